What follows belongs to an exercise in optimizing a design on an open flow for small area and a short achievable clock period; a production flow would make more cautious choices.
RTL that was checked went through simulation tests only; none was proved equivalent to the original.
Order is by start time. A run may have started before the one above it ended, and the first run may already hold edits.
Not every run is shown, and edits may drop behaviour that the tests do not exercise.
For runs 3, 4, 9 to 11, 14, 17, 20, 22 to 27, 29, 32 and 33, only the layout was checked, not whether the RTL still works.
No driver is modelled on the clock port, so clocking that relies on it looks cheaper here than on a real chip.

`flow/run.sh`:
```
#!/bin/bash
# synth_recipe.tcl (not shown) runs the flow's synth.tcl, then flattens the netlist and writes it again
# the make line also repeats each setting of config.mk as NAME=value (left out here)
make -C /OpenROAD-flow-scripts/flow DESIGN_CONFIG=/design/flow/config.mk WORK_HOME=/design/flow/orfs CLKGATE_MAP_FILE= SYNTH_SCRIPT=/design/flow/synth_recipe.tcl finish
```
`flow/config.mk`:
```
export PLATFORM = sky130hd
export DESIGN_NAME = fir_32nd
export DESIGN_NICKNAME = fir_32nd
export VERILOG_FILES = /design/flow/design.v
export SDC_FILE = /design/flow/constraint.sdc
export NUM_CORES = 4
export LEC_CHECK = 0
export CAP_MARGIN = 20
export CORE_MARGIN = 2
export CORE_UTILIZATION = 30
export SLEW_MARGIN = 20
```
`flow/constraint.sdc`:
```
create_clock -name core_clock -period 15.0 [get_ports {clk}]
set_input_delay 3.0000 -clock core_clock [delete_from_list [all_inputs] [get_ports {clk}]]
set_output_delay 3.0000 -clock core_clock [all_outputs]
set_load 0.01 [all_outputs]
```
`flow/design.v`:
```
module fir_32nd (
    input clk,
    input reset,
    input signed [15:0] data_in,
    output reg signed [15:0] filtered_output
);
    parameter signed [15:0] h0  = 16'sd2;
    parameter signed [15:0] h1  = 16'sd188;
    parameter signed [15:0] h2  = 16'sd187;
    parameter signed [15:0] h3  = 16'sd876;
    parameter signed [15:0] h4  = 16'sd1327;
    parameter signed [15:0] h5  = 16'sd2048;
    parameter signed [15:0] h6  = 16'sd2767;
    parameter signed [15:0] h7  = 16'sd3398;
    parameter signed [15:0] h8  = 16'sd3855;
    parameter signed [15:0] h9  = 16'sd4097;
    parameter signed [15:0] h10 = 16'sd3855;
    parameter signed [15:0] h11 = 16'sd3398;
    parameter signed [15:0] h12 = 16'sd2767;
    parameter signed [15:0] h13 = 16'sd2048;
    parameter signed [15:0] h14 = 16'sd1329;
    parameter signed [15:0] h15 = 16'sd702;
    parameter signed [15:0] h16 = 16'sd241;
    parameter signed [15:0] h17 = 16'sd2;  
    parameter signed [15:0] h18 = 16'sd241;
    parameter signed [15:0] h19 = 16'sd702;
    parameter signed [15:0] h20 = 16'sd1329;
    parameter signed [15:0] h21 = 16'sd2048;
    parameter signed [15:0] h22 = 16'sd2767;
    parameter signed [15:0] h23 = 16'sd3398;
    parameter signed [15:0] h24 = 16'sd3855;
    parameter signed [15:0] h25 = 16'sd4097;
    parameter signed [15:0] h26 = 16'sd3855;
    parameter signed [15:0] h27 = 16'sd3398;
    parameter signed [15:0] h28 = 16'sd2767;
    parameter signed [15:0] h29 = 16'sd2048;
    parameter signed [15:0] h30 = 16'sd1329;
    parameter signed [15:0] h31 = 16'sd702;
    parameter signed [15:0] h32 = 16'sd2;
    reg signed [15:0] x[0:32];
    reg signed [31:0] acc;
    integer i;
    always @(posedge clk or posedge reset) begin
        if (reset) begin
            for (i = 0; i < 33; i = i + 1)
                x[i] <= 0;
            acc <= 0;
            filtered_output <= 0;
        end else begin
            for (i = 32; i > 0; i = i - 1)
                x[i] <= x[i - 1];
            x[0] <= data_in;
            acc <= h0  * x[0]  + h1  * x[1]  + h2  * x[2]  + h3  * x[3] +
                   h4  * x[4]  + h5  * x[5]  + h6  * x[6]  + h7  * x[7] +
                   h8  * x[8]  + h9  * x[9]  + h10 * x[10] + h11 * x[11] +
                   h12 * x[12] + h13 * x[13] + h14 * x[14] + h15 * x[15] +
                   h16 * x[16] + h17 * x[17] + h18 * x[18] + h19 * x[19] +
                   h20 * x[20] + h21 * x[21] + h22 * x[22] + h23 * x[23] +
                   h24 * x[24] + h25 * x[25] + h26 * x[26] + h27 * x[27] +
                   h28 * x[28] + h29 * x[29] + h30 * x[30] + h31 * x[31] +
                   h32 * x[32];
            filtered_output <= (acc + (1 <<< 14)) >>> 15;
        end
    end
endmodule
```
==> notes.md, run 1 <==
status: finished clean
Final HPWL DP: 334,000 um
Die Wd: 635 um
Clock Sinks: 561
fmax: 0.0701 GHz
largest cells by area after synthesis: fa_1 (47%), ha_1 (21%), dfrtp_1 (12%)
met3 routed WL: 23,200 um
site row count: 231
Max-Cap Viols: 0
RD Place Congestion: 0.987
DRT antenna net count: 0
Longest Clk Path Bufs: 3
wl on met1: 162,000 um
area leader, netlist: fa_1
DR vias/cell: 4.43
Die ar.: 0.403 mm2
Worst Setup Start Kind: register
initial antenna violation count: 12
DRC: 0
total gr overflow: 0
uppermost layer routed: met5
Wirelength per Cell: 23.0 um
Synth Cell Area: 0.119 mm2
hold slack: 0.399 ns
Mapped Nets: 15,465
first-pass GRT wire length: 549,000 um
I/O pin count: 34
gr usage total: 19.1%
nets: 15,623
Final Cell Area: 0.130 mm2
# fillers: 40,092
dpl cell area: 0.127 mm2
largest net degree at the start of global routing: 125
DRT Wirelength: 370,000 um
register area share after synthesis: 11.8%
Critical Setup Path Class: reg -> reg
Req. time, crit path: 15.61 ns
clk_skew: 0.0406 ns
CP peak stage delay: 0.59 ns
Area growth, synth to finish: 8.69%
Post-synth EDFFs: 0
endpoint arrival time on the critical path: 14.88 ns
vias in the first global route: 79,602
Critical Path Most Common Cell: fa_1
CTS tree: built
slowest CP cell: fa_1
Hold Path Class: reg -> reg
R2R Setup Slk: 0.73 ns
Post-Syn Area per Cell: 11.2 um2
synthesis-stage register bit count: 561
Hold Violations, Final: 0
Worst R2R End: acc[30]$_DFF_PP0_
Rel. slew slack: 23.7%
Worst-Margin Slew: 1.14 ns
Synth Instances: 10,641
Worst Setup EP: acc[30]$_DFF_PP0_
hold buffer count at CTS: 0
RR Startpoint: x[15][2]$_DFF_PP0_
async set or reset register ratio after synthesis: 100%
share of the synthesized area in the top cell type: 47.3%
max-slew violations: 0
number of port buffers: 33
core area: 0.396 mm2
1st-pass router iterations: 6
clk root buf: clkbuf_16
CP Capture Type: register
worst-path maximum fanout: 7
layout cells sized above 1: 2.44%
setup tns final: 0 ns
Netlist cell types: 68
wire length on met2: 169,000 um
die height: 635 um
path depth of the worst reg2reg path: 49
overall via count from detail_route: 71,454
Setup-failing EPs final: 0
initial core utilization: 30.1%
Main synth FF type: dfrtp_1
htree depth: 3
number of warnings issued by yosys: 2
RSZ-0062 raised after global routing: no
Clock transition at path regs: 0.06 ns
crit path launch: x[15][2]$_DFF_PP0_
Final period util: 95.1%
DR iter-0 viols: 5,079
Worst-Skew Late Latency: 0.77 ns
fin crit period: 14.27 ns
CTS Buf Count: 80
state kept, by name (all words and copies together), names as in the netlist:
signal / flops
x: 528
filtered_output: 16
acc: 17
worst max-delay path, delay by kind of cell, from the launching register on:
family                     cells  cell delay [ns]
AOI/OAI and AO/OA             11             2.51
xor gates and xnor gates       3             0.68
adders and majority gates     20             9.26
buffers and inverters         14             1.13
DFF                            1             0.50
and+or+nand+nor                1             0.05
layout by cell type (no fill, tap or decap), types with 31 or more instances in the layout:
cell type        synthesis  routed
nor2_1                 164     163
xor2_1                 146     145
xnor2_1                299     298
diode_2                  0      37
o21ai_0                108     108
fa_1                  2818    2818
o21a_1                  45      45
nand2b_1                31      31
a21oi_1                166     166
inv_1                 3732    3731
nor3_1                  46      46
clkdlybuf4s50_1          0      33
nand3_1                 40      40
a21o_1                  56      56
nand2_1                126     126
ha_1                  1988    1988
clkbuf_16                0      83
dfrtp_1                561     557
buf_4                    0      74
cells by family (layout without fill, tap and decap cells):
group / after synthesis / count (layout) / share of synthesized area [%]
compound gates: 523 / 523 / 2.79
flops: 561 / 561 / 11.8
buf+inv: 3767 / 3990 / 11.9
mux: 18 / 18 / 0.151
fa+ha+maj: 4806 / 4806 / 68.1
xor+xnor: 445 / 445 / 3.27
other cells: 0 / 37 / 0
simple gates: 521 / 521 / 2.06
Yosys cell counts, drive strengths merged, types with 7 or more instances:
library cell and instances:
a211oi 10, a21boi 7, a21o 56, a21oi 170, a31o 8, a31oi 21, a41oi 7, and2 9
and3 20, buf 7, clkbuf 27, dfrtp 561, fa 2818, ha 1988, inv 3732, mux2i 18
nand2 126, nand2b 31, nand3 40, nor2 164, nor2b 24, nor3 46, nor4 8, o211ai 7
o21a 45, o21ai 110, o21bai 21, o41ai 7, or2 20, or3 16, xnor2 299, xor2 146
metrics by stage:
stage / util, % / setup slack, ns / cells
3_5_place_dp: 32.0 / 0.260 / 15958
3_3_place_gp: 32.0 / 0.345 / 15958
2_1_floorplan: - / 2.01 / 10641
6_report: 32.8 / 0.734 / 16143
5_1_grt: 32.8 / 0.0133 / 16136
4_1_cts: 32.7 / 0.176 / 16105
worst min path at each step:
stage / depth (start not counted) / slack (ns) / from / to
after CTS: 0 / 0.40 / x[13][14]$_DFF_PP0_ / x[14][14]$_DFF_PP0_
after detailed placement: 0 / 0.38 / x[13][8]$_DFF_PP0_ / x[14][8]$_DFF_PP0_
after global placement: 0 / 0.38 / x[13][4]$_DFF_PP0_ / x[14][4]$_DFF_PP0_
after floorplan: 0 / 0.37 / x[13][0]$_DFF_PP0_ / x[14][0]$_DFF_PP0_
after global routing: 0 / 0.41 / x[17][1]$_DFF_PP0_ / x[18][1]$_DFF_PP0_
final: 0 / 0.40 / x[13][14]$_DFF_PP0_ / x[14][14]$_DFF_PP0_
final cells by class:
class | instances | area, um2 | share of cell area [%]
multi-input combinational | 6313 | 91200 | 70.3
sequential | 561 | 14000 | 10.8
inverter | 3733 | 14000 | 10.8
tap | 5242 | 6560 | 5.06
clock buffer | 106 | 2290 | 1.77
timing repair buffer | 110 | 946 | 0.729
clock inverter | 41 | 566 | 0.436
antenna | 37 | 92.6 | 0.0714
metal layers:
layer	vias to the layer above	GRT usage, %
met5	-	0
met3	407	3.13
met1	37861	26.1
met2	1759	30.6
met4	4	6.79
li1	31423	-
repair_timing:
item,in CTS,in global routing
endpoints found under the setup margin,0,4
resized for setup,0,6
setup buffers,0,1
Power of run 1 is not shown: default switching activity piles up to over one toggle a cycle in this logic, so the estimate is an artifact.
--- run 2: outline of the changes from run 1 ---
flow/design.v: 65 -> 1915 lines; modules unchanged: 0
  fir_32nd: edited, 65 -> 1915 lines, not shown
==> notes.md, run 2 <==
total gr overflow: 0 (unchanged)
I/O pin count: 34 (unchanged)
worst setup margin: 8.68 ns (+7.94 ns)
CTS Buf Count: 79 (-1.3%)
setup bufs post-CTS: 0 (unchanged)
Worst Setup Start Kind: register
top flop regs: R2a: 31 flops, R1a: 29 flops
Max-Cap Viols: 0 (unchanged)
Final period util: 42.1% (-53 points)
vias in the first global route: 26,778 (-66%)
first-pass GRT wire length: 179,000 um (-67%)
synth cell count leaders: inv_1 (1,158), fa_1 (874), dfrtp_1 (541)
async set or reset register ratio after synthesis: 74.5% (-25 points)
nets: 4,515 (-71%)
hold path depth: 0 (unchanged)
setup tns final: 0 ns (unchanged)
DRT antenna net count: 0 (unchanged)
Post-synth EDFFs: 0 (unchanged)
Post-Syn Area per Cell: 13.0 um2 (+16%)
Req. time, crit path: 15.52 ns (-0.09 ns)
Area growth, synth to finish: 12.8%
Synth Cell Area: 0.0438 mm2 (-63%)
hold buffer count at CTS: 0 (unchanged)
Main synth FF type: dfrtp_1
Post-Layout Cell Count: 5,484 (-66%)
largest cells by area after synthesis: fa_1 (40%), dfrtp_1 (31%), inv_1 (9.9%)
path depth of the worst reg2reg path: 22 (-55%)
RD Place Congestion: 0.959 (-2.8%)
placed cell count: 5,331 (-67%)
synthesis-stage register bit count: 726 (+29%)
RR Startpoint: x1[2]$_DFF_PP0_
fin crit period: 6.32 ns (-7.94 ns)
worst-path maximum fanout: 6 (-1)
Final HPWL DP: 101,000 um (-70%)
fmax: 0.158 GHz (+130%)
clk_skew: 0.0287 ns (-0.0118 ns)
initial antenna violation count: 4 (-8)
Die ar.: 0.149 mm2 (-63%)
initial core utilization: 30.1% (about the same)
critical path cell sequence: fa_1 -> inv_1 -> fa_1 -> inv_1 -> fa_1 -> inv_1 -> fa_1 -> fa_1 -> fa_1 -> fa_1 -> fa_1 -> inv_1 -> ha_1 -> and4b_1 -> o2111ai_1 -> a22oi_2 -> a311o_2 -> a31oi_4 -> a2111oi_2 -> a21oi_1 -> xor2_1 -> nor2_1
Hold Violations, Final: 0 (unchanged)
Hold Path Class: reg -> reg
core area: 0.145 mm2 (-63%)
Synth Instances: 3,377 (-68%)
Worst Hold End: R2a[0]$_DFF_P_
CP peak stage delay: 0.61 ns (+0.02 ns)
most frequent cells in the layout: inv_1 (1,157), fa_1 (874), dfrtp_1 (541)
count leader, synth: inv_1
Critical Path Most Common Cell: fa_1
DRT Wirelength: 119,000 um (-68%)
number of port buffers: 33 (unchanged)
RSZ-0062 raised after global routing: no
pre-CTS setup slack: 8.54 ns (+8.28 ns)
Rel. slew slack: 30.3% (+6.6 points)
clk root buf: clkbuf_16
max reg flops: 31 (-94%)
Setup-failing EPs final: 0 (unchanged)
Longest Clk Path Bufs: 3 (unchanged)
met2 usage: 27.8% (-2.8 points)
global route hottest layer: met2
gr usage total: 16.8% (-2.3 points)
Worst R2R End: filtered_output[14]$_DFF_PP0_
largest net degree at the start of global routing: 188 (+50%)
Die Wd: 386 um (-39%)
DR iter-0 viols: 1,440 (-72%)
Worst-Margin Slew: 1.02 ns (-0.125 ns)
overall via count from detail_route: 23,103 (-68%)
Wirelength per Cell: 21.7 um (-5.6%)
Largest Register: R2a
grt met3 use: 2.81% (-0.32 points)
Worst-Skew Late Latency: 0.67 ns (-0.10 ns)
DRC: 0 (unchanged)
Critical Setup Path Class: reg -> reg
GRT met1 Usage: 22.5% (-3.6 points)
htree depth: 3 (unchanged)
die height: 386 um (-39%)
number of warnings issued by yosys: 1 (-1)
slowest CP cell: dfrtp_1
1st-pass router iterations: 5 (-1)
Clock Sinks: 726 (+29%)
share of the synthesized area in the top cell type: 39.9% (-7.4 points)
area leader, netlist: fa_1
Netlist cell types: 59 (-13%)
register area share after synthesis: 39.3% (+28 points)
endpoint arrival time on the critical path: 6.85 ns (-8.03 ns)
CP Capture Type: register
most common cell after layout, fill and taps aside: inv_1
layout cells sized above 1: 4.43% (+2.0 points)
site row count: 140 (-39%)
DR vias/cell: 4.21 (-4.8%)
hold path start: R1a[0]$_DFF_P_
R2R Setup Slk: 8.68 ns (+7.94 ns)
CTS tree: built
Clock transition at path regs: 0.06 ns (about the same)
CTS resizes: 0 (unchanged)
Mapped Nets: 4,395 (-72%)
status: finished clean
max-slew violations: 0 (unchanged)
[run 2: cell count changes in the layout (fill, tap and decap cells not counted), sizes merged, moves of 128 or more]
cell   before   now
xnor2     299    72
ha       1988   126
fa       2818   874
inv      3734  1162
dfxtp       0   185
xor2      146    18
[run 2: layout make-up]
cell class              instances  area (um2)
fillers                     14290       95900
multi-input cells            1492       22200
flip-flops and latches        726       17200
inverters                    1158        4350
well taps                    1917        2400
clock buffers                 109        2270
clock inverters                39         474
repair buffers                 40         460
diodes                          3        7.51
[run 2: worst max-delay path, delay by kind of cell, from the launching register on]
family          cells  cell delay (ns)
xor+xnor            1             0.15
simple gates        2             0.23
buf+inv             4             0.26
flops               1             0.61
compound gates      6             1.73
fa+ha+maj           9             3.17
[run 2: cell families (layout without fill, tap and decap cells)]
| kind of cell | count (synthesis) | count (layout) | synth area share, % |
|---|---|---|---|
| buf+inv | 1159 | 1346 | 9.93 |
| fa+ha+maj | 1000 | 1000 | 43.5 |
| flops | 726 | 726 | 39.3 |
| compound gates | 211 | 211 | 3.26 |
| simple gates | 190 | 190 | 2.16 |
| xor+xnor | 90 | 90 | 1.80 |
| other cells | 1 | 4 | 0.00856 |
[run 2: stage by stage]
step | area [um2] | hold slack, ns | utilization [%]
floorplan | 43800 | 0.310 | -
global placement | 46600 | 0.317 | 32.1
detailed placement | 46600 | 0.334 | 32.1
CTS | 49400 | 0.338 | 34.0
global route | 49400 | 0.340 | 34.0
finish | 49400 | 0.334 | 34.0
[run 2: how the worst max path moves through the flow]
stage                         start                            end
global route        x1[2]$_DFF_PP0_  filtered_output[14]$_DFF_PP0_
global placement    x1[2]$_DFF_PP0_  filtered_output[14]$_DFF_PP0_
finish              x1[2]$_DFF_PP0_  filtered_output[14]$_DFF_PP0_
CTS                 x1[2]$_DFF_PP0_  filtered_output[14]$_DFF_PP0_
floorplan                     reset   filtered_output[0]$_DFF_PP0_
detailed placement  x1[2]$_DFF_PP0_  filtered_output[14]$_DFF_PP0_
[run 2: routing by layer]
metal	vias to the layer above	wire length [um]
met2	543	57800
met3	149	5820
met5	-	41
li1	9870	-
met1	12535	51600
met4	6	3620
Power of run 2 is left out for the same reason.
--- run 3: outline of the changes from run 2 ---
flow/design.v: 1915 -> 2158 lines; modules unchanged: 0
  fir_32nd: edited, 1915 -> 2150 lines, not shown
  fir_fa: new, 4 lines
  fir_ha: new, 4 lines
==> module fir_fa as of run 3 <==
module fir_fa (input a, input b, input c, output s, output co);
  assign s = a ^ b ^ c;
  assign co = (a & b) | (a & c) | (b & c);
endmodule
==> module fir_ha as of run 3 <==
module fir_ha (input a, input b, output s, output co);
  assign s = a ^ b;
  assign co = a & b;
endmodule
--- a/flow/config.mk
+++ b/flow/config.mk
@@ -9,3 +9,4 @@
 export CORE_MARGIN = 2
-export CORE_UTILIZATION = 30
+export CORE_UTILIZATION = 45
 export SLEW_MARGIN = 20
+export SYNTH_HIERARCHICAL = 1
==> notes.md, run 3 <==
DRT Wirelength: 114,000 um (-4.4%)
Clock Sinks: 751 (+3.4%)
die height: 312 um (-19%)
hold buffer count at CTS: 0 (unchanged)
Post-synth EDFFs: 0 (unchanged)
Final period util: 34.4% (-7.7 points)
Longest Clk Path Bufs: 3 (unchanged)
most common cell after layout, fill and taps aside: fa_1
global route hottest layer: met2
area leader, netlist: fa_1
Critical Path Most Common Cell: buf_4
Req. time, crit path: 15.65 ns (+0.13 ns)
pre-CTS setup slack: 8.91 ns (+0.366 ns)
GRT met1 Usage: 34.7% (+12 points)
Worst-Skew Late Latency: 0.67 ns (about the same)
1st-pass router iterations: 5 (unchanged)
clk root buf: clkbuf_16
Main synth FF type: dfrtp_1
DRC: 0 (unchanged)
overall via count from detail_route: 21,742 (-5.9%)
first-pass GRT wire length: 170,000 um (-5.1%)
CP Capture Type: asynchronous set/reset pin
Synth Instances: 2,713 (-20%)
Netlist cell types: 65 (+10%)
Final HPWL DP: 94,200 um (-6.6%)
endpoint arrival time on the critical path: 5.82 ns (-1.03 ns)
clk_skew: 0.0409 ns (+0.0122 ns)
number of warnings issued by yosys: 7 (+6)
register area share after synthesis: 41.7% (+2.3 points)
count leader, synth: fa_1
CTS tree: built
initial core utilization: 45.5% (+15 points)
initial antenna violation count: 9 (+5)
area of the multi-input gates: 0.0238 mm2 (+6.9%)
Die Wd: 312 um (-19%)
site row count: 112 (-20%)
number of port buffers: 33 (unchanged)
share of the synthesized area in the top cell type: 40.5% (+0.55 points)
DR iter-0 viols: 1,429 (-0.76%)
DR vias/cell: 5.24 (+24%)
Synth Cell Area: 0.0426 mm2 (-2.8%)
critical path cell sequence: clkdlybuf4s50_1 -> clkinvlp_4 -> buf_4 -> buf_4
CTS resizes: 0 (unchanged)
Post-Syn Area per Cell: 15.7 um2 (+21%)
htree depth: 3 (unchanged)
total gr overflow: 0 (unchanged)
CP top delay family: buffers and inverters
DRT antenna net count: 0 (unchanged)
# fillers: 7,823 (-45%)
max-slew violations: 0 (unchanged)
core area: 0.0936 mm2 (-36%)
fmax: 0.194 GHz (+22%)
setup tns final: 0 ns (unchanged)
Setup-failing EPs final: 0 (unchanged)
RSZ-0062 raised after global routing: no
nets: 3,919 (-13%)
RR Startpoint: x1[12]$_DFF_PP0_
crit path launch: reset
Hold Violations, Final: 0 (unchanged)
Worst Setup Start Kind: input port
synth cell count leaders: fa_1 (861), dfrtp_1 (541), inv_1 (281)
top flop regs: R2a: 31 flops, R2b: 31 flops
slowest CP cell: buf_4
fin crit period: 5.17 ns (-1.15 ns)
grt met3 use: 5.41% (+2.6 points)
Util after Layout: 50.6% (+17 points)
largest net degree at the start of global routing: 83 (-56%)
CP peak stage delay: 0.83 ns (+0.22 ns)
Max-Cap Viols: 0 (unchanged)
Rel. slew slack: 35.0% (+4.7 points)
largest cells by area after synthesis: fa_1 (40%), dfrtp_1 (32%), dfxtp_1 (9.9%)
met2 usage: 38.7% (+11 points)
RD Place Congestion: 0.938 (-2.2%)
Area growth, synth to finish: 11.1%
most frequent cells in the layout: fa_1 (861), dfrtp_1 (541), inv_1 (280)
I/O pin count: 34 (unchanged)
Hold Path Class: reg -> reg
worst-path maximum fanout: 77 (+71)
Worst-Margin Slew: 0.966 ns (-0.0523 ns)
hold path start: x14[11]$_DFF_PP0_
gr usage total: 24.7% (+7.8 points)
CTS Buf Count: 80 (+1.3%)
register area: 0.0177 mm2 (+2.9%)
setup bufs post-CTS: 0 (unchanged)
Clock transition at path regs: 0.06 ns (about the same)
Critical path buffers and inverters: 4 (unchanged)
Critical Setup Path Class: in -> async
layout cells sized above 1: 5.63% (+1.2 points)
async set or reset register ratio after synthesis: 72.0% (-2.5 points)
Mapped Nets: 3,801 (-14%)
synthesis-stage register bit count: 751 (+3.4%)
worst setup margin: 9.83 ns (+1.15 ns)
Wirelength per Cell: 27.4 um (+26%)
status: finished clean
Die ar.: 0.0971 mm2 (-35%)
vias in the first global route: 25,226 (-5.8%)
## run 3: cell type report
type	count	area share, %
clock inverter	38	1.07
inverter	281	2.24
clock buffer	109	4.80
multi-input combinational	1675	50.2
timing repair buffer	42	0.849
antenna	2	0.0106
sequential	751	37.5
tap	1254	3.32
## run 3: stage by stage
step	cell area [um2]	instances	hold WS (ns)
CTS	47300	4150	0.343
finish	47300	4152	0.343
floorplan	42600	2713	0.331
global placement	44500	4003	0.331
detailed placement	44500	4003	0.335
global route	47300	4150	0.350
## run 3: final timing paths
check / endpoint / slack [ns] / depth (start not counted)
max: p7[9]$_DFF_PP0_ / 9.83 / 4
min: x15[11]$_DFF_PP0_ / 0.34 / 0
max reg2reg: filtered_output[12]$_DFF_PP0_ / 10.39 / 12
min reg2reg: x15[11]$_DFF_PP0_ / 0.34 / 0
max in group core_clock: filtered_output[12]$_DFF_PP0_ / 10.39 / 12
min in group asynchronous: x5[2]$_DFF_PP0_ / 2.91 / 2
## run 3: kinds of logic after synthesis
kind of cell	synth area share (%)
multiplexers	0.167
XOR/XNOR	1.89
buffers and inverters	2.53
other	0.00880
AO/OA/AOI/OAI	4.69
AND/OR/NAND/NOR	2.44
flip-flops	41.7
adder cells (fa/ha/maj)	46.6
## run 3: per-layer routing
layer / wire length, um / vias up / share of wire (%)
met5: 51 / - / 0.045
met4: 3550 / 8 / 3.1
met3: 6860 / 190 / 6.0
met2: 52800 / 669 / 46
met1: 50400 / 11953 / 44
li1: - / 8922 / -
## run 3: per-module statistics from Yosys (local to each module, per instance)
module,copies in the design,cells,cell area [um2],flops+latches
fir_32nd,1,1807,24800,751
fir_fa,855,1,20.0,0
fir_ha,51,1,12.5,0
## run 3: worst reg2reg max path, stage by stage, from the launching register on
cell and delay [ns]:
dfrtp_1 0.84, fa_1 0.57, fa_1 0.49, inv_1 0.04
ha_1 0.26, inv_1 0.04, ha_1 0.33, nand4_1 0.25
or2_2 0.39, o31ai_2 0.64, a311oi_2 0.28, o21bai_1 0.21
mux2i_1 0.22
Power of run 3 is left out for the same reason.
==> run 4, diff against run 3 <==
--- a/flow/config.mk
+++ b/flow/config.mk
@@ -7,6 +7,6 @@
 export LEC_CHECK = 0
-export CAP_MARGIN = 20
+export CAP_MARGIN = 50
 export CORE_MARGIN = 2
 export CORE_UTILIZATION = 45
-export SLEW_MARGIN = 20
+export SLEW_MARGIN = 70
 export SYNTH_HIERARCHICAL = 1
==> notes.md, run 4 <==
status: finished clean
area of the multi-input gates: 0.0240 mm2 (+0.82%)
most frequent cells in the layout: fa_1 (861), dfrtp_1 (491), inv_1 (280)
# fillers: 7,797 (-0.33%)
R2R Setup Slk: 10.71 ns (+0.32 ns)
Worst Setup Start Kind: register
top flop regs: R2a: 31 flops, R2b: 31 flops
area leader, netlist: fa_1
synthesis-stage register bit count: 751 (unchanged)
Netlist cell types: 65 (unchanged)
Final HPWL DP: 95,300 um (+1.2%)
critical path cell sequence: clkdlybuf4s50_1
hold buffer count at CTS: 0 (unchanged)
htree depth: 3 (unchanged)
Post-Syn Area per Cell: 15.7 um2 (unchanged)
share of the synthesized area in the top cell type: 40.5% (unchanged)
DRC: 0 (unchanged)
CTS tree: built
max-slew violations: 0 (unchanged)
Final period util: 30.2% (-4.2 points)
Synth Instances: 2,713 (unchanged)
die height: 312 um (unchanged)
DR iter-0 viols: 1,503 (+5.2%)
CP top delay family: buffers and inverters
setup tns final: 0 ns (unchanged)
first-pass GRT wire length: 172,000 um (+1.3%)
largest cells by area after synthesis: fa_1 (40%), dfrtp_1 (32%), dfxtp_1 (9.9%)
1st-pass router iterations: 5 (unchanged)
Die ar.: 0.0971 mm2 (unchanged)
layout cells sized above 1: 11.8% (+6.2 points)
initial antenna violation count: 6 (-3)
clk root buf: clkbuf_16
Critical Setup Path Class: reg -> out
Longest Clk Path Bufs: 3 (unchanged)
DRT Wirelength: 115,000 um (+1.3%)
hold path start: x14[7]$_DFF_PP0_
register area share after synthesis: 41.7% (unchanged)
gr usage total: 24.9% (+0.21 points)
Hold Path Class: reg -> reg
CP peak stage delay: 0.56 ns (-0.27 ns)
CTS Buf Count: 82 (+2.5%)
I/O pin count: 34 (unchanged)
endpoint arrival time on the critical path: 1.53 ns (-4.29 ns)
vias in the first global route: 25,444 (+0.86%)
setup bufs post-CTS: 0 (unchanged)
Die Wd: 312 um (unchanged)
Max-Cap Viols: 0 (unchanged)
clk_skew: 0.0353 ns (-0.00562 ns)
register area: 0.0179 mm2 (+1.0%)
fin crit period: 4.53 ns (-0.633 ns)
Req. time, crit path: 12.00 ns (-3.65 ns)
slowest CP cell: clkdlybuf4s50_1
Hold Violations, Final: 0 (unchanged)
Area growth, synth to finish: 12.9%
count leader, synth: fa_1
largest net degree at the start of global routing: 45 (-46%)
initial core utilization: 45.5% (unchanged)
overall via count from detail_route: 21,889 (+0.68%)
async set or reset register ratio after synthesis: 72.0% (unchanged)
fmax: 0.221 GHz (+14%)
RD Place Congestion: 0.938 (unchanged)
Synth Cell Area: 0.0426 mm2 (unchanged)
number of port buffers: 33 (unchanged)
CTS resizes: 0 (unchanged)
RR Startpoint: x1[11]$_DFF_PP0_
total gr overflow: 0 (unchanged)
Clock transition at path regs: 0.06 ns (about the same)
Clock Sinks: 751 (unchanged)
RSZ-0062 raised after global routing: no
crit path launch: filtered_output[5]$_DFF_PP0_
DR vias/cell: 5.24 (about the same)
synth cell count leaders: fa_1 (861), dfrtp_1 (541), inv_1 (281)
number of warnings issued by yosys: 7 (unchanged)
core area: 0.0936 mm2 (unchanged)
most common cell after layout, fill and taps aside: fa_1
worst-path maximum fanout: 1 (-99%)
DRT antenna net count: 0 (unchanged)
Setup-failing EPs final: 0 (unchanged)
Critical path buffers and inverters: 1 (-3)
Mapped Nets: 3,801 (unchanged)
site row count: 112 (unchanged)
Post-synth EDFFs: 0 (unchanged)
Main synth FF type: dfrtp_1
CP Capture Type: output port
Wirelength per Cell: 27.6 um (+0.69%)
nets: 3,940 (+0.54%)
Worst-Skew Late Latency: 0.66 ns (about the same)
## run 4: worst paths after layout
kind	cells after the start	endpoint
worst min-delay path	0	x15[7]$_DFF_PP0_
worst max register to register	8	R1b[13]$_DFF_P_
worst max-delay path	1	filtered_output[5]
min in group asynchronous	2	x6[2]$_DFF_PP0_
worst min register to register	0	x15[7]$_DFF_PP0_
max in group asynchronous	10	filtered_output[5]$_DFF_PP0_
## run 4: final cells by class
cell class / count / area share (%)
Antenna cell: 1 / 0.00520
Clock buffer: 122 / 5.12
Clock inverter: 32 / 0.840
Inverter: 281 / 2.20
Multi-Input combinational cell: 1675 / 49.8
Sequential cell: 751 / 37.3
Tap cell: 1254 / 3.26
Timing Repair Buffer: 61 / 1.48
## run 4: worst reg2reg max path, cell delays in order (launching register included)
cell	delay [ns]
dfrtp_4	0.62
fa_1	0.63
fa_1	0.45
fa_1	0.50
inv_1	0.07
fa_1	0.50
fa_1	0.44
fa_1	0.57
fa_1	0.42
## run 4: cell families (layout without fill, tap and decap cells)
logic type | after synthesis | count (layout) | share of synthesized area (%)
XOR/XNOR | 92 | 92 | 1.89
AND/OR/NAND/NOR | 217 | 217 | 2.44
adder cells (fa/ha/maj) | 1070 | 1070 | 46.6
AO/OA/AOI/OAI | 288 | 288 | 4.69
flip-flops | 751 | 751 | 41.7
multiplexers | 7 | 7 | 0.167
buffers and inverters | 287 | 496 | 2.53
other | 1 | 2 | 0.00880
## run 4: Yosys stat by module, one instance, submodules excluded
| module | cells inside | flops+latches | area [um2] | copies in the design |
|---|---|---|---|---|
| fir_32nd | 1807 | 751 | 24800 | 1 |
| fir_fa | 1 | 0 | 20.0 | 855 |
| fir_ha | 1 | 0 | 12.5 | 51 |
## run 4: metal layers
metal | up-vias | track usage [%] | wire (um)
li1 | 8968 | - | -
met5 | - | 0 | 21
met1 | 12154 | 35.7 | 52400
met2 | 574 | 39.9 | 54300
met3 | 189 | 4.00 | 5370
met4 | 4 | 6.55 | 3000
## run 4: stage by stage
step / instance area (um2) / cells / utilization [%] / setup WS [ns] / hold slack (ns)
after floorplan: 42600 / 2713 / - / 4.64 / 0.331
after global placement: 44500 / 4003 / 47.6 / 8.97 / 0.331
after detailed placement: 45200 / 4020 / 48.2 / 9.72 / 0.335
after CTS: 48000 / 4174 / 51.3 / 10.39 / 0.331
after global routing: 48100 / 4176 / 51.4 / 10.22 / 0.335
final: 48100 / 4177 / 51.4 / 10.47 / 0.328
Power of run 4 is left out for the same reason.
## Run 5: large edit since run 4, in outline
flow/design.v: 2158 -> 2028 lines; modules unchanged: 2
  fir_32nd: edited, 2150 -> 2020 lines, not shown
removed: flow/run.sh
==> flow/flow/run.sh (new file) <==
#!/bin/bash
# Own flow: the standard synthesis, then the standard ORFS steps with
# faster port buffers and a larger setup margin for timing repair.
set -e
bash standard.sh synth > synth.log 2>&1
bash standard.sh SETUP_SLACK_MARGIN=10 BUFFER_PORTS_ARGS="-buffer_cell sky130_fd_sc_hd__buf_4" finish > layout.log 2>&1
==> flow/standard.sh (new file) <==
#!/bin/bash
# synth_recipe.tcl (not shown) runs the flow's synth.tcl, then flattens the netlist and writes it again
# the make line also repeats each setting of config.mk as NAME=value (left out here)
make -C /OpenROAD-flow-scripts/flow DESIGN_CONFIG=/design/flow/config.mk WORK_HOME=/design/flow/orfs CLKGATE_MAP_FILE= SYNTH_SCRIPT=/design/flow/synth_recipe.tcl "${@:-finish}"
--- a/flow/config.mk
+++ b/flow/config.mk
@@ -7,6 +7,6 @@
 export LEC_CHECK = 0
-export CAP_MARGIN = 50
+export CAP_MARGIN = 20
 export CORE_MARGIN = 2
 export CORE_UTILIZATION = 45
-export SLEW_MARGIN = 70
+export SLEW_MARGIN = 20
 export SYNTH_HIERARCHICAL = 1
==> notes.md, run 5 <==
status: finished clean
worst-path maximum fanout: 176 (+175)
RSZ-0062 raised after global routing: no
number of warnings issued by yosys: 7 (unchanged)
Die ar.: 0.0950 mm2 (-2.2%)
site row count: 111 (-0.89%)
setup bufs post-CTS: 0 (unchanged)
DR iter-0 viols: 1,601 (+6.5%)
largest net degree at the start of global routing: 177 (+290%)
Synth Cell Area: 0.0416 mm2 (-2.2%)
Req. time, crit path: 15.70 ns (+3.70 ns)
most frequent cells in the layout: fa_1 (814), dfrtp_1 (541), inv_1 (278)
Area growth, synth to finish: 10.9%
most common cell after layout, fill and taps aside: fa_1
Post-synth EDFFs: 0 (unchanged)
Hold Path Class: reg -> reg
crit path launch: reset
total gr overflow: 0 (unchanged)
Worst-Margin Slew: 0.965 ns
# fillers: 7,643 (-2.0%)
Setup-failing EPs final: 0 (unchanged)
nets: 3,825 (-2.9%)
die height: 308 um (-1.1%)
placed cell count: 3,886 (-3.3%)
DR vias/cell: 5.33 (+1.7%)
RR Startpoint: x1[6]$_DFF_PP0_
first-pass GRT wire length: 162,000 um (-5.8%)
Clock transition at path regs: 0.06 ns (about the same)
Worst R2R End: R1b[14]$_DFF_P_
htree depth: 3 (unchanged)
fin crit period: 4.62 ns (+0.0882 ns)
Rel. slew slack: 35.6%
Clock Sinks: 751 (unchanged)
count leader, synth: fa_1
async set or reset register ratio after synthesis: 72.0% (unchanged)
Synth Instances: 2,672 (-1.5%)
synthesis-stage register bit count: 751 (unchanged)
core area: 0.0917 mm2 (-2.1%)
Worst Setup Start Kind: input port
DRT Wirelength: 109,000 um (-5.7%)
Post-Layout Cell Count: 4,038 (-3.3%)
setup tns final: 0 ns (unchanged)
Mapped Nets: 3,715 (-2.3%)
Worst Setup EP: p8[12]$_DFF_PP0_
share of the synthesized area in the top cell type: 39.1% (-1.3 points)
Final Cell Area: 0.0462 mm2 (-4.0%)
layout cells sized above 1: 6.84% (-5.0 points)
Main synth FF type: dfrtp_1
CTS Buf Count: 80 (-2.4%)
Longest Clk Path Bufs: 3 (unchanged)
Wirelength per Cell: 26.9 um (-2.5%)
top flop regs: R2a: 31 flops, R2b: 31 flops
Netlist cell types: 64 (-1.5%)
fmax: 0.216 GHz (-1.9%)
R2R Setup Slk: 10.45 ns (-0.26 ns)
initial antenna violation count: 4 (-2)
endpoint arrival time on the critical path: 5.32 ns (+3.79 ns)
clk_skew: 0.0277 ns (-0.00758 ns)
number of port buffers: 33 (unchanged)
initial core utilization: 45.4% (-0.063 points)
Worst-Skew Late Latency: 0.65 ns (about the same)
synth cell count leaders: fa_1 (814), dfrtp_1 (541), inv_1 (279)
largest cells by area after synthesis: fa_1 (39%), dfrtp_1 (33%), dfxtp_1 (10%)
max-slew violations: 0 (unchanged)
vias in the first global route: 24,447 (-3.9%)
overall via count from detail_route: 21,520 (-1.7%)
CP Capture Type: asynchronous set/reset pin
register area share after synthesis: 42.6% (+0.94 points)
Hold Violations, Final: 0 (unchanged)
Post-Syn Area per Cell: 15.6 um2 (-0.71%)
area leader, netlist: fa_1
clk root buf: clkbuf_16
DRT antenna net count: 0 (unchanged)
Max-Cap Viols: 0 (unchanged)
Critical Setup Path Class: in -> async
1st-pass router iterations: 5 (unchanged)
Final period util: 30.8% (+0.59 points)
Final HPWL DP: 88,100 um (-7.5%)
RD Place Congestion: 0.951 (+1.4%)
dpl cell area: 0.0434 mm2 (-3.9%)
Die Wd: 308 um (-1.1%)
I/O pin count: 34 (unchanged)
gr usage total: 24.1% (-0.78 points)
hold buffer count at CTS: 0 (unchanged)
path depth of the worst reg2reg path: 9 (+1)
DRC: 0 (unchanged)
CTS tree: built
run 5: cell types whose count changed after synthesis, sizes merged, moves of 7 or more:
cell / previous run / this run
nor2: 71 / 55
nand2: 43 / 64
nor2b: 13 / 5
o21a: 4 / 13
o211ai: 2 / 9
o21bai: 26 / 17
a41oi: 1 / 10
fa: 861 / 814
a21boi: 7 / 0
nand4: 6 / 14
run 5: layer usage:
metal	vias up	share of wire [%]	GRT usage (%)
met5	-	0	0
met4	0	3.6	8.63
met2	755	46	37.5
met3	184	5.9	3.24
li1	8849	-	-
met1	11732	45	35.0
run 5: how the worst min path moves through the flow:
stage	slack [ns]	startpoint	end	cells past startpoint
6_report	0.33	x14[7]$_DFF_PP0_	x15[7]$_DFF_PP0_	0
5_1_grt	0.34	x14[7]$_DFF_PP0_	x15[7]$_DFF_PP0_	0
3_5_place_dp	0.33	x9[7]$_DFF_PP0_	x10[7]$_DFF_PP0_	0
4_1_cts	0.33	x14[7]$_DFF_PP0_	x15[7]$_DFF_PP0_	0
3_3_place_gp	0.33	v1_$_DFF_PP0_	v2_$_DFF_PP0_	0
2_1_floorplan	0.33	v1_$_DFF_PP0_	v2_$_DFF_PP0_	0
run 5: worst max-delay path, cell delays in order:
cell	delay, ns
buf_4	0.12
clkinvlp_4	0.62
buf_12	0.67
clkbuf_8	0.71
run 5: per-stage QoR:
step | setup slack [ns] | util (%) | hold slack, ns
global placement | 9.35 | 47.4 | 0.331
global route | 10.02 | 50.4 | 0.339
detailed placement | 9.25 | 47.4 | 0.335
finish | 10.38 | 50.4 | 0.326
floorplan | 4.64 | - | 0.331
CTS | 10.29 | 50.4 | 0.330
run 5: cell families (layout without fill, tap and decap cells):
family / Yosys count / count (layout) / synth area share (%)
xor+xnor: 87 / 87 / 1.83
flops: 751 / 751 / 42.6
compound gates: 289 / 289 / 4.70
mux: 4 / 4 / 0.0961
other cells: 1 / 4 / 0.00900
simple gates: 226 / 226 / 2.69
fa+ha+maj: 1025 / 1025 / 45.5
buf+inv: 289 / 466 / 2.60
run 5: cell type report:
class | count | area [um2] | area share [%]
diodes | 3 | 7.51 | 0.0163
clock buffers | 113 | 2270 | 4.91
clock inverters | 36 | 505 | 1.09
inverters | 279 | 1050 | 2.28
multi-input cells | 1632 | 22800 | 49.4
flip-flops and latches | 751 | 17700 | 38.4
well taps | 1186 | 1480 | 3.21
repair buffers | 38 | 317 | 0.685
run 5: Yosys stat by module, one instance, submodules excluded:
module	cell area, um2	copies in the design	flip-flops and latches
fir_ha	12.5	54	0
fir_32nd	25100	1	751
fir_fa	20.0	791	0
run 5: timing repair:
action | CTS | global route
pin swaps | 0 | 0
endpoints found under the setup margin | 87 | 87
endpoints found under the hold margin | 0 | 0
gates resized for setup | 1 | 1
Power of run 5 is left out for the same reason.
==> run 6, diff against run 5 <==
==> flow/flow/run.sh (replaced) <==
#!/bin/bash
# Own flow: the standard synthesis, then the standard ORFS steps with
# faster port buffers and a larger setup margin for timing repair.
set -e
bash standard.sh synth > synth.log 2>&1
bash standard.sh SETUP_SLACK_MARGIN=11 BUFFER_PORTS_ARGS="-buffer_cell sky130_fd_sc_hd__buf_4" finish > layout.log 2>&1
==> notes.md, run 6 <==
# fillers: 7,501 (-1.9%)
total gr overflow: 0 (unchanged)
fin crit period: 4.15 ns (-0.468 ns)
CTS tree: built
DR iter-0 viols: 1,703 (+6.4%)
DRC: 0 (unchanged)
number of warnings issued by yosys: 7 (unchanged)
CP Capture Type: register
die height: 308 um (unchanged)
Wirelength per Cell: 26.9 um (+0.22%)
slowest CP cell: fa_1
DRT antenna net count: 0 (unchanged)
area leader, netlist: fa_1
dpl cell area: 0.0434 mm2 (unchanged)
DRT Wirelength: 111,000 um (+2.6%)
Final HPWL DP: 88,100 um (unchanged)
critical path cell sequence: fa_1 -> fa_1 -> fa_1 -> inv_1 -> fa_1 -> inv_2 -> fa_2 -> fa_1 -> fa_2
Mapped Nets: 3,715 (unchanged)
core area: 0.0917 mm2 (unchanged)
Post-Layout Cell Count: 4,132 (+2.3%)
initial core utilization: 45.4% (unchanged)
global route hottest layer: met2
Critical Path Most Common Cell: fa_1
grt met3 use: 3.70% (+0.46 points)
met2 usage: 38.9% (+1.4 points)
Worst Setup Start Kind: register
synth cell count leaders: fa_1 (814), dfrtp_1 (541), inv_1 (279)
Die Wd: 308 um (unchanged)
share of the synthesized area in the top cell type: 39.1% (unchanged)
fmax: 0.241 GHz (+11%)
Main synth FF type: dfrtp_1
overall via count from detail_route: 21,889 (+1.7%)
first-pass GRT wire length: 165,000 um (+1.8%)
max-slew violations: 0 (unchanged)
Setup-failing EPs final: 0 (unchanged)
Worst-Skew Late Latency: 0.66 ns (about the same)
Critical path buffers and inverters: 2 (-2)
1st-pass router iterations: 5 (unchanged)
Post-Syn Area per Cell: 15.6 um2 (unchanged)
htree depth: 3 (unchanged)
clk root buf: clkbuf_16
site row count: 111 (unchanged)
Critical Setup Path Class: reg -> reg
Rel. slew slack: 35.7% (about the same)
Longest Clk Path Bufs: 3 (unchanged)
number of port buffers: 33 (unchanged)
nets: 3,921 (+2.5%)
gr usage total: 24.5% (+0.44 points)
top flop regs: R2a: 31 flops, R2b: 31 flops
async set or reset register ratio after synthesis: 72.0% (unchanged)
I/O pin count: 34 (unchanged)
Netlist cell types: 64 (unchanged)
DR vias/cell: 5.30 (-0.60%)
Clock Sinks: 751 (unchanged)
most frequent cells in the layout: fa_1 (713), dfrtp_1 (501), inv_1 (260)
status: finished clean
RD Place Congestion: 0.951 (unchanged)
layout cells sized above 1: 18.3% (+11 points)
Synth Cell Area: 0.0416 mm2 (unchanged)
placed cell count: 3,886 (unchanged)
CP peak stage delay: 0.56 ns (-0.15 ns)
largest net degree at the start of global routing: 165 (-6.8%)
vias in the first global route: 24,793 (+1.4%)
CTS Buf Count: 80 (unchanged)
Hold Path Class: reg -> reg
initial antenna violation count: 3 (-1)
Post-synth EDFFs: 0 (unchanged)
synthesis-stage register bit count: 751 (unchanged)
Die ar.: 0.0950 mm2 (unchanged)
Max-Cap Viols: 0 (unchanged)
Req. time, crit path: 15.59 ns (-0.11 ns)
setup tns final: 0 ns (unchanged)
Final Cell Area: 0.0478 mm2 (+3.5%)
endpoint arrival time on the critical path: 4.75 ns (-0.57 ns)
GRT met1 Usage: 34.9% (-0.098 points)
RSZ-0062 raised after global routing: yes
largest cells by area after synthesis: fa_1 (39%), dfrtp_1 (33%), dfxtp_1 (10%)
Worst-Margin Slew: 0.965 ns (-0.000202 ns)
count leader, synth: fa_1
clk_skew: 0.0299 ns (+0.00213 ns)
CP top delay family: adder cells
register area share after synthesis: 42.6% (unchanged)
worst-path maximum fanout: 3 (-98%)
Hold Violations, Final: 0 (unchanged)
Synth Instances: 2,672 (unchanged)
Area growth, synth to finish: 14.8%
most common cell after layout, fill and taps aside: fa_1
Final period util: 27.7% (-3.1 points)
Clock transition at path regs: 0.06 ns (about the same)
==> run 6: cells by family (layout without fill, tap and decap cells) <==
group | count (synthesis) | after routing | share of synthesized area [%]
flip-flops | 751 | 751 | 42.6
buffers and inverters | 289 | 562 | 2.60
AO/OA/AOI/OAI | 289 | 289 | 4.70
XOR/XNOR | 87 | 87 | 1.83
AND/OR/NAND/NOR | 226 | 226 | 2.69
adder cells (fa/ha/maj) | 1025 | 1025 | 45.5
other | 1 | 2 | 0.00900
multiplexers | 4 | 4 | 0.0961
==> run 6: timing repair <==
item,4_1_cts,5_1_grt
hold endpoints to repair,0,0
hold buffers,0,0
setup buffers,55,39
setup endpoints to repair,316,236
gates resized for setup,248,117
gates cloned,2,0
pin swaps,51,91
==> run 6: area by class of cell <==
type	count	area (um2)	area share, %
Sequential cell	751	18100	37.8
Clock buffer	113	2270	4.74
Clock inverter	36	505	1.06
Inverter	279	1050	2.20
Timing Repair Buffer	133	1260	2.64
Antenna cell	1	2.50	0.00524
Timing Repair inverter	1	5.00	0.0105
Tap cell	1186	1480	3.10
Multi-Input combinational cell	1632	23100	48.4
==> run 6: per-stage QoR <==
stage	utilization [%]	hold slack (ns)	worst slack [ns]
final	52.1	0.329	10.85
after global routing	52.1	0.340	10.77
after CTS	51.5	0.330	10.80
after detailed placement	47.4	0.335	9.25
after global placement	47.4	0.331	9.35
after floorplan	-	0.331	4.64
==> run 6: Yosys stat by module (local to each module, per instance) <==
module	times used	flops+latches	area, um2	cells inside
fir_fa	791	0	20.0	1
fir_ha	54	0	12.5	1
fir_32nd	1	751	25100	1827
==> run 6: per-layer routing <==
layer,up-vias,wire [um]
li1,9045,-
met1,11930,49400
met2,735,51900
met3,179,6220
met4,0,3850
met5,-,0
==> run 6: path summary, 6_finish.rpt <==
path                                  start                             to  slack, ns  cells after the start
setup / recovery            x1[6]$_DFF_PP0_                R1b[14]$_DFF_P_      10.85                      9
hold reg to reg            x14[7]$_DFF_PP0_               x15[7]$_DFF_PP0_       0.33                      0
min in group asynchronous             reset                x7[4]$_DFF_PP0_       2.48                      2
setup reg to reg            x1[6]$_DFF_PP0_                R1b[14]$_DFF_P_      10.85                      9
max in group asynchronous             reset  filtered_output[14]$_DFF_PP0_      11.17                      3
hold / removal             x14[7]$_DFF_PP0_               x15[7]$_DFF_PP0_       0.33                      0
==> run 6: worst register-to-register path: stages (launching register included) <==
cell and delay, ns:
dfrtp_4 0.51, fa_1 0.56, fa_1 0.43, fa_1 0.51
inv_1 0.06, fa_1 0.51, inv_2 0.04, fa_2 0.52
fa_1 0.42, fa_2 0.53
Power of run 6 is left out for the same reason.
==> run 7, diff against run 6 <==
==> flow/flow/run.sh (replaced) <==
#!/bin/bash
# Own flow: the standard synthesis, then the standard ORFS steps with
# faster port buffers, a reset buffer tree and a larger setup margin.
set -e
bash standard.sh synth > synth.log 2>&1
bash standard.sh SETUP_SLACK_MARGIN=10 BUFFER_PORTS_ARGS="-buffer_cell sky130_fd_sc_hd__buf_4" PRE_RESIZE_TCL=$PWD/flow/pre_resize.tcl finish > layout.log 2>&1
==> flow/flow/pre_resize.tcl (new file) <==
# Split high-fanout nets (the reset net) into a buffer tree.
set_max_fanout 10 [current_design]
==> notes.md, run 7 <==
status: finished clean
initial core utilization: 45.4% (unchanged)
CP Capture Type: asynchronous set/reset pin
initial antenna violation count: 7 (+4)
overall via count from detail_route: 21,770 (-0.54%)
site row count: 111 (unchanged)
CTS tree: built
total gr overflow: 0 (unchanged)
hold buffer count at CTS: 0 (unchanged)
endpoint arrival time on the critical path: 5.67 ns (+0.92 ns)
die height: 308 um (unchanged)
largest cells by area after synthesis: fa_1 (39%), dfrtp_1 (33%), dfxtp_1 (10%)
Post-synth EDFFs: 0 (unchanged)
CTS resizes: 105 (-58%)
RD Place Congestion: 0.951 (unchanged)
count leader, synth: fa_1
most common cell after layout, fill and taps aside: fa_1
synth cell count leaders: fa_1 (814), dfrtp_1 (541), inv_1 (279)
top flop regs: R2a: 31 flops, R2b: 31 flops
number of warnings issued by yosys: 7 (unchanged)
vias in the first global route: 24,953 (+0.65%)
max-slew violations: 0 (unchanged)
async set or reset register ratio after synthesis: 72.0% (unchanged)
setup tns final: 0 ns (unchanged)
fin crit period: 4.84 ns (+0.682 ns)
DR iter-0 viols: 1,594 (-6.4%)
synthesis-stage register bit count: 751 (unchanged)
nets: 3,898 (-0.59%)
Worst Setup Start Kind: input port
dpl cell area: 0.0441 mm2 (+1.7%)
gr usage total: 24.6% (+0.10 points)
Setup-failing EPs final: 0 (unchanged)
Area growth, synth to finish: 12.5%
share of the synthesized area in the top cell type: 39.1% (unchanged)
area leader, netlist: fa_1
Max-Cap Viols: 0 (unchanged)
I/O pin count: 34 (unchanged)
register area share after synthesis: 42.6% (unchanged)
Main synth FF type: dfrtp_1
clk root buf: clkbuf_16
Final period util: 32.2% (+4.5 points)
Die ar.: 0.0950 mm2 (unchanged)
core area: 0.0917 mm2 (unchanged)
Longest Clk Path Bufs: 3 (unchanged)
Post-Syn Area per Cell: 15.6 um2 (unchanged)
layout cells sized above 1: 7.67% (-11 points)
CTS Buf Count: 80 (unchanged)
Critical Setup Path Class: in -> async
DRT Wirelength: 111,000 um (-0.45%)
most frequent cells in the layout: fa_1 (814), dfrtp_1 (541), inv_1 (278)
Final HPWL DP: 91,500 um (+3.8%)
first-pass GRT wire length: 165,000 um (+0.42%)
Synth Cell Area: 0.0416 mm2 (unchanged)
htree depth: 3 (unchanged)
Final Cell Area: 0.0469 mm2 (-2.0%)
Hold Path Class: reg -> reg
Worst-Margin Slew: 0.822 ns (-0.143 ns)
number of diodes: 0 (-1)
Wirelength per Cell: 27.0 um (+0.18%)
Netlist cell types: 64 (unchanged)
RSZ-0062 raised after global routing: no
Mapped Nets: 3,715 (unchanged)
Die Wd: 308 um (unchanged)
Synth Instances: 2,672 (unchanged)
Clock transition at path regs: 0.06 ns (about the same)
setup bufs post-CTS: 0 (-100%)
worst-path maximum fanout: 10 (+7)
clk_skew: 0.0388 ns (+0.00896 ns)
Rel. slew slack: 45.2% (+9.5 points)
Req. time, crit path: 15.84 ns (+0.25 ns)
DRT antenna net count: 0 (unchanged)
fmax: 0.207 GHz (-14%)
Worst-Skew Late Latency: 0.67 ns (about the same)
largest net degree at the start of global routing: 15 (-91%)
DRC: 0 (unchanged)
1st-pass router iterations: 5 (unchanged)
Clock Sinks: 751 (unchanged)
number of port buffers: 33 (unchanged)
Hold Violations, Final: 0 (unchanged)
DR vias/cell: 5.30 (about the same)
==> run 7: stage by stage <==
stage | std cells | util, % | hold WS (ns) | setup WS (ns)
after floorplan | 2672 | - | 0.331 | 4.64
final | 4106 | 51.1 | 0.325 | 10.16
after global routing | 4106 | 51.1 | 0.332 | 10.00
after CTS | 4106 | 51.2 | 0.317 | 10.00
after detailed placement | 3959 | 48.2 | 0.335 | 6.80
after global placement | 3886 | 47.4 | 0.331 | 9.35
==> run 7: final timing paths <==
check                      slack, ns          endpoint  cells after the start              from
hold reg to reg                 0.32  x11[1]$_DFF_PP0_                      0  x10[1]$_DFF_PP0_
setup / recovery               10.16  x17[0]$_DFF_PP0_                      8             reset
max in group core_clock        10.50   R2b[11]$_DFF_P_                      8     G6[5]$_DFF_P_
min in group asynchronous       2.53   x5[5]$_DFF_PP0_                      3             reset
setup reg to reg               10.50   R2b[11]$_DFF_P_                      8     G6[5]$_DFF_P_
hold / removal                  0.32  x11[1]$_DFF_PP0_                      0  x10[1]$_DFF_PP0_
==> run 7: cells by family (layout without fill, tap and decap cells) <==
group / Yosys count / in the layout / share of synthesized area, %
other: 1 / 1 / 0.00900
and+or+nand+nor: 226 / 226 / 2.69
adders and majority gates: 1025 / 1025 / 45.5
DFF: 751 / 751 / 42.6
xor gates and xnor gates: 87 / 87 / 1.83
buffers and inverters: 289 / 537 / 2.60
muxes: 4 / 4 / 0.0961
AOI/OAI and AO/OA: 289 / 289 / 4.70
==> run 7: per-module statistics from Yosys, one instance, submodules excluded <==
module	times used	area (um2)	cells inside	flip-flops and latches
fir_fa	791	20.0	1	0
fir_ha	54	12.5	1	0
fir_32nd	1	25100	1827	751
==> run 7: area by class of cell <==
type,instances,area (um2)
sequential,751,17700
clock inverter,33,504
tap,1186,1480
fill,7573,44800
inverter,279,1050
timing repair buffer,111,1000
clock buffer,114,2260
multi-input combinational,1632,22800
==> run 7: critical path: stages <==
cell and delay, ns:
buf_4 0.12, clkinvlp_4 0.08, clkdlybuf4s50_1 0.61, buf_4 0.24
buf_12 0.15, clkdlybuf4s15_2 0.36, clkdlybuf4s50_1 0.68, clkdlybuf4s15_2 0.41
==> run 7: metal layers <==
| layer | GRT usage, % | wire, um |
|---|---|---|
| met3 | 4.12 | 7180 |
| met1 | 35.0 | 48600 |
| met2 | 38.6 | 51100 |
| met5 | 0 | 27 |
| met4 | 8.85 | 3910 |
Power of run 7 is left out for the same reason.
==> run 8, diff against run 7 <==
==> flow/flow/run.sh (replaced) <==
#!/bin/bash
# Own flow: the standard synthesis, then the standard ORFS steps with
# faster port buffers, a reset buffer tree and a larger setup margin.
set -e
bash standard.sh synth > synth.log 2>&1
bash standard.sh SETUP_SLACK_MARGIN=11 BUFFER_PORTS_ARGS="-buffer_cell sky130_fd_sc_hd__buf_4" PRE_RESIZE_TCL=$PWD/flow/pre_resize.tcl finish > layout.log 2>&1
==> notes.md, run 8 <==
CP Capture Type: register
dpl cell area: 0.0441 mm2 (unchanged)
share of the synthesized area in the top cell type: 39.1% (unchanged)
slowest CP cell: fa_1
core area: 0.0917 mm2 (unchanged)
Mapped Nets: 3,715 (unchanged)
Netlist cell types: 64 (unchanged)
synth cell count leaders: fa_1 (814), dfrtp_1 (541), inv_1 (279)
htree depth: 3 (unchanged)
Final HPWL DP: 91,500 um (unchanged)
Worst-Skew Late Latency: 0.68 ns (about the same)
Worst-Margin Slew: 0.642 ns (-0.180 ns)
async set or reset register ratio after synthesis: 72.0% (unchanged)
most frequent cells in the layout: fa_1 (712), dfrtp_1 (498), inv_1 (250)
Final Cell Area: 0.0486 mm2 (+3.7%)
Main synth FF type: dfrtp_1
Critical Setup Path Class: reg -> reg
Post-Syn Area per Cell: 15.6 um2 (unchanged)
site row count: 111 (unchanged)
Longest Clk Path Bufs: 3 (unchanged)
layout cells sized above 1: 20.7% (+13 points)
Critical path buffers and inverters: 2 (-6)
Hold Path Class: reg -> reg
most common cell after layout, fill and taps aside: fa_1
Hold Violations, Final: 0 (unchanged)
gr usage total: 25.0% (+0.33 points)
DRC: 0 (unchanged)
Critical Path Most Common Cell: fa_1
area leader, netlist: fa_1
max-slew violations: 0 (unchanged)
number of port buffers: 33 (unchanged)
setup tns final: 0 ns (unchanged)
Clock transition at path regs: 0.06 ns (about the same)
clk root buf: clkbuf_16
endpoint arrival time on the critical path: 4.76 ns (-0.91 ns)
RD Place Congestion: 0.951 (unchanged)
register area share after synthesis: 42.6% (unchanged)
top flop regs: R2a: 31 flops, R2b: 31 flops
first-pass GRT wire length: 167,000 um (+1.1%)
Synth Cell Area: 0.0416 mm2 (unchanged)
Die Wd: 308 um (unchanged)
CTS Buf Count: 80 (unchanged)
Die ar.: 0.0950 mm2 (unchanged)
DR vias/cell: 5.25 (-0.96%)
1st-pass router iterations: 7 (+2)
critical path cell sequence: fa_1 -> fa_1 -> fa_1 -> inv_1 -> fa_1 -> inv_2 -> fa_2 -> fa_1 -> fa_2
Final period util: 27.7% (-4.5 points)
overall via count from detail_route: 22,217 (+2.1%)
count leader, synth: fa_1
number of warnings issued by yosys: 7 (unchanged)
DR iter-0 viols: 1,534 (-3.8%)
fin crit period: 4.15 ns (-0.682 ns)
CP top delay family: adder cells
RSZ-0062 raised after global routing: yes
hold buffer count at CTS: 0 (unchanged)
status: finished clean
DRT antenna net count: 0 (unchanged)
Req. time, crit path: 15.60 ns (-0.24 ns)
total gr overflow: 0 (unchanged)
die height: 308 um (unchanged)
initial antenna violation count: 7 (unchanged)
CTS tree: built
vias in the first global route: 25,351 (+1.6%)
clk_skew: 0.0449 ns (+0.00607 ns)
Synth Instances: 2,672 (unchanged)
Rel. slew slack: 57.0% (+12 points)
initial core utilization: 45.4% (unchanged)
Max-Cap Viols: 0 (unchanged)
Post-synth EDFFs: 0 (unchanged)
worst-path maximum fanout: 2 (-8)
fmax: 0.241 GHz (+16%)
Area growth, synth to finish: 16.7%
R2R Setup Slk: 10.85 ns (+0.35 ns)
Setup-failing EPs final: 0 (unchanged)
Worst Setup Start Kind: register
Clock Sinks: 751 (unchanged)
CP peak stage delay: 0.55 ns (-0.13 ns)
nets: 4,022 (+3.2%)
synthesis-stage register bit count: 751 (unchanged)
DRT Wirelength: 113,000 um (+1.9%)
largest net degree at the start of global routing: 15 (unchanged)
Wirelength per Cell: 26.7 um (-1.1%)
I/O pin count: 34 (unchanged)
largest cells by area after synthesis: fa_1 (39%), dfrtp_1 (33%), dfxtp_1 (10%)
==> run 8: cell counts after synthesis <==
No cell type changed its count.
==> run 8: Yosys stat by module (local to each module, per instance) <==
module,flops+latches,cells inside
fir_32nd,751,1827
fir_ha,0,1
fir_fa,0,1
==> run 8: final timing paths <==
path                                   from          endpoint  cells after the start
min in group asynchronous             reset   x5[5]$_DFF_PP0_                      3
max                         x1[3]$_DFF_PP0_   R1b[11]$_DFF_P_                      9
min reg2reg                x10[1]$_DFF_PP0_  x11[1]$_DFF_PP0_                      0
min                        x10[1]$_DFF_PP0_  x11[1]$_DFF_PP0_                      0
max in group asynchronous             reset  x0[13]$_DFF_PP0_                      7
max reg2reg                 x1[3]$_DFF_PP0_   R1b[11]$_DFF_P_                      9
==> run 8: cell type report <==
class                           instances  area, um2
Fill cell                            7447      43000
Multi-Input combinational cell       1632      23200
Sequential cell                       751      18100
Clock buffer                          114       2260
Timing Repair Buffer                  235       2060
Tap cell                             1186       1480
Inverter                              279       1050
Clock inverter                         33        504
Antenna cell                            1       2.50
==> run 8: kinds of logic (layout without fill, tap and decap cells) <==
family	count (synthesis)	in the layout	synth area share [%]
fa+ha+maj	1025	1025	45.5
flops	751	751	42.6
compound gates	289	289	4.70
buf+inv	289	661	2.60
simple gates	226	226	2.69
xor+xnor	87	87	1.83
mux	4	4	0.0961
other cells	1	2	0.00900
==> run 8: what timing repair did <==
item | 4_1_cts | 5_1_grt
buffers inserted | 54 | 70
resized for setup | 465 | 172
pin swaps | 58 | 105
endpoints found under the setup margin | 585 | 298
cloned | 0 | 0
==> run 8: layer usage <==
layer / track usage [%] / share of wire [%]
met4: 9.40 / 4.2
met5: 0 / 0.024
met2: 39.4 / 46
met1: 34.8 / 44
met3: 4.56 / 6.0
==> run 8: metrics by stage <==
stage	std cells	hold slack, ns	worst slack (ns)	utilization, %
final	4231	0.325	10.85	53.0
after global routing	4230	0.331	10.78	53.0
after CTS	4160	0.317	10.80	52.2
after detailed placement	3959	0.335	6.80	48.2
after global placement	3886	0.331	9.35	47.4
after floorplan	2672	0.331	4.64	-
Power of run 8 is left out for the same reason.
## Run 9: large edit since run 8, in outline
flow/design.v: 2028 -> 2128 lines; modules unchanged: 2
  fir_32nd: edited, 2020 -> 2120 lines, not shown
removed: flow/flow/pre_resize.tcl
==> flow/flow/run.sh (replaced) <==
#!/bin/bash
# Own flow: the standard synthesis, then the standard ORFS steps with
# buf_4 port buffers, no delay cells in buffering, a fanout limit that
# turns the reset net into a buffer tree, and a larger setup margin so
# timing repair works on the paths that set the achieved period.
set -e
H=$PWD/flow/hook.tcl
bash standard.sh synth > synth.log 2>&1
bash standard.sh SETUP_SLACK_MARGIN=12 BUFFER_PORTS_ARGS="-buffer_cell sky130_fd_sc_hd__buf_4" \
  PRE_GLOBAL_PLACE_TCL=$H PRE_RESIZE_TCL=$H PRE_CTS_TCL=$H PRE_GLOBAL_ROUTE_TCL=$H finish > layout.log 2>&1
==> flow/flow/hook.tcl (new file) <==
# Keep delay cells out of buffering and sizing; split high-fanout nets (the reset net).
set_dont_use [get_lib_cells {sky130_fd_sc_hd__clkdlybuf4s* sky130_fd_sc_hd__dlygate4sd* sky130_fd_sc_hd__dlymetal6s*}]
set_max_fanout 16 [current_design]
==> notes.md, run 9 <==
status: finished clean
endpoint arrival time on the critical path: 1.22 ns (-3.54 ns)
DRT antenna net count: 0 (unchanged)
Hold Violations, Final: 0 (unchanged)
Die Wd: 315 um (+2.1%)
Final period util: 28.1% (+0.41 points)
top flop regs: R1a: 31 flops, R2a: 31 flops, R2b: 31 flops
synthesis-stage register bit count: 788 (+4.9%)
Mapped Nets: 3,901 (+5.0%)
vias in the first global route: 27,933 (+10%)
DR vias/cell: 5.20 (-0.95%)
share of the synthesized area in the top cell type: 37.5% (-1.6 points)
Final HPWL DP: 92,600 um (+1.2%)
core area: 0.0953 mm2 (+4.0%)
DRC: 0 (unchanged)
Rel. slew slack: 49.8% (-7.2 points)
Setup-failing EPs final: 0 (unchanged)
worst setup margin: 10.78 ns (-0.0618 ns)
async set or reset register ratio after synthesis: 77.5% (+5.5 points)
Main synth FF type: dfrtp_1
fin crit period: 4.22 ns (+0.0618 ns)
Clock transition at path regs: 0.06 ns (about the same)
Req. time, crit path: 12.00 ns (-3.60 ns)
register area share after synthesis: 43.4% (+0.82 points)
nets: 4,518 (+12%)
area leader, netlist: fa_1
R2R Setup Slk: 11.08 ns (+0.23 ns)
count leader, synth: fa_1
layout cells sized above 1: 31.9% (+11 points)
initial core utilization: 45.6% (+0.15 points)
number of warnings issued by yosys: 7 (unchanged)
most common cell after layout, fill and taps aside: fa_1
Max-Cap Viols: 0 (unchanged)
first-pass GRT wire length: 181,000 um (+8.2%)
Clock Sinks: 788 (+4.9%)
Worst Setup Start Kind: register
Critical Setup Path Class: reg -> out
Worst-Margin Slew: 0.746 ns (+0.103 ns)
number of port buffers: 33 (unchanged)
CP Capture Type: output port
synth cell count leaders: fa_1 (814), dfrtp_1 (588), inv_1 (380)
I/O pin count: 34 (unchanged)
most frequent cells in the layout: fa_1 (536), dfrtp_1 (505), inv_1 (312)
RSZ-0062 raised after global routing: yes
DRT Wirelength: 123,000 um (+8.6%)
pre-CTS setup slack: 8.36 ns (+1.56 ns)
1st-pass router iterations: 5 (-2)
fmax: 0.237 GHz (-1.5%)
Worst-Skew Late Latency: 0.68 ns (about the same)
gr usage total: 25.7% (+0.74 points)
worst-path maximum fanout: 1 (-1)
RD Place Congestion: 0.938 (-1.4%)
setup tns final: 0 ns (unchanged)
CP top delay family: flip-flops
Hold Path Class: reg -> reg
Wirelength per Cell: 25.6 um (-4.2%)
slowest CP cell: dfrtp_1
Die ar.: 0.0990 mm2 (+4.2%)
Synth Cell Area: 0.0434 mm2 (+4.3%)
DR iter-0 viols: 1,788 (+17%)
initial antenna violation count: 8 (+1)
largest net degree at the start of global routing: 16 (+1)
hold buffer count at CTS: 0 (unchanged)
Post-Syn Area per Cell: 15.3 um2 (-2.1%)
# fillers: 7,326 (-1.6%)
CTS Buf Count: 83 (+3.8%)
Post-synth EDFFs: 0 (unchanged)
overall via count from detail_route: 24,951 (+12%)
total gr overflow: 0 (unchanged)
critical path cell sequence: buf_6
Synth Instances: 2,847 (+6.5%)
CTS tree: built
clk_skew: 0.0519 ns (+0.00697 ns)
die height: 315 um (+2.1%)
max-slew violations: 0 (unchanged)
CP peak stage delay: 0.41 ns (-0.14 ns)
Netlist cell types: 74 (+16%)
largest cells by area after synthesis: fa_1 (38%), dfrtp_1 (34%), dfxtp_1 (8.2%)
site row count: 113 (+1.8%)
Area growth, synth to finish: 27.0%
Critical path buffers and inverters: 1 (-1)
==> run 9: logic make-up after synthesis <==
family | Yosys count | synth area share, %
adders and majority gates | 1036 | 43.9
DFF | 788 | 43.4
buffers and inverters | 392 | 3.40
and+or+nand+nor | 280 | 3.36
AOI/OAI and AO/OA | 264 | 4.16
xor gates and xnor gates | 84 | 1.69
muxes | 2 | 0.0490
other | 1 | 0.00863
==> run 9: metal layers <==
layer  GRT usage [%]  part of all wire (%)  vias up  wire length (um)
met3            4.71                   7.5      254              9140
met2            40.8                    47      813             57700
li1                -                     -    10345                 -
met4            8.42                   4.2        8              5180
met1            36.2                    41    13531             50600
met5               0                 0.033        -                40
==> run 9: final cells by class <==
cell class	count	area, um2	share of cell area (%)
Clock inverter	41	543	0.984
Multi-Input combinational cell	1667	24500	44.3
Inverter	381	1440	2.61
Antenna cell	1	2.50	0.00454
Tap cell	1265	1580	2.87
Timing Repair Buffer	543	5650	10.2
Clock buffer	111	2320	4.21
Sequential cell	788	19200	34.7
==> run 9: what timing repair did <==
item | in CTS | in global routing
setup buffers | 257 | 156
gates cloned | 16 | 15
endpoints found under the setup margin | 765 | 639
gates resized for setup | 993 | 362
pin swaps | 280 | 134
endpoints found under the hold margin | 0 | 0
==> run 9: Yosys stat by module, one instance, submodules excluded <==
| module | flops+latches | cells | area (um2) | copies in the design |
|---|---|---|---|---|
| fir_32nd | 788 | 1991 | 26800 | 1 |
| fir_fa | 0 | 1 | 20.0 | 791 |
| fir_ha | 0 | 1 | 12.5 | 65 |
==> run 9: final timing paths <==
kind                                                   start                            end  cells after the start
worst max-delay path            filtered_output[3]$_DFF_PP0_             filtered_output[3]                      1
worst min-delay path                       x13[14]$_DFF_PP0_              x14[14]$_DFF_PP0_                      0
worst max register to register              x1[10]$_DFF_PP0_  filtered_output[15]$_DFF_PP0_                     16
worst min register to register             x13[14]$_DFF_PP0_              x14[14]$_DFF_PP0_                      0
max in group asynchronous                              reset               p14[1]$_DFF_PP0_                     14
min in group asynchronous                              reset               x4[12]$_DFF_PP0_                      6
==> run 9: through the flow <==
stage / cells / area, um2 / hold WS, ns / utilization (%)
2_1_floorplan: 2847 / 43500 / 0.331 / -
5_1_grt: 4796 / 55200 / 0.339 / 57.9
4_1_cts: 4625 / 53000 / 0.324 / 55.7
3_5_place_dp: 4200 / 45500 / 0.335 / 47.8
6_report: 4797 / 55200 / 0.317 / 57.9
3_3_place_gp: 4200 / 45500 / 0.332 / 47.8
Power of run 9 is left out for the same reason.
==> run 10, diff against run 9 <==
--- a/flow/flow/run.sh
+++ b/flow/flow/run.sh
@@ -8,3 +8,3 @@
 bash standard.sh synth > synth.log 2>&1
-bash standard.sh SETUP_SLACK_MARGIN=12 BUFFER_PORTS_ARGS="-buffer_cell sky130_fd_sc_hd__buf_4" \
+bash standard.sh SETUP_SLACK_MARGIN=11 BUFFER_PORTS_ARGS="-buffer_cell sky130_fd_sc_hd__buf_4" \
   PRE_GLOBAL_PLACE_TCL=$H PRE_RESIZE_TCL=$H PRE_CTS_TCL=$H PRE_GLOBAL_ROUTE_TCL=$H finish > layout.log 2>&1
==> notes.md, run 10 <==
most frequent cells in the layout: fa_1 (812), dfrtp_1 (560), inv_1 (375)
Post-synth EDFFs: 0 (unchanged)
core area: 0.0953 mm2 (unchanged)
clk_skew: 0.0310 ns (-0.0208 ns)
first-pass GRT wire length: 170,000 um (-6.2%)
Die ar.: 0.0990 mm2 (unchanged)
largest cells by area after synthesis: fa_1 (38%), dfrtp_1 (34%), dfxtp_1 (8.2%)
Req. time, crit path: 12.00 ns (about the same)
global route hottest layer: met2
initial antenna violation count: 1 (-7)
site row count: 113 (unchanged)
CP peak stage delay: 0.42 ns (about the same)
endpoint arrival time on the critical path: 1.20 ns (-0.02 ns)
share of the synthesized area in the top cell type: 37.5% (unchanged)
Clock Sinks: 788 (unchanged)
Main synth FF type: dfrtp_1
RSZ-0062 raised after global routing: yes
top flop regs: R1a: 31 flops, R2a: 31 flops, R2b: 31 flops
1st-pass router iterations: 5 (unchanged)
register area share after synthesis: 43.4% (unchanged)
fmax: 0.238 GHz (+0.28%)
fin crit period: 4.20 ns (-0.0120 ns)
largest net degree at the start of global routing: 17 (+1)
vias in the first global route: 26,902 (-3.7%)
Final HPWL DP: 92,700 um (about the same)
layout cells sized above 1: 10.4% (-21 points)
CP Capture Type: output port
die height: 315 um (unchanged)
gr usage total: 24.2% (-1.5 points)
Synth Instances: 2,847 (unchanged)
Hold Violations, Final: 0 (unchanged)
Die Wd: 315 um (unchanged)
Mapped Nets: 3,901 (unchanged)
slowest CP cell: dfrtp_1
DR vias/cell: 5.20 (about the same)
status: finished clean
area leader, netlist: fa_1
initial core utilization: 45.6% (unchanged)
Clock transition at path regs: 0.06 ns (about the same)
synthesis-stage register bit count: 788 (unchanged)
setup tns final: 0 ns (unchanged)
most common cell after layout, fill and taps aside: fa_1
Worst-Margin Slew: 0.931 ns (+0.185 ns)
max-slew violations: 0 (unchanged)
DRT antenna net count: 0 (unchanged)
grt met3 use: 7.46% (+2.7 points)
number of port buffers: 33 (unchanged)
hold buffer count at CTS: 0 (unchanged)
DR iter-0 viols: 1,559 (-13%)
worst-path maximum fanout: 1 (unchanged)
Worst Setup Start Kind: register
Critical Setup Path Class: reg -> out
Hold Path Class: reg -> reg
total gr overflow: 0 (unchanged)
Synth Cell Area: 0.0434 mm2 (unchanged)
nets: 4,103 (-9.2%)
overall via count from detail_route: 22,812 (-8.6%)
CTS tree: built
Post-Syn Area per Cell: 15.3 um2 (unchanged)
Critical path buffers and inverters: 1 (unchanged)
Max-Cap Viols: 0 (unchanged)
async set or reset register ratio after synthesis: 77.5% (unchanged)
synth cell count leaders: fa_1 (814), dfrtp_1 (588), inv_1 (380)
CTS Buf Count: 82 (-1.2%)
I/O pin count: 34 (unchanged)
critical path cell sequence: buf_6
count leader, synth: fa_1
Wirelength per Cell: 25.5 um (about the same)
CP top delay family: flip-flops
GRT met1 Usage: 31.6% (-4.6 points)
Setup-failing EPs final: 0 (unchanged)
met2 usage: 37.6% (-3.2 points)
Worst-Skew Late Latency: 0.66 ns (-0.02 ns)
number of warnings issued by yosys: 7 (unchanged)
DRC: 0 (unchanged)
DRT Wirelength: 112,000 um (-8.7%)
Netlist cell types: 74 (unchanged)
Final period util: 28.0% (-0.080 points)
Area growth, synth to finish: 12.8%
RD Place Congestion: 0.933 (-0.48%)
Rel. slew slack: 37.3% (-12 points)
-- run 10: final cells by class --
class                           count  area [um2]
Tap cell                         1265        1580
Sequential cell                   788       18900
Timing Repair Buffer              129         863
Inverter                          381        1440
Clock inverter                     31         470
Fill cell                        7951       46300
Antenna cell                        1        2.50
Clock buffer                      122        2380
Multi-Input combinational cell   1667       23300
-- run 10: final timing paths --
path / from / end / slack [ns] / cells past startpoint
setup / recovery: filtered_output[0]$_DFF_PP0_ / filtered_output[0] / 10.80 / 1
hold / removal: x8[10]$_DFF_PP0_ / x9[10]$_DFF_PP0_ / 0.33 / 0
setup reg to reg: x1[13]$_DFF_PP0_ / filtered_output[15]$_DFF_PP0_ / 10.99 / 12
hold reg to reg: x8[10]$_DFF_PP0_ / x9[10]$_DFF_PP0_ / 0.33 / 0
max in group asynchronous: reset / p8[2]$_DFF_PP0_ / 11.18 / 8
min in group asynchronous: reset / x20[10]$_DFF_PP0_ / 2.36 / 3
-- run 10: repair_timing --
action	4_1_cts	5_1_grt
pin swaps	2	20
gates resized for setup	111	59
buffers inserted	15	19
endpoints found under the setup margin	468	178
-- run 10: per-module statistics from Yosys, one instance, submodules excluded --
module / copies in the design / flops+latches / cell area, um2
fir_32nd: 1 / 788 / 26800
fir_fa: 791 / 0 / 20.0
fir_ha: 65 / 0 / 12.5
-- run 10: cell families (layout without fill, tap and decap cells) --
| kind of cell | after synthesis | in the layout | share of synthesized area [%] |
|---|---|---|---|
| AOI/OAI and AO/OA | 264 | 264 | 4.16 |
| xor gates and xnor gates | 84 | 84 | 1.69 |
| adders and majority gates | 1036 | 1036 | 43.9 |
| buffers and inverters | 392 | 663 | 3.40 |
| DFF | 788 | 788 | 43.4 |
| muxes | 2 | 2 | 0.0490 |
| other | 1 | 2 | 0.00863 |
| and+or+nand+nor | 280 | 280 | 3.36 |
-- run 10: through the flow --
| step | setup WS, ns | utilization, % | cells | hold slack (ns) | instance area, um2 |
|---|---|---|---|---|---|
| floorplan | 3.68 | - | 2847 | 0.331 | 43400 |
| global placement | 8.70 | 47.7 | 4196 | 0.331 | 45500 |
| detailed placement | 8.52 | 47.7 | 4196 | 0.335 | 45500 |
| CTS | 10.75 | 51.1 | 4364 | 0.337 | 48700 |
| global route | 10.76 | 51.4 | 4383 | 0.334 | 49000 |
| finish | 10.80 | 51.4 | 4384 | 0.332 | 49000 |
-- run 10: per-layer routing --
layer | vias to the layer above | share of wire (%)
met3 | 213 | 8.6
met2 | 773 | 47
met5 | - | 0.16
met4 | 2 | 4.8
met1 | 12310 | 40
li1 | 9514 | -
Power of run 10 is left out for the same reason.
==> run 11, diff against run 10 <==
--- a/flow/config.mk
+++ b/flow/config.mk
@@ -10,2 +10,4 @@
 export CORE_UTILIZATION = 45
+export CTS_CLUSTER_DIAMETER = 120
+export CTS_CLUSTER_SIZE = 40
 export SLEW_MARGIN = 20
==> notes.md, run 11 <==
DRT Wirelength: 112,000 um (about the same)
Synth Cell Area: 0.0434 mm2 (unchanged)
DRC: 0 (unchanged)
synth cell count leaders: fa_1 (814), dfrtp_1 (588), inv_1 (380)
met3 routed WL: 8490 um (-12%)
Post-synth EDFFs: 0 (unchanged)
Hold Path Class: reg -> reg
Critical path buffers and inverters: 1 (unchanged)
initial core utilization: 45.6% (unchanged)
clk_skew: 0.0429 ns (+0.0118 ns)
dpl cell area: 0.0455 mm2 (unchanged)
CP top delay family: flip-flops
number of diodes: 0 (-1)
pre-CTS setup slack: 8.52 ns (unchanged)
setup tns final: 0 ns (unchanged)
DR vias/cell: 5.27 (+1.3%)
Clock Sinks: 788 (unchanged)
worst-path maximum fanout: 1 (unchanged)
core area: 0.0953 mm2 (unchanged)
CP Capture Type: output port
fmax: 0.236 GHz (-0.59%)
register area share after synthesis: 43.4% (unchanged)
uppermost layer routed: met5
wire length on met2: 53,000 um (+0.97%)
top flop regs: R1a: 31 flops, R2a: 31 flops, R2b: 31 flops
Mapped Nets: 3,901 (unchanged)
I/O pin count: 34 (unchanged)
RSZ-0062 raised after global routing: yes
initial antenna violation count: 3 (+2)
Final period util: 28.2% (+0.17 points)
worst setup margin: 10.77 ns (-0.0248 ns)
Rel. slew slack: 34.5% (-2.8 points)
Max-Cap Viols: 0 (unchanged)
CP peak stage delay: 0.42 ns (about the same)
largest cells by area after synthesis: fa_1 (38%), dfrtp_1 (34%), dfxtp_1 (8.2%)
Final HPWL DP: 92,700 um (unchanged)
Area growth, synth to finish: 9.84%
Worst-Margin Slew: 0.980 ns (+0.0495 ns)
most common cell after layout, fill and taps aside: fa_1
nets: 4,075 (-0.68%)
Worst Setup Start Kind: register
Netlist cell types: 74 (unchanged)
CTS Buf Count: 55 (-33%)
Final Cell Area: 0.0477 mm2 (-2.6%)
Main synth FF type: dfrtp_1
slowest CP cell: dfrtp_1
Setup-failing EPs final: 0 (unchanged)
# fillers: 8,067 (+1.5%)
Post-Syn Area per Cell: 15.3 um2 (unchanged)
share of the synthesized area in the top cell type: 37.5% (unchanged)
1st-pass router iterations: 5 (unchanged)
Die Wd: 315 um (unchanged)
synthesis-stage register bit count: 788 (unchanged)
RD Place Congestion: 0.933 (unchanged)
Critical Setup Path Class: reg -> out
die height: 315 um (unchanged)
status: finished clean
gr usage total: 24.1% (-0.14 points)
Die ar.: 0.0990 mm2 (unchanged)
most frequent cells in the layout: fa_1 (812), dfrtp_1 (561), inv_1 (377)
number of warnings issued by yosys: 7 (unchanged)
first-pass GRT wire length: 170,000 um (-0.14%)
vias in the first global route: 26,602 (-1.1%)
Hold Violations, Final: 0 (unchanged)
endpoint arrival time on the critical path: 1.23 ns (+0.03 ns)
CTS tree: built
max-slew violations: 0 (unchanged)
number of port buffers: 33 (unchanged)
count leader, synth: fa_1
async set or reset register ratio after synthesis: 77.5% (unchanged)
wl on met1: 45,700 um (+2.9%)
total gr overflow: 0 (unchanged)
Wirelength per Cell: 25.9 um (+1.2%)
overall via count from detail_route: 22,836 (+0.11%)
Worst-Skew Late Latency: 0.68 ns (+0.02 ns)
DR iter-0 viols: 1,604 (+2.9%)
fin crit period: 4.23 ns (+0.0248 ns)
layout cells sized above 1: 8.28% (-2.1 points)
Req. time, crit path: 12.00 ns (about the same)
largest net degree at the start of global routing: 18 (+1)
site row count: 113 (unchanged)
Clock transition at path regs: 0.08 ns (+0.02 ns)
Synth Instances: 2,847 (unchanged)
area leader, netlist: fa_1
critical path cell sequence: buf_6
DRT antenna net count: 0 (unchanged)
==> run 11: cell counts after synthesis <==
Identical to the previous run, type by type.
==> run 11: per-module statistics from Yosys, one instance, submodules excluded <==
module / flip-flops and latches / copies in the design / cells inside / cell area, um2
fir_32nd: 788 / 1 / 1991 / 26800
fir_fa: 0 / 791 / 1 / 20.0
fir_ha: 0 / 65 / 1 / 12.5
==> run 11: layout make-up <==
class | instances | area (um2) | share of cell area [%]
Clock buffer | 99 | 1550 | 3.25
Tap cell | 1265 | 1580 | 3.32
Multi-Input combinational cell | 1667 | 23300 | 48.8
Sequential cell | 788 | 18900 | 39.6
Clock inverter | 5 | 92.6 | 0.194
Timing Repair Buffer | 128 | 853 | 1.79
Inverter | 381 | 1430 | 3.01
==> run 11: timing repair <==
item | CTS | global route
setup buffers | 12 | 21
gates resized for setup | 114 | 51
pin swaps | 5 | 12
endpoints found under the setup margin | 469 | 263
hold buffers | 0 | 0
==> run 11: metal layers <==
| layer | global-route usage (%) | vias to the layer above |
|---|---|---|
| met3 | 6.29 | 202 |
| met1 | 32.3 | 12446 |
| met2 | 38.2 | 769 |
| li1 | - | 9415 |
| met4 | 8.93 | 4 |
| met5 | 0 | - |
==> run 11: cells by family (layout without fill, tap and decap cells) <==
group / count (synthesis) / count (layout) / share of synthesized area, %
flops: 788 / 788 / 43.4
other cells: 1 / 1 / 0.00863
xor+xnor: 84 / 84 / 1.69
compound gates: 264 / 264 / 4.16
simple gates: 280 / 280 / 3.36
mux: 2 / 2 / 0.0490
fa+ha+maj: 1036 / 1036 / 43.9
buf+inv: 392 / 613 / 3.40
==> run 11: through the flow <==
stage               hold WS [ns]  cells  util, %
global route               0.321   4333     50.1
CTS                        0.306   4312     49.8
detailed placement         0.335   4196     47.7
finish                     0.310   4333     50.1
global placement           0.331   4196     47.7
floorplan                  0.331   2847        -
==> run 11: worst paths after layout <==
kind	start	endpoint	slack (ns)	cells past startpoint
max	filtered_output[0]$_DFF_PP0_	filtered_output[0]	10.77	1
min	v1_$_DFF_PP0_	v2_$_DFF_PP0_	0.31	0
max reg2reg	x1[13]$_DFF_PP0_	filtered_output[15]$_DFF_PP0_	10.88	12
min reg2reg	v1_$_DFF_PP0_	v2_$_DFF_PP0_	0.31	0
max in group asynchronous	reset	G7[12]$_DFF_PP0_	11.16	6
min in group asynchronous	reset	x16[10]$_DFF_PP0_	2.54	3
Power of run 11 is left out for the same reason.
==> run 12, diff against run 11 <==
==> flow/design.v: back to that of run 5 <==
--- a/flow/config.mk
+++ b/flow/config.mk
@@ -10,4 +10,2 @@
 export CORE_UTILIZATION = 45
-export CTS_CLUSTER_DIAMETER = 120
-export CTS_CLUSTER_SIZE = 40
 export SLEW_MARGIN = 20
==> notes.md, run 12 <==
status: finished clean
CTS tree: built
Mapped Nets: 3,715 (-4.8%)
number of port buffers: 33 (unchanged)
Wirelength per Cell: 26.6 um (+2.8%)
synth cell count leaders: fa_1 (814), dfrtp_1 (541), inv_1 (279)
number of diodes: 0 (unchanged)
critical path cell sequence: fa_2 -> fa_1 -> fa_1 -> inv_1 -> fa_1 -> inv_1 -> fa_2 -> fa_2 -> fa_2
Final HPWL DP: 90,900 um (-2.0%)
DRC: 0 (unchanged)
hold path depth: 0 (unchanged)
largest cells by area after synthesis: fa_1 (39%), dfrtp_1 (33%), dfxtp_1 (10%)
initial antenna violation count: 4 (+1)
Hold Violations, Final: 0 (unchanged)
CP Capture Type: register
site row count: 111 (-1.8%)
Synth Cell Area: 0.0416 mm2 (-4.1%)
async set or reset register ratio after synthesis: 72.0% (-5.5 points)
Setup-failing EPs final: 0 (unchanged)
Die Wd: 308 um (-2.1%)
CTS Buf Count: 80 (+45%)
count leader, synth: fa_1
setup tns final: 0 ns (unchanged)
Main synth FF type: dfrtp_1
1st-pass router iterations: 5 (unchanged)
largest net degree at the start of global routing: 17 (-1)
RSZ-0062 raised after global routing: yes
Netlist cell types: 64 (-14%)
Critical Setup Path Class: reg -> reg
Die ar.: 0.0950 mm2 (-4.1%)
clk_skew: 0.0305 ns (-0.0123 ns)
RD Place Congestion: 0.929 (-0.43%)
most common cell after layout, fill and taps aside: fa_1
Worst-Skew Late Latency: 0.65 ns (-0.03 ns)
slowest CP cell: fa_2
R2R Setup Slk: 10.82 ns (-0.06 ns)
DR iter-0 viols: 1,474 (-8.1%)
most frequent cells in the layout: fa_1 (717), dfrtp_1 (500), inv_1 (260)
Synth Instances: 2,672 (-6.1%)
Post-Syn Area per Cell: 15.6 um2 (+2.2%)
Max-Cap Viols: 0 (unchanged)
gr usage total: 24.7% (+0.61 points)
RR Startpoint: x1[6]$_DFF_PP0_
path depth of the worst reg2reg path: 9 (-3)
core area: 0.0917 mm2 (-3.8%)
nets: 3,998 (-1.9%)
DRT antenna net count: 0 (unchanged)
DRT Wirelength: 112,000 um (-0.20%)
number of warnings issued by yosys: 7 (unchanged)
worst-path maximum fanout: 3 (+2)
vias in the first global route: 25,332 (-4.8%)
Area growth, synth to finish: 14.7%
Worst Hold End: x13[3]$_DFF_PP0_
I/O pin count: 34 (unchanged)
Clock Sinks: 751 (-4.7%)
Worst-Margin Slew: 0.747 ns (-0.233 ns)
area leader, netlist: fa_1
endpoint arrival time on the critical path: 4.77 ns (+3.54 ns)
initial core utilization: 45.4% (-0.15 points)
Clock transition at path regs: 0.06 ns (-0.02 ns)
top flop regs: R2a: 31 flops, R2b: 31 flops
Worst Setup Start Kind: register
Critical Path Most Common Cell: fa_2
DR vias/cell: 5.25 (-0.37%)
Hold Path Class: reg -> reg
CP peak stage delay: 0.59 ns (+0.17 ns)
Critical path buffers and inverters: 2 (+1)
# fillers: 7,551 (-6.4%)
total gr overflow: 0 (unchanged)
max-slew violations: 0 (unchanged)
CP Depth: 9 (+8)
CP top delay family: adder cells
Post-synth EDFFs: 0 (unchanged)
Worst R2R End: R1b[14]$_DFF_P_
Rel. slew slack: 50.2% (+16 points)
hold path start: x12[3]$_DFF_PP0_
share of the synthesized area in the top cell type: 39.1% (+1.6 points)
Req. time, crit path: 15.59 ns (+3.59 ns)
overall via count from detail_route: 22,084 (-3.3%)
synthesis-stage register bit count: 751 (-4.7%)
die height: 308 um (-2.1%)
fmax: 0.239 GHz (+1.1%)
layout cells sized above 1: 17.3% (+9.0 points)
fin crit period: 4.18 ns (-0.0477 ns)
register area share after synthesis: 42.6% (-0.82 points)
Final period util: 27.9% (-0.32 points)
first-pass GRT wire length: 166,000 um (-2.3%)
run 12: per-stage QoR:
| stage | util, % | hold WS [ns] | setup slack, ns | cells | instance area (um2) |
|---|---|---|---|---|---|
| final | 52.1 | 0.342 | 10.82 | 4206 | 47800 |
| after floorplan | - | 0.331 | 4.64 | 2672 | 41700 |
| after global placement | 47.5 | 0.332 | 8.67 | 3927 | 43500 |
| after detailed placement | 47.5 | 0.335 | 8.35 | 3927 | 43500 |
| after CTS | 51.5 | 0.347 | 10.79 | 4134 | 47200 |
| after global routing | 52.1 | 0.349 | 10.75 | 4206 | 47800 |
run 12: cell type report:
type | instances | area [um2] | area share [%]
tap | 1186 | 1480 | 3.11
sequential | 751 | 18100 | 37.8
clock buffer | 108 | 2320 | 4.86
multi-input combinational | 1632 | 23100 | 48.4
inverter | 279 | 1050 | 2.20
timing repair buffer | 211 | 1270 | 2.66
clock inverter | 39 | 473 | 0.990
run 12: worst register-to-register path, stage by stage (launching register included):
cell,delay (ns)
dfrtp_4,0.52
fa_2,0.59
fa_1,0.43
fa_1,0.50
inv_1,0.05
fa_1,0.49
inv_1,0.05
fa_2,0.53
fa_2,0.44
fa_2,0.53
run 12: repair_timing:
action                     4_1_cts  5_1_grt
setup buffers                   60       72
setup endpoints to repair      460      228
hold buffers                     0        0
resized for setup              289      140
pin swaps                       31       88
run 12: Yosys stat by module (local to each module, per instance):
module | times used | cell area (um2)
fir_ha | 54 | 12.5
fir_fa | 791 | 20.0
fir_32nd | 1 | 25100
run 12: worst max path at each step:
stage / from / to / slack [ns]
final: x1[6]$_DFF_PP0_ / R1b[14]$_DFF_P_ / 10.82
after global routing: x1[6]$_DFF_PP0_ / R1b[14]$_DFF_P_ / 10.75
after CTS: filtered_output[15]$_DFF_PP0_ / filtered_output[15] / 10.79
after detailed placement: reset / p15[0]$_DFF_PP0_ / 8.35
after global placement: reset / p15[0]$_DFF_PP0_ / 8.67
after floorplan: reset / filtered_output[0]$_DFF_PP0_ / 4.64
run 12: per-layer routing:
| metal | GRT usage (%) | vias to the layer above | routed length [um] |
|---|---|---|---|
| met5 | 0 | - | 0 |
| met4 | 8.38 | 0 | 3720 |
| met3 | 4.38 | 203 | 6690 |
| met2 | 39.7 | 713 | 52800 |
| met1 | 34.3 | 11976 | 48700 |
| li1 | - | 9192 | - |
run 12: cells by family after synthesis:
group,Yosys count,synth area share (%)
muxes,4,0.0961
adders and majority gates,1025,45.5
AOI/OAI and AO/OA,289,4.70
xor gates and xnor gates,87,1.83
DFF,751,42.6
and+or+nand+nor,226,2.69
buffers and inverters,289,2.60
other,1,0.00900
Power of run 12 is left out for the same reason.
==> run 13: too many edits to list; what changed since run 12 <==
flow/design.v: 2028 -> 2029 lines; modules unchanged: 2
  fir_32nd: edited, 2020 -> 2021 lines, not shown
--- a/flow/config.mk
+++ b/flow/config.mk
@@ -10,2 +10,4 @@
 export CORE_UTILIZATION = 45
+export CTS_CLUSTER_DIAMETER = 120
+export CTS_CLUSTER_SIZE = 40
 export SLEW_MARGIN = 20
==> notes.md, run 13 <==
worst-path maximum fanout: 4 (+1)
Req. time, crit path: 15.50 ns (-0.09 ns)
CP top delay family: adder cells
fmax: 0.237 GHz (-0.72%)
crit path launch: x1[9]$_DFF_PP0_
share of the synthesized area in the top cell type: 39.3% (+0.16 points)
top flop regs: R2a: 31 flops, R2b: 31 flops
area of the multi-input gates: 0.0230 mm2 (-0.40%)
Clock Sinks: 751 (unchanged)
max-slew violations: 0 (unchanged)
Critical Path Most Common Cell: fa_1
initial core utilization: 45.3% (-0.11 points)
DRC: 0 (unchanged)
count leader, synth: fa_1
die height: 308 um (-0.20%)
initial antenna violation count: 10 (+6)
critical path cell sequence: buf_6 -> buf_8 -> fa_1 -> fa_1 -> fa_1 -> inv_2 -> fa_1 -> fa_2 -> fa_1 -> fa_1
dpl cell area: 0.0434 mm2 (-0.33%)
endpoint arrival time on the critical path: 4.71 ns (-0.06 ns)
number of warnings issued by yosys: 7 (unchanged)
Worst-Margin Slew: 0.854 ns (+0.107 ns)
CP Capture Type: register
Post-synth EDFFs: 0 (unchanged)
Rel. slew slack: 43.0% (-7.1 points)
Post-Layout Cell Count: 4,115 (-2.2%)
Final period util: 28.1% (+0.20 points)
1st-pass router iterations: 5 (unchanged)
hold path start: x14[10]$_DFF_PP0_
largest cells by area after synthesis: fa_1 (39%), dfrtp_1 (33%), dfxtp_1 (10%)
CTS tree: built
status: finished clean
DR vias/cell: 5.16 (-1.7%)
Worst Setup Start Kind: register
Hold Violations, Final: 0 (unchanged)
CTS Buf Count: 53 (-34%)
# fillers: 7,545 (-0.079%)
DR iter-0 viols: 1,261 (-14%)
Final HPWL DP: 89,800 um (-1.2%)
Area growth, synth to finish: 12.0%
Synth Cell Area: 0.0415 mm2 (-0.40%)
Hold Path Class: reg -> reg
Setup-failing EPs final: 0 (unchanged)
area leader, netlist: fa_1
most frequent cells in the layout: fa_1 (719), dfrtp_1 (505), inv_1 (253)
RR Startpoint: x1[9]$_DFF_PP0_
Wirelength per Cell: 26.3 um (-1.0%)
register area share after synthesis: 42.8% (+0.17 points)
number of port buffers: 33 (unchanged)
Synth Instances: 2,630 (-1.6%)
setup tns final: 0 ns (unchanged)
Clock transition at path regs: 0.08 ns (+0.02 ns)
site row count: 111 (unchanged)
gr usage total: 24.0% (-0.67 points)
synth cell count leaders: fa_1 (814), dfrtp_1 (541), inv_1 (272)
layout cells sized above 1: 15.1% (-2.2 points)
Worst-Skew Late Latency: 0.64 ns (about the same)
first-pass GRT wire length: 162,000 um (-2.1%)
RSZ-0062 raised after global routing: yes
vias in the first global route: 24,625 (-2.8%)
overall via count from detail_route: 21,237 (-3.8%)
Critical Setup Path Class: reg -> reg
placed cell count: 3,888 (-0.99%)
Critical path buffers and inverters: 3 (+1)
Max-Cap Viols: 0 (unchanged)
slowest CP cell: fa_1
Final Cell Area: 0.0465 mm2 (-2.8%)
most common cell after layout, fill and taps aside: fa_1
Mapped Nets: 3,680 (-0.94%)
nets: 3,933 (-1.6%)
Main synth FF type: dfrtp_1
Netlist cell types: 64 (unchanged)
DRT Wirelength: 108,000 um (-3.2%)
largest net degree at the start of global routing: 18 (+1)
Die ar.: 0.0946 mm2 (-0.39%)
CP peak stage delay: 0.55 ns (-0.04 ns)
async set or reset register ratio after synthesis: 72.0% (unchanged)
I/O pin count: 34 (unchanged)
synthesis-stage register bit count: 751 (unchanged)
clk_skew: 0.0465 ns (+0.0160 ns)
GRT met1 Usage: 33.8% (-0.45 points)
Die Wd: 308 um (-0.20%)
register area: 0.0180 mm2 (-0.12%)
RD Place Congestion: 0.951 (+2.3%)
fin crit period: 4.21 ns (+0.0302 ns)
met2 usage: 38.0% (-1.7 points)
DRT antenna net count: 0 (unchanged)
grt met3 use: 5.20% (+0.83 points)
total gr overflow: 0 (unchanged)
global route hottest layer: met2
core area: 0.0915 mm2 (-0.15%)
Post-Syn Area per Cell: 15.8 um2 (+1.2%)
run 13: what timing repair did:
item                                    4_1_cts  5_1_grt
endpoints found under the setup margin      477      177
hold buffers                                  0        0
gates resized for setup                     282      118
pin swaps                                    51      106
buffers inserted                             52       74
cloned                                        0        0
run 13: kinds of logic (layout without fill, tap and decap cells):
| family | Yosys count | after routing | synth area share, % |
|---|---|---|---|
| other | 1 | 2 | 0.00904 |
| and+or+nand+nor | 218 | 218 | 2.58 |
| adders and majority gates | 1032 | 1032 | 45.9 |
| buffers and inverters | 278 | 576 | 2.52 |
| DFF | 751 | 751 | 42.8 |
| AOI/OAI and AO/OA | 251 | 251 | 4.17 |
| xor gates and xnor gates | 96 | 96 | 2.03 |
| muxes | 3 | 3 | 0.0724 |
run 13: layer usage:
metal | part of all wire (%) | vias up
met5 | 0.085 | -
met2 | 46 | 640
li1 | - | 8894
met1 | 44 | 11494
met3 | 6.5 | 195
met4 | 3.3 | 14
run 13: worst paths after layout:
path,end,slack (ns),cells past startpoint
worst max-delay path,R1b[12]$_DFF_P_,10.79,10
worst min-delay path,x15[10]$_DFF_PP0_,0.34,0
worst max register to register,R1b[12]$_DFF_P_,10.79,10
worst min register to register,x15[10]$_DFF_PP0_,0.34,0
max in group asynchronous,p10[0]$_DFF_PP0_,11.22,7
min in group asynchronous,x4[9]$_DFF_PP0_,2.49,3
run 13: final cells by class:
type / count / area share [%]
Multi-Input combinational cell: 1601 / 49.6
Sequential cell: 751 / 38.8
Clock buffer: 96 / 3.32
Tap cell: 1186 / 3.19
Timing Repair Buffer: 204 / 2.75
Inverter: 272 / 2.21
Clock inverter: 4 / 0.116
Antenna cell: 1 / 0.00539
run 13: per-stage QoR:
stage	setup WS (ns)	hold slack [ns]	utilization [%]
floorplan	4.64	0.331	-
global placement	8.67	0.331	47.4
detailed placement	8.49	0.335	47.4
CTS	10.77	0.341	50.1
global route	10.69	0.350	50.8
finish	10.79	0.336	50.8
run 13: per-module statistics from Yosys, one instance, submodules excluded:
module | flip-flops and latches | area (um2) | copies in the design
fir_fa | 0 | 20.0 | 791
fir_32nd | 751 | 24900 | 1
fir_ha | 0 | 12.5 | 61
Power of run 13 is left out for the same reason.
==> run 14: too many edits to list; what changed since run 13 <==
flow/design.v: 2029 -> 2083 lines; modules unchanged: 2
  fir_32nd: edited, 2021 -> 2075 lines, not shown
==> notes.md, run 14 <==
status: finished clean
Final period util: 28.2% (+0.15 points)
Post-synth EDFFs: 0 (unchanged)
Die Wd: 312 um (+1.4%)
core area: 0.0936 mm2 (+2.3%)
I/O pin count: 34 (unchanged)
Main synth FF type: dfrtp_1
Hold Violations, Final: 0 (unchanged)
RD Place Congestion: 0.898 (-5.6%)
slowest CP cell: fa_1
Netlist cell types: 56 (-13%)
area leader, netlist: fa_1
layout cells sized above 1: 8.21% (-6.9 points)
setup tns final: 0 ns (unchanged)
Final HPWL DP: 90,400 um (+0.62%)
critical path cell sequence: buf_8 -> fa_1 -> fa_1 -> ha_4 -> ha_4 -> a21o_1 -> a311o_1 -> a2111oi_4 -> nor4_2 -> o311ai_2 -> buf_4 -> a31oi_2 -> or3_1 -> and3_1
nets: 3,933 (unchanged)
Setup-failing EPs final: 0 (unchanged)
largest net degree at the start of global routing: 18 (unchanged)
endpoint arrival time on the critical path: 4.79 ns (+0.08 ns)
initial core utilization: 45.6% (+0.27 points)
most common cell after layout, fill and taps aside: fa_1
DR vias/cell: 5.14 (-0.41%)
CTS tree: built
register area share after synthesis: 44.2% (+1.4 points)
total gr overflow: 0 (unchanged)
Synth Cell Area: 0.0427 mm2 (+2.9%)
max-slew violations: 0 (unchanged)
Synth Instances: 2,694 (+2.4%)
Post-Syn Area per Cell: 15.8 um2 (+0.43%)
Mapped Nets: 3,750 (+1.9%)
fin crit period: 4.23 ns (+0.0221 ns)
DR iter-0 viols: 1,586 (+26%)
worst-path maximum fanout: 5 (+1)
hold path start: x13[6]$_DFF_PP0_
top flop regs: R1a: 31 flops, R2a: 31 flops, R2b: 31 flops
RR Startpoint: x1[13]$_DFF_PP0_
Wirelength per Cell: 26.1 um (-0.77%)
first-pass GRT wire length: 167,000 um (+2.9%)
Worst Setup Start Kind: register
largest cells by area after synthesis: fa_1 (38%), dfrtp_1 (34%), dfxtp_1 (8.3%)
dpl cell area: 0.0447 mm2 (+3.1%)
DRT antenna net count: 0 (unchanged)
Critical Setup Path Class: reg -> reg
Clock Sinks: 788 (+4.9%)
synth cell count leaders: fa_1 (814), dfrtp_1 (588), inv_1 (302)
overall via count from detail_route: 21,474 (+1.1%)
Hold Path Class: reg -> reg
share of the synthesized area in the top cell type: 38.2% (-1.1 points)
Max-Cap Viols: 0 (unchanged)
fmax: 0.236 GHz (-0.52%)
RSZ-0062 raised after global routing: yes
Worst-Margin Slew: 1.10 ns (+0.249 ns)
number of diodes: 0 (-1)
gr usage total: 23.8% (-0.28 points)
1st-pass router iterations: 5 (unchanged)
Area growth, synth to finish: 10.1%
DRC: 0 (unchanged)
die height: 312 um (+1.4%)
Rel. slew slack: 25.6% (-17 points)
most frequent cells in the layout: fa_1 (812), dfrtp_1 (565), inv_1 (300)
CTS Buf Count: 55 (+3.8%)
number of warnings issued by yosys: 7 (unchanged)
Worst-Skew Late Latency: 0.68 ns (+0.04 ns)
initial antenna violation count: 0 (-10)
crit path launch: x1[13]$_DFF_PP0_
clk_skew: 0.0483 ns (+0.00184 ns)
CP Capture Type: register
vias in the first global route: 25,460 (+3.4%)
CP peak stage delay: 0.53 ns (-0.02 ns)
site row count: 112 (+0.90%)
number of port buffers: 33 (unchanged)
Die ar.: 0.0973 mm2 (+2.8%)
Clock transition at path regs: 0.07 ns (about the same)
Req. time, crit path: 15.56 ns (+0.06 ns)
synthesis-stage register bit count: 788 (+4.9%)
DRT Wirelength: 109,000 um (+0.75%)
async set or reset register ratio after synthesis: 77.5% (+5.5 points)
Final Cell Area: 0.0470 mm2 (+1.2%)
count leader, synth: fa_1
-- run 14: logic make-up after synthesis --
| logic type | synth area share (%) |
|---|---|
| compound gates | 4.08 |
| xor+xnor | 1.91 |
| fa+ha+maj | 44.8 |
| buf+inv | 2.69 |
| flops | 44.2 |
| mux | 0.120 |
| other cells | 0.00879 |
| simple gates | 2.25 |
-- run 14: worst paths after layout --
| kind | to | slack (ns) | depth (start not counted) |
|---|---|---|---|
| max reg2reg | filtered_output[15]$_DFF_PP0_ | 10.77 | 14 |
| min reg2reg | x14[6]$_DFF_PP0_ | 0.33 | 0 |
| min | x14[6]$_DFF_PP0_ | 0.33 | 0 |
| max | filtered_output[15]$_DFF_PP0_ | 10.77 | 14 |
| max in group asynchronous | G7[8]$_DFF_PP0_ | 11.21 | 5 |
| min in group asynchronous | x6[10]$_DFF_PP0_ | 2.38 | 3 |
-- run 14: per-module statistics from Yosys, one instance, submodules excluded --
module	cells	flops+latches
fir_32nd	1836	788
fir_ha	1	0
fir_fa	1	0
-- run 14: what timing repair did --
item	CTS	global route
resized for setup	109	61
pin swaps	8	7
setup endpoints to repair	532	230
hold buffers	0	0
setup buffers	16	17
-- run 14: area by class of cell --
type / count / area, um2
fill: 7983 / 46600
multi-input combinational: 1600 / 22800
sequential: 788 / 18900
tap: 1254 / 1570
clock buffer: 100 / 1560
inverter: 302 / 1140
timing repair buffer: 130 / 876
clock inverter: 4 / 87.6
-- run 14: metal layers --
layer / track usage (%) / wire length, um
met5: 0 / 0
met4: 5.67 / 2700
met3: 3.70 / 5650
met2: 39.1 / 53200
met1: 33.6 / 47500
-- run 14: per-stage QoR --
stage	util [%]	cells	setup slack, ns	hold WS, ns
2_1_floorplan	-	2694	3.68	0.331
3_3_place_gp	47.8	4041	8.60	0.331
3_5_place_dp	47.8	4041	8.24	0.335
4_1_cts	49.9	4161	10.76	0.334
5_1_grt	50.2	4178	10.63	0.343
6_report	50.2	4178	10.77	0.327
-- run 14: critical path: cells and delay by family (launching register included) --
kind,cells,cell delay [ns]
AO/OA/AOI/OAI,5,1.21
adder cells (fa/ha/maj),4,1.49
buffers and inverters,2,0.35
flip-flops,1,0.48
AND/OR/NAND/NOR,3,0.63
Power of run 14 is left out for the same reason.
==> run 15, diff against run 14 <==
==> flow/design.v: back to that of run 13 <==
--- a/flow/config.mk
+++ b/flow/config.mk
@@ -9,3 +9,3 @@
 export CORE_MARGIN = 2
-export CORE_UTILIZATION = 45
+export CORE_UTILIZATION = 60
 export CTS_CLUSTER_DIAMETER = 120
==> notes.md, run 15 <==
layout cells sized above 1: 15.2% (+7.0 points)
endpoint arrival time on the critical path: 4.72 ns (-0.07 ns)
DRT Wirelength: 106,000 um (-3.0%)
die height: 267 um (-14%)
initial antenna violation count: 7 (+7)
vias in the first global route: 24,555 (-3.6%)
RD Place Congestion: 0.951 (+5.9%)
number of port buffers: 33 (unchanged)
Critical Setup Path Class: reg -> reg
register area: 0.0180 mm2 (-4.7%)
largest net degree at the start of global routing: 18 (unchanged)
Final Cell Area: 0.0459 mm2 (-2.3%)
setup tns final: 0 ns (unchanged)
RSZ-0062 raised after global routing: yes
Mapped Nets: 3,680 (-1.9%)
synthesis-stage register bit count: 751 (-4.7%)
top flop regs: R2a: 31 flops, R2b: 31 flops
synth cell count leaders: fa_1 (814), dfrtp_1 (541), inv_1 (272)
Post-Synth Adder-Cell Area: 45.9% (+1.1 points)
total gr overflow: 0 (unchanged)
# fillers: 4,844 (-39%)
Die ar.: 0.0713 mm2 (-27%)
crit path launch: x1[9]$_DFF_PP0_
Post-Syn Area per Cell: 15.8 um2 (-0.43%)
Post-synth EDFFs: 0 (unchanged)
CTS Buf Count: 53 (-3.6%)
CTS tree: built
hold path start: x11[2]$_DFF_PP0_
Req. time, crit path: 15.55 ns (about the same)
Netlist cell types: 64 (+14%)
largest cells by area after synthesis: fa_1 (39%), dfrtp_1 (33%), dfxtp_1 (10%)
1st-pass router iterations: 5 (unchanged)
Final HPWL DP: 87,500 um (-3.2%)
Worst Setup Start Kind: register
Area growth, synth to finish: 10.7%
worst-path maximum fanout: 4 (-1)
core area: 0.0685 mm2 (-27%)
Main synth FF type: dfrtp_1
Synth Cell Area: 0.0415 mm2 (-2.8%)
main combinational cell family by area after synthesis: adder cells
dpl cell area: 0.0430 mm2 (-3.9%)
Final period util: 27.7% (-0.48 points)
Worst-Margin Slew: 0.805 ns (-0.299 ns)
Hold Violations, Final: 0 (unchanged)
count leader, synth: fa_1
status: finished clean
Clock Sinks: 751 (-4.7%)
multiplexer area fraction after synthesis: 0.0724% (-0.048 points)
I/O pin count: 34 (unchanged)
Setup-failing EPs final: 0 (unchanged)
most frequent cells in the layout: fa_1 (715), dfrtp_1 (509), inv_1 (253)
Synth Instances: 2,630 (-2.4%)
initial core utilization: 60.6% (+15 points)
Rel. slew slack: 46.3% (+21 points)
Hold Path Class: reg -> reg
gr usage total: 31.8% (+8.0 points)
DRT antenna net count: 0 (unchanged)
DR vias/cell: 5.68 (+10%)
share of the synthesized area in the top cell type: 39.3% (+1.1 points)
area of the multi-input gates: 0.0231 mm2 (+1.1%)
area leader, netlist: fa_1
Clock transition at path regs: 0.08 ns (about the same)
Max-Cap Viols: 0 (unchanged)
clk_skew: 0.0254 ns (-0.0229 ns)
Wirelength per Cell: 28.0 um (+7.4%)
nets: 3,896 (-0.94%)
Simple-Gate Fraction of Synth Area: 2.58% (+0.33 points)
Worst-Skew Late Latency: 0.63 ns (-0.05 ns)
site row count: 96 (-14%)
fmax: 0.240 GHz (+1.7%)
RR Startpoint: x1[9]$_DFF_PP0_
number of warnings issued by yosys: 7 (unchanged)
most common cell after layout, fill and taps aside: fa_1
DRC: 0 (unchanged)
Die Wd: 267 um (-14%)
overall via count from detail_route: 21,416 (-0.27%)
post-synthesis compound-gate area fraction: 4.17% (+0.099 points)
CP Capture Type: register
xor/xnor cell area share of the yosys netlist: 2.03% (+0.12 points)
DR iter-0 viols: 1,603 (+1.1%)
async set or reset register ratio after synthesis: 72.0% (-5.5 points)
register area share after synthesis: 42.8% (-1.4 points)
fin crit period: 4.16 ns (-0.0722 ns)
first-pass GRT wire length: 159,000 um (-4.9%)
max-slew violations: 0 (unchanged)
-- run 15: cell types whose count changed after synthesis, moves of 10 or more --
cell	change
inv_1	-30
o21ai_0	-25
dfrtp_1	-47
a21oi_1	+10
dfstp_2	-23
dfxtp_1	+33
-- run 15: cell type report --
class,count,area share [%]
clock buffer,94,3.29
multi-input combinational,1601,50.3
clock inverter,3,0.0818
antenna,1,0.00545
sequential,751,39.3
tap,882,2.40
timing repair buffer,167,2.41
inverter,272,2.23
-- run 15: per-stage QoR --
step | hold slack (ns) | instances | setup WS [ns] | util [%]
floorplan | 0.331 | 2630 | 4.64 | -
global placement | 0.332 | 3582 | 8.57 | 62.8
detailed placement | 0.335 | 3582 | 8.35 | 62.8
CTS | 0.344 | 3731 | 10.82 | 66.4
global route | 0.348 | 3770 | 10.73 | 67.1
finish | 0.340 | 3771 | 10.84 | 67.1
-- run 15: per-module statistics from Yosys, one instance, submodules excluded --
module	cells	area (um2)	flops+latches	times used
fir_ha	1	12.5	0	61
fir_32nd	1778	24900	751	1
fir_fa	1	20.0	0	791
-- run 15: repair_timing --
item,CTS,global route
buffers inserted,52,39
resized for setup,277,106
endpoints found under the hold margin,0,0
pin swaps,77,73
endpoints found under the setup margin,483,194
hold buffers,0,0
-- run 15: final timing paths --
kind | end | slack, ns | depth (start not counted)
min | x12[2]$_DFF_PP0_ | 0.34 | 0
max | R1b[12]$_DFF_P_ | 10.84 | 11
min in group asynchronous | x11[7]$_DFF_PP0_ | 2.30 | 2
min reg2reg | x12[2]$_DFF_PP0_ | 0.34 | 0
max in group asynchronous | p8[16]$_DFF_PP0_ | 11.19 | 8
max reg2reg | R1b[12]$_DFF_P_ | 10.84 | 11
-- run 15: critical path, cell delays in order, from the launching register on --
cell and delay, ns:
dfrtp_4 0.49, buf_2 0.15, fa_1 0.53, fa_2 0.45
fa_1 0.49, inv_1 0.05, fa_2 0.51, inv_1 0.05
fa_2 0.34, inv_2 0.07, fa_2 0.45, fa_2 0.53
-- run 15: logic make-up after synthesis --
logic type | count (synthesis)
DFF | 751
xor gates and xnor gates | 96
muxes | 3
and+or+nand+nor | 218
buffers and inverters | 278
adders and majority gates | 1032
AOI/OAI and AO/OA | 251
other | 1
-- run 15: per-layer routing --
layer,track usage (%),vias to the layer above,part of all wire [%]
met5,0,-,0.043
met4,9.00,6,3.0
met3,7.14,160,7.4
met2,49.6,679,46
met1,45.9,11746,43
li1,-,8825,-
Power of run 15 is left out for the same reason.
==> run 16, diff against run 15 <==
--- a/flow/config.mk
+++ b/flow/config.mk
@@ -9,3 +9,3 @@
 export CORE_MARGIN = 2
-export CORE_UTILIZATION = 60
+export CORE_UTILIZATION = 75
 export CTS_CLUSTER_DIAMETER = 120
@@ -14 +14,2 @@
 export SYNTH_HIERARCHICAL = 1
+export TNS_END_PERCENT = 5
==> notes.md, run 16 <==
first-pass GRT wire length: 161,000 um (+1.5%)
number of warnings issued by yosys: 7 (unchanged)
number of port buffers: 33 (unchanged)
die height: 239 um (-10%)
Final Cell Area: 0.0446 mm2 (-2.8%)
CP Capture Type: register
Die ar.: 0.0572 mm2 (-20%)
Max-Cap Viols: 0 (unchanged)
Rel. slew slack: 43.4% (-2.9 points)
Mapped Nets: 3,680 (unchanged)
top flop regs: R2a: 31 flops, R2b: 31 flops
max-slew violations: 0 (unchanged)
Post-synth EDFFs: 0 (unchanged)
largest cells by area after synthesis: fa_1 (39%), dfrtp_1 (33%), dfxtp_1 (10%)
Hold Violations, Final: 0 (unchanged)
total gr overflow: 0 (unchanged)
dpl cell area: 0.0428 mm2 (-0.55%)
DRT Wirelength: 106,000 um (+0.30%)
CP peak stage delay: 0.62 ns (+0.09 ns)
Critical path buffers and inverters: 2 (-2)
Clock Sinks: 751 (unchanged)
gr usage total: 40.3% (+8.5 points)
most common cell after layout, fill and taps aside: fa_1
worst-path maximum fanout: 4 (unchanged)
slowest CP cell: dfxtp_1
Wirelength per Cell: 30.1 um (+7.4%)
fmax: 0.239 GHz (-0.36%)
count leader, synth: fa_1
1st-pass router iterations: 5 (unchanged)
DRC: 0 (unchanged)
Synth Instances: 2,630 (unchanged)
status: finished clean
Main synth FF type: dfrtp_1
Area growth, synth to finish: 7.59%
Netlist cell types: 64 (unchanged)
Worst-Skew Late Latency: 0.62 ns (about the same)
Setup-failing EPs final: 0 (unchanged)
synth cell count leaders: fa_1 (814), dfrtp_1 (541), inv_1 (272)
Clock transition at path regs: 0.09 ns (about the same)
setup tns final: 0 ns (unchanged)
async set or reset register ratio after synthesis: 72.0% (unchanged)
Post-Syn Area per Cell: 15.8 um2 (unchanged)
initial core utilization: 75.6% (+15 points)
CTS Buf Count: 52 (-1.9%)
Util after Layout: 81.3% (+14 points)
critical path cell sequence: fa_1 -> fa_1 -> fa_1 -> inv_1 -> fa_1 -> inv_1 -> fa_1 -> fa_1 -> fa_1
overall via count from detail_route: 22,075 (+3.1%)
Critical Setup Path Class: reg -> reg
hold slack: 0.343 ns (+0.00318 ns)
core area: 0.0549 mm2 (-20%)
Die Wd: 239 um (-10%)
RD Place Congestion: 0.990 (+4.1%)
Worst-Margin Slew: 0.849 ns (+0.0442 ns)
Critical Path Most Common Cell: fa_1
largest net degree at the start of global routing: 18 (unchanged)
Synth Cell Area: 0.0415 mm2 (unchanged)
register area share after synthesis: 42.8% (unchanged)
Hold Path Class: reg -> reg
layout cells sized above 1: 8.75% (-6.4 points)
DR vias/cell: 6.27 (+10%)
CTS tree: built
clk_skew: 0.0186 ns (-0.00682 ns)
most frequent cells in the layout: fa_1 (814), dfrtp_1 (520), inv_1 (270)
DR iter-0 viols: 1,917 (+20%)
Req. time, crit path: 15.51 ns (-0.04 ns)
share of the synthesized area in the top cell type: 39.3% (unchanged)
fin crit period: 4.18 ns (+0.0150 ns)
CP top delay family: adder cells
vias in the first global route: 25,646 (+4.4%)
RSZ-0062 raised after global routing: yes
synthesis-stage register bit count: 751 (unchanged)
Final HPWL DP: 85,500 um (-2.2%)
DRT antenna net count: 0 (unchanged)
I/O pin count: 34 (unchanged)
endpoint arrival time on the critical path: 4.68 ns (-0.04 ns)
initial antenna violation count: 10 (+3)
Final period util: 27.8% (+0.10 points)
Worst Setup Start Kind: register
area leader, netlist: fa_1
nets: 3,821 (-1.9%)
site row count: 86 (-10%)
## run 16: final cells by class
| class | instances | area, um2 |
|---|---|---|
| Antenna cell | 5 | 12.5 |
| Inverter | 272 | 1020 |
| Clock inverter | 1 | 16.3 |
| Tap cell | 704 | 881 |
| Timing Repair Buffer | 93 | 576 |
| Sequential cell | 751 | 17900 |
| Fill cell | 2791 | 10200 |
| Clock buffer | 93 | 1500 |
| Multi-Input combinational cell | 1601 | 22700 |
## run 16: modules after synthesis (local to each module, per instance)
| module | flip-flops and latches | cell area [um2] | copies in the design | cells inside |
|---|---|---|---|---|
| fir_32nd | 751 | 24900 | 1 | 1778 |
| fir_fa | 0 | 20.0 | 791 | 1 |
| fir_ha | 0 | 12.5 | 61 | 1 |
## run 16: cell families after synthesis
kind of cell               count (synthesis)  synth area share (%)
xor gates and xnor gates                  96                  2.03
adders and majority gates               1032                  45.9
muxes                                      3                0.0724
AOI/OAI and AO/OA                        251                  4.17
and+or+nand+nor                          218                  2.58
buffers and inverters                    278                  2.52
DFF                                      751                  42.8
other                                      1               0.00904
## run 16: timing repair
action / CTS / global route
hold buffers: 0 / 0
resized for setup: 100 / 61
endpoints found under the setup margin: 427 / 266
pin swaps: 0 / 2
setup buffers: 10 / 7
## run 16: per-layer routing
layer | track usage [%] | up-vias | share of wire, %
met5 | 0 | - | 0.054
met4 | 15.9 | 8 | 4.8
met3 | 11.8 | 309 | 11
met2 | 62.5 | 1247 | 47
met1 | 55.6 | 11827 | 37
li1 | - | 8684 | -
## run 16: final timing paths
path                                 start                 to  slack [ns]  depth (start not counted)
setup / recovery            G8[10]$_DFF_P_    R2b[15]$_DFF_P_       10.82                          9
hold / removal             x8[0]$_DFF_PP0_    x9[0]$_DFF_PP0_        0.34                          0
setup reg to reg            G8[10]$_DFF_P_    R2b[15]$_DFF_P_       10.82                          9
hold reg to reg            x8[0]$_DFF_PP0_    x9[0]$_DFF_PP0_        0.34                          0
max in group asynchronous            reset  p10[15]$_DFF_PP0_       11.01                          7
min in group asynchronous            reset    x1[6]$_DFF_PP0_        2.34                          2
## run 16: per-stage QoR
stage / instances / setup WS [ns]
after floorplan: 2630 / 4.64
after CTS: 3508 / 10.80
after global routing: 3516 / 10.77
after detailed placement: 3404 / 8.65
after global placement: 3404 / 8.95
final: 3520 / 10.82
Power of run 16 is left out for the same reason.
==> run 17, diff against run 16 <==
==> flow/design.v: back to that of run 14 <==
--- a/flow/config.mk
+++ b/flow/config.mk
@@ -9,3 +9,3 @@
 export CORE_MARGIN = 2
-export CORE_UTILIZATION = 75
+export CORE_UTILIZATION = 65
 export CTS_CLUSTER_DIAMETER = 120
==> notes.md, run 17 <==
status: finished clean
slowest CP cell: dfrtp_1
largest cells by area after synthesis: fa_1 (38%), dfrtp_1 (34%), dfxtp_1 (8.3%)
Final HPWL DP: 86,200 um (+0.76%)
placed cell count: 3,634 (+6.8%)
die height: 260 um (+8.8%)
most common cell after layout, fill and taps aside: fa_1
initial antenna violation count: 3 (-7)
async set or reset register ratio after synthesis: 77.5% (+5.5 points)
Synth Instances: 2,694 (+2.4%)
main combinational cell family by area after synthesis: adder cells
endpoint arrival time on the critical path: 1.15 ns (-3.53 ns)
core area: 0.0647 mm2 (+18%)
Max-Cap Viols: 0 (unchanged)
clk_skew: 0.0213 ns (+0.00270 ns)
Die Wd: 260 um (+8.8%)
Worst Setup Start Kind: register
register area share after synthesis: 44.2% (+1.4 points)
hold path depth: 0 (unchanged)
DRT Wirelength: 106,000 um (-0.33%)
DR vias/cell: 5.83 (-7.0%)
site row count: 93 (+8.1%)
CP Depth: 1 (-8)
Final Cell Area: 0.0462 mm2 (+3.5%)
Wirelength per Cell: 28.1 um (-6.8%)
largest net degree at the start of global routing: 18 (unchanged)
Mapped Nets: 3,750 (+1.9%)
total gr overflow: 0 (unchanged)
Hold Path Class: reg -> reg
post-synthesis compound-gate area fraction: 4.08% (-0.099 points)
overall via count from detail_route: 21,942 (-0.60%)
fmax: 0.241 GHz (+0.70%)
Main synth FF type: dfrtp_1
first-pass GRT wire length: 161,000 um (+0.14%)
RD Place Congestion: 0.942 (-4.9%)
Worst-Margin Slew: 0.969 ns (+0.119 ns)
synth cell count leaders: fa_1 (814), dfrtp_1 (588), inv_1 (302)
most frequent cells in the layout: fa_1 (814), dfrtp_1 (566), inv_1 (301)
number of warnings issued by yosys: 7 (unchanged)
Post-synth EDFFs: 0 (unchanged)
CTS tree: built
CP top delay family: flip-flops
hold buffer count at CTS: 0 (unchanged)
CP Capture Type: output port
# fillers: 4,280 (+53%)
layout cells sized above 1: 7.02% (-1.7 points)
Post-Layout Cell Count: 3,764 (+6.9%)
critical path cell sequence: buf_4
xor/xnor cell area share of the yosys netlist: 1.91% (-0.12 points)
Netlist cell types: 56 (-13%)
Critical path buffers and inverters: 1 (-1)
Clock Sinks: 788 (+4.9%)
RSZ-0062 raised after global routing: yes
I/O pin count: 34 (unchanged)
path depth of the worst reg2reg path: 13 (+4)
gr usage total: 33.9% (-6.4 points)
DRT antenna net count: 0 (unchanged)
share of the synthesized area in the top cell type: 38.2% (-1.1 points)
Synth Cell Area: 0.0427 mm2 (+2.9%)
synthesis-stage register bit count: 788 (+4.9%)
Worst-Skew Late Latency: 0.64 ns (+0.02 ns)
Simple-Gate Fraction of Synth Area: 2.25% (-0.33 points)
Critical Setup Path Class: reg -> out
number of port buffers: 33 (unchanged)
CP peak stage delay: 0.38 ns (-0.24 ns)
Setup-failing EPs final: 0 (unchanged)
DR iter-0 viols: 1,636 (-15%)
Post-Synth Adder-Cell Area: 44.8% (-1.1 points)
Area growth, synth to finish: 8.20%
1st-pass router iterations: 5 (unchanged)
initial core utilization: 66.0% (-9.6 points)
Die ar.: 0.0677 mm2 (+18%)
nets: 3,916 (+2.5%)
Hold Violations, Final: 0 (unchanged)
DRC: 0 (unchanged)
area leader, netlist: fa_1
multiplexer area fraction after synthesis: 0.120% (+0.048 points)
vias in the first global route: 25,424 (-0.87%)
Rel. slew slack: 34.7% (-8.6 points)
Util after Layout: 71.4% (-10 points)
Clock transition at path regs: 0.08 ns (about the same)
Post-Syn Area per Cell: 15.8 um2 (+0.43%)
count leader, synth: fa_1
max-slew violations: 0 (unchanged)
Req. time, crit path: 12.00 ns (-3.51 ns)
setup tns final: 0 ns (unchanged)
fin crit period: 4.15 ns (-0.0288 ns)
CTS Buf Count: 55 (+5.8%)
dpl cell area: 0.0442 mm2 (+3.4%)
top flop regs: R1a: 31 flops, R2a: 31 flops, R2b: 31 flops
worst-path maximum fanout: 1 (-3)
Final period util: 27.7% (-0.19 points)
## run 17: cell types whose count changed in the layout (fill, tap and decap cells not counted), moves of 9 or more
cell,change
dfrtp_1,+46
inv_1,+31
o21ai_0,+24
dfxtp_2,-56
dfxtp_4,-11
buf_1,+18
a21oi_1,-9
dfstp_2,+23
dfxtp_1,+34
## run 17: logic make-up (layout without fill, tap and decap cells)
logic type      Yosys count  count (layout)
compound gates          263             263
xor+xnor                 93              93
fa+ha+maj              1038            1038
buf+inv                 306             518
flops                   788             788
mux                       5               5
other cells               1               4
simple gates            200             200
## run 17: final timing paths
kind	startpoint	endpoint	slack, ns
min	p7[4]$_DFF_PP0_	p8[4]$_DFF_PP0_	0.34
min in group asynchronous	reset	x13[10]$_DFF_PP0_	2.51
max reg2reg	x1[11]$_DFF_PP0_	filtered_output[15]$_DFF_PP0_	10.87
max	filtered_output[5]$_DFF_PP0_	filtered_output[5]	10.85
min reg2reg	p7[4]$_DFF_PP0_	p8[4]$_DFF_PP0_	0.34
max in group asynchronous	reset	p7[4]$_DFF_PP0_	11.00
## run 17: cell type report
class / count / area (um2) / area share, %
Antenna cell: 3 / 7.51 / 0.0163
Clock buffer: 100 / 1550 / 3.35
Clock inverter: 3 / 45.0 / 0.0975
Inverter: 302 / 1140 / 2.46
Multi-Input combinational cell: 1600 / 22800 / 49.4
Sequential cell: 788 / 18900 / 40.9
Tap cell: 855 / 1070 / 2.32
Timing Repair Buffer: 113 / 672 / 1.46
## run 17: stage by stage
step / hold WS, ns / worst slack, ns
3_5_place_dp: 0.335 / 8.26
4_1_cts: 0.342 / 10.66
2_1_floorplan: 0.331 / 3.68
5_1_grt: 0.349 / 10.75
3_3_place_gp: 0.332 / 8.51
6_report: 0.343 / 10.85
## run 17: what timing repair did
item,4_1_cts,5_1_grt
buffers inserted,4,20
resized for setup,53,50
endpoints found under the setup margin,473,230
hold endpoints to repair,0,0
pin swaps,1,13
## run 17: layer usage
| metal | global-route usage, % | part of all wire, % | vias to the layer above | routed length (um) |
|---|---|---|---|---|
| li1 | - | - | 8904 | - |
| met1 | 48.5 | 41 | 12020 | 43700 |
| met5 | 0 | 0.012 | - | 13 |
| met3 | 5.81 | 6.5 | 221 | 6920 |
| met2 | 54.1 | 48 | 795 | 50600 |
| met4 | 12.0 | 4.3 | 2 | 4510 |
## run 17: Yosys stat by module, one instance, submodules excluded
module / cells inside / flops+latches / times used
fir_fa: 1 / 0 / 791
fir_ha: 1 / 0 / 67
fir_32nd: 1836 / 788 / 1
Power of run 17 is left out for the same reason.
==> run 18, diff against run 17 <==
==> flow/design.v: back to that of run 13 <==
--- a/flow/config.mk
+++ b/flow/config.mk
@@ -14,2 +14,2 @@
 export SYNTH_HIERARCHICAL = 1
-export TNS_END_PERCENT = 5
+export TNS_END_PERCENT = 0
==> notes.md, run 18 <==
overall via count from detail_route: 21,251 (-3.1%)
endpoint arrival time on the critical path: 4.65 ns (+3.50 ns)
setup tns final: 0 ns (unchanged)
DRT Wirelength: 102,000 um (-3.2%)
Max-Cap Viols: 0 (unchanged)
R2R Setup Slk: 10.82 ns (-0.05 ns)
Post-synth EDFFs: 0 (unchanged)
Mapped Nets: 3,680 (-1.9%)
Synth Cell Area: 0.0415 mm2 (-2.8%)
Post-Syn Area per Cell: 15.8 um2 (-0.43%)
largest cells by area after synthesis: fa_1 (39%), dfrtp_1 (33%), dfxtp_1 (10%)
site row count: 92 (-1.1%)
top flop regs: R2a: 31 flops, R2b: 31 flops
area leader, netlist: fa_1
number of warnings issued by yosys: 7 (unchanged)
first-pass GRT wire length: 155,000 um (-4.0%)
I/O pin count: 34 (unchanged)
die height: 257 um (-1.4%)
Rel. slew slack: 43.6% (+8.9 points)
CTS Buf Count: 52 (-5.5%)
count leader, synth: fa_1
gr usage total: 33.1% (-0.83 points)
RSZ-0062 raised after global routing: yes
Setup-failing EPs final: 0 (unchanged)
Clock Sinks: 751 (-4.7%)
hold slack: 0.343 ns (-0.000557 ns)
Final HPWL DP: 85,300 um (-1.0%)
share of the synthesized area in the top cell type: 39.3% (+1.1 points)
worst setup margin: 10.82 ns (-0.0271 ns)
Req. time, crit path: 15.47 ns (+3.47 ns)
fin crit period: 4.18 ns (+0.0271 ns)
Critical Setup Path Class: reg -> reg
max-slew violations: 0 (unchanged)
Die ar.: 0.0659 mm2 (-2.8%)
Hold Violations, Final: 0 (unchanged)
Worst-Margin Slew: 0.846 ns (-0.123 ns)
Worst-Skew Late Latency: 0.62 ns (-0.02 ns)
synth cell count leaders: fa_1 (814), dfrtp_1 (541), inv_1 (272)
Clock transition at path regs: 0.09 ns (about the same)
largest net degree at the start of global routing: 18 (unchanged)
1st-pass router iterations: 5 (unchanged)
Area growth, synth to finish: 7.85%
Worst Setup EP: R1a[13]$_DFF_P_
initial antenna violation count: 6 (+3)
Hold Path Class: reg -> reg
Wirelength per Cell: 28.0 um (-0.38%)
Synth Instances: 2,630 (-2.4%)
register area share after synthesis: 42.8% (-1.4 points)
fmax: 0.240 GHz (-0.65%)
status: finished clean
Main synth FF type: dfrtp_1
crit path launch: x1[11]$_DFF_PP0_
CP Capture Type: register
RR Startpoint: x1[11]$_DFF_PP0_
pre-CTS setup slack: 8.56 ns (+0.296 ns)
DRT antenna net count: 0 (unchanged)
total gr overflow: 0 (unchanged)
most frequent cells in the layout: fa_1 (814), dfrtp_1 (523), inv_1 (271)
DR vias/cell: 5.81 (-0.32%)
synthesis-stage register bit count: 751 (-4.7%)
path depth of the worst reg2reg path: 10 (-3)
number of port buffers: 33 (unchanged)
DR iter-0 viols: 1,879 (+15%)
initial core utilization: 65.8% (-0.20 points)
Worst R2R End: R1a[13]$_DFF_P_
layout cells sized above 1: 8.36% (+1.3 points)
Netlist cell types: 64 (+14%)
RD Place Congestion: 0.957 (+1.6%)
clk_skew: 0.0304 ns (+0.00911 ns)
most common cell after layout, fill and taps aside: fa_1
worst-path maximum fanout: 6 (+5)
Final period util: 27.8% (+0.18 points)
core area: 0.0631 mm2 (-2.5%)
Post-Layout Cell Count: 3,657 (-2.8%)
DRC: 0 (unchanged)
nets: 3,818 (-2.5%)
Die Wd: 257 um (-1.4%)
vias in the first global route: 24,531 (-3.5%)
Worst Setup Start Kind: register
async set or reset register ratio after synthesis: 72.0% (-5.5 points)
placed cell count: 3,544 (-2.5%)
CTS tree: built
run 18: cell count changes in the layout (fill, tap and decap cells not counted), moves of 10 or more:
cell	change
a21oi_1	+10
dfstp_2	-23
o21ai_0	-24
dfxtp_4	+14
buf_1	-15
inv_1	-30
dfrtp_1	-43
dfxtp_1	-34
dfxtp_2	+53
run 18: how the worst min path moves through the flow:
stage                     start                to  slack (ns)  depth (start not counted)
3_5_place_dp   x10[9]$_DFF_PP0_  x11[9]$_DFF_PP0_        0.33                          0
4_1_cts        x13[2]$_DFF_PP0_  x14[2]$_DFF_PP0_        0.35                          0
3_3_place_gp   x12[6]$_DFF_PP0_  x13[6]$_DFF_PP0_        0.33                          0
6_report        x8[4]$_DFF_PP0_   x9[4]$_DFF_PP0_        0.34                          0
2_1_floorplan     v1_$_DFF_PP0_     v2_$_DFF_PP0_        0.33                          0
5_1_grt         x8[4]$_DFF_PP0_   x9[4]$_DFF_PP0_        0.35                          0
run 18: critical path, stage by stage (launching register included):
cell and delay (ns):
dfrtp_4 0.60, fa_1 0.53, fa_1 0.43, fa_1 0.51, inv_1 0.07, fa_1 0.47
inv_1 0.05, fa_1 0.36, inv_1 0.07, fa_1 0.43, fa_1 0.50
run 18: cell type report:
cell class                 count  area, um2
timing repair buffer          90        539
fill                        4165      18300
clock buffer                  94       1480
tap                          846       1060
sequential                   751      17900
clock inverter                 2       17.5
inverter                     272       1020
multi-input combinational   1601      22700
antenna                        1       2.50
run 18: logic make-up (layout without fill, tap and decap cells):
logic type	Yosys count	after routing	synth area share (%)
AOI/OAI and AO/OA	251	251	4.17
xor gates and xnor gates	96	96	2.03
adders and majority gates	1032	1032	45.9
buffers and inverters	278	458	2.52
DFF	751	751	42.8
muxes	3	3	0.0724
other	1	2	0.00904
and+or+nand+nor	218	218	2.58
run 18: modules after synthesis, one instance, submodules excluded:
module    area (um2)  times used  flops+latches
fir_ha          12.5          61              0
fir_32nd       24900           1            751
fir_fa          20.0         791              0
run 18: repair_timing:
action | 4_1_cts | 5_1_grt
resized for setup | 96 | 55
endpoints found under the setup margin | 451 | 299
hold buffers | 0 | 0
setup buffers | 0 | 16
run 18: layer usage:
metal / global-route usage [%] / share of wire, %
met1: 48.6 / 43
met2: 51.6 / 47
met3: 7.17 / 7.4
met4: 8.69 / 2.8
met5: 0 / 0.054
run 18: stage by stage:
stage,instance area [um2],utilization (%)
4_1_cts,44600,70.6
6_report,44700,70.9
3_5_place_dp,42900,68.1
5_1_grt,44700,70.9
3_3_place_gp,42900,68.1
2_1_floorplan,41500,-
Power of run 18 is left out for the same reason.
==> run 19, diff against run 18 <==
--- a/flow/config.mk
+++ b/flow/config.mk
@@ -9,3 +9,4 @@
 export CORE_MARGIN = 2
-export CORE_UTILIZATION = 65
+export CORE_UTILIZATION = 60
+export CTS_BUF_LIST = sky130_fd_sc_hd__clkbuf_8
 export CTS_CLUSTER_DIAMETER = 120
@@ -14,2 +15,2 @@
 export SYNTH_HIERARCHICAL = 1
-export TNS_END_PERCENT = 0
+export TNS_END_PERCENT = 5
==> notes.md, run 19 <==
status: finished clean
Final period util: 28.3% (+0.48 points)
Hold Path Class: reg -> reg
fin crit period: 4.25 ns (+0.0725 ns)
critical path cell sequence: fa_1 -> fa_1 -> fa_1 -> fa_1 -> fa_1 -> fa_1 -> fa_1
clk_skew: 0.0410 ns (+0.0106 ns)
worst-path maximum fanout: 5 (-1)
Area growth, synth to finish: 6.50%
path depth of the worst reg2reg path: 7 (-3)
nets: 3,812 (-0.16%)
DR vias/cell: 5.66 (-2.7%)
hold path start: x14[12]$_DFF_PP0_
Synth Cell Area: 0.0415 mm2 (unchanged)
Wirelength per Cell: 28.3 um (+1.1%)
initial core utilization: 60.6% (-5.2 points)
DRT antenna net count: 0 (unchanged)
top flop regs: R2a: 31 flops, R2b: 31 flops
Critical Path Most Common Cell: fa_1
synthesis-stage register bit count: 751 (unchanged)
Die Wd: 267 um (+4.0%)
1st-pass router iterations: 7 (+2)
hold path depth: 0 (unchanged)
layout cells sized above 1: 7.85% (-0.52 points)
slowest CP cell: dfxtp_1
share of the synthesized area in the top cell type: 39.3% (unchanged)
register area: 0.0178 mm2 (-0.33%)
die height: 267 um (+4.0%)
CP peak stage delay: 0.69 ns (+0.09 ns)
Rel. slew slack: 44.6% (+1.0 points)
Req. time, crit path: 15.60 ns (+0.13 ns)
area of the multi-input gates: 0.0227 mm2 (unchanged)
I/O pin count: 34 (unchanged)
Final Cell Area: 0.0442 mm2 (-1.3%)
RSZ-0062 raised after global routing: yes
Clock Sinks: 751 (unchanged)
Synth Instances: 2,630 (unchanged)
hold buffer count at CTS: 0 (unchanged)
R2R Setup Slk: 10.75 ns (-0.07 ns)
Worst Setup Start Kind: register
register area share after synthesis: 42.8% (unchanged)
dpl cell area: 0.0430 mm2 (+0.11%)
Worst-Skew Late Latency: 0.72 ns (+0.10 ns)
Netlist cell types: 64 (unchanged)
vias in the first global route: 23,894 (-2.6%)
overall via count from detail_route: 20,860 (-1.8%)
gr usage total: 31.5% (-1.6 points)
async set or reset register ratio after synthesis: 72.0% (unchanged)
total gr overflow: 0 (unchanged)
most common cell after layout, fill and taps aside: fa_1
initial antenna violation count: 8 (+2)
first-pass GRT wire length: 156,000 um (+0.49%)
hold slack: 0.344 ns (+0.00123 ns)
Worst-Margin Slew: 0.831 ns (-0.0150 ns)
Post-synth EDFFs: 0 (unchanged)
Worst R2R End: R2b[18]$_DFF_P_
largest net degree at the start of global routing: 18 (unchanged)
site row count: 96 (+4.3%)
most frequent cells in the layout: fa_1 (814), dfrtp_1 (528), inv_1 (308)
largest cells by area after synthesis: fa_1 (39%), dfrtp_1 (33%), dfxtp_1 (10%)
Die ar.: 0.0713 mm2 (+8.2%)
core area: 0.0685 mm2 (+8.5%)
max-slew violations: 0 (unchanged)
count leader, synth: fa_1
RR Startpoint: G14[16]$_DFF_P_
RD Place Congestion: 0.975 (+1.9%)
Main synth FF type: dfrtp_1
DRC: 0 (unchanged)
Clock transition at path regs: 0.11 ns (+0.02 ns)
Critical path buffers and inverters: 0 (-3)
Post-Syn Area per Cell: 15.8 um2 (unchanged)
CTS tree: built
number of warnings issued by yosys: 7 (unchanged)
synth cell count leaders: fa_1 (814), dfrtp_1 (541), inv_1 (272)
setup tns final: 0 ns (unchanged)
Critical Setup Path Class: reg -> reg
Mapped Nets: 3,680 (unchanged)
endpoint arrival time on the critical path: 4.84 ns (+0.19 ns)
DR iter-0 viols: 1,488 (-21%)
fmax: 0.235 GHz (-1.7%)
DRT Wirelength: 104,000 um (+2.0%)
Setup-failing EPs final: 0 (unchanged)
CP Capture Type: register
Hold Violations, Final: 0 (unchanged)
area leader, netlist: fa_1
CP top delay family: adder cells
Max-Cap Viols: 0 (unchanged)
CTS Buf Count: 53 (+1.9%)
# fillers: 4,933 (+18%)
Final HPWL DP: 87,600 um (+2.7%)
Worst Hold End: x15[12]$_DFF_PP0_
number of port buffers: 33 (unchanged)
-- run 19: cell counts after synthesis --
No cell type changed its count.
-- run 19: cell families (layout without fill, tap and decap cells) --
group	count (synthesis)	after routing	synth area share (%)
fa+ha+maj	1032	1032	45.9
flops	751	751	42.8
buf+inv	278	452	2.52
compound gates	251	251	4.17
simple gates	218	218	2.58
xor+xnor	96	96	2.03
mux	3	3	0.0724
other cells	1	3	0.00904
-- run 19: repair_timing --
item	CTS	global route
pin swaps	0	2
setup endpoints to repair	407	292
cloned	0	0
resized for setup	74	45
setup buffers	0	8
-- run 19: Yosys stat by module (local to each module, per instance) --
module,area (um2),cells,times used
fir_32nd,24900,1778,1
fir_ha,12.5,1,61
fir_fa,20.0,1,791
-- run 19: per-layer routing --
layer	vias to the layer above	global-route usage, %	share of wire, %
met1	11330	44.2	42
li1	8649	-	-
met2	716	49.0	46
met5	-	0	0.051
met4	8	8.09	2.8
met3	157	9.60	8.6
-- run 19: cell type report --
cell class / instances / share of cell area, %
Tap cell: 882 / 2.50
Inverter: 272 / 2.32
Antenna cell: 2 / 0.0113
Sequential cell: 751 / 40.4
Clock buffer: 53 / 1.65
Multi-Input combinational cell: 1601 / 51.4
Clock inverter: 44 / 0.541
Timing Repair Buffer: 83 / 1.18
-- run 19: worst max-delay path by stage --
stage                                             start                            to  slack, ns  cells after the start
after floorplan                                   reset  filtered_output[0]$_DFF_PP0_       4.64                      1
after global placement                            reset             x12[15]$_DFF_PP0_       8.76                      7
after detailed placement                          reset              x6[15]$_DFF_PP0_       8.59                      7
after CTS                 filtered_output[12]$_DFF_PP0_           filtered_output[12]      10.71                      1
after global routing                              reset              p7[16]$_DFF_PP0_      10.71                      6
final                                   G14[16]$_DFF_P_               R2b[18]$_DFF_P_      10.75                      7
-- run 19: stage by stage --
step | util (%) | setup slack (ns) | cells
floorplan | - | 4.64 | 2630
global placement | 62.8 | 8.76 | 3581
detailed placement | 62.8 | 8.59 | 3581
CTS | 64.3 | 10.71 | 3678
global route | 64.5 | 10.71 | 3687
finish | 64.5 | 10.75 | 3688
Power of run 19 is left out for the same reason.
--- run 20: outline of the changes from run 19 ---
flow/design.v: 2029 -> 2053 lines; modules unchanged: 2
  fir_32nd: edited, 2021 -> 2045 lines, not shown
--- a/flow/config.mk
+++ b/flow/config.mk
@@ -10,3 +10,2 @@
 export CORE_UTILIZATION = 60
-export CTS_BUF_LIST = sky130_fd_sc_hd__clkbuf_8
 export CTS_CLUSTER_DIAMETER = 120
==> notes.md, run 20 <==
DRC: 0 (unchanged)
vias in the first global route: 25,130 (+5.2%)
met3 routed WL: 7210 um (-20%)
share of the synthesized area in the top cell type: 38.1% (-1.2 points)
largest net degree at the start of global routing: 18 (unchanged)
wl on met1: 44,500 um (+1.2%)
Post-synth EDFFs: 0 (unchanged)
Max-Cap Viols: 0 (unchanged)
setup tns final: 0 ns (unchanged)
Main synth FF type: dfrtp_1
DR iter-0 viols: 1,603 (+7.7%)
critical path cell sequence: buf_4
clk_skew: 0.0302 ns (-0.0108 ns)
Worst Setup Start Kind: register
hold buffer count at CTS: 0 (unchanged)
register area share after synthesis: 44.3% (+1.5 points)
async set or reset register ratio after synthesis: 77.7% (+5.6 points)
Rel. slew slack: 30.1% (-14 points)
CTS Buf Count: 55 (+3.8%)
top flop regs: R1a: 31 flops, R2a: 31 flops, R2b: 31 flops
I/O pin count: 34 (unchanged)
slowest CP cell: dfrtp_1
Req. time, crit path: 12.00 ns (-3.60 ns)
RD Place Congestion: 0.951 (-2.5%)
Netlist cell types: 61 (-4.7%)
endpoint arrival time on the critical path: 1.13 ns (-3.71 ns)
Final HPWL DP: 87,800 um (+0.17%)
overall via count from detail_route: 21,593 (+3.5%)
RSZ-0062 raised after global routing: yes
initial core utilization: 60.3% (-0.31 points)
1st-pass router iterations: 7 (unchanged)
Worst-Margin Slew: 1.04 ns (+0.210 ns)
status: finished clean
gr usage total: 30.3% (-1.2 points)
uppermost layer routed: met4
Die ar.: 0.0736 mm2 (+3.3%)
count leader, synth: fa_1
fmax: 0.242 GHz (+2.8%)
Die Wd: 271 um (+1.6%)
Synth Instances: 2,733 (+3.9%)
Setup-failing EPs final: 0 (unchanged)
DRT antenna net count: 0 (unchanged)
die height: 271 um (+1.6%)
worst-path maximum fanout: 1 (-4)
largest cells by area after synthesis: fa_1 (38%), dfrtp_1 (35%), dfxtp_1 (8.3%)
max-slew violations: 0 (unchanged)
layout cells sized above 1: 5.96% (-1.9 points)
total gr overflow: 0 (unchanged)
Hold Violations, Final: 0 (unchanged)
CTS tree: built
synth cell count leaders: fa_1 (815), dfrtp_1 (592), inv_1 (316)
fin crit period: 4.13 ns (-0.117 ns)
area leader, netlist: fa_1
DRT Wirelength: 105,000 um (+0.68%)
number of port buffers: 33 (unchanged)
Hold Path Class: reg -> reg
# fillers: 5,151 (+4.4%)
CP Capture Type: output port
Clock Sinks: 793 (+5.6%)
CP peak stage delay: 0.37 ns (-0.32 ns)
DR vias/cell: 5.58 (-1.3%)
most common cell after layout, fill and taps aside: fa_1
core area: 0.0711 mm2 (+3.9%)
first-pass GRT wire length: 160,000 um (+2.9%)
Synth Cell Area: 0.0429 mm2 (+3.3%)
Critical path buffers and inverters: 1 (+1)
Worst-Skew Late Latency: 0.64 ns (-0.08 ns)
wire length on met2: 50,300 um (+4.0%)
number of warnings issued by yosys: 7 (unchanged)
most frequent cells in the layout: fa_1 (815), dfrtp_1 (586), inv_1 (315)
Post-Syn Area per Cell: 15.7 um2 (-0.55%)
site row count: 98 (+2.1%)
Wirelength per Cell: 27.2 um (-4.0%)
Mapped Nets: 3,774 (+2.6%)
Critical Setup Path Class: reg -> out
Final period util: 27.5% (-0.78 points)
Clock transition at path regs: 0.08 ns (-0.03 ns)
initial antenna violation count: 5 (-3)
synthesis-stage register bit count: 793 (+5.6%)
Area growth, synth to finish: 7.75%
nets: 3,915 (+2.7%)
CP top delay family: flip-flops
## run 20: cell count changes after synthesis, moves of 9 or more
| cell | before | now |
|---|---|---|
| dfrtp_1 | 541 | 592 |
| o21ai_0 | 26 | 45 |
| o21a_1 | 4 | 13 |
| a21oi_1 | 84 | 96 |
| inv_1 | 272 | 316 |
| dfxtp_1 | 210 | 177 |
| dfstp_2 | 0 | 24 |
| and2_1 | 1 | 11 |
| o211ai_1 | 3 | 12 |
| ha_1 | 218 | 208 |
| a211oi_1 | 5 | 18 |
| nand2b_1 | 7 | 16 |
## run 20: cell families (layout without fill, tap and decap cells)
| family | after synthesis | after routing | share of synthesized area (%) |
|---|---|---|---|
| fa+ha+maj | 1023 | 1023 | 44.1 |
| simple gates | 197 | 197 | 2.20 |
| compound gates | 290 | 290 | 4.34 |
| buf+inv | 326 | 511 | 2.87 |
| other cells | 1 | 2 | 0.00875 |
| flops | 793 | 793 | 44.3 |
| mux | 13 | 13 | 0.315 |
| xor+xnor | 90 | 90 | 1.84 |
## run 20: through the flow
step	instance area (um2)	util (%)	worst slack (ns)	hold WS, ns	cells
finish	46200	65.0	10.87	0.339	3869
global route	46200	64.9	10.81	0.344	3868
CTS	46200	64.9	10.75	0.346	3868
detailed placement	44500	62.5	8.33	0.335	3763
global placement	44500	62.5	8.56	0.331	3763
floorplan	42900	-	3.61	0.324	2733
## run 20: final timing paths
kind	start	to	slack (ns)	cells after the start
worst max register to register	x1[7]$_DFF_PP0_	R0b[15]$_DFF_PP0_	10.91	9
worst min register to register	x17[14]$_DFF_PP0_	x18[14]$_DFF_PP0_	0.34	0
worst min-delay path	x17[14]$_DFF_PP0_	x18[14]$_DFF_PP0_	0.34	0
min in group asynchronous	reset	x16[14]$_DFF_PP0_	2.57	3
worst max-delay path	filtered_output[4]$_DFF_PP0_	filtered_output[4]	10.87	1
max in group asynchronous	reset	filtered_output[12]$_DFF_PP0_	10.99	6
## run 20: per-module statistics from Yosys, one instance, submodules excluded
module	flops+latches	cell area [um2]	cells inside
fir_fa	0	20.0	1
fir_32nd	793	26400	1890
fir_ha	0	12.5	1
## run 20: final cells by class
class,instances,area (um2),share of cell area [%]
well taps,950,1190,2.57
clock inverters,3,33.8,0.0731
clock buffers,98,1560,3.37
multi-input cells,1614,22700,49.0
inverters,316,1190,2.58
repair buffers,94,573,1.24
diodes,1,2.50,0.00542
flip-flops and latches,793,19000,41.1
## run 20: what timing repair did
item,4_1_cts,5_1_grt
setup endpoints to repair,392,258
buffers inserted,4,0
resized for setup,36,21
## run 20: metal layers
layer  vias up  global-route usage (%)
li1       8979                       -
met1     11821                    42.9
met2       624                    48.7
met3       169                    6.43
met4         0                    8.31
met5         -                       0
Power of run 20 is left out for the same reason.
==> run 21, diff against run 20 <==
==> flow/design.v: back to that of run 13 <==
==> notes.md, run 21 <==
number of warnings issued by yosys: 7 (unchanged)
largest cells by area after synthesis: fa_1 (39%), dfrtp_1 (33%), dfxtp_1 (10%)
Mapped Nets: 3,680 (-2.5%)
initial core utilization: 60.6% (+0.31 points)
async set or reset register ratio after synthesis: 72.0% (-5.6 points)
Die Wd: 267 um (-1.6%)
dpl cell area: 0.0430 mm2 (-3.4%)
Final Cell Area: 0.0452 mm2 (-2.3%)
overall via count from detail_route: 20,906 (-3.2%)
synthesis-stage register bit count: 751 (-5.3%)
CTS Buf Count: 53 (-3.6%)
most frequent cells in the layout: fa_1 (809), dfrtp_1 (517), inv_1 (268)
fmax: 0.241 GHz (-0.46%)
CTS tree: built
Wirelength per Cell: 28.2 um (+4.0%)
core area: 0.0685 mm2 (-3.7%)
worst-path maximum fanout: 1 (unchanged)
Final HPWL DP: 87,600 um (-0.17%)
CP Depth: 1 (unchanged)
slowest CP cell: dfrtp_1
DR vias/cell: 5.62 (+0.67%)
pre-CTS setup slack: 8.59 ns (+0.261 ns)
register area share after synthesis: 42.8% (-1.5 points)
1st-pass router iterations: 5 (-2)
most common cell after layout, fill and taps aside: fa_1
Main synth FF type: dfrtp_1
DR iter-0 viols: 1,545 (-3.6%)
global route hottest layer: met2
area leader, netlist: fa_1
Worst R2R End: R1b[15]$_DFF_P_
endpoint arrival time on the critical path: 1.15 ns (+0.02 ns)
first-pass GRT wire length: 156,000 um (-2.4%)
Rel. slew slack: 44.3% (+14 points)
Req. time, crit path: 12.00 ns (about the same)
vias in the first global route: 24,066 (-4.2%)
number of port buffers: 33 (unchanged)
synth cell count leaders: fa_1 (814), dfrtp_1 (541), inv_1 (272)
critical path cell sequence: buf_6
Max-Cap Viols: 0 (unchanged)
Die ar.: 0.0713 mm2 (-3.2%)
met2 usage: 49.2% (+0.52 points)
Worst-Margin Slew: 0.835 ns (-0.206 ns)
worst setup margin: 10.85 ns (-0.0192 ns)
Final period util: 27.7% (+0.13 points)
fin crit period: 4.15 ns (+0.0192 ns)
Synth Instances: 2,630 (-3.8%)
Netlist cell types: 64 (+4.9%)
status: finished clean
Critical Setup Path Class: reg -> out
Area growth, synth to finish: 8.84%
share of the synthesized area in the top cell type: 39.3% (+1.2 points)
Synth Cell Area: 0.0415 mm2 (-3.2%)
clk_skew: 0.0326 ns (+0.00246 ns)
Worst-Skew Late Latency: 0.64 ns (about the same)
Clock transition at path regs: 0.08 ns (about the same)
Hold Violations, Final: 0 (unchanged)
nets: 3,844 (-1.8%)
Post-synth EDFFs: 0 (unchanged)
Worst Setup Start Kind: register
Critical path buffers and inverters: 1 (unchanged)
hold path start: x14[12]$_DFF_PP0_
RSZ-0062 raised after global routing: yes
CP top delay family: flip-flops
CP Capture Type: output port
max-slew violations: 0 (unchanged)
site row count: 96 (-2.0%)
largest net degree at the start of global routing: 18 (unchanged)
Worst Hold End: x15[12]$_DFF_PP0_
DRC: 0 (unchanged)
die height: 267 um (-1.6%)
R2R Setup Slk: 10.87 ns (-0.04 ns)
Hold Path Class: reg -> reg
DRT Wirelength: 105,000 um (about the same)
initial antenna violation count: 5 (unchanged)
Clock Sinks: 751 (-5.3%)
total gr overflow: 0 (unchanged)
DRT antenna net count: 0 (unchanged)
RR Startpoint: x1[12]$_DFF_PP0_
count leader, synth: fa_1
layout cells sized above 1: 9.59% (+3.6 points)
Post-Syn Area per Cell: 15.8 um2 (+0.56%)
GRT met1 Usage: 43.6% (+0.75 points)
top flop regs: R2a: 31 flops, R2b: 31 flops
path depth of the worst reg2reg path: 10 (+1)
Setup-failing EPs final: 0 (unchanged)
hold path depth: 0 (unchanged)
RD Place Congestion: 0.975 (+2.5%)
grt met3 use: 10.5% (+4.1 points)
I/O pin count: 34 (unchanged)
setup tns final: 0 ns (unchanged)
gr usage total: 31.7% (+1.4 points)
CP peak stage delay: 0.39 ns (+0.02 ns)
run 21: cell types whose count changed after synthesis, moves of 9 or more:
cell / previous run / this run
dfrtp_1: 592 / 541
inv_1: 316 / 272
dfxtp_1: 177 / 210
dfstp_2: 24 / 0
o21ai_0: 45 / 26
a211oi_1: 18 / 5
a21oi_1: 96 / 84
and2_1: 11 / 1
ha_1: 208 / 218
nand2b_1: 16 / 7
o211ai_1: 12 / 3
o21a_1: 13 / 4
run 21: worst register-to-register path: stages (launching register included):
cell and delay, ns:
dfrtp_4 0.53, fa_1 0.54, fa_1 0.43, fa_1 0.52, inv_1 0.08, fa_1 0.49, inv_1 0.05, fa_1 0.36
inv_1 0.08, fa_1 0.43, fa_1 0.48
run 21: kinds of logic (layout without fill, tap and decap cells):
family	Yosys count	count (layout)	synth area share [%]
multiplexers	3	3	0.0724
buffers and inverters	278	484	2.52
adder cells (fa/ha/maj)	1032	1032	45.9
flip-flops	751	751	42.8
other	1	4	0.00904
AND/OR/NAND/NOR	218	218	2.58
AO/OA/AOI/OAI	251	251	4.17
XOR/XNOR	96	96	2.03
run 21: worst max-delay path by stage:
stage	start	to	slack, ns
floorplan	reset	filtered_output[0]$_DFF_PP0_	4.64
global placement	reset	x12[15]$_DFF_PP0_	8.76
detailed placement	reset	x6[15]$_DFF_PP0_	8.59
CTS	filtered_output[12]$_DFF_PP0_	filtered_output[12]	10.82
global route	x1[7]$_DFF_PP0_	R1b[15]$_DFF_P_	10.74
finish	filtered_output[12]$_DFF_PP0_	filtered_output[12]	10.85
run 21: modules after synthesis, one instance, submodules excluded:
module	copies in the design	flops+latches	cells	area [um2]
fir_32nd	1	751	1778	24900
fir_fa	791	0	1	20.0
fir_ha	61	0	1	12.5
run 21: final cells by class:
| type | count | area, um2 |
|---|---|---|
| sequential | 751 | 18000 |
| clock buffer | 90 | 1470 |
| timing repair buffer | 115 | 698 |
| tap | 882 | 1100 |
| multi-input combinational | 1601 | 22800 |
| fill | 4807 | 23300 |
| clock inverter | 7 | 111 |
| inverter | 272 | 1020 |
| antenna | 3 | 7.51 |
run 21: metrics by stage:
step / hold WS (ns) / instances / util, %
2_1_floorplan: 0.331 / 2630 / -
3_5_place_dp: 0.335 / 3581 / 62.8
5_1_grt: 0.351 / 3718 / 65.9
3_3_place_gp: 0.332 / 3581 / 62.8
4_1_cts: 0.346 / 3689 / 65.4
6_report: 0.340 / 3721 / 65.9
run 21: timing repair:
| item | in CTS | in global routing |
|---|---|---|
| buffers inserted | 11 | 29 |
| hold buffers | 0 | 0 |
| gates resized for setup | 109 | 99 |
| endpoints found under the setup margin | 422 | 263 |
| pin swaps | 0 | 17 |
run 21: routing by layer:
metal  up-vias  wire length [um]
met5         -                35
met2       752             48900
met3       161              9840
li1       8734                 -
met4         6              3000
met1     11253             43300
Power of run 21 is left out for the same reason.
==> run 22, diff against run 21 <==
==> flow/design.v (replaced) <==
module fir_32nd (
    input clk,
    input reset,
    input signed [15:0] data_in,
    output reg signed [15:0] filtered_output
);
  reg [15:0] x0;
  reg [15:0] x1;
  reg [15:0] x2;
  reg [15:0] x3;
  reg [15:0] x4;
  reg [15:0] x5;
  reg [15:0] x6;
  reg [15:0] x7;
  reg [15:0] x8;
  reg [15:0] x9;
  reg [15:0] x10;
  reg [15:0] x11;
  reg [15:0] x12;
  reg [15:0] x13;
  reg [15:0] x14;
  reg [15:0] x15;
  reg [15:0] x16;
  reg [15:0] x17;
  reg [15:0] x18;
  reg [15:0] x19;
  reg [15:0] x20;
  reg [16:0] p5;
  reg [16:0] p6;
  reg [16:0] p7;
  reg [16:0] p8;
  reg [16:0] p9;
  reg [16:0] p10;
  reg [16:0] p11;
  reg [16:0] p12;
  reg [16:0] p13;
  reg [16:0] p14;
  reg [16:0] p15;
  reg [17:0] G6;
  reg [17:0] G7;
  reg [17:0] G8;
  reg [17:0] G14;
  reg [17:0] G15;
  reg [28:0] R1a;
  reg [28:0] R1b;
  reg [30:0] R2a;
  reg [30:0] R2b;
  reg [0:0] v1_;
  reg [0:0] v2_;
  wire m0 = ~x0[15];
  wire m1 = ~x1[15];
  wire m2 = ~x2[15];
  wire m3 = ~x3[15];
  wire m4 = ~x15[15];
  wire m5 = ~x16[15];
  wire m6 = ~x17[15];
  wire m7 = ~p8[16];
  wire m8 = ~p12[16];
  wire m9 = ~p15[16];
  wire s10, c10;
  fir_ha us10 (x0[1], x0[2], s10, c10);
  wire s11, c11;
  fir_fa us11 (x0[2], x0[3], x1[2], s11, c11);
  wire s12, c12;
  fir_fa us12 (x0[3], x0[4], x1[3], s12, c12);
  wire s13, c13;
  fir_ha us13 (x0[8], x1[8], s13, c13);
  wire s14, c14;
  fir_fa us14 (x0[4], x0[5], x1[4], s14, c14);
  wire s15, c15;
  fir_fa us15 (x0[9], x1[9], x1[11], s15, c15);
  wire s16, c16;
  fir_ha us16 (x1[5], x2[1], s16, c16);
  wire s17, c17;
  fir_fa us17 (x0[5], x0[6], x1[5], s17, c17);
  wire s18, c18;
  fir_fa us18 (x1[6], x2[2], x15[4], s18, c18);
  wire s19, c19;
  fir_fa us19 (x0[10], x1[10], x1[12], s19, c19);
  wire s20, c20;
  fir_ha us20 (x16[11], x17[12], s20, c20);
  wire s21, c21;
  fir_fa us21 (x0[6], x0[7], x1[6], s21, c21);
  wire s22, c22;
  fir_fa us22 (x1[7], x2[3], x15[5], s22, c22);
  wire s23, c23;
  fir_fa us23 (x0[11], x1[11], x1[13], s23, c23);
  wire s24, c24;
  fir_fa us24 (x16[12], x17[13], x17[5], s24, c24);
  wire s25, c25;
  fir_fa us25 (x0[7], x0[8], x1[7], s25, c25);
  wire s26, c26;
  fir_fa us26 (x1[8], x2[4], x15[6], s26, c26);
  wire s27, c27;
  fir_fa us27 (x0[12], x1[12], x1[14], s27, c27);
  wire s28, c28;
  fir_fa us28 (x16[13], x17[14], x17[6], s28, c28);
  wire s29, c29;
  fir_fa us29 (x0[8], x0[9], x1[8], s29, c29);
  wire s30, c30;
  fir_fa us30 (x1[9], x2[5], x15[7], s30, c30);
  wire s31, c31;
  fir_fa us31 (x0[13], x1[13], m1, s31, c31);
  wire s32, c32;
  fir_fa us32 (x16[14], m6, x17[7], s32, c32);
  wire s33, c33;
  fir_fa us33 (x0[9], x0[10], x1[9], s33, c33);
  wire s34, c34;
  fir_fa us34 (x1[10], x2[6], x15[8], s34, c34);
  wire s35, c35;
  fir_ha us35 (x0[14], x1[14], s35, c35);
  wire s36, c36;
  fir_ha us36 (x0[10], x0[11], s36, c36);
  wire s37, c37;
  fir_fa us37 (x0[4], x1[4], x1[6], s37, c37);
  wire s38, c38;
  fir_fa us38 (x0[5], x1[5], x1[7], s38, c38);
  wire s39, c39;
  fir_fa us39 (x0[0], x0[1], x1[0], s39, c39);
  wire s40, c40;
  fir_fa us40 (x2[5], x2[3], x2[0], s40, c40);
  wire s41, c41;
  fir_fa us41 (x0[6], x1[6], x1[8], s41, c41);
  wire s42, c42;
  fir_fa us42 (x1[1], x1[2], x15[0], s42, c42);
  wire s43, c43;
  fir_fa us43 (x2[6], x2[4], x2[1], s43, c43);
  wire s44, c44;
  fir_fa us44 (x16[7], x17[8], x17[0], s44, c44);
  wire s45, c45;
  fir_ha us45 (x3[7], x15[8], s45, c45);
  wire s46, c46;
  fir_fa us46 (x0[7], x1[7], x1[9], s46, c46);
  wire s47, c47;
  fir_fa us47 (x1[3], x15[1], x16[8], s47, c47);
  wire s48, c48;
  fir_fa us48 (x2[7], x2[5], x2[2], s48, c48);
  wire s49, c49;
  fir_fa us49 (x17[9], x17[1], p8[9], s49, c49);
  wire s50, c50;
  fir_fa us50 (x3[8], x15[9], x15[5], s50, c50);
  wire s51, c51;
  fir_ha us51 (p15[8], c10, s51, c51);
  wire s52, c52;
  fir_fa us52 (x1[4], x2[0], x15[2], s52, c52);
  wire s53, c53;
  fir_fa us53 (x1[10], x2[8], x2[6], s53, c53);
  wire s54, c54;
  fir_fa us54 (x16[9], x17[10], x17[2], s54, c54);
  wire s55, c55;
  fir_fa us55 (x2[3], x3[9], x15[10], s55, c55);
  wire s56, c56;
  fir_fa us56 (p8[10], p15[9], c11, s56, c56);
  wire s57, c57;
  fir_fa us57 (x15[6], x17[6], s13, s57, c57);
  wire s58, c58;
  fir_fa us58 (x15[3], x16[10], x17[11], s58, c58);
  wire s59, c59;
  fir_fa us59 (x2[9], x2[7], x2[4], s59, c59);
  wire s60, c60;
  fir_fa us60 (x17[3], p8[11], p12[0], s60, c60);
  wire s61, c61;
  fir_fa us61 (x3[10], x15[11], x15[7], s61, c61);
  wire s62, c62;
  fir_fa us62 (p15[10], s16, c12, s62, c62);
  wire s63, c63;
  fir_fa us63 (x17[7], c13, s15, s63, c63);
  wire s64, c64;
  fir_fa us64 (x17[4], p8[12], p8[0], s64, c64);
  wire s65, c65;
  fir_fa us65 (x2[10], x2[8], x2[5], s65, c65);
  wire s66, c66;
  fir_fa us66 (p12[1], p15[11], c16, s66, c66);
  wire s67, c67;
  fir_fa us67 (x3[11], x15[12], x15[8], s67, c67);
  wire s68, c68;
  fir_fa us68 (s20, c14, s17, s68, c68);
  wire s69, c69;
  fir_fa us69 (x17[8], c15, s19, s69, c69);
  wire s70, c70;
  fir_fa us70 (p8[13], p8[1], p12[2], s70, c70);
  wire s71, c71;
  fir_fa us71 (x2[11], x2[9], x2[6], s71, c71);
  wire s72, c72;
  fir_fa us72 (p15[12], c20, c17, s72, c72);
  wire s73, c73;
  fir_fa us73 (x3[12], x15[13], x15[9], s73, c73);
  wire s74, c74;
  fir_fa us74 (c18, s21, s22, s74, c74);
  wire s75, c75;
  fir_fa us75 (x17[9], c19, s23, s75, c75);
  wire s76, c76;
  fir_fa us76 (p8[14], p8[2], p12[3], s76, c76);
  wire s77, c77;
  fir_fa us77 (x2[12], x2[10], x2[7], s77, c77);
  wire s78, c78;
  fir_fa us78 (p15[13], c21, c22, s78, c78);
  wire s79, c79;
  fir_fa us79 (x3[13], x15[14], x15[10], s79, c79);
  wire s80, c80;
  fir_fa us80 (c24, s25, s26, s80, c80);
  wire s81, c81;
  fir_fa us81 (x17[10], c23, s27, s81, c81);
  wire s82, c82;
  fir_fa us82 (p8[15], p8[3], p12[4], s82, c82);
  wire s83, c83;
  fir_fa us83 (x2[13], x2[11], x2[8], s83, c83);
  wire s84, c84;
  fir_fa us84 (p15[14], c25, c26, s84, c84);
  wire s85, c85;
  fir_fa us85 (x3[14], m4, x15[11], s85, c85);
  wire s86, c86;
  fir_fa us86 (c28, s29, s30, s86, c86);
  wire s87, c87;
  fir_fa us87 (x17[11], c27, s31, s87, c87);
  wire s88, c88;
  fir_fa us88 (m5, x17[8], m7, s88, c88);
  wire s89, c89;
  fir_fa us89 (p8[4], p12[5], p15[15], s89, c89);
  wire s90, c90;
  fir_fa us90 (x2[14], x2[12], x2[9], s90, c90);
  wire s91, c91;
  fir_fa us91 (c29, c30, c32, s91, c91);
  wire s92, c92;
  fir_fa us92 (m3, x15[12], x17[12], s92, c92);
  wire i93 = ~s35;
  wire s94, c94;
  fir_fa us94 (s33, s34, i93, s94, c94);
  wire s95, c95;
  fir_fa us95 (x1[10], x1[11], x2[7], s95, c95);
  wire s96, c96;
  fir_fa us96 (x15[9], x17[9], p8[5], s96, c96);
  wire s97, c97;
  fir_fa us97 (m0, m1, m2, s97, c97);
  wire s98, c98;
  fir_fa us98 (p12[6], m9, s36, s98, c98);
  wire s99, c99;
  fir_fa us99 (x2[13], x2[10], x15[13], s99, c99);
  wire i100 = ~x17[13];
  wire s101, c101;
  fir_fa us101 (c33, c34, i100, s101, c101);
  wire s102, c102;
  fir_fa us102 (x0[11], x0[12], x1[11], s102, c102);
  wire s103, c103;
  fir_fa us103 (x1[12], x2[8], x15[10], s103, c103);
  wire s104, c104;
  fir_fa us104 (x17[10], p8[6], p12[7], s104, c104);
  wire s105, c105;
  fir_ha us105 (x2[14], x2[11], s105, c105);
  wire s106, c106;
  fir_fa us106 (x0[12], x0[13], x1[12], s106, c106);
  wire s107, c107;
  fir_fa us107 (x1[13], x2[9], x15[11], s107, c107);
  wire s108, c108;
  fir_ha us108 (x0[0], x1[0], s108, c108);
  wire s109, c109;
  fir_fa us109 (x0[1], x1[1], x1[3], s109, c109);
  wire s110, c110;
  fir_fa us110 (x0[2], x1[2], x1[4], s110, c110);
  wire s111, c111;
  fir_fa us111 (x2[2], x2[0], x3[3], s111, c111);
  wire s112, c112;
  fir_ha us112 (x16[3], x17[4], s112, c112);
  wire s113, c113;
  fir_fa us113 (x0[3], x1[3], x1[5], s113, c113);
  wire s114, c114;
  fir_fa us114 (x2[3], x2[1], x3[4], s114, c114);
  wire s115, c115;
  fir_fa us115 (x16[4], x17[5], p8[5], s115, c115);
  wire s116, c116;
  fir_ha us116 (x15[5], x15[1], s116, c116);
  wire s117, c117;
  fir_fa us117 (x2[4], x2[2], x3[5], s117, c117);
  wire s118, c118;
  fir_fa us118 (x0[0], x1[0], x16[5], s118, c118);
  wire s119, c119;
  fir_fa us119 (x15[6], x15[2], x17[2], s119, c119);
  wire s120, c120;
  fir_fa us120 (x17[6], p8[6], p15[5], s120, c120);
  wire s121, c121;
  fir_fa us121 (x3[6], x15[7], x15[3], s121, c121);
  wire s122, c122;
  fir_fa us122 (x1[1], x16[6], x17[7], s122, c122);
  wire s123, c123;
  fir_fa us123 (x17[3], c37, s38, s123, c123);
  wire s124, c124;
  fir_fa us124 (p8[7], p15[6], s39, s124, c124);
  wire s125, c125;
  fir_fa us125 (x15[4], x17[4], s45, s125, c125);
  wire s126, c126;
  fir_fa us126 (p8[8], p15[7], s10, s126, c126);
  wire s127, c127;
  fir_fa us127 (c38, c40, s41, s127, c127);
  wire s128, c128;
  fir_fa us128 (c39, s42, s44, s128, c128);
  wire s129, c129;
  fir_fa us129 (x17[5], c45, c41, s129, c129);
  wire s130, c130;
  fir_fa us130 (c42, c44, s47, s130, c130);
  wire s131, c131;
  fir_fa us131 (c43, s46, s48, s131, c131);
  wire s132, c132;
  fir_fa us132 (s49, s11, s51, s132, c132);
  wire s133, c133;
  fir_fa us133 (c47, c49, s52, s133, c133);
  wire s134, c134;
  fir_fa us134 (c46, c48, c50, s134, c134);
  wire s135, c135;
  fir_fa us135 (s54, s12, c51, s135, c135);
  wire s136, c136;
  fir_fa us136 (s53, s55, s57, s136, c136);
  wire s137, c137;
  fir_fa us137 (c52, c54, s58, s137, c137);
  wire s138, c138;
  fir_fa us138 (c53, c55, s59, s138, c138);
  wire s139, c139;
  fir_fa us139 (s60, s14, c56, s139, c139);
  wire s140, c140;
  fir_fa us140 (s61, c57, s63, s140, c140);
  wire s141, c141;
  fir_fa us141 (c58, c60, s64, s141, c141);
  wire s142, c142;
  fir_fa us142 (c59, c61, s65, s142, c142);
  wire s143, c143;
  fir_fa us143 (s18, s66, c62, s143, c143);
  wire s144, c144;
  fir_fa us144 (s67, c63, s69, s144, c144);
  wire s145, c145;
  fir_fa us145 (c64, s70, s24, s145, c145);
  wire s146, c146;
  fir_fa us146 (c65, c67, s71, s146, c146);
  wire s147, c147;
  fir_fa us147 (c66, c68, s72, s147, c147);
  wire s148, c148;
  fir_fa us148 (s73, c69, s75, s148, c148);
  wire s149, c149;
  fir_fa us149 (c70, s76, s28, s149, c149);
  wire s150, c150;
  fir_fa us150 (c71, c73, s77, s150, c150);
  wire s151, c151;
  fir_fa us151 (c72, c74, s78, s151, c151);
  wire s152, c152;
  fir_fa us152 (s79, c75, s81, s152, c152);
  wire s153, c153;
  fir_fa us153 (c76, s82, s32, s153, c153);
  wire s154, c154;
  fir_fa us154 (c77, c79, s83, s154, c154);
  wire s155, c155;
  fir_fa us155 (c78, c80, s84, s155, c155);
  wire s156, c156;
  fir_fa us156 (s85, c81, s87, s156, c156);
  wire s157, c157;
  fir_fa us157 (c82, s88, s89, s157, c157);
  wire s158, c158;
  fir_fa us158 (c83, c85, s90, s158, c158);
  wire s159, c159;
  fir_fa us159 (c84, c86, s91, s159, c159);
  wire s160, c160;
  fir_fa us160 (s92, c31, c87, s160, c160);
  wire s161, c161;
  fir_fa us161 (c88, c89, s95, s161, c161);
  wire s162, c162;
  fir_fa us162 (s96, s98, c91, s162, c162);
  wire s163, c163;
  fir_fa us163 (c35, c90, c92, s163, c163);
  wire i164 = ~s97;
  wire s165, c165;
  fir_fa us165 (c94, s101, i164, s165, c165);
  wire s166, c166;
  fir_fa us166 (c36, c95, c96, s166, c166);
  wire s167, c167;
  fir_fa us167 (s102, s103, s104, s167, c167);
  wire s168, c168;
  fir_fa us168 (x15[14], x17[14], s105, s168, c168);
  wire i169 = ~c97;
  wire s170, c170;
  fir_fa us170 (c98, c101, i169, s170, c170);
  wire s171, c171;
  fir_fa us171 (x17[11], p8[7], p12[8], s171, c171);
  wire s172, c172;
  fir_fa us172 (c102, c103, c104, s172, c172);
  wire s173, c173;
  fir_fa us173 (m2, x2[12], m4, s173, c173);
  wire i174 = ~m6;
  wire s175, c175;
  fir_fa us175 (s106, s107, i174, s175, c175);
  wire s176, c176;
  fir_fa us176 (x0[13], x0[14], x1[13], s176, c176);
  wire s177, c177;
  fir_fa us177 (x1[14], x2[10], x15[12], s177, c177);
  wire s178, c178;
  fir_fa us178 (x17[12], p8[8], p12[9], s178, c178);
  wire s179, c179;
  fir_ha us179 (c106, c107, s179, c179);
  wire s180, c180;
  fir_fa us180 (x0[14], m0, x1[14], s180, c180);
  wire s181, c181;
  fir_fa us181 (m1, x2[11], x15[13], s181, c181);
  wire s182, c182;
  fir_ha us182 (x17[13], p8[9], s182, c182);
  wire s183, c183;
  fir_fa us183 (m0, m1, x2[12], s183, c183);
  wire s184, c184;
  fir_ha us184 (x16[0], x17[1], s184, c184);
  wire s185, c185;
  fir_fa us185 (x1[2], x2[0], x3[1], s185, c185);
  wire s186, c186;
  fir_fa us186 (x16[1], x17[2], p8[2], s186, c186);
  wire s187, c187;
  fir_fa us187 (x2[1], x3[2], x15[3], s187, c187);
  wire s188, c188;
  fir_fa us188 (x16[2], x17[3], p8[3], s188, c188);
  wire s189, c189;
  fir_ha us189 (c108, s109, s189, c189);
  wire s190, c190;
  fir_fa us190 (x15[4], x15[0], x17[0], s190, c190);
  wire s191, c191;
  fir_fa us191 (p8[4], p15[3], s112, s191, c191);
  wire s192, c192;
  fir_fa us192 (c109, s110, s111, s192, c192);
  wire s193, c193;
  fir_fa us193 (x17[1], s116, c110, s193, c193);
  wire s194, c194;
  fir_fa us194 (p15[4], c112, s115, s194, c194);
  wire s195, c195;
  fir_fa us195 (c111, s113, s114, s195, c195);
  wire s196, c196;
  fir_fa us196 (c116, c113, c114, s196, c196);
  wire s197, c197;
  fir_fa us197 (c115, s118, s120, s197, c197);
  wire s198, c198;
  fir_fa us198 (s117, s119, s37, s198, c198);
  wire s199, c199;
  fir_fa us199 (c117, c119, s121, s199, c199);
  wire s200, c200;
  fir_fa us200 (c118, c120, s122, s200, c200);
  wire i201 = ~s124;
  wire s202, c202;
  fir_fa us202 (s40, s123, i201, s202, c202);
  wire s203, c203;
  fir_fa us203 (c121, s43, s125, s203, c203);
  wire s204, c204;
  fir_fa us204 (c122, s126, c124, s204, c204);
  wire i205 = ~s128;
  wire s206, c206;
  fir_fa us206 (c123, s127, i205, s206, c206);
  wire s207, c207;
  fir_fa us207 (s50, c125, c127, s207, c207);
  wire s208, c208;
  fir_fa us208 (c126, c128, s130, s208, c208);
  wire i209 = ~s132;
  wire s210, c210;
  fir_fa us210 (s129, s131, i209, s210, c210);
  wire s211, c211;
  fir_fa us211 (c130, s133, s56, s211, c211);
  wire s212, c212;
  fir_fa us212 (c129, c131, s134, s212, c212);
  wire i213 = ~s136;
  wire s214, c214;
  fir_fa us214 (s135, c132, i213, s214, c214);
  wire s215, c215;
  fir_fa us215 (c133, s137, s62, s215, c215);
  wire s216, c216;
  fir_fa us216 (c134, s138, c136, s216, c216);
  wire i217 = ~s140;
  wire s218, c218;
  fir_fa us218 (c135, s139, i217, s218, c218);
  wire s219, c219;
  fir_fa us219 (c137, s141, s68, s219, c219);
  wire s220, c220;
  fir_fa us220 (c138, s142, c140, s220, c220);
  wire i221 = ~s144;
  wire s222, c222;
  fir_fa us222 (c139, s143, i221, s222, c222);
  wire s223, c223;
  fir_fa us223 (c141, s145, s74, s223, c223);
  wire s224, c224;
  fir_fa us224 (c142, s146, c144, s224, c224);
  wire i225 = ~s148;
  wire s226, c226;
  fir_fa us226 (c143, s147, i225, s226, c226);
  wire s227, c227;
  fir_fa us227 (c145, s149, s80, s227, c227);
  wire s228, c228;
  fir_fa us228 (c146, s150, c148, s228, c228);
  wire i229 = ~s152;
  wire s230, c230;
  fir_fa us230 (c147, s151, i229, s230, c230);
  wire s231, c231;
  fir_fa us231 (c149, s153, s86, s231, c231);
  wire s232, c232;
  fir_fa us232 (c150, s154, c152, s232, c232);
  wire i233 = ~s156;
  wire s234, c234;
  fir_fa us234 (c151, s155, i233, s234, c234);
  wire s235, c235;
  fir_fa us235 (c153, s157, s94, s235, c235);
  wire s236, c236;
  fir_fa us236 (c154, s158, c156, s236, c236);
  wire i237 = ~s160;
  wire s238, c238;
  fir_fa us238 (c155, s159, i237, s238, c238);
  wire s239, c239;
  fir_fa us239 (c157, s161, c159, s239, c239);
  wire s240, c240;
  fir_fa us240 (s99, c158, s163, s240, c240);
  wire i241 = ~c160;
  wire s242, c242;
  fir_fa us242 (s162, s165, i241, s242, c242);
  wire s243, c243;
  fir_fa us243 (c161, s166, s167, s243, c243);
  wire s244, c244;
  fir_fa us244 (c162, c165, s170, s244, c244);
  wire s245, c245;
  fir_fa us245 (c99, s168, c163, s245, c245);
  wire s246, c246;
  fir_fa us246 (s171, c166, c167, s246, c246);
  wire s247, c247;
  fir_fa us247 (s172, s175, c170, s247, c247);
  wire s248, c248;
  fir_fa us248 (c105, s173, c168, s248, c248);
  wire s249, c249;
  fir_fa us249 (c171, s176, s177, s249, c249);
  wire s250, c250;
  fir_fa us250 (s178, s179, c172, s250, c250);
  wire i251 = ~c175;
  wire s252, c252;
  fir_fa us252 (x2[13], c173, i251, s252, c252);
  wire s253, c253;
  fir_fa us253 (p12[10], s182, c176, s253, c253);
  wire s254, c254;
  fir_fa us254 (c177, c178, s180, s254, c254);
  wire i255 = ~x2[14];
  wire s256, c256;
  fir_fa us256 (s181, c179, i255, s256, c256);
  wire s257, c257;
  fir_fa us257 (x15[14], x17[14], p8[10], s257, c257);
  wire s258, c258;
  fir_fa us258 (p12[11], c182, c180, s258, c258);
  wire i259 = ~m2;
  wire s260, c260;
  fir_fa us260 (c181, s183, i259, s260, c260);
  wire s261, c261;
  fir_fa us261 (x2[13], m4, m6, s261, c261);
  wire s262, c262;
  fir_ha us262 (p8[11], p12[12], s262, c262);
  wire s263, c263;
  fir_fa us263 (p8[1], p15[0], s184, s263, c263);
  wire s264, c264;
  fir_fa us264 (p15[1], c184, s186, s264, c264);
  wire s265, c265;
  fir_ha us265 (x15[2], s108, s265, c265);
  wire s266, c266;
  fir_fa us266 (p15[2], c186, s188, s266, c266);
  wire s267, c267;
  fir_fa us267 (c185, s187, s189, s267, c267);
  wire s268, c268;
  fir_fa us268 (c187, s190, c189, s268, c268);
  wire i269 = ~s192;
  wire s270, c270;
  fir_fa us270 (c188, s191, i269, s270, c270);
  wire s271, c271;
  fir_fa us271 (c190, c192, s193, s271, c271);
  wire i272 = ~s195;
  wire s273, c273;
  fir_fa us273 (c191, s194, i272, s273, c273);
  wire s274, c274;
  fir_fa us274 (c193, c195, s196, s274, c274);
  wire i275 = ~s198;
  wire s276, c276;
  fir_fa us276 (c194, s197, i275, s276, c276);
  wire s277, c277;
  fir_fa us277 (c196, c198, s199, s277, c277);
  wire i278 = ~s202;
  wire s279, c279;
  fir_fa us279 (c197, s200, i278, s279, c279);
  wire s280, c280;
  fir_fa us280 (c199, s203, c202, s280, c280);
  wire i281 = ~s206;
  wire s282, c282;
  fir_fa us282 (c200, s204, i281, s282, c282);
  wire s283, c283;
  fir_fa us283 (c203, s207, c206, s283, c283);
  wire i284 = ~s210;
  wire s285, c285;
  fir_fa us285 (c204, s208, i284, s285, c285);
  wire s286, c286;
  fir_fa us286 (c208, s211, s214, s286, c286);
  wire s287, c287;
  fir_fa us287 (c207, s212, c210, s287, c287);
  wire s288, c288;
  fir_fa us288 (c211, s215, c214, s288, c288);
  wire i289 = ~s218;
  wire s290, c290;
  fir_fa us290 (c212, s216, i289, s290, c290);
  wire s291, c291;
  fir_fa us291 (c215, s219, c218, s291, c291);
  wire i292 = ~s222;
  wire s293, c293;
  fir_fa us293 (c216, s220, i292, s293, c293);
  wire s294, c294;
  fir_fa us294 (c219, s223, c222, s294, c294);
  wire i295 = ~s226;
  wire s296, c296;
  fir_fa us296 (c220, s224, i295, s296, c296);
  wire s297, c297;
  fir_fa us297 (c223, s227, c226, s297, c297);
  wire i298 = ~s230;
  wire s299, c299;
  fir_fa us299 (c224, s228, i298, s299, c299);
  wire s300, c300;
  fir_fa us300 (c227, s231, c230, s300, c300);
  wire i301 = ~s234;
  wire s302, c302;
  fir_fa us302 (c228, s232, i301, s302, c302);
  wire s303, c303;
  fir_fa us303 (c231, s235, c234, s303, c303);
  wire i304 = ~s238;
  wire s305, c305;
  fir_fa us305 (c232, s236, i304, s305, c305);
  wire s306, c306;
  fir_fa us306 (c235, s239, c238, s306, c306);
  wire i307 = ~s242;
  wire s308, c308;
  fir_fa us308 (s240, c236, i307, s308, c308);
  wire s309, c309;
  fir_fa us309 (s243, c239, s244, s309, c309);
  wire i310 = ~c242;
  wire s311, c311;
  fir_fa us311 (c240, s245, i310, s311, c311);
  wire s312, c312;
  fir_fa us312 (c243, s246, c244, s312, c312);
  wire i313 = ~s247;
  wire s314, c314;
  fir_fa us314 (s248, c245, i313, s314, c314);
  wire s315, c315;
  fir_fa us315 (s249, c246, s250, s315, c315);
  wire i316 = ~c247;
  wire s317, c317;
  fir_fa us317 (c248, s252, i316, s317, c317);
  wire s318, c318;
  fir_fa us318 (c249, s253, s254, s318, c318);
  wire i319 = ~c252;
  wire s320, c320;
  fir_fa us320 (s256, c250, i319, s320, c320);
  wire s321, c321;
  fir_fa us321 (s257, c253, c254, s321, c321);
  wire s322, c322;
  fir_fa us322 (s258, s260, c256, s322, c322);
  wire s323, c323;
  fir_fa us323 (s262, c257, s261, s323, c323);
  wire s324, c324;
  fir_fa us324 (c183, c258, c260, s324, c324);
  wire s325, c325;
  fir_fa us325 (x2[14], p8[12], p12[13], s325, c325);
  wire s326, c326;
  fir_ha us326 (c262, c261, s326, c326);
  wire s327, c327;
  fir_ha us327 (m2, p8[13], s327, c327);
  wire s328, c328;
  fir_ha us328 (x17[0], p8[0], s328, c328);
  wire s329, c329;
  fir_fa us329 (x1[1], x3[0], x15[1], s329, c329);
  wire i330 = ~s185;
  wire s331, c331;
  fir_fa us331 (c263, s264, i330, s331, c331);
  wire i332 = ~c265;
  wire s333, c333;
  fir_fa us333 (c264, s266, i332, s333, c333);
  wire i334 = ~s268;
  wire s335, c335;
  fir_fa us335 (c266, s270, i334, s335, c335);
  wire i336 = ~c268;
  wire s337, c337;
  fir_fa us337 (c270, s273, i336, s337, c337);
  wire i338 = ~c271;
  wire s339, c339;
  fir_fa us339 (c273, s276, i338, s339, c339);
  wire i340 = ~c274;
  wire s341, c341;
  fir_fa us341 (c276, s279, i340, s341, c341);
  wire i342 = ~c277;
  wire s343, c343;
  fir_fa us343 (c279, s282, i342, s343, c343);
  wire i344 = ~c280;
  wire s345, c345;
  fir_fa us345 (c282, s285, i344, s345, c345);
  wire i346 = ~c283;
  wire s347, c347;
  fir_fa us347 (c285, s286, i346, s347, c347);
  wire i348 = ~c287;
  wire s349, c349;
  fir_fa us349 (c286, s288, i348, s349, c349);
  wire i350 = ~c290;
  wire s351, c351;
  fir_fa us351 (c288, s291, i350, s351, c351);
  wire i352 = ~c293;
  wire s353, c353;
  fir_fa us353 (c291, s294, i352, s353, c353);
  wire i354 = ~c296;
  wire s355, c355;
  fir_fa us355 (c294, s297, i354, s355, c355);
  wire i356 = ~c299;
  wire s357, c357;
  fir_fa us357 (c297, s300, i356, s357, c357);
  wire i358 = ~c302;
  wire s359, c359;
  fir_fa us359 (c300, s303, i358, s359, c359);
  wire i360 = ~c305;
  wire s361, c361;
  fir_fa us361 (c303, s306, i360, s361, c361);
  wire i362 = ~c308;
  wire s363, c363;
  fir_fa us363 (s309, c306, i362, s363, c363);
  wire i364 = ~s314;
  wire s365, c365;
  fir_fa us365 (c309, s312, i364, s365, c365);
  wire i366 = ~c314;
  wire s367, c367;
  fir_fa us367 (s315, c312, i366, s367, c367);
  wire s368, c368;
  fir_fa us368 (s318, c315, s320, s368, c368);
  wire s369, c369;
  fir_fa us369 (c318, s321, s322, s369, c369);
  wire s370, c370;
  fir_fa us370 (s323, c321, s324, s370, c370);
  wire s371, c371;
  fir_fa us371 (s325, s326, c323, s371, c371);
  wire s372, c372;
  fir_fa us372 (p12[14], s327, c325, s372, c372);
  wire s373, c373;
  fir_ha us373 (p8[14], p12[15], s373, c373);
  wire s374, c374;
  fir_ha us374 (x1[0], x15[0], s374, c374);
  wire i375 = ~s329;
  wire s376, c376;
  fir_fa us376 (c328, s263, i375, s376, c376);
  wire i377 = ~s331;
  wire s378, c378;
  fir_fa us378 (c329, s265, i377, s378, c378);
  wire i379 = ~s267;
  wire s380, c380;
  fir_fa us380 (c331, s333, i379, s380, c380);
  wire i381 = ~c267;
  wire s382, c382;
  fir_fa us382 (c333, s335, i381, s382, c382);
  wire i383 = ~s271;
  wire s384, c384;
  fir_fa us384 (c335, s337, i383, s384, c384);
  wire i385 = ~s274;
  wire s386, c386;
  fir_fa us386 (c337, s339, i385, s386, c386);
  wire i387 = ~s277;
  wire s388, c388;
  fir_fa us388 (c339, s341, i387, s388, c388);
  wire i389 = ~s280;
  wire s390, c390;
  fir_fa us390 (c341, s343, i389, s390, c390);
  wire i391 = ~s283;
  wire s392, c392;
  fir_fa us392 (c343, s345, i391, s392, c392);
  wire i393 = ~s287;
  wire s394, c394;
  fir_fa us394 (c345, s347, i393, s394, c394);
  wire i395 = ~s290;
  wire s396, c396;
  fir_fa us396 (c347, s349, i395, s396, c396);
  wire i397 = ~s293;
  wire s398, c398;
  fir_fa us398 (c349, s351, i397, s398, c398);
  wire i399 = ~s296;
  wire s400, c400;
  fir_fa us400 (c351, s353, i399, s400, c400);
  wire i401 = ~s299;
  wire s402, c402;
  fir_fa us402 (c353, s355, i401, s402, c402);
  wire i403 = ~s302;
  wire s404, c404;
  fir_fa us404 (c355, s357, i403, s404, c404);
  wire i405 = ~s305;
  wire s406, c406;
  fir_fa us406 (c357, s359, i405, s406, c406);
  wire i407 = ~s308;
  wire s408, c408;
  fir_fa us408 (c359, s361, i407, s408, c408);
  wire i409 = ~s311;
  wire s410, c410;
  fir_fa us410 (c361, s363, i409, s410, c410);
  wire i411 = ~c311;
  wire s412, c412;
  fir_fa us412 (s365, c363, i411, s412, c412);
  wire i413 = ~s317;
  wire s414, c414;
  fir_fa us414 (c365, s367, i413, s414, c414);
  wire i415 = ~c317;
  wire s416, c416;
  fir_fa us416 (s368, c367, i415, s416, c416);
  wire s417, c417;
  fir_fa us417 (c320, s369, c368, s417, c417);
  wire s418, c418;
  fir_fa us418 (c322, s370, c369, s418, c418);
  wire s419, c419;
  fir_fa us419 (s371, c324, c370, s419, c419);
  wire s420, c420;
  fir_fa us420 (c326, s372, c371, s420, c420);
  wire s421, c421;
  fir_fa us421 (c327, s373, c372, s421, c421);
  wire s422, c422;
  fir_fa us422 (p8[15], m8, c373, s422, c422);
  wire m423 = ~G6[17];
  wire m424 = ~G7[17];
  wire m425 = ~G8[17];
  wire m426 = ~G14[17];
  wire m427 = ~G15[17];
  wire s428, c428;
  fir_ha us428 (G6[1], G6[2], s428, c428);
  wire s429, c429;
  fir_fa us429 (G6[0], G6[2], G6[3], s429, c429);
  wire s430, c430;
  fir_fa us430 (G6[5], G7[1], G7[3], s430, c430);
  wire s431, c431;
  fir_fa us431 (G6[1], G6[3], G6[4], s431, c431);
  wire s432, c432;
  fir_fa us432 (G6[6], G7[0], G7[2], s432, c432);
  wire s433, c433;
  fir_fa us433 (G7[4], G7[7], G8[6], s433, c433);
  wire s434, c434;
  fir_ha us434 (G14[0], G14[2], s434, c434);
  wire s435, c435;
  fir_fa us435 (G6[0], G6[2], G6[4], s435, c435);
  wire s436, c436;
  fir_fa us436 (G6[5], G6[7], G7[0], s436, c436);
  wire s437, c437;
  fir_fa us437 (G7[1], G7[3], G7[5], s437, c437);
  wire s438, c438;
  fir_fa us438 (G7[8], G8[7], G14[1], s438, c438);
  wire s439, c439;
  fir_fa us439 (G14[3], G14[6], G14[7], s439, c439);
  wire s440, c440;
  fir_ha us440 (G14[11], G15[2], s440, c440);
  wire s441, c441;
  fir_fa us441 (G6[1], G6[3], G6[5], s441, c441);
  wire s442, c442;
  fir_fa us442 (G6[6], G6[8], G7[1], s442, c442);
  wire s443, c443;
  fir_fa us443 (G7[2], G7[4], G7[6], s443, c443);
  wire s444, c444;
  fir_fa us444 (G7[9], G8[8], G8[0], s444, c444);
  wire s445, c445;
  fir_fa us445 (G14[2], G14[4], G14[7], s445, c445);
  wire s446, c446;
  fir_fa us446 (G14[8], G14[12], G15[3], s446, c446);
  wire s447, c447;
  fir_fa us447 (G6[12], G7[11], G8[12], s447, c447);
  wire s448, c448;
  fir_fa us448 (G6[2], G6[4], G6[6], s448, c448);
  wire s449, c449;
  fir_fa us449 (G6[7], G6[9], G7[2], s449, c449);
  wire s450, c450;
  fir_fa us450 (G7[3], G7[5], G7[7], s450, c450);
  wire s451, c451;
  fir_fa us451 (G7[10], G8[9], G8[1], s451, c451);
  wire s452, c452;
  fir_fa us452 (G14[3], G14[5], G14[8], s452, c452);
  wire s453, c453;
  fir_fa us453 (G14[9], G14[13], G15[4], s453, c453);
  wire s454, c454;
  fir_fa us454 (G6[13], G7[12], G8[13], s454, c454);
  wire s455, c455;
  fir_ha us455 (G15[6], G15[7], s455, c455);
  wire s456, c456;
  fir_fa us456 (G6[3], G6[5], G6[7], s456, c456);
  wire s457, c457;
  fir_fa us457 (G6[8], G6[10], G7[3], s457, c457);
  wire s458, c458;
  fir_fa us458 (G7[4], G7[6], G7[8], s458, c458);
  wire s459, c459;
  fir_fa us459 (G7[11], G8[10], G8[2], s459, c459);
  wire s460, c460;
  fir_fa us460 (G14[4], G14[6], G14[9], s460, c460);
  wire s461, c461;
  fir_fa us461 (G14[10], G14[14], G15[5], s461, c461);
  wire s462, c462;
  fir_fa us462 (G6[14], G7[13], G8[14], s462, c462);
  wire s463, c463;
  fir_fa us463 (G15[7], G15[8], R1a[14], s463, c463);
  wire s464, c464;
  fir_fa us464 (G6[4], G6[6], G6[8], s464, c464);
  wire s465, c465;
  fir_fa us465 (G6[9], G6[11], G7[4], s465, c465);
  wire s466, c466;
  fir_fa us466 (G7[5], G7[7], G7[9], s466, c466);
  wire s467, c467;
  fir_fa us467 (G7[12], G8[11], G8[3], s467, c467);
  wire s468, c468;
  fir_fa us468 (G14[5], G14[7], G14[10], s468, c468);
  wire s469, c469;
  fir_fa us469 (G14[11], G14[15], G15[6], s469, c469);
  wire s470, c470;
  fir_fa us470 (G6[15], G7[14], G8[15], s470, c470);
  wire s471, c471;
  fir_fa us471 (G15[8], G15[9], R1a[15], s471, c471);
  wire s472, c472;
  fir_fa us472 (G6[5], G6[7], G6[9], s472, c472);
  wire s473, c473;
  fir_fa us473 (G6[10], G6[12], G7[5], s473, c473);
  wire s474, c474;
  fir_fa us474 (G7[6], G7[8], G7[10], s474, c474);
  wire s475, c475;
  fir_fa us475 (G7[13], G8[12], G8[4], s475, c475);
  wire s476, c476;
  fir_fa us476 (G14[6], G14[8], G14[11], s476, c476);
  wire s477, c477;
  fir_fa us477 (G14[12], G14[16], G15[7], s477, c477);
  wire s478, c478;
  fir_fa us478 (G6[16], G7[15], G8[16], s478, c478);
  wire s479, c479;
  fir_fa us479 (G15[9], G15[10], R1a[16], s479, c479);
  wire s480, c480;
  fir_fa us480 (G6[6], G6[8], G6[10], s480, c480);
  wire s481, c481;
  fir_fa us481 (G6[11], G6[13], G7[6], s481, c481);
  wire s482, c482;
  fir_fa us482 (G7[7], G7[9], G7[11], s482, c482);
  wire s483, c483;
  fir_fa us483 (G7[14], G8[13], G8[5], s483, c483);
  wire s484, c484;
  fir_fa us484 (G14[7], G14[9], G14[12], s484, c484);
  wire s485, c485;
  fir_fa us485 (G14[13], m426, G15[8], s485, c485);
  wire s486, c486;
  fir_fa us486 (m423, G7[16], m425, s486, c486);
  wire s487, c487;
  fir_fa us487 (G15[10], G15[11], R1a[17], s487, c487);
  wire s488, c488;
  fir_fa us488 (G6[7], G6[9], G6[11], s488, c488);
  wire s489, c489;
  fir_fa us489 (G6[12], G6[14], G7[7], s489, c489);
  wire s490, c490;
  fir_fa us490 (G7[8], G7[10], G7[12], s490, c490);
  wire s491, c491;
  fir_fa us491 (G7[15], G8[14], G8[6], s491, c491);
  wire s492, c492;
  fir_fa us492 (G14[8], G14[10], G14[13], s492, c492);
  wire s493, c493;
  fir_fa us493 (G14[14], G15[9], G15[11], s493, c493);
  wire s494, c494;
  fir_ha us494 (G15[12], R1a[18], s494, c494);
  wire s495, c495;
  fir_fa us495 (G6[8], G6[10], G6[12], s495, c495);
  wire s496, c496;
  fir_fa us496 (G6[13], G6[15], G7[8], s496, c496);
  wire s497, c497;
  fir_fa us497 (G7[9], G7[11], G7[13], s497, c497);
  wire s498, c498;
  fir_fa us498 (G7[16], G8[15], G8[7], s498, c498);
  wire s499, c499;
  fir_fa us499 (G14[9], G14[11], G14[14], s499, c499);
  wire s500, c500;
  fir_fa us500 (G6[9], G6[11], G6[13], s500, c500);
  wire s501, c501;
  fir_fa us501 (G6[14], G6[16], G7[9], s501, c501);
  wire s502, c502;
  fir_fa us502 (G7[10], G7[12], G7[14], s502, c502);
  wire s503, c503;
  fir_fa us503 (m424, G8[16], G8[8], s503, c503);
  wire s504, c504;
  fir_fa us504 (G6[10], G6[12], G6[14], s504, c504);
  wire s505, c505;
  fir_fa us505 (G6[15], m423, G7[10], s505, c505);
  wire s506, c506;
  fir_fa us506 (G7[11], G7[13], G7[15], s506, c506);
  wire s507, c507;
  fir_fa us507 (G6[11], G6[13], G6[15], s507, c507);
  wire s508, c508;
  fir_fa us508 (G6[0], G6[2], G7[0], s508, c508);
  wire s509, c509;
  fir_fa us509 (G6[0], G6[1], G6[3], s509, c509);
  wire s510, c510;
  fir_fa us510 (G7[1], G7[4], G8[3], s510, c510);
  wire s511, c511;
  fir_ha us511 (G14[2], G14[3], s511, c511);
  wire s512, c512;
  fir_fa us512 (G6[4], G7[0], G7[2], s512, c512);
  wire s513, c513;
  fir_fa us513 (G7[5], G8[4], G14[0], s513, c513);
  wire s514, c514;
  fir_fa us514 (G14[3], G14[4], G14[8], s514, c514);
  wire s515, c515;
  fir_fa us515 (G15[1], G15[2], R1a[8], s515, c515);
  wire s516, c516;
  fir_ha us516 (G6[8], G7[7], s516, c516);
  wire s517, c517;
  fir_fa us517 (G7[6], G8[5], G14[1], s517, c517);
  wire s518, c518;
  fir_fa us518 (G14[4], G14[5], G14[9], s518, c518);
  wire s519, c519;
  fir_fa us519 (G15[0], G15[2], G15[3], s519, c519);
  wire s520, c520;
  fir_fa us520 (R1a[9], R1b[9], c428, s520, c520);
  wire s521, c521;
  fir_fa us521 (G6[9], G7[8], G8[9], s521, c521);
  wire s522, c522;
  fir_ha us522 (s429, s430, s522, c522);
  wire s523, c523;
  fir_fa us523 (G14[5], G14[6], G14[10], s523, c523);
  wire s524, c524;
  fir_fa us524 (G15[1], G15[3], G15[4], s524, c524);
  wire s525, c525;
  fir_fa us525 (R1a[10], R1b[10], s434, s525, c525);
  wire s526, c526;
  fir_fa us526 (c429, c430, s431, s526, c526);
  wire s527, c527;
  fir_fa us527 (G6[10], G7[9], G8[10], s527, c527);
  wire i528 = ~G8[2];
  wire s529, c529;
  fir_fa us529 (s432, s433, i528, s529, c529);
  wire s530, c530;
  fir_fa us530 (G15[4], G15[5], R1a[11], s530, c530);
  wire s531, c531;
  fir_fa us531 (R1b[11], c434, s440, s531, c531);
  wire s532, c532;
  fir_fa us532 (c431, c432, c433, s532, c532);
  wire s533, c533;
  fir_fa us533 (s435, s436, s437, s533, c533);
  wire s534, c534;
  fir_fa us534 (G6[11], G7[10], G8[11], s534, c534);
  wire i535 = ~G8[3];
  wire s536, c536;
  fir_fa us536 (s438, s439, i535, s536, c536);
  wire s537, c537;
  fir_fa us537 (G15[5], G15[6], R1a[12], s537, c537);
  wire s538, c538;
  fir_fa us538 (R1b[12], c440, c435, s538, c538);
  wire s539, c539;
  fir_fa us539 (c436, c437, c438, s539, c539);
  wire s540, c540;
  fir_fa us540 (c439, s441, s442, s540, c540);
  wire s541, c541;
  fir_fa us541 (s443, s444, s445, s541, c541);
  wire s542, c542;
  fir_fa us542 (G8[4], G15[11], s447, s542, c542);
  wire s543, c543;
  fir_fa us543 (R1a[13], R1b[13], s455, s543, c543);
  wire s544, c544;
  fir_fa us544 (c441, c442, c443, s544, c544);
  wire s545, c545;
  fir_fa us545 (c444, c445, c446, s545, c545);
  wire s546, c546;
  fir_fa us546 (s448, s449, s450, s546, c546);
  wire s547, c547;
  fir_fa us547 (G8[5], G15[12], c447, s547, c547);
  wire s548, c548;
  fir_fa us548 (s451, s452, s453, s548, c548);
  wire s549, c549;
  fir_fa us549 (R1b[14], c455, c448, s549, c549);
  wire s550, c550;
  fir_fa us550 (c449, c450, c451, s550, c550);
  wire s551, c551;
  fir_fa us551 (c452, c453, s456, s551, c551);
  wire s552, c552;
  fir_fa us552 (s457, s458, s459, s552, c552);
  wire s553, c553;
  fir_fa us553 (G8[6], G15[13], c454, s553, c553);
  wire s554, c554;
  fir_fa us554 (s460, s461, s463, s554, c554);
  wire s555, c555;
  fir_fa us555 (R1b[15], c456, c457, s555, c555);
  wire s556, c556;
  fir_fa us556 (c458, c459, c460, s556, c556);
  wire s557, c557;
  fir_fa us557 (c461, c463, s464, s557, c557);
  wire s558, c558;
  fir_fa us558 (s465, s466, s467, s558, c558);
  wire s559, c559;
  fir_fa us559 (G8[7], G15[14], c462, s559, c559);
  wire s560, c560;
  fir_fa us560 (s468, s469, s471, s560, c560);
  wire s561, c561;
  fir_fa us561 (R1b[16], c464, c465, s561, c561);
  wire s562, c562;
  fir_fa us562 (c466, c467, c468, s562, c562);
  wire s563, c563;
  fir_fa us563 (c469, c471, s472, s563, c563);
  wire s564, c564;
  fir_fa us564 (s473, s474, s475, s564, c564);
  wire s565, c565;
  fir_fa us565 (G8[8], G15[15], c470, s565, c565);
  wire s566, c566;
  fir_fa us566 (s476, s477, s479, s566, c566);
  wire s567, c567;
  fir_fa us567 (R1b[17], c472, c473, s567, c567);
  wire s568, c568;
  fir_fa us568 (c474, c475, c476, s568, c568);
  wire s569, c569;
  fir_fa us569 (c477, c479, s480, s569, c569);
  wire s570, c570;
  fir_fa us570 (s481, s482, s483, s570, c570);
  wire s571, c571;
  fir_fa us571 (G8[9], G15[16], c478, s571, c571);
  wire s572, c572;
  fir_fa us572 (s484, s485, s487, s572, c572);
  wire s573, c573;
  fir_fa us573 (R1b[18], s494, c480, s573, c573);
  wire s574, c574;
  fir_fa us574 (c481, c482, c483, s574, c574);
  wire s575, c575;
  fir_fa us575 (c484, c485, c487, s575, c575);
  wire s576, c576;
  fir_fa us576 (s488, s489, s490, s576, c576);
  wire s577, c577;
  fir_fa us577 (m424, G8[10], m427, s577, c577);
  wire s578, c578;
  fir_fa us578 (s491, s492, s493, s578, c578);
  wire s579, c579;
  fir_fa us579 (G14[15], G15[10], G15[12], s579, c579);
  wire s580, c580;
  fir_fa us580 (G15[13], R1a[19], R1b[19], s580, c580);
  wire s581, c581;
  fir_fa us581 (c494, c488, c489, s581, c581);
  wire s582, c582;
  fir_fa us582 (c490, c491, c492, s582, c582);
  wire s583, c583;
  fir_fa us583 (c493, s495, s496, s583, c583);
  wire s584, c584;
  fir_fa us584 (s497, s498, s499, s584, c584);
  wire s585, c585;
  fir_fa us585 (G14[10], G14[12], G14[15], s585, c585);
  wire s586, c586;
  fir_fa us586 (G14[16], G15[11], G15[13], s586, c586);
  wire s587, c587;
  fir_fa us587 (G15[14], R1a[20], R1b[20], s587, c587);
  wire s588, c588;
  fir_fa us588 (c495, c496, c497, s588, c588);
  wire s589, c589;
  fir_fa us589 (c498, c499, s500, s589, c589);
  wire s590, c590;
  fir_fa us590 (s501, s502, s503, s590, c590);
  wire s591, c591;
  fir_fa us591 (m425, G8[9], G14[11], s591, c591);
  wire s592, c592;
  fir_fa us592 (G14[13], G14[16], m426, s592, c592);
  wire s593, c593;
  fir_fa us593 (G15[12], G15[14], G15[15], s593, c593);
  wire s594, c594;
  fir_fa us594 (R1a[21], R1b[21], c500, s594, c594);
  wire s595, c595;
  fir_fa us595 (c501, c502, c503, s595, c595);
  wire s596, c596;
  fir_fa us596 (s504, s505, s506, s596, c596);
  wire s597, c597;
  fir_fa us597 (G6[16], G7[11], G7[12], s597, c597);
  wire s598, c598;
  fir_fa us598 (G7[14], G7[16], G8[10], s598, c598);
  wire s599, c599;
  fir_fa us599 (G14[12], G14[14], m426, s599, c599);
  wire s600, c600;
  fir_fa us600 (G15[13], G15[15], G15[16], s600, c600);
  wire s601, c601;
  fir_fa us601 (R1a[22], R1b[22], c504, s601, c601);
  wire s602, c602;
  fir_fa us602 (c505, c506, s507, s602, c602);
  wire s603, c603;
  fir_fa us603 (G6[12], G6[14], G6[16], s603, c603);
  wire s604, c604;
  fir_fa us604 (m423, G7[12], G7[13], s604, c604);
  wire s605, c605;
  fir_fa us605 (G7[15], m424, G8[11], s605, c605);
  wire s606, c606;
  fir_fa us606 (G14[13], G14[15], G15[14], s606, c606);
  wire s607, c607;
  fir_fa us607 (G15[16], m427, R1a[23], s607, c607);
  wire s608, c608;
  fir_ha us608 (R1b[23], c507, s608, c608);
  wire s609, c609;
  fir_fa us609 (G6[13], G6[15], m423, s609, c609);
  wire s610, c610;
  fir_fa us610 (G7[13], G7[14], G7[16], s610, c610);
  wire s611, c611;
  fir_fa us611 (G8[12], G14[14], G14[16], s611, c611);
  wire s612, c612;
  fir_ha us612 (G15[15], m427, s612, c612);
  wire s613, c613;
  fir_fa us613 (G6[14], G6[16], G7[14], s613, c613);
  wire s614, c614;
  fir_ha us614 (G7[15], m424, s614, c614);
  wire s615, c615;
  fir_fa us615 (G6[0], G7[1], G8[0], s615, c615);
  wire s616, c616;
  fir_fa us616 (G6[1], G7[2], G8[1], s616, c616);
  wire s617, c617;
  fir_fa us617 (G14[0], G14[1], G14[5], s617, c617);
  wire s618, c618;
  fir_fa us618 (G7[3], G8[2], G14[1], s618, c618);
  wire s619, c619;
  fir_fa us619 (G14[2], G14[6], G15[0], s619, c619);
  wire s620, c620;
  fir_fa us620 (G6[6], G7[5], G8[6], s620, c620);
  wire s621, c621;
  fir_fa us621 (G14[7], G15[0], G15[1], s621, c621);
  wire s622, c622;
  fir_fa us622 (R1a[7], R1b[7], s511, s622, c622);
  wire s623, c623;
  fir_fa us623 (G6[7], G7[6], G8[7], s623, c623);
  wire s624, c624;
  fir_ha us624 (c508, s509, s624, c624);
  wire s625, c625;
  fir_fa us625 (R1b[8], c511, s428, s625, c625);
  wire s626, c626;
  fir_fa us626 (c509, c510, s512, s626, c626);
  wire s627, c627;
  fir_fa us627 (G8[8], G8[0], G15[7], s627, c627);
  wire s628, c628;
  fir_fa us628 (s513, s514, s515, s628, c628);
  wire s629, c629;
  fir_fa us629 (c512, c513, c514, s629, c629);
  wire s630, c630;
  fir_fa us630 (c515, s517, s518, s630, c630);
  wire s631, c631;
  fir_fa us631 (G8[1], G15[8], c516, s631, c631);
  wire s632, c632;
  fir_fa us632 (s519, s520, s522, s632, c632);
  wire s633, c633;
  fir_fa us633 (c517, c518, c519, s633, c633);
  wire s634, c634;
  fir_fa us634 (s523, s524, c520, s634, c634);
  wire s635, c635;
  fir_fa us635 (c522, s525, s526, s635, c635);
  wire s636, c636;
  fir_fa us636 (G15[9], c521, s527, s636, c636);
  wire s637, c637;
  fir_fa us637 (c523, c524, s530, s637, c637);
  wire s638, c638;
  fir_fa us638 (c525, s531, c526, s638, c638);
  wire s639, c639;
  fir_fa us639 (c529, s532, s533, s639, c639);
  wire s640, c640;
  fir_fa us640 (G15[10], c527, s534, s640, c640);
  wire s641, c641;
  fir_fa us641 (c530, s537, s446, s641, c641);
  wire s642, c642;
  fir_fa us642 (c531, c532, c533, s642, c642);
  wire s643, c643;
  fir_fa us643 (c536, s538, s539, s643, c643);
  wire i644 = ~c534;
  wire s645, c645;
  fir_fa us645 (s540, s541, i644, s645, c645);
  wire s646, c646;
  fir_fa us646 (c537, s543, c538, s646, c646);
  wire s647, c647;
  fir_fa us647 (c539, c540, c541, s647, c647);
  wire s648, c648;
  fir_fa us648 (s544, s545, s546, s648, c648);
  wire s649, c649;
  fir_fa us649 (s454, c542, s547, s649, c649);
  wire s650, c650;
  fir_fa us650 (c543, c544, c545, s650, c650);
  wire s651, c651;
  fir_fa us651 (c546, c548, s549, s651, c651);
  wire s652, c652;
  fir_fa us652 (s550, s551, s552, s652, c652);
  wire s653, c653;
  fir_fa us653 (s462, c547, s553, s653, c653);
  wire s654, c654;
  fir_fa us654 (c549, c550, c551, s654, c654);
  wire s655, c655;
  fir_fa us655 (c552, c554, s555, s655, c655);
  wire s656, c656;
  fir_fa us656 (s556, s557, s558, s656, c656);
  wire s657, c657;
  fir_fa us657 (s470, c553, s559, s657, c657);
  wire s658, c658;
  fir_fa us658 (c555, c556, c557, s658, c658);
  wire s659, c659;
  fir_fa us659 (c558, c560, s561, s659, c659);
  wire s660, c660;
  fir_fa us660 (s562, s563, s564, s660, c660);
  wire s661, c661;
  fir_fa us661 (s478, c559, s565, s661, c661);
  wire s662, c662;
  fir_fa us662 (c561, c562, c563, s662, c662);
  wire s663, c663;
  fir_fa us663 (c564, c566, s567, s663, c663);
  wire s664, c664;
  fir_fa us664 (s568, s569, s570, s664, c664);
  wire s665, c665;
  fir_fa us665 (s486, c565, s571, s665, c665);
  wire s666, c666;
  fir_fa us666 (c567, c568, c569, s666, c666);
  wire s667, c667;
  fir_fa us667 (c570, c572, s573, s667, c667);
  wire s668, c668;
  fir_fa us668 (s574, s575, s576, s668, c668);
  wire s669, c669;
  fir_fa us669 (s577, c486, c571, s669, c669);
  wire s670, c670;
  fir_fa us670 (s579, s580, c573, s670, c670);
  wire s671, c671;
  fir_fa us671 (c574, c575, c576, s671, c671);
  wire s672, c672;
  fir_fa us672 (c578, s581, s582, s672, c672);
  wire i673 = ~G8[11];
  wire s674, c674;
  fir_fa us674 (s583, s584, i673, s674, c674);
  wire s675, c675;
  fir_fa us675 (c579, c580, s585, s675, c675);
  wire s676, c676;
  fir_fa us676 (s586, s587, c581, s676, c676);
  wire s677, c677;
  fir_fa us677 (c582, c583, c584, s677, c677);
  wire s678, c678;
  fir_fa us678 (s588, s589, s590, s678, c678);
  wire s679, c679;
  fir_fa us679 (c585, c586, c587, s679, c679);
  wire s680, c680;
  fir_fa us680 (s591, s592, s593, s680, c680);
  wire s681, c681;
  fir_fa us681 (c588, c589, c590, s681, c681);
  wire s682, c682;
  fir_fa us682 (s594, s595, s596, s682, c682);
  wire s683, c683;
  fir_fa us683 (c591, c592, c593, s683, c683);
  wire s684, c684;
  fir_fa us684 (s597, s598, s599, s684, c684);
  wire s685, c685;
  fir_fa us685 (s600, c594, c595, s685, c685);
  wire s686, c686;
  fir_fa us686 (c596, s601, s602, s686, c686);
  wire s687, c687;
  fir_fa us687 (c597, c598, c599, s687, c687);
  wire s688, c688;
  fir_fa us688 (c600, s603, s604, s688, c688);
  wire s689, c689;
  fir_fa us689 (s605, s606, s607, s689, c689);
  wire s690, c690;
  fir_fa us690 (s608, c601, c602, s690, c690);
  wire s691, c691;
  fir_fa us691 (R1a[24], R1b[24], s612, s691, c691);
  wire s692, c692;
  fir_fa us692 (c603, c604, c605, s692, c692);
  wire s693, c693;
  fir_fa us693 (c606, c607, s609, s693, c693);
  wire s694, c694;
  fir_fa us694 (s610, s611, c608, s694, c694);
  wire s695, c695;
  fir_fa us695 (G8[13], G14[15], m426, s695, c695);
  wire s696, c696;
  fir_fa us696 (G15[16], R1a[25], R1b[25], s696, c696);
  wire s697, c697;
  fir_fa us697 (c612, s614, c609, s697, c697);
  wire s698, c698;
  fir_fa us698 (c610, c611, s613, s698, c698);
  wire s699, c699;
  fir_fa us699 (G6[15], m423, G7[15], s699, c699);
  wire s700, c700;
  fir_fa us700 (G7[16], G8[14], G14[16], s700, c700);
  wire s701, c701;
  fir_fa us701 (m427, R1a[26], R1b[26], s701, c701);
  wire s702, c702;
  fir_ha us702 (G6[16], G7[16], s702, c702);
  wire s703, c703;
  fir_ha us703 (G6[1], G7[0], s703, c703);
  wire s704, c704;
  fir_fa us704 (G6[2], G7[1], G8[2], s704, c704);
  wire s705, c705;
  fir_fa us705 (G6[3], G7[2], G8[3], s705, c705);
  wire s706, c706;
  fir_ha us706 (G7[0], G14[3], s706, c706);
  wire s707, c707;
  fir_fa us707 (G14[0], G14[4], R1a[4], s707, c707);
  wire s708, c708;
  fir_fa us708 (G6[4], G7[3], G8[4], s708, c708);
  wire s709, c709;
  fir_ha us709 (R1b[4], s615, s709, c709);
  wire s710, c710;
  fir_fa us710 (R1a[5], R1b[5], c615, s710, c710);
  wire s711, c711;
  fir_fa us711 (G6[5], G7[4], G8[5], s711, c711);
  wire i712 = ~G15[4];
  wire s713, c713;
  fir_fa us713 (s616, s617, i712, s713, c713);
  wire s714, c714;
  fir_fa us714 (R1a[6], R1b[6], c616, s714, c714);
  wire s715, c715;
  fir_fa us715 (c617, s618, s619, s715, c715);
  wire i716 = ~s508;
  wire s717, c717;
  fir_fa us717 (G15[5], s620, i716, s717, c717);
  wire s718, c718;
  fir_fa us718 (c618, c619, s621, s718, c718);
  wire s719, c719;
  fir_fa us719 (s510, s622, s624, s719, c719);
  wire s720, c720;
  fir_fa us720 (G15[6], c620, s623, s720, c720);
  wire s721, c721;
  fir_fa us721 (c621, c624, c622, s721, c721);
  wire s722, c722;
  fir_fa us722 (s625, s626, s628, s722, c722);
  wire s723, c723;
  fir_fa us723 (s516, c623, s627, s723, c723);
  wire s724, c724;
  fir_fa us724 (c625, c626, c628, s724, c724);
  wire s725, c725;
  fir_fa us725 (s629, s630, s632, s725, c725);
  wire s726, c726;
  fir_fa us726 (c627, s521, s631, s726, c726);
  wire s727, c727;
  fir_fa us727 (c629, c630, s633, s727, c727);
  wire s728, c728;
  fir_fa us728 (s529, s634, c632, s728, c728);
  wire i729 = ~s635;
  wire s730, c730;
  fir_fa us730 (c631, s636, i729, s730, c730);
  wire s731, c731;
  fir_fa us731 (c633, s637, s536, s731, c731);
  wire s732, c732;
  fir_fa us732 (c634, c635, s638, s732, c732);
  wire i733 = ~s639;
  wire s734, c734;
  fir_fa us734 (c636, s640, i733, s734, c734);
  wire s735, c735;
  fir_fa us735 (c637, s641, c638, s735, c735);
  wire s736, c736;
  fir_fa us736 (c639, s642, s643, s736, c736);
  wire i737 = ~s645;
  wire s738, c738;
  fir_fa us738 (c640, s542, i737, s738, c738);
  wire s739, c739;
  fir_fa us739 (c641, s548, c642, s739, c739);
  wire s740, c740;
  fir_fa us740 (c643, c645, s646, s740, c740);
  wire i741 = ~s649;
  wire s742, c742;
  fir_fa us742 (s647, s648, i741, s742, c742);
  wire s743, c743;
  fir_fa us743 (s554, c646, c647, s743, c743);
  wire s744, c744;
  fir_fa us744 (c648, s650, s651, s744, c744);
  wire i745 = ~s652;
  wire s746, c746;
  fir_fa us746 (c649, s653, i745, s746, c746);
  wire s747, c747;
  fir_fa us747 (s560, c650, c651, s747, c747);
  wire s748, c748;
  fir_fa us748 (c652, s654, s655, s748, c748);
  wire i749 = ~s656;
  wire s750, c750;
  fir_fa us750 (c653, s657, i749, s750, c750);
  wire s751, c751;
  fir_fa us751 (s566, c654, c655, s751, c751);
  wire s752, c752;
  fir_fa us752 (c656, s658, s659, s752, c752);
  wire i753 = ~s660;
  wire s754, c754;
  fir_fa us754 (c657, s661, i753, s754, c754);
  wire s755, c755;
  fir_fa us755 (s572, c658, c659, s755, c755);
  wire s756, c756;
  fir_fa us756 (c660, s662, s663, s756, c756);
  wire i757 = ~s664;
  wire s758, c758;
  fir_fa us758 (c661, s665, i757, s758, c758);
  wire s759, c759;
  fir_fa us759 (s578, c662, c663, s759, c759);
  wire s760, c760;
  fir_fa us760 (c664, s666, s667, s760, c760);
  wire i761 = ~s668;
  wire s762, c762;
  fir_fa us762 (c665, s669, i761, s762, c762);
  wire s763, c763;
  fir_fa us763 (c666, c667, c668, s763, c763);
  wire s764, c764;
  fir_fa us764 (s670, s671, s672, s764, c764);
  wire i765 = ~s674;
  wire s766, c766;
  fir_fa us766 (c577, c669, i765, s766, c766);
  wire s767, c767;
  fir_fa us767 (s675, c670, c671, s767, c767);
  wire s768, c768;
  fir_fa us768 (c672, c674, s676, s768, c768);
  wire i769 = ~G8[12];
  wire s770, c770;
  fir_fa us770 (s677, s678, i769, s770, c770);
  wire s771, c771;
  fir_fa us771 (c675, s679, s680, s771, c771);
  wire s772, c772;
  fir_fa us772 (c676, c677, c678, s772, c772);
  wire i773 = ~G8[13];
  wire s774, c774;
  fir_fa us774 (s681, s682, i773, s774, c774);
  wire s775, c775;
  fir_fa us775 (c679, c680, s683, s775, c775);
  wire s776, c776;
  fir_fa us776 (s684, c681, c682, s776, c776);
  wire i777 = ~G8[14];
  wire s778, c778;
  fir_fa us778 (s685, s686, i777, s778, c778);
  wire s779, c779;
  fir_fa us779 (c683, c684, s687, s779, c779);
  wire s780, c780;
  fir_fa us780 (s688, s689, c685, s780, c780);
  wire i781 = ~G8[15];
  wire s782, c782;
  fir_fa us782 (c686, s690, i781, s782, c782);
  wire s783, c783;
  fir_fa us783 (s691, c687, c688, s783, c783);
  wire s784, c784;
  fir_fa us784 (c689, s692, s693, s784, c784);
  wire i785 = ~G8[16];
  wire s786, c786;
  fir_fa us786 (s694, c690, i785, s786, c786);
  wire s787, c787;
  fir_fa us787 (s695, s696, c691, s787, c787);
  wire s788, c788;
  fir_fa us788 (c692, c693, s697, s788, c788);
  wire i789 = ~m425;
  wire s790, c790;
  fir_fa us790 (s698, c694, i789, s790, c790);
  wire s791, c791;
  fir_fa us791 (c614, c695, c696, s791, c791);
  wire s792, c792;
  fir_fa us792 (s699, s700, s701, s792, c792);
  wire s793, c793;
  fir_fa us793 (c613, c697, c698, s793, c793);
  wire s794, c794;
  fir_fa us794 (m424, G8[15], m426, s794, c794);
  wire s795, c795;
  fir_fa us795 (R1a[27], R1b[27], s702, s795, c795);
  wire s796, c796;
  fir_fa us796 (c699, c700, c701, s796, c796);
  wire s797, c797;
  fir_fa us797 (m423, m424, G8[16], s797, c797);
  wire s798, c798;
  fir_ha us798 (R1a[28], R1b[28], s798, c798);
  wire s799, c799;
  fir_ha us799 (G6[0], G8[0], s799, c799);
  wire s800, c800;
  fir_fa us800 (G8[1], G15[0], R1a[1], s800, c800);
  wire s801, c801;
  fir_ha us801 (G14[1], R1b[1], s801, c801);
  wire s802, c802;
  fir_fa us802 (G15[1], R1b[2], c703, s802, c802);
  wire i803 = ~s704;
  wire s804, c804;
  fir_fa us804 (G14[2], R1a[2], i803, s804, c804);
  wire s805, c805;
  fir_fa us805 (G15[2], R1a[3], c704, s805, c805);
  wire i806 = ~s705;
  wire s807, c807;
  fir_fa us807 (R1b[3], s706, i806, s807, c807);
  wire s808, c808;
  fir_fa us808 (c706, s707, s709, s808, c808);
  wire s809, c809;
  fir_fa us809 (G15[3], c705, s708, s809, c809);
  wire s810, c810;
  fir_fa us810 (c707, c709, s710, s810, c810);
  wire i811 = ~s713;
  wire s812, c812;
  fir_fa us812 (c708, s711, i811, s812, c812);
  wire s813, c813;
  fir_fa us813 (c710, c713, s714, s813, c813);
  wire i814 = ~s715;
  wire s815, c815;
  fir_fa us815 (c711, s717, i814, s815, c815);
  wire s816, c816;
  fir_fa us816 (c714, c715, s718, s816, c816);
  wire i817 = ~s719;
  wire s818, c818;
  fir_fa us818 (s720, c717, i817, s818, c818);
  wire s819, c819;
  fir_fa us819 (c718, c719, s721, s819, c819);
  wire i820 = ~s722;
  wire s821, c821;
  fir_fa us821 (c720, s723, i820, s821, c821);
  wire s822, c822;
  fir_fa us822 (c721, c722, s724, s822, c822);
  wire i823 = ~s725;
  wire s824, c824;
  fir_fa us824 (c723, s726, i823, s824, c824);
  wire s825, c825;
  fir_fa us825 (c724, s727, c725, s825, c825);
  wire i826 = ~s728;
  wire s827, c827;
  fir_fa us827 (c726, s730, i826, s827, c827);
  wire s828, c828;
  fir_fa us828 (c727, s731, c728, s828, c828);
  wire i829 = ~s732;
  wire s830, c830;
  fir_fa us830 (c730, s734, i829, s830, c830);
  wire s831, c831;
  fir_fa us831 (c731, c732, s735, s831, c831);
  wire i832 = ~s736;
  wire s833, c833;
  fir_fa us833 (c734, s738, i832, s833, c833);
  wire s834, c834;
  fir_fa us834 (c735, c736, s739, s834, c834);
  wire i835 = ~c738;
  wire s836, c836;
  fir_fa us836 (s740, s742, i835, s836, c836);
  wire s837, c837;
  fir_fa us837 (c739, c740, s743, s837, c837);
  wire i838 = ~s746;
  wire s839, c839;
  fir_fa us839 (s744, c742, i838, s839, c839);
  wire s840, c840;
  fir_fa us840 (c743, c744, s747, s840, c840);
  wire i841 = ~s748;
  wire s842, c842;
  fir_fa us842 (c746, s750, i841, s842, c842);
  wire s843, c843;
  fir_fa us843 (c747, c748, s751, s843, c843);
  wire i844 = ~s752;
  wire s845, c845;
  fir_fa us845 (c750, s754, i844, s845, c845);
  wire s846, c846;
  fir_fa us846 (c751, c752, s755, s846, c846);
  wire i847 = ~s756;
  wire s848, c848;
  fir_fa us848 (c754, s758, i847, s848, c848);
  wire s849, c849;
  fir_fa us849 (c755, c756, s759, s849, c849);
  wire i850 = ~s760;
  wire s851, c851;
  fir_fa us851 (c758, s762, i850, s851, c851);
  wire s852, c852;
  fir_fa us852 (c759, c760, s763, s852, c852);
  wire i853 = ~s764;
  wire s854, c854;
  fir_fa us854 (c762, s766, i853, s854, c854);
  wire s855, c855;
  fir_fa us855 (c763, c764, s767, s855, c855);
  wire i856 = ~c766;
  wire s857, c857;
  fir_fa us857 (s768, s770, i856, s857, c857);
  wire s858, c858;
  fir_fa us858 (s771, c767, c768, s858, c858);
  wire s859, c859;
  fir_fa us859 (c770, s772, s774, s859, c859);
  wire s860, c860;
  fir_fa us860 (c771, s775, c772, s860, c860);
  wire s861, c861;
  fir_fa us861 (c774, s776, s778, s861, c861);
  wire s862, c862;
  fir_fa us862 (c775, s779, c776, s862, c862);
  wire s863, c863;
  fir_fa us863 (c778, s780, s782, s863, c863);
  wire s864, c864;
  fir_fa us864 (c779, s783, s784, s864, c864);
  wire s865, c865;
  fir_fa us865 (c780, c782, s786, s865, c865);
  wire s866, c866;
  fir_fa us866 (s787, c783, c784, s866, c866);
  wire s867, c867;
  fir_fa us867 (s788, s790, c786, s867, c867);
  wire s868, c868;
  fir_fa us868 (s791, s792, c787, s868, c868);
  wire s869, c869;
  fir_fa us869 (c788, s793, c790, s869, c869);
  wire s870, c870;
  fir_fa us870 (s794, s795, c791, s870, c870);
  wire s871, c871;
  fir_fa us871 (c792, s796, c793, s871, c871);
  wire s872, c872;
  fir_fa us872 (c702, s798, c794, s872, c872);
  wire s873, c873;
  fir_fa us873 (s797, c795, c796, s873, c873);
  wire s874, c874;
  fir_ha us874 (m425, c798, s874, c874);
  wire s875, c875;
  fir_ha us875 (G14[0], R1b[0], s875, c875);
  wire s876, c876;
  fir_fa us876 (c799, s703, s800, s876, c876);
  wire i877 = ~c800;
  wire s878, c878;
  fir_fa us878 (c801, s804, i877, s878, c878);
  wire i879 = ~c802;
  wire s880, c880;
  fir_fa us880 (c804, s807, i879, s880, c880);
  wire i881 = ~c805;
  wire s882, c882;
  fir_fa us882 (c807, s808, i881, s882, c882);
  wire i883 = ~c809;
  wire s884, c884;
  fir_fa us884 (c808, s810, i883, s884, c884);
  wire i885 = ~c812;
  wire s886, c886;
  fir_fa us886 (c810, s813, i885, s886, c886);
  wire i887 = ~c815;
  wire s888, c888;
  fir_fa us888 (c813, s816, i887, s888, c888);
  wire i889 = ~c818;
  wire s890, c890;
  fir_fa us890 (c816, s819, i889, s890, c890);
  wire i891 = ~c821;
  wire s892, c892;
  fir_fa us892 (c819, s822, i891, s892, c892);
  wire i893 = ~c824;
  wire s894, c894;
  fir_fa us894 (c822, s825, i893, s894, c894);
  wire i895 = ~c827;
  wire s896, c896;
  fir_fa us896 (c825, s828, i895, s896, c896);
  wire i897 = ~c830;
  wire s898, c898;
  fir_fa us898 (c828, s831, i897, s898, c898);
  wire s899, c899;
  fir_fa us899 (c831, s834, s836, s899, c899);
  wire s900, c900;
  fir_fa us900 (c834, s837, c836, s900, c900);
  wire s901, c901;
  fir_fa us901 (c837, s840, c839, s901, c901);
  wire i902 = ~c842;
  wire s903, c903;
  fir_fa us903 (c840, s843, i902, s903, c903);
  wire i904 = ~c845;
  wire s905, c905;
  fir_fa us905 (c843, s846, i904, s905, c905);
  wire i906 = ~c848;
  wire s907, c907;
  fir_fa us907 (c846, s849, i906, s907, c907);
  wire i908 = ~c851;
  wire s909, c909;
  fir_fa us909 (c849, s852, i908, s909, c909);
  wire s910, c910;
  fir_fa us910 (c852, s855, s857, s910, c910);
  wire s911, c911;
  fir_fa us911 (c855, s858, s859, s911, c911);
  wire s912, c912;
  fir_fa us912 (c858, c859, s860, s912, c912);
  wire s913, c913;
  fir_fa us913 (c860, c861, s862, s913, c913);
  wire s914, c914;
  fir_fa us914 (s864, c862, c863, s914, c914);
  wire s915, c915;
  fir_fa us915 (c864, s866, c865, s915, c915);
  wire s916, c916;
  fir_fa us916 (s868, c866, s869, s916, c916);
  wire s917, c917;
  fir_fa us917 (s870, c868, s871, s917, c917);
  wire s918, c918;
  fir_fa us918 (s872, c870, s873, s918, c918);
  wire s919, c919;
  fir_fa us919 (c797, s874, c872, s919, c919);
  wire s920, c920;
  fir_ha us920 (R1a[0], s799, s920, c920);
  wire i921 = ~s876;
  wire s922, c922;
  fir_fa us922 (c875, s801, i921, s922, c922);
  wire i923 = ~s878;
  wire s924, c924;
  fir_fa us924 (s802, c876, i923, s924, c924);
  wire i925 = ~s805;
  wire s926, c926;
  fir_fa us926 (c878, s880, i925, s926, c926);
  wire i927 = ~s809;
  wire s928, c928;
  fir_fa us928 (c880, s882, i927, s928, c928);
  wire i929 = ~s812;
  wire s930, c930;
  fir_fa us930 (c882, s884, i929, s930, c930);
  wire i931 = ~s815;
  wire s932, c932;
  fir_fa us932 (c884, s886, i931, s932, c932);
  wire i933 = ~s818;
  wire s934, c934;
  fir_fa us934 (c886, s888, i933, s934, c934);
  wire i935 = ~s821;
  wire s936, c936;
  fir_fa us936 (c888, s890, i935, s936, c936);
  wire i937 = ~s824;
  wire s938, c938;
  fir_fa us938 (c890, s892, i937, s938, c938);
  wire i939 = ~s827;
  wire s940, c940;
  fir_fa us940 (c892, s894, i939, s940, c940);
  wire i941 = ~s830;
  wire s942, c942;
  fir_fa us942 (c894, s896, i941, s942, c942);
  wire i943 = ~s833;
  wire s944, c944;
  fir_fa us944 (c896, s898, i943, s944, c944);
  wire i945 = ~c833;
  wire s946, c946;
  fir_fa us946 (c898, s899, i945, s946, c946);
  wire s947, c947;
  fir_fa us947 (s839, c899, s900, s947, c947);
  wire i948 = ~s842;
  wire s949, c949;
  fir_fa us949 (c900, s901, i948, s949, c949);
  wire i950 = ~s845;
  wire s951, c951;
  fir_fa us951 (c901, s903, i950, s951, c951);
  wire i952 = ~s848;
  wire s953, c953;
  fir_fa us953 (c903, s905, i952, s953, c953);
  wire i954 = ~s851;
  wire s955, c955;
  fir_fa us955 (c905, s907, i954, s955, c955);
  wire i956 = ~s854;
  wire s957, c957;
  fir_fa us957 (c907, s909, i956, s957, c957);
  wire i958 = ~c854;
  wire s959, c959;
  fir_fa us959 (c909, s910, i958, s959, c959);
  wire s960, c960;
  fir_fa us960 (c857, s911, c910, s960, c960);
  wire s961, c961;
  fir_fa us961 (s861, c911, s912, s961, c961);
  wire s962, c962;
  fir_fa us962 (s863, c912, s913, s962, c962);
  wire s963, c963;
  fir_fa us963 (s865, c913, s914, s963, c963);
  wire s964, c964;
  fir_fa us964 (s867, c914, s915, s964, c964);
  wire s965, c965;
  fir_fa us965 (c867, s916, c915, s965, c965);
  wire s966, c966;
  fir_fa us966 (c869, s917, c916, s966, c966);
  wire s967, c967;
  fir_fa us967 (s918, c871, c917, s967, c967);
  wire s968, c968;
  fir_fa us968 (s919, c873, c918, s968, c968);
  wire s969, c969;
  fir_ha us969 (c874, c919, s969, c969);
  wire m970 = ~p6[16];
  wire s971, c971;
  fir_ha us971 (p6[0], x1[10], s971, c971);
  wire s972, c972;
  fir_fa us972 (p6[1], x1[11], R2a[12], s972, c972);
  wire s973, c973;
  fir_fa us973 (p6[2], x1[12], R2a[13], s973, c973);
  wire s974, c974;
  fir_fa us974 (p6[3], x1[13], R2a[14], s974, c974);
  wire s975, c975;
  fir_fa us975 (p6[4], x1[14], R2a[15], s975, c975);
  wire s976, c976;
  fir_fa us976 (p6[5], m1, R2a[16], s976, c976);
  wire s977, c977;
  fir_ha us977 (p6[6], R2a[17], s977, c977);
  wire s978, c978;
  fir_ha us978 (p6[7], R2a[18], s978, c978);
  wire s979, c979;
  fir_ha us979 (p6[8], R2a[19], s979, c979);
  wire s980, c980;
  fir_ha us980 (p6[9], R2a[20], s980, c980);
  wire s981, c981;
  fir_ha us981 (p6[10], R2a[21], s981, c981);
  wire s982, c982;
  fir_ha us982 (p6[11], R2a[22], s982, c982);
  wire s983, c983;
  fir_ha us983 (p6[12], R2a[23], s983, c983);
  wire s984, c984;
  fir_ha us984 (p6[13], R2a[24], s984, c984);
  wire s985, c985;
  fir_ha us985 (p6[14], R2a[25], s985, c985);
  wire s986, c986;
  fir_ha us986 (p6[15], R2a[26], s986, c986);
  wire s987, c987;
  fir_ha us987 (m970, R2a[27], s987, c987);
  wire s988, c988;
  fir_ha us988 (x1[0], R2b[1], s988, c988);
  wire i989 = ~R2b[2];
  wire s990, c990;
  fir_fa us990 (x1[1], R2a[2], i989, s990, c990);
  wire i991 = ~R2a[3];
  wire s992, c992;
  fir_fa us992 (x1[2], R2b[3], i991, s992, c992);
  wire s993, c993;
  fir_fa us993 (x1[3], R2a[4], R2b[4], s993, c993);
  wire s994, c994;
  fir_fa us994 (x1[4], R2a[5], R2b[5], s994, c994);
  wire s995, c995;
  fir_fa us995 (x1[5], R2a[6], R2b[6], s995, c995);
  wire s996, c996;
  fir_fa us996 (x1[6], R2a[7], R2b[7], s996, c996);
  wire s997, c997;
  fir_fa us997 (x1[7], R2a[8], R2b[8], s997, c997);
  wire s998, c998;
  fir_fa us998 (x1[8], R2a[9], R2b[9], s998, c998);
  wire s999, c999;
  fir_fa us999 (x1[9], R2a[10], R2b[10], s999, c999);
  wire s1000, c1000;
  fir_fa us1000 (R2a[11], R2b[11], s971, s1000, c1000);
  wire s1001, c1001;
  fir_fa us1001 (R2b[12], c971, s972, s1001, c1001);
  wire s1002, c1002;
  fir_fa us1002 (R2b[13], c972, s973, s1002, c1002);
  wire s1003, c1003;
  fir_fa us1003 (R2b[14], c973, s974, s1003, c1003);
  wire s1004, c1004;
  fir_fa us1004 (R2b[15], c974, s975, s1004, c1004);
  wire s1005, c1005;
  fir_fa us1005 (R2b[16], c975, s976, s1005, c1005);
  wire s1006, c1006;
  fir_fa us1006 (R2b[17], s977, c976, s1006, c1006);
  wire s1007, c1007;
  fir_fa us1007 (R2b[18], c977, s978, s1007, c1007);
  wire s1008, c1008;
  fir_fa us1008 (R2b[19], c978, s979, s1008, c1008);
  wire s1009, c1009;
  fir_fa us1009 (R2b[20], c979, s980, s1009, c1009);
  wire s1010, c1010;
  fir_fa us1010 (R2b[21], c980, s981, s1010, c1010);
  wire s1011, c1011;
  fir_fa us1011 (R2b[22], c981, s982, s1011, c1011);
  wire s1012, c1012;
  fir_fa us1012 (R2b[23], c982, s983, s1012, c1012);
  wire s1013, c1013;
  fir_fa us1013 (R2b[24], c983, s984, s1013, c1013);
  wire s1014, c1014;
  fir_fa us1014 (R2b[25], c984, s985, s1014, c1014);
  wire s1015, c1015;
  fir_fa us1015 (R2b[26], c985, s986, s1015, c1015);
  wire s1016, c1016;
  fir_fa us1016 (R2b[27], c986, s987, s1016, c1016);
  wire s1017, c1017;
  fir_fa us1017 (R2a[28], R2b[28], c987, s1017, c1017);
  wire s1018, c1018;
  fir_ha us1018 (R2a[29], R2b[29], s1018, c1018);
  wire s1019, c1019;
  fir_ha us1019 (R2a[30], R2b[30], s1019, c1019);
  wire i1020 = ~R2a[0];
  wire i1021 = ~R2a[1];
  wire [30:0] fa_ = {c1018, c1017, c1016, c1015, c1014, c1013, c1012, c1011, c1010, c1009, c1008, c1007, c1006, c1005, c1004, c1003, c1002, c1001, c1000, c999, c998, c997, c996, c995, c994, c993, c992, c990, c988, s988, i1020};
  wire [30:0] fb_ = {s1019, s1018, s1017, s1016, s1015, s1014, s1013, s1012, s1011, s1010, s1009, s1008, s1007, s1006, s1005, s1004, s1003, s1002, s1001, s1000, s999, s998, s997, s996, s995, s994, s993, s992, s990, i1021, R2b[0]};
  wire [30:0] fk_ = 31'd2039987089;
  wire [30:0] fs_ = fa_ ^ fb_ ^ fk_;
  wire [30:0] fc_ = (fa_ & fb_) | (fa_ & fk_) | (fb_ & fk_);
  wire [30:0] fsum = fs_ + {fc_[29:0], 1'b0};
  always @(posedge clk or posedge reset) begin
    if (reset) begin
      x0 <= 16'd0;
      x1 <= 16'd0;
      x2 <= 16'd0;
      x3 <= 16'd0;
      x4 <= 16'd0;
      x5 <= 16'd0;
      x6 <= 16'd0;
      x7 <= 16'd0;
      x8 <= 16'd0;
      x9 <= 16'd0;
      x10 <= 16'd0;
      x11 <= 16'd0;
      x12 <= 16'd0;
      x13 <= 16'd0;
      x14 <= 16'd0;
      x15 <= 16'd0;
      x16 <= 16'd0;
      x17 <= 16'd0;
      x18 <= 16'd0;
      x19 <= 16'd0;
      x20 <= 16'd0;
      p5 <= 17'd0;
      p6 <= 17'd0;
      p7 <= 17'd0;
      p8 <= 17'd0;
      p9 <= 17'd0;
      p10 <= 17'd0;
      p11 <= 17'd0;
      p12 <= 17'd0;
      p13 <= 17'd0;
      p14 <= 17'd0;
      p15 <= 17'd0;
      v1_ <= 1'd0;
      v2_ <= 1'd0;
      filtered_output <= 16'd0;
    end else begin
      x0 <= data_in;
      x1 <= x0;
      x2 <= x1;
      x3 <= x2;
      x4 <= x3;
      x5 <= x4;
      x6 <= x5;
      x7 <= x6;
      x8 <= x7;
      x9 <= x8;
      x10 <= x9;
      x11 <= x10;
      x12 <= x11;
      x13 <= x12;
      x14 <= x13;
      x15 <= x14;
      x16 <= x15;
      x17 <= x16;
      x18 <= x17;
      x19 <= x18;
      x20 <= x19;
      p5 <= {x4[15], x4} + {x20[15], x20};
      p6 <= p5;
      p7 <= p6;
      p8 <= p7;
      p9 <= p8;
      p10 <= p9;
      p11 <= p10;
      p12 <= p11;
      p13 <= p12;
      p14 <= p13;
      p15 <= p14;
      v1_ <= 1'b1;
      v2_ <= v1_;
      filtered_output <= v2_ ? fsum[30:15] : 16'd0;
    end
  end
  always @(posedge clk) begin
    G6 <= {{1{p5[16]}}, p5} + {{1{p11[16]}}, p11};
    G7 <= {{1{p6[16]}}, p6} + {{1{p10[16]}}, p10};
    G8 <= {{1{p7[16]}}, p7} + {{1{p9[16]}}, p9};
    G14 <= {{1{p13[16]}}, p13} + {{2{x19[15]}}, x19} + {{2{x3[15]}}, x3};
    G15 <= {{1{p14[16]}}, p14} + {{2{x18[15]}}, x18};
    R1a <= {c422, c421, c420, c419, c418, c417, c416, c414, c412, c410, c408, c406, c404, c402, c400, c398, c396, c394, c392, c390, c388, c386, c384, c382, c380, c378, c376, c374, s374};
    R1b <= {m7, s422, s421, s420, s419, s418, s417, s416, s414, s412, s410, s408, s406, s404, s402, s400, s398, s396, s394, s392, s390, s388, s386, s384, s382, s380, s378, s376, s328};
    R2a <= {c968, c967, c966, c965, c964, c963, c962, c961, c960, c959, c957, c955, c953, c951, c949, c947, c946, c944, c942, c940, c938, c936, c934, c932, c930, c928, c926, c924, c922, c920, s920};
    R2b <= {s969, s968, s967, s966, s965, s964, s963, s962, s961, s960, s959, s957, s955, s953, s951, s949, s947, s946, s944, s942, s940, s938, s936, s934, s932, s930, s928, s926, s924, s922, s875};
  end
endmodule
module fir_fa (input a, input b, input c, output s, output co);
  assign s = a ^ b ^ c;
  assign co = (a & b) | (a & c) | (b & c);
endmodule
module fir_ha (input a, input b, output s, output co);
  assign s = a ^ b;
  assign co = a & b;
endmodule
--- a/flow/config.mk
+++ b/flow/config.mk
@@ -10,2 +10,3 @@
 export CORE_UTILIZATION = 60
+export CTS_BUF_LIST = sky130_fd_sc_hd__clkbuf_8 sky130_fd_sc_hd__clkbuf_16
 export CTS_CLUSTER_DIAMETER = 120
==> notes.md, run 22 <==
RR Startpoint: x1[11]$_DFF_PP0_
number of warnings issued by yosys: 7 (unchanged)
Hold Path Class: reg -> reg
Worst R2R End: R1b[12]$_DFF_P_
vias in the first global route: 24,660 (+2.5%)
Netlist cell types: 71 (+11%)
Worst-Skew Late Latency: 0.63 ns (about the same)
count leader, synth: fa_1
fin crit period: 4.23 ns (+0.0761 ns)
Post-Syn Area per Cell: 15.7 um2 (-0.40%)
Synth Instances: 2,648 (+0.68%)
hold path start: x9[3]$_DFF_PP0_
initial core utilization: 60.7% (+0.062 points)
Worst Hold End: x10[3]$_DFF_PP0_
Clock Sinks: 751 (unchanged)
Wirelength per Cell: 28.0 um (-0.89%)
RD Place Congestion: 0.942 (-3.4%)
R2R Setup Slk: 10.77 ns (-0.10 ns)
Area growth, synth to finish: 8.17%
synthesis-stage register bit count: 751 (unchanged)
DR iter-0 viols: 1,646 (+6.5%)
DR vias/cell: 5.72 (+1.8%)
setup tns final: 0 ns (unchanged)
Clock transition at path regs: 0.08 ns (about the same)
site row count: 96 (unchanged)
Max-Cap Viols: 0 (unchanged)
largest net degree at the start of global routing: 18 (unchanged)
endpoint arrival time on the critical path: 4.71 ns (+3.56 ns)
Mapped Nets: 3,698 (+0.49%)
top flop regs: R2a: 31 flops, R2b: 31 flops
Synth Cell Area: 0.0416 mm2 (+0.28%)
CTS tree: built
max-slew violations: 0 (unchanged)
total gr overflow: 0 (unchanged)
Main synth FF type: dfrtp_1
worst-path maximum fanout: 6 (+5)
I/O pin count: 34 (unchanged)
async set or reset register ratio after synthesis: 72.0% (unchanged)
Post-synth EDFFs: 0 (unchanged)
Critical Setup Path Class: reg -> reg
most common cell after layout, fill and taps aside: fa_1
largest cells by area after synthesis: fa_1 (39%), dfrtp_1 (33%), dfxtp_1 (10%)
layout cells sized above 1: 7.65% (-1.9 points)
hold path depth: 0 (unchanged)
Final period util: 28.2% (+0.51 points)
clk_skew: 0.0312 ns (-0.00143 ns)
path depth of the worst reg2reg path: 10 (unchanged)
Setup-failing EPs final: 0 (unchanged)
synth cell count leaders: fa_1 (814), dfrtp_1 (541), inv_1 (256)
number of port buffers: 33 (unchanged)
1st-pass router iterations: 5 (unchanged)
DRT Wirelength: 106,000 um (+0.42%)
register area share after synthesis: 42.7% (-0.12 points)
Hold Violations, Final: 0 (unchanged)
Req. time, crit path: 15.49 ns (+3.49 ns)
Die ar.: 0.0715 mm2 (+0.27%)
initial antenna violation count: 6 (+1)
Final HPWL DP: 88,600 um (+1.2%)
area leader, netlist: fa_1
core area: 0.0686 mm2 (+0.18%)
Die Wd: 267 um (+0.13%)
first-pass GRT wire length: 160,000 um (+2.2%)
DRC: 0 (unchanged)
die height: 267 um (+0.13%)
Worst-Margin Slew: 0.923 ns (+0.0871 ns)
status: finished clean
Rel. slew slack: 38.2% (-6.1 points)
most frequent cells in the layout: fa_1 (808), dfrtp_1 (531), inv_1 (294)
gr usage total: 31.9% (+0.25 points)
share of the synthesized area in the top cell type: 39.2% (-0.11 points)
Worst Setup Start Kind: register
fmax: 0.237 GHz (-1.8%)
DRT antenna net count: 0 (unchanged)
nets: 3,844 (unchanged)
overall via count from detail_route: 21,552 (+3.1%)
RSZ-0062 raised after global routing: yes
CTS Buf Count: 52 (-1.9%)
CP Capture Type: register
==> run 22: cell count changes after synthesis, moves of 6 or more <==
cell / before / now
nor4_1: 1 / 7
and3_1: 11 / 17
a211oi_1: 5 / 15
o21a_1: 4 / 24
o21ai_0: 26 / 44
xnor2_1: 67 / 60
a21oi_1: 84 / 73
and4_1: 8 / 2
inv_1: 272 / 256
a21oi_2: 7 / 1
nand2_1: 56 / 48
o211ai_1: 3 / 9
nor2_1: 54 / 68
==> run 22: stage by stage <==
step | utilization (%) | area, um2 | setup WS [ns] | hold slack (ns) | instances
global route | 65.6 | 45000 | 10.67 | 0.355 | 3769
finish | 65.6 | 45000 | 10.77 | 0.347 | 3770
detailed placement | 62.9 | 43200 | 8.64 | 0.335 | 3651
floorplan | - | 41600 | 4.64 | 0.331 | 2648
global placement | 62.9 | 43200 | 8.75 | 0.331 | 3651
CTS | 65.3 | 44800 | 10.73 | 0.348 | 3751
==> run 22: final cells by class <==
type                            instances  area (um2)
Antenna cell                            1        2.50
Clock buffer                           53        1330
Clock inverter                         45         200
Fill cell                            4904       23600
Inverter                              256         976
Multi-Input combinational cell       1636       22900
Sequential cell                       751       17900
Tap cell                              931        1160
Timing Repair Buffer                   97         581
==> run 22: routing by layer <==
metal  part of all wire [%]  global-route usage [%]  routed length (um)  vias up
met5                 0.0085                       0                   9        -
met4                    3.7                    10.3                3880        2
met3                    7.5                    5.96                7940      185
met2                     46                    49.0               48500      806
met1                     43                    47.2               45200    11763
li1                       -                       -                   -     8796
==> run 22: logic make-up (layout without fill, tap and decap cells) <==
family	count (synthesis)	in the layout	synth area share, %
adder cells (fa/ha/maj)	1032	1032	45.7
AND/OR/NAND/NOR	234	234	2.81
flip-flops	751	751	42.7
XOR/XNOR	88	88	1.85
AO/OA/AOI/OAI	276	276	4.45
multiplexers	5	5	0.123
other	1	2	0.00901
buffers and inverters	261	451	2.38
==> run 22: timing repair <==
| item | 4_1_cts | 5_1_grt |
|---|---|---|
| pin swaps | 0 | 7 |
| resized for setup | 80 | 49 |
| hold buffers | 0 | 0 |
| cloned | 0 | 0 |
| endpoints found under the hold margin | 0 | 0 |
| setup buffers | 2 | 18 |
| endpoints found under the setup margin | 423 | 375 |
==> run 22: worst max-delay path by stage <==
stage / start / end / slack, ns / depth (start not counted)
2_1_floorplan: reset / filtered_output[0]$_DFF_PP0_ / 4.64 / 1
3_3_place_gp: reset / filtered_output[1]$_DFF_PP0_ / 8.75 / 7
3_5_place_dp: reset / filtered_output[2]$_DFF_PP0_ / 8.64 / 7
4_1_cts: G6[0]$_DFF_P_ / R2b[12]$_DFF_P_ / 10.73 / 9
5_1_grt: G8[7]$_DFF_P_ / R2b[13]$_DFF_P_ / 10.67 / 7
6_report: x1[11]$_DFF_PP0_ / R1b[12]$_DFF_P_ / 10.77 / 10
==> run 22: critical path: stages, from the launching register on <==
cell and delay (ns):
dfrtp_4 0.60, fa_1 0.54, fa_1 0.44, fa_1 0.50, inv_1 0.06, fa_1 0.49
inv_1 0.05, fa_1 0.37, inv_1 0.10, fa_1 0.44, fa_1 0.48
==> run 22: per-module statistics from Yosys (local to each module, per instance) <==
module	copies in the design	cells inside
fir_fa	791	1
fir_32nd	1	1796
fir_ha	61	1
Power of run 22 is left out for the same reason.
==> run 23, diff against run 22 <==
--- a/flow/flow/run.sh
+++ b/flow/flow/run.sh
@@ -8,3 +8,3 @@
 bash standard.sh synth > synth.log 2>&1
-bash standard.sh SETUP_SLACK_MARGIN=11 BUFFER_PORTS_ARGS="-buffer_cell sky130_fd_sc_hd__buf_4" \
+bash standard.sh SETUP_SLACK_MARGIN=10.9 BUFFER_PORTS_ARGS="-buffer_cell sky130_fd_sc_hd__buf_4" \
   PRE_GLOBAL_PLACE_TCL=$H PRE_RESIZE_TCL=$H PRE_CTS_TCL=$H PRE_GLOBAL_ROUTE_TCL=$H finish > layout.log 2>&1
--- a/flow/config.mk
+++ b/flow/config.mk
@@ -10,3 +10,2 @@
 export CORE_UTILIZATION = 60
-export CTS_BUF_LIST = sky130_fd_sc_hd__clkbuf_8 sky130_fd_sc_hd__clkbuf_16
 export CTS_CLUSTER_DIAMETER = 120
==> notes.md, run 23 <==
status: finished clean
initial core utilization: 60.7% (unchanged)
I/O pin count: 34 (unchanged)
dpl cell area: 0.0432 mm2 (unchanged)
Worst-Skew Late Latency: 0.63 ns (about the same)
Netlist cell types: 71 (unchanged)
Worst Hold End: x10[3]$_DFF_PP0_
Req. time, crit path: 15.50 ns (about the same)
Critical Setup Path Class: reg -> reg
Hold Violations, Final: 0 (unchanged)
Critical Path Most Common Cell: fa_1
Post-Syn Area per Cell: 15.7 um2 (unchanged)
R2R Setup Slk: 10.69 ns (-0.08 ns)
# fillers: 4,922 (+0.37%)
Wirelength per Cell: 28.1 um (+0.33%)
Rel. slew slack: 37.3% (-0.91 points)
Post-synth EDFFs: 0 (unchanged)
RR Startpoint: G14[8]$_DFF_P_
Area growth, synth to finish: 7.72%
synth cell count leaders: fa_1 (814), dfrtp_1 (541), inv_1 (256)
Clock transition at path regs: 0.07 ns (about the same)
placed cell count: 3,651 (unchanged)
CTS Buf Count: 52 (unchanged)
CP peak stage delay: 0.70 ns (+0.10 ns)
Final period util: 28.7% (+0.55 points)
hold buffer count at CTS: 0 (unchanged)
overall via count from detail_route: 21,445 (-0.50%)
layout cells sized above 1: 6.10% (-1.5 points)
Main synth FF type: dfrtp_1
hold path depth: 0 (unchanged)
path depth of the worst reg2reg path: 7 (-3)
1st-pass router iterations: 7 (+2)
count leader, synth: fa_1
area leader, netlist: fa_1
Final HPWL DP: 88,600 um (unchanged)
Max-Cap Viols: 0 (unchanged)
register area share after synthesis: 42.7% (unchanged)
Post-Layout Cell Count: 3,752 (-0.48%)
vias in the first global route: 24,669 (+0.036%)
top flop regs: R2a: 31 flops, R2b: 31 flops
endpoint arrival time on the critical path: 4.80 ns (+0.09 ns)
DRT Wirelength: 105,000 um (-0.15%)
Final Cell Area: 0.0448 mm2 (-0.42%)
gr usage total: 31.9% (about the same)
RD Place Congestion: 0.942 (unchanged)
Critical path buffers and inverters: 0 (-3)
clk_skew: 0.0297 ns (-0.00149 ns)
Die ar.: 0.0715 mm2 (unchanged)
largest cells by area after synthesis: fa_1 (39%), dfrtp_1 (33%), dfxtp_1 (10%)
hold slack: 0.347 ns (+0.0000110 ns)
max-slew violations: 0 (unchanged)
fin crit period: 4.31 ns (+0.0831 ns)
Die Wd: 267 um (unchanged)
Clock Sinks: 751 (unchanged)
DR vias/cell: 5.72 (about the same)
core area: 0.0686 mm2 (unchanged)
largest net degree at the start of global routing: 18 (unchanged)
Setup-failing EPs final: 0 (unchanged)
number of port buffers: 33 (unchanged)
CP Capture Type: register
most frequent cells in the layout: fa_1 (814), dfrtp_1 (533), inv_1 (254)
Synth Cell Area: 0.0416 mm2 (unchanged)
CTS tree: built
nets: 3,826 (-0.47%)
slowest CP cell: dfxtp_1
setup tns final: 0 ns (unchanged)
Worst-Margin Slew: 0.936 ns (+0.0136 ns)
first-pass GRT wire length: 160,000 um (about the same)
Mapped Nets: 3,698 (unchanged)
synthesis-stage register bit count: 751 (unchanged)
initial antenna violation count: 6 (unchanged)
Hold Path Class: reg -> reg
worst-path maximum fanout: 5 (-1)
critical path cell sequence: fa_1 -> fa_1 -> fa_1 -> fa_1 -> fa_1 -> fa_1 -> fa_1
Worst Setup Start Kind: register
CP top delay family: adder cells
total gr overflow: 0 (unchanged)
RSZ-0062 raised after global routing: yes
most common cell after layout, fill and taps aside: fa_1
Synth Instances: 2,648 (unchanged)
async set or reset register ratio after synthesis: 72.0% (unchanged)
Worst R2R End: R2b[20]$_DFF_P_
fmax: 0.232 GHz (-1.9%)
number of warnings issued by yosys: 7 (unchanged)
share of the synthesized area in the top cell type: 39.2% (unchanged)
DRC: 0 (unchanged)
DR iter-0 viols: 1,678 (+1.9%)
hold path start: x9[3]$_DFF_PP0_
site row count: 96 (unchanged)
die height: 267 um (unchanged)
DRT antenna net count: 0 (unchanged)
==> run 23: cell counts after synthesis <==
No cell type changed its count.
==> run 23: logic make-up (layout without fill, tap and decap cells) <==
family | after synthesis | count (layout) | synth area share [%]
AND/OR/NAND/NOR | 234 | 234 | 2.81
flip-flops | 751 | 751 | 42.7
adder cells (fa/ha/maj) | 1032 | 1032 | 45.7
multiplexers | 5 | 5 | 0.123
buffers and inverters | 261 | 433 | 2.38
XOR/XNOR | 88 | 88 | 1.85
other | 1 | 2 | 0.00901
AO/OA/AOI/OAI | 276 | 276 | 4.45
==> run 23: layout make-up <==
class | count | area [um2] | share of cell area (%)
Multi-Input combinational cell | 1636 | 22900 | 51.0
Sequential cell | 751 | 17800 | 39.7
Clock buffer | 96 | 1490 | 3.32
Tap cell | 931 | 1160 | 2.60
Inverter | 256 | 968 | 2.16
Timing Repair Buffer | 79 | 495 | 1.11
Clock inverter | 2 | 38.8 | 0.0866
Antenna cell | 1 | 2.50 | 0.00558
==> run 23: worst max-delay path by stage <==
stage	start	endpoint	slack [ns]	depth (start not counted)
2_1_floorplan	reset	filtered_output[0]$_DFF_PP0_	4.64	1
3_3_place_gp	reset	filtered_output[1]$_DFF_PP0_	8.75	7
3_5_place_dp	reset	filtered_output[2]$_DFF_PP0_	8.64	7
4_1_cts	G6[8]$_DFF_P_	R2b[16]$_DFF_P_	10.67	9
5_1_grt	x1[7]$_DFF_PP0_	R1b[16]$_DFF_P_	10.56	9
6_report	G14[8]$_DFF_P_	R2b[20]$_DFF_P_	10.69	7
==> run 23: modules after synthesis, one instance, submodules excluded <==
module    flops+latches  area [um2]  cells inside
fir_ha                0        12.5             1
fir_32nd            751       25000          1796
fir_fa                0        20.0             1
==> run 23: timing repair <==
item                                    4_1_cts  5_1_grt
gates cloned                                  0        0
gates resized for setup                      56       15
setup buffers                                 2        0
endpoints found under the setup margin      415      372
==> run 23: metrics by stage <==
step / setup WS (ns) / util [%]
after floorplan: 4.64 / -
final: 10.69 / 65.3
after global routing: 10.56 / 65.3
after CTS: 10.67 / 65.3
after detailed placement: 8.64 / 62.9
after global placement: 8.75 / 62.9
==> run 23: per-layer routing <==
metal / vias to the layer above / GRT usage (%) / wire length, um / part of all wire [%]
met2: 787 / 49.0 / 48100 / 46
met5: - / 0 / 9 / 0.0085
met4: 2 / 10.3 / 3980 / 3.8
met1: 11707 / 47.2 / 45600 / 43
li1: 8764 / - / - / -
met3: 185 / 5.96 / 7660 / 7.3
Power of run 23 is left out for the same reason.
==> run 24: too many edits to list; what changed since run 23 <==
flow/design.v: 2024 -> 2036 lines; modules unchanged: 2
  fir_32nd: edited, 2016 -> 2028 lines, not shown
--- a/flow/flow/run.sh
+++ b/flow/flow/run.sh
@@ -8,3 +8,3 @@
 bash standard.sh synth > synth.log 2>&1
-bash standard.sh SETUP_SLACK_MARGIN=10.9 BUFFER_PORTS_ARGS="-buffer_cell sky130_fd_sc_hd__buf_4" \
+bash standard.sh SETUP_SLACK_MARGIN=11 BUFFER_PORTS_ARGS="-buffer_cell sky130_fd_sc_hd__buf_4" \
   PRE_GLOBAL_PLACE_TCL=$H PRE_RESIZE_TCL=$H PRE_CTS_TCL=$H PRE_GLOBAL_ROUTE_TCL=$H finish > layout.log 2>&1
--- a/flow/config.mk
+++ b/flow/config.mk
@@ -10,4 +10,4 @@
 export CORE_UTILIZATION = 60
-export CTS_CLUSTER_DIAMETER = 120
-export CTS_CLUSTER_SIZE = 40
+export CTS_CLUSTER_DIAMETER = 60
+export CTS_CLUSTER_SIZE = 30
 export SLEW_MARGIN = 20
==> notes.md, run 24 <==
Rel. slew slack: 36.4% (-0.92 points)
die height: 270 um (+1.1%)
DR iter-0 viols: 1,596 (-4.9%)
hold buffer count at CTS: 0 (unchanged)
Final period util: 27.9% (-0.84 points)
DRT antenna net count: 0 (unchanged)
Mapped Nets: 3,695 (-0.081%)
CTS tree: built
gr usage total: 29.9% (-2.0 points)
fin crit period: 4.18 ns (-0.126 ns)
first-pass GRT wire length: 156,000 um (-2.2%)
Post-synth EDFFs: 0 (unchanged)
slowest CP cell: buf_2
CP peak stage delay: 0.40 ns (-0.30 ns)
Synth Instances: 2,654 (+0.23%)
status: finished clean
Synth Cell Area: 0.0425 mm2 (+2.2%)
Worst Setup Start Kind: input port
setup bufs post-CTS: 0 (-2)
CTS Buf Count: 69 (+33%)
Setup-failing EPs final: 0 (unchanged)
pre-CTS setup slack: 8.44 ns (-0.200 ns)
initial antenna violation count: 5 (-1)
DRT Wirelength: 102,000 um (-3.2%)
synthesis-stage register bit count: 794 (+5.7%)
DR vias/cell: 5.55 (-2.9%)
layout cells sized above 1: 6.89% (+0.79 points)
vias in the first global route: 24,613 (-0.23%)
total gr overflow: 0 (unchanged)
Critical Path Most Common Cell: buf_2
max-slew violations: 0 (unchanged)
count leader, synth: fa_1
initial core utilization: 60.6% (about the same)
Netlist cell types: 57 (-20%)
clk_skew: 0.0337 ns (+0.00396 ns)
Main synth FF type: dfrtp_1
synth cell count leaders: fa_1 (815), dfrtp_1 (591), inv_1 (283)
Hold Path Class: reg -> reg
Die Wd: 270 um (+1.1%)
most frequent cells in the layout: fa_1 (815), dfrtp_1 (591), inv_1 (282)
most common cell after layout, fill and taps aside: fa_1
Wirelength per Cell: 26.8 um (-4.5%)
Final HPWL DP: 85,000 um (-4.1%)
DRC: 0 (unchanged)
area leader, netlist: fa_1
CP top delay family: buffers and inverters
core area: 0.0701 mm2 (+2.3%)
critical path cell sequence: buf_4 -> clkinvlp_4 -> buf_2 -> buf_2 -> buf_2 -> buf_2
Worst-Skew Late Latency: 0.65 ns (+0.02 ns)
number of warnings issued by yosys: 7 (unchanged)
setup tns final: 0 ns (unchanged)
Clock Sinks: 794 (+5.7%)
largest cells by area after synthesis: fa_1 (38%), dfrtp_1 (35%), dfxtp_1 (8.3%)
Critical path buffers and inverters: 6 (+6)
RD Place Congestion: 0.914 (-3.0%)
share of the synthesized area in the top cell type: 38.4% (-0.81 points)
register area share after synthesis: 44.7% (+2.1 points)
Post-Syn Area per Cell: 16.0 um2 (+2.0%)
worst setup margin: 10.82 ns (+0.126 ns)
Die ar.: 0.0730 mm2 (+2.2%)
number of port buffers: 33 (unchanged)
async set or reset register ratio after synthesis: 77.7% (+5.7 points)
# fillers: 4,983 (+1.2%)
site row count: 97 (+1.0%)
largest net degree at the start of global routing: 18 (unchanged)
CP Capture Type: asynchronous set/reset pin
Clock transition at path regs: 0.07 ns (about the same)
worst-path maximum fanout: 16 (+11)
nets: 3,853 (+0.71%)
top flop regs: R1a: 31 flops, R2a: 31 flops, R2b: 31 flops
1st-pass router iterations: 7 (unchanged)
register area: 0.0190 mm2 (+7.0%)
Worst-Margin Slew: 0.954 ns (+0.0182 ns)
Hold Violations, Final: 0 (unchanged)
RSZ-0062 raised after global routing: yes
fmax: 0.239 GHz (+3.0%)
Req. time, crit path: 15.74 ns (+0.24 ns)
endpoint arrival time on the critical path: 4.92 ns (+0.12 ns)
Max-Cap Viols: 0 (unchanged)
I/O pin count: 34 (unchanged)
Critical Setup Path Class: in -> async
Area growth, synth to finish: 9.16%
area of the multi-input gates: 0.0224 mm2 (-1.9%)
hold slack: 0.333 ns (-0.0142 ns)
overall via count from detail_route: 21,108 (-1.6%)
==> run 24: changes by cell type after synthesis, moves of 15 or more <==
cell     before  now
dfstp_2       0   26
inv_1       256  283
a21oi_1      73   88
dfxtp_1     210  177
dfrtp_1     541  591
nor2_1       68   34
==> run 24: cell type report <==
type,instances,share of cell area (%)
diodes,3,0.0162
clock buffers,95,3.93
clock inverters,25,0.827
inverters,283,2.30
multi-input cells,1576,48.4
flip-flops and latches,794,41.0
well taps,940,2.53
repair buffers,88,1.09
==> run 24: metrics by stage <==
stage,util (%),cells,cell area (um2)
2_1_floorplan,-,2654,42500
3_3_place_gp,63.0,3681,44200
3_5_place_dp,63.0,3681,44200
4_1_cts,66.2,3801,46400
5_1_grt,66.2,3801,46400
6_report,66.2,3804,46400
==> run 24: path summary, 6_finish.rpt <==
kind,startpoint,to,slack [ns],depth (start not counted)
worst max register to register,x1[8]$_DFF_PP0_,R0b[17]$_DFF_PP0_,10.84,7
worst min register to register,p10[5]$_DFF_PP0_,p11[5]$_DFF_PP0_,0.33,0
worst max-delay path,reset,R0b[16]$_DFF_PP1_,10.82,6
max in group core_clock,filtered_output[15]$_DFF_PP0_,filtered_output[15],10.82,1
worst min-delay path,p10[5]$_DFF_PP0_,p11[5]$_DFF_PP0_,0.33,0
min in group asynchronous,reset,x13[3]$_DFF_PP0_,2.32,2
==> run 24: kinds of logic (layout without fill, tap and decap cells) <==
group | Yosys count | count (layout) | share of synthesized area, %
compound gates | 269 | 269 | 4.07
xor+xnor | 97 | 97 | 2.00
fa+ha+maj | 1023 | 1023 | 44.5
buf+inv | 284 | 491 | 2.51
flops | 794 | 794 | 44.7
mux | 4 | 4 | 0.0941
other cells | 1 | 4 | 0.00882
simple gates | 182 | 182 | 2.13
==> run 24: modules after synthesis, one instance, submodules excluded <==
module	flip-flops and latches	cell area, um2	copies in the design
fir_ha	0	12.5	51
fir_fa	0	20.0	792
fir_32nd	794	26000	1
==> run 24: worst reg2reg max path: stages (launching register included) <==
cell and delay (ns):
dfrtp_1 0.97, fa_1 0.58, fa_1 0.49, inv_1 0.05
fa_1 0.41, fa_1 0.44, fa_1 0.59, fa_1 0.48
==> run 24: layer usage <==
metal	up-vias	wire length, um	global-route usage, %
li1	8751	-	-
met1	11559	45400	43.9
met2	608	47900	46.9
met3	190	5710	5.60
met4	0	3010	8.26
met5	-	0	0
==> run 24: repair_timing <==
action,4_1_cts,5_1_grt
gates resized for setup,32,4
setup endpoints to repair,430,288
cloned,0,0
pin swaps,0,0
Power of run 24 is left out for the same reason.
==> run 25, diff against run 24 <==
==> flow/flow/run.sh (replaced) <==
#!/bin/bash
# Own flow: the standard synthesis, then the standard ORFS steps with
# buf_4 port buffers, no delay cells in buffering, a fanout limit that
# turns the reset net into a buffer tree, and a larger setup margin so
# timing repair works on the paths that set the achieved period, and
# clock tree options for a shallower (lower-latency) balanced tree.
set -e
H=$PWD/flow/hook.tcl
bash standard.sh synth > synth.log 2>&1
bash standard.sh SETUP_SLACK_MARGIN=11 BUFFER_PORTS_ARGS="-buffer_cell sky130_fd_sc_hd__buf_4" \
  PRE_GLOBAL_PLACE_TCL=$H PRE_RESIZE_TCL=$H PRE_CTS_TCL=$H PRE_GLOBAL_ROUTE_TCL=$H CTS_ARGS="-sink_clustering_enable -repair_clock_nets -sink_clustering_size 30 -sink_clustering_max_diameter 100 -dont_use_dummy_load" finish > layout.log 2>&1
--- a/flow/config.mk
+++ b/flow/config.mk
@@ -10,4 +10,2 @@
 export CORE_UTILIZATION = 60
-export CTS_CLUSTER_DIAMETER = 60
-export CTS_CLUSTER_SIZE = 30
 export SLEW_MARGIN = 20
==> notes.md, run 25 <==
status: finished clean
RSZ-0062 raised after global routing: yes
initial core utilization: 60.6% (unchanged)
overall via count from detail_route: 20,934 (-0.82%)
Req. time, crit path: 15.70 ns (-0.04 ns)
Netlist cell types: 57 (unchanged)
Post-Layout Cell Count: 3,743 (-1.6%)
most frequent cells in the layout: fa_1 (815), dfrtp_1 (591), inv_1 (282)
count leader, synth: fa_1
Final Cell Area: 0.0457 mm2 (-1.6%)
site row count: 97 (unchanged)
Clock transition at path regs: 0.07 ns (about the same)
max-slew violations: 0 (unchanged)
Worst Setup Start Kind: input port
largest cells by area after synthesis: fa_1 (38%), dfrtp_1 (35%), dfxtp_1 (8.3%)
DRC: 0 (unchanged)
DR iter-0 viols: 1,461 (-8.5%)
Critical Setup Path Class: in -> async
nets: 3,842 (-0.29%)
setup bufs post-CTS: 0 (unchanged)
hold buffer count at CTS: 0 (unchanged)
initial antenna violation count: 6 (+1)
die height: 270 um (unchanged)
Worst-Skew Late Latency: 0.64 ns (about the same)
Worst-Margin Slew: 0.930 ns (-0.0239 ns)
Post-Syn Area per Cell: 16.0 um2 (unchanged)
largest net degree at the start of global routing: 17 (-1)
layout cells sized above 1: 5.72% (-1.2 points)
CTS resizes: 32 (unchanged)
CTS Buf Count: 58 (-16%)
1st-pass router iterations: 7 (unchanged)
most common cell after layout, fill and taps aside: fa_1
area leader, netlist: fa_1
placed cell count: 3,681 (unchanged)
Synth Cell Area: 0.0425 mm2 (unchanged)
Max-Cap Viols: 0 (unchanged)
core area: 0.0701 mm2 (unchanged)
number of port buffers: 33 (unchanged)
gr usage total: 29.7% (-0.19 points)
DRT Wirelength: 101,000 um (-0.53%)
number of warnings issued by yosys: 7 (unchanged)
Main synth FF type: dfrtp_1
Synth Instances: 2,654 (unchanged)
I/O pin count: 34 (unchanged)
async set or reset register ratio after synthesis: 77.7% (unchanged)
Hold Path Class: reg -> reg
setup tns final: 0 ns (unchanged)
DR vias/cell: 5.59 (+0.79%)
Post-synth EDFFs: 0 (unchanged)
top flop regs: R1a: 31 flops, R2a: 31 flops, R2b: 31 flops
Wirelength per Cell: 27.1 um (+1.1%)
Final HPWL DP: 85,000 um (unchanged)
worst-path maximum fanout: 16 (unchanged)
Area growth, synth to finish: 7.38%
fin crit period: 4.17 ns (-0.0128 ns)
share of the synthesized area in the top cell type: 38.4% (unchanged)
CP Capture Type: asynchronous set/reset pin
dpl cell area: 0.0442 mm2 (unchanged)
Rel. slew slack: 38.0% (+1.6 points)
endpoint arrival time on the critical path: 4.86 ns (-0.06 ns)
synthesis-stage register bit count: 794 (unchanged)
CTS tree: built
Die Wd: 270 um (unchanged)
Mapped Nets: 3,695 (unchanged)
total gr overflow: 0 (unchanged)
fmax: 0.240 GHz (+0.30%)
register area share after synthesis: 44.7% (unchanged)
Clock Sinks: 794 (unchanged)
Final period util: 27.8% (-0.085 points)
first-pass GRT wire length: 156,000 um (-0.27%)
Hold Violations, Final: 0 (unchanged)
clk_skew: 0.0576 ns (+0.0240 ns)
Die ar.: 0.0730 mm2 (unchanged)
vias in the first global route: 24,486 (-0.52%)
DRT antenna net count: 0 (unchanged)
synth cell count leaders: fa_1 (815), dfrtp_1 (591), inv_1 (283)
RD Place Congestion: 0.914 (unchanged)
Setup-failing EPs final: 0 (unchanged)
[run 25: cell counts after synthesis]
No cell type changed its count.
[run 25: layout make-up]
cell class,count,area (um2)
diodes,4,10.0
clock buffers,58,1450
fillers,5033,24500
inverters,283,1070
multi-input cells,1576,22400
flip-flops and latches,794,19000
well taps,940,1180
repair buffers,88,503
[run 25: cell families (layout without fill, tap and decap cells)]
kind of cell | count (synthesis) | count (layout) | synth area share, %
adder cells (fa/ha/maj) | 1023 | 1023 | 44.5
AND/OR/NAND/NOR | 182 | 182 | 2.13
XOR/XNOR | 97 | 97 | 2.00
AO/OA/AOI/OAI | 269 | 269 | 4.07
multiplexers | 4 | 4 | 0.0941
other | 1 | 5 | 0.00882
flip-flops | 794 | 794 | 44.7
buffers and inverters | 284 | 429 | 2.51
[run 25: path summary, 6_finish.rpt]
path	startpoint	to	slack (ns)	depth (start not counted)
worst max-delay path	reset	R0a[17]$_DFF_PP1_	10.83	6
worst min-delay path	x8[0]$_DFF_PP0_	x9[0]$_DFF_PP0_	0.34	0
max in group core_clock	filtered_output[15]$_DFF_PP0_	filtered_output[15]	10.83	1
min in group asynchronous	reset	x13[3]$_DFF_PP0_	2.32	2
worst max register to register	x1[11]$_DFF_PP0_	R0b[17]$_DFF_PP0_	10.84	7
worst min register to register	x8[0]$_DFF_PP0_	x9[0]$_DFF_PP0_	0.34	0
[run 25: Yosys stat by module, one instance, submodules excluded]
module | times used | flip-flops and latches
fir_32nd | 1 | 794
fir_ha | 51 | 0
fir_fa | 792 | 0
[run 25: critical path: stages]
cell,delay [ns]
buf_4,0.12
clkinvlp_4,0.21
buf_2,0.40
buf_2,0.39
buf_2,0.35
buf_2,0.37
[run 25: stage by stage]
stage	util (%)	worst slack [ns]	hold slack, ns
2_1_floorplan	-	3.60	0.324
3_3_place_gp	63.0	8.65	0.332
3_5_place_dp	63.0	8.44	0.335
4_1_cts	65.1	10.75	0.341
5_1_grt	65.1	10.60	0.346
6_report	65.1	10.83	0.337
[run 25: per-layer routing]
metal	vias to the layer above	global-route usage (%)	wire length [um]
met1	11469	43.7	44800
li1	8668	-	-
met4	2	7.20	2560
met5	-	0	13
met2	636	46.9	47800
met3	159	5.71	6330
Power of run 25 is left out for the same reason.
==> run 26, diff against run 25 <==
--- a/flow/flow/run.sh
+++ b/flow/flow/run.sh
@@ -10,2 +10,2 @@
 bash standard.sh SETUP_SLACK_MARGIN=11 BUFFER_PORTS_ARGS="-buffer_cell sky130_fd_sc_hd__buf_4" \
-  PRE_GLOBAL_PLACE_TCL=$H PRE_RESIZE_TCL=$H PRE_CTS_TCL=$H PRE_GLOBAL_ROUTE_TCL=$H CTS_ARGS="-sink_clustering_enable -repair_clock_nets -sink_clustering_size 30 -sink_clustering_max_diameter 100 -dont_use_dummy_load" finish > layout.log 2>&1
+  PRE_GLOBAL_PLACE_TCL=$H PRE_RESIZE_TCL=$H PRE_CTS_TCL=$H PRE_GLOBAL_ROUTE_TCL=$H CTS_ARGS="-sink_clustering_enable -repair_clock_nets -sink_clustering_size 40 -sink_clustering_max_diameter 150 -sink_clustering_levels 1 -dont_use_dummy_load" finish > layout.log 2>&1
==> notes.md, run 26 <==
CP Capture Type: asynchronous set/reset pin
CP peak stage delay: 0.41 ns (about the same)
Critical path buffers and inverters: 6 (unchanged)
synth cell count leaders: fa_1 (815), dfrtp_1 (591), inv_1 (283)
area leader, netlist: fa_1
first-pass GRT wire length: 156,000 um (-0.17%)
die height: 270 um (unchanged)
CTS tree: built
fin crit period: 4.18 ns (+0.00700 ns)
nets: 3,839 (-0.078%)
Die Wd: 270 um (unchanged)
top flop regs: R1a: 31 flops, R2a: 31 flops, R2b: 31 flops
Hold Violations, Final: 0 (unchanged)
Max-Cap Viols: 0 (unchanged)
CP top delay family: buffers and inverters
Clock transition at path regs: 0.07 ns (about the same)
Die ar.: 0.0730 mm2 (unchanged)
Area growth, synth to finish: 7.21%
# fillers: 5,041 (+0.16%)
DRT antenna net count: 0 (unchanged)
count leader, synth: fa_1
I/O pin count: 34 (unchanged)
RSZ-0062 raised after global routing: yes
Worst-Margin Slew: 1.01 ns (+0.0761 ns)
gr usage total: 29.7% (-0.054 points)
Worst Setup Start Kind: input port
DR vias/cell: 5.58 (-0.19%)
Wirelength per Cell: 27.1 um (+0.14%)
DR iter-0 viols: 1,498 (+2.5%)
endpoint arrival time on the critical path: 4.91 ns (+0.05 ns)
Final period util: 27.8% (+0.047 points)
RR Startpoint: x1[8]$_DFF_PP0_
site row count: 97 (unchanged)
Worst Hold End: x11[2]$_DFF_PP0_
overall via count from detail_route: 20,877 (-0.27%)
hold path depth: 0 (unchanged)
setup tns final: 0 ns (unchanged)
most common cell after layout, fill and taps aside: fa_1
CTS Buf Count: 55 (-5.2%)
Hold Path Class: reg -> reg
number of warnings issued by yosys: 7 (unchanged)
register area share after synthesis: 44.7% (unchanged)
clk_skew: 0.0602 ns (+0.00258 ns)
critical path cell sequence: buf_4 -> clkinvlp_4 -> buf_2 -> buf_2 -> buf_2 -> buf_2
async set or reset register ratio after synthesis: 77.7% (unchanged)
vias in the first global route: 24,427 (-0.24%)
share of the synthesized area in the top cell type: 38.4% (unchanged)
Final HPWL DP: 85,000 um (unchanged)
1st-pass router iterations: 5 (-2)
worst-path maximum fanout: 16 (unchanged)
Clock Sinks: 794 (unchanged)
hold path start: x10[2]$_DFF_PP0_
slowest CP cell: buf_2
Setup-failing EPs final: 0 (unchanged)
pre-CTS setup slack: 8.44 ns (unchanged)
Post-synth EDFFs: 0 (unchanged)
most frequent cells in the layout: fa_1 (815), dfrtp_1 (591), inv_1 (282)
core area: 0.0701 mm2 (unchanged)
max-slew violations: 0 (unchanged)
Worst R2R End: R1b[14]$_DFF_P_
placed cell count: 3,681 (unchanged)
Req. time, crit path: 15.74 ns (+0.04 ns)
R2R Setup Slk: 10.83 ns (about the same)
DRC: 0 (unchanged)
CP Depth: 6 (unchanged)
synthesis-stage register bit count: 794 (unchanged)
Critical Setup Path Class: in -> async
Post-Layout Cell Count: 3,740 (-0.080%)
Synth Instances: 2,654 (unchanged)
Worst-Skew Late Latency: 0.64 ns (about the same)
worst setup margin: 10.82 ns (-0.00700 ns)
status: finished clean
total gr overflow: 0 (unchanged)
initial antenna violation count: 6 (unchanged)
fmax: 0.239 GHz (-0.17%)
initial core utilization: 60.6% (unchanged)
layout cells sized above 1: 5.62% (-0.10 points)
Critical Path Most Common Cell: buf_2
RD Place Congestion: 0.914 (unchanged)
Mapped Nets: 3,695 (unchanged)
hold slack: 0.333 ns (-0.00419 ns)
largest net degree at the start of global routing: 17 (unchanged)
number of port buffers: 33 (unchanged)
Synth Cell Area: 0.0425 mm2 (unchanged)
Netlist cell types: 57 (unchanged)
DRT Wirelength: 102,000 um (about the same)
Rel. slew slack: 32.9% (-5.1 points)
Post-Syn Area per Cell: 16.0 um2 (unchanged)
largest cells by area after synthesis: fa_1 (38%), dfrtp_1 (35%), dfxtp_1 (8.3%)
path depth of the worst reg2reg path: 8 (+1)
Main synth FF type: dfrtp_1
-- run 26: how the worst max path moves through the flow --
| stage | start | endpoint | slack [ns] |
|---|---|---|---|
| 2_1_floorplan | reset | G7[0]$_DFF_PP0_ | 3.60 |
| 3_3_place_gp | reset | p9[13]$_DFF_PP0_ | 8.65 |
| 3_5_place_dp | reset | p11[13]$_DFF_PP0_ | 8.44 |
| 4_1_cts | reset | x9[1]$_DFF_PP0_ | 10.74 |
| 5_1_grt | reset | x15[5]$_DFF_PP0_ | 10.59 |
| 6_report | reset | filtered_output[12]$_DFF_PP0_ | 10.82 |
-- run 26: worst reg2reg max path: stages (launching register included) --
cell and delay (ns):
dfrtp_1 1.01, fa_1 0.58, fa_1 0.46, fa_1 0.49, inv_1 0.05, fa_1 0.48, inv_1 0.05, fa_1 0.47
fa_1 0.48
-- run 26: per-layer routing --
metal  GRT usage [%]  routed length, um  vias to the layer above
li1                -                  -                     8661
met1            44.0              45000                    11508
met2            47.2              48300                      566
met3            5.19               5970                      142
met4            6.34               2240                        0
met5               0                  0                        -
-- run 26: Yosys stat by module (local to each module, per instance) --
module,copies in the design,flops+latches,cell area (um2),cells inside
fir_32nd,1,794,26000,1811
fir_fa,792,0,20.0,1
fir_ha,51,0,12.5,1
-- run 26: timing repair --
item | 4_1_cts | 5_1_grt
buffers inserted | 0 | 0
gates resized for setup | 32 | 3
hold buffers | 0 | 0
setup endpoints to repair | 429 | 293
-- run 26: cell families (layout without fill, tap and decap cells) --
kind of cell	count (synthesis)	count (layout)	synth area share, %
AO/OA/AOI/OAI	269	269	4.07
AND/OR/NAND/NOR	182	182	2.13
XOR/XNOR	97	97	2.00
multiplexers	4	4	0.0941
buffers and inverters	284	426	2.51
other	1	5	0.00882
adder cells (fa/ha/maj)	1023	1023	44.5
flip-flops	794	794	44.7
-- run 26: metrics by stage --
stage	area, um2	utilization [%]
CTS	45600	65.0
global placement	44200	63.0
detailed placement	44200	63.0
finish	45600	65.0
floorplan	42500	-
global route	45600	65.0
-- run 26: area by class of cell --
type / instances / area (um2) / share of cell area (%)
antenna: 4 / 10.0 / 0.0220
clock buffer: 55 / 1380 / 3.02
inverter: 283 / 1070 / 2.34
multi-input combinational: 1576 / 22400 / 49.2
sequential: 794 / 19000 / 41.7
tap: 940 / 1180 / 2.58
timing repair buffer: 88 / 503 / 1.10
Power of run 26 is left out for the same reason.
==> run 27, diff against run 26 <==
==> flow/flow/run.sh (replaced) <==
#!/bin/bash
# Own flow: the standard synthesis, then the standard ORFS steps with
# buf_4 port buffers, no delay cells in buffering, the reset net rebuilt
# as a balanced buffer tree after placement (flow/reset_tree.tcl), and a
# larger setup margin so timing repair works on the paths that set the
# achieved period.
set -e
H=$PWD/flow/hook.tcl
bash standard.sh synth > synth.log 2>&1
bash standard.sh SETUP_SLACK_MARGIN=11 BUFFER_PORTS_ARGS="-buffer_cell sky130_fd_sc_hd__buf_4" \
  PRE_GLOBAL_PLACE_TCL=$H PRE_RESIZE_TCL=$H POST_RESIZE_TCL=$PWD/flow/reset_tree.tcl PRE_CTS_TCL=$H PRE_GLOBAL_ROUTE_TCL=$H finish > layout.log 2>&1
==> flow/flow/hook.tcl (replaced) <==
# Keep delay cells out of buffering and sizing.
set_dont_use [get_lib_cells {sky130_fd_sc_hd__clkdlybuf4s* sky130_fd_sc_hd__dlygate4sd* sky130_fd_sc_hd__dlymetal6s*}]
==> flow/flow/reset_tree.tcl (new file) <==
# Rebuild the asynchronous reset net as a balanced two-level buffer tree.
# The reset port's buffer drives the inverter that makes the active-low
# RESET_B/SET_B signal; every buffer below that inverter is removed and
# the flip-flops are re-clustered by recursive bisection of their
# locations: leaf buffers drive up to LEAF pins, mid buffers drive up to
# MID leaf buffers, and the inverter drives the mid buffers.
set LEAF 20
set MID 8
set block [ord::get_db_block]
set db [ord::get_db]

proc is_async_pin {it} {
  set n [[$it getMTerm] getName]
  return [expr {$n eq "RESET_B" || $n eq "SET_B"}]
}
proc is_buf {inst} {
  set m [[$inst getMaster] getName]
  return [expr {[string match "sky130_fd_sc_hd__buf_*" $m] || [string match "sky130_fd_sc_hd__clkbuf_*" $m]}]
}
proc out_iterm {inst} {
  foreach it [$inst getITerms] {
    if {[$it isOutputSignal]} { return $it }
  }
  return ""
}

# root: the net driven by the inverter fed from the reset port's buffer
set rport [$block findBTerm reset]
set pnet [$rport getNet]
set root ""
set inv ""
foreach it [$pnet getITerms] {
  set b [$it getInst]
  set bo [out_iterm $b]
  if {$bo eq ""} continue
  foreach it2 [[$bo getNet] getITerms] {
    if {[$it2 isInputSignal]} {
      set m [[[$it2 getInst] getMaster] getName]
      if {[string match "*inv*" $m]} { set inv [$it2 getInst]; set root [[out_iterm $inv] getNet] }
    }
  }
}
if {$root eq ""} { puts "reset_tree: root not found"; return }

# collect sinks and the buffers between the root and the sinks
set sinks {}
set bufs {}
set nets {}
proc walk {net} {
  global sinks bufs nets
  foreach it [$net getITerms] {
    if {![$it isInputSignal]} continue
    set inst [$it getInst]
    if {[is_async_pin $it]} {
      lappend sinks $it
    } elseif {[is_buf $inst]} {
      lappend bufs $inst
      set o [[out_iterm $inst] getNet]
      lappend nets $o
      walk $o
    } else {
      puts "reset_tree: unexpected load [$inst getName]/[[$it getMTerm] getName]"
    }
  }
}
walk $root
puts "reset_tree: [llength $sinks] sinks, removing [llength $bufs] buffers"
foreach it $sinks { $it disconnect }
foreach b $bufs { odb::dbInst_destroy $b }
foreach n $nets { odb::dbNet_destroy $n }

proc loc {it} {
  set bb [[$it getInst] getBBox]
  return [list [expr {([$bb xMin] + [$bb xMax]) / 2}] [expr {([$bb yMin] + [$bb yMax]) / 2}]]
}
# recursive bisection of {x y payload} items into groups of at most n
proc bisect {items n} {
  if {[llength $items] <= $n} { return [list $items] }
  set xs [lsort -integer [lmap i $items {lindex $i 0}]]
  set ys [lsort -integer [lmap i $items {lindex $i 1}]]
  set k [expr {([lindex $xs end] - [lindex $xs 0]) >= ([lindex $ys end] - [lindex $ys 0]) ? 0 : 1}]
  set s [lsort -integer -index $k $items]
  set h [expr {[llength $s] / 2}]
  return [concat [bisect [lrange $s 0 [expr {$h - 1}]] $n] [bisect [lrange $s $h end] $n]]
}
proc centroid {grp} {
  set sx 0; set sy 0
  foreach i $grp { incr sx [lindex $i 0]; incr sy [lindex $i 1] }
  set c [llength $grp]
  return [list [expr {$sx / $c}] [expr {$sy / $c}]]
}
set cnt 0
proc add_buf {master xy innet} {
  global block db cnt
  set name "rsttree_$cnt"
  incr cnt
  set inst [odb::dbInst_create $block [$db findMaster $master] $name]
  $inst setLocation [lindex $xy 0] [lindex $xy 1]
  $inst setPlacementStatus PLACED
  set net [odb::dbNet_create $block "${name}_o"]
  [$inst findITerm A] connect $innet
  [$inst findITerm X] connect $net
  return [list $inst $net]
}

set items [lmap it $sinks {concat [loc $it] [list $it]}]
set leaves {}
foreach grp [bisect $items $LEAF] {
  set xy [centroid $grp]
  lassign [add_buf sky130_fd_sc_hd__buf_4 $xy $root] inst net
  foreach i $grp { [lindex $i 2] connect $net }
  lappend leaves [concat $xy [list $inst]]
}
foreach grp [bisect $leaves $MID] {
  set xy [centroid $grp]
  lassign [add_buf sky130_fd_sc_hd__buf_8 $xy $root] inst net
  foreach i $grp {
    set a [[lindex $i 2] findITerm A]
    $a disconnect
    $a connect $net
  }
}
$inv swapMaster [$db findMaster sky130_fd_sc_hd__inv_8]
puts "reset_tree: built [llength $leaves] leaf buffers, $cnt buffers in all"
--- a/flow/config.mk
+++ b/flow/config.mk
@@ -10,2 +10,4 @@
 export CORE_UTILIZATION = 60
+export CTS_CLUSTER_DIAMETER = 120
+export CTS_CLUSTER_SIZE = 40
 export SLEW_MARGIN = 20
==> notes.md, run 27 <==
die height: 270 um (unchanged)
I/O pin count: 34 (unchanged)
Post-synth EDFFs: 0 (unchanged)
largest cells by area after synthesis: fa_1 (38%), dfrtp_1 (35%), dfxtp_1 (8.3%)
synthesis-stage register bit count: 794 (unchanged)
number of warnings issued by yosys: 7 (unchanged)
Err: Error: resize.tcl, 39 divide by zero
status: aborted with a tool error
Synth Instances: 2,654 (unchanged)
synth cell count leaders: fa_1 (815), dfrtp_1 (591), inv_1 (283)
Synth Cell Area: 0.0425 mm2 (unchanged)
initial core utilization: 60.6% (unchanged)
count leader, synth: fa_1
RD Place Congestion: 0.930 (+1.7%)
register area share after synthesis: 44.7% (unchanged)
Fail Step: placement repair
Post-Syn Area per Cell: 16.0 um2 (unchanged)
async set or reset register ratio after synthesis: 77.7% (unchanged)
number of port buffers: 33 (unchanged)
Netlist cell types: 57 (unchanged)
area leader, netlist: fa_1
Mapped Nets: 3,695 (unchanged)
share of the synthesized area in the top cell type: 38.4% (unchanged)
site row count: 97 (unchanged)
Die Wd: 270 um (unchanged)
Main synth FF type: dfrtp_1
run 27: cell families after synthesis:
family          after synthesis  synth area share (%)
fa+ha+maj                  1023                  44.5
flops                       794                  44.7
buf+inv                     284                  2.51
compound gates              269                  4.07
simple gates                182                  2.13
xor+xnor                     97                  2.00
mux                           4                0.0941
other cells                   1               0.00882
run 27: through the flow:
step | instance area (um2) | setup slack [ns] | hold WS, ns | std cells
2_1_floorplan | 42500 | 3.60 | 0.324 | 2654
3_3_place_gp | 44000 | 8.58 | 0.332 | 3640
run 27: worst max-delay path by stage:
| stage | start | cells past startpoint | endpoint | slack, ns |
|---|---|---|---|---|
| after global placement | reset | 5 | p10[14]$_DFF_PP0_ | 8.58 |
| after floorplan | reset | 1 | G7[0]$_DFF_PP0_ | 3.60 |
run 27: per-module statistics from Yosys, one instance, submodules excluded:
module    cell area [um2]  flops+latches  cells
fir_32nd            26000            794   1811
fir_fa               20.0              0      1
fir_ha               12.5              0      1
==> run 28, diff against run 27 <==
==> flow/design.v: back to that of run 13 <==
==> notes.md, run 28 <==
die height: 267 um (-1.2%)
Fail Step: placement repair
count leader, synth: fa_1
Post-synth EDFFs: 0 (unchanged)
status: aborted with a tool error
Synth Cell Area: 0.0415 mm2 (-2.5%)
Err: Error: resize.tcl, 39 divide by zero
largest cells by area after synthesis: fa_1 (39%), dfrtp_1 (33%), dfxtp_1 (10%)
RD Place Congestion: 0.970 (+4.3%)
Die Wd: 267 um (-1.2%)
share of the synthesized area in the top cell type: 39.3% (+0.92 points)
Mapped Nets: 3,680 (-0.41%)
Synth Instances: 2,630 (-0.90%)
I/O pin count: 34 (unchanged)
register area share after synthesis: 42.8% (-1.9 points)
site row count: 96 (-1.0%)
synth cell count leaders: fa_1 (814), dfrtp_1 (541), inv_1 (272)
initial core utilization: 60.6% (about the same)
Post-Syn Area per Cell: 15.8 um2 (-1.6%)
number of port buffers: 33 (unchanged)
Netlist cell types: 64 (+12%)
synthesis-stage register bit count: 751 (-5.4%)
Main synth FF type: dfrtp_1
async set or reset register ratio after synthesis: 72.0% (-5.7 points)
number of warnings issued by yosys: 7 (unchanged)
area leader, netlist: fa_1
[run 28: logic make-up after synthesis]
family	share of synthesized area [%]
adder cells (fa/ha/maj)	45.9
XOR/XNOR	2.03
other	0.00904
buffers and inverters	2.52
AND/OR/NAND/NOR	2.58
flip-flops	42.8
multiplexers	0.0724
AO/OA/AOI/OAI	4.17
[run 28: stage by stage]
step / setup slack (ns) / instance area, um2 / instances / hold WS (ns)
floorplan: 4.64 / 41500 / 2630 / 0.331
global placement: 8.94 / 42900 / 3546 / 0.331
[run 28: worst max path at each step]
| stage | start | endpoint | slack, ns |
|---|---|---|---|
| 2_1_floorplan | reset | filtered_output[0]$_DFF_PP0_ | 4.64 |
| 3_3_place_gp | reset | x3[15]$_DFF_PP0_ | 8.94 |
[run 28: modules after synthesis, one instance, submodules excluded]
| module | cell area (um2) | times used |
|---|---|---|
| fir_32nd | 24900 | 1 |
| fir_fa | 20.0 | 791 |
| fir_ha | 12.5 | 61 |
==> run 29, diff against run 28 <==
==> flow/design.v: back to that of run 24 <==
--- a/flow/flow/reset_tree.tcl
+++ b/flow/flow/reset_tree.tcl
@@ -6,6 +6,8 @@
 # MID leaf buffers, and the inverter drives the mid buffers.
-set LEAF 20
-set MID 8
-set block [ord::get_db_block]
-set db [ord::get_db]
+# (This file is sourced from inside a proc: keep state in ::rt.)
+namespace eval rt {}
+set ::rt::LEAF 20
+set ::rt::MID 8
+set ::rt::block [ord::get_db_block]
+set ::rt::db [ord::get_db]
 
@@ -27,3 +29,3 @@
 # root: the net driven by the inverter fed from the reset port's buffer
-set rport [$block findBTerm reset]
+set rport [$::rt::block findBTerm reset]
 set pnet [$rport getNet]
@@ -45,7 +47,6 @@
 # collect sinks and the buffers between the root and the sinks
-set sinks {}
-set bufs {}
-set nets {}
-proc walk {net} {
-  global sinks bufs nets
+set ::rt::sinks {}
+set ::rt::bufs {}
+set ::rt::nets {}
+proc ::rt::walk {net} {
   foreach it [$net getITerms] {
@@ -54,8 +55,8 @@
     if {[is_async_pin $it]} {
-      lappend sinks $it
+      lappend ::rt::sinks $it
     } elseif {[is_buf $inst]} {
-      lappend bufs $inst
+      lappend ::rt::bufs $inst
       set o [[out_iterm $inst] getNet]
-      lappend nets $o
-      walk $o
+      lappend ::rt::nets $o
+      ::rt::walk $o
     } else {
@@ -65,7 +66,9 @@
 }
-walk $root
-puts "reset_tree: [llength $sinks] sinks, removing [llength $bufs] buffers"
+::rt::walk $root
+set sinks $::rt::sinks
+puts "reset_tree: [llength $sinks] sinks, removing [llength $::rt::bufs] buffers"
+if {[llength $sinks] == 0} { return }
 foreach it $sinks { $it disconnect }
-foreach b $bufs { odb::dbInst_destroy $b }
-foreach n $nets { odb::dbNet_destroy $n }
+foreach b $::rt::bufs { odb::dbInst_destroy $b }
+foreach n $::rt::nets { odb::dbNet_destroy $n }
 
@@ -91,11 +94,10 @@
 }
-set cnt 0
+set ::rt::cnt 0
 proc add_buf {master xy innet} {
-  global block db cnt
-  set name "rsttree_$cnt"
-  incr cnt
-  set inst [odb::dbInst_create $block [$db findMaster $master] $name]
+  set name "rsttree_$::rt::cnt"
+  incr ::rt::cnt
+  set inst [odb::dbInst_create $::rt::block [$::rt::db findMaster $master] $name]
   $inst setLocation [lindex $xy 0] [lindex $xy 1]
   $inst setPlacementStatus PLACED
-  set net [odb::dbNet_create $block "${name}_o"]
+  set net [odb::dbNet_create $::rt::block "${name}_o"]
   [$inst findITerm A] connect $innet
@@ -107,3 +109,3 @@
 set leaves {}
-foreach grp [bisect $items $LEAF] {
+foreach grp [bisect $items $::rt::LEAF] {
   set xy [centroid $grp]
@@ -113,3 +115,3 @@
 }
-foreach grp [bisect $leaves $MID] {
+foreach grp [bisect $leaves $::rt::MID] {
   set xy [centroid $grp]
@@ -122,3 +124,3 @@
 }
-$inv swapMaster [$db findMaster sky130_fd_sc_hd__inv_8]
-puts "reset_tree: built [llength $leaves] leaf buffers, $cnt buffers in all"
+$inv swapMaster [$::rt::db findMaster sky130_fd_sc_hd__inv_8]
+puts "reset_tree: built [llength $leaves] leaf buffers, $::rt::cnt buffers in all"
--- a/flow/config.mk
+++ b/flow/config.mk
@@ -11,3 +11,3 @@
 export CTS_CLUSTER_DIAMETER = 120
-export CTS_CLUSTER_SIZE = 40
+export CTS_CLUSTER_SIZE = 16
 export SLEW_MARGIN = 20
==> notes.md, run 29 <==
vias in the first global route: 24,639
Synth Instances: 2,654 (+0.91%)
RD Place Congestion: 0.930 (-4.2%)
fin crit period: 4.15 ns
worst-path maximum fanout: 1
Clock transition at path regs: 0.09 ns
first-pass GRT wire length: 157,000 um
async set or reset register ratio after synthesis: 77.7% (+5.7 points)
CTS tree: built
Max-Cap Viols: 0
CTS Buf Count: 55
endpoint arrival time on the critical path: 1.15 ns
share of the synthesized area in the top cell type: 38.4% (-0.92 points)
initial antenna violation count: 8
Netlist cell types: 57 (-11%)
Post-Syn Area per Cell: 16.0 um2 (+1.6%)
Main synth FF type: dfrtp_1
total gr overflow: 0
Area growth, synth to finish: 7.96%
core area: 0.0701 mm2
nets: 3,826
DR vias/cell: 5.60
synthesis-stage register bit count: 794 (+5.7%)
met3 routed WL: 5830 um
site row count: 97 (+1.0%)
CP top delay family: flip-flops
Mapped Nets: 3,695 (+0.41%)
Post-synth EDFFs: 0 (unchanged)
fmax: 0.241 GHz
die height: 270 um (+1.2%)
DRT antenna net count: 0
1st-pass router iterations: 5
register area share after synthesis: 44.7% (+1.9 points)
Critical Setup Path Class: reg -> out
gr usage total: 30.2%
CP Capture Type: output port
DRC: 0
CTS resizes: 5
Worst Setup Start Kind: register
Setup-failing EPs final: 0
largest cells by area after synthesis: fa_1 (38%), dfrtp_1 (35%), dfxtp_1 (8.3%)
wire length on met2: 48,800 um
Clock Sinks: 794
CP peak stage delay: 0.39 ns
Hold Violations, Final: 0
number of port buffers: 33 (unchanged)
DR iter-0 viols: 1,561
largest net degree at the start of global routing: 21
most frequent cells in the layout: fa_1 (815), dfrtp_1 (587), inv_1 (282)
top flop regs: R1a: 31 flops, R2a: 31 flops, R2b: 31 flops
most common cell after layout, fill and taps aside: fa_1
setup tns final: 0 ns
Die Wd: 270 um (+1.2%)
wl on met1: 45,500 um
Hold Path Class: reg -> reg
Final period util: 27.6%
slowest CP cell: dfrtp_1
critical path cell sequence: buf_6
Final HPWL DP: 85,500 um
Critical path buffers and inverters: 1
Worst-Margin Slew: 0.955 ns
synth cell count leaders: fa_1 (815), dfrtp_1 (591), inv_1 (283)
area leader, netlist: fa_1
I/O pin count: 34 (unchanged)
DRT Wirelength: 104,000 um
max-slew violations: 0
clk_skew: 0.0349 ns
hold buffer count at CTS: 0
RSZ-0062 raised after global routing: yes
overall via count from detail_route: 21,114
Die ar.: 0.0730 mm2
count leader, synth: fa_1
status: finished clean
Req. time, crit path: 12.00 ns
setup bufs post-CTS: 0
uppermost layer routed: met4
Worst-Skew Late Latency: 0.65 ns
Synth Cell Area: 0.0425 mm2 (+2.5%)
layout cells sized above 1: 6.08%
initial core utilization: 60.6% (about the same)
Rel. slew slack: 35.8%
number of warnings issued by yosys: 7 (unchanged)
Wirelength per Cell: 27.4 um
[run 29: cell count changes after synthesis, sizes merged, moves of 8 or more]
cell,delta
and2,+16
nand2b,+11
dfrtp,+50
nand2,-8
a211oi,+10
and4,-8
dfstp,+26
dfxtp,-33
nor2,-20
nor3,-8
ha,-10
o21ai,+17
inv,+11
[run 29: modules after synthesis, one instance, submodules excluded]
module / times used / flops+latches / cells
fir_32nd: 1 / 794 / 1811
fir_fa: 792 / 0 / 1
fir_ha: 51 / 0 / 1
[run 29: area by class of cell, without the clock buffers]
class / count / area, um2
Tap cell: 940 / 1180
Timing Repair Buffer: 39 / 290
Antenna cell: 1 / 2.50
Clock inverter: 2 / 37.5
Buffer: 36 / 300
Multi-Input combinational cell: 1576 / 22400
Inverter: 283 / 1070
Fill cell: 5023 / 24200
Sequential cell: 794 / 19000
[run 29: path summary, 6_finish.rpt]
path,from,to,slack [ns],cells past startpoint
max in group asynchronous,reset,x1[8]$_DFF_PP0_,11.98,4
min in group asynchronous,reset,x18[11]$_DFF_PP0_,2.66,4
max reg2reg,x1[9]$_DFF_PP0_,R0b[14]$_DFF_PP0_,10.97,9
max,filtered_output[12]$_DFF_PP0_,filtered_output[12],10.85,1
min,x6[13]$_DFF_PP0_,x7[13]$_DFF_PP0_,0.34,0
min reg2reg,x6[13]$_DFF_PP0_,x7[13]$_DFF_PP0_,0.34,0
[run 29: metrics by stage]
step	cells	hold slack [ns]	instance area (um2)	util [%]	setup WS (ns)
2_1_floorplan	2654	0.324	42500	-	3.60
3_3_place_gp	3640	0.332	44000	62.8	8.58
3_5_place_dp	3668	0.335	44300	63.1	10.83
4_1_cts	3771	0.335	45900	65.4	10.82
5_1_grt	3771	0.348	45900	65.4	10.80
6_report	3772	0.337	45900	65.5	10.85
[run 29: logic make-up (layout without fill, tap and decap cells)]
family | count (synthesis) | after routing | synth area share [%]
AOI/OAI and AO/OA | 269 | 269 | 4.07
xor gates and xnor gates | 97 | 97 | 2.00
adders and majority gates | 1023 | 1023 | 44.5
buffers and inverters | 284 | 461 | 2.51
DFF | 794 | 794 | 44.7
muxes | 4 | 4 | 0.0941
other | 1 | 2 | 0.00882
and+or+nand+nor | 182 | 182 | 2.13
[run 29: layer usage]
layer	vias up	track usage (%)
met1	11597	44.8
li1	8689	-
met2	636	47.5
met4	0	8.97
met3	192	4.50
met5	-	0
Power of run 29 is left out for the same reason.
==> run 30, diff against run 29 <==
==> flow/design.v: back to that of run 13 <==
==> notes.md, run 30 <==
Die Wd: 267 um (-1.2%)
number of port buffers: 33 (unchanged)
Post-Syn Area per Cell: 15.8 um2 (-1.6%)
Setup-failing EPs final: 0 (unchanged)
Max-Cap Viols: 0 (unchanged)
fin crit period: 4.13 ns (-0.0128 ns)
CTS tree: built
critical path cell sequence: buf_1 -> fa_2 -> fa_2 -> fa_1 -> inv_1 -> fa_1 -> fa_2 -> fa_2 -> fa_1
nets: 3,827 (+0.026%)
clk_skew: 0.0521 ns (+0.0173 ns)
status: finished clean
share of the synthesized area in the top cell type: 39.3% (+0.92 points)
largest net degree at the start of global routing: 18 (-14%)
site row count: 96 (-1.0%)
# fillers: 4,803 (-4.4%)
die height: 267 um (-1.2%)
Mapped Nets: 3,680 (-0.41%)
DRC: 0 (unchanged)
max-slew violations: 0 (unchanged)
Synth Cell Area: 0.0415 mm2 (-2.5%)
core area: 0.0685 mm2 (-2.4%)
count leader, synth: fa_1
Final HPWL DP: 87,200 um (+1.9%)
Final period util: 27.6% (-0.085 points)
register area share after synthesis: 42.8% (-1.9 points)
Post-synth EDFFs: 0 (unchanged)
Netlist cell types: 64 (+12%)
slowest CP cell: fa_2
Die ar.: 0.0713 mm2 (-2.4%)
setup tns final: 0 ns (unchanged)
most common cell after layout, fill and taps aside: fa_1
Hold Path Class: reg -> reg
gr usage total: 31.6% (+1.4 points)
top flop regs: R2a: 31 flops, R2b: 31 flops
Clock transition at path regs: 0.08 ns (about the same)
endpoint arrival time on the critical path: 4.64 ns (+3.49 ns)
first-pass GRT wire length: 158,000 um (about the same)
initial core utilization: 60.6% (about the same)
CTS Buf Count: 53 (-3.6%)
number of warnings issued by yosys: 7 (unchanged)
Worst Setup Start Kind: register
CP top delay family: adder cells
RSZ-0062 raised after global routing: yes
RD Place Congestion: 0.970 (+4.3%)
Main synth FF type: dfrtp_1
area of the multi-input gates: 0.0227 mm2 (+1.3%)
Worst-Skew Late Latency: 0.66 ns (about the same)
CP peak stage delay: 0.55 ns (+0.16 ns)
Wirelength per Cell: 28.1 um (+2.5%)
async set or reset register ratio after synthesis: 72.0% (-5.7 points)
initial antenna violation count: 3 (-5)
synth cell count leaders: fa_1 (814), dfrtp_1 (541), inv_1 (272)
most frequent cells in the layout: fa_1 (802), dfrtp_1 (517), inv_1 (268)
Worst-Margin Slew: 0.660 ns (-0.295 ns)
register area: 0.0180 mm2 (-5.5%)
1st-pass router iterations: 6 (+1)
Synth Instances: 2,630 (-0.90%)
Critical Setup Path Class: reg -> reg
total gr overflow: 0 (unchanged)
DRT antenna net count: 0 (unchanged)
area leader, netlist: fa_1
Critical path buffers and inverters: 2 (+1)
layout cells sized above 1: 9.85% (+3.8 points)
DR iter-0 viols: 1,737 (+11%)
number of diodes: 0 (-1)
Util after Layout: 65.9% (+0.45 points)
hold buffer count at CTS: 0 (unchanged)
overall via count from detail_route: 21,119 (+0.024%)
Req. time, crit path: 15.51 ns (+3.51 ns)
Area growth, synth to finish: 8.77%
CP Capture Type: register
synthesis-stage register bit count: 751 (-5.4%)
DR vias/cell: 5.70 (+1.9%)
largest cells by area after synthesis: fa_1 (39%), dfrtp_1 (33%), dfxtp_1 (10%)
Critical Path Most Common Cell: fa_2
Rel. slew slack: 55.6% (+20 points)
vias in the first global route: 24,465 (-0.71%)
fmax: 0.242 GHz (+0.31%)
I/O pin count: 34 (unchanged)
Clock Sinks: 751 (-5.4%)
DRT Wirelength: 104,000 um (+0.62%)
Hold Violations, Final: 0 (unchanged)
worst-path maximum fanout: 4 (+3)
[run 30: cell count changes in the layout (fill, tap and decap cells not counted), moves of 13 or more]
| cell | delta |
|---|---|
| o21ai_0 | -18 |
| dfxtp_1 | -41 |
| dfxtp_2 | +38 |
| and2_1 | -16 |
| inv_1 | -14 |
| dfrtp_1 | -70 |
| dfstp_2 | -26 |
| dfrtp_2 | +15 |
| fa_1 | -13 |
| nor2_1 | +20 |
| dfxtp_4 | +36 |
[run 30: final cells by class, without the clock buffers]
class                   instances  area share (%)
clock inverters                 5           0.169
inverters                     272            2.28
multi-input cells            1601            50.4
flip-flops and latches        751            39.8
plain buffers                  36           0.665
well taps                     882            2.45
repair buffers                 62           0.948
[run 30: Yosys stat by module (local to each module, per instance)]
module	times used	cells	flops+latches	area, um2
fir_ha	61	1	0	12.5
fir_fa	791	1	0	20.0
fir_32nd	1	1778	751	24900
[run 30: repair_timing]
| action | in CTS | in global routing |
|---|---|---|
| pin swaps | 10 | 9 |
| setup buffers | 21 | 8 |
| endpoints found under the setup margin | 87 | 79 |
| resized for setup | 111 | 50 |
[run 30: final timing paths]
path | start | to | slack [ns] | cells after the start
setup / recovery | x1[12]$_DFF_PP0_ | R1b[13]$_DFF_P_ | 10.87 | 9
setup reg to reg | x1[12]$_DFF_PP0_ | R1b[13]$_DFF_P_ | 10.87 | 9
hold reg to reg | x7[4]$_DFF_PP0_ | x8[4]$_DFF_PP0_ | 0.34 | 0
max in group asynchronous | reset | filtered_output[4]$_DFF_PP0_ | 11.97 | 4
min in group asynchronous | reset | x12[10]$_DFF_PP0_ | 2.67 | 4
hold / removal | x7[4]$_DFF_PP0_ | x8[4]$_DFF_PP0_ | 0.34 | 0
[run 30: logic make-up after synthesis]
logic type	Yosys count	synth area share, %
flip-flops	751	42.8
multiplexers	3	0.0724
AND/OR/NAND/NOR	218	2.58
AO/OA/AOI/OAI	251	4.17
buffers and inverters	278	2.52
other	1	0.00904
XOR/XNOR	96	2.03
adder cells (fa/ha/maj)	1032	45.9
[run 30: stage by stage]
step	hold WS, ns	std cells	cell area, um2	worst slack, ns
final	0.336	3703	45100	10.87
after global routing	0.336	3703	45100	10.78
after CTS	0.337	3695	45000	10.84
after detailed placement	0.335	3575	43100	10.55
after global placement	0.331	3546	42900	8.94
after floorplan	0.331	2630	41500	4.64
[run 30: per-layer routing]
| metal | wire [um] | track usage, % | share of wire (%) |
|---|---|---|---|
| met1 | 44900 | 46.1 | 43 |
| met2 | 49000 | 49.7 | 47 |
| met3 | 6880 | 5.83 | 6.6 |
| met4 | 3360 | 9.17 | 3.2 |
| met5 | 25 | 0 | 0.024 |
Power of run 30 is left out for the same reason.
==> run 31, diff against run 30 <==
--- a/flow/design.v
+++ b/flow/design.v
@@ -322,3 +322,3 @@
   wire s137, c137;
-  fir_fa us137 (c56, c58, s62, s137, c137);
+  fir_fa us137 (c56, s62, c58, s137, c137);
   wire s138, c138;
@@ -330,3 +330,3 @@
   wire s141, c141;
-  fir_fa us141 (c62, c64, s68, s141, c141);
+  fir_fa us141 (c62, s68, c64, s141, c141);
   wire s142, c142;
@@ -338,3 +338,3 @@
   wire s145, c145;
-  fir_fa us145 (c70, s73, s75, s145, c145);
+  fir_fa us145 (s73, c70, s75, s145, c145);
   wire s146, c146;
@@ -344,3 +344,3 @@
   wire s148, c148;
-  fir_fa us148 (c73, c75, s82, s148, c148);
+  fir_fa us148 (c73, s82, c75, s148, c148);
   wire s149, c149;
@@ -349,7 +349,7 @@
   wire s151, c151;
-  fir_fa us151 (c78, s85, i150, s151, c151);
+  fir_fa us151 (i150, c78, s85, s151, c151);
   wire s152, c152;
-  fir_fa us152 (c79, c80, s86, s152, c152);
+  fir_fa us152 (c79, c80, c23, s152, c152);
   wire s153, c153;
-  fir_fa us153 (s87, s88, c23, s153, c153);
+  fir_fa us153 (s86, s87, s88, s153, c153);
   wire s154, c154;
@@ -366,3 +366,3 @@
   wire s160, c160;
-  fir_fa us160 (s94, c90, i159, s160, c160);
+  fir_fa us160 (s94, i159, c90, s160, c160);
   wire s161, c161;
@@ -375,3 +375,3 @@
   wire s165, c165;
-  fir_fa us165 (s96, s97, i164, s165, c165);
+  fir_fa us165 (i164, s96, s97, s165, c165);
   wire s166, c166;
@@ -437,3 +437,3 @@
   wire s197, c197;
-  fir_fa us197 (s40, c115, c117, s197, c197);
+  fir_fa us197 (s40, c115, s119, s197, c197);
   wire s198, c198;
@@ -442,5 +442,5 @@
   wire s200, c200;
-  fir_fa us200 (s119, s121, i199, s200, c200);
+  fir_fa us200 (c117, s121, i199, s200, c200);
   wire s201, c201;
-  fir_fa us201 (c120, s123, s46, s201, c201);
+  fir_fa us201 (s46, c120, s123, s201, c201);
   wire s202, c202;
@@ -451,3 +451,3 @@
   wire s205, c205;
-  fir_fa us205 (c123, s127, s52, s205, c205);
+  fir_fa us205 (s52, c123, s127, s205, c205);
   wire s206, c206;
@@ -458,3 +458,3 @@
   wire s209, c209;
-  fir_fa us209 (c127, s131, s58, s209, c209);
+  fir_fa us209 (c127, s58, s131, s209, c209);
   wire s210, c210;
@@ -479,3 +479,3 @@
   wire s221, c221;
-  fir_fa us221 (c139, s78, c141, s221, c221);
+  fir_fa us221 (c139, s78, s143, s221, c221);
   wire s222, c222;
@@ -484,3 +484,3 @@
   wire s224, c224;
-  fir_fa us224 (s143, s145, i223, s224, c224);
+  fir_fa us224 (c141, i223, s145, s224, c224);
   wire s225, c225;
@@ -491,3 +491,3 @@
   wire s228, c228;
-  fir_fa us228 (s148, s151, i227, s228, c228);
+  fir_fa us228 (i227, s148, s151, s228, c228);
   wire s229, c229;
@@ -495,7 +495,7 @@
   wire s230, c230;
-  fir_fa us230 (c148, c151, s155, s230, c230);
+  fir_fa us230 (c148, s155, c151, s230, c230);
   wire s231, c231;
-  fir_fa us231 (c149, s154, s91, s231, c231);
+  fir_fa us231 (s91, c149, s154, s231, c231);
   wire s232, c232;
-  fir_fa us232 (c152, c153, s156, s232, c232);
+  fir_fa us232 (s156, c152, c153, s232, c232);
   wire s233, c233;
@@ -503,3 +503,3 @@
   wire s234, c234;
-  fir_fa us234 (s158, c154, c91, s234, c234);
+  fir_fa us234 (s158, c91, c154, s234, c234);
   wire s235, c235;
@@ -507,3 +507,3 @@
   wire s236, c236;
-  fir_fa us236 (c157, s163, s165, s236, c236);
+  fir_fa us236 (c157, s165, s163, s236, c236);
   wire i237 = ~c160;
@@ -517,3 +517,3 @@
   wire s242, c242;
-  fir_fa us242 (c163, c165, i241, s242, c242);
+  fir_fa us242 (i241, c163, c165, s242, c242);
   wire s243, c243;
@@ -551,3 +551,3 @@
   wire s260, c260;
-  fir_fa us260 (c180, c182, s183, s260, c260);
+  fir_fa us260 (c180, s183, c182, s260, c260);
   wire i261 = ~s185;
@@ -556,3 +556,3 @@
   wire s263, c263;
-  fir_fa us263 (c183, c185, s186, s263, c263);
+  fir_fa us263 (c183, s186, c185, s263, c263);
   wire i264 = ~s188;
@@ -615,8 +615,8 @@
   wire s298, c298;
-  fir_fa us298 (c229, s232, c230, s298, c298);
-  wire i299 = ~s233;
+  fir_fa us298 (s232, c229, s233, s298, c298);
+  wire i299 = ~c230;
   wire s300, c300;
-  fir_fa us300 (c231, s234, i299, s300, c300);
+  fir_fa us300 (s234, c231, i299, s300, c300);
   wire s301, c301;
-  fir_fa us301 (c232, s235, s236, s301, c301);
+  fir_fa us301 (s235, c232, s236, s301, c301);
   wire i302 = ~c233;
@@ -628,8 +628,8 @@
   wire s306, c306;
-  fir_fa us306 (c236, s242, i305, s306, c306);
+  fir_fa us306 (s242, c236, i305, s306, c306);
   wire s307, c307;
-  fir_fa us307 (c239, s243, s244, s307, c307);
+  fir_fa us307 (s243, c239, s244, s307, c307);
   wire i308 = ~s246;
   wire s309, c309;
-  fir_fa us309 (c240, c242, i308, s309, c309);
+  fir_fa us309 (c240, i308, c242, s309, c309);
   wire s310, c310;
@@ -638,5 +638,5 @@
   wire s312, c312;
-  fir_fa us312 (s249, c246, i311, s312, c312);
+  fir_fa us312 (s249, i311, c246, s312, c312);
   wire s313, c313;
-  fir_fa us313 (c247, s250, c173, s313, c313);
+  fir_fa us313 (c247, c173, s250, s313, c313);
   wire i314 = ~c248;
@@ -657,30 +657,30 @@
   wire s323, c323;
-  fir_fa us323 (c252, s253, i322, s323, c323);
+  fir_fa us323 (i322, c252, s253, s323, c323);
   wire i324 = ~c254;
   wire s325, c325;
-  fir_fa us325 (c253, s255, i324, s325, c325);
+  fir_fa us325 (i324, c253, s255, s325, c325);
   wire i326 = ~s257;
   wire s327, c327;
-  fir_fa us327 (c255, s259, i326, s327, c327);
+  fir_fa us327 (c255, i326, s259, s327, c327);
   wire i328 = ~c257;
   wire s329, c329;
-  fir_fa us329 (c259, s262, i328, s329, c329);
+  fir_fa us329 (i328, c259, s262, s329, c329);
   wire i330 = ~c260;
   wire s331, c331;
-  fir_fa us331 (c262, s265, i330, s331, c331);
+  fir_fa us331 (i330, c262, s265, s331, c331);
   wire i332 = ~c263;
   wire s333, c333;
-  fir_fa us333 (c265, s268, i332, s333, c333);
+  fir_fa us333 (i332, c265, s268, s333, c333);
   wire i334 = ~c266;
   wire s335, c335;
-  fir_fa us335 (c268, s271, i334, s335, c335);
+  fir_fa us335 (i334, c268, s271, s335, c335);
   wire i336 = ~c269;
   wire s337, c337;
-  fir_fa us337 (c271, s274, i336, s337, c337);
+  fir_fa us337 (i336, c271, s274, s337, c337);
   wire i338 = ~c272;
   wire s339, c339;
-  fir_fa us339 (c274, s275, i338, s339, c339);
+  fir_fa us339 (i338, c274, s275, s339, c339);
   wire i340 = ~c276;
   wire s341, c341;
-  fir_fa us341 (c275, s277, i340, s341, c341);
+  fir_fa us341 (i340, c275, s277, s341, c341);
   wire i342 = ~c279;
@@ -703,6 +703,6 @@
   fir_fa us353 (c292, s295, i352, s353, c353);
-  wire i354 = ~c297;
+  wire i354 = ~s300;
   wire s355, c355;
-  fir_fa us355 (c295, s298, i354, s355, c355);
-  wire i356 = ~c300;
+  fir_fa us355 (s298, c295, i354, s355, c355);
+  wire i356 = ~s303;
   wire s357, c357;
@@ -710,3 +710,3 @@
   wire s358, c358;
-  fir_fa us358 (c301, s304, s306, s358, c358);
+  fir_fa us358 (s304, c301, s306, s358, c358);
   wire s359, c359;
@@ -714,3 +714,3 @@
   wire s360, c360;
-  fir_fa us360 (c307, s310, c309, s360, c360);
+  fir_fa us360 (s310, c307, c309, s360, c360);
   wire i361 = ~s315;
@@ -728,3 +728,3 @@
   wire s368, c368;
-  fir_fa us368 (c320, s252, i367, s368, c368);
+  fir_fa us368 (c320, i367, s252, s368, c368);
   wire i369 = ~s323;
@@ -734,54 +734,54 @@
   wire s372, c372;
-  fir_fa us372 (c323, s325, i371, s372, c372);
+  fir_fa us372 (c323, i371, s325, s372, c372);
   wire i373 = ~c256;
   wire s374, c374;
-  fir_fa us374 (c325, s327, i373, s374, c374);
+  fir_fa us374 (i373, c325, s327, s374, c374);
   wire i375 = ~s260;
   wire s376, c376;
-  fir_fa us376 (c327, s329, i375, s376, c376);
+  fir_fa us376 (i375, c327, s329, s376, c376);
   wire i377 = ~s263;
   wire s378, c378;
-  fir_fa us378 (c329, s331, i377, s378, c378);
+  fir_fa us378 (i377, c329, s331, s378, c378);
   wire i379 = ~s266;
   wire s380, c380;
-  fir_fa us380 (c331, s333, i379, s380, c380);
+  fir_fa us380 (i379, c331, s333, s380, c380);
   wire i381 = ~s269;
   wire s382, c382;
-  fir_fa us382 (c333, s335, i381, s382, c382);
+  fir_fa us382 (i381, c333, s335, s382, c382);
   wire i383 = ~s272;
   wire s384, c384;
-  fir_fa us384 (c335, s337, i383, s384, c384);
+  fir_fa us384 (i383, c335, s337, s384, c384);
   wire i385 = ~s276;
   wire s386, c386;
-  fir_fa us386 (c337, s339, i385, s386, c386);
+  fir_fa us386 (i385, c337, s339, s386, c386);
   wire i387 = ~s279;
   wire s388, c388;
-  fir_fa us388 (c339, s341, i387, s388, c388);
+  fir_fa us388 (i387, c339, s341, s388, c388);
   wire i389 = ~s282;
   wire s390, c390;
-  fir_fa us390 (c341, s343, i389, s390, c390);
+  fir_fa us390 (i389, c341, s343, s390, c390);
   wire i391 = ~s285;
   wire s392, c392;
-  fir_fa us392 (c343, s345, i391, s392, c392);
+  fir_fa us392 (i391, c343, s345, s392, c392);
   wire i393 = ~s288;
   wire s394, c394;
-  fir_fa us394 (c345, s347, i393, s394, c394);
+  fir_fa us394 (i393, c345, s347, s394, c394);
   wire i395 = ~s291;
   wire s396, c396;
-  fir_fa us396 (c347, s349, i395, s396, c396);
+  fir_fa us396 (i395, c347, s349, s396, c396);
   wire i397 = ~s294;
   wire s398, c398;
-  fir_fa us398 (c349, s351, i397, s398, c398);
+  fir_fa us398 (i397, c349, s351, s398, c398);
   wire i399 = ~s297;
   wire s400, c400;
-  fir_fa us400 (c351, s353, i399, s400, c400);
-  wire i401 = ~s300;
+  fir_fa us400 (i399, c351, s353, s400, c400);
+  wire i401 = ~c297;
   wire s402, c402;
-  fir_fa us402 (c353, s355, i401, s402, c402);
-  wire i403 = ~s303;
+  fir_fa us402 (i401, s355, c353, s402, c402);
+  wire i403 = ~c300;
   wire s404, c404;
-  fir_fa us404 (c355, s357, i403, s404, c404);
+  fir_fa us404 (i403, s357, c355, s404, c404);
   wire i405 = ~c303;
   wire s406, c406;
-  fir_fa us406 (s358, c357, i405, s406, c406);
+  fir_fa us406 (i405, s358, c357, s406, c406);
   wire s407, c407;
@@ -790,12 +790,12 @@
   wire s409, c409;
-  fir_fa us409 (c359, s360, i408, s409, c409);
+  fir_fa us409 (i408, c359, s360, s409, c409);
   wire i410 = ~c312;
   wire s411, c411;
-  fir_fa us411 (s362, c360, i410, s411, c411);
+  fir_fa us411 (i410, s362, c360, s411, c411);
   wire i412 = ~c315;
   wire s413, c413;
-  fir_fa us413 (s363, c362, i412, s413, c413);
+  fir_fa us413 (s363, i412, c362, s413, c413);
   wire i414 = ~x2[15];
   wire s415, c415;
-  fir_fa us415 (s364, c363, i414, s415, c415);
+  fir_fa us415 (i414, s364, c363, s415, c415);
   wire s416, c416;
@@ -804,3 +804,3 @@
   wire s418, c418;
-  fir_fa us418 (p8[15], c365, i417, s418, c418);
+  fir_fa us418 (p8[15], i417, c365, s418, c418);
   wire s419, c419;
@@ -1007,3 +1007,3 @@
   wire s520, c520;
-  fir_fa us520 (s423, s424, i519, s520, c520);
+  fir_fa us520 (i519, s423, s424, s520, c520);
   wire s521, c521;
@@ -1020,3 +1020,3 @@
   wire s527, c527;
-  fir_fa us527 (s429, s430, i526, s527, c527);
+  fir_fa us527 (i526, s429, s430, s527, c527);
   wire s528, c528;
@@ -1105,3 +1105,3 @@
   wire s570, c570;
-  fir_fa us570 (s483, s484, i569, s570, c570);
+  fir_fa us570 (i569, s483, s484, s570, c570);
   wire s571, c571;
@@ -1130,3 +1130,3 @@
   wire s583, c583;
-  fir_fa us583 (s493, s494, i582, s583, c583);
+  fir_fa us583 (i582, s493, s494, s583, c583);
   wire s584, c584;
@@ -1155,3 +1155,3 @@
   wire s596, c596;
-  fir_fa us596 (c497, s498, i595, s596, c596);
+  fir_fa us596 (i595, c497, s498, s596, c596);
   wire s597, c597;
@@ -1221,3 +1221,3 @@
   wire s629, c629;
-  fir_fa us629 (c513, s516, s517, s629, c629);
+  fir_fa us629 (s516, c513, s520, s629, c629);
   wire s630, c630;
@@ -1229,3 +1229,3 @@
   wire s633, c633;
-  fir_fa us633 (c520, s523, s524, s633, c633);
+  fir_fa us633 (c520, s527, s523, s633, c633);
   wire s634, c634;
@@ -1235,8 +1235,8 @@
   wire s636, c636;
-  fir_fa us636 (c522, c523, c524, s636, c636);
+  fir_fa us636 (c522, s529, c523, s636, c636);
   wire s637, c637;
-  fir_fa us637 (c527, s529, s530, s637, c637);
+  fir_fa us637 (c527, c524, s530, s637, c637);
   wire i638 = ~c525;
   wire s639, c639;
-  fir_fa us639 (s531, s532, i638, s639, c639);
+  fir_fa us639 (i638, s531, s532, s639, c639);
   wire s640, c640;
@@ -1248,7 +1248,7 @@
   wire s643, c643;
-  fir_fa us643 (s445, c533, s538, s643, c643);
+  fir_fa us643 (s445, s538, c533, s643, c643);
   wire s644, c644;
-  fir_fa us644 (c534, c535, c536, s644, c644);
+  fir_fa us644 (c534, s540, c535, s644, c644);
   wire s645, c645;
-  fir_fa us645 (c537, c539, s540, s645, c645);
+  fir_fa us645 (c536, c537, c539, s645, c645);
   wire s646, c646;
@@ -1258,5 +1258,5 @@
   wire s648, c648;
-  fir_fa us648 (c540, c541, c542, s648, c648);
+  fir_fa us648 (c540, s546, c541, s648, c648);
   wire s649, c649;
-  fir_fa us649 (c543, c545, s546, s649, c649);
+  fir_fa us649 (c542, c543, c545, s649, c649);
   wire s650, c650;
@@ -1266,5 +1266,5 @@
   wire s652, c652;
-  fir_fa us652 (c546, c547, c548, s652, c652);
+  fir_fa us652 (c546, s552, c547, s652, c652);
   wire s653, c653;
-  fir_fa us653 (c549, c551, s552, s653, c653);
+  fir_fa us653 (c548, c549, c551, s653, c653);
   wire s654, c654;
@@ -1274,19 +1274,19 @@
   wire s656, c656;
-  fir_fa us656 (s477, c552, c553, s656, c656);
+  fir_fa us656 (s477, c552, s558, s656, c656);
   wire s657, c657;
-  fir_fa us657 (c554, c555, c557, s657, c657);
+  fir_fa us657 (c553, c554, c555, s657, c657);
   wire s658, c658;
-  fir_fa us658 (s558, s559, s560, s658, c658);
+  fir_fa us658 (c557, s559, s560, s658, c658);
   wire i659 = ~c556;
   wire s660, c660;
-  fir_fa us660 (s561, s562, i659, s660, c660);
+  fir_fa us660 (i659, s561, s562, s660, c660);
   wire s661, c661;
-  fir_fa us661 (s564, c558, c559, s661, c661);
+  fir_fa us661 (s564, c558, s565, s661, c661);
   wire s662, c662;
-  fir_fa us662 (c560, c561, c562, s662, c662);
+  fir_fa us662 (c559, c560, s570, s662, c662);
   wire s663, c663;
-  fir_fa us663 (s565, s566, s567, s663, c663);
+  fir_fa us663 (c561, c562, s566, s663, c663);
   wire i664 = ~c478;
   wire s665, c665;
-  fir_fa us665 (s568, s570, i664, s665, c665);
+  fir_fa us665 (i664, s567, s568, s665, c665);
   wire s666, c666;
@@ -1294,5 +1294,5 @@
   wire s667, c667;
-  fir_fa us667 (c565, c566, c567, s667, c667);
+  fir_fa us667 (c565, s573, c566, s667, c667);
   wire s668, c668;
-  fir_fa us668 (c568, c570, s573, s668, c668);
+  fir_fa us668 (c567, c570, c568, s668, c668);
   wire s669, c669;
@@ -1302,7 +1302,7 @@
   wire s671, c671;
-  fir_fa us671 (s578, c573, c574, s671, c671);
+  fir_fa us671 (s578, c573, s579, s671, c671);
   wire s672, c672;
-  fir_fa us672 (c575, c576, s579, s672, c672);
+  fir_fa us672 (c574, c575, s583, s672, c672);
   wire s673, c673;
-  fir_fa us673 (s580, s581, s583, s673, c673);
+  fir_fa us673 (c576, s580, s581, s673, c673);
   wire s674, c674;
@@ -1310,8 +1310,8 @@
   wire s675, c675;
-  fir_fa us675 (s585, c579, c580, s675, c675);
+  fir_fa us675 (s585, c579, s586, s675, c675);
   wire s676, c676;
-  fir_fa us676 (c581, c583, s586, s676, c676);
+  fir_fa us676 (c580, c581, c583, s676, c676);
   wire i677 = ~G14[17];
   wire s678, c678;
-  fir_fa us678 (s587, s589, i677, s678, c678);
+  fir_fa us678 (i677, s587, s589, s678, c678);
   wire s679, c679;
@@ -1321,6 +1321,6 @@
   wire s681, c681;
-  fir_fa us681 (c586, c587, c589, s681, c681);
+  fir_fa us681 (c586, s594, c587, s681, c681);
   wire i682 = ~G14[17];
   wire s683, c683;
-  fir_fa us683 (s594, s596, i682, s683, c683);
+  fir_fa us683 (i682, s596, c589, s683, c683);
   wire s684, c684;
@@ -1333,3 +1333,3 @@
   wire s688, c688;
-  fir_fa us688 (c594, c596, i687, s688, c688);
+  fir_fa us688 (i687, c594, c596, s688, c688);
   wire s689, c689;
@@ -1378,3 +1378,3 @@
   wire s711, c711;
-  fir_fa us711 (s610, s611, i710, s711, c711);
+  fir_fa us711 (i710, s610, s611, s711, c711);
   wire s712, c712;
@@ -1393,5 +1393,5 @@
   wire s719, c719;
-  fir_fa us719 (c615, c618, c616, s719, c719);
+  fir_fa us719 (c615, c616, s619, s719, c719);
   wire s720, c720;
-  fir_fa us720 (s619, s620, s622, s720, c720);
+  fir_fa us720 (c618, s620, s622, s720, c720);
   wire s721, c721;
@@ -1407,3 +1407,3 @@
   wire s726, c726;
-  fir_fa us726 (s520, s628, c626, s726, c726);
+  fir_fa us726 (s517, s628, c626, s726, c726);
   wire i727 = ~s629;
@@ -1412,3 +1412,3 @@
   wire s729, c729;
-  fir_fa us729 (c627, s631, s527, s729, c729);
+  fir_fa us729 (c627, s631, s524, s729, c729);
   wire s730, c730;
@@ -1421,3 +1421,3 @@
   wire s734, c734;
-  fir_fa us734 (c633, s636, s637, s734, c734);
+  fir_fa us734 (s636, c633, s637, s734, c734);
   wire i735 = ~s639;
@@ -1426,12 +1426,12 @@
   wire s737, c737;
-  fir_fa us737 (c635, s539, c636, s737, c737);
+  fir_fa us737 (c635, s539, s640, s737, c737);
   wire s738, c738;
-  fir_fa us738 (c637, c639, s640, s738, c738);
+  fir_fa us738 (c636, c637, c639, s738, c738);
   wire i739 = ~s643;
   wire s740, c740;
-  fir_fa us740 (s641, s642, i739, s740, c740);
+  fir_fa us740 (i739, s641, s642, s740, c740);
   wire s741, c741;
-  fir_fa us741 (s545, c640, c641, s741, c741);
+  fir_fa us741 (s545, c640, s644, s741, c741);
   wire s742, c742;
-  fir_fa us742 (c642, s644, s645, s742, c742);
+  fir_fa us742 (c641, c642, s645, s742, c742);
   wire i743 = ~s646;
@@ -1440,5 +1440,5 @@
   wire s745, c745;
-  fir_fa us745 (s551, c644, c645, s745, c745);
+  fir_fa us745 (s551, c644, s648, s745, c745);
   wire s746, c746;
-  fir_fa us746 (c646, s648, s649, s746, c746);
+  fir_fa us746 (c645, c646, s649, s746, c746);
   wire i747 = ~s650;
@@ -1449,3 +1449,3 @@
   wire s750, c750;
-  fir_fa us750 (c650, s652, s653, s750, c750);
+  fir_fa us750 (s652, c650, s653, s750, c750);
   wire i751 = ~s654;
@@ -1454,6 +1454,6 @@
   wire s753, c753;
-  fir_fa us753 (c652, c653, c654, s753, c753);
+  fir_fa us753 (s656, c652, c653, s753, c753);
   wire s754, c754;
-  fir_fa us754 (s656, s657, s658, s754, c754);
-  wire i755 = ~s660;
+  fir_fa us754 (c654, s657, s660, s754, c754);
+  wire i755 = ~s658;
   wire s756, c756;
@@ -1461,8 +1461,8 @@
   wire s757, c757;
-  fir_fa us757 (c656, c657, c658, s757, c757);
+  fir_fa us757 (c656, s661, c657, s757, c757);
   wire s758, c758;
-  fir_fa us758 (s661, s662, s663, s758, c758);
+  fir_fa us758 (c658, s662, c660, s758, c758);
   wire i759 = ~c563;
   wire s760, c760;
-  fir_fa us760 (s665, c660, i759, s760, c760);
+  fir_fa us760 (i759, s665, s663, s760, c760);
   wire s761, c761;
@@ -1470,13 +1470,13 @@
   wire s762, c762;
-  fir_fa us762 (c663, c665, s667, s762, c762);
+  fir_fa us762 (s667, c665, c663, s762, c762);
   wire i763 = ~G8[11];
   wire s764, c764;
-  fir_fa us764 (s668, s669, i763, s764, c764);
+  fir_fa us764 (i763, s668, s669, s764, c764);
   wire s765, c765;
-  fir_fa us765 (c666, s670, c667, s765, c765);
+  fir_fa us765 (c666, s670, s671, s765, c765);
   wire s766, c766;
-  fir_fa us766 (c668, c669, s671, s766, c766);
+  fir_fa us766 (c667, c668, c669, s766, c766);
   wire i767 = ~G8[12];
   wire s768, c768;
-  fir_fa us768 (s672, s673, i767, s768, c768);
+  fir_fa us768 (i767, s672, s673, s768, c768);
   wire s769, c769;
@@ -1484,6 +1484,6 @@
   wire s770, c770;
-  fir_fa us770 (c672, c673, s675, s770, c770);
+  fir_fa us770 (s675, c672, c673, s770, c770);
   wire i771 = ~s588;
   wire s772, c772;
-  fir_fa us772 (s676, s678, i771, s772, c772);
+  fir_fa us772 (i771, s676, s678, s772, c772);
   wire s773, c773;
@@ -1491,6 +1491,6 @@
   wire s774, c774;
-  fir_fa us774 (c675, c676, c678, s774, c774);
+  fir_fa us774 (c675, s681, c676, s774, c774);
   wire i775 = ~c588;
   wire s776, c776;
-  fir_fa us776 (s681, s683, i775, s776, c776);
+  fir_fa us776 (i775, s683, c678, s776, c776);
   wire s777, c777;
@@ -1501,10 +1501,10 @@
   wire s780, c780;
-  fir_fa us780 (c683, s688, i779, s780, c780);
+  fir_fa us780 (i779, s688, c683, s780, c780);
   wire s781, c781;
-  fir_fa us781 (c602, c684, c685, s781, c781);
+  fir_fa us781 (c602, s689, c684, s781, c781);
   wire s782, c782;
-  fir_fa us782 (s689, s690, s691, s782, c782);
+  fir_fa us782 (c685, s690, s691, s782, c782);
   wire i783 = ~s692;
   wire s784, c784;
-  fir_fa us784 (c686, c688, i783, s784, c784);
+  fir_fa us784 (i783, c686, c688, s784, c784);
   wire s785, c785;
@@ -1519,3 +1519,3 @@
   wire s790, c790;
-  fir_fa us790 (c694, c695, s699, s790, c790);
+  fir_fa us790 (c694, s699, c695, s790, c790);
   wire s791, c791;
@@ -1559,3 +1559,3 @@
   wire s812, c812;
-  fir_fa us812 (c708, c711, s712, s812, c812);
+  fir_fa us812 (c708, s712, c711, s812, c812);
   wire i813 = ~s713;
@@ -1569,3 +1569,3 @@
   wire s818, c818;
-  fir_fa us818 (c716, c717, s719, s818, c818);
+  fir_fa us818 (c716, s719, c717, s818, c818);
   wire i819 = ~s720;
@@ -1574,3 +1574,3 @@
   wire s821, c821;
-  fir_fa us821 (c719, c720, s722, s821, c821);
+  fir_fa us821 (c719, s722, c720, s821, c821);
   wire i822 = ~s723;
@@ -1582,3 +1582,3 @@
   wire s826, c826;
-  fir_fa us826 (c724, s728, i825, s826, c826);
+  fir_fa us826 (c724, i825, s728, s826, c826);
   wire s827, c827;
@@ -1587,5 +1587,5 @@
   wire s829, c829;
-  fir_fa us829 (c728, s732, i828, s829, c829);
+  fir_fa us829 (c728, i828, s732, s829, c829);
   wire s830, c830;
-  fir_fa us830 (c729, c730, s733, s830, c830);
+  fir_fa us830 (c729, s733, c730, s830, c830);
   wire i831 = ~s734;
@@ -1594,13 +1594,13 @@
   wire s833, c833;
-  fir_fa us833 (c733, c734, s737, s833, c833);
+  fir_fa us833 (s737, c733, s738, s833, c833);
   wire i834 = ~c736;
   wire s835, c835;
-  fir_fa us835 (s738, s740, i834, s835, c835);
+  fir_fa us835 (c734, s740, i834, s835, c835);
   wire s836, c836;
-  fir_fa us836 (c737, c738, s741, s836, c836);
+  fir_fa us836 (c737, s741, c738, s836, c836);
   wire i837 = ~s744;
   wire s838, c838;
-  fir_fa us838 (s742, c740, i837, s838, c838);
+  fir_fa us838 (c740, s742, i837, s838, c838);
   wire s839, c839;
-  fir_fa us839 (c741, c742, s745, s839, c839);
+  fir_fa us839 (c741, s745, c742, s839, c839);
   wire i840 = ~s746;
@@ -1609,3 +1609,3 @@
   wire s842, c842;
-  fir_fa us842 (c745, c746, s749, s842, c842);
+  fir_fa us842 (c745, s749, c746, s842, c842);
   wire i843 = ~s750;
@@ -1614,3 +1614,3 @@
   wire s845, c845;
-  fir_fa us845 (c749, c750, s753, s845, c845);
+  fir_fa us845 (c749, s753, c750, s845, c845);
   wire i846 = ~s754;
@@ -1619,38 +1619,38 @@
   wire s848, c848;
-  fir_fa us848 (c753, c754, s757, s848, c848);
+  fir_fa us848 (c753, s757, c754, s848, c848);
   wire i849 = ~c756;
   wire s850, c850;
-  fir_fa us850 (s758, s760, i849, s850, c850);
+  fir_fa us850 (s760, s758, i849, s850, c850);
   wire s851, c851;
-  fir_fa us851 (c757, c758, s761, s851, c851);
+  fir_fa us851 (c757, s761, c760, s851, c851);
   wire s852, c852;
-  fir_fa us852 (s762, s764, c760, s852, c852);
+  fir_fa us852 (c758, s762, s764, s852, c852);
   wire s853, c853;
-  fir_fa us853 (c761, c762, c764, s853, c853);
+  fir_fa us853 (s765, c761, c762, s853, c853);
   wire s854, c854;
-  fir_fa us854 (s765, s766, s768, s854, c854);
+  fir_fa us854 (s766, c764, s768, s854, c854);
   wire s855, c855;
-  fir_fa us855 (c765, c766, c768, s855, c855);
+  fir_fa us855 (c765, s769, c766, s855, c855);
   wire s856, c856;
-  fir_fa us856 (s769, s770, s772, s856, c856);
+  fir_fa us856 (s770, c768, s772, s856, c856);
   wire s857, c857;
-  fir_fa us857 (s773, c769, c770, s857, c857);
+  fir_fa us857 (s773, c769, s774, s857, c857);
   wire s858, c858;
-  fir_fa us858 (c772, s774, s776, s858, c858);
+  fir_fa us858 (c770, s776, c772, s858, c858);
   wire s859, c859;
-  fir_fa us859 (c773, s777, c774, s859, c859);
+  fir_fa us859 (c773, s777, s778, s859, c859);
   wire s860, c860;
-  fir_fa us860 (c776, s778, s780, s860, c860);
+  fir_fa us860 (c774, s780, c776, s860, c860);
   wire s861, c861;
-  fir_fa us861 (c777, s781, s782, s861, c861);
+  fir_fa us861 (s781, c777, s782, s861, c861);
   wire s862, c862;
-  fir_fa us862 (c778, c780, s784, s862, c862);
+  fir_fa us862 (c778, s784, c780, s862, c862);
   wire s863, c863;
-  fir_fa us863 (s785, c781, c782, s863, c863);
+  fir_fa us863 (s785, c781, s786, s863, c863);
   wire i864 = ~s788;
   wire s865, c865;
-  fir_fa us865 (s786, c784, i864, s865, c865);
+  fir_fa us865 (c782, i864, c784, s865, c865);
   wire s866, c866;
-  fir_fa us866 (s789, c785, c786, s866, c866);
-  wire i867 = ~s790;
+  fir_fa us866 (s789, c785, s790, s866, c866);
+  wire i867 = ~c786;
   wire s868, c868;
@@ -1658,3 +1658,3 @@
   wire s869, c869;
-  fir_fa us869 (s792, c789, s793, s869, c869);
+  fir_fa us869 (s792, s793, c789, s869, c869);
   wire i870 = ~c790;
@@ -1674,12 +1674,12 @@
   wire s878, c878;
-  fir_fa us878 (c800, s803, i877, s878, c878);
+  fir_fa us878 (c800, i877, s803, s878, c878);
   wire i879 = ~c801;
   wire s880, c880;
-  fir_fa us880 (c803, s806, i879, s880, c880);
+  fir_fa us880 (i879, c803, s806, s880, c880);
   wire i881 = ~c804;
   wire s882, c882;
-  fir_fa us882 (c806, s807, i881, s882, c882);
+  fir_fa us882 (i881, c806, s807, s882, c882);
   wire i883 = ~c808;
   wire s884, c884;
-  fir_fa us884 (c807, s809, i883, s884, c884);
+  fir_fa us884 (i883, c807, s809, s884, c884);
   wire i885 = ~c811;
@@ -1720,26 +1720,26 @@
   wire s907, c907;
-  fir_fa us907 (c848, s851, s852, s907, c907);
+  fir_fa us907 (c848, s851, c850, s907, c907);
   wire s908, c908;
-  fir_fa us908 (c851, s853, s854, s908, c908);
+  fir_fa us908 (c851, s853, c852, s908, c908);
   wire s909, c909;
-  fir_fa us909 (c853, c854, s855, s909, c909);
+  fir_fa us909 (c853, s855, c854, s909, c909);
   wire s910, c910;
-  fir_fa us910 (c855, c856, s857, s910, c910);
+  fir_fa us910 (c855, s857, c856, s910, c910);
   wire s911, c911;
-  fir_fa us911 (c857, c858, s859, s911, c911);
+  fir_fa us911 (s859, c857, c858, s911, c911);
   wire s912, c912;
-  fir_fa us912 (s861, c859, c860, s912, c912);
+  fir_fa us912 (s861, c859, s862, s912, c912);
   wire s913, c913;
-  fir_fa us913 (c861, s863, c862, s913, c913);
+  fir_fa us913 (s863, c861, s865, s913, c913);
   wire s914, c914;
-  fir_fa us914 (c863, s866, c865, s914, c914);
-  wire i915 = ~c868;
+  fir_fa us914 (s866, c863, c865, s914, c914);
+  wire i915 = ~s871;
   wire s916, c916;
   fir_fa us916 (s869, c866, i915, s916, c916);
-  wire i917 = ~c871;
+  wire i917 = ~s873;
   wire s918, c918;
-  fir_fa us918 (c869, s872, i917, s918, c918);
+  fir_fa us918 (s872, c869, i917, s918, c918);
   wire i919 = ~s874;
   wire s920, c920;
-  fir_fa us920 (c796, c872, i919, s920, c920);
+  fir_fa us920 (c796, i919, c872, s920, c920);
   wire s921, c921;
@@ -1754,33 +1754,33 @@
   wire s927, c927;
-  fir_fa us927 (c878, s880, i926, s927, c927);
+  fir_fa us927 (i926, c878, s880, s927, c927);
   wire i928 = ~s808;
   wire s929, c929;
-  fir_fa us929 (c880, s882, i928, s929, c929);
+  fir_fa us929 (i928, c880, s882, s929, c929);
   wire i930 = ~s811;
   wire s931, c931;
-  fir_fa us931 (c882, s884, i930, s931, c931);
+  fir_fa us931 (i930, c882, s884, s931, c931);
   wire i932 = ~s814;
   wire s933, c933;
-  fir_fa us933 (c884, s886, i932, s933, c933);
+  fir_fa us933 (i932, c884, s886, s933, c933);
   wire i934 = ~s817;
   wire s935, c935;
-  fir_fa us935 (c886, s888, i934, s935, c935);
+  fir_fa us935 (i934, c886, s888, s935, c935);
   wire i936 = ~s820;
   wire s937, c937;
-  fir_fa us937 (c888, s890, i936, s937, c937);
+  fir_fa us937 (c888, i936, s890, s937, c937);
   wire i938 = ~s823;
   wire s939, c939;
-  fir_fa us939 (c890, s892, i938, s939, c939);
+  fir_fa us939 (c890, i938, s892, s939, c939);
   wire i940 = ~s826;
   wire s941, c941;
-  fir_fa us941 (c892, s894, i940, s941, c941);
+  fir_fa us941 (i940, c892, s894, s941, c941);
   wire i942 = ~s829;
   wire s943, c943;
-  fir_fa us943 (c894, s896, i942, s943, c943);
+  fir_fa us943 (i942, c894, s896, s943, c943);
   wire i944 = ~s832;
   wire s945, c945;
-  fir_fa us945 (c896, s898, i944, s945, c945);
+  fir_fa us945 (i944, c896, s898, s945, c945);
   wire i946 = ~c832;
   wire s947, c947;
-  fir_fa us947 (c898, s899, i946, s947, c947);
+  fir_fa us947 (i946, c898, s899, s947, c947);
   wire s948, c948;
@@ -1789,16 +1789,16 @@
   wire s950, c950;
-  fir_fa us950 (c900, s901, i949, s950, c950);
+  fir_fa us950 (i949, c900, s901, s950, c950);
   wire i951 = ~s844;
   wire s952, c952;
-  fir_fa us952 (c901, s903, i951, s952, c952);
+  fir_fa us952 (i951, c901, s903, s952, c952);
   wire i953 = ~s847;
   wire s954, c954;
-  fir_fa us954 (c903, s905, i953, s954, c954);
+  fir_fa us954 (i953, c903, s905, s954, c954);
   wire i955 = ~c847;
   wire s956, c956;
-  fir_fa us956 (c905, s906, i955, s956, c956);
+  fir_fa us956 (i955, c905, s906, s956, c956);
   wire s957, c957;
-  fir_fa us957 (c850, s907, c906, s957, c957);
+  fir_fa us957 (s852, s907, c906, s957, c957);
   wire s958, c958;
-  fir_fa us958 (c852, s908, c907, s958, c958);
+  fir_fa us958 (s854, c907, s908, s958, c958);
   wire s959, c959;
@@ -1810,17 +1810,17 @@
   wire s962, c962;
-  fir_fa us962 (s862, c911, s912, s962, c962);
+  fir_fa us962 (c860, s912, c911, s962, c962);
   wire s963, c963;
-  fir_fa us963 (s865, c912, s913, s963, c963);
+  fir_fa us963 (c862, s913, c912, s963, c963);
   wire i964 = ~s868;
   wire s965, c965;
-  fir_fa us965 (c913, s914, i964, s965, c965);
-  wire i966 = ~s871;
+  fir_fa us965 (i964, c913, s914, s965, c965);
+  wire i966 = ~c868;
   wire s967, c967;
-  fir_fa us967 (s916, c914, i966, s967, c967);
-  wire i968 = ~s873;
+  fir_fa us967 (i966, s916, c914, s967, c967);
+  wire i968 = ~c871;
   wire s969, c969;
-  fir_fa us969 (c916, s918, i968, s969, c969);
+  fir_fa us969 (i968, s918, c916, s969, c969);
   wire i970 = ~c873;
   wire s971, c971;
-  fir_fa us971 (s920, c918, i970, s971, c971);
+  fir_fa us971 (s920, i970, c918, s971, c971);
   wire i972 = ~c874;
@@ -1896,3 +1896,3 @@
   wire s1009, c1009;
-  fir_fa us1009 (c978, s979, i1008, s1009, c1009);
+  fir_fa us1009 (i1008, c978, s979, s1009, c1009);
   wire s1010, c1010;
@@ -1919,3 +1919,3 @@
   wire s1021, c1021;
-  fir_fa us1021 (c989, s990, i1020, s1021, c1021);
+  fir_fa us1021 (i1020, c989, s990, s1021, c1021);
   wire s1022, c1022;
--- a/flow/flow/run.sh
+++ b/flow/flow/run.sh
@@ -5,3 +5,3 @@
 # larger setup margin so timing repair works on the paths that set the
-# achieved period.
+# achieved period. CTS_ARGS picks smaller leaf clock buffers.
 set -e
@@ -10,2 +10,3 @@
 bash standard.sh SETUP_SLACK_MARGIN=11 BUFFER_PORTS_ARGS="-buffer_cell sky130_fd_sc_hd__buf_4" \
-  PRE_GLOBAL_PLACE_TCL=$H PRE_RESIZE_TCL=$H POST_RESIZE_TCL=$PWD/flow/reset_tree.tcl PRE_CTS_TCL=$H PRE_GLOBAL_ROUTE_TCL=$H finish > layout.log 2>&1
+  PRE_GLOBAL_PLACE_TCL=$H PRE_RESIZE_TCL=$H POST_RESIZE_TCL=$PWD/flow/reset_tree.tcl PRE_CTS_TCL=$H PRE_GLOBAL_ROUTE_TCL=$H \
+  CTS_ARGS="-sink_clustering_enable -repair_clock_nets -sink_clustering_size 16 -sink_clustering_max_diameter 120 -dont_use_dummy_load" finish > layout.log 2>&1
==> notes.md, run 31 <==
Die ar.: 0.0713 mm2 (unchanged)
setup tns final: 0 ns (unchanged)
vias in the first global route: 24,233 (-0.95%)
Synth Cell Area: 0.0415 mm2 (unchanged)
slowest CP cell: dfrtp_1
fin crit period: 4.11 ns (-0.0222 ns)
overall via count from detail_route: 21,001 (-0.56%)
site row count: 96 (unchanged)
Final period util: 27.4% (-0.15 points)
CTS Buf Count: 52 (-1.9%)
die height: 267 um (unchanged)
Worst-Margin Slew: 0.665 ns (+0.00479 ns)
initial core utilization: 60.6% (unchanged)
Worst Hold End: x14[9]$_DFF_PP0_
DR vias/cell: 5.74 (+0.58%)
largest net degree at the start of global routing: 18 (unchanged)
path depth of the worst reg2reg path: 11 (+2)
total gr overflow: 0 (unchanged)
Setup-failing EPs final: 0 (unchanged)
CP top delay family: flip-flops
I/O pin count: 34 (unchanged)
synthesis-stage register bit count: 751 (unchanged)
Hold Path Class: reg -> reg
number of warnings issued by yosys: 7 (unchanged)
endpoint arrival time on the critical path: 1.11 ns (-3.53 ns)
most frequent cells in the layout: fa_1 (806), dfrtp_1 (525), inv_1 (270)
Clock Sinks: 751 (unchanged)
Synth Instances: 2,630 (unchanged)
Post-synth EDFFs: 0 (unchanged)
Final HPWL DP: 89,200 um (+2.4%)
Die Wd: 267 um (unchanged)
hold buffer count at CTS: 0 (unchanged)
Critical path buffers and inverters: 1 (-1)
Worst Setup Start Kind: register
worst-path maximum fanout: 1 (-3)
DR iter-0 viols: 1,692 (-2.6%)
initial antenna violation count: 5 (+2)
fmax: 0.243 GHz (+0.54%)
CTS tree: built
status: finished clean
DRC: 0 (unchanged)
count leader, synth: fa_1
Hold Violations, Final: 0 (unchanged)
synth cell count leaders: fa_1 (814), dfrtp_1 (541), inv_1 (272)
gr usage total: 32.2% (+0.55 points)
area leader, netlist: fa_1
Main synth FF type: dfrtp_1
Critical Setup Path Class: reg -> out
RSZ-0062 raised after global routing: yes
# fillers: 4,830 (+0.56%)
DRT antenna net count: 0 (unchanged)
Req. time, crit path: 12.00 ns (-3.51 ns)
Rel. slew slack: 55.4% (-0.26 points)
largest cells by area after synthesis: fa_1 (39%), dfrtp_1 (33%), dfxtp_1 (10%)
hold path start: x13[9]$_DFF_PP0_
CP Depth: 1 (-8)
layout cells sized above 1: 9.50% (-0.35 points)
Clock transition at path regs: 0.07 ns (about the same)
share of the synthesized area in the top cell type: 39.3% (unchanged)
number of port buffers: 33 (unchanged)
Max-Cap Viols: 0 (unchanged)
top flop regs: R2a: 31 flops, R2b: 31 flops
Post-Syn Area per Cell: 15.8 um2 (unchanged)
nets: 3,830 (+0.078%)
clk_skew: 0.0504 ns (-0.00171 ns)
Worst-Skew Late Latency: 0.63 ns (-0.03 ns)
RR Startpoint: x1[12]$_DFF_PP0_
CP peak stage delay: 0.38 ns (-0.17 ns)
Mapped Nets: 3,680 (unchanged)
register area share after synthesis: 42.8% (unchanged)
core area: 0.0685 mm2 (unchanged)
DRT Wirelength: 107,000 um (+3.0%)
hold path depth: 0 (unchanged)
first-pass GRT wire length: 159,000 um (+0.67%)
R2R Setup Slk: 10.90 ns (+0.03 ns)
async set or reset register ratio after synthesis: 72.0% (unchanged)
Wirelength per Cell: 29.3 um (+4.2%)
CP Capture Type: output port
Netlist cell types: 64 (unchanged)
Area growth, synth to finish: 8.25%
most common cell after layout, fill and taps aside: fa_1
Worst R2R End: R1b[13]$_DFF_P_
1st-pass router iterations: 7 (+1)
max-slew violations: 0 (unchanged)
critical path cell sequence: buf_4
RD Place Congestion: 0.941 (-3.0%)
## run 31: cell counts after synthesis
Identical to the previous run, type by type.
## run 31: metal layers
layer | wire (um) | global-route usage [%]
met1 | 46100 | 45.9
met2 | 49300 | 49.7
met3 | 7700 | 7.55
met4 | 4200 | 10.7
met5 | 13 | 0
## run 31: final cells by class, without the clock buffers
| type | count | area, um2 | share of cell area [%] |
|---|---|---|---|
| buffer | 36 | 300 | 0.669 |
| multi-input combinational | 1601 | 22800 | 50.7 |
| tap | 882 | 1100 | 2.46 |
| antenna | 1 | 2.50 | 0.00557 |
| sequential | 751 | 18000 | 40.0 |
| inverter | 272 | 1030 | 2.29 |
| timing repair buffer | 66 | 443 | 0.986 |
## run 31: worst max-delay path by stage
stage | from | end | slack, ns
6_report | filtered_output[14]$_DFF_PP0_ | filtered_output[14] | 10.89
5_1_grt | x1[12]$_DFF_PP0_ | R1b[13]$_DFF_P_ | 10.81
2_1_floorplan | reset | filtered_output[0]$_DFF_PP0_ | 4.64
4_1_cts | filtered_output[10]$_DFF_PP0_ | filtered_output[10] | 10.87
3_3_place_gp | reset | filtered_output[13]$_DFF_PP0_ | 9.49
3_5_place_dp | G6[7]$_DFF_P_ | R2b[17]$_DFF_P_ | 10.62
## run 31: timing repair
| action | in CTS | in global routing |
|---|---|---|
| endpoints found under the setup margin | 82 | 72 |
| pin swaps | 7 | 4 |
| gates resized for setup | 129 | 28 |
| setup buffers | 8 | 24 |
## run 31: through the flow
stage	util (%)	std cells	setup slack (ns)	instance area, um2	hold WS [ns]
2_1_floorplan	-	2630	4.64	41500	0.331
3_3_place_gp	62.6	3546	9.49	42900	0.332
3_5_place_dp	63.0	3576	10.62	43100	0.335
4_1_cts	65.3	3636	10.87	44700	0.341
5_1_grt	65.6	3660	10.81	44900	0.347
6_report	65.6	3661	10.89	44900	0.338
## run 31: logic make-up (layout without fill, tap and decap cells)
logic type	Yosys count	in the layout	synth area share [%]
mux	3	3	0.0724
xor+xnor	96	96	2.03
flops	751	751	42.8
buf+inv	278	426	2.52
other cells	1	2	0.00904
simple gates	218	218	2.58
fa+ha+maj	1032	1032	45.9
compound gates	251	251	4.17
## run 31: Yosys stat by module (local to each module, per instance)
| module | flip-flops and latches | cells |
|---|---|---|
| fir_32nd | 751 | 1778 |
| fir_fa | 0 | 1 |
| fir_ha | 0 | 1 |
Power of run 31 is left out for the same reason.
==> run 32: too many edits to list; what changed since run 31 <==
flow/design.v: 2029 -> 2029 lines; modules unchanged: 2
  fir_32nd: edited, 2021 -> 2021 lines, not shown
--- a/flow/flow/run.sh
+++ b/flow/flow/run.sh
@@ -11,2 +11,2 @@
   PRE_GLOBAL_PLACE_TCL=$H PRE_RESIZE_TCL=$H POST_RESIZE_TCL=$PWD/flow/reset_tree.tcl PRE_CTS_TCL=$H PRE_GLOBAL_ROUTE_TCL=$H \
-  CTS_ARGS="-sink_clustering_enable -repair_clock_nets -sink_clustering_size 16 -sink_clustering_max_diameter 120 -dont_use_dummy_load" finish > layout.log 2>&1
+  CTS_ARGS="-sink_clustering_enable -repair_clock_nets -sink_clustering_size 12 -sink_clustering_max_diameter 100 -sink_clustering_buffer sky130_fd_sc_hd__clkbuf_8 -root_buf sky130_fd_sc_hd__clkbuf_16 -buf_list sky130_fd_sc_hd__clkbuf_16 -dont_use_dummy_load" finish > layout.log 2>&1
==> notes.md, run 32 <==
Hold Path Class: reg -> reg
largest net degree at the start of global routing: 18 (unchanged)
RSZ-0062 raised after global routing: yes
setup tns final: 0 ns (unchanged)
met2 usage: 52.4% (+2.7 points)
core area: 0.0685 mm2 (unchanged)
Critical path buffers and inverters: 3 (+2)
hold path depth: 0 (unchanged)
Final period util: 27.8% (+0.35 points)
Worst Hold End: x10[13]$_DFF_PP0_
initial antenna violation count: 2 (-3)
largest cells by area after synthesis: fa_1 (39%), dfrtp_1 (33%), dfxtp_1 (10%)
number of port buffers: 33 (unchanged)
Critical Setup Path Class: reg -> reg
share of the synthesized area in the top cell type: 39.3% (unchanged)
Die ar.: 0.0713 mm2 (unchanged)
site row count: 96 (unchanged)
Worst-Skew Late Latency: 0.60 ns (-0.03 ns)
async set or reset register ratio after synthesis: 72.0% (unchanged)
die height: 267 um (unchanged)
# fillers: 4,952 (+2.5%)
Max-Cap Viols: 0 (unchanged)
hold buffer count at CTS: 0 (unchanged)
overall via count from detail_route: 20,952 (-0.23%)
hold path start: x9[13]$_DFF_PP0_
Worst-Margin Slew: 0.897 ns (+0.232 ns)
status: finished clean
DRT antenna net count: 0 (unchanged)
DRC: 0 (unchanged)
fmax: 0.240 GHz (-1.3%)
initial core utilization: 60.6% (unchanged)
Synth Cell Area: 0.0415 mm2 (unchanged)
CTS Buf Count: 73 (+40%)
Wirelength per Cell: 28.9 um (-1.5%)
Hold Violations, Final: 0 (unchanged)
Setup-failing EPs final: 0 (unchanged)
area leader, netlist: fa_1
area of the multi-input gates: 0.0227 mm2 (-0.17%)
vias in the first global route: 24,404 (+0.71%)
1st-pass router iterations: 5 (-2)
number of warnings issued by yosys: 7 (unchanged)
clk_skew: 0.0466 ns (-0.00383 ns)
Worst Setup Start Kind: register
global route hottest layer: met2
Worst R2R End: R1b[14]$_DFF_P_
Die Wd: 267 um (unchanged)
Critical Path Most Common Cell: fa_1
R2R Setup Slk: 10.84 ns (-0.06 ns)
Area growth, synth to finish: 7.26%
slowest CP cell: fa_1
top flop regs: R2a: 31 flops, R2b: 31 flops
CP top delay family: adder cells
first-pass GRT wire length: 160,000 um (+0.86%)
synth cell count leaders: fa_1 (814), dfrtp_1 (541), inv_1 (272)
RD Place Congestion: 0.947 (+0.69%)
layout cells sized above 1: 9.81% (+0.31 points)
path depth of the worst reg2reg path: 10 (-1)
Clock transition at path regs: 0.08 ns (about the same)
Clock Sinks: 751 (unchanged)
total gr overflow: 0 (unchanged)
register area share after synthesis: 42.8% (unchanged)
DR iter-0 viols: 1,430 (-15%)
DR vias/cell: 5.72 (-0.37%)
grt met3 use: 6.23% (-1.3 points)
CTS tree: built
most common cell after layout, fill and taps aside: fa_1
endpoint arrival time on the critical path: 4.65 ns (+3.54 ns)
CP Capture Type: register
Post-synth EDFFs: 0 (unchanged)
most frequent cells in the layout: fa_1 (808), dfrtp_1 (515), inv_1 (270)
Rel. slew slack: 39.8% (-16 points)
RR Startpoint: x3[12]$_DFF_PP0_
gr usage total: 32.4% (+0.22 points)
Post-Syn Area per Cell: 15.8 um2 (unchanged)
I/O pin count: 34 (unchanged)
Netlist cell types: 64 (unchanged)
worst-path maximum fanout: 2 (+1)
critical path cell sequence: fa_1 -> fa_1 -> fa_1 -> inv_1 -> fa_1 -> inv_1 -> fa_1 -> inv_1 -> fa_1 -> fa_2
Req. time, crit path: 15.49 ns (+3.49 ns)
max-slew violations: 0 (unchanged)
nets: 3,835 (+0.13%)
Mapped Nets: 3,680 (unchanged)
synthesis-stage register bit count: 751 (unchanged)
count leader, synth: fa_1
Main synth FF type: dfrtp_1
fin crit period: 4.16 ns (+0.0532 ns)
Synth Instances: 2,630 (unchanged)
register area: 0.0179 mm2 (-0.24%)
DRT Wirelength: 106,000 um (-1.4%)
GRT met1 Usage: 43.7% (-2.2 points)
Final HPWL DP: 88,000 um (-1.4%)
CP peak stage delay: 0.59 ns (+0.21 ns)
-- run 32: layout make-up, without the clock buffers --
class / instances / share of cell area (%)
inverters: 272 / 2.31
plain buffers: 36 / 0.675
flip-flops and latches: 751 / 40.3
repair buffers: 50 / 0.700
well taps: 882 / 2.48
diodes: 1 / 0.00562
multi-input cells: 1601 / 51.0
-- run 32: worst reg2reg max path: stages, from the launching register on --
cell	delay, ns
dfrtp_2	0.44
fa_1	0.59
fa_1	0.46
fa_1	0.52
inv_1	0.06
fa_1	0.47
inv_1	0.05
fa_1	0.35
inv_1	0.10
fa_1	0.43
fa_2	0.59
-- run 32: repair_timing --
item,in CTS,in global routing
pin swaps,1,6
gates cloned,0,0
setup endpoints to repair,66,64
gates resized for setup,121,11
setup buffers,14,3
-- run 32: logic make-up (layout without fill, tap and decap cells) --
| group | after synthesis | after routing | share of synthesized area [%] |
|---|---|---|---|
| other cells | 1 | 2 | 0.00904 |
| buf+inv | 278 | 431 | 2.52 |
| flops | 751 | 751 | 42.8 |
| compound gates | 251 | 251 | 4.17 |
| xor+xnor | 96 | 96 | 2.03 |
| simple gates | 218 | 218 | 2.58 |
| fa+ha+maj | 1032 | 1032 | 45.9 |
| mux | 3 | 3 | 0.0724 |
-- run 32: through the flow --
| stage | instances | cell area, um2 | setup WS (ns) | util, % | hold WS [ns] |
|---|---|---|---|---|---|
| global placement | 3546 | 42900 | 8.86 | 62.6 | 0.331 |
| global route | 3665 | 44500 | 10.77 | 65.0 | 0.312 |
| finish | 3666 | 44500 | 10.84 | 65.0 | 0.300 |
| detailed placement | 3575 | 43100 | 10.65 | 63.0 | 0.335 |
| CTS | 3662 | 44500 | 10.85 | 64.9 | 0.298 |
| floorplan | 2630 | 41500 | 4.64 | - | 0.331 |
-- run 32: worst max-delay path by stage --
stage                     start  depth (start not counted)                           end
5_1_grt        x3[12]$_DFF_PP0_                         10               R1b[14]$_DFF_P_
3_3_place_gp              reset                          5             p11[16]$_DFF_PP0_
6_report       x3[12]$_DFF_PP0_                         10               R1b[14]$_DFF_P_
2_1_floorplan             reset                          1  filtered_output[0]$_DFF_PP0_
4_1_cts        x3[12]$_DFF_PP0_                         10               R1b[14]$_DFF_P_
3_5_place_dp      G8[9]$_DFF_P_                          7               R2b[13]$_DFF_P_
-- run 32: modules after synthesis, one instance, submodules excluded --
module | cells | cell area (um2) | flops+latches | times used
fir_ha | 1 | 12.5 | 0 | 61
fir_fa | 1 | 20.0 | 0 | 791
fir_32nd | 1778 | 24900 | 751 | 1
-- run 32: routing by layer --
metal | vias to the layer above | routed length (um) | share of wire [%]
met1 | 11447 | 43300 | 41
met3 | 220 | 5970 | 5.6
met5 | - | 0 | 0
met4 | 0 | 5410 | 5.1
li1 | 8666 | - | -
met2 | 619 | 51100 | 48
Power of run 32 is left out for the same reason.
==> run 33, diff against run 32 <==
--- a/flow/flow/run.sh
+++ b/flow/flow/run.sh
@@ -11,2 +11,2 @@
   PRE_GLOBAL_PLACE_TCL=$H PRE_RESIZE_TCL=$H POST_RESIZE_TCL=$PWD/flow/reset_tree.tcl PRE_CTS_TCL=$H PRE_GLOBAL_ROUTE_TCL=$H \
-  CTS_ARGS="-sink_clustering_enable -repair_clock_nets -sink_clustering_size 12 -sink_clustering_max_diameter 100 -sink_clustering_buffer sky130_fd_sc_hd__clkbuf_8 -root_buf sky130_fd_sc_hd__clkbuf_16 -buf_list sky130_fd_sc_hd__clkbuf_16 -dont_use_dummy_load" finish > layout.log 2>&1
+  CTS_ARGS="-sink_clustering_enable -repair_clock_nets -sink_clustering_size 16 -sink_clustering_max_diameter 120 -dont_use_dummy_load" finish > layout.log 2>&1
==> notes.md, run 33 <==
status: finished clean
worst-path maximum fanout: 2 (unchanged)
fmax: 0.241 GHz (+0.36%)
Critical Path Most Common Cell: fa_1
site row count: 96 (unchanged)
met3 routed WL: 5680 um (-5.0%)
count leader, synth: fa_1
initial antenna violation count: 4 (+2)
Area growth, synth to finish: 7.69%
critical path cell sequence: fa_1 -> fa_1 -> fa_1 -> inv_1 -> fa_1 -> inv_1 -> fa_1 -> inv_1 -> fa_1 -> fa_2
path depth of the worst reg2reg path: 10 (unchanged)
Post-Syn Area per Cell: 15.8 um2 (unchanged)
Max-Cap Viols: 0 (unchanged)
gr usage total: 32.4% (about the same)
largest net degree at the start of global routing: 18 (unchanged)
Synth Instances: 2,630 (unchanged)
DRT antenna net count: 0 (unchanged)
Post-synth EDFFs: 0 (unchanged)
RSZ-0062 raised after global routing: yes
Hold Violations, Final: 0 (unchanged)
uppermost layer routed: met5
number of diodes: 0 (-1)
Final period util: 27.7% (-0.099 points)
Critical Setup Path Class: reg -> reg
clk_skew: 0.0446 ns (-0.00195 ns)
wl on met1: 43,100 um (-0.31%)
async set or reset register ratio after synthesis: 72.0% (unchanged)
DRT Wirelength: 106,000 um (about the same)
Worst R2R End: R1b[14]$_DFF_P_
largest cells by area after synthesis: fa_1 (39%), dfrtp_1 (33%), dfxtp_1 (10%)
Rel. slew slack: 41.6% (+1.8 points)
Clock Sinks: 751 (unchanged)
number of warnings issued by yosys: 7 (unchanged)
synth cell count leaders: fa_1 (814), dfrtp_1 (541), inv_1 (272)
top flop regs: R2a: 31 flops, R2b: 31 flops
hold buffer count at CTS: 0 (unchanged)
hold slack: 0.344 ns (+0.0437 ns)
Clock transition at path regs: 0.07 ns (about the same)
setup tns final: 0 ns (unchanged)
CP top delay family: adder cells
Mapped Nets: 3,680 (unchanged)
Critical path buffers and inverters: 3 (unchanged)
slowest CP cell: fa_1
Die ar.: 0.0713 mm2 (unchanged)
hold path start: x10[8]$_DFF_PP0_
CTS Buf Count: 52 (-29%)
CP peak stage delay: 0.59 ns (about the same)
# fillers: 4,910 (-0.85%)
Main synth FF type: dfrtp_1
register area share after synthesis: 42.8% (unchanged)
DR iter-0 viols: 1,475 (+3.1%)
area leader, netlist: fa_1
layout cells sized above 1: 9.56% (-0.25 points)
first-pass GRT wire length: 160,000 um (+0.13%)
number of port buffers: 33 (unchanged)
Wirelength per Cell: 29.1 um (+0.73%)
Die Wd: 267 um (unchanged)
overall via count from detail_route: 20,881 (-0.34%)
Worst Setup Start Kind: register
hold path depth: 0 (unchanged)
1st-pass router iterations: 5 (unchanged)
most frequent cells in the layout: fa_1 (806), dfrtp_1 (508), inv_1 (268)
Hold Path Class: reg -> reg
Final HPWL DP: 88,000 um (unchanged)
Worst Hold End: x11[8]$_DFF_PP0_
synthesis-stage register bit count: 751 (unchanged)
vias in the first global route: 24,372 (-0.13%)
share of the synthesized area in the top cell type: 39.3% (unchanged)
nets: 3,813 (-0.57%)
initial core utilization: 60.6% (unchanged)
endpoint arrival time on the critical path: 4.66 ns (about the same)
most common cell after layout, fill and taps aside: fa_1
DR vias/cell: 5.73 (+0.29%)
Req. time, crit path: 15.51 ns (+0.02 ns)
CTS tree: built
wire length on met2: 51,600 um (+1.0%)
Synth Cell Area: 0.0415 mm2 (unchanged)
die height: 267 um (unchanged)
RD Place Congestion: 0.947 (unchanged)
I/O pin count: 34 (unchanged)
total gr overflow: 0 (unchanged)
Worst-Skew Late Latency: 0.62 ns (+0.02 ns)
max-slew violations: 0 (unchanged)
R2R Setup Slk: 10.85 ns (about the same)
RR Startpoint: x3[12]$_DFF_PP0_
crit path launch: x3[12]$_DFF_PP0_
fin crit period: 4.15 ns (-0.0148 ns)
Worst-Margin Slew: 0.867 ns (-0.0302 ns)
DRC: 0 (unchanged)
Netlist cell types: 64 (unchanged)
CP Capture Type: register
Setup-failing EPs final: 0 (unchanged)
core area: 0.0685 mm2 (unchanged)
run 33: cell counts after synthesis:
No cell type changed its count.
run 33: worst max path at each step:
stage / end / slack [ns] / cells after the start
after floorplan: filtered_output[0]$_DFF_PP0_ / 4.64 / 1
after global placement: p11[16]$_DFF_PP0_ / 8.86 / 5
after detailed placement: R2b[13]$_DFF_P_ / 10.65 / 7
after CTS: R1b[14]$_DFF_P_ / 10.85 / 10
after global routing: R1b[14]$_DFF_P_ / 10.76 / 10
final: R1b[14]$_DFF_P_ / 10.85 / 10
run 33: cell families after synthesis:
group	count (synthesis)	synth area share, %
and+or+nand+nor	218	2.58
other	1	0.00904
AOI/OAI and AO/OA	251	4.17
adders and majority gates	1032	45.9
muxes	3	0.0724
xor gates and xnor gates	96	2.03
buffers and inverters	278	2.52
DFF	751	42.8
run 33: modules after synthesis, one instance, submodules excluded:
module	times used	cells	area, um2
fir_32nd	1	1778	24900
fir_fa	791	1	20.0
fir_ha	61	1	12.5
run 33: what timing repair did:
| action | in CTS | in global routing |
|---|---|---|
| pin swaps | 0 | 6 |
| setup buffers | 11 | 5 |
| endpoints found under the setup margin | 67 | 68 |
| cloned | 0 | 0 |
| gates resized for setup | 110 | 19 |
run 33: layout make-up, without the clock buffers:
| class | count | area [um2] | area share (%) |
|---|---|---|---|
| timing repair buffer | 49 | 315 | 0.706 |
| multi-input combinational | 1601 | 22700 | 50.9 |
| tap | 882 | 1100 | 2.47 |
| inverter | 272 | 1030 | 2.30 |
| buffer | 36 | 300 | 0.672 |
| sequential | 751 | 17900 | 40.1 |
run 33: metrics by stage:
stage | utilization (%) | std cells | area [um2] | worst slack, ns
2_1_floorplan | - | 2630 | 41500 | 4.64
3_3_place_gp | 62.6 | 3546 | 42900 | 8.86
3_5_place_dp | 63.0 | 3575 | 43100 | 10.65
4_1_cts | 65.2 | 3638 | 44600 | 10.85
5_1_grt | 65.2 | 3643 | 44700 | 10.76
6_report | 65.2 | 3643 | 44700 | 10.85
run 33: per-layer routing:
layer / GRT usage [%] / vias to the layer above
li1: - / 8635
met1: 43.7 / 11465
met2: 52.9 / 586
met3: 5.38 / 193
met4: 13.7 / 2
met5: 0 / -
Power of run 33 is left out for the same reason.
==> run 34, diff against run 33 <==
==> flow/design.v: back to that of run 31 <==
--- a/flow/flow/run.sh
+++ b/flow/flow/run.sh
@@ -11,2 +11,2 @@
   PRE_GLOBAL_PLACE_TCL=$H PRE_RESIZE_TCL=$H POST_RESIZE_TCL=$PWD/flow/reset_tree.tcl PRE_CTS_TCL=$H PRE_GLOBAL_ROUTE_TCL=$H \
-  CTS_ARGS="-sink_clustering_enable -repair_clock_nets -sink_clustering_size 16 -sink_clustering_max_diameter 120 -dont_use_dummy_load" finish > layout.log 2>&1
+  CTS_ARGS="-sink_clustering_enable -repair_clock_nets -sink_clustering_size 12 -sink_clustering_max_diameter 100 -sink_clustering_buffer sky130_fd_sc_hd__clkbuf_8 -root_buf sky130_fd_sc_hd__clkbuf_16 -buf_list sky130_fd_sc_hd__clkbuf_16 -dont_use_dummy_load" finish > layout.log 2>&1
--- a/flow/config.mk
+++ b/flow/config.mk
@@ -9,3 +9,3 @@
 export CORE_MARGIN = 2
-export CORE_UTILIZATION = 60
+export CORE_UTILIZATION = 70
 export CTS_CLUSTER_DIAMETER = 120
==> notes.md, run 34 <==
Worst-Margin Slew: 0.640 ns (-0.226 ns)
Worst-Skew Late Latency: 0.57 ns (-0.05 ns)
hold buffer count at CTS: 0 (unchanged)
area leader, netlist: fa_1
die height: 247 um (-7.3%)
RSZ-0062 raised after global routing: yes
fin crit period: 4.09 ns (-0.0552 ns)
Clock Sinks: 751 (unchanged)
R2R Setup Slk: 10.91 ns (+0.06 ns)
async set or reset register ratio after synthesis: 72.0% (unchanged)
Critical path buffers and inverters: 0 (-3)
Worst Setup Start Kind: register
Post-Layout Cell Count: 3,564 (-2.2%)
hold slack: 0.314 ns (-0.0300 ns)
count leader, synth: fa_1
dpl cell area: 0.0430 mm2 (-0.32%)
most frequent cells in the layout: fa_1 (802), dfrtp_1 (517), inv_1 (267)
number of warnings issued by yosys: 7 (unchanged)
total gr overflow: 0 (unchanged)
Req. time, crit path: 15.45 ns (-0.06 ns)
Wirelength per Cell: 29.2 um (+0.37%)
Final period util: 27.3% (-0.37 points)
Mapped Nets: 3,680 (unchanged)
number of port buffers: 33 (unchanged)
max-slew violations: 0 (unchanged)
DRT Wirelength: 104,000 um (-1.8%)
DRT antenna net count: 0 (unchanged)
largest net degree at the start of global routing: 18 (unchanged)
initial core utilization: 70.6% (+10 points)
Final HPWL DP: 85,700 um (-2.6%)
Netlist cell types: 64 (unchanged)
# fillers: 3,422 (-30%)
critical path cell sequence: fa_1 -> fa_1 -> fa_1 -> fa_2 -> fa_2 -> fa_1 -> fa_1
worst-path maximum fanout: 6 (+4)
Synth Cell Area: 0.0415 mm2 (unchanged)
first-pass GRT wire length: 157,000 um (-2.3%)
core area: 0.0588 mm2 (-14%)
crit path launch: G6[6]$_DFF_P_
initial antenna violation count: 7 (+3)
layout cells sized above 1: 10.7% (+1.1 points)
synthesis-stage register bit count: 751 (unchanged)
Die Wd: 247 um (-7.3%)
share of the synthesized area in the top cell type: 39.3% (unchanged)
CTS tree: built
Synth Instances: 2,630 (unchanged)
RR Startpoint: G6[6]$_DFF_P_
CP Capture Type: register
RD Place Congestion: 1.01 (+6.6%)
endpoint arrival time on the critical path: 4.54 ns (-0.12 ns)
DRC: 0 (unchanged)
register area share after synthesis: 42.8% (unchanged)
synth cell count leaders: fa_1 (814), dfrtp_1 (541), inv_1 (272)
site row count: 89 (-7.3%)
Critical Setup Path Class: reg -> reg
Main synth FF type: dfrtp_1
1st-pass router iterations: 7 (+2)
overall via count from detail_route: 21,662 (+3.7%)
CP Depth: 7 (-3)
most common cell after layout, fill and taps aside: fa_1
Worst Setup EP: R2b[18]$_DFF_P_
Hold Violations, Final: 0 (unchanged)
Area growth, synth to finish: 7.43%
global route hottest layer: met2
Setup-failing EPs final: 0 (unchanged)
DR vias/cell: 6.08 (+6.0%)
met2 usage: 56.5% (+3.6 points)
DR iter-0 viols: 1,886 (+28%)
GRT met1 Usage: 53.5% (+9.8 points)
vias in the first global route: 24,911 (+2.2%)
I/O pin count: 34 (unchanged)
Worst R2R End: R2b[18]$_DFF_P_
Hold Path Class: reg -> reg
Rel. slew slack: 57.3% (+16 points)
grt met3 use: 8.61% (+3.2 points)
setup tns final: 0 ns (unchanged)
Post-synth EDFFs: 0 (unchanged)
top flop regs: R2a: 31 flops, R2b: 31 flops
largest cells by area after synthesis: fa_1 (39%), dfrtp_1 (33%), dfxtp_1 (10%)
CP top delay family: adder cells
Critical Path Most Common Cell: fa_1
gr usage total: 36.8% (+4.5 points)
CP peak stage delay: 0.62 ns (+0.03 ns)
status: finished clean
Post-Syn Area per Cell: 15.8 um2 (unchanged)
Final Cell Area: 0.0446 mm2 (-0.24%)
path depth of the worst reg2reg path: 7 (-3)
CTS Buf Count: 73 (+40%)
fmax: 0.244 GHz (+1.3%)
clk_skew: 0.0356 ns (-0.00900 ns)
Clock transition at path regs: 0.08 ns (about the same)
Die ar.: 0.0612 mm2 (-14%)
placed cell count: 3,466 (-3.0%)
slowest CP cell: fa_1
Max-Cap Viols: 0 (unchanged)
nets: 3,840 (+0.71%)
==> run 34: cell counts after synthesis <==
No cell type changed its count.
==> run 34: through the flow <==
step                util, %  setup slack (ns)
detailed placement     73.1             10.61
CTS                    75.3             10.88
floorplan                 -              4.64
global placement       72.7              8.74
finish                 75.8             10.91
global route           75.8             10.87
==> run 34: area by class of cell, without the clock buffers <==
cell class                 instances  area [um2]  area share, %
tap                              773         967           2.17
sequential                       751       18000           40.3
inverter                         272        1030           2.31
antenna                            3        7.51         0.0168
buffer                            36         300          0.674
multi-input combinational       1601       22800           51.2
timing repair buffer              55         394          0.884
==> run 34: repair_timing <==
action / CTS / global route
gates resized for setup: 98 / 67
pin swaps: 0 / 10
endpoints found under the setup margin: 80 / 75
buffers inserted: 5 / 17
==> run 34: worst min-delay path by stage <==
stage / start / end / slack, ns / cells past startpoint
after floorplan: v1_$_DFF_PP0_ / v2_$_DFF_PP0_ / 0.33 / 0
after global placement: x14[0]$_DFF_PP0_ / x15[0]$_DFF_PP0_ / 0.33 / 0
after detailed placement: x10[5]$_DFF_PP0_ / x11[5]$_DFF_PP0_ / 0.33 / 0
after CTS: x5[5]$_DFF_PP0_ / x6[5]$_DFF_PP0_ / 0.31 / 0
after global routing: x5[5]$_DFF_PP0_ / x6[5]$_DFF_PP0_ / 0.31 / 0
final: x5[5]$_DFF_PP0_ / x6[5]$_DFF_PP0_ / 0.31 / 0
==> run 34: routing by layer <==
layer / routed length (um) / part of all wire (%)
met5: 0 / 0
met4: 3840 / 3.7
met3: 9490 / 9.1
met2: 48700 / 47
met1: 42000 / 40
==> run 34: modules after synthesis, one instance, submodules excluded <==
module | times used | cells
fir_32nd | 1 | 1778
fir_ha | 61 | 1
fir_fa | 791 | 1
==> run 34: cells by family (layout without fill, tap and decap cells) <==
family	after synthesis	in the layout	share of synthesized area [%]
AO/OA/AOI/OAI	251	251	4.17
XOR/XNOR	96	96	2.03
adder cells (fa/ha/maj)	1032	1032	45.9
buffers and inverters	278	436	2.52
flip-flops	751	751	42.8
multiplexers	3	3	0.0724
other	1	4	0.00904
AND/OR/NAND/NOR	218	218	2.58
Power of run 34 is left out for the same reason.
==> run 35, diff against run 34 <==
--- a/flow/config.mk
+++ b/flow/config.mk
@@ -9,3 +9,3 @@
 export CORE_MARGIN = 2
-export CORE_UTILIZATION = 70
+export CORE_UTILIZATION = 60
 export CTS_CLUSTER_DIAMETER = 120
==> notes.md, run 35 <==
critical path cell sequence: buf_1 -> fa_1 -> fa_1 -> fa_1 -> inv_1 -> fa_1 -> inv_1 -> fa_1 -> inv_1 -> fa_1 -> fa_1
DR iter-0 viols: 1,765 (-6.4%)
RSZ-0062 raised after global routing: yes
Clock transition at path regs: 0.09 ns (about the same)
Final period util: 27.5% (+0.24 points)
setup tns final: 0 ns (unchanged)
fmax: 0.242 GHz (-0.89%)
initial core utilization: 60.6% (-10 points)
Final HPWL DP: 89,200 um (+4.1%)
Die ar.: 0.0713 mm2 (+16%)
Simple-Gate Fraction of Synth Area: 2.58% (unchanged)
R2R Setup Slk: 10.87 ns (-0.04 ns)
Rel. slew slack: 55.2% (-2.1 points)
1st-pass router iterations: 5 (-2)
Post-Synth Adder-Cell Area: 45.9% (unchanged)
register area share after synthesis: 42.8% (unchanged)
status: finished clean
RR Startpoint: x1[12]$_DFF_PP0_
Hold Violations, Final: 0 (unchanged)
I/O pin count: 34 (unchanged)
Max-Cap Viols: 0 (unchanged)
multiplexer area fraction after synthesis: 0.0724% (unchanged)
area leader, netlist: fa_1
Post-synth EDFFs: 0 (unchanged)
share of the synthesized area in the top cell type: 39.3% (unchanged)
CP Depth: 11 (+4)
site row count: 96 (+7.9%)
xor/xnor cell area share of the yosys netlist: 2.03% (unchanged)
Worst Setup Start Kind: register
Synth Instances: 2,630 (unchanged)
endpoint arrival time on the critical path: 4.56 ns (+0.02 ns)
worst-path maximum fanout: 4 (-2)
Worst Setup EP: R1b[13]$_DFF_P_
initial antenna violation count: 4 (-3)
synthesis-stage register bit count: 751 (unchanged)
max-slew violations: 0 (unchanged)
largest cells by area after synthesis: fa_1 (39%), dfrtp_1 (33%), dfxtp_1 (10%)
vias in the first global route: 24,331 (-2.3%)
top flop regs: R2a: 31 flops, R2b: 31 flops
CTS tree: built
core area: 0.0685 mm2 (+16%)
Critical Setup Path Class: reg -> reg
DRT antenna net count: 0 (unchanged)
Mapped Nets: 3,680 (unchanged)
Netlist cell types: 64 (unchanged)
Setup-failing EPs final: 0 (unchanged)
overall via count from detail_route: 20,995 (-3.1%)
Worst-Skew Late Latency: 0.60 ns (+0.03 ns)
most common cell after layout, fill and taps aside: fa_1
Wirelength per Cell: 29.1 um (-0.41%)
Req. time, crit path: 15.43 ns (-0.02 ns)
CTS Buf Count: 73 (unchanged)
synth cell count leaders: fa_1 (814), dfrtp_1 (541), inv_1 (272)
Die Wd: 267 um (+7.9%)
clk_skew: 0.0619 ns (+0.0262 ns)
DRT Wirelength: 107,000 um (+2.6%)
nets: 3,840 (unchanged)
Area growth, synth to finish: 7.39% (about the same)
crit path launch: x1[12]$_DFF_PP0_
Hold Path Class: reg -> reg
number of warnings issued by yosys: 7 (unchanged)
die height: 267 um (+7.9%)
main combinational cell family by area after synthesis: adder cells
RD Place Congestion: 0.941 (-6.9%)
CP top delay family: adder cells
number of port buffers: 33 (unchanged)
Synth Cell Area: 0.0415 mm2 (unchanged)
CP Capture Type: register
hold slack: 0.321 ns (+0.00691 ns)
DR vias/cell: 5.72 (-5.9%)
slowest CP cell: dfrtp_4
post-synthesis compound-gate area fraction: 4.17% (unchanged)
layout cells sized above 1: 9.40% (-1.3 points)
Util after Layout: 65.1% (-11 points)
first-pass GRT wire length: 159,000 um (+1.8%)
Critical path buffers and inverters: 4 (+4)
Worst R2R End: R1b[13]$_DFF_P_
total gr overflow: 0 (unchanged)
DRC: 0 (unchanged)
CP peak stage delay: 0.53 ns (-0.09 ns)
Post-Syn Area per Cell: 15.8 um2 (unchanged)
gr usage total: 32.2% (-4.7 points)
Main synth FF type: dfrtp_1
count leader, synth: fa_1
async set or reset register ratio after synthesis: 72.0% (unchanged)
Clock Sinks: 751 (unchanged)
Critical Path Most Common Cell: fa_1
fin crit period: 4.13 ns (+0.0367 ns)
largest net degree at the start of global routing: 18 (unchanged)
most frequent cells in the layout: fa_1 (811), dfrtp_1 (525), inv_1 (270)
Worst-Margin Slew: 0.670 ns (+0.0295 ns)
path depth of the worst reg2reg path: 11 (+4)
-- run 35: logic make-up after synthesis --
family,count (synthesis)
adder cells (fa/ha/maj),1032
other,1
flip-flops,751
XOR/XNOR,96
multiplexers,3
AND/OR/NAND/NOR,218
buffers and inverters,278
AO/OA/AOI/OAI,251
-- run 35: modules after synthesis (local to each module, per instance) --
module    cells  area (um2)  flip-flops and latches
fir_ha        1        12.5                       0
fir_fa        1        20.0                       0
fir_32nd   1778       24900                     751
-- run 35: worst min-delay path by stage --
stage / slack (ns) / cells past startpoint / from / to
after CTS: 0.32 / 0 / x7[9]$_DFF_PP0_ / x8[9]$_DFF_PP0_
after floorplan: 0.33 / 0 / v1_$_DFF_PP0_ / v2_$_DFF_PP0_
final: 0.32 / 0 / x7[9]$_DFF_PP0_ / x8[9]$_DFF_PP0_
after detailed placement: 0.33 / 0 / x9[2]$_DFF_PP0_ / x10[2]$_DFF_PP0_
after global routing: 0.33 / 0 / x7[9]$_DFF_PP0_ / x8[9]$_DFF_PP0_
after global placement: 0.33 / 0 / x10[2]$_DFF_PP0_ / x11[2]$_DFF_PP0_
-- run 35: final cells by class, without the clock buffers --
| cell class | count | area [um2] |
|---|---|---|
| Antenna cell | 2 | 5.00 |
| Fill cell | 4864 | 23900 |
| Tap cell | 882 | 1100 |
| Buffer | 36 | 300 |
| Sequential cell | 751 | 17900 |
| Inverter | 272 | 1030 |
| Timing Repair Buffer | 55 | 362 |
| Multi-Input combinational cell | 1601 | 22700 |
-- run 35: per-layer routing --
metal	wire (um)	GRT usage (%)	vias up
met3	7430	6.14	186
met2	49600	50.1	726
li1	-	-	8648
met5	27	0	-
met4	3390	9.78	4
met1	46200	47.0	11431
-- run 35: repair_timing --
item	CTS	global route
buffers inserted	3	18
pin swaps	0	4
resized for setup	101	20
hold buffers	0	0
setup endpoints to repair	79	74
-- run 35: through the flow --
step / instances / worst slack (ns) / area, um2
after floorplan: 2630 / 4.64 / 41500
after global routing: 3670 / 10.78 / 44500
after CTS: 3652 / 10.87 / 44400
final: 3672 / 10.87 / 44500
after detailed placement: 3576 / 10.62 / 43100
after global placement: 3546 / 9.49 / 42900
Power of run 35 is left out for the same reason.
## Run 36: large edit since run 35, in outline
flow/design.v: 2029 -> 2073 lines; modules unchanged: 2
  fir_32nd: edited, 2021 -> 2065 lines, not shown
--- a/flow/config.mk
+++ b/flow/config.mk
@@ -9,3 +9,3 @@
 export CORE_MARGIN = 2
-export CORE_UTILIZATION = 60
+export CORE_UTILIZATION = 70
 export CTS_CLUSTER_DIAMETER = 120
==> notes.md, run 36 <==
most common cell after layout, fill and taps aside: fa_1
Hold Violations, Final: 0 (unchanged)
DRT antenna net count: 0 (unchanged)
hold buffer count at CTS: 0 (unchanged)
die height: 248 um (-7.1%)
DR vias/cell: 6.09 (+6.5%)
largest net degree at the start of global routing: 18 (unchanged)
Main synth FF type: dfrtp_1
share of the synthesized area in the top cell type: 39.1% (-0.22 points)
endpoint arrival time on the critical path: 1.11 ns (-3.45 ns)
Critical path buffers and inverters: 1 (-3)
Max-Cap Viols: 0 (unchanged)
CP top delay family: flip-flops
fmax: 0.243 GHz (+0.39%)
hold path start: x6[7]$_DFF_PP0_
RD Place Congestion: 0.991 (+5.3%)
layout cells sized above 1: 8.39% (-1.0 points)
met3 routed WL: 8690 um (+17%)
Post-Syn Area per Cell: 15.5 um2 (-1.6%)
first-pass GRT wire length: 157,000 um (-1.4%)
RSZ-0062 raised after global routing: yes
DRT Wirelength: 104,000 um (-2.6%)
core area: 0.0590 mm2 (-14%)
Post-synth EDFFs: 0 (unchanged)
register area share after synthesis: 42.5% (-0.23 points)
Worst Setup Start Kind: register
max-slew violations: 0 (unchanged)
synthesis-stage register bit count: 751 (unchanged)
wire length on met2: 49,200 um (-0.84%)
setup tns final: 0 ns (unchanged)
wl on met1: 41,300 um (-11%)
area leader, netlist: fa_1
gr usage total: 36.7% (+4.5 points)
Req. time, crit path: 12.00 ns (-3.43 ns)
site row count: 89 (-7.3%)
Mapped Nets: 3,737 (+1.5%)
Worst-Skew Late Latency: 0.60 ns (about the same)
Rel. slew slack: 46.6% (-8.6 points)
vias in the first global route: 25,299 (+4.0%)
Hold Path Class: reg -> reg
initial antenna violation count: 3 (-1)
uppermost layer routed: met4
largest cells by area after synthesis: fa_1 (39%), dfrtp_1 (32%), dfxtp_1 (10%)
Synth Instances: 2,687 (+2.2%)
CTS tree: built
Setup-failing EPs final: 0 (unchanged)
count leader, synth: fa_1
number of warnings issued by yosys: 7 (unchanged)
slowest CP cell: dfrtp_1
Netlist cell types: 57 (-11%)
Die ar.: 0.0616 mm2 (-14%)
initial core utilization: 70.7% (+10 points)
Area growth, synth to finish: 6.58%
crit path launch: filtered_output[2]$_DFF_PP0_
Clock Sinks: 751 (unchanged)
fin crit period: 4.11 ns (-0.0158 ns)
CP Capture Type: output port
CTS Buf Count: 72 (-1.4%)
I/O pin count: 34 (unchanged)
top flop regs: R2a: 31 flops, R2b: 31 flops
RR Startpoint: p8[14]$_DFF_PP0_
1st-pass router iterations: 5 (unchanged)
worst-path maximum fanout: 1 (-3)
total gr overflow: 0 (unchanged)
status: finished clean
Die Wd: 248 um (-7.1%)
synth cell count leaders: fa_1 (814), dfrtp_1 (541), inv_1 (296)
most frequent cells in the layout: fa_1 (810), dfrtp_1 (526), inv_1 (295)
Wirelength per Cell: 28.8 um (-0.74%)
Critical Setup Path Class: reg -> out
clk_skew: 0.0471 ns (-0.0147 ns)
Worst-Margin Slew: 0.795 ns (+0.126 ns)
CP peak stage delay: 0.40 ns (-0.13 ns)
Synth Cell Area: 0.0417 mm2 (+0.55%)
DR iter-0 viols: 1,837 (+4.1%)
Final period util: 27.4% (-0.11 points)
number of port buffers: 33 (unchanged)
async set or reset register ratio after synthesis: 72.0% (unchanged)
DRC: 0 (unchanged)
critical path cell sequence: buf_6
Clock transition at path regs: 0.09 ns (about the same)
Final HPWL DP: 86,700 um (-2.9%)
overall via count from detail_route: 21,931 (+4.5%)
nets: 3,878 (+0.99%)
-- run 36: cell count changes after synthesis, sizes merged, moves of 9 or more --
cell,before,now
inv,272,296
nand2,57,37
nor2,54,77
o21a,5,16
o21ai,36,49
o21bai,19,28
-- run 36: what timing repair did --
action | 4_1_cts | 5_1_grt
gates resized for setup | 60 | 28
endpoints found under the setup margin | 52 | 65
buffers inserted | 0 | 3
pin swaps | 0 | 9
-- run 36: metal layers --
layer  GRT usage (%)  vias up
met5               0        -
met4            15.0        0
met3            8.05      244
met2            57.4      996
met1            51.5    11896
li1                -     8795
-- run 36: layout make-up, without the clock buffers --
class	instances	area [um2]
diodes	3	7.51
multi-input cells	1634	22800
well taps	773	967
inverters	296	1120
plain buffers	36	300
repair buffers	37	270
flip-flops and latches	751	17900
fillers	3567	14600
-- run 36: through the flow --
stage               hold slack, ns  instance area (um2)  std cells  utilization [%]  setup slack (ns)
floorplan                    0.331                41700       2687                -              4.64
detailed placement           0.335                43200       3524             73.2             10.72
finish                       0.332                44500       3602             75.3             10.89
CTS                          0.336                44400       3596             75.2             10.87
global route                 0.329                44500       3599             75.3             10.84
global placement             0.332                43000       3495             72.8              9.22
-- run 36: final timing paths --
| check | slack (ns) | depth (start not counted) | to |
|---|---|---|---|
| setup / recovery | 10.89 | 1 | filtered_output[2] |
| hold / removal | 0.33 | 0 | x7[7]$_DFF_PP0_ |
| setup reg to reg | 10.89 | 7 | R1b[15]$_DFF_P_ |
| hold reg to reg | 0.33 | 0 | x7[7]$_DFF_PP0_ |
| max in group asynchronous | 11.94 | 4 | p7[8]$_DFF_PP0_ |
| min in group asynchronous | 2.72 | 4 | x8[7]$_DFF_PP0_ |
-- run 36: cells by family (layout without fill, tap and decap cells) --
group	count (synthesis)	after routing	synth area share, %
adder cells (fa/ha/maj)	1032	1032	45.6
flip-flops	751	751	42.5
buffers and inverters	302	441	2.72
AO/OA/AOI/OAI	290	290	4.60
AND/OR/NAND/NOR	216	216	2.52
XOR/XNOR	89	89	1.87
multiplexers	6	6	0.147
other	1	4	0.00899
-- run 36: per-module statistics from Yosys (local to each module, per instance) --
module    copies in the design  cells inside  area (um2)  flip-flops and latches
fir_ha                      61             1        12.5                       0
fir_32nd                     1          1835       25100                     751
fir_fa                     791             1        20.0                       0
Power of run 36 is left out for the same reason.
==> run 37, diff against run 36 <==
--- a/flow/config.mk
+++ b/flow/config.mk
@@ -9,3 +9,3 @@
 export CORE_MARGIN = 2
-export CORE_UTILIZATION = 70
+export CORE_UTILIZATION = 60
 export CTS_CLUSTER_DIAMETER = 120
==> notes.md, run 37 <==
DRT antenna net count: 0 (unchanged)
Worst Setup Start Kind: register
crit path launch: filtered_output[12]$_DFF_PP0_
Req. time, crit path: 12.00 ns (about the same)
Critical path buffers and inverters: 1 (unchanged)
nets: 3,877 (-0.026%)
Max-Cap Viols: 0 (unchanged)
CP peak stage delay: 0.40 ns (about the same)
synth cell count leaders: fa_1 (814), dfrtp_1 (541), inv_1 (296)
overall via count from detail_route: 21,406 (-2.4%)
number of warnings issued by yosys: 7 (unchanged)
Rel. slew slack: 44.8% (-1.8 points)
Setup-failing EPs final: 0 (unchanged)
RD Place Congestion: 0.945 (-4.7%)
# fillers: 4,998 (+40%)
number of diodes: 0 (-3)
CP top delay family: flip-flops
Main synth FF type: dfrtp_1
worst-path maximum fanout: 1 (unchanged)
RR Startpoint: p8[15]$_DFF_PP0_
status: finished clean
core area: 0.0687 mm2 (+16%)
RSZ-0062 raised after global routing: yes
total gr overflow: 0 (unchanged)
CP Capture Type: output port
gr usage total: 32.0% (-4.8 points)
Worst-Skew Late Latency: 0.60 ns (about the same)
Critical Setup Path Class: reg -> out
CTS Buf Count: 72 (unchanged)
synthesis-stage register bit count: 751 (unchanged)
Post-Syn Area per Cell: 15.5 um2 (unchanged)
Hold Path Class: reg -> reg
critical path cell sequence: buf_6
DR iter-0 viols: 1,506 (-18%)
I/O pin count: 34 (unchanged)
setup tns final: 0 ns (unchanged)
clk_skew: 0.0439 ns (-0.00327 ns)
vias in the first global route: 24,736 (-2.2%)
number of port buffers: 33 (unchanged)
count leader, synth: fa_1
register area share after synthesis: 42.5% (unchanged)
slowest CP cell: dfrtp_1
Synth Cell Area: 0.0417 mm2 (unchanged)
largest cells by area after synthesis: fa_1 (39%), dfrtp_1 (32%), dfxtp_1 (10%)
site row count: 96 (+7.9%)
endpoint arrival time on the critical path: 1.10 ns (about the same)
DRT Wirelength: 106,000 um (+1.6%)
CTS tree: built
Die Wd: 268 um (+7.9%)
async set or reset register ratio after synthesis: 72.0% (unchanged)
Die ar.: 0.0716 mm2 (+16%)
fin crit period: 4.10 ns (-0.0167 ns)
Final HPWL DP: 88,800 um (+2.4%)
top flop regs: R2a: 31 flops, R2b: 31 flops
Wirelength per Cell: 28.1 um (-2.5%)
DRC: 0 (unchanged)
most common cell after layout, fill and taps aside: fa_1
layout cells sized above 1: 8.71% (+0.32 points)
initial core utilization: 60.7% (-10 points)
hold buffer count at CTS: 0 (unchanged)
DR vias/cell: 5.70 (-6.4%)
Hold Violations, Final: 0 (unchanged)
Post-synth EDFFs: 0 (unchanged)
1st-pass router iterations: 7 (+2)
share of the synthesized area in the top cell type: 39.1% (unchanged)
fmax: 0.244 GHz (+0.41%)
Clock transition at path regs: 0.08 ns (about the same)
Final period util: 27.3% (-0.11 points)
most frequent cells in the layout: fa_1 (812), dfrtp_1 (523), inv_1 (295)
largest net degree at the start of global routing: 18 (unchanged)
Synth Instances: 2,687 (unchanged)
area leader, netlist: fa_1
Clock Sinks: 751 (unchanged)
Netlist cell types: 57 (unchanged)
die height: 268 um (+7.9%)
max-slew violations: 0 (unchanged)
hold path start: x14[3]$_DFF_PP0_
initial antenna violation count: 9 (+6)
first-pass GRT wire length: 159,000 um (+1.5%)
Area growth, synth to finish: 7.07%
Mapped Nets: 3,737 (unchanged)
Worst-Margin Slew: 0.828 ns (+0.0325 ns)
[run 37: cell counts after synthesis]
No cell type changed its count.
[run 37: timing repair]
action,4_1_cts,5_1_grt
pin swaps,0,2
buffers inserted,0,2
resized for setup,59,36
endpoints found under the hold margin,0,0
endpoints found under the setup margin,51,64
[run 37: per-layer routing]
metal | GRT usage, % | vias to the layer above | wire length, um
met2 | 50.5 | 745 | 49500
met1 | 45.0 | 11627 | 44800
met4 | 10.0 | 10 | 3770
met3 | 7.17 | 213 | 7470
met5 | 0 | - | 53
li1 | - | 8811 | -
[run 37: cells by family after synthesis]
logic type | Yosys count | synth area share, %
other cells | 1 | 0.00899
buf+inv | 302 | 2.72
fa+ha+maj | 1032 | 45.6
simple gates | 216 | 2.52
compound gates | 290 | 4.60
mux | 6 | 0.147
flops | 751 | 42.5
xor+xnor | 89 | 1.87
[run 37: cell type report, without the clock buffers]
type                    instances  area [um2]  share of cell area (%)
plain buffers                  36         300                   0.672
well taps                     931        1160                    2.61
inverters                     296        1120                    2.50
repair buffers                 36         268                   0.600
flip-flops and latches        751       17900                    40.0
multi-input cells            1634       22900                    51.2
[run 37: path summary, 6_finish.rpt]
kind	end	cells after the start	slack, ns
min	x15[3]$_DFF_PP0_	0	0.34
min in group asynchronous	x7[5]$_DFF_PP0_	4	2.70
max reg2reg	R1a[17]$_DFF_P_	7	10.94
max	filtered_output[12]	1	10.90
min reg2reg	x15[3]$_DFF_PP0_	0	0.34
max in group asynchronous	p11[8]$_DFF_PP0_	4	11.95
[run 37: worst register-to-register path: cells and delay by family (launching register included)]
kind                     cells  cell delay [ns]
flip-flops                   1             0.49
adder cells (fa/ha/maj)      7             3.40
[run 37: modules after synthesis (local to each module, per instance)]
| module | flip-flops and latches | cell area, um2 |
|---|---|---|
| fir_32nd | 751 | 25100 |
| fir_fa | 0 | 20.0 |
| fir_ha | 0 | 12.5 |
[run 37: through the flow]
step / instance area, um2 / util (%) / worst slack [ns] / std cells / hold slack (ns)
finish: 44700 / 65.0 / 10.90 / 3756 / 0.341
global route: 44700 / 65.0 / 10.87 / 3756 / 0.346
CTS: 44600 / 64.9 / 10.88 / 3754 / 0.347
detailed placement: 43400 / 63.2 / 10.73 / 3682 / 0.335
global placement: 43200 / 62.8 / 8.72 / 3652 / 0.331
floorplan: 41700 / - / 4.64 / 2687 / 0.331
Power of run 37 is left out for the same reason.
==> run 38, diff against run 37 <==
--- a/flow/config.mk
+++ b/flow/config.mk
@@ -14,2 +14,2 @@
 export SYNTH_HIERARCHICAL = 1
-export TNS_END_PERCENT = 5
+export TNS_END_PERCENT = 20
==> notes.md, run 38 <==
register area share after synthesis: 42.5% (unchanged)
top flop regs: R2a: 31 flops, R2b: 31 flops
most common cell after layout, fill and taps aside: fa_1
Req. time, crit path: 12.00 ns (about the same)
site row count: 96 (unchanged)
hold buffer count at CTS: 0 (unchanged)
RR Startpoint: G15[11]$_DFF_P_
crit path launch: filtered_output[12]$_DFF_PP0_
number of warnings issued by yosys: 7 (unchanged)
fmax: 0.244 GHz (about the same)
register area: 0.0179 mm2 (+0.24%)
Rel. slew slack: 43.5% (-1.3 points)
slowest CP cell: dfrtp_1
Post-Syn Area per Cell: 15.5 um2 (unchanged)
area leader, netlist: fa_1
max-slew violations: 0 (unchanged)
worst-path maximum fanout: 1 (unchanged)
DRT Wirelength: 106,000 um (+0.14%)
Setup-failing EPs final: 0 (unchanged)
Worst Setup Start Kind: register
Worst-Margin Slew: 0.838 ns (+0.0101 ns)
largest cells by area after synthesis: fa_1 (39%), dfrtp_1 (32%), dfxtp_1 (10%)
path depth of the worst reg2reg path: 7 (unchanged)
status: finished clean
DRT antenna net count: 0 (unchanged)
Critical path buffers and inverters: 1 (unchanged)
Area growth, synth to finish: 7.32%
first-pass GRT wire length: 160,000 um (+0.16%)
hold slack: 0.342 ns (+0.000849 ns)
number of port buffers: 33 (unchanged)
initial antenna violation count: 8 (-1)
Mapped Nets: 3,737 (unchanged)
CTS tree: built
DRC: 0 (unchanged)
critical path cell sequence: buf_6
Main synth FF type: dfrtp_1
nets: 3,888 (+0.28%)
most frequent cells in the layout: fa_1 (804), dfrtp_1 (517), inv_1 (295)
Post-synth EDFFs: 0 (unchanged)
overall via count from detail_route: 21,416 (+0.047%)
Hold Path Class: reg -> reg
fin crit period: 4.10 ns (-0.00180 ns)
CP top delay family: flip-flops
vias in the first global route: 24,741 (+0.020%)
synthesis-stage register bit count: 751 (unchanged)
Worst-Skew Late Latency: 0.60 ns (about the same)
core area: 0.0687 mm2 (unchanged)
# fillers: 5,003 (+0.10%)
total gr overflow: 0 (unchanged)
layout cells sized above 1: 9.52% (+0.81 points)
count leader, synth: fa_1
Synth Instances: 2,687 (unchanged)
R2R Setup Slk: 10.98 ns (+0.04 ns)
1st-pass router iterations: 7 (unchanged)
Post-Layout Cell Count: 3,768 (+0.32%)
Critical Setup Path Class: reg -> out
Die Wd: 268 um (unchanged)
worst setup margin: 10.90 ns (+0.00180 ns)
CP Capture Type: output port
die height: 268 um (unchanged)
RSZ-0062 raised after global routing: yes
RD Place Congestion: 0.945 (unchanged)
Wirelength per Cell: 28.1 um (-0.17%)
DR iter-0 viols: 1,517 (+0.73%)
async set or reset register ratio after synthesis: 72.0% (unchanged)
CTS Buf Count: 72 (unchanged)
endpoint arrival time on the critical path: 1.10 ns (about the same)
pre-CTS setup slack: 10.73 ns (unchanged)
Max-Cap Viols: 0 (unchanged)
Synth Cell Area: 0.0417 mm2 (unchanged)
synth cell count leaders: fa_1 (814), dfrtp_1 (541), inv_1 (296)
placed cell count: 3,682 (unchanged)
setup tns final: 0 ns (unchanged)
gr usage total: 32.0% (+0.041 points)
Final period util: 27.3% (about the same)
CP peak stage delay: 0.40 ns (about the same)
Hold Violations, Final: 0 (unchanged)
clk_skew: 0.0434 ns (-0.000515 ns)
DR vias/cell: 5.68 (-0.27%)
area of the multi-input gates: 0.0229 mm2 (about the same)
Clock transition at path regs: 0.08 ns (about the same)
I/O pin count: 34 (unchanged)
share of the synthesized area in the top cell type: 39.1% (unchanged)
Clock Sinks: 751 (unchanged)
Netlist cell types: 57 (unchanged)
Die ar.: 0.0716 mm2 (unchanged)
largest net degree at the start of global routing: 18 (unchanged)
Worst Setup EP: filtered_output[12]
Worst R2R End: R2b[18]$_DFF_P_
initial core utilization: 60.7% (unchanged)
Final HPWL DP: 88,800 um (unchanged)
CP Depth: 1 (unchanged)
## run 38: layout make-up, without the clock buffers
| type | instances | share of cell area [%] |
|---|---|---|
| Multi-Input combinational cell | 1634 | 51.1 |
| Antenna cell | 1 | 0.00559 |
| Timing Repair Buffer | 47 | 0.690 |
| Buffer | 36 | 0.671 |
| Inverter | 296 | 2.50 |
| Tap cell | 931 | 2.60 |
| Sequential cell | 751 | 40.0 |
## run 38: cells by family (layout without fill, tap and decap cells)
kind of cell             Yosys count  after routing  synth area share, %
other                              1              2              0.00899
buffers and inverters            302            451                 2.72
multiplexers                       6              6                0.147
AO/OA/AOI/OAI                    290            290                 4.60
AND/OR/NAND/NOR                  216            216                 2.52
adder cells (fa/ha/maj)         1032           1032                 45.6
flip-flops                       751            751                 42.5
XOR/XNOR                          89             89                 1.87
## run 38: worst min path at each step
stage	startpoint	end	slack (ns)	depth (start not counted)
after global placement	x14[3]$_DFF_PP0_	x15[3]$_DFF_PP0_	0.33	0
final	x14[3]$_DFF_PP0_	x15[3]$_DFF_PP0_	0.34	0
after floorplan	v1_$_DFF_PP0_	v2_$_DFF_PP0_	0.33	0
after detailed placement	x10[2]$_DFF_PP0_	x11[2]$_DFF_PP0_	0.33	0
after global routing	x13[7]$_DFF_PP0_	x14[7]$_DFF_PP0_	0.35	0
after CTS	x14[3]$_DFF_PP0_	x15[3]$_DFF_PP0_	0.35	0
## run 38: per-module statistics from Yosys, one instance, submodules excluded
module,cell area [um2],flops+latches,times used
fir_32nd,25100,751,1
fir_fa,20.0,0,791
fir_ha,12.5,0,61
## run 38: metrics by stage
stage	cell area (um2)	utilization (%)
2_1_floorplan	41700	-
3_3_place_gp	43200	62.8
5_1_grt	44800	65.2
4_1_cts	44700	65.0
3_5_place_dp	43400	63.2
6_report	44800	65.2
## run 38: what timing repair did
| item | CTS | global route |
|---|---|---|
| pin swaps | 5 | 2 |
| setup endpoints to repair | 51 | 58 |
| buffers inserted | 5 | 8 |
| resized for setup | 93 | 35 |
## run 38: metal layers
layer | routed length, um | share of wire (%) | vias up | global-route usage (%)
li1 | - | - | 8837 | -
met1 | 44800 | 42 | 11662 | 45.3
met2 | 50100 | 47 | 728 | 50.7
met3 | 7460 | 7.1 | 181 | 6.96
met4 | 3380 | 3.2 | 8 | 9.69
met5 | 33 | 0.031 | - | 0
Power of run 38 is left out for the same reason.
==> run 39, diff against run 38 <==
--- a/flow/flow/run.sh
+++ b/flow/flow/run.sh
@@ -9,3 +9,3 @@
 bash standard.sh synth > synth.log 2>&1
-bash standard.sh SETUP_SLACK_MARGIN=11 BUFFER_PORTS_ARGS="-buffer_cell sky130_fd_sc_hd__buf_4" \
+bash standard.sh SETUP_SLACK_MARGIN=11.2 BUFFER_PORTS_ARGS="-buffer_cell sky130_fd_sc_hd__buf_4" \
   PRE_GLOBAL_PLACE_TCL=$H PRE_RESIZE_TCL=$H POST_RESIZE_TCL=$PWD/flow/reset_tree.tcl PRE_CTS_TCL=$H PRE_GLOBAL_ROUTE_TCL=$H \
--- a/flow/config.mk
+++ b/flow/config.mk
@@ -14,2 +14,2 @@
 export SYNTH_HIERARCHICAL = 1
-export TNS_END_PERCENT = 20
+export TNS_END_PERCENT = 5
==> notes.md, run 39 <==
Rel. slew slack: 43.8% (+0.30 points)
Final HPWL DP: 88,800 um (unchanged)
nets: 3,901 (+0.33%)
DRC: 0 (unchanged)
DRT antenna net count: 0 (unchanged)
Die Wd: 268 um (unchanged)
Critical path buffers and inverters: 1 (unchanged)
Synth Instances: 2,687 (unchanged)
Max-Cap Viols: 0 (unchanged)
setup tns final: 0 ns (unchanged)
DR vias/cell: 5.68 (about the same)
count leader, synth: fa_1
endpoint arrival time on the critical path: 1.10 ns (about the same)
overall via count from detail_route: 21,477 (+0.28%)
Final period util: 27.3% (about the same)
initial core utilization: 60.7% (unchanged)
fin crit period: 4.10 ns (+0.00200 ns)
status: finished clean
largest net degree at the start of global routing: 18 (unchanged)
CTS Buf Count: 72 (unchanged)
DRT Wirelength: 106,000 um (-0.12%)
Post-synth EDFFs: 0 (unchanged)
DR iter-0 viols: 1,457 (-4.0%)
async set or reset register ratio after synthesis: 72.0% (unchanged)
fmax: 0.244 GHz (about the same)
register area share after synthesis: 42.5% (unchanged)
Wirelength per Cell: 27.9 um (-0.44%)
synthesis-stage register bit count: 751 (unchanged)
critical path cell sequence: buf_6
hold buffer count at CTS: 0 (unchanged)
Area growth, synth to finish: 7.87%
gr usage total: 32.0% (about the same)
Setup-failing EPs final: 0 (unchanged)
Main synth FF type: dfrtp_1
initial antenna violation count: 9 (+1)
worst-path maximum fanout: 1 (unchanged)
CP top delay family: flip-flops
R2R Setup Slk: 10.95 ns (-0.03 ns)
vias in the first global route: 24,828 (+0.35%)
CTS tree: built
number of port buffers: 33 (unchanged)
Util after Layout: 65.5% (+0.33 points)
core area: 0.0687 mm2 (unchanged)
top flop regs: R2a: 31 flops, R2b: 31 flops
layout cells sized above 1: 10.5% (+1.0 points)
site row count: 96 (unchanged)
Mapped Nets: 3,737 (unchanged)
CP peak stage delay: 0.40 ns (about the same)
Worst-Margin Slew: 0.834 ns (-0.00439 ns)
most common cell after layout, fill and taps aside: fa_1
Critical Setup Path Class: reg -> out
CP Capture Type: output port
synth cell count leaders: fa_1 (814), dfrtp_1 (541), inv_1 (296)
RSZ-0062 raised after global routing: yes
Hold Violations, Final: 0 (unchanged)
Die ar.: 0.0716 mm2 (unchanged)
Netlist cell types: 57 (unchanged)
1st-pass router iterations: 5 (-2)
Post-Syn Area per Cell: 15.5 um2 (unchanged)
Worst-Skew Late Latency: 0.60 ns (about the same)
largest cells by area after synthesis: fa_1 (39%), dfrtp_1 (32%), dfxtp_1 (10%)
Synth Cell Area: 0.0417 mm2 (unchanged)
I/O pin count: 34 (unchanged)
Req. time, crit path: 12.00 ns (about the same)
placed cell count: 3,682 (unchanged)
area leader, netlist: fa_1
Post-Layout Cell Count: 3,780 (+0.32%)
share of the synthesized area in the top cell type: 39.1% (unchanged)
number of warnings issued by yosys: 7 (unchanged)
Worst Setup Start Kind: register
die height: 268 um (unchanged)
Clock transition at path regs: 0.08 ns (about the same)
slowest CP cell: dfrtp_1
Clock Sinks: 751 (unchanged)
Hold Path Class: reg -> reg
most frequent cells in the layout: fa_1 (795), dfrtp_1 (518), inv_1 (294)
total gr overflow: 0 (unchanged)
RD Place Congestion: 0.945 (unchanged)
max-slew violations: 0 (unchanged)
first-pass GRT wire length: 160,000 um (about the same)
number of diodes: 0 (-1)
clk_skew: 0.0421 ns (-0.00124 ns)
-- run 39: changes by cell type in the layout (fill, tap and decap cells not counted), sizes merged --
cell	change
diode	-1
inv	-1
buf	+13
clkinvlp	+1
-- run 39: repair_timing --
item	4_1_cts	5_1_grt
endpoints found under the setup margin	77	82
buffers inserted	19	7
pin swaps	10	5
gates resized for setup	126	51
hold endpoints to repair	0	0
-- run 39: final timing paths --
check,from,to,cells after the start
worst min register to register,x14[3]$_DFF_PP0_,x15[3]$_DFF_PP0_,0
worst max-delay path,filtered_output[12]$_DFF_PP0_,filtered_output[12],1
worst min-delay path,x14[3]$_DFF_PP0_,x15[3]$_DFF_PP0_,0
min in group asynchronous,reset,x7[5]$_DFF_PP0_,4
max in group asynchronous,reset,p11[8]$_DFF_PP0_,4
worst max register to register,p8[15]$_DFF_PP0_,R1a[17]$_DFF_P_,7
-- run 39: cells by family after synthesis --
group | share of synthesized area [%]
AO/OA/AOI/OAI | 4.60
XOR/XNOR | 1.87
adder cells (fa/ha/maj) | 45.6
buffers and inverters | 2.72
flip-flops | 42.5
multiplexers | 0.147
other | 0.00899
AND/OR/NAND/NOR | 2.52
-- run 39: routing by layer --
metal  part of all wire [%]  GRT usage, %  wire (um)  up-vias
met5                  0.044             0         46        -
met4                    3.3          9.86       3520       10
met3                    7.3          7.26       7750      195
met2                     47          50.7      49900      718
met1                     42          45.0      44400    11703
li1                       -             -          -     8851
-- run 39: cell type report, without the clock buffers --
type	instances	area [um2]
Inverter	296	1120
Buffer	36	300
Timing Repair Buffer	60	410
Fill cell	4963	23700
Sequential cell	751	18000
Tap cell	931	1160
Multi-Input combinational cell	1634	22900
-- run 39: modules after synthesis (local to each module, per instance) --
module / cells / times used / area, um2 / flops+latches
fir_32nd: 1835 / 1 / 25100 / 751
fir_fa: 1 / 791 / 20.0 / 0
fir_ha: 1 / 61 / 12.5 / 0
-- run 39: stage by stage --
step | cell area (um2) | hold WS (ns) | setup WS, ns
floorplan | 41700 | 0.331 | 4.64
global placement | 43200 | 0.331 | 8.72
detailed placement | 43400 | 0.335 | 10.73
CTS | 44800 | 0.347 | 10.88
global route | 45000 | 0.346 | 10.87
finish | 45000 | 0.341 | 10.90
Power of run 39 is left out for the same reason.
==> run 40, diff against run 39 <==
--- a/flow/flow/run.sh
+++ b/flow/flow/run.sh
@@ -9,3 +9,3 @@
 bash standard.sh synth > synth.log 2>&1
-bash standard.sh SETUP_SLACK_MARGIN=11.2 BUFFER_PORTS_ARGS="-buffer_cell sky130_fd_sc_hd__buf_4" \
+bash standard.sh SETUP_SLACK_MARGIN=11 BUFFER_PORTS_ARGS="-buffer_cell sky130_fd_sc_hd__buf_4" \
   PRE_GLOBAL_PLACE_TCL=$H PRE_RESIZE_TCL=$H POST_RESIZE_TCL=$PWD/flow/reset_tree.tcl PRE_CTS_TCL=$H PRE_GLOBAL_ROUTE_TCL=$H \
--- a/flow/flow/reset_tree.tcl
+++ b/flow/flow/reset_tree.tcl
@@ -8,3 +8,3 @@
 namespace eval rt {}
-set ::rt::LEAF 20
+set ::rt::LEAF 24
 set ::rt::MID 8
@@ -111,3 +111,3 @@
   set xy [centroid $grp]
-  lassign [add_buf sky130_fd_sc_hd__buf_4 $xy $root] inst net
+  lassign [add_buf sky130_fd_sc_hd__buf_2 $xy $root] inst net
   foreach i $grp { [lindex $i 2] connect $net }
==> notes.md, run 40 <==
Post-Syn Area per Cell: 15.5 um2 (unchanged)
vias in the first global route: 24,866 (+0.15%)
slowest CP cell: dfrtp_1
Max-Cap Viols: 0 (unchanged)
Worst-Margin Slew: 0.877 ns (+0.0437 ns)
Final HPWL DP: 88,700 um (about the same)
setup tns final: 0 ns (unchanged)
uppermost layer routed: met5
largest cells by area after synthesis: fa_1 (39%), dfrtp_1 (32%), dfxtp_1 (10%)
Post-Synth Adder-Cell Area: 45.6% (unchanged)
share of the synthesized area in the top cell type: 39.1% (unchanged)
post-synthesis compound-gate area fraction: 4.60% (unchanged)
Post-synth EDFFs: 0 (unchanged)
first-pass GRT wire length: 160,000 um (+0.28%)
area leader, netlist: fa_1
Setup-failing EPs final: 0 (unchanged)
CTS tree: built
most common cell after layout, fill and taps aside: fa_1
core area: 0.0687 mm2 (unchanged)
I/O pin count: 34 (unchanged)
CP top delay family: flip-flops
wl on met1: 45,200 um (+1.7%)
initial core utilization: 60.7% (unchanged)
RD Place Congestion: 0.945 (unchanged)
1st-pass router iterations: 5 (unchanged)
DR iter-0 viols: 1,626 (+12%)
met3 routed WL: 7070 um (-8.7%)
number of warnings issued by yosys: 7 (unchanged)
async set or reset register ratio after synthesis: 72.0% (unchanged)
Critical Setup Path Class: reg -> out
Worst Setup Start Kind: register
Worst-Skew Late Latency: 0.60 ns (about the same)
count leader, synth: fa_1
multiplexer area fraction after synthesis: 0.147% (unchanged)
RSZ-0062 raised after global routing: yes
CP peak stage delay: 0.39 ns (about the same)
initial antenna violation count: 9 (unchanged)
Die ar.: 0.0716 mm2 (unchanged)
overall via count from detail_route: 21,553 (+0.35%)
critical path cell sequence: buf_6
DRC: 0 (unchanged)
Req. time, crit path: 12.00 ns (about the same)
main combinational cell family by area after synthesis: adder cells
synthesis-stage register bit count: 751 (unchanged)
number of port buffers: 33 (unchanged)
Simple-Gate Fraction of Synth Area: 2.52% (unchanged)
clk_skew: 0.0361 ns (-0.00600 ns)
layout cells sized above 1: 9.26% (-1.3 points)
worst-path maximum fanout: 1 (unchanged)
largest net degree at the start of global routing: 18 (unchanged)
endpoint arrival time on the critical path: 1.10 ns (about the same)
Rel. slew slack: 40.9% (-2.9 points)
xor/xnor cell area share of the yosys netlist: 1.87% (unchanged)
Wirelength per Cell: 28.2 um (+0.90%)
Critical path buffers and inverters: 1 (unchanged)
most frequent cells in the layout: fa_1 (806), dfrtp_1 (521), inv_1 (295)
Main synth FF type: dfrtp_1
Netlist cell types: 57 (unchanged)
Final Cell Area: 0.0446 mm2 (-0.84%)
Mapped Nets: 3,737 (unchanged)
CTS Buf Count: 72 (unchanged)
status: finished clean
Clock transition at path regs: 0.08 ns (about the same)
Synth Instances: 2,687 (unchanged)
site row count: 96 (unchanged)
die height: 268 um (unchanged)
max-slew violations: 0 (unchanged)
DRT antenna net count: 0 (unchanged)
DRT Wirelength: 106,000 um (+0.37%)
Clock Sinks: 751 (unchanged)
Synth Cell Area: 0.0417 mm2 (unchanged)
total gr overflow: 0 (unchanged)
register area share after synthesis: 42.5% (unchanged)
dpl cell area: 0.0433 mm2 (-0.18%)
wire length on met2: 50,000 um (+0.21%)
synth cell count leaders: fa_1 (814), dfrtp_1 (541), inv_1 (296)
top flop regs: R2a: 31 flops, R2b: 31 flops
Hold Violations, Final: 0 (unchanged)
nets: 3,880 (-0.54%)
Die Wd: 268 um (unchanged)
DR vias/cell: 5.73 (+0.89%)
fin crit period: 4.10 ns (+0.000300 ns)
Hold Path Class: reg -> reg
fmax: 0.244 GHz (about the same)
Final period util: 27.3% (about the same)
gr usage total: 32.1% (+0.092 points)
CP Capture Type: output port
Area growth, synth to finish: 6.96%
[run 40: cell counts after synthesis]
Identical to the previous run, type by type.
[run 40: logic make-up (layout without fill, tap and decap cells)]
| kind of cell | after synthesis | in the layout |
|---|---|---|
| AO/OA/AOI/OAI | 290 | 290 |
| XOR/XNOR | 89 | 89 |
| adder cells (fa/ha/maj) | 1032 | 1032 |
| buffers and inverters | 302 | 443 |
| flip-flops | 751 | 751 |
| multiplexers | 6 | 6 |
| other | 1 | 2 |
| AND/OR/NAND/NOR | 216 | 216 |
[run 40: Yosys stat by module (local to each module, per instance)]
| module | area (um2) | flip-flops and latches |
|---|---|---|
| fir_ha | 12.5 | 0 |
| fir_32nd | 25100 | 751 |
| fir_fa | 20.0 | 0 |
[run 40: routing by layer]
layer  global-route usage [%]  vias up
met5                        0        -
met4                     10.2        2
met3                     5.85      195
met1                     46.1    11786
li1                         -     8807
met2                     50.8      763
[run 40: area by class of cell, without the clock buffers]
class / instances / area, um2
diodes: 1 / 2.50
plain buffers: 36 / 220
fillers: 4949 / 24100
inverters: 296 / 1120
multi-input cells: 1634 / 22900
flip-flops and latches: 751 / 17900
well taps: 931 / 1160
repair buffers: 39 / 275
[run 40: final timing paths]
kind                                               start                   to  slack, ns  cells past startpoint
setup / recovery           filtered_output[12]$_DFF_PP0_  filtered_output[12]      10.90                      1
hold / removal                          x12[4]$_DFF_PP0_     x13[4]$_DFF_PP0_       0.35                      0
setup reg to reg                        x1[13]$_DFF_PP0_      R1b[14]$_DFF_P_      10.94                      7
hold reg to reg                         x12[4]$_DFF_PP0_     x13[4]$_DFF_PP0_       0.35                      0
max in group asynchronous                          reset      p7[9]$_DFF_PP0_      11.78                      4
min in group asynchronous                          reset      x8[7]$_DFF_PP0_       2.77                      4
[run 40: timing repair]
item / 4_1_cts / 5_1_grt
endpoints found under the setup margin: 51 / 65
gates resized for setup: 61 / 52
gates cloned: 0 / 0
hold buffers: 0 / 0
pin swaps: 0 / 3
setup buffers: 0 / 5
[run 40: through the flow]
stage	worst slack, ns	std cells	hold slack, ns	util [%]
3_3_place_gp	8.72	3652	0.331	62.8
5_1_grt	10.87	3759	0.344	64.9
3_5_place_dp	10.76	3682	0.335	63.1
2_1_floorplan	4.64	2687	0.331	-
6_report	10.90	3760	0.346	64.9
4_1_cts	10.87	3754	0.348	64.8
Power of run 40 is left out for the same reason.

-- re-timing with driven ports --
How much do the figures lean on ideal ports? The routed layouts below were timed once more, with nothing changed but the port constraints.
Step 1 assumes that a clkbuf_16 drives the clock port and a buf_2 every other input.
Step 2 moves the port delays by t, midway between the first and last clock arrival at a register: inputs arrive t later, outputs are due t later. That takes back most of the time a late clock gives input paths.
a / b / c = ideal / step 1 / step 2; a / b = the first two.
| run | t, ns | setup slack, ns | cell pins on the clock port's net |
|---|---|---|---|
| run 1 | 0.844 | 0.734 / 0.734 / 0.734 | 1 |
| run 2 | 0.718 | 8.679 / 8.679 / 8.679 | 1 |
| run 3 | 0.712 | 9.833 / 9.869 / 9.158 | 1 |
| run 4 | 0.712 | 10.466 / 10.397 / 9.817 | 1 |
| run 5 | 0.704 | 10.378 / 10.420 / 9.717 | 1 |
| run 6 | 0.704 | 10.846 / 10.786 / 10.509 | 1 |
| run 7 | 0.718 | 10.163 / 10.209 / 9.491 | 1 |
| run 8 | 0.720 | 10.845 / 10.784 / 10.440 | 1 |
| run 9 | 0.719 | 10.783 / 10.716 / 10.716 | 1 |
| run 10 | 0.710 | 10.795 / 10.729 / 10.512 | 1 |
| run 11 | 0.724 | 10.770 / 10.704 / 10.477 | 1 |
| run 12 | 0.704 | 10.818 / 10.778 / 10.513 | 1 |
| run 13 | 0.678 | 10.788 / 10.788 / 10.577 | 1 |
| run 14 | 0.722 | 10.766 / 10.709 / 10.535 | 1 |
| run 15 | 0.674 | 10.838 / 10.789 / 10.551 | 1 |
| run 16 | 0.673 | 10.823 / 10.810 / 10.371 | 1 |
| run 17 | 0.691 | 10.852 / 10.786 / 10.339 | 1 |
| run 18 | 0.671 | 10.825 / 10.793 / 10.368 | 1 |
| run 19 | 0.754 | 10.752 / 10.705 / 10.214 | 1 |
| run 20 | 0.685 | 10.869 / 10.804 / 10.348 | 1 |
| run 21 | 0.690 | 10.850 / 10.782 / 10.395 | 1 |
| run 22 | 0.686 | 10.774 / 10.774 / 10.315 | 1 |
| run 23 | 0.686 | 10.691 / 10.691 / 10.209 | 1 |
| run 24 | 0.694 | 10.817 / 10.751 / 10.167 | 1 |
| run 25 | 0.679 | 10.830 / 10.764 / 10.194 | 1 |
| run 26 | 0.681 | 10.823 / 10.776 / 10.184 | 1 |
| run 29 | 0.704 | 10.855 / 10.787 / 10.969 | 1 |
| run 30 | 0.695 | 10.868 / 10.818 / 10.868 | 1 |
| run 31 | 0.669 | 10.890 / 10.823 / 10.902 | 1 |
| run 32 | 0.635 | 10.837 / 10.837 / 10.837 | 1 |
| run 33 | 0.663 | 10.851 / 10.835 / 10.851 | 1 |
| run 34 | 0.623 | 10.906 / 10.858 / 10.906 | 1 |
| run 35 | 0.641 | 10.870 / 10.829 / 10.870 | 1 |
| run 36 | 0.635 | 10.886 / 10.824 / 10.891 | 1 |
| run 37 | 0.637 | 10.902 / 10.838 / 10.940 | 1 |
| run 38 | 0.639 | 10.904 / 10.839 / 10.984 | 1 |
| run 39 | 0.639 | 10.902 / 10.837 / 10.948 | 1 |
| run 40 | 0.647 | 10.902 / 10.834 / 10.937 | 1 |
After both steps setup and hold are still met in every run listed. The setup slack of run 3, which loses most, moves by +0.036 ns with the drivers and by -0.675 ns with both steps. Setup slack includes reset recovery checks.
